This design comes from an exercise in tuning for small area and a short achievable clock period on the open sky130 flow, not from production work.
At most, simulation tests tie the RTL to the original design; equivalence was not proved.
Order is by start time. A run may have started before the one above it ended, and the first run may already hold edits.
The series may have gaps, and a smaller design here may also do less where the tests do not look.
Function not checked in runs 9 to 13, 15, 17, 20, 22, 23, 26, 32 and 33: the RTL went through the layout flow alone.
Power is estimated from default activity; no workload was simulated.

### flow/run.sh
#!/bin/bash
# synth_recipe.tcl (not shown) runs the flow's synth.tcl, then flattens the netlist and writes it again
# the make line also repeats each setting of config.mk as NAME=value (left out here)
make -C /OpenROAD-flow-scripts/flow DESIGN_CONFIG=/design/flow/config.mk WORK_HOME=/design/flow/orfs CLKGATE_MAP_FILE= SYNTH_SCRIPT=/design/flow/synth_recipe.tcl finish
### flow/config.mk
export PLATFORM = sky130hd
export DESIGN_NAME = e203_exu_alu_dpath
export DESIGN_NICKNAME = e203_exu_alu_dpath
export VERILOG_FILES = /design/flow/design.v
export SDC_FILE = /design/flow/constraint.sdc
export NUM_CORES = 4
export LEC_CHECK = 0
export CAP_MARGIN = 20
export CORE_MARGIN = 2
export CORE_UTILIZATION = 40
export SETUP_SLACK_MARGIN = 0.3
export SLEW_MARGIN = 20
### flow/constraint.sdc
create_clock -name core_clock -period 8.5 [get_ports {clk}]
set_input_delay 1.7000 -clock core_clock [delete_from_list [all_inputs] [get_ports {clk}]]
set_output_delay 1.7000 -clock core_clock [all_outputs]
set_load 0.01 [all_outputs]
### flow/design.v
module sirv_gnrl_dffl # (
  parameter DW = 32
)(
  input lden,
  input [DW-1:0] dnxt,
  output [DW-1:0] qout,
  input clk
);
reg [DW-1:0] qout_r;
always @(posedge clk) begin: DFFL_PROC
  if (lden == 1'b1)
    qout_r <= dnxt;
end
assign qout = qout_r;
endmodule
module e203_exu_alu_dpath(
  input alu_req_alu,
  input alu_req_alu_add,
  input alu_req_alu_sub,
  input alu_req_alu_xor,
  input alu_req_alu_sll,
  input alu_req_alu_srl,
  input alu_req_alu_sra,
  input alu_req_alu_or,
  input alu_req_alu_and,
  input alu_req_alu_slt,
  input alu_req_alu_sltu,
  input alu_req_alu_lui,
  input [32-1:0] alu_req_alu_op1,
  input [32-1:0] alu_req_alu_op2,
  output [32-1:0] alu_req_alu_res,
  input bjp_req_alu,
  input [32-1:0] bjp_req_alu_op1,
  input [32-1:0] bjp_req_alu_op2,
  input bjp_req_alu_cmp_eq,
  input bjp_req_alu_cmp_ne,
  input bjp_req_alu_cmp_lt,
  input bjp_req_alu_cmp_gt,
  input bjp_req_alu_cmp_ltu,
  input bjp_req_alu_cmp_gtu,
  input bjp_req_alu_add,
  output bjp_req_alu_cmp_res,
  output [32-1:0] bjp_req_alu_add_res,
  input agu_req_alu,
  input [32-1:0] agu_req_alu_op1,
  input [32-1:0] agu_req_alu_op2,
  input agu_req_alu_swap,
  input agu_req_alu_add,
  input agu_req_alu_and,
  input agu_req_alu_or,
  input agu_req_alu_xor,
  input agu_req_alu_max,
  input agu_req_alu_min,
  input agu_req_alu_maxu,
  input agu_req_alu_minu,
  output [32-1:0] agu_req_alu_res,
  input agu_sbf_0_ena,
  input [32-1:0] agu_sbf_0_nxt,
  output [32-1:0] agu_sbf_0_r,
  input agu_sbf_1_ena,
  input [32-1:0] agu_sbf_1_nxt,
  output [32-1:0] agu_sbf_1_r,
  input clk,
  input rst_n
);
wire [32-1:0] mux_op1;
wire [32-1:0] mux_op2;
wire [32-1:0] misc_op1 = mux_op1[32-1:0];
wire [32-1:0] misc_op2 = mux_op2[32-1:0];
wire [32-1:0] shifter_op1 = alu_req_alu_op1[32-1:0];
wire [32-1:0] shifter_op2 = alu_req_alu_op2[32-1:0];
wire op_max;
wire op_min;
wire op_maxu;
wire op_minu;
wire op_add;
wire op_sub;
wire op_addsub = op_add | op_sub;
wire op_or;
wire op_xor;
wire op_and;
wire op_sll;
wire op_srl;
wire op_sra;
wire op_slt;
wire op_sltu;
wire op_mvop2;
wire op_cmp_eq;
wire op_cmp_ne;
wire op_cmp_lt;
wire op_cmp_gt;
wire op_cmp_ltu;
wire op_cmp_gtu;
wire cmp_res;
wire sbf_0_ena;
wire [32:0] sbf_0_nxt;
wire [32:0] sbf_0_r;
wire sbf_1_ena;
wire [32:0] sbf_1_nxt;
wire [32:0] sbf_1_r;
wire [32-1:0] shifter_in1;
wire [4:0] shifter_in2;
wire [32-1:0] shifter_res;
wire op_shift = op_sra | op_sll | op_srl;
wire [32-1:0] shifter_op1_reverse = {shifter_op1[00], shifter_op1[01], shifter_op1[02], shifter_op1[03],
                            shifter_op1[04], shifter_op1[05], shifter_op1[06], shifter_op1[07],
                            shifter_op1[08], shifter_op1[09], shifter_op1[10], shifter_op1[11],
                            shifter_op1[12], shifter_op1[13], shifter_op1[14], shifter_op1[15],
                            shifter_op1[16], shifter_op1[17], shifter_op1[18], shifter_op1[19],
                            shifter_op1[20], shifter_op1[21], shifter_op1[22], shifter_op1[23],
                            shifter_op1[24], shifter_op1[25], shifter_op1[26], shifter_op1[27],
                            shifter_op1[28], shifter_op1[29], shifter_op1[30], shifter_op1[31]};
assign shifter_in1 = {32{op_shift}} & ((op_sra | op_srl) ? shifter_op1_reverse : shifter_op1);
assign shifter_in2 = {5{op_shift}} & shifter_op2[4:0];
assign shifter_res = (shifter_in1 << shifter_in2);
wire [32-1:0] sll_res = shifter_res;
wire [32-1:0] srl_res = {shifter_res[00], shifter_res[01], shifter_res[02], shifter_res[03],
                                 shifter_res[04], shifter_res[05], shifter_res[06], shifter_res[07],
                                 shifter_res[08], shifter_res[09], shifter_res[10], shifter_res[11],
                                 shifter_res[12], shifter_res[13], shifter_res[14], shifter_res[15],
                                 shifter_res[16], shifter_res[17], shifter_res[18], shifter_res[19],
                                 shifter_res[20], shifter_res[21], shifter_res[22], shifter_res[23],
                                 shifter_res[24], shifter_res[25], shifter_res[26], shifter_res[27],
                                 shifter_res[28], shifter_res[29], shifter_res[30], shifter_res[31]};
wire [32-1:0] eff_mask = (~(32'b0)) >> shifter_in2;
wire [32-1:0] sra_res = (srl_res & eff_mask) | ({32{shifter_op1[31]}} & (~eff_mask));
wire op_unsigned = op_sltu | op_cmp_ltu | op_cmp_gtu | op_maxu | op_minu;
wire [(32+1)-1:0] misc_adder_op1 =
  {{(32+1) - 32{(~op_unsigned) & misc_op1[32-1]}}, misc_op1};
wire [(32+1)-1:0] misc_adder_op2 =
  {{(32+1) - 32{(~op_unsigned) & misc_op2[32-1]}}, misc_op2};
wire [(32+1)-1:0] adder_op1 =
  misc_adder_op1;
wire [(32+1)-1:0] adder_op2 =
  misc_adder_op2;
wire adder_cin;
wire [(32+1)-1:0] adder_in1;
wire [(32+1)-1:0] adder_in2;
wire [(32+1)-1:0] adder_res;
wire adder_add;
wire adder_sub;
assign adder_add =
  op_add;
assign adder_sub =
  (op_sub | (op_cmp_lt | op_cmp_gt |
             op_cmp_ltu | op_cmp_gtu |
             op_max | op_maxu |
             op_min | op_minu |
             op_slt | op_sltu));
wire adder_addsub = adder_add | adder_sub;
assign adder_in1 = {(32+1){adder_addsub}} & adder_op1;
assign adder_in2 = {(32+1){adder_addsub}} & (adder_sub ? (~adder_op2) : adder_op2);
assign adder_cin = adder_addsub & adder_sub;
assign adder_res = adder_in1 + adder_in2 + adder_cin;
wire [32-1:0] xorer_in1;
wire [32-1:0] xorer_in2;
wire xorer_op = op_xor | (op_cmp_eq | op_cmp_ne);
assign xorer_in1 = {32{xorer_op}} & misc_op1;
assign xorer_in2 = {32{xorer_op}} & misc_op2;
wire [32-1:0] xorer_res = xorer_in1 ^ xorer_in2;
wire [32-1:0] orer_res = misc_op1 | misc_op2;
wire [32-1:0] ander_res = misc_op1 & misc_op2;
wire neq = (|xorer_res);
wire cmp_res_ne = (op_cmp_ne & neq);
wire cmp_res_eq = op_cmp_eq & (~neq);
wire cmp_res_lt = op_cmp_lt & adder_res[32];
wire cmp_res_ltu = op_cmp_ltu & adder_res[32];
wire op1_gt_op2 = (~adder_res[32]);
wire cmp_res_gt = op_cmp_gt & op1_gt_op2;
wire cmp_res_gtu = op_cmp_gtu & op1_gt_op2;
assign cmp_res = cmp_res_eq | cmp_res_ne | cmp_res_lt |
                 cmp_res_gt | cmp_res_ltu | cmp_res_gtu;
wire [32-1:0] mvop2_res = misc_op2;
wire op_slttu = (op_slt | op_sltu);
wire slttu_cmp_lt = op_slttu & adder_res[32];
wire [32-1:0] slttu_res = slttu_cmp_lt ? 32'b1 : 32'b0;
wire maxmin_sel_op1 = ((op_max | op_maxu) & op1_gt_op2) |
                      ((op_min | op_minu) & (~op1_gt_op2));
wire [32-1:0] maxmin_res = maxmin_sel_op1 ? misc_op1 : misc_op2;
wire [32-1:0] alu_dpath_res = ({32{op_or}} & orer_res) |
                                      ({32{op_and}} & ander_res) |
                                      ({32{op_xor}} & xorer_res) |
                                      ({32{op_addsub}} & adder_res[32-1:0]) |
                                      ({32{op_srl}} & srl_res) |
                                      ({32{op_sll}} & sll_res) |
                                      ({32{op_sra}} & sra_res) |
                                      ({32{op_mvop2}} & mvop2_res) |
                                      ({32{op_slttu}} & slttu_res) |
                                      ({32{op_max | op_maxu | op_min | op_minu}} & maxmin_res);
sirv_gnrl_dffl #(33) sbf_0_dffl(sbf_0_ena, sbf_0_nxt, sbf_0_r, clk);
sirv_gnrl_dffl #(33) sbf_1_dffl(sbf_1_ena, sbf_1_nxt, sbf_1_r, clk);
localparam DPATH_MIX_WIDTH = ((32 * 2) + 21);
assign {
  mux_op1,
  mux_op2,
  op_max,
  op_min,
  op_maxu,
  op_minu,
  op_add,
  op_sub,
  op_or,
  op_xor,
  op_and,
  op_sll,
  op_srl,
  op_sra,
  op_slt,
  op_sltu,
  op_mvop2,
  op_cmp_eq,
  op_cmp_ne,
  op_cmp_lt,
  op_cmp_gt,
  op_cmp_ltu,
  op_cmp_gtu
} = ({DPATH_MIX_WIDTH{alu_req_alu}} & {
  alu_req_alu_op1,
  alu_req_alu_op2,
  1'b0,
  1'b0,
  1'b0,
  1'b0,
  alu_req_alu_add,
  alu_req_alu_sub,
  alu_req_alu_or,
  alu_req_alu_xor,
  alu_req_alu_and,
  alu_req_alu_sll,
  alu_req_alu_srl,
  alu_req_alu_sra,
  alu_req_alu_slt,
  alu_req_alu_sltu,
  alu_req_alu_lui,
  1'b0,
  1'b0,
  1'b0,
  1'b0,
  1'b0,
  1'b0
}) | ({DPATH_MIX_WIDTH{bjp_req_alu}} & {
  bjp_req_alu_op1,
  bjp_req_alu_op2,
  1'b0,
  1'b0,
  1'b0,
  1'b0,
  bjp_req_alu_add,
  1'b0,
  1'b0,
  1'b0,
  1'b0,
  1'b0,
  1'b0,
  1'b0,
  1'b0,
  1'b0,
  1'b0,
  bjp_req_alu_cmp_eq,
  bjp_req_alu_cmp_ne,
  bjp_req_alu_cmp_lt,
  bjp_req_alu_cmp_gt,
  bjp_req_alu_cmp_ltu,
  bjp_req_alu_cmp_gtu
}) | ({DPATH_MIX_WIDTH{agu_req_alu}} & {
  agu_req_alu_op1,
  agu_req_alu_op2,
  agu_req_alu_max,
  agu_req_alu_min,
  agu_req_alu_maxu,
  agu_req_alu_minu,
  agu_req_alu_add,
  1'b0,
  agu_req_alu_or,
  agu_req_alu_xor,
  agu_req_alu_and,
  1'b0,
  1'b0,
  1'b0,
  1'b0,
  1'b0,
  agu_req_alu_swap,
  1'b0,
  1'b0,
  1'b0,
  1'b0,
  1'b0,
  1'b0
});
assign alu_req_alu_res = alu_dpath_res[32-1:0];
assign agu_req_alu_res = alu_dpath_res[32-1:0];
assign bjp_req_alu_add_res = alu_dpath_res[32-1:0];
assign bjp_req_alu_cmp_res = cmp_res;
assign sbf_0_ena =
  agu_sbf_0_ena;
assign sbf_1_ena =
  agu_sbf_1_ena;
assign sbf_0_nxt =
  {1'b0, agu_sbf_0_nxt};
assign sbf_1_nxt =
  {1'b0, agu_sbf_1_nxt};
assign agu_sbf_0_r = sbf_0_r[32-1:0];
assign agu_sbf_1_r = sbf_1_r[32-1:0];
endmodule
==> notes.md, run 1 <==
maximum number of buffers from clock root to sink - 2
total via count after detailed routing - 15570
Clock Root Buffer - clkbuf_16
run status - finished clean
number of CTS-inserted buffers - 9
placer's final routability congestion estimate - 1.112
wire length of the first global-routing pass - 91870 um
Post-synth EDFFs - 64
post-route minimum period - 8.163 ns
Post-Place Cell Area - 16320 um^2
data arrival time of the critical path - 6.46 ns
antenna diode count - 0
path class of the lowest-slack min-delay path - input pin to flop
Area contributors post-synth - edfxtp_1, o21ai_0, nand2_1, a21oi_1, nor2_1
dominant cell type by area after synthesis - edfxtp_1
First-pass DRT Iterations - 8
synth unique cells - 74
antenna violations before repair - 1
cell with the most instances after synthesis - nand2_1
vias in the first global route - 14480
total number of nets in the final design - 2324
core area - 26060 um^2
number of filler cells placed in the layout - 2272
detailed-route DRC error count - 0
number of synthesized register bits - 64
Post-synth top flop - edfxtp_1
Port Buffers - 449
all-layer global routing usage - 43.28%
endpoint class of the critical path - output port
number of buffers inserted for hold repair after clock tree synthesis - 0
antenna-violating nets left - 0
final period utilization - 96.03%
Critical Path Source Type - input pin
type of the setup path with the least slack - input pin to output port
CP max FO - 8
die span in x - 166.9 um
total wirelength of the detailed-routed design - 64490 um
clock sink total - 64
CTS H-Tree Depth - 3
TNS Setup - 0 ns
maximum clock frequency - 122.5 MHz
DIE HEIGHT - 166.9 um
share of cells above drive strength 1 - 16.70%
worst slew pin tran - 0.8887 ns
LEAKAGE - 6.712 nW
Post-synth ARST share - 0%
number of placement rows - 59
area of the mapped netlist - 10610 um^2
floorplan die area - 27850 um^2
number of design-rule violations left by the first detailed-router iteration - 2468
half-perimeter wire length of the detailed placement result - 51560 um
number of warning messages in the yosys log - 1
pin count of the biggest net entering global routing - 79
max-cap violation count - 0
Slew headroom - 40.76%
IR Drop Worst-Case VDD - 0.1782 mV
Post-Layout Inst Area - 16860 um^2
initial cell density of the core - 40.73%
setup repair after global routing missed its margin - false
vias per cell - 6.650
total grt overflow - 0
Max Transition Viols Final - 0
top cell types by occurrence after synthesis - nand2_1, nor2_1, o21ai_0
area growth from synthesis to layout - 58.87%
power per standard cell area - 144.2 nW/um^2
count of endpoints failing setup in the final report - 0
total count of hold-check failures in the final report - 0
portion of synthesized cell area occupied by the leading cell type - 18.11%
required time of the worst setup path - 6.80 ns
I/O Pins - 451
Post-Syn Area per Cell - 7.191 um^2
sequential element share of the synthesized area - 18.11%
clock tree from TritonCTS - yes
worst hold margin - 1.924 ns
post-CTS clock slew at the launch and capture registers of the worst setup and hold paths - 0.06 ns
routed length per instance - 27.55 um
net count after synthesis - 1799
post-synthesis cell count - 1476
[registers in the layout (all words and copies together), names as in the netlist]
name and count:
sbf_0_dffl.qout_r 32, sbf_1_dffl.qout_r 32
[kinds of logic (layout without fill, tap and decap cells)]
kind of cell / count (synthesis) / in the layout / share of synthesized area (%)
compound gates: 595 / 595 / 37.95
simple gates: 464 / 464 / 19.77
buf+inv: 204 / 734 / 9.655
flops: 64 / 64 / 18.11
mux: 59 / 59 / 5.717
xor+xnor: 57 / 57 / 4.774
fa+ha+maj: 33 / 33 / 4.032
[worst max-delay path, stage by stage]
cell            delay [ns]
dlymetal6s2s_1        0.14
o41ai_2               0.32
buf_4                 0.16
and3_4                0.23
inv_2                 0.06
buf_4                 0.14
fa_2                  0.48
fa_2                  0.42
a21o_1                0.18
a221o_1               0.39
a31oi_4               0.26
o21ai_4               0.12
a31oi_4               0.23
xor2_2                0.19
mux2_4                0.39
buf_12                0.17
buf_4                 0.18
nand3_1               0.12
o211ai_1              0.11
buf_4                 0.17
dlygate4sd2_1         0.28
[where the power goes]
| part | switching (mW) | total (mW) | leakage (nW) | internal [mW] |
|---|---|---|---|---|
| clock network | 0.146 | 0.406 | 0.161 | 0.260 |
| logic | 0.902 | 1.64 | 5.93 | 0.740 |
| registers | 0.00863 | 0.384 | 0.626 | 0.375 |
[stage by stage]
step	utilization (%)	setup slack [ns]	total power, mW	cells
floorplan	-	0.3219	1.203	1476
global placement	62.64	-0.5879	1.949	2301
detailed placement	62.64	-0.6368	1.966	2301
CTS	64.00	0.2016	2.342	2325
global route	64.71	0.2709	2.513	2341
finish	64.71	0.3374	2.432	2341
[path summary, 6_finish.rpt]
check,cells past startpoint,startpoint,slack [ns],end
min,1,agu_sbf_1_nxt[12],1.92,sbf_1_dffl.qout_r[12]
max,21,bjp_req_alu_cmp_gtu,0.34,alu_req_alu_res[20]
[placed cells by master (no fill, tap or decap), drive strengths merged, types with 22 or more instances in the layout]
cell and count:
nor3 29, dlygate4sd2 65, mux2i 49, xnor2 34, nand4 22, o22ai 56, o21ai 116, o21a 33
xor2 23, clkdlybuf4s50 335, inv 28, a22oi 40, edfxtp 64, buf 261, a21oi 112, a222oi 38
o211ai 22, nand2 152, nand3 66, ha 31, nor2 132, a31oi 39
[timing repair]
item	4_1_cts	5_1_grt
cloned	0	1
gates resized for setup	181	54
endpoints found under the setup margin	97	97
pin swaps	27	22
buffers inserted	8	15
[layer usage]
metal / share of wire (%) / track usage, %
met5: 0.017 / 0
met4: 7.3 / 26.65
met3: 13 / 9.720
met2: 44 / 68.40
met1: 36 / 53.55
[final cells by class]
| cell class | count | area (um^2) | share of cell area [%] |
|---|---|---|---|
| Multi-Input combinational cell | 1208 | 7841 | 46.50 |
| Clock inverter | 7 | 100.1 | 0.5936 |
| Tap cell | 335 | 419.2 | 2.486 |
| Clock buffer | 9 | 225.2 | 1.336 |
| Sequential cell | 64 | 1922 | 11.40 |
| Inverter | 25 | 93.84 | 0.5565 |
| Timing Repair Buffer | 693 | 6261 | 37.13 |
==> inputs of run 2 (changes only) <==
==> flow/design.v (replaced) <==
module sirv_gnrl_dffl # (
  parameter DW = 32
)(
  input lden,
  input [DW-1:0] dnxt,
  output [DW-1:0] qout,
  input clk
);
reg [DW-1:0] qout_r;
always @(posedge clk) begin: DFFL_PROC
  if (lden == 1'b1)
    qout_r <= dnxt;
end
assign qout = qout_r;
endmodule
module e203_exu_alu_dpath(
  input alu_req_alu,
  input alu_req_alu_add,
  input alu_req_alu_sub,
  input alu_req_alu_xor,
  input alu_req_alu_sll,
  input alu_req_alu_srl,
  input alu_req_alu_sra,
  input alu_req_alu_or,
  input alu_req_alu_and,
  input alu_req_alu_slt,
  input alu_req_alu_sltu,
  input alu_req_alu_lui,
  input [32-1:0] alu_req_alu_op1,
  input [32-1:0] alu_req_alu_op2,
  output [32-1:0] alu_req_alu_res,
  input bjp_req_alu,
  input [32-1:0] bjp_req_alu_op1,
  input [32-1:0] bjp_req_alu_op2,
  input bjp_req_alu_cmp_eq,
  input bjp_req_alu_cmp_ne,
  input bjp_req_alu_cmp_lt,
  input bjp_req_alu_cmp_gt,
  input bjp_req_alu_cmp_ltu,
  input bjp_req_alu_cmp_gtu,
  input bjp_req_alu_add,
  output bjp_req_alu_cmp_res,
  output [32-1:0] bjp_req_alu_add_res,
  input agu_req_alu,
  input [32-1:0] agu_req_alu_op1,
  input [32-1:0] agu_req_alu_op2,
  input agu_req_alu_swap,
  input agu_req_alu_add,
  input agu_req_alu_and,
  input agu_req_alu_or,
  input agu_req_alu_xor,
  input agu_req_alu_max,
  input agu_req_alu_min,
  input agu_req_alu_maxu,
  input agu_req_alu_minu,
  output [32-1:0] agu_req_alu_res,
  input agu_sbf_0_ena,
  input [32-1:0] agu_sbf_0_nxt,
  output [32-1:0] agu_sbf_0_r,
  input agu_sbf_1_ena,
  input [32-1:0] agu_sbf_1_nxt,
  output [32-1:0] agu_sbf_1_r,
  input clk,
  input rst_n
);
localparam W = 32;
wire alu = alu_req_alu;
wire bjp = bjp_req_alu;
wire agu = agu_req_alu;
wire op_sub = (alu & (alu_req_alu_sub | alu_req_alu_slt | alu_req_alu_sltu))
            | (bjp & ~bjp_req_alu_add)
            | (agu & (agu_req_alu_max | agu_req_alu_min | agu_req_alu_maxu | agu_req_alu_minu));
wire e_c = (alu & (alu_req_alu_add | alu_req_alu_sub | alu_req_alu_lui))
         | (bjp & bjp_req_alu_add)
         | (agu & (agu_req_alu_add | agu_req_alu_swap));
wire op_or  = (alu & alu_req_alu_or)  | (agu & agu_req_alu_or);
wire op_and = (alu & alu_req_alu_and) | (agu & agu_req_alu_and);
wire op_xor = (alu & alu_req_alu_xor) | (agu & agu_req_alu_xor);
wire e_g = op_or | op_and;
wire e_p = ~(e_c | op_or | op_xor);
wire op_unsigned = (alu & alu_req_alu_sltu)
                 | (bjp & (bjp_req_alu_cmp_ltu | bjp_req_alu_cmp_gtu))
                 | (agu & (agu_req_alu_maxu | agu_req_alu_minu));
wire op_slt  = alu & (alu_req_alu_slt | alu_req_alu_sltu);
wire op_maxs = agu & (agu_req_alu_max | agu_req_alu_maxu);
wire op_mins = agu & (agu_req_alu_min | agu_req_alu_minu);
wire a_alu = alu & ~alu_req_alu_lui;
wire a_agu = agu & ~agu_req_alu_swap;
wire [W-1:0] a = ({W{a_alu}} & alu_req_alu_op1) | ({W{bjp}} & bjp_req_alu_op1) | ({W{a_agu}} & agu_req_alu_op1);
wire [W-1:0] b = ({W{alu}} & alu_req_alu_op2) | ({W{bjp}} & bjp_req_alu_op2) | ({W{agu}} & agu_req_alu_op2);
wire [W-1:0] bx = b ^ {W{op_sub}};
wire [W-1:0] p  = a ^ bx;
wire [W-1:0] g  = a & bx;
wire [W-1:0] G0 = {g[W-1:1], g[0] | (p[0] & op_sub)};
wire [W-1:0] P0 = p;
wire [W-1:0] Gl [0:5];
wire [W-1:0] Pl [0:5];
assign Gl[0] = G0;
assign Pl[0] = P0;
genvar lv, i;
generate
  for (lv = 0; lv < 5; lv = lv + 1) begin : g_lv
    for (i = 0; i < W; i = i + 1) begin : g_bit
      if ((i >> lv) & 1) begin : g_comb
        localparam integer J = ((i >> lv) << lv) - 1;
        assign Gl[lv+1][i] = Gl[lv][i] | (Pl[lv][i] & Gl[lv][J]);
        assign Pl[lv+1][i] = Pl[lv][i] & Pl[lv][J];
      end else begin : g_pass
        assign Gl[lv+1][i] = Gl[lv][i];
        assign Pl[lv+1][i] = Pl[lv][i];
      end
    end
  end
endgenerate
wire [W:0] c = {Gl[5], op_sub};
wire [W-1:0] x = (c[W-1:0] & {W{e_c}}) | (g & {W{e_g}}) | (p & {W{e_p}});
wire [W-1:0] sum_res = p ^ x;
wire ult = ~c[W];
wire lt  = ult ^ (~op_unsigned & (a[W-1] ^ b[W-1]));
wire eq  = &p;
assign bjp_req_alu_cmp_res = (bjp_req_alu_cmp_eq & eq)
                           | (bjp_req_alu_cmp_ne & ~eq)
                           | ((bjp_req_alu_cmp_lt | bjp_req_alu_cmp_ltu) & lt)
                           | ((bjp_req_alu_cmp_gt | bjp_req_alu_cmp_gtu) & ~lt);
wire sel_a = (op_maxs & ~lt) | (op_mins & lt);
wire sel_b = (op_maxs & lt) | (op_mins & ~lt);
wire [W-1:0] mm_res = (a & {W{sel_a}}) | (b & {W{sel_b}});
wire [4:0] sh = alu_req_alu_op2[4:0];
wire op_sll = alu & alu_req_alu_sll;
wire op_shift = alu & (alu_req_alu_sll | alu_req_alu_srl | alu_req_alu_sra);
wire [4:0] rot = op_sll ? (5'd0 - sh) : sh;   
wire [W-1:0] rl [0:5];
assign rl[0] = alu_req_alu_op1;
generate
  for (lv = 0; lv < 5; lv = lv + 1) begin : g_rot
    assign rl[lv+1] = rot[lv] ? {rl[lv][(1<<lv)-1:0], rl[lv][W-1:(1<<lv)]} : rl[lv];
  end
endgenerate
wire [W-1:0] shmask;
generate
  for (i = 0; i < W; i = i + 1) begin : g_mask
    assign shmask[i] = op_shift & (op_sll ? (sh <= i) : ((W - 1 - i) >= sh));
  end
endgenerate
wire fill = alu & alu_req_alu_sra & alu_req_alu_op1[W-1];
wire [W-1:0] sh_res = (rl[5] & shmask) | ({W{fill}} & ~shmask);
assign alu_req_alu_res     = sum_res | sh_res | {{W-1{1'b0}}, op_slt & lt};
assign agu_req_alu_res     = sum_res | mm_res;
assign bjp_req_alu_add_res = sum_res;
sirv_gnrl_dffl #(W) sbf_0_dffl(agu_sbf_0_ena, agu_sbf_0_nxt, agu_sbf_0_r, clk);
sirv_gnrl_dffl #(W) sbf_1_dffl(agu_sbf_1_ena, agu_sbf_1_nxt, agu_sbf_1_r, clk);
endmodule
==> notes.md, run 2 <==
wire length of the first global-routing pass - 66850 um (-27%)
Max Transition Viols Final - 0 (unchanged)
count of endpoints failing setup in the final report - 0 (unchanged)
maximum clock frequency - 122.2 MHz (-0.26%)
total count of hold-check failures in the final report - 0 (unchanged)
delay of the slowest critical-path stage - 0.73 ns (+0.25 ns)
max-cap violation count - 0 (unchanged)
total number of nets in the final design - 1860 (-20%)
power per standard cell area - 170.2 nW/um^2 (+18%)
number of design-rule violations left by the first detailed-router iteration - 1239 (-50%)
Reg area - 1922 um^2 (unchanged)
total wirelength of the detailed-routed design - 45720 um (-29%)
DIE HEIGHT - 152.2 um (-8.8%)
antenna-violating nets left - 0 (unchanged)
vias per cell - 6.081 (-8.6%)
Multi-input gate area - 6590 um^2 (-16%)
I/O Pins - 451 (unchanged)
antenna violations before repair - 1 (unchanged)
setup repair after global routing missed its margin - true
post-route minimum period - 8.184 ns (+0.02153 ns)
initial cell density of the core - 40.49% (-0.24 points)
startpoint of the lowest-slack hold path - agu_sbf_1_nxt[7]
type of the setup path with the least slack - input pin to output port
Slew headroom - 26.50% (-14 points)
Area contributors post-synth - edfxtp_1, mux2i_1, nand2_1, ha_1, a21oi_1
run status - finished clean
largest registers - sbf_0_dffl.qout_r: 32 flops, sbf_1_dffl.qout_r: 32 flops
Clock Root Buffer - clkbuf_16
Post-synth ARST share - 0% (unchanged)
total grt overflow - 0 (unchanged)
die span in x - 152.2 um (-8.8%)
placer's final routability congestion estimate - 1.013 (-8.9%)
CP max FO - 32 (+24)
clock sink total - 64 (unchanged)
number of filler cells placed in the layout - 1859 (-18%)
area of the mapped netlist - 8782 um^2 (-17%)
Worst Setup SP - alu_req_alu_lui
commonest cells after routing, fill and taps aside - clkdlybuf4s50_1, mux2i_1, nand2_1
Post-Layout Inst Area - 14590 um^2 (-13%)
sequential element share of the synthesized area - 21.88% (+3.8 points)
net count after synthesis - 1385 (-23%)
half-perimeter wire length of the detailed placement result - 36730 um (-29%)
number of placement rows - 54 (-8.5%)
required time of the worst setup path - 6.80 ns (about the same)
number of CTS-inserted buffers - 9 (unchanged)
detailed-route DRC error count - 0 (unchanged)
cell with the most instances after synthesis - mux2i_1
routed length per instance - 25.14 um (-8.8%)
Port Buffers - 449 (unchanged)
Post-Place Cell Area - 13980 um^2 (-14%)
IR Drop Worst-Case VDD - 0.1296 mV (-27%)
floorplan die area - 23160 um^2 (-17%)
number of synthesized register bits - 64 (unchanged)
final period utilization - 96.28% (+0.25 points)
all-layer global routing usage - 37.27% (-6.0 points)
First-pass DRT Iterations - 7 (-1)
number of buffers inserted for hold repair after clock tree synthesis - 0 (unchanged)
portion of synthesized cell area occupied by the leading cell type - 21.88% (+3.8 points)
total chip power - 2.484 mW (+2.1%)
worst slew pin tran - 1.103 ns (+0.2139 ns)
top cell types by occurrence after synthesis - mux2i_1, nand2_1, a21oi_1
synth unique cells - 70 (-5.4%)
CTS H-Tree Depth - 3 (unchanged)
commonest non-fill, non-tap cell in the layout - clkdlybuf4s50_1
vias in the first global route - 10880 (-25%)
dominant cell type by area after synthesis - edfxtp_1
post-CTS clock slew at the launch and capture registers of the worst setup and hold paths - 0.06 ns (about the same)
data arrival time of the critical path - 6.48 ns (+0.02 ns)
share of cells above drive strength 1 - 11.12% (-5.6 points)
endpoint class of the critical path - output port
post-synthesis cell count - 1058 (-28%)
Critical Path Source Type - input pin
number of warning messages in the yosys log - 2 (+1)
pin count of the biggest net entering global routing - 39 (-51%)
Post-synth EDFFs - 64 (unchanged)
total via count after detailed routing - 11060 (-29%)
Slowest-stage cell, CP - o21ai_0
area growth from synthesis to layout - 66.16%
Post-Syn Area per Cell - 8.301 um^2 (+15%)
Most Frequent Cell on Critical Path - clkdlybuf4s50_1
core area - 21690 um^2 (-17%)
Post-synth top flop - edfxtp_1
clock tree from TritonCTS - yes
path class of the lowest-slack min-delay path - input pin to flop
crit path cell chain - clkdlybuf4s50_1 -> nor2b_2 -> buf_12 -> a222oi_1 -> buf_4 -> inv_1 -> ha_1 -> nand4_1 -> or3_1 -> o22a_2 -> a31oi_1 -> a21boi_0 -> o21ai_0 -> a221o_1 -> clkdlybuf4s50_1
TNS Setup - 0 ns (unchanged)
maximum number of buffers from clock root to sink - 2 (unchanged)
LEAKAGE - 6.234 nW (-7.1%)
## run 2: routing by layer
| layer | vias to the layer above | GRT usage [%] | routed length, um |
|---|---|---|---|
| met1 | 5222 | 47.62 | 17950 |
| met4 | 0 | 8.812 | 1528 |
| li1 | 5072 | - | - |
| met3 | 88 | 8.959 | 4354 |
| met5 | - | 0 | 0 |
| met2 | 679 | 63.73 | 21880 |
## run 2: kinds of logic (layout without fill, tap and decap cells)
logic type | count (synthesis) | count (layout) | synth area share [%]
xor+xnor | 35 | 35 | 3.576
fa+ha+maj | 37 | 37 | 5.271
mux | 189 | 189 | 21.87
compound gates | 340 | 340 | 28.34
flops | 64 | 64 | 21.88
simple gates | 278 | 278 | 13.93
other cells | 0 | 1 | 0
buf+inv | 115 | 595 | 5.129
## run 2: worst paths after layout
| check | to | slack [ns] | depth (start not counted) |
|---|---|---|---|
| max | agu_req_alu_res[16] | 0.32 | 15 |
| min | sbf_1_dffl.qout_r[7] | 1.92 | 1 |
## run 2: stage by stage
stage,instances,worst slack (ns),util (%),hold slack [ns]
2_1_floorplan,1058,0.8626,-,1.799
3_3_place_gp,1783,0.1249,64.44,2.256
3_5_place_dp,1783,0.06126,64.44,2.258
4_1_cts,1804,0.2964,65.97,1.914
5_1_grt,1818,0.2227,67.27,1.915
6_report,1819,0.3159,67.28,1.923
## run 2: worst max-delay path, delay by kind of cell
family / cells / cell delay [ns]
adder cells (fa/ha/maj): 1 / 0.33
buffers and inverters: 5 / 1.49
AND/OR/NAND/NOR: 3 / 0.57
AO/OA/AOI/OAI: 6 / 2.38
## run 2: timing repair
| item | CTS | global route |
|---|---|---|
| setup endpoints to repair | 50 | 57 |
| resized for setup | 18 | 34 |
| setup buffers | 5 | 11 |
| cloned | 0 | 3 |
| pin swaps | 6 | 11 |
## run 2: area by class of cell
type,count,area share [%]
flip-flops and latches,64,13.17
inverters,40,1.029
clock inverters,7,0.3258
clock buffers,9,1.543
well taps,280,2.401
multi-input cells,879,45.16
diodes,1,0.01715
repair buffers,539,36.35
## run 2: power by group
group / switching, mW / internal, mW / total [mW]
sequential: 0.00703 / 0.375 / 0.382
combinational: 0.901 / 0.871 / 1.77
clock: 0.133 / 0.197 / 0.330
total: 1.04 / 1.44 / 2.48
==> inputs of run 3 (changes only) <==
==> flow/flow/run.sh (new file) <==
#!/bin/bash
set -euo pipefail
export BUFFER_PORTS_ARGS="-buffer_cell sky130_fd_sc_hd__buf_1"
bash standard.sh > standard_flow.log 2>&1
==> flow/standard.sh (new file) <==
#!/bin/bash
# synth_recipe.tcl (not shown) runs the flow's synth.tcl, then flattens the netlist and writes it again
# the make line also repeats each setting of config.mk as NAME=value (left out here)
make -C /OpenROAD-flow-scripts/flow DESIGN_CONFIG=/design/flow/config.mk WORK_HOME=/design/flow/orfs CLKGATE_MAP_FILE= SYNTH_SCRIPT=/design/flow/synth_recipe.tcl "${@:-finish}"
removed: flow/run.sh
==> notes.md, run 3 <==
run status - finished clean
post-CTS clock slew at the launch and capture registers of the worst setup and hold paths - 0.05 ns (about the same)
type of the setup path with the least slack - input pin to output port
fin cells - 1775 (-2.4%)
worst setup slack after placement - 0.4484 ns (+0.3871 ns)
Post-synth top flop - edfxtp_1
area growth from synthesis to layout - 28.91%
core area - 21690 um^2 (unchanged)
Switching Share - 46.11% (+4.2 points)
combinational share of power - 62.5% (-8.8 points)
total number of nets in the final design - 1817 (-2.3%)
placer's final routability congestion estimate - 1.068 (+5.4%)
total wirelength of the detailed-routed design - 41540 um (-9.2%)
First-pass DRT Iterations - 7 (unchanged)
crit path cell chain - clkbuf_2 -> buf_12 -> a222oi_1 -> xnor2_1 -> ha_1 -> and3_1 -> and2_1 -> a2111oi_0 -> a31o_2 -> o31ai_4 -> a31o_2 -> a31oi_1 -> a2bb2oi_1 -> o211ai_1 -> buf_1
buffers inserted by post-CTS timing repair - 0 (-5)
commonest cells after routing, fill and taps aside - buf_1, mux2i_1, nand2_1
total chip power - 2.135 mW (-14%)
final period utilization - 94.75% (-1.5 points)
maximum number of buffers from clock root to sink - 2 (unchanged)
sequential element share of the synthesized area - 21.88% (unchanged)
Port Buffers - 449 (unchanged)
TNS Setup - 0 ns (unchanged)
IR Drop Worst-Case VDD - 0.1817 mV (+40%)
Post-synth ARST share - 0% (unchanged)
area of the mapped netlist - 8782 um^2 (unchanged)
wire length of the first global-routing pass - 60860 um (-9.0%)
Post-Place Cells - 1759 (-1.3%)
data arrival time of the critical path - 6.35 ns (-0.13 ns)
path class of the lowest-slack min-delay path - input pin to flop
maximum clock frequency - 124.2 MHz (+1.6%)
CP delay by family, top - compound AO/OA/AOI/OAI gates
Max Transition Viols Final - 0 (unchanged)
count of endpoints failing setup in the final report - 0 (unchanged)
Critical Path Source Type - input pin
half-perimeter wire length of the detailed placement result - 33590 um (-8.5%)
synth unique cells - 70 (unchanged)
all-layer global routing usage - 33.96% (-3.3 points)
number of design-rule violations left by the first detailed-router iteration - 1297 (+4.7%)
worst slew pin tran - 1.103 ns (+0.0001678 ns)
cell with the most instances after synthesis - mux2i_1
Post-Layout Inst Area - 11320 um^2 (-22%)
Multi-input gate area - 6475 um^2 (-1.7%)
post-route minimum period - 8.053 ns (-0.1307 ns)
die span in x - 152.2 um (unchanged)
I/O Pins - 451 (unchanged)
antenna violations before repair - 2 (+1)
post-synthesis cell count - 1058 (unchanged)
largest registers - sbf_0_dffl.qout_r: 32 flops, sbf_1_dffl.qout_r: 32 flops
commonest non-fill, non-tap cell in the layout - buf_1
number of CTS-inserted buffers - 9 (unchanged)
number of warning messages in the yosys log - 2 (unchanged)
initial cell density of the core - 40.49% (unchanged)
delay of the slowest critical-path stage - 0.76 ns (+0.03 ns)
antenna-violating nets left - 0 (unchanged)
portion of total power attributed to sequential cells - 17.9% (+2.5 points)
DIE HEIGHT - 152.2 um (unchanged)
total via count after detailed routing - 10780 (-2.6%)
worst hold margin - 1.536 ns (-0.3876 ns)
floorplan die area - 23160 um^2 (unchanged)
CTS H-Tree Depth - 3 (unchanged)
routed length per instance - 23.40 um (-6.9%)
clock sink total - 64 (unchanged)
top cell types by occurrence after synthesis - mux2i_1, nand2_1, a21oi_1
Slowest-stage cell, CP - a222oi_1
portion of synthesized cell area occupied by the leading cell type - 21.88% (unchanged)
Reg area - 1922 um^2 (unchanged)
CP max FO - 41 (+28%)
Post-synth EDFFs - 64 (unchanged)
Clock Root Buffer - clkbuf_16
required time of the worst setup path - 6.80 ns (about the same)
vias in the first global route - 10140 (-6.8%)
endpoint class of the critical path - output port
setup repair after global routing missed its margin - false
number of placement rows - 54 (unchanged)
final core utilization - 52.20% (-15 points)
LEAKAGE - 4.688 nW (-25%)
number of buffers inserted for hold repair after clock tree synthesis - 0 (unchanged)
Post-Syn Area per Cell - 8.301 um^2 (unchanged)
internal power of the cells - 1.150 mW (-20%)
final setup slack of the worst path - 0.4466 ns (+0.1307 ns)
dominant cell type by area after synthesis - edfxtp_1
detailed-route DRC error count - 0 (unchanged)
total grt overflow - 0 (unchanged)
total count of hold-check failures in the final report - 0 (unchanged)
number of filler cells placed in the layout - 2221 (+19%)
Post-Place Cell Area - 10970 um^2 (-22%)
max-cap violation count - 0 (unchanged)
Slew headroom - 26.13% (-0.37 points)
power per standard cell area - 188.6 nW/um^2 (+11%)
net count after synthesis - 1385 (unchanged)
part of the total power dissipated in the clock network - 19.6% (+6.3 points)
vias per cell - 6.071 (-0.16%)
number of synthesized register bits - 64 (unchanged)
antenna diode count - 0 (-1)
clock tree from TritonCTS - yes
share of cells above drive strength 1 - 7.692% (-3.4 points)
Area contributors post-synth - edfxtp_1, mux2i_1, nand2_1, ha_1, a21oi_1
Most Frequent Cell on Critical Path - a31o_2
pin count of the biggest net entering global routing - 42 (+7.7%)
net switching component of the power - 984.2 uW (-5.4%)
Buf/Inv on CP - 3 (-2)
==> run 3: cell types whose count changed in the layout (fill, tap and decap cells not counted), moves of 3 or more <==
cell,previous run,this run
buf_6,3,0
buf_4,78,44
dlygate4sd2_1,7,0
bufinv_16,0,3
buf_1,0,446
buf_12,7,3
dlymetal6s2s_1,12,0
clkdlybuf4s50_1,426,0
buf_2,3,0
==> run 3: cells by family (layout without fill, tap and decap cells) <==
logic type | count (synthesis) | count (layout) | share of synthesized area, %
XOR/XNOR | 35 | 35 | 3.576
AO/OA/AOI/OAI | 340 | 340 | 28.34
multiplexers | 189 | 189 | 21.87
flip-flops | 64 | 64 | 21.88
buffers and inverters | 115 | 552 | 5.129
adder cells (fa/ha/maj) | 37 | 37 | 5.271
AND/OR/NAND/NOR | 278 | 278 | 13.93
==> run 3: repair_timing <==
action | in CTS | in global routing
endpoints found under the setup margin | 0 | 40
gates resized for setup | 0 | 4
endpoints found under the hold margin | 0 | 0
==> run 3: final cells by class <==
cell class                      instances  area share [%]
Inverter                               40           1.326
Tap cell                              280           3.095
Clock inverter                          7           1.050
Timing Repair Buffer                  496           18.37
Sequential cell                        64           16.98
Clock buffer                            9           1.989
Multi-Input combinational cell        879           57.19
==> run 3: layer usage <==
| layer | global-route usage [%] | vias to the layer above | share of wire (%) |
|---|---|---|---|
| li1 | - | 4971 | - |
| met1 | 44.58 | 5150 | 40 |
| met2 | 57.31 | 597 | 48 |
| met3 | 7.651 | 58 | 10 |
| met4 | 7.432 | 0 | 2.1 |
| met5 | 0 | - | 0 |
==> run 3: worst paths after layout <==
kind / depth (start not counted) / startpoint / end
worst min-delay path: 1 / agu_sbf_1_nxt[24] / sbf_1_dffl.qout_r[24]
worst max-delay path: 15 / bjp_req_alu / alu_req_alu_res[29]
==> run 3: power groups by stage <==
| stage | registers, mW | clock network, mW | logic, mW |
|---|---|---|---|
| after CTS | 0.382 | 0.424 | 1.31 |
| after floorplan | 0.402 | 0 | 0.778 |
| final | 0.382 | 0.418 | 1.34 |
| after global routing | 0.384 | 0.439 | 1.43 |
| after detailed placement | 0.388 | 0 | 1.30 |
| after global placement | 0.387 | 0 | 1.29 |
==> inputs of run 4 (changes only) <==
--- a/flow/config.mk
+++ b/flow/config.mk
@@ -5,8 +5,9 @@
 export SDC_FILE = /design/flow/constraint.sdc
 export NUM_CORES = 4
 export LEC_CHECK = 0
+export ABC_CLOCK_PERIOD_IN_PS = 3000
 export CAP_MARGIN = 20
 export CORE_MARGIN = 2
 export CORE_UTILIZATION = 40
-export SETUP_SLACK_MARGIN = 0.3
+export SETUP_SLACK_MARGIN = 2.0
 export SLEW_MARGIN = 20
==> notes.md, run 4 <==
power per standard cell area - 194.2 nW/um^2 (+3.0%)
share of cells above drive strength 1 - 28.06% (+20 points)
number of synthesized register bits - 64 (unchanged)
number of CTS-inserted buffers - 9 (unchanged)
I/O Pins - 451 (unchanged)
Port Buffers - 449 (unchanged)
worst slew pin tran - 0.9191 ns (-0.1836 ns)
net count after synthesis - 1385 (unchanged)
TNS Setup - 0 ns (unchanged)
required time of the worst setup path - 6.80 ns (about the same)
number of filler cells placed in the layout - 1834 (-17%)
Critical Path Source Type - input pin
Post-Syn Area per Cell - 8.301 um^2 (unchanged)
total number of nets in the final design - 1954 (+7.5%)
portion of synthesized cell area occupied by the leading cell type - 21.88% (unchanged)
run status - finished clean
endpoint class of the critical path - output port
Post-Place Cells - 1756 (-0.17%)
IR Drop Worst-Case VDD - 0.1711 mV (-5.9%)
maximum number of buffers from clock root to sink - 2 (unchanged)
wire length of the first global-routing pass - 66250 um (+8.9%)
post-synthesis cell count - 1058 (unchanged)
count of endpoints failing setup in the final report - 0 (unchanged)
type of the setup path with the least slack - input pin to output port
Clock Root Buffer - clkbuf_16
area of the mapped netlist - 8782 um^2 (unchanged)
data arrival time of the critical path - 5.78 ns (-0.57 ns)
number of warning messages in the yosys log - 2 (unchanged)
LEAKAGE - 5.859 nW (+25%)
vias per cell - 6.146 (+1.2%)
First-pass DRT Iterations - 7 (unchanged)
fin cells - 1912 (+7.7%)
clock sink total - 64 (unchanged)
number of buffers inserted for hold repair after clock tree synthesis - 0 (unchanged)
vias in the first global route - 10870 (+7.2%)
commonest non-fill, non-tap cell in the layout - buf_1
total via count after detailed routing - 11750 (+9.0%)
pin count of the biggest net entering global routing - 36 (-14%)
detailed-route DRC error count - 0 (unchanged)
placer's final routability congestion estimate - 0.9943 (-6.9%)
antenna violations before repair - 3 (+1)
number of design-rule violations left by the first detailed-router iteration - 1383 (+6.6%)
clock tree from TritonCTS - yes
final period utilization - 88.04% (-6.7 points)
post-CTS clock slew at the launch and capture registers of the worst setup and hold paths - 0.06 ns (about the same)
die span in x - 152.2 um (unchanged)
total grt overflow - 0 (unchanged)
top cell types by occurrence after synthesis - mux2i_1, nand2_1, a21oi_1
all-layer global routing usage - 36.85% (+2.9 points)
area growth from synthesis to layout - 61.58%
routed length per instance - 24.33 um (+4.0%)
Post-synth EDFFs - 64 (unchanged)
commonest cells after routing, fill and taps aside - buf_1, nand2_1, mux2i_1
maximum clock frequency - 133.6 MHz (+7.6%)
total wirelength of the detailed-routed design - 46530 um (+12%)
path class of the lowest-slack min-delay path - input pin to flop
worst hold margin - 1.535 ns (-0.0009300 ns)
floorplan die area - 23160 um^2 (unchanged)
dominant cell type by area after synthesis - edfxtp_1
Max Transition Viols Final - 0 (unchanged)
number of placement rows - 54 (unchanged)
Slew headroom - 38.08% (+12 points)
DIE HEIGHT - 152.2 um (unchanged)
total count of hold-check failures in the final report - 0 (unchanged)
half-perimeter wire length of the detailed placement result - 34110 um (+1.5%)
synth unique cells - 70 (unchanged)
core area - 21690 um^2 (unchanged)
total chip power - 2.756 mW (+29%)
antenna diode count - 0 (unchanged)
CTS H-Tree Depth - 3 (unchanged)
Area contributors post-synth - edfxtp_1, mux2i_1, nand2_1, ha_1, a21oi_1
initial cell density of the core - 40.49% (unchanged)
post-route minimum period - 7.484 ns (-0.5697 ns)
antenna-violating nets left - 0 (unchanged)
Post-synth top flop - edfxtp_1
setup repair after global routing missed its margin - true
largest registers - sbf_0_dffl.qout_r: 32 flops, sbf_1_dffl.qout_r: 32 flops
cell with the most instances after synthesis - mux2i_1
sequential element share of the synthesized area - 21.88% (unchanged)
Post-synth ARST share - 0% (unchanged)
max-cap violation count - 0 (unchanged)
CP max FO - 7 (-83%)
## run 4: cell type report
class / instances / area, um^2 / share of cell area [%]
multi-input combinational: 879 / 7535 / 53.10
sequential: 64 / 1922 / 13.54
timing repair buffer: 633 / 3889 / 27.40
tap: 280 / 350.3 / 2.469
clock inverter: 7 / 118.9 / 0.8377
inverter: 40 / 150.1 / 1.058
clock buffer: 9 / 225.2 / 1.587
## run 4: power breakdown
group	switching [mW]	internal, mW
clock	0.132	0.286
sequential	0.00643	0.375
combinational	1.05	0.905
## run 4: timing repair
action,in CTS,in global routing
gates resized for setup,205,153
gates cloned,6,1
setup endpoints to repair,91,92
pin swaps,59,44
buffers inserted,82,51
## run 4: final timing paths
path | from | end | slack [ns] | depth (start not counted)
max | agu_req_alu | alu_req_alu_res[25] | 1.02 | 18
min | agu_sbf_1_nxt[28] | sbf_1_dffl.qout_r[28] | 1.53 | 1
## run 4: critical path: stages
cell and delay (ns):
buf_8 0.10, nor2b_4 0.14, buf_12 0.14, a222oi_1 0.62, inv_1 0.21, ha_4 0.33, nand4_1 0.11, or3_1 0.33
o22a_2 0.23, a31o_4 0.26, o31ai_4 0.38, a21o_1 0.20, buf_4 0.11, buf_4 0.09, a21boi_2 0.06, o22ai_4 0.28
a311o_1 0.29, buf_2 0.18
## run 4: cell families (layout without fill, tap and decap cells)
family / count (synthesis) / count (layout) / share of synthesized area [%]
compound gates: 340 / 340 / 28.34
simple gates: 278 / 278 / 13.93
buf+inv: 115 / 689 / 5.129
xor+xnor: 35 / 35 / 3.576
mux: 189 / 189 / 21.87
fa+ha+maj: 37 / 37 / 5.271
flops: 64 / 64 / 21.88
## run 4: stage by stage
stage,area (um^2),setup slack (ns),util (%)
6_report,14190,1.016,65.43
5_1_grt,14190,1.024,65.43
3_3_place_gp,11130,0.7098,51.30
3_5_place_dp,11130,0.6840,51.30
2_1_floorplan,9020,1.489,-
4_1_cts,13150,1.186,60.64
## run 4: metal layers
| metal | vias up | track usage, % | wire (um) |
|---|---|---|---|
| met5 | - | 0 | 25 |
| met4 | 4 | 12.68 | 2231 |
| met3 | 140 | 8.333 | 4943 |
| met2 | 806 | 61.82 | 21740 |
| met1 | 5545 | 46.84 | 17590 |
| li1 | 5256 | - | - |
==> inputs of run 5 (changes only) <==
--- a/flow/config.mk
+++ b/flow/config.mk
@@ -5,7 +5,6 @@
 export SDC_FILE = /design/flow/constraint.sdc
 export NUM_CORES = 4
 export LEC_CHECK = 0
-export ABC_CLOCK_PERIOD_IN_PS = 3000
 export CAP_MARGIN = 20
 export CORE_MARGIN = 2
 export CORE_UTILIZATION = 40
==> notes.md, run 5 <==
total grt overflow - 0 (unchanged)
fin cells - 1912 (unchanged)
Post-Layout Inst Area - 14190 um^2 (unchanged)
Post-Place Cells - 1756 (unchanged)
CP max FO - 7 (unchanged)
endpoint class of the critical path - output port
vias in the first global route - 10870 (unchanged)
core area - 21690 um^2 (unchanged)
part of the total power dissipated in the clock network - 15.2% (about the same)
pin count of the biggest net entering global routing - 36 (unchanged)
worst slew pin tran - 0.9191 ns (unchanged)
synth unique cells - 70 (unchanged)
area growth from synthesis to layout - 61.58% (unchanged)
cell with the most instances after synthesis - mux2i_1
run status - finished clean
DIE HEIGHT - 152.2 um (unchanged)
First-pass DRT Iterations - 7 (unchanged)
setup repair after global routing missed its margin - true
total via count after detailed routing - 11750 (unchanged)
number of buffers inserted for hold repair after clock tree synthesis - 0 (unchanged)
Switching Share - 43.15% (unchanged)
portion of total power attributed to sequential cells - 13.9% (about the same)
all-layer global routing usage - 36.85% (unchanged)
vias per cell - 6.146 (unchanged)
combinational share of power - 70.9% (about the same)
maximum number of buffers from clock root to sink - 2 (unchanged)
net count after synthesis - 1385 (unchanged)
maximum clock frequency - 133.6 MHz (unchanged)
power per standard cell area - 194.2 nW/um^2 (unchanged)
Port Buffers - 449 (unchanged)
area of the mapped netlist - 8782 um^2 (unchanged)
antenna violations before repair - 3 (unchanged)
wire length of the first global-routing pass - 66250 um (unchanged)
crit path cell chain - buf_8 -> nor2b_4 -> buf_12 -> a222oi_1 -> inv_1 -> ha_4 -> nand4_1 -> or3_1 -> o22a_2 -> a31o_4 -> o31ai_4 -> a21o_1 -> buf_4 -> buf_4 -> a21boi_2 -> o22ai_4 -> a311o_1 -> buf_2
number of design-rule violations left by the first detailed-router iteration - 1383 (unchanged)
count of endpoints failing setup in the final report - 0 (unchanged)
Post-synth top flop - edfxtp_1
antenna diode count - 0 (unchanged)
number of placement rows - 54 (unchanged)
type of the setup path with the least slack - input pin to output port
number of CTS-inserted buffers - 9 (unchanged)
internal power of the cells - 1.567 mW (unchanged)
delay of the slowest critical-path stage - 0.62 ns (about the same)
Most Frequent Cell on Critical Path - buf_4
post-synthesis cell count - 1058 (unchanged)
share of cells above drive strength 1 - 28.06% (unchanged)
Area contributors post-synth - edfxtp_1, mux2i_1, nand2_1, ha_1, a21oi_1
final period utilization - 88.04% (unchanged)
Slew headroom - 38.08% (unchanged)
Post-synth ARST share - 0% (unchanged)
Max Transition Viols Final - 0 (unchanged)
Post-Syn Area per Cell - 8.301 um^2 (unchanged)
top cell types by occurrence after synthesis - mux2i_1, nand2_1, a21oi_1
placer's final routability congestion estimate - 0.9943 (unchanged)
total count of hold-check failures in the final report - 0 (unchanged)
half-perimeter wire length of the detailed placement result - 34110 um (unchanged)
Post-synth EDFFs - 64 (unchanged)
dominant cell type by area after synthesis - edfxtp_1
net switching component of the power - 1.189 mW (unchanged)
initial cell density of the core - 40.49% (unchanged)
post-CTS clock slew at the launch and capture registers of the worst setup and hold paths - 0.06 ns (about the same)
max-cap violation count - 0 (unchanged)
worst setup slack after placement - 0.6840 ns (unchanged)
total wirelength of the detailed-routed design - 46530 um (unchanged)
Clock Root Buffer - clkbuf_16
clock tree from TritonCTS - yes
floorplan die area - 23160 um^2 (unchanged)
IR Drop Worst-Case VDD - 0.1711 mV (unchanged)
die span in x - 152.2 um (unchanged)
final setup slack of the worst path - 1.016 ns (unchanged)
LEAKAGE - 5.859 nW (unchanged)
commonest cells after routing, fill and taps aside - buf_1, nand2_1, mux2i_1
path class of the lowest-slack min-delay path - input pin to flop
antenna-violating nets left - 0 (unchanged)
final core utilization - 65.43% (unchanged)
TNS Setup - 0 ns (unchanged)
Slowest-stage cell, CP - a222oi_1
Critical Path Source Type - input pin
clock sink total - 64 (unchanged)
routed length per instance - 24.33 um (unchanged)
commonest non-fill, non-tap cell in the layout - buf_1
Post-Place Cell Area - 11130 um^2 (unchanged)
largest registers - sbf_0_dffl.qout_r: 32 flops, sbf_1_dffl.qout_r: 32 flops
required time of the worst setup path - 6.80 ns (about the same)
post-route minimum period - 7.484 ns (unchanged)
I/O Pins - 451 (unchanged)
detailed-route DRC error count - 0 (unchanged)
number of synthesized register bits - 64 (unchanged)
data arrival time of the critical path - 5.78 ns (about the same)
total number of nets in the final design - 1954 (unchanged)
CTS H-Tree Depth - 3 (unchanged)
number of warning messages in the yosys log - 2 (unchanged)
portion of synthesized cell area occupied by the leading cell type - 21.88% (unchanged)
sequential element share of the synthesized area - 21.88% (unchanged)
run 5: cell counts after synthesis:
Identical to the previous run, type by type.
run 5: area by class of cell:
| class | count | area (um^2) |
|---|---|---|
| multi-input combinational | 879 | 7535 |
| clock buffer | 9 | 225.2 |
| fill | 1834 | 7498 |
| sequential | 64 | 1922 |
| inverter | 40 | 150.1 |
| timing repair buffer | 633 | 3889 |
| clock inverter | 7 | 118.9 |
| tap | 280 | 350.3 |
run 5: kinds of logic after synthesis:
group,after synthesis,synth area share (%)
simple gates,278,13.93
xor+xnor,35,3.576
fa+ha+maj,37,5.271
mux,189,21.87
buf+inv,115,5.129
compound gates,340,28.34
flops,64,21.88
run 5: power by group through the flow:
stage / logic [mW] / registers [mW] / clock network, mW
floorplan: 0.825 / 0.402 / 0
global placement: 1.34 / 0.387 / 0
detailed placement: 1.34 / 0.388 / 0
CTS: 1.70 / 0.382 / 0.426
global route: 2.04 / 0.385 / 0.436
finish: 1.96 / 0.382 / 0.419
run 5: per-stage QoR:
step / total power, mW / hold slack, ns
2_1_floorplan: 1.227 / 1.799
3_3_place_gp: 1.723 / 1.868
3_5_place_dp: 1.733 / 1.871
4_1_cts: 2.506 / 1.523
5_1_grt: 2.862 / 1.522
6_report: 2.756 / 1.535
run 5: what timing repair did:
item,4_1_cts,5_1_grt
endpoints found under the hold margin,0,0
pin swaps,59,44
resized for setup,205,153
endpoints found under the setup margin,91,92
setup buffers,82,51
gates cloned,6,1
run 5: layer usage:
| layer | global-route usage [%] | vias to the layer above | wire [um] |
|---|---|---|---|
| met3 | 8.333 | 140 | 4943 |
| met5 | 0 | - | 25 |
| met1 | 46.84 | 5545 | 17590 |
| met4 | 12.68 | 4 | 2231 |
| li1 | - | 5256 | - |
| met2 | 61.82 | 806 | 21740 |
run 5: worst paths after layout:
kind	slack (ns)	endpoint	start	depth (start not counted)
setup / recovery	1.02	alu_req_alu_res[25]	agu_req_alu	18
hold / removal	1.53	sbf_1_dffl.qout_r[28]	agu_sbf_1_nxt[28]	1
run 5: worst max-delay path: cells and delay by family:
family                   cells  cell delay (ns)
AO/OA/AOI/OAI                8             2.32
buffers and inverters        6             0.83
AND/OR/NAND/NOR              3             0.58
adder cells (fa/ha/maj)      1             0.33
==> inputs of run 6 (changes only) <==
--- a/flow/config.mk
+++ b/flow/config.mk
@@ -8,5 +8,5 @@
 export CAP_MARGIN = 20
 export CORE_MARGIN = 2
 export CORE_UTILIZATION = 40
-export SETUP_SLACK_MARGIN = 2.0
+export SETUP_SLACK_MARGIN = 1.3
 export SLEW_MARGIN = 20
==> notes.md, run 6 <==
number of filler cells placed in the layout - 2003 (+9.2%)
largest registers - sbf_0_dffl.qout_r: 32 flops, sbf_1_dffl.qout_r: 32 flops
CP max FO - 7 (unchanged)
GRT busiest layer - met2
post-CTS clock slew at the launch and capture registers of the worst setup and hold paths - 0.06 ns (about the same)
half-perimeter wire length of the detailed placement result - 34590 um (+1.4%)
commonest cells after routing, fill and taps aside - buf_1, mux2i_1, nand2_1
worst setup slack after placement - 0.5911 ns (-0.09293 ns)
Area contributors post-synth - edfxtp_1, mux2i_1, nand2_1, ha_1, a21oi_1
Slowest-stage cell, CP - a222oi_1
power per standard cell area - 187.9 nW/um^2 (-3.2%)
Port Buffers - 449 (unchanged)
top cell types by occurrence after synthesis - mux2i_1, nand2_1, a21oi_1
final setup slack of the worst path - 1.228 ns (+0.2118 ns)
data arrival time of the critical path - 5.57 ns (-0.21 ns)
total via count after detailed routing - 11490 (-2.2%)
number of design-rule violations left by the first detailed-router iteration - 1360 (-1.7%)
total number of nets in the final design - 1923 (-1.6%)
area growth from synthesis to layout - 51.02%
number of synthesized register bits - 64 (unchanged)
CTS H-Tree Depth - 3 (unchanged)
met1 capacity usage during global routing - 46.42% (-0.42 points)
TNS Setup - 0 ns (unchanged)
number of warning messages in the yosys log - 2 (unchanged)
First-pass DRT Iterations - 6 (-1)
cell with the most instances after synthesis - mux2i_1
Slew headroom - 32.13% (-6.0 points)
synth unique cells - 70 (unchanged)
Post-synth EDFFs - 64 (unchanged)
placer's final routability congestion estimate - 1.075 (+8.1%)
endpoint class of the critical path - output port
clock sink total - 64 (unchanged)
net count after synthesis - 1385 (unchanged)
setup repair after global routing missed its margin - true
initial cell density of the core - 40.49% (unchanged)
vias per cell - 6.105 (-0.66%)
core area - 21690 um^2 (unchanged)
all-layer global routing usage - 36.03% (-0.82 points)
crit path cell chain - clkbuf_16 -> nor2b_4 -> buf_12 -> a222oi_1 -> inv_1 -> ha_4 -> nand3_4 -> or3_1 -> o22a_2 -> a31o_4 -> o31ai_4 -> buf_6 -> a21o_1 -> a2111oi_2 -> or4_4 -> a211o_1 -> buf_6
Max Transition Viols Final - 0 (unchanged)
die span in x - 152.2 um (unchanged)
sequential element share of the synthesized area - 21.88% (unchanged)
number of CTS-inserted buffers - 9 (unchanged)
total chip power - 2.493 mW (-9.5%)
total wirelength of the detailed-routed design - 45990 um (-1.2%)
detailed-route DRC error count - 0 (unchanged)
Most Frequent Cell on Critical Path - buf_6
Post-Syn Area per Cell - 8.301 um^2 (unchanged)
path class of the lowest-slack min-delay path - input pin to flop
I/O Pins - 451 (unchanged)
delay of the slowest critical-path stage - 0.49 ns (-0.13 ns)
GR Util met2 - 61.80% (about the same)
portion of synthesized cell area occupied by the leading cell type - 21.88% (unchanged)
Critical Path Source Type - input pin
area of the mapped netlist - 8782 um^2 (unchanged)
wire length of the first global-routing pass - 64690 um (-2.4%)
commonest non-fill, non-tap cell in the layout - buf_1
maximum number of buffers from clock root to sink - 2 (unchanged)
antenna-violating nets left - 0 (unchanged)
required time of the worst setup path - 6.80 ns (about the same)
GRT met3 Usage - 6.826% (-1.5 points)
antenna violations before repair - 1 (-2)
post-synthesis cell count - 1058 (unchanged)
total count of hold-check failures in the final report - 0 (unchanged)
number of placement rows - 54 (unchanged)
dominant cell type by area after synthesis - edfxtp_1
routed length per instance - 24.44 um (+0.41%)
run status - finished clean
IR Drop Worst-Case VDD - 0.1621 mV (-5.3%)
total grt overflow - 0 (unchanged)
DIE HEIGHT - 152.2 um (unchanged)
Post-synth ARST share - 0% (unchanged)
worst slew pin tran - 1.007 ns (+0.08834 ns)
max-cap violation count - 0 (unchanged)
clock tree from TritonCTS - yes
floorplan die area - 23160 um^2 (unchanged)
share of cells above drive strength 1 - 20.80% (-7.3 points)
final period utilization - 85.55% (-2.5 points)
Clock Root Buffer - clkbuf_16
Post-synth top flop - edfxtp_1
LEAKAGE - 5.572 nW (-4.9%)
pin count of the biggest net entering global routing - 36 (unchanged)
post-route minimum period - 7.272 ns (-0.2118 ns)
count of endpoints failing setup in the final report - 0 (unchanged)
type of the setup path with the least slack - input pin to output port
vias in the first global route - 10710 (-1.5%)
maximum clock frequency - 137.5 MHz (+2.9%)
==> run 6: worst max-delay path: cells and delay by family <==
family | cells | cell delay [ns]
fa+ha+maj | 1 | 0.34
compound gates | 7 | 1.70
buf+inv | 5 | 0.81
simple gates | 4 | 1.01
==> run 6: report_power, final <==
group | switching [mW] | internal (mW) | leakage (nW)
clock network | 0.142 | 0.260 | 0.157
logic | 0.979 | 0.729 | 4.79
registers | 0.00697 | 0.375 | 0.626
total | 1.13 | 1.36 | 5.57
==> run 6: kinds of logic (layout without fill, tap and decap cells) <==
group,Yosys count,after routing,synth area share [%]
DFF,64,64,21.88
and+or+nand+nor,278,278,13.93
other,0,1,0
AOI/OAI and AO/OA,340,340,28.34
adders and majority gates,37,37,5.271
buffers and inverters,115,658,5.129
xor gates and xnor gates,35,35,3.576
muxes,189,189,21.87
==> run 6: stage by stage <==
stage          util (%)  std cells  hold slack [ns]  instance area, um^2
3_5_place_dp      50.75       1760            1.871                11010
6_report          61.15       1882            1.538                13260
3_3_place_gp      50.75       1760            1.869                11010
2_1_floorplan         -       1058            1.799                 8826
4_1_cts           56.37       1835            1.532                12230
5_1_grt           61.14       1881            1.530                13260
==> run 6: worst paths after layout <==
check / endpoint / cells past startpoint / start
max: alu_req_alu_res[26] / 17 / alu_req_alu
min: sbf_1_dffl.qout_r[26] / 1 / agu_sbf_1_nxt[26]
==> run 6: layout make-up <==
class / count / area, um^2 / share of cell area [%]
clock inverter: 7 / 102.6 / 0.7736
antenna: 1 / 2.502 / 0.01887
clock buffer: 9 / 225.2 / 1.698
tap: 280 / 350.3 / 2.642
multi-input combinational: 879 / 7208 / 54.35
sequential: 64 / 1922 / 14.49
timing repair buffer: 602 / 3299 / 24.88
inverter: 40 / 152.6 / 1.151
==> run 6: repair_timing <==
item | CTS | global route
endpoints found under the setup margin | 71 | 64
gates resized for setup | 66 | 167
buffers inserted | 54 | 42
hold buffers | 0 | 0
gates cloned | 5 | 3
pin swaps | 42 | 63
==> run 6: routing by layer <==
layer	up-vias	wire (um)
met5	-	0
met4	0	1640
met3	103	4324
met2	706	21930
met1	5484	18100
li1	5197	-
==> inputs of run 7 (changes only) <==
--- a/flow/config.mk
+++ b/flow/config.mk
@@ -8,5 +8,5 @@
 export CAP_MARGIN = 20
 export CORE_MARGIN = 2
 export CORE_UTILIZATION = 40
-export SETUP_SLACK_MARGIN = 1.3
+export SETUP_SLACK_MARGIN = 0.8
 export SLEW_MARGIN = 20
==> notes.md, run 7 <==
Switching Share - 45.94% (+0.66 points)
antenna diode count - 0 (-1)
Max Transition Viols Final - 0 (unchanged)
Port Buffers - 449 (unchanged)
TNS Setup - 0 ns (unchanged)
final period utilization - 89.71% (+4.2 points)
half-perimeter wire length of the detailed placement result - 33590 um (-2.9%)
path class of the lowest-slack min-delay path - input pin to flop
worst slew pin tran - 1.103 ns (+0.09510 ns)
largest registers - sbf_0_dffl.qout_r: 32 flops, sbf_1_dffl.qout_r: 32 flops
required time of the worst setup path - 6.80 ns (about the same)
Worst Setup SP - bjp_req_alu
vias in the first global route - 10190 (-4.9%)
internal power of the cells - 1.177 mW (-14%)
all-layer global routing usage - 34.01% (-2.0 points)
Post-synth ARST share - 0% (unchanged)
total routed wire length on the met1 layer - 16810 um (-7.1%)
total number of nets in the final design - 1837 (-4.5%)
share of cells above drive strength 1 - 9.835% (-11 points)
number of warning messages in the yosys log - 2 (unchanged)
clock tree from TritonCTS - yes
Slew headroom - 26.14% (-6.0 points)
commonest cells after routing, fill and taps aside - buf_1, mux2i_1, nand2_1
First-pass DRT Iterations - 6 (unchanged)
Worst Setup EP - alu_req_alu_res[26]
IR Drop Worst-Case VDD - 0.1824 mV (+13%)
number of buffers inserted for hold repair after clock tree synthesis - 0 (unchanged)
total via count after detailed routing - 10860 (-5.5%)
sequential element share of the synthesized area - 21.88% (unchanged)
post-synthesis cell count - 1058 (unchanged)
net switching component of the power - 1.000 mW (-11%)
post-CTS clock slew at the launch and capture registers of the worst setup and hold paths - 0.05 ns (about the same)
worst hold margin - 1.536 ns (-0.002000 ns)
Area contributors post-synth - edfxtp_1, mux2i_1, nand2_1, ha_1, a21oi_1
net count after synthesis - 1385 (unchanged)
antenna violations before repair - 2 (+1)
pin count of the biggest net entering global routing - 42 (+17%)
wire length of the first global-routing pass - 60940 um (-5.8%)
max-cap violation count - 0 (unchanged)
final core utilization - 53.54% (-7.6 points)
CTS H-Tree Depth - 3 (unchanged)
Clock Root Buffer - clkbuf_16
number of design-rule violations left by the first detailed-router iteration - 1392 (+2.4%)
Post-synth top flop - edfxtp_1
run status - finished clean
initial cell density of the core - 40.49% (unchanged)
commonest non-fill, non-tap cell in the layout - buf_1
placer's final routability congestion estimate - 1.068 (-0.62%)
Critical Path Source Type - input pin
portion of synthesized cell area occupied by the leading cell type - 21.88% (unchanged)
DIE HEIGHT - 152.2 um (unchanged)
part of the total power dissipated in the clock network - 19.2% (+3.1 points)
Post-Syn Area per Cell - 8.301 um^2 (unchanged)
number of placement rows - 54 (unchanged)
endpoint class of the critical path - output port
antenna-violating nets left - 0 (unchanged)
total grt overflow - 0 (unchanged)
wire length on met2 - 20210 um (-7.8%)
Slowest-stage cell, CP - a222oi_1
count of endpoints failing setup in the final report - 0 (unchanged)
combinational share of power - 63.2% (-5.3 points)
area growth from synthesis to layout - 32.21%
area of the mapped netlist - 8782 um^2 (unchanged)
cell with the most instances after synthesis - mux2i_1
vias per cell - 6.048 (-0.93%)
total wirelength of the detailed-routed design - 42530 um (-7.5%)
maximum clock frequency - 131.1 MHz (-4.6%)
portion of total power attributed to sequential cells - 17.5% (+2.2 points)
delay of the slowest critical-path stage - 0.61 ns (+0.12 ns)
synth unique cells - 70 (unchanged)
number of CTS-inserted buffers - 9 (unchanged)
wire length on met3 - 4476 um (+3.5%)
crit path cell chain - clkbuf_4 -> buf_12 -> a222oi_1 -> inv_1 -> ha_4 -> nand4_1 -> or3_1 -> o22a_2 -> a31o_2 -> o31ai_4 -> a21o_1 -> a2111oi_1 -> or4_4 -> a211o_1 -> clkbuf_2
post-route minimum period - 7.625 ns (+0.3532 ns)
number of synthesized register bits - 64 (unchanged)
type of the setup path with the least slack - input pin to output port
detailed-route DRC error count - 0 (unchanged)
die span in x - 152.2 um (unchanged)
setup repair after global routing missed its margin - false
Post-synth EDFFs - 64 (unchanged)
I/O Pins - 451 (unchanged)
total count of hold-check failures in the final report - 0 (unchanged)
core area - 21690 um^2 (unchanged)
CP max FO - 11 (+4)
top cell types by occurrence after synthesis - mux2i_1, nand2_1, a21oi_1
power per standard cell area - 187.5 nW/um^2 (-0.25%)
routed length per instance - 23.69 um (-3.0%)
clock sink total - 64 (unchanged)
data arrival time of the critical path - 5.93 ns (+0.36 ns)
top sig layer - met4
dominant cell type by area after synthesis - edfxtp_1
floorplan die area - 23160 um^2 (unchanged)
maximum number of buffers from clock root to sink - 2 (unchanged)
startpoint of the lowest-slack hold path - agu_sbf_1_nxt[15]
LEAKAGE - 4.824 nW (-13%)
run 7: cell counts after synthesis:
No cell type changed its count.
run 7: metal layers:
metal | global-route usage (%) | vias up
met2 | 57.76 | 658
met4 | 7.165 | 0
li1 | - | 5015
met3 | 7.679 | 64
met5 | 0 | -
met1 | 44.43 | 5120
run 7: final cells by class:
cell class / instances / area [um^2]
inverters: 40 / 150.1
multi-input cells: 880 / 6574
clock inverters: 7 / 118.9
well taps: 280 / 350.3
flip-flops and latches: 64 / 1922
repair buffers: 515 / 2271
clock buffers: 9 / 225.2
fillers: 2195 / 10080
run 7: worst min-delay path by stage:
| stage | endpoint | depth (start not counted) |
|---|---|---|
| floorplan | sbf_0_dffl.qout_r[0] | 0 |
| global placement | sbf_1_dffl.qout_r[14] | 1 |
| detailed placement | sbf_0_dffl.qout_r[3] | 1 |
| finish | sbf_1_dffl.qout_r[15] | 1 |
| CTS | sbf_1_dffl.qout_r[24] | 1 |
| global route | sbf_1_dffl.qout_r[26] | 1 |
run 7: cells by family after synthesis:
kind of cell	after synthesis	synth area share, %
flops	64	21.88
fa+ha+maj	37	5.271
mux	189	21.87
buf+inv	115	5.129
xor+xnor	35	3.576
compound gates	340	28.34
simple gates	278	13.93
run 7: what timing repair did:
action,CTS,global route
resized for setup,10,17
setup buffers,6,11
pin swaps,7,11
cloned,0,3
setup endpoints to repair,51,58
run 7: worst max-delay path: cells and delay by family:
kind / cells / cell delay, ns
AO/OA/AOI/OAI: 7 / 2.00
adder cells (fa/ha/maj): 1 / 0.34
buffers and inverters: 4 / 0.76
AND/OR/NAND/NOR: 3 / 1.11
run 7: metrics by stage:
stage | std cells | instance area [um^2] | setup WS (ns) | power [mW]
after CTS | 1781 | 11410 | 0.8025 | 2.128
final | 1795 | 11610 | 0.8749 | 2.177
after global routing | 1795 | 11610 | 0.8027 | 2.291
after detailed placement | 1759 | 10970 | 0.4484 | 1.691
after global placement | 1759 | 10970 | 0.5439 | 1.681
after floorplan | 1058 | 8782 | 0.8626 | 1.181
run 7: power groups by stage:
stage | clock network [mW] | logic, mW | registers (mW)
6_report | 0.418 | 1.38 | 0.382
5_1_grt | 0.439 | 1.47 | 0.384
4_1_cts | 0.424 | 1.32 | 0.382
3_5_place_dp | 0 | 1.30 | 0.388
3_3_place_gp | 0 | 1.29 | 0.387
2_1_floorplan | 0 | 0.778 | 0.402
==> inputs of run 8 (changes only) <==
==> flow/flow/run.sh (replaced) <==
#!/bin/bash
# Layout flow: the standard flow (standard.sh) with two changes:
#  - synthesis is the standard script (synth_recipe.tcl: same passes, flatten,
#    renames) except that ABC maps the logic with flow/abc.script;
#  - every port gets a buffer (as standard), but the plain buf_1 rather than
#    the delay cell buffer_ports picks by default.
set -euo pipefail
HERE=$(pwd)
export BUFFER_PORTS_ARGS="-buffer_cell sky130_fd_sc_hd__buf_1"
export MY_ABC_SCRIPT="$HERE/flow/abc.script"
make -C "$FLOW_HOME" DESIGN_CONFIG="$HERE/config.mk" WORK_HOME="$HERE/orfs" CLKGATE_MAP_FILE= \
  SYNTH_SCRIPT="$HERE/flow/synth.tcl" synth > "$HERE/synth_make.log" 2>&1
bash standard.sh > "$HERE/standard_flow.log" 2>&1
==> flow/flow/abc.script (new file) <==
strash
dch
map
buffer
upsize
dnsize
==> flow/flow/synth.tcl (new file) <==
# synth_recipe.tcl, with ABC's mapping script replaced by MY_ABC_SCRIPT.
proc synth {args} { yosys synth -nofsm -noshare {*}$args }
proc abc {args} {
  set i [lsearch -exact $args -script]
  if {$i >= 0 && [info exists ::env(MY_ABC_SCRIPT)]} { lset args [expr {$i + 1}] $::env(MY_ABC_SCRIPT) }
  puts "abc (own script): $args"
  yosys abc {*}$args
}
source $::env(SCRIPTS_DIR)/synth.tcl
# left out here: clear keep_hierarchy, flatten, clean up, hide names made inside functions, write 1_2_yosys.v
==> notes.md, run 8 <==
Post-synth ARST share - 0% (unchanged)
Area contributors post-synth - edfxtp_1, nand2_1, o21ai_0, nand3_1, a22oi_1
share of cells above drive strength 1 - 6.670% (-3.2 points)
detailed-route DRC error count - 0 (unchanged)
simple-gate portion of the synthesized area - 28.52% (+15 points)
worst setup slack after placement - 0.7601 ns (+0.3118 ns)
number of placement rows - 55 (+1.9%)
CTS H-Tree Depth - 3 (unchanged)
delay of the slowest critical-path stage - 0.40 ns (-0.21 ns)
wire length of the first global-routing pass - 66420 um (+9.0%)
core area - 22500 um^2 (+3.8%)
Post-synth top flop - edfxtp_1
Post-Layout Inst Area - 11430 um^2 (-1.6%)
Post-Place Cells - 2084 (+18%)
pin count of the biggest net entering global routing - 67 (+60%)
antenna violations before repair - 0 (-2)
half-perimeter wire length of the detailed placement result - 37610 um (+12%)
compound-gate portion of the synthesized area - 29.40% (+1.1 points)
Slew headroom - 42.43% (+16 points)
total wirelength of the detailed-routed design - 46030 um (+8.2%)
number of CTS-inserted buffers - 9 (unchanged)
fraction of the mapped netlist area in adder cells - 5.087% (-0.18 points)
total chip power - 2.081 mW (-4.4%)
Post-synth EDFFs - 64 (unchanged)
IR Drop Worst-Case VDD - 0.1312 mV (-28%)
worst slew pin tran - 0.8626 ns (-0.2399 ns)
sequential element share of the synthesized area - 21.12% (-0.76 points)
clock sink total - 64 (unchanged)
run status - finished clean
Most Frequent Cell on Critical Path - nand3_1
total via count after detailed routing - 12160 (+12%)
CP delay by family, top - compound AO/OA/AOI/OAI gates
initial cell density of the core - 40.44% (-0.053 points)
Port Buffers - 449 (unchanged)
mux contribution to synthesized area - 2.434% (-19 points)
number of warning messages in the yosys log - 2 (unchanged)
vias in the first global route - 11150 (+9.4%)
power per standard cell area - 182.1 nW/um^2 (-2.9%)
count of endpoints failing setup in the final report - 0 (unchanged)
portion of synthesized cell area occupied by the leading cell type - 21.12% (-0.76 points)
Slowest-stage cell, CP - o21bai_1
area of the mapped netlist - 9100 um^2 (+3.6%)
maximum number of buffers from clock root to sink - 2 (unchanged)
type of the setup path with the least slack - input pin to output port
top cell types by occurrence after synthesis - nand2_1, o21ai_0, nand3_1
commonest cells after routing, fill and taps aside - buf_1, nand2_1, o21ai_0
TNS Setup - 0 ns (unchanged)
number of synthesized register bits - 64 (unchanged)
I/O Pins - 451 (unchanged)
Critical Path Source Type - input pin
synth unique cells - 53 (-24%)
path class of the lowest-slack min-delay path - input pin to flop
die span in x - 154.8 um (+1.7%)
max-cap violation count - 0 (unchanged)
number of buffers inserted for hold repair after clock tree synthesis - 0 (unchanged)
First-pass DRT Iterations - 6 (unchanged)
data arrival time of the critical path - 5.75 ns (-0.18 ns)
final period utilization - 87.62% (-2.1 points)
total count of hold-check failures in the final report - 0 (unchanged)
crit path cell chain - buf_1 -> o21ai_2 -> o211a_1 -> nand2_4 -> buf_4 -> xor2_1 -> ha_1 -> a21oi_1 -> nor2_1 -> nor2_1 -> o21ai_0 -> nand3_1 -> nand3_1 -> o21bai_1 -> o211ai_1 -> nand3_1 -> buf_8 -> nand3_1 -> nand4_1 -> buf_1
largest registers - sbf_0_dffl.qout_r: 32 flops, sbf_1_dffl.qout_r: 32 flops
number of design-rule violations left by the first detailed-router iteration - 1247 (-10%)
Buf/Inv on CP - 4 (unchanged)
total number of nets in the final design - 2139 (+16%)
Max Transition Viols Final - 0 (unchanged)
LEAKAGE - 4.723 nW (-2.1%)
commonest non-fill, non-tap cell in the layout - buf_1
fin cells - 2099 (+17%)
xor/xnor share of the synthesized area - 4.042% (+0.47 points)
Post-Place Cell Area - 11130 um^2 (+1.5%)
vias per cell - 5.794 (-4.2%)
maximum clock frequency - 134.3 MHz (+2.4%)
routed length per instance - 21.93 um (-7.4%)
required time of the worst setup path - 6.80 ns (about the same)
post-CTS clock slew at the launch and capture registers of the worst setup and hold paths - 0.05 ns (about the same)
CP max FO - 32 (+21)
antenna-violating nets left - 0 (unchanged)
cell with the most instances after synthesis - nand2_1
net count after synthesis - 1725 (+25%)
endpoint class of the critical path - output port
Post-Syn Area per Cell - 6.509 um^2 (-22%)
placer's final routability congestion estimate - 1.030 (-3.5%)
worst hold margin - 1.541 ns (+0.004860 ns)
DIE HEIGHT - 154.8 um (+1.7%)
antenna diode count - 0 (unchanged)
all-layer global routing usage - 36.64% (+2.6 points)
post-synthesis cell count - 1398 (+32%)
post-route minimum period - 7.448 ns (-0.1774 ns)
total grt overflow - 0 (unchanged)
dominant cell type by area after synthesis - edfxtp_1
setup repair after global routing missed its margin - false
clock tree from TritonCTS - yes
area growth from synthesis to layout - 25.57%
floorplan die area - 23970 um^2 (+3.5%)
final setup slack of the worst path - 1.052 ns (+0.1774 ns)
Clock Root Buffer - clkbuf_16
final core utilization - 50.78% (-2.8 points)
main combinational cell family by area after synthesis - compound AO/OA/AOI/OAI gates
-- run 8: layout make-up --
| type | count | area [um^2] |
|---|---|---|
| clock buffer | 10 | 229.0 |
| clock inverter | 3 | 12.51 |
| fill | 2437 | 11080 |
| inverter | 132 | 495.5 |
| multi-input combinational | 1115 | 6390 |
| sequential | 64 | 1922 |
| tap | 285 | 356.6 |
| timing repair buffer | 490 | 2022 |
-- run 8: timing repair --
action / in CTS / in global routing
gates resized for setup: 1 / 9
pin swaps: 0 / 1
endpoints found under the setup margin: 6 / 35
buffers inserted: 0 / 2
-- run 8: path summary, 6_finish.rpt --
check	end	slack, ns	depth (start not counted)	from
worst max-delay path	agu_req_alu_res[20]	1.05	20	agu_req_alu_min
worst min-delay path	sbf_1_dffl.qout_r[3]	1.54	1	agu_sbf_1_nxt[3]
-- run 8: power by group --
group          internal [mW]  switching (mW)  leakage (nW)
registers              0.376         0.00719         0.626
clock network          0.189           0.122         0.119
logic                  0.424           0.962          3.98
-- run 8: metal layers --
layer,global-route usage (%),part of all wire [%]
met1,50.49,42
met2,56.57,43
met3,9.611,11
met4,10.54,3.2
met5,0,0
-- run 8: logic make-up (layout without fill, tap and decap cells) --
logic type,after synthesis,in the layout
xor+xnor,42,42
mux,22,22
buf+inv,219,635
simple gates,600,600
compound gates,414,414
flops,64,64
fa+ha+maj,37,37
==> inputs of run 9 (changes only) <==
--- a/flow/design.v
+++ b/flow/design.v
@@ -93,26 +93,124 @@
 wire [W-1:0] g  = a & bx;
 wire [W-1:0] G0 = {g[W-1:1], g[0] | (p[0] & op_sub)};
 wire [W-1:0] P0 = p;
-wire [W-1:0] Gl [0:5];
-wire [W-1:0] Pl [0:5];
-assign Gl[0] = G0;
-assign Pl[0] = P0;
+wire [W-1:0] Gout;
 genvar lv, i;
-generate
-  for (lv = 0; lv < 5; lv = lv + 1) begin : g_lv
-    for (i = 0; i < W; i = i + 1) begin : g_bit
-      if ((i >> lv) & 1) begin : g_comb
-        localparam integer J = ((i >> lv) << lv) - 1;
-        assign Gl[lv+1][i] = Gl[lv][i] | (Pl[lv][i] & Gl[lv][J]);
-        assign Pl[lv+1][i] = Pl[lv][i] & Pl[lv][J];
-      end else begin : g_pass
-        assign Gl[lv+1][i] = Gl[lv][i];
-        assign Pl[lv+1][i] = Pl[lv][i];
-      end
-    end
-  end
-endgenerate
-wire [W:0] c = {Gl[5], op_sub};
+wire pg_g0_1 = G0[1] | (P0[1] & G0[0]);
+wire pg_g0_3 = G0[3] | (P0[3] & G0[2]);
+wire pg_p0_3 = P0[3] & P0[2];
+wire pg_g0_5 = G0[5] | (P0[5] & G0[4]);
+wire pg_p0_5 = P0[5] & P0[4];
+wire pg_g0_7 = G0[7] | (P0[7] & G0[6]);
+wire pg_p0_7 = P0[7] & P0[6];
+wire pg_g0_9 = G0[9] | (P0[9] & G0[8]);
+wire pg_p0_9 = P0[9] & P0[8];
+wire pg_g0_11 = G0[11] | (P0[11] & G0[10]);
+wire pg_p0_11 = P0[11] & P0[10];
+wire pg_g0_13 = G0[13] | (P0[13] & G0[12]);
+wire pg_p0_13 = P0[13] & P0[12];
+wire pg_g0_15 = G0[15] | (P0[15] & G0[14]);
+wire pg_p0_15 = P0[15] & P0[14];
+wire pg_g0_17 = G0[17] | (P0[17] & G0[16]);
+wire pg_p0_17 = P0[17] & P0[16];
+wire pg_g0_19 = G0[19] | (P0[19] & G0[18]);
+wire pg_p0_19 = P0[19] & P0[18];
+wire pg_g0_21 = G0[21] | (P0[21] & G0[20]);
+wire pg_p0_21 = P0[21] & P0[20];
+wire pg_g0_23 = G0[23] | (P0[23] & G0[22]);
+wire pg_p0_23 = P0[23] & P0[22];
+wire pg_g0_25 = G0[25] | (P0[25] & G0[24]);
+wire pg_p0_25 = P0[25] & P0[24];
+wire pg_g0_27 = G0[27] | (P0[27] & G0[26]);
+wire pg_p0_27 = P0[27] & P0[26];
+wire pg_g0_29 = G0[29] | (P0[29] & G0[28]);
+wire pg_p0_29 = P0[29] & P0[28];
+wire pg_g0_31 = G0[31] | (P0[31] & G0[30]);
+wire pg_p0_31 = P0[31] & P0[30];
+wire pg_g1_3 = pg_g0_3 | (pg_p0_3 & pg_g0_1);
+wire pg_g1_7 = pg_g0_7 | (pg_p0_7 & pg_g0_5);
+wire pg_p1_7 = pg_p0_7 & pg_p0_5;
+wire pg_g1_11 = pg_g0_11 | (pg_p0_11 & pg_g0_9);
+wire pg_p1_11 = pg_p0_11 & pg_p0_9;
+wire pg_g1_15 = pg_g0_15 | (pg_p0_15 & pg_g0_13);
+wire pg_p1_15 = pg_p0_15 & pg_p0_13;
+wire pg_g1_19 = pg_g0_19 | (pg_p0_19 & pg_g0_17);
+wire pg_p1_19 = pg_p0_19 & pg_p0_17;
+wire pg_g1_23 = pg_g0_23 | (pg_p0_23 & pg_g0_21);
+wire pg_p1_23 = pg_p0_23 & pg_p0_21;
+wire pg_g1_27 = pg_g0_27 | (pg_p0_27 & pg_g0_25);
+wire pg_p1_27 = pg_p0_27 & pg_p0_25;
+wire pg_g1_31 = pg_g0_31 | (pg_p0_31 & pg_g0_29);
+wire pg_p1_31 = pg_p0_31 & pg_p0_29;
+wire pg_g2_7 = pg_g1_7 | (pg_p1_7 & pg_g1_3);
+wire pg_g2_15 = pg_g1_15 | (pg_p1_15 & pg_g1_11);
+wire pg_p2_15 = pg_p1_15 & pg_p1_11;
+wire pg_g2_23 = pg_g1_23 | (pg_p1_23 & pg_g1_19);
+wire pg_p2_23 = pg_p1_23 & pg_p1_19;
+wire pg_g2_31 = pg_g1_31 | (pg_p1_31 & pg_g1_27);
+wire pg_p2_31 = pg_p1_31 & pg_p1_27;
+wire pg_g3_15 = pg_g2_15 | (pg_p2_15 & pg_g2_7);
+wire pg_g3_31 = pg_g2_31 | (pg_p2_31 & pg_g2_23);
+wire pg_p3_31 = pg_p2_31 & pg_p2_23;
+wire pg_g4_31 = pg_g3_31 | (pg_p3_31 & pg_g3_15);
+wire pg_g5_23 = pg_g2_23 | (pg_p2_23 & pg_g3_15);
+wire pg_g6_11 = pg_g1_11 | (pg_p1_11 & pg_g2_7);
+wire pg_g6_19 = pg_g1_19 | (pg_p1_19 & pg_g3_15);
+wire pg_g6_27 = pg_g1_27 | (pg_p1_27 & pg_g5_23);
+wire pg_g7_5 = pg_g0_5 | (pg_p0_5 & pg_g1_3);
+wire pg_g7_9 = pg_g0_9 | (pg_p0_9 & pg_g2_7);
+wire pg_g7_13 = pg_g0_13 | (pg_p0_13 & pg_g6_11);
+wire pg_g7_17 = pg_g0_17 | (pg_p0_17 & pg_g3_15);
+wire pg_g7_21 = pg_g0_21 | (pg_p0_21 & pg_g6_19);
+wire pg_g7_25 = pg_g0_25 | (pg_p0_25 & pg_g5_23);
+wire pg_g7_29 = pg_g0_29 | (pg_p0_29 & pg_g6_27);
+wire pg_g8_2 = G0[2] | (P0[2] & pg_g0_1);
+wire pg_g8_4 = G0[4] | (P0[4] & pg_g1_3);
+wire pg_g8_6 = G0[6] | (P0[6] & pg_g7_5);
+wire pg_g8_8 = G0[8] | (P0[8] & pg_g2_7);
+wire pg_g8_10 = G0[10] | (P0[10] & pg_g7_9);
+wire pg_g8_12 = G0[12] | (P0[12] & pg_g6_11);
+wire pg_g8_14 = G0[14] | (P0[14] & pg_g7_13);
+wire pg_g8_16 = G0[16] | (P0[16] & pg_g3_15);
+wire pg_g8_18 = G0[18] | (P0[18] & pg_g7_17);
+wire pg_g8_20 = G0[20] | (P0[20] & pg_g6_19);
+wire pg_g8_22 = G0[22] | (P0[22] & pg_g7_21);
+wire pg_g8_24 = G0[24] | (P0[24] & pg_g5_23);
+wire pg_g8_26 = G0[26] | (P0[26] & pg_g7_25);
+wire pg_g8_28 = G0[28] | (P0[28] & pg_g6_27);
+wire pg_g8_30 = G0[30] | (P0[30] & pg_g7_29);
+assign Gout[0] = G0[0];
+assign Gout[1] = pg_g0_1;
+assign Gout[2] = pg_g8_2;
+assign Gout[3] = pg_g1_3;
+assign Gout[4] = pg_g8_4;
+assign Gout[5] = pg_g7_5;
+assign Gout[6] = pg_g8_6;
+assign Gout[7] = pg_g2_7;
+assign Gout[8] = pg_g8_8;
+assign Gout[9] = pg_g7_9;
+assign Gout[10] = pg_g8_10;
+assign Gout[11] = pg_g6_11;
+assign Gout[12] = pg_g8_12;
+assign Gout[13] = pg_g7_13;
+assign Gout[14] = pg_g8_14;
+assign Gout[15] = pg_g3_15;
+assign Gout[16] = pg_g8_16;
+assign Gout[17] = pg_g7_17;
+assign Gout[18] = pg_g8_18;
+assign Gout[19] = pg_g6_19;
+assign Gout[20] = pg_g8_20;
+assign Gout[21] = pg_g7_21;
+assign Gout[22] = pg_g8_22;
+assign Gout[23] = pg_g5_23;
+assign Gout[24] = pg_g8_24;
+assign Gout[25] = pg_g7_25;
+assign Gout[26] = pg_g8_26;
+assign Gout[27] = pg_g6_27;
+assign Gout[28] = pg_g8_28;
+assign Gout[29] = pg_g7_29;
+assign Gout[30] = pg_g8_30;
+assign Gout[31] = pg_g4_31;
+wire [W:0] c = {Gout, op_sub};
 wire [W-1:0] x = (c[W-1:0] & {W{e_c}}) | (g & {W{e_g}}) | (p & {W{e_p}});
 wire [W-1:0] sum_res = p ^ x;
 wire ult = ~c[W];
==> notes.md, run 9 <==
CTS H-Tree Depth - 3 (unchanged)
number of filler cells placed in the layout - 2355 (-3.4%)
data arrival time of the critical path - 5.81 ns (+0.06 ns)
number of CTS-inserted buffers - 9 (unchanged)
number of placement rows - 54 (-1.8%)
commonest non-fill, non-tap cell in the layout - buf_1
total number of nets in the final design - 2053 (-4.0%)
TNS Setup - 0 ns (unchanged)
maximum number of buffers from clock root to sink - 2 (unchanged)
post-synthesis cell count - 1310 (-6.3%)
compound-gate portion of the synthesized area - 30.42% (+1.0 points)
count of instances resized after the clock tree is built - 0 (-1)
endpoint class of the critical path - output port
share of cells above drive strength 1 - 5.604% (-1.1 points)
delay of the slowest critical-path stage - 0.41 ns (about the same)
final period utilization - 88.32% (+0.70 points)
count of endpoints failing setup in the final report - 0 (unchanged)
total via count after detailed routing - 11720 (-3.6%)
fin cells - 2011 (-4.2%)
crit path cell chain - clkbuf_2 -> buf_4 -> inv_1 -> nor2_2 -> buf_4 -> a22oi_1 -> o21ai_0 -> ha_1 -> a21oi_1 -> o21ai_0 -> a21oi_1 -> o21ai_0 -> a21oi_1 -> nand2_1 -> nand2_1 -> nand2_1 -> o21ai_2 -> buf_4 -> a221o_1 -> buf_1
area of the mapped netlist - 8773 um^2 (-3.6%)
I/O Pins - 451 (unchanged)
worst-case hold path end point - sbf_1_dffl.qout_r[14]
number of buffers inserted for hold repair after clock tree synthesis - 0 (unchanged)
half-perimeter wire length of the detailed placement result - 36330 um (-3.4%)
clock tree from TritonCTS - yes
Post-synth EDFFs - 64 (unchanged)
top cell types by occurrence after synthesis - nand2_1, o21ai_0, inv_1
pin count of the biggest net entering global routing - 40 (-40%)
CP delay by family, top - compound AO/OA/AOI/OAI gates
required time of the worst setup path - 6.80 ns (about the same)
Area contributors post-synth - edfxtp_1, nand2_1, a22oi_1, o21ai_0, ha_1
synth unique cells - 45 (-15%)
commonest cells after routing, fill and taps aside - buf_1, nand2_1, o21ai_0
largest registers - sbf_0_dffl.qout_r: 32 flops, sbf_1_dffl.qout_r: 32 flops
Post-Place Cell Area - 10780 um^2 (-3.1%)
number of synthesized register bits - 64 (unchanged)
die span in x - 152.1 um (-1.8%)
setup repair after global routing missed its margin - false
IR Drop Worst-Case VDD - 0.08660 mV (-34%)
total wirelength of the detailed-routed design - 43970 um (-4.5%)
number of warning messages in the yosys log - 2 (unchanged)
Port Buffers - 449 (unchanged)
Slew headroom - 42.29% (-0.14 points)
total chip power - 2.063 mW (-0.83%)
Post-synth top flop - edfxtp_1
core area - 21690 um^2 (-3.6%)
placer's final routability congestion estimate - 1.059 (+2.8%)
DIE HEIGHT - 152.1 um (-1.8%)
post-CTS clock slew at the launch and capture registers of the worst setup and hold paths - 0.06 ns (about the same)
Buf/Inv on CP - 6 (+2)
antenna diode count - 0 (unchanged)
path class of the lowest-slack min-delay path - input pin to flop
Post-Place Cells - 1995 (-4.3%)
Critical Path Source Type - input pin
all-layer global routing usage - 36.19% (-0.46 points)
LEAKAGE - 4.646 nW (-1.6%)
worst slew pin tran - 0.8648 ns (+0.002127 ns)
buffers inserted by post-CTS timing repair - 0 (unchanged)
initial cell density of the core - 40.45% (about the same)
post-route minimum period - 7.507 ns (+0.05975 ns)
detailed-route DRC error count - 0 (unchanged)
antenna violations before repair - 1 (+1)
area growth from synthesis to layout - 26.61%
fraction of the mapped netlist area in adder cells - 5.277% (+0.19 points)
maximum clock frequency - 133.2 MHz (-0.80%)
number of design-rule violations left by the first detailed-router iteration - 1410 (+13%)
CP max FO - 31 (-3.1%)
Slowest-stage cell, CP - ha_1
simple-gate portion of the synthesized area - 24.20% (-4.3 points)
net count after synthesis - 1637 (-5.1%)
sequential element share of the synthesized area - 21.91% (+0.79 points)
worst hold stages - 1 (unchanged)
clock sink total - 64 (unchanged)
cell with the most instances after synthesis - nand2_1
main combinational cell family by area after synthesis - compound AO/OA/AOI/OAI gates
Post-Syn Area per Cell - 6.697 um^2 (+2.9%)
Post-Layout Inst Area - 11110 um^2 (-2.8%)
run status - finished clean
vias in the first global route - 10510 (-5.7%)
Max Transition Viols Final - 0 (unchanged)
startpoint of the lowest-slack hold path - agu_sbf_1_nxt[14]
total grt overflow - 0 (unchanged)
floorplan die area - 23130 um^2 (-3.5%)
portion of synthesized cell area occupied by the leading cell type - 21.91% (+0.79 points)
power per standard cell area - 185.8 nW/um^2 (+2.0%)
vias per cell - 5.827 (+0.58%)
type of the setup path with the least slack - input pin to output port
mux contribution to synthesized area - 5.020% (+2.6 points)
Post-synth ARST share - 0% (unchanged)
antenna-violating nets left - 0 (unchanged)
First-pass DRT Iterations - 8 (+2)
wire length of the first global-routing pass - 64490 um (-2.9%)
xor/xnor share of the synthesized area - 4.492% (+0.45 points)
routed length per instance - 21.87 um (-0.29%)
total count of hold-check failures in the final report - 0 (unchanged)
Clock Root Buffer - clkbuf_16
max-cap violation count - 0 (unchanged)
dominant cell type by area after synthesis - edfxtp_1
==> run 9: cell count changes after synthesis, moves of 8 or more <==
cell,previous run,this run
nand3_1,144,59
o21ai_0,145,133
a22oi_1,73,104
nor2_1,82,74
mux2i_1,21,44
a21oi_1,61,71
inv_1,127,118
o21ai_1,15,1
==> run 9: worst max-delay path by stage <==
stage                startpoint             endpoint  slack [ns]  cells after the start
floorplan           alu_req_alu  agu_req_alu_res[24]        2.13                     18
global placement    bjp_req_alu  alu_req_alu_res[10]        1.10                     18
detailed placement  bjp_req_alu  alu_req_alu_res[10]        1.05                     18
CTS                 bjp_req_alu  alu_req_alu_res[10]        1.02                     18
global route        agu_req_alu   agu_req_alu_res[3]        0.79                     20
finish              agu_req_alu   agu_req_alu_res[3]        0.99                     20
==> run 9: power by group <==
part	internal [mW]	total, mW	switching, mW
clock	0.226	0.361	0.135
sequential	0.375	0.382	0.00660
combinational	0.410	1.32	0.911
total	1.01	2.06	1.05
==> run 9: cell type report <==
| type | count | area (um^2) | share of cell area [%] |
|---|---|---|---|
| Sequential cell | 64 | 1922 | 17.30 |
| Tap cell | 280 | 350.3 | 3.154 |
| Inverter | 120 | 450.4 | 4.055 |
| Clock inverter | 7 | 71.32 | 0.6420 |
| Clock buffer | 9 | 225.2 | 2.027 |
| Multi-Input combinational cell | 1049 | 6145 | 55.32 |
| Timing Repair Buffer | 482 | 1944 | 17.50 |
==> run 9: cell families (layout without fill, tap and decap cells) <==
group                      Yosys count  after routing
muxes                               44             44
adders and majority gates           37             37
and+or+nand+nor                    505            505
buffers and inverters              197            618
xor gates and xnor gates            45             45
AOI/OAI and AO/OA                  418            418
DFF                                 64             64
==> run 9: per-stage QoR <==
step                      util, %  worst slack (ns)  hold WS [ns]
after floorplan                 -             2.133         1.799
after global placement      49.71             1.097         1.869
after detailed placement    49.71             1.049         1.871
after CTS                   51.07             1.024         1.523
after global routing        51.22            0.7936         1.521
final                       51.22            0.9926         1.532
==> run 9: metal layers <==
metal / vias to the layer above / track usage (%) / part of all wire [%] / wire (um)
met5: - / 0 / 0.043 / 19
met4: 2 / 10.19 / 3.4 / 1506
met3: 102 / 7.844 / 11 / 4873
met2: 726 / 57.87 / 45 / 19760
met1: 5410 / 49.39 / 41 / 17810
li1: 5479 / - / - / -
==> inputs of run 10 (changes only) <==
--- a/flow/config.mk
+++ b/flow/config.mk
@@ -8,5 +8,5 @@
 export CAP_MARGIN = 20
 export CORE_MARGIN = 2
 export CORE_UTILIZATION = 40
-export SETUP_SLACK_MARGIN = 0.8
+export SETUP_SLACK_MARGIN = 1.2
 export SLEW_MARGIN = 20
==> notes.md, run 10 <==
run status - finished clean
vias in the first global route - 10520 (+0.10%)
portion of synthesized cell area occupied by the leading cell type - 21.91% (unchanged)
Area contributors post-synth - edfxtp_1, nand2_1, a22oi_1, o21ai_0, ha_1
wire length of the first global-routing pass - 64490 um (unchanged)
half-perimeter wire length of the detailed placement result - 36330 um (unchanged)
Post-synth ARST share - 0% (unchanged)
setup repair after global routing missed its margin - false
worst hold margin - 1.534 ns (+0.001480 ns)
total chip power - 2.082 mW (+0.90%)
number of design-rule violations left by the first detailed-router iteration - 1433 (+1.6%)
path class of the lowest-slack min-delay path - input pin to flop
Post-Layout Inst Area - 11210 um^2 (+0.89%)
die span in x - 152.1 um (unchanged)
TNS Setup - 0 ns (unchanged)
LEAKAGE - 4.686 nW (+0.86%)
number of warning messages in the yosys log - 2 (unchanged)
pin count of the biggest net entering global routing - 40 (unchanged)
Max Transition Viols Final - 0 (unchanged)
worst slew pin tran - 0.8670 ns (+0.002206 ns)
power per standard cell area - 185.8 nW/um^2 (about the same)
total number of nets in the final design - 2055 (+0.097%)
placer's final routability congestion estimate - 1.059 (unchanged)
detailed-route DRC error count - 0 (unchanged)
antenna-violating nets left - 0 (unchanged)
post-CTS clock slew at the launch and capture registers of the worst setup and hold paths - 0.06 ns (about the same)
commonest non-fill, non-tap cell in the layout - buf_1
cell with the most instances after synthesis - nand2_1
share of cells above drive strength 1 - 6.347% (+0.74 points)
net count after synthesis - 1637 (unchanged)
Post-synth EDFFs - 64 (unchanged)
Post-synth top flop - edfxtp_1
clock sink total - 64 (unchanged)
total count of hold-check failures in the final report - 0 (unchanged)
Post-Place Cells - 1995 (unchanged)
Critical Path Source Type - input pin
DIE HEIGHT - 152.1 um (unchanged)
endpoint class of the critical path - output port
post-synthesis cell count - 1310 (unchanged)
final core utilization - 51.67% (+0.46 points)
Worst Setup SP - alu_req_alu_op2[3]
Port Buffers - 449 (unchanged)
number of placement rows - 54 (unchanged)
post-route minimum period - 7.104 ns (-0.4037 ns)
maximum clock frequency - 140.8 MHz (+5.7%)
clock tree from TritonCTS - yes
dominant cell type by area after synthesis - edfxtp_1
all-layer global routing usage - 36.19% (about the same)
IR Drop Worst-Case VDD - 0.08678 mV (+0.21%)
Post-Place Cell Area - 10780 um^2 (unchanged)
total grt overflow - 0 (unchanged)
I/O Pins - 451 (unchanged)
Slew headroom - 42.14% (-0.15 points)
final setup slack of the worst path - 1.396 ns (+0.4037 ns)
Clock Root Buffer - clkbuf_16
synth unique cells - 45 (unchanged)
worst setup slack after placement - 1.049 ns (unchanged)
vias per cell - 5.834 (+0.11%)
count of endpoints failing setup in the final report - 0 (unchanged)
floorplan die area - 23130 um^2 (unchanged)
antenna diode count - 0 (unchanged)
antenna violations before repair - 1 (unchanged)
max-cap violation count - 0 (unchanged)
number of synthesized register bits - 64 (unchanged)
number of CTS-inserted buffers - 9 (unchanged)
required time of the worst setup path - 6.80 ns (about the same)
area growth from synthesis to layout - 27.74%
CTS H-Tree Depth - 3 (unchanged)
sequential element share of the synthesized area - 21.91% (unchanged)
routed length per instance - 21.80 um (-0.31%)
First-pass DRT Iterations - 7 (-1)
area of the mapped netlist - 8773 um^2 (unchanged)
total via count after detailed routing - 11740 (+0.20%)
commonest cells after routing, fill and taps aside - buf_1, nand2_1, o21ai_0
CP max FO - 21 (-32%)
top cell types by occurrence after synthesis - nand2_1, o21ai_0, inv_1
fin cells - 2013 (+0.099%)
initial cell density of the core - 40.45% (unchanged)
maximum number of buffers from clock root to sink - 2 (unchanged)
type of the setup path with the least slack - input pin to output port
total wirelength of the detailed-routed design - 43880 um (-0.21%)
Post-Syn Area per Cell - 6.697 um^2 (unchanged)
Worst Setup EP - agu_req_alu_res[3]
data arrival time of the critical path - 5.40 ns (-0.41 ns)
final period utilization - 83.57% (-4.7 points)
largest registers - sbf_0_dffl.qout_r: 32 flops, sbf_1_dffl.qout_r: 32 flops
core area - 21690 um^2 (unchanged)
==> run 10: cell counts after synthesis <==
Identical to the previous run, type by type.
==> run 10: critical path, cell delays in order <==
cell	delay, ns
buf_1	0.35
clkinvlp_4	0.36
o21ai_1	0.39
xor2_1	0.13
ha_1	0.35
inv_1	0.06
o21ai_0	0.26
o21bai_2	0.21
a21boi_4	0.10
o21bai_4	0.19
nand3_2	0.12
nand2_1	0.11
nand2_1	0.07
nand2_1	0.13
o21ai_2	0.08
buf_6	0.18
a221o_1	0.42
buf_1	0.17
==> run 10: worst min path at each step <==
stage	startpoint	endpoint	slack, ns	depth (start not counted)
5_1_grt	agu_sbf_1_nxt[14]	sbf_1_dffl.qout_r[14]	1.52	1
3_5_place_dp	agu_sbf_0_nxt[15]	sbf_0_dffl.qout_r[15]	1.87	1
4_1_cts	agu_sbf_1_nxt[12]	sbf_1_dffl.qout_r[12]	1.52	1
3_3_place_gp	agu_sbf_0_nxt[5]	sbf_0_dffl.qout_r[5]	1.87	1
6_report	agu_sbf_1_nxt[12]	sbf_1_dffl.qout_r[12]	1.53	1
2_1_floorplan	agu_sbf_0_nxt[0]	sbf_0_dffl.qout_r[0]	1.80	0
==> run 10: report_power, final <==
group          switching (mW)  internal (mW)  total [mW]
logic                   0.917          0.422        1.34
registers             0.00667          0.375       0.382
clock network           0.135          0.226       0.361
total                    1.06           1.02        2.08
==> run 10: area by class of cell <==
cell class / instances / area (um^2)
Fill cell: 2340 / 10480
Tap cell: 280 / 350.3
Clock buffer: 9 / 225.2
Timing Repair Buffer: 484 / 1987
Multi-Input combinational cell: 1049 / 6197
Clock inverter: 7 / 71.32
Inverter: 120 / 454.2
Sequential cell: 64 / 1922
==> run 10: logic make-up (layout without fill, tap and decap cells) <==
kind of cell | after synthesis | after routing | synth area share [%]
AOI/OAI and AO/OA | 418 | 418 | 30.42
xor gates and xnor gates | 45 | 45 | 4.492
adders and majority gates | 37 | 37 | 5.277
buffers and inverters | 197 | 620 | 8.685
DFF | 64 | 64 | 21.91
muxes | 44 | 44 | 5.020
and+or+nand+nor | 505 | 505 | 24.20
==> run 10: timing repair <==
item	4_1_cts	5_1_grt
buffers inserted	0	2
pin swaps	0	3
resized for setup	6	29
hold buffers	0	0
endpoints found under the setup margin	45	64
==> run 10: layer usage <==
layer	track usage, %	wire, um	vias up
met1	49.49	17910	5436
met4	10.01	1448	2
met2	58.00	19710	724
li1	-	-	5483
met3	7.644	4796	98
met5	0	19	-
==> inputs of run 11 (changes only) <==
--- a/flow/config.mk
+++ b/flow/config.mk
@@ -7,6 +7,6 @@
 export LEC_CHECK = 0
 export CAP_MARGIN = 20
 export CORE_MARGIN = 2
-export CORE_UTILIZATION = 40
-export SETUP_SLACK_MARGIN = 1.2
+export CORE_UTILIZATION = 60
+export SETUP_SLACK_MARGIN = 0.8
 export SLEW_MARGIN = 20
==> notes.md, run 11 <==
sequential element share of the synthesized area - 21.91% (unchanged)
Post-synth top flop - edfxtp_1
DIE HEIGHT - 124.9 um (-18%)
Post-synth ARST share - 0% (unchanged)
Post-synth EDFFs - 64 (unchanged)
run status - aborted with a tool error
Error Message - [ERROR PPL-0024] Number of IO pins (451) exceeds maximum number of available positions (444). Increase the die perimeter from 499.68um to 613.36um.
Area contributors post-synth - edfxtp_1, nand2_1, a22oi_1, o21ai_0, ha_1
top cell types by occurrence after synthesis - nand2_1, o21ai_0, inv_1
initial cell density of the core - 60.83% (+20 points)
portion of synthesized cell area occupied by the leading cell type - 21.91% (unchanged)
post-synthesis cell count - 1310 (unchanged)
number of warning messages in the yosys log - 2 (unchanged)
die span in x - 124.9 um (-18%)
last stage the flow got to - I/O pin placement
number of placement rows - 44 (-19%)
area of the mapped netlist - 8773 um^2 (unchanged)
dominant cell type by area after synthesis - edfxtp_1
cell with the most instances after synthesis - nand2_1
number of synthesized register bits - 64 (unchanged)
net count after synthesis - 1637 (unchanged)
synth unique cells - 45 (unchanged)
Post-Syn Area per Cell - 6.697 um^2 (unchanged)
-- run 11: cell counts after synthesis --
Identical to the previous run, type by type.
-- run 11: kinds of logic after synthesis --
logic type / after synthesis / share of synthesized area, %
muxes: 44 / 5.020
and+or+nand+nor: 505 / 24.20
adders and majority gates: 37 / 5.277
DFF: 64 / 21.91
buffers and inverters: 197 / 8.685
xor gates and xnor gates: 45 / 4.492
AOI/OAI and AO/OA: 418 / 30.42
==> inputs of run 12 (changes only) <==
--- a/flow/config.mk
+++ b/flow/config.mk
@@ -7,6 +7,6 @@
 export LEC_CHECK = 0
 export CAP_MARGIN = 20
 export CORE_MARGIN = 2
-export CORE_UTILIZATION = 60
-export SETUP_SLACK_MARGIN = 0.8
+export CORE_UTILIZATION = 40
+export SETUP_SLACK_MARGIN = 1.6
 export SLEW_MARGIN = 20
==> notes.md, run 12 <==
run status - finished clean
placer's final routability congestion estimate - 1.059
count of endpoints failing setup in the final report - 0
post-synthesis cell count - 1310 (unchanged)
synth unique cells - 45 (unchanged)
pin count of the biggest net entering global routing - 40
data arrival time of the critical path - 5.15 ns
commonest cells after routing, fill and taps aside - buf_1, nand2_1, inv_1, o21ai_0, a22oi_1
die span in x - 152.1 um (+22%)
Switching Share - 50.32%
commonest non-fill, non-tap cell in the layout - buf_1
power per standard cell area - 186.0 nW/um^2
number of placement rows - 54 (+23%)
total via count after detailed routing - 11970
portion of synthesized cell area occupied by the leading cell type - 21.91% (unchanged)
antenna diode count - 0
number of buffers inserted for hold repair after clock tree synthesis - 0
part of the total power dissipated in the clock network - 16.4%
total chip power - 2.211 mW
wire length of the first global-routing pass - 65160 um
Post-Layout Inst Area - 11890 um^2
type of the setup path with the least slack - input pin to output port
clock tree from TritonCTS - yes
number of CTS-inserted buffers - 9
Post-synth EDFFs - 64 (unchanged)
floorplan die area - 23130 um^2
Area contributors post-synth - edfxtp_1, nand2_1, a22oi_1, o21ai_0, ha_1
Post-Place Cells - 1995
total grt overflow - 0
endpoint class of the critical path - output port
net switching component of the power - 1.112 mW
CTS H-Tree Depth - 3
half-perimeter wire length of the detailed placement result - 36330 um
initial cell density of the core - 40.45% (-20 points)
Clock Root Buffer - clkbuf_16
IR Drop Worst-Case VDD - 0.08588 mV
clock sink total - 64
share of cells above drive strength 1 - 12.05%
DIE HEIGHT - 152.1 um (+22%)
top cell types by occurrence after synthesis - nand2_1, o21ai_0, inv_1
largest registers - sbf_0_dffl.qout_r: 32 flops, sbf_1_dffl.qout_r: 32 flops
Post-synth top flop - edfxtp_1
Critical Path Source Type - input pin
I/O Pins - 451
maximum clock frequency - 145.9 MHz
CP max FO - 29
post-CTS clock slew at the launch and capture registers of the worst setup and hold paths - 0.06 ns
dominant cell type by area after synthesis - edfxtp_1
maximum number of buffers from clock root to sink - 2
final period utilization - 80.64%
Post-Place Cell Area - 10780 um^2
Max Transition Viols Final - 0
Post-Syn Area per Cell - 6.697 um^2 (unchanged)
area growth from synthesis to layout - 35.47%
vias in the first global route - 10610
worst slew pin tran - 0.8118 ns
post-route minimum period - 6.855 ns
internal power of the cells - 1.098 mW
total wirelength of the detailed-routed design - 45310 um
core area - 21690 um^2
First-pass DRT Iterations - 6
detailed-route DRC error count - 0
Slowest-stage cell, CP - a221o_1
Port Buffers - 449
number of synthesized register bits - 64 (unchanged)
net count after synthesis - 1637 (unchanged)
TNS Setup - 0 ns
path class of the lowest-slack min-delay path - input pin to flop
delay of the slowest critical-path stage - 0.38 ns
required time of the worst setup path - 6.80 ns
antenna violations before repair - 0
routed length per instance - 22.31 um
portion of total power attributed to sequential cells - 17.3%
combinational share of power - 66.4%
area of the mapped netlist - 8773 um^2 (unchanged)
sequential element share of the synthesized area - 21.91% (unchanged)
number of warning messages in the yosys log - 2 (unchanged)
Slew headroom - 45.70%
max-cap violation count - 0
Most Frequent Cell on Critical Path - buf_12
fin cells - 2031
Post-synth ARST share - 0% (unchanged)
number of design-rule violations left by the first detailed-router iteration - 1497
antenna-violating nets left - 0
setup repair after global routing missed its margin - false
vias per cell - 5.895
total count of hold-check failures in the final report - 0
LEAKAGE - 4.867 nW
final core utilization - 54.80%
cell with the most instances after synthesis - nand2_1
total number of nets in the final design - 2073
crit path cell chain - clkbuf_4 -> inv_1 -> buf_6 -> nor2_4 -> buf_12 -> a22oi_2 -> nand2_2 -> ha_4 -> inv_1 -> nor3_4 -> nand4_1 -> o21bai_4 -> nand3_2 -> nand2_1 -> nand2_1 -> nand2_2 -> o21ai_4 -> buf_12 -> buf_12 -> a221o_1 -> clkbuf_2
all-layer global routing usage - 36.51%
==> run 12: worst max-delay path, delay by kind of cell <==
| family | cells | cell delay, ns |
|---|---|---|
| AND/OR/NAND/NOR | 8 | 1.05 |
| adder cells (fa/ha/maj) | 1 | 0.31 |
| AO/OA/AOI/OAI | 4 | 0.91 |
| buffers and inverters | 8 | 1.17 |
==> run 12: what timing repair did <==
item	in CTS	in global routing
cloned	1	3
endpoints found under the setup margin	80	80
setup buffers	3	13
gates resized for setup	48	117
pin swaps	3	26
==> run 12: final timing paths <==
check / to / cells past startpoint / startpoint
setup / recovery: agu_req_alu_res[3] / 21 / alu_req_alu
hold / removal: sbf_1_dffl.qout_r[12] / 1 / agu_sbf_1_nxt[12]
==> run 12: cell type report <==
cell class,instances,area [um^2]
clock buffer,9,225.2
clock inverter,7,71.32
fill,2278,9803
inverter,120,470.5
multi-input combinational,1050,6586
sequential,64,1922
tap,280,350.3
timing repair buffer,500,2255
timing repair inverter,1,5.005
==> run 12: metrics by stage <==
stage | worst slack (ns) | hold WS [ns]
floorplan | 2.133 | 1.799
global placement | 1.097 | 1.869
detailed placement | 1.049 | 1.871
CTS | 1.581 | 1.523
global route | 1.553 | 1.521
finish | 1.645 | 1.534
==> run 12: kinds of logic after synthesis <==
kind of cell	after synthesis	synth area share (%)
AO/OA/AOI/OAI	418	30.42
XOR/XNOR	45	4.492
adder cells (fa/ha/maj)	37	5.277
buffers and inverters	197	8.685
flip-flops	64	21.91
multiplexers	44	5.020
AND/OR/NAND/NOR	505	24.20
==> run 12: power by group through the flow <==
stage          clock network, mW  logic (mW)  registers, mW
2_1_floorplan                  0       0.730          0.402
3_3_place_gp                   0        1.27          0.387
3_5_place_dp                   0        1.27          0.389
4_1_cts                    0.368        1.31          0.382
5_1_grt                    0.382        1.55          0.384
6_report                   0.362        1.47          0.382
==> run 12: layer usage <==
layer  track usage, %  wire, um  vias up
met3            8.585      4960       68
li1                 -         -     5526
met5                0         0        -
met2            58.79     20930      728
met1            49.22     18320     5651
met4            9.924      1107        0
==> inputs of run 13 (changes only) <==
--- a/flow/config.mk
+++ b/flow/config.mk
@@ -8,5 +8,6 @@
 export CAP_MARGIN = 20
 export CORE_MARGIN = 2
 export CORE_UTILIZATION = 40
-export SETUP_SLACK_MARGIN = 1.6
+export CTS_BUF_LIST = sky130_fd_sc_hd__clkbuf_8
+export SETUP_SLACK_MARGIN = 1.2
 export SLEW_MARGIN = 20
==> notes.md, run 13 <==
type of the setup path with the least slack - input pin to output port
Post-synth top flop - edfxtp_1
number of buffers inserted for hold repair after clock tree synthesis - 0 (unchanged)
sequential element share of the synthesized area - 21.91% (unchanged)
clock sink total - 64 (unchanged)
net count after synthesis - 1637 (unchanged)
commonest cells after routing, fill and taps aside - buf_1, nand2_1, o21ai_0
Slowest-stage cell, CP - a221o_1
worst hold margin - 1.514 ns (-0.02071 ns)
required time of the worst setup path - 6.80 ns (about the same)
routed length per instance - 21.94 um (-1.7%)
Clock Root Buffer - clkbuf_8
number of synthesized register bits - 64 (unchanged)
data arrival time of the critical path - 5.41 ns (+0.26 ns)
Slew headroom - 40.63% (-5.1 points)
pin count of the biggest net entering global routing - 40 (unchanged)
run status - finished clean
Max Transition Viols Final - 0 (unchanged)
worst slew pin tran - 0.8896 ns (+0.07785 ns)
share of cells above drive strength 1 - 6.347% (-5.7 points)
all-layer global routing usage - 36.24% (-0.27 points)
maximum number of buffers from clock root to sink - 2 (unchanged)
wire length of the first global-routing pass - 64560 um (-0.92%)
maximum clock frequency - 140.6 MHz (-3.6%)
number of placement rows - 54 (unchanged)
CP max FO - 21 (-28%)
area growth from synthesis to layout - 26.58%
endpoint class of the critical path - output port
I/O Pins - 451 (unchanged)
delay of the slowest critical-path stage - 0.43 ns (+0.05 ns)
die span in x - 152.1 um (unchanged)
total grt overflow - 0 (unchanged)
antenna violations before repair - 1 (+1)
final setup slack of the worst path - 1.389 ns (-0.2564 ns)
placer's final routability congestion estimate - 1.059 (unchanged)
Post-Syn Area per Cell - 6.697 um^2 (unchanged)
largest registers - sbf_0_dffl.qout_r: 32 flops, sbf_1_dffl.qout_r: 32 flops
Most Frequent Cell on Critical Path - nand2_1
count of endpoints failing setup in the final report - 0 (unchanged)
number of CTS-inserted buffers - 9 (unchanged)
DIE HEIGHT - 152.1 um (unchanged)
total number of nets in the final design - 2055 (-0.87%)
Post-Place Cells - 1995 (unchanged)
Area contributors post-synth - edfxtp_1, nand2_1, a22oi_1, o21ai_0, ha_1
final core utilization - 51.21% (-3.6 points)
LEAKAGE - 4.640 nW (-4.7%)
Post-Place Cell Area - 10780 um^2 (unchanged)
number of warning messages in the yosys log - 2 (unchanged)
floorplan die area - 23130 um^2 (unchanged)
half-perimeter wire length of the detailed placement result - 36330 um (unchanged)
Post-synth EDFFs - 64 (unchanged)
core area - 21690 um^2 (unchanged)
post-synthesis cell count - 1310 (unchanged)
Critical Path Source Type - input pin
power per standard cell area - 178.5 nW/um^2 (-4.0%)
vias in the first global route - 10530 (-0.79%)
top cell types by occurrence after synthesis - nand2_1, o21ai_0, inv_1
TNS Setup - 0 ns (unchanged)
First-pass DRT Iterations - 6 (unchanged)
IR Drop Worst-Case VDD - 0.08690 mV (+1.2%)
dominant cell type by area after synthesis - edfxtp_1
crit path cell chain - buf_1 -> clkinvlp_4 -> o21ai_1 -> xor2_1 -> ha_1 -> inv_1 -> o21ai_0 -> o21bai_2 -> a21boi_4 -> o21bai_4 -> nand3_2 -> nand2_1 -> nand2_1 -> nand2_1 -> o21ai_2 -> buf_6 -> a221o_1 -> buf_1
total count of hold-check failures in the final report - 0 (unchanged)
total wirelength of the detailed-routed design - 44160 um (-2.5%)
commonest non-fill, non-tap cell in the layout - buf_1
synth unique cells - 45 (unchanged)
cell with the most instances after synthesis - nand2_1
CTS H-Tree Depth - 3 (unchanged)
clock tree from TritonCTS - yes
fin cells - 2013 (-0.89%)
detailed-route DRC error count - 0 (unchanged)
Post-synth ARST share - 0% (unchanged)
portion of synthesized cell area occupied by the leading cell type - 21.91% (unchanged)
worst setup slack after placement - 1.049 ns (unchanged)
Post-Layout Inst Area - 11110 um^2 (-6.6%)
setup repair after global routing missed its margin - false
post-route minimum period - 7.111 ns (+0.2564 ns)
number of design-rule violations left by the first detailed-router iteration - 1566 (+4.6%)
CP delay by family, top - compound AO/OA/AOI/OAI gates
area of the mapped netlist - 8773 um^2 (unchanged)
final period utilization - 83.66% (+3.0 points)
initial cell density of the core - 40.45% (unchanged)
antenna diode count - 0 (unchanged)
antenna-violating nets left - 0 (unchanged)
total chip power - 1.982 mW (-10%)
total via count after detailed routing - 11820 (-1.3%)
Buf/Inv on CP - 5 (-3)
post-CTS clock slew at the launch and capture registers of the worst setup and hold paths - 0.08 ns (+0.02 ns)
Port Buffers - 449 (unchanged)
vias per cell - 5.873 (-0.38%)
max-cap violation count - 0 (unchanged)
path class of the lowest-slack min-delay path - input pin to flop
-- run 13: logic make-up after synthesis --
logic type,count (synthesis),synth area share (%)
AOI/OAI and AO/OA,418,30.42
xor gates and xnor gates,45,4.492
muxes,44,5.020
adders and majority gates,37,5.277
buffers and inverters,197,8.685
DFF,64,21.91
and+or+nand+nor,505,24.20
-- run 13: layout make-up --
cell class                 count  area [um^2]
timing repair buffer         484         1987
tap                          280        350.3
sequential                    64         1922
clock inverter                 7        71.32
clock buffer                   9        123.9
multi-input combinational   1049         6197
fill                        2355        10580
inverter                     120        454.2
-- run 13: power breakdown --
| group | switching (mW) | internal, mW | total (mW) |
|---|---|---|---|
| sequential | 0.00684 | 0.375 | 0.382 |
| combinational | 0.921 | 0.422 | 1.34 |
| clock | 0.123 | 0.135 | 0.258 |
| total | 1.05 | 0.932 | 1.98 |
-- run 13: what timing repair did --
action,CTS,global route
setup endpoints to repair,45,64
endpoints found under the hold margin,0,0
pin swaps,0,3
gates resized for setup,6,29
buffers inserted,0,2
-- run 13: metal layers --
layer / part of all wire, % / up-vias / global-route usage, % / wire, um
li1: - / 5480 / - / -
met1: 40 / 5492 / 49.57 / 17760
met2: 45 / 762 / 58.17 / 20060
met3: 11 / 86 / 7.330 / 4960
met4: 3.1 / 2 / 10.32 / 1362
met5: 0.027 / - / 0 / 12
-- run 13: final timing paths --
path,from,to,slack (ns),depth (start not counted)
max,alu_req_alu_op2[3],agu_req_alu_res[3],1.39,18
min,agu_sbf_1_nxt[12],sbf_1_dffl.qout_r[12],1.51,1
==> inputs of run 14 (changes only) <==
--- a/flow/design.v
+++ b/flow/design.v
@@ -224,27 +224,38 @@
 wire sel_b = (op_maxs & lt) | (op_mins & ~lt);
 wire [W-1:0] mm_res = (a & {W{sel_a}}) | (b & {W{sel_b}});
 wire [4:0] sh = alu_req_alu_op2[4:0];
-wire op_sll = alu & alu_req_alu_sll;
-wire op_shift = alu & (alu_req_alu_sll | alu_req_alu_srl | alu_req_alu_sra);
-wire [4:0] rot = op_sll ? (5'd0 - sh) : sh;   
-wire [W-1:0] rl [0:5];
-assign rl[0] = alu_req_alu_op1;
-generate
-  for (lv = 0; lv < 5; lv = lv + 1) begin : g_rot
-    assign rl[lv+1] = rot[lv] ? {rl[lv][(1<<lv)-1:0], rl[lv][W-1:(1<<lv)]} : rl[lv];
-  end
-endgenerate
-wire [W-1:0] shmask;
-generate
-  for (i = 0; i < W; i = i + 1) begin : g_mask
-    assign shmask[i] = op_shift & (op_sll ? (sh <= i) : ((W - 1 - i) >= sh));
-  end
-endgenerate
-wire fill = alu & alu_req_alu_sra & alu_req_alu_op1[W-1];
-wire [W-1:0] sh_res = (rl[5] & shmask) | ({W{fill}} & ~shmask);
+wire [W-1:0] sh_res;
+e203_alu_shifter u_sh(.alu(alu), .sll(alu_req_alu_sll), .srl(alu_req_alu_srl), .sra(alu_req_alu_sra),
+                      .a(alu_req_alu_op1), .sh(sh), .sh_res(sh_res));
 assign alu_req_alu_res     = sum_res | sh_res | {{W-1{1'b0}}, op_slt & lt};
 assign agu_req_alu_res     = sum_res | mm_res;
 assign bjp_req_alu_add_res = sum_res;
 sirv_gnrl_dffl #(W) sbf_0_dffl(agu_sbf_0_ena, agu_sbf_0_nxt, agu_sbf_0_r, clk);
 sirv_gnrl_dffl #(W) sbf_1_dffl(agu_sbf_1_ena, agu_sbf_1_nxt, agu_sbf_1_r, clk);
 endmodule
+module e203_alu_shifter(
+  input alu, input sll, input srl, input sra,
+  input [31:0] a, input [4:0] sh,
+  output [31:0] sh_res
+);
+localparam W = 32;
+genvar lv, i;
+wire op_sll = alu & sll;
+wire op_shift = alu & (sll | srl | sra);
+wire op_right = alu & (srl | sra);
+wire fill = alu & sra & a[W-1];
+wire [W-1:0] shin;
+generate for (i = 0; i < W; i = i + 1) begin : g_rin
+  assign shin[i] = op_right ? a[W-1-i] : a[i];
+end endgenerate
+wire [W-1:0] sl [0:5];
+assign sl[0] = shin;
+generate
+  for (lv = 0; lv < 5; lv = lv + 1) begin : g_sl
+    assign sl[lv+1] = sh[lv] ? {sl[lv][W-1-(1<<lv):0], {(1<<lv){fill}}} : sl[lv];
+  end
+endgenerate
+generate for (i = 0; i < W; i = i + 1) begin : g_rout
+  assign sh_res[i] = op_shift & (op_right ? sl[5][W-1-i] : sl[5][i]);
+end endgenerate
+endmodule
==> flow/flow/run.sh (replaced) <==
#!/bin/bash
# Layout flow: the standard flow (standard.sh) with two changes:
#  - synthesis is the standard script (synth_recipe.tcl: same passes, then
#    flatten and renames) except for the ABC mapping scripts (see synth.tcl);
#  - every port gets a buffer, as standard, but the plain buf_1 rather than
#    the delay cell buffer_ports picks by default.
set -euo pipefail
HERE=$(pwd)
export BUFFER_PORTS_ARGS="-buffer_cell sky130_fd_sc_hd__buf_1"
export MY_ABC_SCRIPT="$HERE/flow/abc.script"
if [[ -f "$HERE/flow/abc_sh.script" ]]; then
  export MY_ABC_SCRIPT_SH="$HERE/flow/abc_sh.script"
  export SYNTH_KEEP_MODULES="e203_alu_shifter"
fi
make -C "$FLOW_HOME" DESIGN_CONFIG="$HERE/config.mk" WORK_HOME="$HERE/orfs" CLKGATE_MAP_FILE= \
  SYNTH_SCRIPT="$HERE/flow/synth.tcl" synth > "$HERE/synth_make.log" 2>&1
unset SYNTH_KEEP_MODULES MY_ABC_SCRIPT MY_ABC_SCRIPT_SH
bash standard.sh > "$HERE/standard_flow.log" 2>&1
==> flow/flow/abc_sh.script (new file) <==
strash
&get -n
&fraig -x
&put
scorr
dc2
strash
&get -n
&dch -f
&nf -R 1000
&put
buffer
upsize
dnsize
==> flow/flow/synth.tcl (replaced) <==
# synth_recipe.tcl, with ABC's mapping script replaced: flow/abc.script for the
# top module and, when the design keeps a shifter module apart
# (SYNTH_KEEP_MODULES), flow/abc_sh.script for that module. Everything is
# flattened at the end exactly as synth_recipe.tcl does.
proc synth {args} { yosys synth -nofsm -noshare {*}$args }
proc abc {args} {
  set i [lsearch -exact $args -script]
  set top $args
  lset top [expr {$i + 1}] $::env(MY_ABC_SCRIPT)
  if {[info exists ::env(MY_ABC_SCRIPT_SH)] && [info exists ::env(SYNTH_KEEP_MODULES)]} {
    set sh $args
    lset sh [expr {$i + 1}] $::env(MY_ABC_SCRIPT_SH)
    foreach m $::env(SYNTH_KEEP_MODULES) { yosys abc {*}$sh $m }
    yosys abc {*}$top $::env(DESIGN_NAME)
  } else {
    yosys abc {*}$top
  }
}
source $::env(SCRIPTS_DIR)/synth.tcl
# left out here: clear keep_hierarchy, flatten, clean up, hide names made inside functions, write 1_2_yosys.v
--- a/flow/config.mk
+++ b/flow/config.mk
@@ -8,6 +8,5 @@
 export CAP_MARGIN = 20
 export CORE_MARGIN = 2
 export CORE_UTILIZATION = 40
-export CTS_BUF_LIST = sky130_fd_sc_hd__clkbuf_8
 export SETUP_SLACK_MARGIN = 1.2
 export SLEW_MARGIN = 20
==> notes.md, run 14 <==
net switching component of the power - 970.7 uW (-7.6%)
commonest cells after routing, fill and taps aside - buf_1, nand2_1, nor2_1
placer's final routability congestion estimate - 0.9892 (-6.6%)
wire length of the first global-routing pass - 59050 um (-8.5%)
largest registers - sbf_0_dffl.qout_r: 32 flops, sbf_1_dffl.qout_r: 32 flops
total number of nets in the final design - 1970 (-4.1%)
number of filler cells placed in the layout - 2215 (-5.9%)
power per standard cell area - 182.9 nW/um^2 (+2.5%)
max-cap violation count - 0 (unchanged)
worst hold stages - 1 (unchanged)
post-synthesis cell count - 1237 (-5.6%)
I/O Pins - 451 (unchanged)
number of buffers inserted for hold repair after clock tree synthesis - 0 (unchanged)
worst slew pin tran - 0.9871 ns (+0.09751 ns)
cell with the most instances after synthesis - nand2_1
LEAKAGE - 4.366 nW (-5.9%)
combinational share of power - 62.6% (-5.1 points)
CTS H-Tree Depth - 3 (unchanged)
number of placement rows - 53 (-1.9%)
delay of the slowest critical-path stage - 0.46 ns (+0.03 ns)
detailed-route DRC error count - 0 (unchanged)
number of warning messages in the yosys log - 2 (unchanged)
Post-synth EDFFs - 64 (unchanged)
post-CTS clock slew at the launch and capture registers of the worst setup and hold paths - 0.05 ns (-0.03 ns)
fin cells - 1927 (-4.3%)
part of the total power dissipated in the clock network - 17.9% (+4.9 points)
sequential element share of the synthesized area - 22.74% (+0.83 points)
Switching Share - 49.31% (-3.7 points)
worst setup slack after placement - 0.6953 ns (-0.3541 ns)
half-perimeter wire length of the detailed placement result - 33650 um (-7.4%)
CP delay by family, top - simple AND/OR/NAND/NOR gates
maximum clock frequency - 140.6 MHz (about the same)
total via count after detailed routing - 10970 (-7.2%)
antenna violations before repair - 0 (-1)
area of the mapped netlist - 8452 um^2 (-3.7%)
pin count of the biggest net entering global routing - 54 (+35%)
core area - 20890 um^2 (-3.7%)
all-layer global routing usage - 35.13% (-1.1 points)
total wirelength of the detailed-routed design - 41330 um (-6.4%)
endpoint class of the critical path - output port
final setup slack of the worst path - 1.389 ns (+0.0005200 ns)
Max Transition Viols Final - 0 (unchanged)
internal power of the cells - 997.9 uW (+7.1%)
clock sink total - 64 (unchanged)
IR Drop Worst-Case VDD - 0.1135 mV (+31%)
setup repair after global routing missed its margin - false
number of synthesized register bits - 64 (unchanged)
commonest non-fill, non-tap cell in the layout - buf_1
dominant cell type by area after synthesis - edfxtp_1
path class of the lowest-slack min-delay path - input pin to flop
floorplan die area - 22310 um^2 (-3.6%)
number of CTS-inserted buffers - 9 (unchanged)
vias in the first global route - 9877 (-6.2%)
Post-Place Cell Area - 10350 um^2 (-4.0%)
First-pass DRT Iterations - 5 (-1)
Post-Layout Inst Area - 10760 um^2 (-3.1%)
number of design-rule violations left by the first detailed-router iteration - 1121 (-28%)
type of the setup path with the least slack - input pin to output port
clock tree from TritonCTS - yes
Critical Path Source Type - input pin
crit path cell chain - clkbuf_2 -> inv_1 -> nor2_2 -> buf_4 -> buf_6 -> a22oi_1 -> nand2_1 -> ha_1 -> inv_1 -> nor2_1 -> nand3_1 -> nor2_1 -> nand3_2 -> nand3_1 -> nand2_2 -> o21ai_4 -> buf_12 -> nand2_1 -> o2111ai_1 -> buf_1
Slowest-stage cell, CP - ha_1
run status - finished clean
total count of hold-check failures in the final report - 0 (unchanged)
antenna diode count - 0 (unchanged)
net count after synthesis - 1559 (-4.8%)
routed length per instance - 21.45 um (-2.2%)
share of cells above drive strength 1 - 6.719% (+0.37 points)
top cell types by occurrence after synthesis - nand2_1, nor2_1, o21ai_0
data arrival time of the critical path - 5.41 ns (about the same)
antenna-violating nets left - 0 (unchanged)
CP max FO - 32 (+52%)
Slew headroom - 34.19% (-6.4 points)
initial cell density of the core - 40.46% (about the same)
portion of synthesized cell area occupied by the leading cell type - 22.74% (+0.83 points)
portion of total power attributed to sequential cells - 19.4% (about the same)
maximum number of buffers from clock root to sink - 2 (unchanged)
Post-synth top flop - edfxtp_1
Port Buffers - 449 (unchanged)
Post-Place Cells - 1909 (-4.3%)
total grt overflow - 0 (unchanged)
post-route minimum period - 7.111 ns (-0.0005200 ns)
TNS Setup - 0 ns (unchanged)
count of endpoints failing setup in the final report - 0 (unchanged)
DIE HEIGHT - 149.4 um (-1.8%)
die span in x - 149.4 um (-1.8%)
required time of the worst setup path - 6.80 ns (about the same)
Post-synth ARST share - 0% (unchanged)
synth unique cells - 62 (+38%)
vias per cell - 5.691 (-3.1%)
area growth from synthesis to layout - 27.34%
Buf/Inv on CP - 7 (+2)
final period utilization - 83.66% (about the same)
Area contributors post-synth - edfxtp_1, nand2_1, o21ai_0, a22oi_1, nor2_1
Post-Syn Area per Cell - 6.833 um^2 (+2.0%)
WP depth - 20 (+2)
Clock Root Buffer - clkbuf_16
==> run 14: changes by cell type after synthesis, moves of 6 or more <==
cell / change
xor2_1: -6
nand2_1: -19
a21oi_1: +15
a31oi_1: -9
clkbuf_1: -7
or2_2: -13
nand3_1: -19
a22oi_2: +10
nor2_1: +58
o211ai_1: -14
inv_1: -45
o21ai_0: -16
a22oi_1: -34
==> run 14: Yosys stat by module (local to each module, per instance) <==
module	cell area (um^2)	copies in the design	flip-flops and latches	cells
e203_exu_alu_dpath	6166	1	64	803
e203_alu_shifter	2286	1	0	434
==> run 14: path summary, 6_finish.rpt <==
kind / start / slack (ns) / endpoint
worst max-delay path: alu_req_alu / 1.39 / agu_req_alu_res[23]
worst min-delay path: agu_sbf_0_nxt[19] / 1.54 / sbf_0_dffl.qout_r[19]
==> run 14: kinds of logic after synthesis <==
family	count (synthesis)	share of synthesized area, %
AOI/OAI and AO/OA	374	28.82
xor gates and xnor gates	39	4.041
muxes	48	5.773
DFF	64	22.74
buffers and inverters	151	7.491
and+or+nand+nor	529	26.40
adders and majority gates	32	4.737
==> run 14: power by group through the flow <==
stage / registers [mW] / clock network, mW / logic, mW
4_1_cts: 0.383 / 0.361 / 1.21
2_1_floorplan: 0.402 / 0 / 0.705
3_5_place_dp: 0.389 / 0 / 1.18
3_3_place_gp: 0.388 / 0 / 1.18
6_report: 0.383 / 0.353 / 1.23
5_1_grt: 0.385 / 0.376 / 1.33
==> run 14: layer usage <==
layer / part of all wire, % / GRT usage (%) / vias up / wire (um)
met5: 0 / 0 / - / 0
met4: 2.1 / 7.286 / 0 / 855
met3: 8.6 / 6.636 / 55 / 3555
met2: 48 / 59.70 / 599 / 19910
met1: 41 / 46.44 / 5138 / 17010
li1: - / - / 5174 / -
==> run 14: metrics by stage <==
stage | hold WS (ns) | power (mW) | util, %
floorplan | 1.799 | 1.108 | -
detailed placement | 1.871 | 1.572 | 49.54
global placement | 1.868 | 1.563 | 49.51
global route | 1.523 | 2.087 | 51.52
CTS | 1.527 | 1.950 | 51.13
finish | 1.541 | 1.969 | 51.52
==> run 14: repair_timing <==
| item | in CTS | in global routing |
|---|---|---|
| buffers inserted | 0 | 1 |
| pin swaps | 1 | 1 |
| endpoints found under the hold margin | 0 | 0 |
| setup endpoints to repair | 46 | 69 |
| cloned | 2 | 0 |
| gates resized for setup | 6 | 18 |
==> run 14: layout make-up <==
class,instances,area (um^2),share of cell area (%)
inverter,75,281.5,2.616
clock buffer,10,229.0,2.127
sequential,64,1922,17.86
timing repair buffer,474,1924,17.88
multi-input combinational,1024,6003,55.78
clock inverter,5,58.81,0.5464
tap,275,344.1,3.197
==> inputs of run 15 (changes only) <==
--- a/flow/design.v
+++ b/flow/design.v
@@ -224,38 +224,27 @@
 wire sel_b = (op_maxs & lt) | (op_mins & ~lt);
 wire [W-1:0] mm_res = (a & {W{sel_a}}) | (b & {W{sel_b}});
 wire [4:0] sh = alu_req_alu_op2[4:0];
-wire [W-1:0] sh_res;
-e203_alu_shifter u_sh(.alu(alu), .sll(alu_req_alu_sll), .srl(alu_req_alu_srl), .sra(alu_req_alu_sra),
-                      .a(alu_req_alu_op1), .sh(sh), .sh_res(sh_res));
+wire op_sll = alu & alu_req_alu_sll;
+wire op_shift = alu & (alu_req_alu_sll | alu_req_alu_srl | alu_req_alu_sra);
+wire [4:0] rot = op_sll ? (5'd0 - sh) : sh;   
+wire [W-1:0] rl [0:5];
+assign rl[0] = alu_req_alu_op1;
+generate
+  for (lv = 0; lv < 5; lv = lv + 1) begin : g_rot
+    assign rl[lv+1] = rot[lv] ? {rl[lv][(1<<lv)-1:0], rl[lv][W-1:(1<<lv)]} : rl[lv];
+  end
+endgenerate
+wire [W-1:0] shmask;
+generate
+  for (i = 0; i < W; i = i + 1) begin : g_mask
+    assign shmask[i] = op_shift & (op_sll ? (sh <= i) : ((W - 1 - i) >= sh));
+  end
+endgenerate
+wire fill = alu & alu_req_alu_sra & alu_req_alu_op1[W-1];
+wire [W-1:0] sh_res = (rl[5] & shmask) | ({W{fill}} & ~shmask);
 assign alu_req_alu_res     = sum_res | sh_res | {{W-1{1'b0}}, op_slt & lt};
 assign agu_req_alu_res     = sum_res | mm_res;
 assign bjp_req_alu_add_res = sum_res;
 sirv_gnrl_dffl #(W) sbf_0_dffl(agu_sbf_0_ena, agu_sbf_0_nxt, agu_sbf_0_r, clk);
 sirv_gnrl_dffl #(W) sbf_1_dffl(agu_sbf_1_ena, agu_sbf_1_nxt, agu_sbf_1_r, clk);
 endmodule
-module e203_alu_shifter(
-  input alu, input sll, input srl, input sra,
-  input [31:0] a, input [4:0] sh,
-  output [31:0] sh_res
-);
-localparam W = 32;
-genvar lv, i;
-wire op_sll = alu & sll;
-wire op_shift = alu & (sll | srl | sra);
-wire op_right = alu & (srl | sra);
-wire fill = alu & sra & a[W-1];
-wire [W-1:0] shin;
-generate for (i = 0; i < W; i = i + 1) begin : g_rin
-  assign shin[i] = op_right ? a[W-1-i] : a[i];
-end endgenerate
-wire [W-1:0] sl [0:5];
-assign sl[0] = shin;
-generate
-  for (lv = 0; lv < 5; lv = lv + 1) begin : g_sl
-    assign sl[lv+1] = sh[lv] ? {sl[lv][W-1-(1<<lv):0], {(1<<lv){fill}}} : sl[lv];
-  end
-endgenerate
-generate for (i = 0; i < W; i = i + 1) begin : g_rout
-  assign sh_res[i] = op_shift & (op_right ? sl[5][W-1-i] : sl[5][i]);
-end endgenerate
-endmodule
==> flow/flow/abc.script (replaced) <==
strash
&get -n
&fraig -x
&put
scorr
dc2
strash
&get -n
&dch -f
&nf -R 1000
&put
buffer
upsize
dnsize
removed: flow/flow/abc_sh.script
==> notes.md, run 15 <==
run status - finished clean
xor/xnor share of the synthesized area - 3.950% (-0.092 points)
setup repair after global routing missed its margin - true
post-route minimum period - 7.985 ns (+0.8742 ns)
half-perimeter wire length of the detailed placement result - 34450 um (+2.4%)
max-cap violation count - 0 (unchanged)
Post-synth EDFFs - 64 (unchanged)
number of design-rule violations left by the first detailed-router iteration - 1849 (+65%)
vias in the first global route - 10510 (+6.4%)
Switching Share - 48.29% (-1.0 points)
part of the total power dissipated in the clock network - 13.8% (-4.1 points)
cell with the most instances after synthesis - o21ai_0
post-CTS clock slew at the launch and capture registers of the worst setup and hold paths - 0.06 ns (about the same)
placer's final routability congestion estimate - 1.027 (+3.8%)
total wirelength of the detailed-routed design - 46740 um (+13%)
Post-Place Cells - 1730 (-9.4%)
commonest cells after routing, fill and taps aside - buf_1, nor2_1, buf_4
area of the mapped netlist - 7983 um^2 (-5.6%)
initial cell density of the core - 40.88% (+0.42 points)
compound-gate portion of the synthesized area - 34.00% (+5.2 points)
main combinational cell family by area after synthesis - compound AO/OA/AOI/OAI gates
Post-synth ARST share - 0% (unchanged)
total grt overflow - 0 (unchanged)
worst hold stages - 1 (unchanged)
final period utilization - 93.94% (+10 points)
core area - 19530 um^2 (-6.5%)
antenna-violating nets left - 0 (unchanged)
Post-synth top flop - edfxtp_1
number of placement rows - 51 (-3.8%)
TNS Setup - 0 ns (unchanged)
fin cells - 1834 (-4.8%)
vias per cell - 6.334 (+11%)
net switching component of the power - 1.187 mW (+22%)
First-pass DRT Iterations - 13 (+8)
delay of the slowest critical-path stage - 0.41 ns (-0.05 ns)
commonest non-fill, non-tap cell in the layout - buf_1
path class of the lowest-slack min-delay path - input pin to flop
count of endpoints failing setup in the final report - 0 (unchanged)
CP max FO - 19 (-41%)
antenna violations before repair - 5 (+5)
simple-gate portion of the synthesized area - 16.44% (-10 points)
Port Buffers - 449 (unchanged)
data arrival time of the critical path - 6.28 ns (+0.87 ns)
Area contributors post-synth - edfxtp_1, a222oi_1, o21ai_0, a21oi_1, mux2i_1
sequential element share of the synthesized area - 24.08% (+1.3 points)
portion of total power attributed to sequential cells - 15.5% (-3.9 points)
fraction of the mapped netlist area in adder cells - 5.799% (+1.1 points)
Slowest-stage cell, CP - a222oi_1
clock sink total - 64 (unchanged)
share of cells above drive strength 1 - 23.93% (+17 points)
worst slew pin tran - 1.266 ns (+0.2793 ns)
clock tree from TritonCTS - yes
post-synthesis cell count - 1051 (-15%)
number of synthesized register bits - 64 (unchanged)
required time of the worst setup path - 6.80 ns (about the same)
all-layer global routing usage - 40.21% (+5.1 points)
total count of hold-check failures in the final report - 0 (unchanged)
number of warning messages in the yosys log - 2 (unchanged)
mux contribution to synthesized area - 9.922% (+4.1 points)
internal power of the cells - 1.271 mW (+27%)
worst hold margin - 1.527 ns (-0.01393 ns)
floorplan die area - 21100 um^2 (-5.4%)
Critical Path Source Type - input pin
routed length per instance - 25.48 um (+19%)
power per standard cell area - 198.2 nW/um^2 (+8.4%)
Slew headroom - 14.68% (-20 points)
total number of nets in the final design - 1889 (-4.1%)
synth unique cells - 58 (-6.5%)
detailed-route DRC error count - 0 (unchanged)
maximum clock frequency - 125.2 MHz (-11%)
net count after synthesis - 1378 (-12%)
Post-Syn Area per Cell - 7.595 um^2 (+11%)
wire length of the first global-routing pass - 65070 um (+10%)
number of filler cells placed in the layout - 1765 (-20%)
Max Transition Viols Final - 0 (unchanged)
total via count after detailed routing - 11620 (+5.9%)
top cell types by occurrence after synthesis - o21ai_0, a21oi_1, nor2_1
die span in x - 145.3 um (-2.7%)
portion of synthesized cell area occupied by the leading cell type - 24.08% (+1.3 points)
area growth from synthesis to layout - 55.33%
maximum number of buffers from clock root to sink - 2 (unchanged)
Most Frequent Cell on Critical Path - buf_4
I/O Pins - 451 (unchanged)
dominant cell type by area after synthesis - edfxtp_1
IR Drop Worst-Case VDD - 0.1267 mV (+12%)
type of the setup path with the least slack - input pin to output port
DIE HEIGHT - 145.3 um (-2.7%)
endpoint class of the critical path - output port
LEAKAGE - 4.945 nW (+13%)
CTS H-Tree Depth - 3 (unchanged)
crit path cell chain - clkbuf_16 -> nor2b_4 -> buf_4 -> buf_4 -> nand2_1 -> nand2_1 -> ha_1 -> nand4_1 -> nor2_2 -> a2111oi_4 -> nor2_2 -> a2111oi_4 -> o21ai_2 -> a21oi_2 -> o21ai_2 -> and2_4 -> inv_4 -> o22ai_4 -> buf_4 -> a222oi_1 -> nand3_1 -> o21ai_4 -> a211o_1 -> clkbuf_2
combinational share of power - 70.6% (+8.0 points)
Clock Root Buffer - clkbuf_16
pin count of the biggest net entering global routing - 47 (-13%)
number of CTS-inserted buffers - 9 (unchanged)
largest registers - sbf_0_dffl.qout_r: 32 flops, sbf_1_dffl.qout_r: 32 flops
[run 15: logic make-up after synthesis]
logic type | count (synthesis)
muxes | 76
AOI/OAI and AO/OA | 419
buffers and inverters | 120
and+or+nand+nor | 299
xor gates and xnor gates | 36
adders and majority gates | 37
DFF | 64
[run 15: worst max-delay path: cells and delay by family]
family | cells | cell delay, ns
and+or+nand+nor | 8 | 1.48
adders and majority gates | 1 | 0.36
buffers and inverters | 6 | 0.96
AOI/OAI and AO/OA | 9 | 1.74
[run 15: layout make-up]
| type | count | area [um^2] | share of cell area (%) |
|---|---|---|---|
| flip-flops and latches | 64 | 1922 | 15.50 |
| multi-input cells | 870 | 6511 | 52.51 |
| repair buffers | 579 | 3201 | 25.81 |
| diodes | 2 | 5.005 | 0.04036 |
| clock buffers | 9 | 225.2 | 1.816 |
| clock inverters | 7 | 46.29 | 0.3734 |
| inverters | 38 | 157.7 | 1.271 |
| well taps | 265 | 331.6 | 2.674 |
[run 15: per-layer routing]
layer / vias to the layer above / GRT usage (%) / routed length (um)
met5: - / 0 / 23
met4: 4 / 11.32 / 1982
met3: 152 / 10.28 / 5797
met2: 947 / 65.40 / 20910
met1: 5419 / 52.89 / 18020
li1: 5094 / - / -
[run 15: through the flow]
stage	power, mW	area (um^2)	setup slack, ns	util (%)
finish	2.457	12400	0.5152	63.50
global route	2.550	12390	0.3956	63.48
CTS	2.239	11690	0.7492	59.88
detailed placement	1.638	10310	0.2025	52.79
global placement	1.633	10310	0.2737	52.79
floorplan	1.146	8258	1.141	-
[run 15: worst paths after layout]
kind | startpoint | end | slack (ns)
setup / recovery | agu_req_alu | alu_req_alu_res[29] | 0.52
hold / removal | agu_sbf_1_nxt[28] | sbf_1_dffl.qout_r[28] | 1.53
[run 15: timing repair]
item / CTS / global route
buffers inserted: 40 / 38
pin swaps: 42 / 21
cloned: 6 / 2
hold endpoints to repair: 0 / 0
resized for setup: 173 / 101
endpoints found under the setup margin: 70 / 75
hold buffers: 0 / 0
[run 15: power groups by stage]
stage / combinational [mW] / sequential, mW / clock, mW
final: 1.74 / 0.382 / 0.340
after global placement: 1.25 / 0.387 / 0
after global routing: 1.81 / 0.384 / 0.357
after floorplan: 0.744 / 0.402 / 0
after CTS: 1.52 / 0.382 / 0.340
after detailed placement: 1.25 / 0.388 / 0
==> inputs of run 16 (changes only) <==
--- a/flow/design.v
+++ b/flow/design.v
@@ -224,27 +224,38 @@
 wire sel_b = (op_maxs & lt) | (op_mins & ~lt);
 wire [W-1:0] mm_res = (a & {W{sel_a}}) | (b & {W{sel_b}});
 wire [4:0] sh = alu_req_alu_op2[4:0];
-wire op_sll = alu & alu_req_alu_sll;
-wire op_shift = alu & (alu_req_alu_sll | alu_req_alu_srl | alu_req_alu_sra);
-wire [4:0] rot = op_sll ? (5'd0 - sh) : sh;   
-wire [W-1:0] rl [0:5];
-assign rl[0] = alu_req_alu_op1;
-generate
-  for (lv = 0; lv < 5; lv = lv + 1) begin : g_rot
-    assign rl[lv+1] = rot[lv] ? {rl[lv][(1<<lv)-1:0], rl[lv][W-1:(1<<lv)]} : rl[lv];
-  end
-endgenerate
-wire [W-1:0] shmask;
-generate
-  for (i = 0; i < W; i = i + 1) begin : g_mask
-    assign shmask[i] = op_shift & (op_sll ? (sh <= i) : ((W - 1 - i) >= sh));
-  end
-endgenerate
-wire fill = alu & alu_req_alu_sra & alu_req_alu_op1[W-1];
-wire [W-1:0] sh_res = (rl[5] & shmask) | ({W{fill}} & ~shmask);
+wire [W-1:0] sh_res;
+e203_alu_shifter u_sh(.alu(alu), .sll(alu_req_alu_sll), .srl(alu_req_alu_srl), .sra(alu_req_alu_sra),
+                      .a(alu_req_alu_op1), .sh(sh), .sh_res(sh_res));
 assign alu_req_alu_res     = sum_res | sh_res | {{W-1{1'b0}}, op_slt & lt};
 assign agu_req_alu_res     = sum_res | mm_res;
 assign bjp_req_alu_add_res = sum_res;
 sirv_gnrl_dffl #(W) sbf_0_dffl(agu_sbf_0_ena, agu_sbf_0_nxt, agu_sbf_0_r, clk);
 sirv_gnrl_dffl #(W) sbf_1_dffl(agu_sbf_1_ena, agu_sbf_1_nxt, agu_sbf_1_r, clk);
 endmodule
+module e203_alu_shifter(
+  input alu, input sll, input srl, input sra,
+  input [31:0] a, input [4:0] sh,
+  output [31:0] sh_res
+);
+localparam W = 32;
+genvar lv, i;
+wire op_sll = alu & sll;
+wire op_shift = alu & (sll | srl | sra);
+wire op_right = alu & (srl | sra);
+wire fill = alu & sra & a[W-1];
+wire [W-1:0] shin;
+generate for (i = 0; i < W; i = i + 1) begin : g_rin
+  assign shin[i] = op_right ? a[W-1-i] : a[i];
+end endgenerate
+wire [W-1:0] sl [0:5];
+assign sl[0] = shin;
+generate
+  for (lv = 0; lv < 5; lv = lv + 1) begin : g_sl
+    assign sl[lv+1] = sh[lv] ? {sl[lv][W-1-(1<<lv):0], {(1<<lv){fill}}} : sl[lv];
+  end
+endgenerate
+generate for (i = 0; i < W; i = i + 1) begin : g_rout
+  assign sh_res[i] = op_shift & (op_right ? sl[5][W-1-i] : sl[5][i]);
+end endgenerate
+endmodule
==> flow/flow/abc.script (replaced) <==
strash
dch
map
buffer
upsize
dnsize
==> flow/flow/abc_sh.script (new file) <==
strash
&get -n
&fraig -x
&put
scorr
dc2
strash
&get -n
&dch -f
&nf -R 1000
&put
buffer
upsize
dnsize
--- a/flow/config.mk
+++ b/flow/config.mk
@@ -8,5 +8,6 @@
 export CAP_MARGIN = 20
 export CORE_MARGIN = 2
 export CORE_UTILIZATION = 40
+export CTS_BUF_LIST = sky130_fd_sc_hd__clkbuf_8
 export SETUP_SLACK_MARGIN = 1.2
 export SLEW_MARGIN = 20
==> notes.md, run 16 <==
routed length per instance - 21.32 um (-16%)
vias per cell - 5.632 (-11%)
post-CTS clock slew at the launch and capture registers of the worst setup and hold paths - 0.08 ns (+0.02 ns)
placer's final routability congestion estimate - 0.9892 (-3.7%)
met1 capacity usage during global routing - 46.27% (-6.6 points)
Multi-input gate area - 5998 um^2 (-7.9%)
TNS Setup - 0 ns (unchanged)
GRT busiest layer - met2
crit path cell chain - buf_1 -> o21ai_2 -> o211a_4 -> nand2_4 -> buf_4 -> xor2_1 -> ha_1 -> nand2_1 -> nor3_1 -> nand4_1 -> o21bai_4 -> nand3_2 -> nand2_2 -> nand2_1 -> nand3_1 -> o21a_2 -> a21oi_1 -> nand2_1 -> buf_1
CTS H-Tree Depth - 3 (unchanged)
worst slew pin tran - 0.9704 ns (-0.2961 ns)
max-cap violation count - 0 (unchanged)
GRT met3 Usage - 6.850% (-3.4 points)
number of CTS-inserted buffers - 9 (unchanged)
all-layer global routing usage - 34.83% (-5.4 points)
GR Util met2 - 58.49% (-6.9 points)
setup repair after global routing missed its margin - true
area of the mapped netlist - 8452 um^2 (+5.9%)
clock tree from TritonCTS - yes
number of warning messages in the yosys log - 2 (unchanged)
area growth from synthesis to layout - 26.04%
Max Transition Viols Final - 0 (unchanged)
total wirelength of the detailed-routed design - 41080 um (-12%)
Post-synth top flop - edfxtp_1
total via count after detailed routing - 10850 (-6.6%)
largest registers - sbf_0_dffl.qout_r: 32 flops, sbf_1_dffl.qout_r: 32 flops
cell with the most instances after synthesis - nand2_1
top cell types by occurrence after synthesis - nand2_1, nor2_1, o21ai_0
antenna diode count - 0 (-2)
synth unique cells - 62 (+6.9%)
half-perimeter wire length of the detailed placement result - 33650 um (-2.3%)
share of cells above drive strength 1 - 6.598% (-17 points)
total count of hold-check failures in the final report - 0 (unchanged)
sequential element share of the synthesized area - 22.74% (-1.3 points)
floorplan die area - 22310 um^2 (+5.7%)
DIE HEIGHT - 149.4 um (+2.8%)
Post-synth ARST share - 0% (unchanged)
type of the setup path with the least slack - input pin to output port
wire length of the first global-routing pass - 58640 um (-9.9%)
antenna-violating nets left - 0 (unchanged)
power per standard cell area - 174.6 nW/um^2 (-12%)
path class of the lowest-slack min-delay path - input pin to flop
CP max FO - 13 (-6)
core area - 20890 um^2 (+7.0%)
final setup slack of the worst path - 1.382 ns (+0.8668 ns)
clock sink total - 64 (unchanged)
number of placement rows - 53 (+3.9%)
post-synthesis cell count - 1237 (+18%)
count of endpoints failing setup in the final report - 0 (unchanged)
startpoint of the lowest-slack hold path - agu_sbf_0_nxt[8]
number of design-rule violations left by the first detailed-router iteration - 947 (-49%)
maximum number of buffers from clock root to sink - 2 (unchanged)
Slew headroom - 35.31% (+21 points)
final period utilization - 83.74% (-10 points)
Most Frequent Cell on Critical Path - nand2_1
detailed-route DRC error count - 0 (unchanged)
IR Drop Worst-Case VDD - 0.1085 mV (-14%)
Post-synth EDFFs - 64 (unchanged)
post-route minimum period - 7.118 ns (-0.8668 ns)
die span in x - 149.4 um (+2.8%)
commonest non-fill, non-tap cell in the layout - buf_1
initial cell density of the core - 40.46% (-0.42 points)
Slowest-stage cell, CP - o21a_2
vias in the first global route - 9778 (-7.0%)
Port Buffers - 449 (unchanged)
number of filler cells placed in the layout - 2238 (+27%)
Reg area - 1922 um^2 (unchanged)
number of synthesized register bits - 64 (unchanged)
number of buffers inserted for hold repair after clock tree synthesis - 0 (unchanged)
Area contributors post-synth - edfxtp_1, nand2_1, o21ai_0, a22oi_1, nor2_1
maximum clock frequency - 140.5 MHz (+12%)
delay of the slowest critical-path stage - 0.41 ns (about the same)
worst hold stages - 1 (unchanged)
worst-case hold path end point - sbf_0_dffl.qout_r[8]
Post-Syn Area per Cell - 6.833 um^2 (-10%)
required time of the worst setup path - 6.80 ns (about the same)
run status - finished clean
antenna violations before repair - 0 (-5)
data arrival time of the critical path - 5.42 ns (-0.86 ns)
endpoint class of the critical path - output port
pin count of the biggest net entering global routing - 54 (+15%)
I/O Pins - 451 (unchanged)
net count after synthesis - 1559 (+13%)
Clock Root Buffer - clkbuf_8
Critical Path Source Type - input pin
dominant cell type by area after synthesis - edfxtp_1
total number of nets in the final design - 1970 (+4.3%)
portion of synthesized cell area occupied by the leading cell type - 22.74% (-1.3 points)
total grt overflow - 0 (unchanged)
LEAKAGE - 4.323 nW (-13%)
worst setup slack after placement - 0.6953 ns (+0.4928 ns)
commonest cells after routing, fill and taps aside - buf_1, nand2_1, nor2_1
First-pass DRT Iterations - 6 (-7)
run 16: cell type report:
| class | instances | area share (%) |
|---|---|---|
| clock buffers | 9 | 1.163 |
| repair buffers | 474 | 18.03 |
| inverters | 75 | 2.643 |
| well taps | 275 | 3.230 |
| clock inverters | 6 | 0.5873 |
| multi-input cells | 1024 | 56.31 |
| flip-flops and latches | 64 | 18.04 |
run 16: logic make-up (layout without fill, tap and decap cells):
group	Yosys count	in the layout	share of synthesized area (%)
AND/OR/NAND/NOR	529	529	26.40
AO/OA/AOI/OAI	374	376	28.82
buffers and inverters	151	564	7.491
flip-flops	64	64	22.74
multiplexers	48	48	5.773
XOR/XNOR	39	39	4.041
adder cells (fa/ha/maj)	32	32	4.737
run 16: metal layers:
metal  vias up  wire (um)
met4         0       1004
met5         -          0
met1      5079      16970
li1       5174          -
met2       537      19510
met3        63       3598
run 16: per-module statistics from Yosys, one instance, submodules excluded:
| module | area [um^2] | flip-flops and latches | cells inside |
|---|---|---|---|
| e203_alu_shifter | 2286 | 0 | 434 |
| e203_exu_alu_dpath | 6166 | 64 | 803 |
run 16: critical path: cells and delay by family:
kind            cells  cell delay [ns]
simple gates        9             1.34
compound gates      5             1.30
buf+inv             3             0.54
fa+ha+maj           1             0.35
xor+xnor            1             0.17
run 16: how the worst max path moves through the flow:
stage | from | to | slack [ns] | depth (start not counted)
after floorplan | agu_req_alu_min | agu_req_alu_res[19] | 1.92 | 20
after global placement | agu_req_alu | agu_req_alu_res[23] | 0.80 | 18
after detailed placement | agu_req_alu | agu_req_alu_res[23] | 0.70 | 18
after CTS | agu_req_alu | agu_req_alu_res[21] | 1.18 | 19
after global routing | alu_req_alu | agu_req_alu_res[23] | 1.18 | 22
final | agu_req_alu_minu | agu_req_alu_res[6] | 1.38 | 19
run 16: where the power goes:
part           internal, mW  switching [mW]
logic                 0.397           0.833
clock network         0.133           0.115
registers             0.375         0.00696
run 16: through the flow:
| step | utilization [%] | total power, mW | area, um^2 | instances | hold slack [ns] |
|---|---|---|---|---|---|
| after floorplan | - | 1.108 | 8452 | 1237 | 1.799 |
| after global placement | 49.51 | 1.563 | 10340 | 1909 | 1.868 |
| after detailed placement | 49.54 | 1.572 | 10350 | 1909 | 1.871 |
| after CTS | 50.68 | 1.841 | 10590 | 1926 | 1.509 |
| after global routing | 51.00 | 1.977 | 10650 | 1927 | 1.499 |
| final | 51.00 | 1.860 | 10650 | 1927 | 1.525 |
run 16: repair_timing:
action,4_1_cts,5_1_grt
pin swaps,1,1
setup endpoints to repair,46,67
setup buffers,0,1
gates cloned,2,0
resized for setup,6,15
==> inputs of run 17 (changes only) <==
--- a/flow/design.v
+++ b/flow/design.v
@@ -224,10 +224,9 @@
 wire sel_b = (op_maxs & lt) | (op_mins & ~lt);
 wire [W-1:0] mm_res = (a & {W{sel_a}}) | (b & {W{sel_b}});
 wire [4:0] sh = alu_req_alu_op2[4:0];
-wire [W-1:0] sh_res;
 e203_alu_shifter u_sh(.alu(alu), .sll(alu_req_alu_sll), .srl(alu_req_alu_srl), .sra(alu_req_alu_sra),
-                      .a(alu_req_alu_op1), .sh(sh), .sh_res(sh_res));
-assign alu_req_alu_res     = sum_res | sh_res | {{W-1{1'b0}}, op_slt & lt};
+                      .a(alu_req_alu_op1), .sh(sh), .base(sum_res | {{W-1{1'b0}}, op_slt & lt}),
+                      .res(alu_req_alu_res));
 assign agu_req_alu_res     = sum_res | mm_res;
 assign bjp_req_alu_add_res = sum_res;
 sirv_gnrl_dffl #(W) sbf_0_dffl(agu_sbf_0_ena, agu_sbf_0_nxt, agu_sbf_0_r, clk);
@@ -236,7 +235,8 @@
 module e203_alu_shifter(
   input alu, input sll, input srl, input sra,
   input [31:0] a, input [4:0] sh,
-  output [31:0] sh_res
+  input [31:0] base,
+  output [31:0] res
 );
 localparam W = 32;
 genvar lv, i;
@@ -256,6 +256,6 @@
   end
 endgenerate
 generate for (i = 0; i < W; i = i + 1) begin : g_rout
-  assign sh_res[i] = op_shift & (op_right ? sl[5][W-1-i] : sl[5][i]);
+  assign res[i] = base[i] | (op_shift & (op_right ? sl[5][W-1-i] : sl[5][i]));
 end endgenerate
 endmodule
==> notes.md, run 17 <==
run status - finished clean
number of synthesized register bits - 64 (unchanged)
all-layer global routing usage - 35.50% (+0.67 points)
number of warning messages in the yosys log - 2 (unchanged)
GRT busiest layer - met2
clock sink total - 64 (unchanged)
post-synthesis cell count - 1185 (-4.2%)
sequential element share of the synthesized area - 23.26% (+0.52 points)
fin cells - 1884 (-2.2%)
post-route minimum period - 7.156 ns (+0.03807 ns)
type of the setup path with the least slack - input pin to output port
detailed-route DRC error count - 0 (unchanged)
die span in x - 147.7 um (-1.1%)
half-perimeter wire length of the detailed placement result - 32610 um (-3.1%)
number of CTS-inserted buffers - 9 (unchanged)
area of the mapped netlist - 8262 um^2 (-2.3%)
antenna-violating nets left - 0 (unchanged)
power per standard cell area - 182.8 nW/um^2 (+4.7%)
Clock Root Buffer - clkbuf_8
net count after synthesis - 1507 (-3.3%)
required time of the worst setup path - 6.80 ns (about the same)
TNS Setup - 0 ns (unchanged)
dominant cell type by area after synthesis - edfxtp_1
cell with the most instances after synthesis - nand2_1
total count of hold-check failures in the final report - 0 (unchanged)
I/O Pins - 451 (unchanged)
count of endpoints failing setup in the final report - 0 (unchanged)
placer's final routability congestion estimate - 1.009 (+2.0%)
LEAKAGE - 4.386 nW (+1.5%)
worst hold stages - 1 (unchanged)
synth unique cells - 64 (+3.2%)
total via count after detailed routing - 10640 (-1.9%)
core area - 20230 um^2 (-3.1%)
top cell types by occurrence after synthesis - nand2_1, nor2_1, a21oi_1
clock tree from TritonCTS - yes
vias in the first global route - 9758 (-0.20%)
commonest cells after routing, fill and taps aside - buf_1, nand2_1, nor2_1
number of buffers inserted for hold repair after clock tree synthesis - 0 (unchanged)
antenna diode count - 0 (unchanged)
path class of the lowest-slack min-delay path - input pin to flop
CP max FO - 18 (+5)
total grt overflow - 0 (unchanged)
vias per cell - 5.650 (+0.31%)
total number of nets in the final design - 1931 (-2.0%)
area growth from synthesis to layout - 29.86%
routed length per instance - 21.69 um (+1.7%)
GR Util met2 - 55.77% (-2.7 points)
maximum number of buffers from clock root to sink - 2 (unchanged)
Post-synth EDFFs - 64 (unchanged)
DIE HEIGHT - 147.7 um (-1.1%)
portion of synthesized cell area occupied by the leading cell type - 23.26% (+0.52 points)
First-pass DRT Iterations - 5 (-1)
worst-case hold path end point - sbf_0_dffl.qout_r[10]
Area contributors post-synth - edfxtp_1, nand2_1, a21oi_1, a22oi_1, o21ai_0
largest registers - sbf_0_dffl.qout_r: 32 flops, sbf_1_dffl.qout_r: 32 flops
number of design-rule violations left by the first detailed-router iteration - 1077 (+14%)
total wirelength of the detailed-routed design - 40860 um (-0.54%)
wire length of the first global-routing pass - 58330 um (-0.52%)
maximum clock frequency - 139.7 MHz (-0.53%)
commonest non-fill, non-tap cell in the layout - buf_1
antenna violations before repair - 0 (unchanged)
GRT met3 Usage - 5.525% (-1.3 points)
pin count of the biggest net entering global routing - 67 (+24%)
max-cap violation count - 0 (unchanged)
Post-Place Cells - 1853 (-2.9%)
setup repair after global routing missed its margin - false
initial cell density of the core - 40.83% (+0.37 points)
data arrival time of the critical path - 5.46 ns (+0.04 ns)
Critical Path Source Type - input pin
final core utilization - 53.02% (+2.0 points)
total chip power - 1.961 mW (+5.4%)
endpoint class of the critical path - output port
floorplan die area - 21820 um^2 (-2.2%)
CTS H-Tree Depth - 3 (unchanged)
number of filler cells placed in the layout - 2170 (-3.0%)
number of placement rows - 52 (-1.9%)
startpoint of the lowest-slack hold path - agu_sbf_0_nxt[10]
Post-synth top flop - edfxtp_1
Post-synth ARST share - 0% (unchanged)
Port Buffers - 449 (unchanged)
Post-Syn Area per Cell - 6.972 um^2 (+2.0%)
IR Drop Worst-Case VDD - 0.1304 mV (+20%)
post-CTS clock slew at the launch and capture registers of the worst setup and hold paths - 0.08 ns (about the same)
met1 capacity usage during global routing - 49.62% (+3.4 points)
share of cells above drive strength 1 - 9.356% (+2.8 points)
Max Transition Viols Final - 0 (unchanged)
Slew headroom - 40.59% (+5.3 points)
final period utilization - 84.19% (+0.45 points)
worst slew pin tran - 0.8818 ns (-0.08863 ns)
[run 17: cell types whose count changed in the layout (fill, tap and decap cells not counted), sizes merged, moves of 12 or more]
cell,change
nand2,-17
a21oi,+29
inv,-12
clkbuf,+14
o21a,-14
or2,-16
[run 17: power breakdown]
part | total [mW] | internal [mW] | switching, mW
Sequential | 0.382 | 0.375 | 0.00706
Clock | 0.260 | 0.135 | 0.125
Combinational | 1.32 | 0.443 | 0.875
Total | 1.96 | 0.953 | 1.01
[run 17: cell type report]
class,instances,area (um^2),area share (%)
multi-input combinational,982,5871,54.72
timing repair buffer,489,2167,20.20
sequential,64,1922,17.91
tap,270,337.8,3.149
inverter,63,236.5,2.204
clock buffer,9,123.9,1.155
clock inverter,7,71.32,0.6647
[run 17: logic make-up (layout without fill, tap and decap cells)]
| logic type | after synthesis | after routing | synth area share [%] |
|---|---|---|---|
| AOI/OAI and AO/OA | 383 | 384 | 29.70 |
| xor gates and xnor gates | 39 | 39 | 4.135 |
| adders and majority gates | 32 | 32 | 4.846 |
| buffers and inverters | 140 | 568 | 7.345 |
| DFF | 64 | 64 | 23.26 |
| muxes | 56 | 56 | 7.466 |
| and+or+nand+nor | 471 | 471 | 23.25 |
[run 17: worst max-delay path, cell delays in order]
cell	delay, ns
buf_1	0.09
o21ai_2	0.25
o211a_4	0.24
nand2_4	0.07
buf_12	0.17
buf_6	0.15
xor2_1	0.14
ha_1	0.33
a21oi_2	0.16
o21ai_0	0.10
a21oi_1	0.20
nor2_1	0.07
nor2_1	0.14
inv_2	0.08
a221oi_4	0.36
nand2_2	0.11
nand2_2	0.10
nand2_4	0.08
o21ai_4	0.24
buf_6	0.14
buf_12	0.12
a21oi_1	0.06
nand2_1	0.19
buf_2	0.17
[run 17: worst max path at each step]
| stage | from | end | slack, ns | cells past startpoint |
|---|---|---|---|---|
| floorplan | agu_req_alu_min | alu_req_alu_res[31] | 1.96 | 18 |
| global placement | alu_req_alu | agu_req_alu_res[21] | 0.82 | 23 |
| finish | agu_req_alu_max | agu_req_alu_res[7] | 1.34 | 24 |
| CTS | agu_req_alu | agu_req_alu_res[3] | 1.21 | 24 |
| detailed placement | alu_req_alu | agu_req_alu_res[21] | 0.75 | 23 |
| global route | alu_req_alu | agu_req_alu_res[9] | 1.14 | 24 |
[run 17: routing by layer]
layer,up-vias,share of wire [%]
met1,4931,43
li1,5065,-
met2,573,45
met3,75,8.7
met5,-,0
met4,0,3.7
[run 17: metrics by stage]
| stage | cell area (um^2) | setup slack, ns | hold slack (ns) |
|---|---|---|---|
| 6_report | 10730 | 1.344 | 1.515 |
| 3_5_place_dp | 10160 | 0.7490 | 1.870 |
| 3_3_place_gp | 10160 | 0.8176 | 1.868 |
| 2_1_floorplan | 8262 | 1.958 | 1.799 |
| 5_1_grt | 10730 | 1.140 | 1.497 |
| 4_1_cts | 10520 | 1.205 | 1.503 |
[run 17: repair_timing]
item	CTS	global route
hold endpoints to repair	0	0
pin swaps	4	13
endpoints found under the setup margin	46	51
resized for setup	18	53
setup buffers	3	8
cloned	3	1
[run 17: modules after synthesis (local to each module, per instance)]
module,cells,flip-flops and latches,times used
e203_exu_alu_dpath,766,64,1
e203_alu_shifter,419,0,1
==> inputs of run 18 (changes only) <==
--- a/flow/design.v
+++ b/flow/design.v
@@ -224,9 +224,10 @@
 wire sel_b = (op_maxs & lt) | (op_mins & ~lt);
 wire [W-1:0] mm_res = (a & {W{sel_a}}) | (b & {W{sel_b}});
 wire [4:0] sh = alu_req_alu_op2[4:0];
+wire [W-1:0] sh_res;
 e203_alu_shifter u_sh(.alu(alu), .sll(alu_req_alu_sll), .srl(alu_req_alu_srl), .sra(alu_req_alu_sra),
-                      .a(alu_req_alu_op1), .sh(sh), .base(sum_res | {{W-1{1'b0}}, op_slt & lt}),
-                      .res(alu_req_alu_res));
+                      .a(alu_req_alu_op1), .sh(sh), .sh_res(sh_res));
+assign alu_req_alu_res     = sum_res | sh_res | {{W-1{1'b0}}, op_slt & lt};
 assign agu_req_alu_res     = sum_res | mm_res;
 assign bjp_req_alu_add_res = sum_res;
 sirv_gnrl_dffl #(W) sbf_0_dffl(agu_sbf_0_ena, agu_sbf_0_nxt, agu_sbf_0_r, clk);
@@ -235,8 +236,7 @@
 module e203_alu_shifter(
   input alu, input sll, input srl, input sra,
   input [31:0] a, input [4:0] sh,
-  input [31:0] base,
-  output [31:0] res
+  output [31:0] sh_res
 );
 localparam W = 32;
 genvar lv, i;
@@ -256,6 +256,6 @@
   end
 endgenerate
 generate for (i = 0; i < W; i = i + 1) begin : g_rout
-  assign res[i] = base[i] | (op_shift & (op_right ? sl[5][W-1-i] : sl[5][i]));
+  assign sh_res[i] = op_shift & (op_right ? sl[5][W-1-i] : sl[5][i]);
 end endgenerate
 endmodule
--- a/flow/config.mk
+++ b/flow/config.mk
@@ -9,5 +9,5 @@
 export CORE_MARGIN = 2
 export CORE_UTILIZATION = 40
 export CTS_BUF_LIST = sky130_fd_sc_hd__clkbuf_8
-export SETUP_SLACK_MARGIN = 1.2
+export SETUP_SLACK_MARGIN = 1.0
 export SLEW_MARGIN = 20
==> notes.md, run 18 <==
Switching Share - 51.41% (about the same)
final period utilization - 85.87% (+1.7 points)
post-route minimum period - 7.299 ns (+0.1431 ns)
Reg area - 1922 um^2 (unchanged)
antenna violations before repair - 1 (+1)
number of buffers inserted for hold repair after clock tree synthesis - 0 (unchanged)
top cell types by occurrence after synthesis - nand2_1, nor2_1, o21ai_0
endpoint class of the critical path - output port
Most Frequent Cell on Critical Path - nand2_2
Post-synth EDFFs - 64 (unchanged)
LEAKAGE - 4.305 nW (-1.8%)
Post-synth top flop - edfxtp_1
internal power of the cells - 901.8 uW (-5.4%)
total number of nets in the final design - 1968 (+1.9%)
power per standard cell area - 175.1 nW/um^2 (-4.2%)
CTS H-Tree Depth - 3 (unchanged)
post-CTS clock slew at the launch and capture registers of the worst setup and hold paths - 0.07 ns (about the same)
commonest non-fill, non-tap cell in the layout - buf_1
Post-Layout Inst Area - 10600 um^2 (-1.2%)
startpoint of the lowest-slack hold path - agu_sbf_0_nxt[26]
Area contributors post-synth - edfxtp_1, nand2_1, o21ai_0, a22oi_1, nor2_1
net switching component of the power - 954.3 uW (-5.3%)
portion of synthesized cell area occupied by the leading cell type - 22.74% (-0.52 points)
all-layer global routing usage - 34.61% (-0.89 points)
number of CTS-inserted buffers - 9 (unchanged)
placer's final routability congestion estimate - 0.9892 (-2.0%)
half-perimeter wire length of the detailed placement result - 33650 um (+3.2%)
worst hold stages - 1 (unchanged)
clock sink total - 64 (unchanged)
CP delay by family, top - compound AO/OA/AOI/OAI gates
data arrival time of the critical path - 5.60 ns (+0.14 ns)
wire length of the first global-routing pass - 57940 um (-0.67%)
area growth from synthesis to layout - 25.43%
die span in x - 149.4 um (+1.1%)
largest registers - sbf_0_dffl.qout_r: 32 flops, sbf_1_dffl.qout_r: 32 flops
Slowest-stage cell, CP - a22oi_1
maximum number of buffers from clock root to sink - 2 (unchanged)
routed length per instance - 21.24 um (-2.1%)
max-cap violation count - 0 (unchanged)
synth unique cells - 62 (-3.1%)
total chip power - 1.856 mW (-5.3%)
WP depth - 20 (-17%)
buffers inserted by post-CTS timing repair - 0 (-3)
CP max FO - 53 (+35)
floorplan die area - 22310 um^2 (+2.2%)
IR Drop Worst-Case VDD - 0.1071 mV (-18%)
net count after synthesis - 1559 (+3.5%)
vias per cell - 5.597 (-0.94%)
post-synthesis cell count - 1237 (+4.4%)
Post-synth ARST share - 0% (unchanged)
Multi-input gate area - 5971 um^2 (+1.7%)
share of cells above drive strength 1 - 6.303% (-3.1 points)
commonest cells after routing, fill and taps aside - buf_1, nand2_1, nor2_1
number of warning messages in the yosys log - 2 (unchanged)
part of the total power dissipated in the clock network - 13.4% (about the same)
fin cells - 1926 (+2.2%)
worst-case hold path end point - sbf_0_dffl.qout_r[26]
antenna-violating nets left - 0 (unchanged)
I/O Pins - 451 (unchanged)
worst hold margin - 1.524 ns (+0.009520 ns)
dominant cell type by area after synthesis - edfxtp_1
First-pass DRT Iterations - 5 (unchanged)
total via count after detailed routing - 10780 (+1.3%)
cell with the most instances after synthesis - nand2_1
total wirelength of the detailed-routed design - 40900 um (+0.10%)
count of endpoints failing setup in the final report - 0 (unchanged)
Clock Root Buffer - clkbuf_8
setup repair after global routing missed its margin - true
TNS Setup - 0 ns (unchanged)
Post-Place Cell Area - 10350 um^2 (+1.9%)
Slew headroom - 26.15% (-14 points)
core area - 20890 um^2 (+3.2%)
clock tree from TritonCTS - yes
final core utilization - 50.75% (-2.3 points)
combinational share of power - 66.1% (-1.1 points)
area of the mapped netlist - 8452 um^2 (+2.3%)
delay of the slowest critical-path stage - 0.54 ns (+0.18 ns)
Post-Place Cells - 1909 (+3.0%)
sequential element share of the synthesized area - 22.74% (-0.52 points)
number of design-rule violations left by the first detailed-router iteration - 994 (-7.7%)
number of synthesized register bits - 64 (unchanged)
initial cell density of the core - 40.46% (-0.37 points)
maximum clock frequency - 137.0 MHz (-2.0%)
number of placement rows - 53 (+1.9%)
Max Transition Viols Final - 0 (unchanged)
run status - finished clean
crit path cell chain - clkbuf_2 -> buf_4 -> a22oi_1 -> nand2_1 -> ha_1 -> a21oi_1 -> o21ai_0 -> a21oi_1 -> nor2_1 -> nor2_1 -> inv_1 -> a221oi_4 -> nand2_2 -> nand2_2 -> nand2_2 -> o21ai_4 -> buf_12 -> nand2_1 -> o2111ai_1 -> buf_1
final setup slack of the worst path - 1.201 ns (-0.1431 ns)
Port Buffers - 449 (unchanged)
worst setup slack after placement - 0.6953 ns (-0.05364 ns)
total count of hold-check failures in the final report - 0 (unchanged)
number of filler cells placed in the layout - 2234 (+2.9%)
vias in the first global route - 9768 (+0.10%)
DIE HEIGHT - 149.4 um (+1.1%)
total grt overflow - 0 (unchanged)
pin count of the biggest net entering global routing - 54 (-19%)
path class of the lowest-slack min-delay path - input pin to flop
Post-Syn Area per Cell - 6.833 um^2 (-2.0%)
detailed-route DRC error count - 0 (unchanged)
portion of total power attributed to sequential cells - 20.6% (+1.1 points)
worst slew pin tran - 1.108 ns (+0.2258 ns)
Buf/Inv on CP - 5 (-2)
type of the setup path with the least slack - input pin to output port
required time of the worst setup path - 6.80 ns (about the same)
Critical Path Source Type - input pin
[run 18: cell types whose count changed after synthesis, moves of 12 or more]
| cell | before | now |
|---|---|---|
| a21oi_1 | 113 | 86 |
| inv_1 | 61 | 73 |
| nand2_1 | 276 | 293 |
| o21a_1 | 5 | 18 |
| o21ai_0 | 102 | 117 |
| or2_2 | 1 | 17 |
[run 18: power groups by stage]
stage	Clock, mW	Combinational (mW)	Sequential (mW)
2_1_floorplan	0	0.705	0.402
3_3_place_gp	0	1.18	0.388
3_5_place_dp	0	1.18	0.389
4_1_cts	0.253	1.20	0.382
5_1_grt	0.269	1.32	0.384
6_report	0.248	1.23	0.382
[run 18: what timing repair did]
action                     CTS  global route
setup endpoints to repair   32            47
gates cloned                 1             0
resized for setup            3             9
pin swaps                    1             1
[run 18: cell families (layout without fill, tap and decap cells)]
family	Yosys count	in the layout	synth area share (%)
AND/OR/NAND/NOR	529	529	26.40
AO/OA/AOI/OAI	374	375	28.82
buffers and inverters	151	563	7.491
flip-flops	64	64	22.74
multiplexers	48	48	5.773
XOR/XNOR	39	39	4.041
adder cells (fa/ha/maj)	32	32	4.737
other	0	1	0
[run 18: worst max-delay path by stage]
stage          slack [ns]                   to             from
2_1_floorplan        1.92  agu_req_alu_res[19]  agu_req_alu_min
3_3_place_gp         0.80  agu_req_alu_res[23]      agu_req_alu
3_5_place_dp         0.70  agu_req_alu_res[23]      agu_req_alu
4_1_cts              1.13  agu_req_alu_res[23]      agu_req_alu
5_1_grt              0.98  agu_req_alu_res[23]      agu_req_alu
6_report             1.20  agu_req_alu_res[23]      bjp_req_alu
[run 18: modules after synthesis, one instance, submodules excluded]
module,area (um^2),times used
e203_alu_shifter,2286,1
e203_exu_alu_dpath,6166,1
[run 18: area by class of cell]
class / count / share of cell area, %
flip-flops and latches: 64 / 18.13
clock buffers: 9 / 1.168
multi-input cells: 1023 / 56.32
clock inverters: 6 / 0.5901
inverters: 75 / 2.655
repair buffers: 473 / 17.87
diodes: 1 / 0.02360
well taps: 275 / 3.246
[run 18: metal layers]
metal  up-vias  GRT usage (%)  part of all wire [%]
li1       5164              -                     -
met1      4970          45.25                    41
met2       562          55.57                    46
met3        83          8.196                   8.7
met4         0          12.62                   3.7
met5         -              0                     0
==> inputs of run 19 (changes only) <==
--- a/flow/config.mk
+++ b/flow/config.mk
@@ -9,5 +9,5 @@
 export CORE_MARGIN = 2
 export CORE_UTILIZATION = 40
 export CTS_BUF_LIST = sky130_fd_sc_hd__clkbuf_8
-export SETUP_SLACK_MARGIN = 1.0
+export SETUP_SLACK_MARGIN = 1.5
 export SLEW_MARGIN = 20
==> notes.md, run 19 <==
Critical Path Source Type - input pin
clock tree from TritonCTS - yes
maximum number of buffers from clock root to sink - 2 (unchanged)
Post-Syn Area per Cell - 6.833 um^2 (unchanged)
Buf/Inv on CP - 6 (+1)
Clock Root Buffer - clkbuf_8
sequential element share of the synthesized area - 22.74% (unchanged)
antenna violations before repair - 0 (-1)
wire length of the first global-routing pass - 58510 um (+0.99%)
WP depth - 22 (+10%)
area growth from synthesis to layout - 32.41%
count of endpoints failing setup in the final report - 0 (unchanged)
area of the mapped netlist - 8452 um^2 (unchanged)
TNS Setup - 0 ns (unchanged)
dominant cell type by area after synthesis - edfxtp_1
type of the setup path with the least slack - input pin to output port
path class of the lowest-slack min-delay path - input pin to flop
final period utilization - 81.88% (-4.0 points)
Worst Setup SP - agu_req_alu_maxu
core area - 20890 um^2 (unchanged)
post-synthesis cell count - 1237 (unchanged)
CP delay by family, top - compound AO/OA/AOI/OAI gates
vias in the first global route - 9848 (+0.82%)
endpoint class of the critical path - output port
CP max FO - 8 (-85%)
vias per cell - 5.665 (+1.2%)
Port Buffers - 449 (unchanged)
First-pass DRT Iterations - 6 (+1)
Post-Place Cell Area - 10350 um^2 (unchanged)
Post-Place Cells - 1909 (unchanged)
run status - finished clean
Most Frequent Cell on Critical Path - nand2_4
number of CTS-inserted buffers - 9 (unchanged)
power per standard cell area - 173.5 nW/um^2 (-0.88%)
post-CTS clock slew at the launch and capture registers of the worst setup and hold paths - 0.07 ns (about the same)
data arrival time of the critical path - 5.26 ns (-0.34 ns)
die span in x - 149.4 um (unchanged)
DIE HEIGHT - 149.4 um (unchanged)
net count after synthesis - 1559 (unchanged)
final setup slack of the worst path - 1.540 ns (+0.3391 ns)
I/O Pins - 451 (unchanged)
detailed-route DRC error count - 0 (unchanged)
cell with the most instances after synthesis - nand2_1
portion of synthesized cell area occupied by the leading cell type - 22.74% (unchanged)
top cell types by occurrence after synthesis - nand2_1, nor2_1, o21ai_0
CTS H-Tree Depth - 3 (unchanged)
clock sink total - 64 (unchanged)
pin count of the biggest net entering global routing - 54 (unchanged)
Post-synth ARST share - 0% (unchanged)
maximum clock frequency - 143.7 MHz (+4.9%)
antenna diode count - 0 (-1)
Max Transition Viols Final - 0 (unchanged)
final core utilization - 53.57% (+2.8 points)
post-route minimum period - 6.960 ns (-0.3391 ns)
commonest non-fill, non-tap cell in the layout - buf_1
commonest cells after routing, fill and taps aside - buf_1, nand2_1, nor2_1
max-cap violation count - 0 (unchanged)
required time of the worst setup path - 6.80 ns (about the same)
half-perimeter wire length of the detailed placement result - 33650 um (unchanged)
synth unique cells - 62 (unchanged)
total wirelength of the detailed-routed design - 42260 um (+3.3%)
fin cells - 1951 (+1.3%)
antenna-violating nets left - 0 (unchanged)
largest registers - sbf_0_dffl.qout_r: 32 flops, sbf_1_dffl.qout_r: 32 flops
number of warning messages in the yosys log - 2 (unchanged)
Slowest-stage cell, CP - o21ai_4
total via count after detailed routing - 11050 (+2.5%)
placer's final routability congestion estimate - 0.9892 (unchanged)
worst slew pin tran - 0.8862 ns (-0.2214 ns)
number of synthesized register bits - 64 (unchanged)
Post-Layout Inst Area - 11190 um^2 (+5.6%)
setup repair after global routing missed its margin - false
Worst Setup EP - agu_req_alu_res[23]
initial cell density of the core - 40.46% (unchanged)
Area contributors post-synth - edfxtp_1, nand2_1, o21ai_0, a22oi_1, nor2_1
total grt overflow - 0 (unchanged)
total count of hold-check failures in the final report - 0 (unchanged)
routed length per instance - 21.66 um (+2.0%)
all-layer global routing usage - 34.87% (+0.26 points)
Slew headroom - 40.92% (+15 points)
share of cells above drive strength 1 - 10.98% (+4.7 points)
floorplan die area - 22310 um^2 (unchanged)
IR Drop Worst-Case VDD - 0.1073 mV (+0.14%)
number of design-rule violations left by the first detailed-router iteration - 1000 (+0.60%)
number of placement rows - 53 (unchanged)
number of buffers inserted for hold repair after clock tree synthesis - 0 (unchanged)
Post-synth EDFFs - 64 (unchanged)
crit path cell chain - buf_1 -> o21ai_4 -> o21a_1 -> nand2_4 -> buf_12 -> buf_6 -> xor2_1 -> ha_1 -> inv_1 -> o21ai_0 -> a21oi_1 -> a21boi_4 -> o21bai_4 -> nand3_4 -> nand2_2 -> nand2_4 -> nand2_4 -> o21ai_4 -> buf_12 -> nand2_1 -> o2111ai_1 -> buf_2
worst setup slack after placement - 0.6953 ns (unchanged)
delay of the slowest critical-path stage - 0.34 ns (-0.20 ns)
LEAKAGE - 4.510 nW (+4.8%)
Post-synth top flop - edfxtp_1
total number of nets in the final design - 1994 (+1.3%)
run 19: layout make-up:
| cell class | count | area, um^2 |
|---|---|---|
| Clock inverter | 6 | 62.56 |
| Sequential cell | 64 | 1922 |
| Inverter | 75 | 281.5 |
| Timing Repair Buffer | 498 | 2208 |
| Clock buffer | 9 | 123.9 |
| Tap cell | 275 | 344.1 |
| Fill cell | 2170 | 9698 |
| Multi-Input combinational cell | 1024 | 6248 |
run 19: how the worst min path moves through the flow:
stage                            startpoint                    end  slack (ns)  cells after the start
after floorplan            agu_sbf_0_nxt[0]   sbf_0_dffl.qout_r[0]        1.80                      0
after global placement    agu_sbf_0_nxt[19]  sbf_0_dffl.qout_r[19]        1.87                      1
after detailed placement  agu_sbf_0_nxt[12]  sbf_0_dffl.qout_r[12]        1.87                      1
after CTS                 agu_sbf_0_nxt[26]  sbf_0_dffl.qout_r[26]        1.51                      1
after global routing      agu_sbf_0_nxt[21]  sbf_0_dffl.qout_r[21]        1.50                      1
final                     agu_sbf_0_nxt[26]  sbf_0_dffl.qout_r[26]        1.52                      1
run 19: repair_timing:
action | CTS | global route
cloned | 2 | 3
resized for setup | 18 | 87
endpoints found under the setup margin | 78 | 79
pin swaps | 2 | 22
buffers inserted | 2 | 20
run 19: cell families (layout without fill, tap and decap cells):
group                    after synthesis  count (layout)  synth area share (%)
adder cells (fa/ha/maj)               32              32                 4.737
AND/OR/NAND/NOR                      529             529                 26.40
multiplexers                          48              48                 5.773
XOR/XNOR                              39              39                 4.041
flip-flops                            64              64                 22.74
buffers and inverters                151             588                 7.491
AO/OA/AOI/OAI                        374             376                 28.82
run 19: per-module statistics from Yosys, one instance, submodules excluded:
module | cells inside | copies in the design | cell area [um^2] | flops+latches
e203_exu_alu_dpath | 803 | 1 | 6166 | 64
e203_alu_shifter | 434 | 1 | 2286 | 0
run 19: report_power, final:
| part | internal [mW] | total (mW) | switching (mW) | leakage (nW) |
|---|---|---|---|---|
| registers | 0.375 | 0.382 | 0.00696 | 0.626 |
| clock network | 0.133 | 0.249 | 0.116 | 0.0925 |
| logic | 0.442 | 1.31 | 0.869 | 3.79 |
run 19: stage by stage:
step	hold slack, ns	power (mW)
6_report	1.524	1.942
5_1_grt	1.499	2.051
4_1_cts	1.509	1.847
3_5_place_dp	1.871	1.572
3_3_place_gp	1.868	1.563
2_1_floorplan	1.799	1.108
run 19: per-layer routing:
| metal | share of wire, % | GRT usage, % | up-vias |
|---|---|---|---|
| li1 | - | - | 5224 |
| met1 | 40 | 45.14 | 5137 |
| met2 | 47 | 57.34 | 606 |
| met3 | 9.0 | 8.379 | 86 |
| met4 | 3.3 | 10.86 | 0 |
| met5 | 0 | 0 | - |
==> inputs of run 20 (changes only) <==
--- a/flow/design.v
+++ b/flow/design.v
@@ -64,6 +64,7 @@
   input rst_n
 );
 localparam W = 32;
+genvar lv, i;
 wire alu = alu_req_alu;
 wire bjp = bjp_req_alu;
 wire agu = agu_req_alu;
@@ -84,9 +85,15 @@
 wire op_slt  = alu & (alu_req_alu_slt | alu_req_alu_sltu);
 wire op_maxs = agu & (agu_req_alu_max | agu_req_alu_maxu);
 wire op_mins = agu & (agu_req_alu_min | agu_req_alu_minu);
-wire a_alu = alu & ~alu_req_alu_lui;
+wire a_alu_r = alu & (alu_req_alu_srl | alu_req_alu_sra);
+wire a_alu = alu & ~alu_req_alu_lui & ~(alu_req_alu_srl | alu_req_alu_sra);
 wire a_agu = agu & ~agu_req_alu_swap;
-wire [W-1:0] a = ({W{a_alu}} & alu_req_alu_op1) | ({W{bjp}} & bjp_req_alu_op1) | ({W{a_agu}} & agu_req_alu_op1);
+wire [W-1:0] alu_op1_rev;
+generate for (i = 0; i < W; i = i + 1) begin : g_op1rev
+  assign alu_op1_rev[i] = alu_req_alu_op1[W-1-i];
+end endgenerate
+wire [W-1:0] a = ({W{a_alu}} & alu_req_alu_op1) | ({W{a_alu_r}} & alu_op1_rev)
+               | ({W{bjp}} & bjp_req_alu_op1) | ({W{a_agu}} & agu_req_alu_op1);
 wire [W-1:0] b = ({W{alu}} & alu_req_alu_op2) | ({W{bjp}} & bjp_req_alu_op2) | ({W{agu}} & agu_req_alu_op2);
 wire [W-1:0] bx = b ^ {W{op_sub}};
 wire [W-1:0] p  = a ^ bx;
@@ -94,7 +101,6 @@
 wire [W-1:0] G0 = {g[W-1:1], g[0] | (p[0] & op_sub)};
 wire [W-1:0] P0 = p;
 wire [W-1:0] Gout;
-genvar lv, i;
 wire pg_g0_1 = G0[1] | (P0[1] & G0[0]);
 wire pg_g0_3 = G0[3] | (P0[3] & G0[2]);
 wire pg_p0_3 = P0[3] & P0[2];
@@ -224,10 +230,9 @@
 wire sel_b = (op_maxs & lt) | (op_mins & ~lt);
 wire [W-1:0] mm_res = (a & {W{sel_a}}) | (b & {W{sel_b}});
 wire [4:0] sh = alu_req_alu_op2[4:0];
-wire [W-1:0] sh_res;
 e203_alu_shifter u_sh(.alu(alu), .sll(alu_req_alu_sll), .srl(alu_req_alu_srl), .sra(alu_req_alu_sra),
-                      .a(alu_req_alu_op1), .sh(sh), .sh_res(sh_res));
-assign alu_req_alu_res     = sum_res | sh_res | {{W-1{1'b0}}, op_slt & lt};
+                      .a(a), .a31(alu_req_alu_op1[W-1]), .sh(sh), .base(sum_res | {{W-1{1'b0}}, op_slt & lt}),
+                      .res(alu_req_alu_res));
 assign agu_req_alu_res     = sum_res | mm_res;
 assign bjp_req_alu_add_res = sum_res;
 sirv_gnrl_dffl #(W) sbf_0_dffl(agu_sbf_0_ena, agu_sbf_0_nxt, agu_sbf_0_r, clk);
@@ -235,27 +240,26 @@
 endmodule
 module e203_alu_shifter(
   input alu, input sll, input srl, input sra,
-  input [31:0] a, input [4:0] sh,
-  output [31:0] sh_res
+  input [31:0] a,    
+  input a31,         
+  input [4:0] sh,
+  input [31:0] base,
+  output [31:0] res
 );
 localparam W = 32;
 genvar lv, i;
 wire op_sll = alu & sll;
 wire op_shift = alu & (sll | srl | sra);
 wire op_right = alu & (srl | sra);
-wire fill = alu & sra & a[W-1];
-wire [W-1:0] shin;
-generate for (i = 0; i < W; i = i + 1) begin : g_rin
-  assign shin[i] = op_right ? a[W-1-i] : a[i];
-end endgenerate
+wire fill = alu & sra & a31;
 wire [W-1:0] sl [0:5];
-assign sl[0] = shin;
+assign sl[0] = a;
 generate
   for (lv = 0; lv < 5; lv = lv + 1) begin : g_sl
     assign sl[lv+1] = sh[lv] ? {sl[lv][W-1-(1<<lv):0], {(1<<lv){fill}}} : sl[lv];
   end
 endgenerate
 generate for (i = 0; i < W; i = i + 1) begin : g_rout
-  assign sh_res[i] = op_shift & (op_right ? sl[5][W-1-i] : sl[5][i]);
+  assign res[i] = base[i] | (op_shift & (op_right ? sl[5][W-1-i] : sl[5][i]));
 end endgenerate
 endmodule
--- a/flow/config.mk
+++ b/flow/config.mk
@@ -9,5 +9,5 @@
 export CORE_MARGIN = 2
 export CORE_UTILIZATION = 40
 export CTS_BUF_LIST = sky130_fd_sc_hd__clkbuf_8
-export SETUP_SLACK_MARGIN = 1.5
+export SETUP_SLACK_MARGIN = 1.2
 export SLEW_MARGIN = 20
==> notes.md, run 20 <==
worst slew pin tran - 1.048 ns (+0.1616 ns)
placer's final routability congestion estimate - 1.056 (+6.7%)
post-route minimum period - 7.189 ns (+0.2288 ns)
Slew headroom - 29.41% (-12 points)
share of cells above drive strength 1 - 10.75% (-0.23 points)
number of buffers inserted for hold repair after clock tree synthesis - 0 (unchanged)
Buf/Inv on CP - 6 (unchanged)
CP max FO - 14 (+6)
First-pass DRT Iterations - 8 (+2)
core area - 19650 um^2 (-5.9%)
DIE HEIGHT - 146.1 um (-2.2%)
cell with the most instances after synthesis - nand2_1
vias in the first global route - 10090 (+2.4%)
die span in x - 146.1 um (-2.2%)
max-cap violation count - 0 (unchanged)
vias per cell - 5.737 (+1.3%)
initial cell density of the core - 41.09% (+0.63 points)
LEAKAGE - 4.472 nW (-0.85%)
dominant cell type by area after synthesis - edfxtp_1
Worst Setup EP - alu_req_alu_res[0]
number of CTS-inserted buffers - 9 (unchanged)
maximum number of buffers from clock root to sink - 2 (unchanged)
CP delay by family, top - compound AO/OA/AOI/OAI gates
path class of the lowest-slack min-delay path - input pin to flop
commonest non-fill, non-tap cell in the layout - buf_1
I/O Pins - 451 (unchanged)
all-layer global routing usage - 38.27% (+3.4 points)
post-synthesis cell count - 1174 (-5.1%)
IR Drop Worst-Case VDD - 0.1204 mV (+12%)
clock sink total - 64 (unchanged)
antenna-violating nets left - 0 (unchanged)
maximum clock frequency - 139.1 MHz (-3.2%)
CTS H-Tree Depth - 3 (unchanged)
area of the mapped netlist - 8075 um^2 (-4.5%)
power per standard cell area - 186.7 nW/um^2 (+7.6%)
pin count of the biggest net entering global routing - 54 (unchanged)
antenna violations before repair - 1 (+1)
Post-synth ARST share - 0% (unchanged)
net count after synthesis - 1496 (-4.0%)
Post-synth top flop - edfxtp_1
commonest cells after routing, fill and taps aside - buf_1, nand2_1, a21oi_1, o21ai_0, inv_1
Critical Path Source Type - input pin
sequential element share of the synthesized area - 23.80% (+1.1 points)
top cell types by occurrence after synthesis - nand2_1, o21ai_0, a21oi_1
worst hold margin - 1.489 ns (-0.03511 ns)
count of endpoints failing setup in the final report - 0 (unchanged)
area growth from synthesis to layout - 35.92%
Max Transition Viols Final - 0 (unchanged)
clock tree from TritonCTS - yes
total via count after detailed routing - 10970 (-0.76%)
number of placement rows - 51 (-3.8%)
number of design-rule violations left by the first detailed-router iteration - 1153 (+15%)
synth unique cells - 50 (-19%)
Post-Syn Area per Cell - 6.878 um^2 (+0.67%)
wire length of the first global-routing pass - 61790 um (+5.6%)
floorplan die area - 21340 um^2 (-4.3%)
Port Buffers - 449 (unchanged)
run status - finished clean
routed length per instance - 22.74 um (+5.0%)
delay of the slowest critical-path stage - 0.46 ns (+0.12 ns)
total grt overflow - 0 (unchanged)
number of synthesized register bits - 64 (unchanged)
endpoint class of the critical path - output port
post-CTS clock slew at the launch and capture registers of the worst setup and hold paths - 0.09 ns (+0.02 ns)
Post-synth EDFFs - 64 (unchanged)
total wirelength of the detailed-routed design - 43490 um (+2.9%)
type of the setup path with the least slack - input pin to output port
setup repair after global routing missed its margin - false
number of warning messages in the yosys log - 2 (unchanged)
required time of the worst setup path - 6.80 ns (about the same)
data arrival time of the critical path - 5.49 ns (+0.23 ns)
portion of synthesized cell area occupied by the leading cell type - 23.80% (+1.1 points)
final period utilization - 84.58% (+2.7 points)
TNS Setup - 0 ns (unchanged)
half-perimeter wire length of the detailed placement result - 35240 um (+4.7%)
crit path cell chain - clkbuf_2 -> buf_8 -> o21ai_4 -> o211a_1 -> nand2_2 -> buf_12 -> xor2_1 -> ha_1 -> a21oi_2 -> o21ai_1 -> a21oi_2 -> nor2_1 -> nor2_1 -> nand2_1 -> a221oi_2 -> o211ai_1 -> nand2_2 -> buf_4 -> inv_1 -> o31ai_1 -> a221o_1 -> buf_1
Clock Root Buffer - clkbuf_8
total count of hold-check failures in the final report - 0 (unchanged)
WP depth - 22 (unchanged)
detailed-route DRC error count - 0 (unchanged)
Worst Setup SP - agu_req_alu
worst hold stages - 1 (unchanged)
Slowest-stage cell, CP - o31ai_1
Area contributors post-synth - edfxtp_1, nand2_1, o21ai_0, a21oi_1, ha_1
total number of nets in the final design - 1963 (-1.6%)
largest registers - sbf_0_dffl.qout_r: 32 flops, sbf_1_dffl.qout_r: 32 flops
==> run 20: changes by cell type in the layout (fill, tap and decap cells not counted), moves of 10 or more <==
cell and delta:
a221o_1 +19, a22oi_1 -26, a22oi_2 -17, buf_4 +40, mux2i_1 -11, nand2_1 +18, nand3_1 +26, nand3b_1 -10
nand4_1 +37, nor2_1 -60, o21ai_0 -37, o21ai_1 +12, or2_2 -17
==> run 20: cell families after synthesis <==
| family | Yosys count | share of synthesized area [%] |
|---|---|---|
| simple gates | 502 | 26.17 |
| compound gates | 334 | 26.50 |
| buf+inv | 155 | 7.871 |
| flops | 64 | 23.80 |
| mux | 49 | 6.585 |
| xor+xnor | 38 | 4.121 |
| fa+ha+maj | 32 | 4.958 |
==> run 20: metal layers <==
| layer | vias to the layer above | track usage (%) | share of wire (%) |
|---|---|---|---|
| li1 | 5131 | - | - |
| met4 | 0 | 13.54 | 3.7 |
| met3 | 85 | 6.656 | 9.7 |
| met5 | - | 0 | 0 |
| met2 | 677 | 65.42 | 48 |
| met1 | 5076 | 48.72 | 39 |
==> run 20: worst min-delay path by stage <==
stage	from	endpoint	slack, ns
after floorplan	agu_sbf_0_nxt[0]	sbf_0_dffl.qout_r[0]	1.80
after global placement	agu_sbf_1_nxt[5]	sbf_1_dffl.qout_r[5]	1.87
after detailed placement	agu_sbf_1_nxt[16]	sbf_1_dffl.qout_r[16]	1.87
after CTS	agu_sbf_1_nxt[16]	sbf_1_dffl.qout_r[16]	1.48
after global routing	agu_sbf_1_nxt[16]	sbf_1_dffl.qout_r[16]	1.47
final	agu_sbf_1_nxt[21]	sbf_1_dffl.qout_r[21]	1.49
==> run 20: per-module statistics from Yosys (local to each module, per instance) <==
module / cell area, um^2 / cells inside / flops+latches
e203_alu_shifter: 2021 / 324 / 0
e203_exu_alu_dpath: 6055 / 850 / 64
==> run 20: through the flow <==
step | instances | power (mW) | utilization, % | instance area [um^2] | setup WS [ns]
after global routing | 1912 | 2.155 | 55.84 | 10980 | 1.210
after detailed placement | 1867 | 1.627 | 51.84 | 10190 | 0.5156
final | 1912 | 2.049 | 55.84 | 10980 | 1.311
after CTS | 1895 | 1.964 | 54.00 | 10610 | 1.200
after global placement | 1867 | 1.618 | 51.84 | 10190 | 0.6564
after floorplan | 1174 | 1.117 | - | 8075 | 1.786
==> run 20: what timing repair did <==
action | in CTS | in global routing
setup buffers | 10 | 14
pin swaps | 2 | 16
gates cloned | 2 | 2
gates resized for setup | 17 | 56
setup endpoints to repair | 55 | 63
==> run 20: final cells by class <==
class | instances | area, um^2
clock inverters | 7 | 102.6
diodes | 1 | 2.502
fillers | 2093 | 8678
multi-input cells | 955 | 5756
well taps | 265 | 331.6
flip-flops and latches | 64 | 1922
inverters | 79 | 300.3
repair buffers | 531 | 2430
repair inverters | 1 | 7.507
clock buffers | 9 | 123.9
==> run 20: report_power, final <==
part / switching (mW) / internal (mW) / total [mW]
Clock: 0.143 / 0.168 / 0.311
Sequential: 0.00898 / 0.375 / 0.384
Combinational: 0.889 / 0.466 / 1.35
Total: 1.04 / 1.01 / 2.05
==> inputs of run 21 (changes only) <==
==> flow/design.v: back to that of run 14 <==
--- a/flow/config.mk
+++ b/flow/config.mk
@@ -9,5 +9,7 @@
 export CORE_MARGIN = 2
 export CORE_UTILIZATION = 40
 export CTS_BUF_LIST = sky130_fd_sc_hd__clkbuf_8
+export CTS_CLUSTER_DIAMETER = 200
+export CTS_CLUSTER_SIZE = 32
 export SETUP_SLACK_MARGIN = 1.2
 export SLEW_MARGIN = 20
==> notes.md, run 21 <==
Port Buffers - 449 (unchanged)
post-route minimum period - 7.118 ns (-0.07086 ns)
Slowest-stage cell, CP - o21a_2
portion of synthesized cell area occupied by the leading cell type - 22.74% (-1.1 points)
maximum number of buffers from clock root to sink - 2 (unchanged)
DIE HEIGHT - 149.4 um (+2.2%)
post-CTS clock slew at the launch and capture registers of the worst setup and hold paths - 0.08 ns (about the same)
wire length of the first global-routing pass - 58640 um (-5.1%)
antenna-violating nets left - 0 (unchanged)
top cell types by occurrence after synthesis - nand2_1, nor2_1, o21ai_0
cell with the most instances after synthesis - nand2_1
I/O Pins - 451 (unchanged)
number of CTS-inserted buffers - 9 (unchanged)
setup repair after global routing missed its margin - true
core area - 20890 um^2 (+6.3%)
antenna violations before repair - 0 (-1)
Clock Root Buffer - clkbuf_8
Most Frequent Cell on Critical Path - nand2_1
share of cells above drive strength 1 - 6.598% (-4.2 points)
Slew headroom - 35.31% (+5.9 points)
total wirelength of the detailed-routed design - 41080 um (-5.5%)
First-pass DRT Iterations - 6 (-2)
largest registers - sbf_0_dffl.qout_r: 32 flops, sbf_1_dffl.qout_r: 32 flops
path class of the lowest-slack min-delay path - input pin to flop
number of design-rule violations left by the first detailed-router iteration - 947 (-18%)
worst hold stages - 1 (unchanged)
Buf/Inv on CP - 3 (-3)
power per standard cell area - 174.6 nW/um^2 (-6.5%)
IR Drop Worst-Case VDD - 0.1085 mV (-9.9%)
Area contributors post-synth - edfxtp_1, nand2_1, o21ai_0, a22oi_1, nor2_1
CTS H-Tree Depth - 3 (unchanged)
area growth from synthesis to layout - 26.04%
commonest cells after routing, fill and taps aside - buf_1, nand2_1, nor2_1
Critical Path Source Type - input pin
endpoint class of the critical path - output port
placer's final routability congestion estimate - 0.9892 (-6.3%)
WP depth - 19 (-14%)
CP delay by family, top - simple AND/OR/NAND/NOR gates
maximum clock frequency - 140.5 MHz (+0.99%)
vias per cell - 5.632 (-1.8%)
post-synthesis cell count - 1237 (+5.4%)
delay of the slowest critical-path stage - 0.41 ns (-0.05 ns)
Max Transition Viols Final - 0 (unchanged)
required time of the worst setup path - 6.80 ns (about the same)
Post-synth EDFFs - 64 (unchanged)
data arrival time of the critical path - 5.42 ns (-0.07 ns)
Post-Syn Area per Cell - 6.833 um^2 (-0.67%)
sequential element share of the synthesized area - 22.74% (-1.1 points)
dominant cell type by area after synthesis - edfxtp_1
CP max FO - 13 (-1)
run status - finished clean
number of warning messages in the yosys log - 2 (unchanged)
Post-Layout Inst Area - 10650 um^2 (-2.9%)
Post-synth top flop - edfxtp_1
pin count of the biggest net entering global routing - 54 (unchanged)
worst slew pin tran - 0.9704 ns (-0.07738 ns)
Post-Place Cell Area - 10350 um^2 (+1.6%)
total grt overflow - 0 (unchanged)
commonest non-fill, non-tap cell in the layout - buf_1
floorplan die area - 22310 um^2 (+4.5%)
count of endpoints failing setup in the final report - 0 (unchanged)
synth unique cells - 62 (+24%)
all-layer global routing usage - 34.83% (-3.4 points)
total via count after detailed routing - 10850 (-1.1%)
vias in the first global route - 9778 (-3.1%)
half-perimeter wire length of the detailed placement result - 33650 um (-4.5%)
net count after synthesis - 1559 (+4.2%)
die span in x - 149.4 um (+2.2%)
clock sink total - 64 (unchanged)
max-cap violation count - 0 (unchanged)
total number of nets in the final design - 1970 (+0.36%)
initial cell density of the core - 40.46% (-0.63 points)
crit path cell chain - buf_1 -> o21ai_2 -> o211a_4 -> nand2_4 -> buf_4 -> xor2_1 -> ha_1 -> nand2_1 -> nor3_1 -> nand4_1 -> o21bai_4 -> nand3_2 -> nand2_2 -> nand2_1 -> nand3_1 -> o21a_2 -> a21oi_1 -> nand2_1 -> buf_1
clock tree from TritonCTS - yes
total count of hold-check failures in the final report - 0 (unchanged)
number of placement rows - 53 (+3.9%)
TNS Setup - 0 ns (unchanged)
Post-synth ARST share - 0% (unchanged)
LEAKAGE - 4.323 nW (-3.3%)
area of the mapped netlist - 8452 um^2 (+4.7%)
routed length per instance - 21.32 um (-6.3%)
antenna diode count - 0 (-1)
final period utilization - 83.74% (-0.83 points)
detailed-route DRC error count - 0 (unchanged)
type of the setup path with the least slack - input pin to output port
number of synthesized register bits - 64 (unchanged)
## run 21: kinds of logic (layout without fill, tap and decap cells)
kind of cell / Yosys count / in the layout / synth area share, %
xor+xnor: 39 / 39 / 4.041
fa+ha+maj: 32 / 32 / 4.737
buf+inv: 151 / 564 / 7.491
mux: 48 / 48 / 5.773
flops: 64 / 64 / 22.74
compound gates: 374 / 376 / 28.82
simple gates: 529 / 529 / 26.40
## run 21: Yosys stat by module, one instance, submodules excluded
module	cell area (um^2)	cells	flops+latches	copies in the design
e203_exu_alu_dpath	6166	803	64	1
e203_alu_shifter	2286	434	0	1
## run 21: path summary, 6_finish.rpt
path	to	slack (ns)	start
worst max-delay path	agu_req_alu_res[6]	1.38	agu_req_alu_minu
worst min-delay path	sbf_0_dffl.qout_r[8]	1.52	agu_sbf_0_nxt[8]
## run 21: final cells by class
cell class | count | area (um^2)
multi-input combinational | 1024 | 5998
clock buffer | 9 | 123.9
inverter | 75 | 281.5
sequential | 64 | 1922
timing repair buffer | 474 | 1921
clock inverter | 6 | 62.56
tap | 275 | 344.1
fill | 2238 | 10240
## run 21: timing repair
| item | 4_1_cts | 5_1_grt |
|---|---|---|
| setup endpoints to repair | 46 | 67 |
| gates resized for setup | 6 | 15 |
| hold buffers | 0 | 0 |
| setup buffers | 0 | 1 |
| pin swaps | 1 | 1 |
| cloned | 2 | 0 |
## run 21: report_power, final
part           total (mW)  internal (mW)  leakage, nW  switching, mW
Combinational        1.23          0.397         3.60          0.833
Sequential          0.382          0.375        0.626        0.00696
Clock               0.248          0.133       0.0925          0.115
## run 21: metal layers
metal	up-vias	GRT usage (%)	routed length (um)
met5	-	0	0
met4	0	7.714	1004
met3	63	6.850	3598
met2	537	58.49	19510
met1	5079	46.27	16970
li1	5174	-	-
## run 21: metrics by stage
step	worst slack, ns	power, mW	util, %	cells	hold WS (ns)
finish	1.382	1.860	51.00	1927	1.525
global route	1.181	1.977	51.00	1927	1.499
CTS	1.185	1.841	50.68	1926	1.509
detailed placement	0.6953	1.572	49.54	1909	1.871
global placement	0.8000	1.563	49.51	1909	1.868
floorplan	1.918	1.108	-	1237	1.799
==> inputs of run 22 (changes only) <==
--- a/flow/design.v
+++ b/flow/design.v
@@ -127,88 +127,134 @@
 wire pg_g0_31 = G0[31] | (P0[31] & G0[30]);
 wire pg_p0_31 = P0[31] & P0[30];
 wire pg_g1_3 = pg_g0_3 | (pg_p0_3 & pg_g0_1);
+wire pg_g1_5 = pg_g0_5 | (pg_p0_5 & pg_g0_3);
+wire pg_p1_5 = pg_p0_5 & pg_p0_3;
 wire pg_g1_7 = pg_g0_7 | (pg_p0_7 & pg_g0_5);
 wire pg_p1_7 = pg_p0_7 & pg_p0_5;
+wire pg_g1_9 = pg_g0_9 | (pg_p0_9 & pg_g0_7);
+wire pg_p1_9 = pg_p0_9 & pg_p0_7;
 wire pg_g1_11 = pg_g0_11 | (pg_p0_11 & pg_g0_9);
 wire pg_p1_11 = pg_p0_11 & pg_p0_9;
+wire pg_g1_13 = pg_g0_13 | (pg_p0_13 & pg_g0_11);
+wire pg_p1_13 = pg_p0_13 & pg_p0_11;
 wire pg_g1_15 = pg_g0_15 | (pg_p0_15 & pg_g0_13);
 wire pg_p1_15 = pg_p0_15 & pg_p0_13;
+wire pg_g1_17 = pg_g0_17 | (pg_p0_17 & pg_g0_15);
+wire pg_p1_17 = pg_p0_17 & pg_p0_15;
 wire pg_g1_19 = pg_g0_19 | (pg_p0_19 & pg_g0_17);
 wire pg_p1_19 = pg_p0_19 & pg_p0_17;
+wire pg_g1_21 = pg_g0_21 | (pg_p0_21 & pg_g0_19);
+wire pg_p1_21 = pg_p0_21 & pg_p0_19;
 wire pg_g1_23 = pg_g0_23 | (pg_p0_23 & pg_g0_21);
 wire pg_p1_23 = pg_p0_23 & pg_p0_21;
+wire pg_g1_25 = pg_g0_25 | (pg_p0_25 & pg_g0_23);
+wire pg_p1_25 = pg_p0_25 & pg_p0_23;
 wire pg_g1_27 = pg_g0_27 | (pg_p0_27 & pg_g0_25);
 wire pg_p1_27 = pg_p0_27 & pg_p0_25;
+wire pg_g1_29 = pg_g0_29 | (pg_p0_29 & pg_g0_27);
+wire pg_p1_29 = pg_p0_29 & pg_p0_27;
 wire pg_g1_31 = pg_g0_31 | (pg_p0_31 & pg_g0_29);
 wire pg_p1_31 = pg_p0_31 & pg_p0_29;
+wire pg_g2_5 = pg_g1_5 | (pg_p1_5 & pg_g0_1);
 wire pg_g2_7 = pg_g1_7 | (pg_p1_7 & pg_g1_3);
+wire pg_g2_9 = pg_g1_9 | (pg_p1_9 & pg_g1_5);
+wire pg_p2_9 = pg_p1_9 & pg_p1_5;
+wire pg_g2_11 = pg_g1_11 | (pg_p1_11 & pg_g1_7);
+wire pg_p2_11 = pg_p1_11 & pg_p1_7;
+wire pg_g2_13 = pg_g1_13 | (pg_p1_13 & pg_g1_9);
+wire pg_p2_13 = pg_p1_13 & pg_p1_9;
 wire pg_g2_15 = pg_g1_15 | (pg_p1_15 & pg_g1_11);
 wire pg_p2_15 = pg_p1_15 & pg_p1_11;
+wire pg_g2_17 = pg_g1_17 | (pg_p1_17 & pg_g1_13);
+wire pg_p2_17 = pg_p1_17 & pg_p1_13;
+wire pg_g2_19 = pg_g1_19 | (pg_p1_19 & pg_g1_15);
+wire pg_p2_19 = pg_p1_19 & pg_p1_15;
+wire pg_g2_21 = pg_g1_21 | (pg_p1_21 & pg_g1_17);
+wire pg_p2_21 = pg_p1_21 & pg_p1_17;
 wire pg_g2_23 = pg_g1_23 | (pg_p1_23 & pg_g1_19);
 wire pg_p2_23 = pg_p1_23 & pg_p1_19;
+wire pg_g2_25 = pg_g1_25 | (pg_p1_25 & pg_g1_21);
+wire pg_p2_25 = pg_p1_25 & pg_p1_21;
+wire pg_g2_27 = pg_g1_27 | (pg_p1_27 & pg_g1_23);
+wire pg_p2_27 = pg_p1_27 & pg_p1_23;
+wire pg_g2_29 = pg_g1_29 | (pg_p1_29 & pg_g1_25);
+wire pg_p2_29 = pg_p1_29 & pg_p1_25;
 wire pg_g2_31 = pg_g1_31 | (pg_p1_31 & pg_g1_27);
 wire pg_p2_31 = pg_p1_31 & pg_p1_27;
+wire pg_g3_9 = pg_g2_9 | (pg_p2_9 & pg_g0_1);
+wire pg_g3_11 = pg_g2_11 | (pg_p2_11 & pg_g1_3);
+wire pg_g3_13 = pg_g2_13 | (pg_p2_13 & pg_g2_5);
 wire pg_g3_15 = pg_g2_15 | (pg_p2_15 & pg_g2_7);
+wire pg_g3_17 = pg_g2_17 | (pg_p2_17 & pg_g2_9);
+wire pg_p3_17 = pg_p2_17 & pg_p2_9;
+wire pg_g3_19 = pg_g2_19 | (pg_p2_19 & pg_g2_11);
+wire pg_p3_19 = pg_p2_19 & pg_p2_11;
+wire pg_g3_21 = pg_g2_21 | (pg_p2_21 & pg_g2_13);
+wire pg_p3_21 = pg_p2_21 & pg_p2_13;
+wire pg_g3_23 = pg_g2_23 | (pg_p2_23 & pg_g2_15);
+wire pg_p3_23 = pg_p2_23 & pg_p2_15;
+wire pg_g3_25 = pg_g2_25 | (pg_p2_25 & pg_g2_17);
+wire pg_p3_25 = pg_p2_25 & pg_p2_17;
+wire pg_g3_27 = pg_g2_27 | (pg_p2_27 & pg_g2_19);
+wire pg_p3_27 = pg_p2_27 & pg_p2_19;
+wire pg_g3_29 = pg_g2_29 | (pg_p2_29 & pg_g2_21);
+wire pg_p3_29 = pg_p2_29 & pg_p2_21;
 wire pg_g3_31 = pg_g2_31 | (pg_p2_31 & pg_g2_23);
 wire pg_p3_31 = pg_p2_31 & pg_p2_23;
+wire pg_g4_17 = pg_g3_17 | (pg_p3_17 & pg_g0_1);
+wire pg_g4_19 = pg_g3_19 | (pg_p3_19 & pg_g1_3);
+wire pg_g4_21 = pg_g3_21 | (pg_p3_21 & pg_g2_5);
+wire pg_g4_23 = pg_g3_23 | (pg_p3_23 & pg_g2_7);
+wire pg_g4_25 = pg_g3_25 | (pg_p3_25 & pg_g3_9);
+wire pg_g4_27 = pg_g3_27 | (pg_p3_27 & pg_g3_11);
+wire pg_g4_29 = pg_g3_29 | (pg_p3_29 & pg_g3_13);
 wire pg_g4_31 = pg_g3_31 | (pg_p3_31 & pg_g3_15);
-wire pg_g5_23 = pg_g2_23 | (pg_p2_23 & pg_g3_15);
-wire pg_g6_11 = pg_g1_11 | (pg_p1_11 & pg_g2_7);
-wire pg_g6_19 = pg_g1_19 | (pg_p1_19 & pg_g3_15);
-wire pg_g6_27 = pg_g1_27 | (pg_p1_27 & pg_g5_23);
-wire pg_g7_5 = pg_g0_5 | (pg_p0_5 & pg_g1_3);
-wire pg_g7_9 = pg_g0_9 | (pg_p0_9 & pg_g2_7);
-wire pg_g7_13 = pg_g0_13 | (pg_p0_13 & pg_g6_11);
-wire pg_g7_17 = pg_g0_17 | (pg_p0_17 & pg_g3_15);
-wire pg_g7_21 = pg_g0_21 | (pg_p0_21 & pg_g6_19);
-wire pg_g7_25 = pg_g0_25 | (pg_p0_25 & pg_g5_23);
-wire pg_g7_29 = pg_g0_29 | (pg_p0_29 & pg_g6_27);
-wire pg_g8_2 = G0[2] | (P0[2] & pg_g0_1);
-wire pg_g8_4 = G0[4] | (P0[4] & pg_g1_3);
-wire pg_g8_6 = G0[6] | (P0[6] & pg_g7_5);
-wire pg_g8_8 = G0[8] | (P0[8] & pg_g2_7);
-wire pg_g8_10 = G0[10] | (P0[10] & pg_g7_9);
-wire pg_g8_12 = G0[12] | (P0[12] & pg_g6_11);
-wire pg_g8_14 = G0[14] | (P0[14] & pg_g7_13);
-wire pg_g8_16 = G0[16] | (P0[16] & pg_g3_15);
-wire pg_g8_18 = G0[18] | (P0[18] & pg_g7_17);
-wire pg_g8_20 = G0[20] | (P0[20] & pg_g6_19);
-wire pg_g8_22 = G0[22] | (P0[22] & pg_g7_21);
-wire pg_g8_24 = G0[24] | (P0[24] & pg_g5_23);
-wire pg_g8_26 = G0[26] | (P0[26] & pg_g7_25);
-wire pg_g8_28 = G0[28] | (P0[28] & pg_g6_27);
-wire pg_g8_30 = G0[30] | (P0[30] & pg_g7_29);
+wire pg_g5_2 = G0[2] | (P0[2] & pg_g0_1);
+wire pg_g5_4 = G0[4] | (P0[4] & pg_g1_3);
+wire pg_g5_6 = G0[6] | (P0[6] & pg_g2_5);
+wire pg_g5_8 = G0[8] | (P0[8] & pg_g2_7);
+wire pg_g5_10 = G0[10] | (P0[10] & pg_g3_9);
+wire pg_g5_12 = G0[12] | (P0[12] & pg_g3_11);
+wire pg_g5_14 = G0[14] | (P0[14] & pg_g3_13);
+wire pg_g5_16 = G0[16] | (P0[16] & pg_g3_15);
+wire pg_g5_18 = G0[18] | (P0[18] & pg_g4_17);
+wire pg_g5_20 = G0[20] | (P0[20] & pg_g4_19);
+wire pg_g5_22 = G0[22] | (P0[22] & pg_g4_21);
+wire pg_g5_24 = G0[24] | (P0[24] & pg_g4_23);
+wire pg_g5_26 = G0[26] | (P0[26] & pg_g4_25);
+wire pg_g5_28 = G0[28] | (P0[28] & pg_g4_27);
+wire pg_g5_30 = G0[30] | (P0[30] & pg_g4_29);
 assign Gout[0] = G0[0];
 assign Gout[1] = pg_g0_1;
-assign Gout[2] = pg_g8_2;
+assign Gout[2] = pg_g5_2;
 assign Gout[3] = pg_g1_3;
-assign Gout[4] = pg_g8_4;
-assign Gout[5] = pg_g7_5;
-assign Gout[6] = pg_g8_6;
+assign Gout[4] = pg_g5_4;
+assign Gout[5] = pg_g2_5;
+assign Gout[6] = pg_g5_6;
 assign Gout[7] = pg_g2_7;
-assign Gout[8] = pg_g8_8;
-assign Gout[9] = pg_g7_9;
-assign Gout[10] = pg_g8_10;
-assign Gout[11] = pg_g6_11;
-assign Gout[12] = pg_g8_12;
-assign Gout[13] = pg_g7_13;
-assign Gout[14] = pg_g8_14;
+assign Gout[8] = pg_g5_8;
+assign Gout[9] = pg_g3_9;
+assign Gout[10] = pg_g5_10;
+assign Gout[11] = pg_g3_11;
+assign Gout[12] = pg_g5_12;
+assign Gout[13] = pg_g3_13;
+assign Gout[14] = pg_g5_14;
 assign Gout[15] = pg_g3_15;
-assign Gout[16] = pg_g8_16;
-assign Gout[17] = pg_g7_17;
-assign Gout[18] = pg_g8_18;
-assign Gout[19] = pg_g6_19;
-assign Gout[20] = pg_g8_20;
-assign Gout[21] = pg_g7_21;
-assign Gout[22] = pg_g8_22;
-assign Gout[23] = pg_g5_23;
-assign Gout[24] = pg_g8_24;
-assign Gout[25] = pg_g7_25;
-assign Gout[26] = pg_g8_26;
-assign Gout[27] = pg_g6_27;
-assign Gout[28] = pg_g8_28;
-assign Gout[29] = pg_g7_29;
-assign Gout[30] = pg_g8_30;
+assign Gout[16] = pg_g5_16;
+assign Gout[17] = pg_g4_17;
+assign Gout[18] = pg_g5_18;
+assign Gout[19] = pg_g4_19;
+assign Gout[20] = pg_g5_20;
+assign Gout[21] = pg_g4_21;
+assign Gout[22] = pg_g5_22;
+assign Gout[23] = pg_g4_23;
+assign Gout[24] = pg_g5_24;
+assign Gout[25] = pg_g4_25;
+assign Gout[26] = pg_g5_26;
+assign Gout[27] = pg_g4_27;
+assign Gout[28] = pg_g5_28;
+assign Gout[29] = pg_g4_29;
+assign Gout[30] = pg_g5_30;
 assign Gout[31] = pg_g4_31;
 wire [W:0] c = {Gout, op_sub};
 wire [W-1:0] x = (c[W-1:0] & {W{e_c}}) | (g & {W{e_g}}) | (p & {W{e_p}});
--- a/flow/config.mk
+++ b/flow/config.mk
@@ -9,7 +9,5 @@
 export CORE_MARGIN = 2
 export CORE_UTILIZATION = 40
 export CTS_BUF_LIST = sky130_fd_sc_hd__clkbuf_8
-export CTS_CLUSTER_DIAMETER = 200
-export CTS_CLUSTER_SIZE = 32
 export SETUP_SLACK_MARGIN = 1.2
 export SLEW_MARGIN = 20
==> notes.md, run 22 <==
CTS H-Tree Depth - 3 (unchanged)
First-pass DRT Iterations - 6 (unchanged)
Area contributors post-synth - edfxtp_1, nand2_1, nand3_1, nor2_1, a22oi_1
type of the setup path with the least slack - input pin to output port
run status - finished clean
number of CTS-inserted buffers - 9 (unchanged)
Post-Syn Area per Cell - 6.654 um^2 (-2.6%)
synth unique cells - 60 (-3.2%)
IR Drop Worst-Case VDD - 0.06790 mV (-37%)
commonest cells after routing, fill and taps aside - buf_1, nand2_1, nor2_1
area growth from synthesis to layout - 25.92% (about the same)
count of endpoints failing setup in the final report - 0 (unchanged)
final period utilization - 84.61% (+0.87 points)
die span in x - 151.5 um (+1.4%)
Post-Layout Inst Area - 10960 um^2 (+2.9%)
CP delay by family, top - buffers and inverters
Clock Root Buffer - clkbuf_8
clock tree from TritonCTS - yes
path class of the lowest-slack min-delay path - input pin to flop
number of buffers inserted for hold repair after clock tree synthesis - 0 (unchanged)
portion of total power attributed to sequential cells - 19.7% (-0.8 points)
total number of nets in the final design - 2042 (+3.7%)
TNS Setup - 0 ns (unchanged)
CP max FO - 32 (+19)
all-layer global routing usage - 37.59% (+2.8 points)
number of placement rows - 53 (unchanged)
endpoint class of the critical path - output port
LEAKAGE - 4.500 nW (+4.1%)
antenna violations before repair - 0 (unchanged)
detailed-route DRC error count - 0 (unchanged)
share of cells above drive strength 1 - 5.568% (-1.0 points)
net count after synthesis - 1630 (+4.6%)
clock sink total - 64 (unchanged)
Max Transition Viols Final - 0 (unchanged)
post-route minimum period - 7.192 ns (+0.07362 ns)
worst slew pin tran - 0.9055 ns (-0.06489 ns)
number of design-rule violations left by the first detailed-router iteration - 996 (+5.2%)
Post-synth EDFFs - 64 (unchanged)
total chip power - 1.943 mW (+4.5%)
initial cell density of the core - 41.01% (+0.55 points)
WP depth - 19 (unchanged)
total wirelength of the detailed-routed design - 45470 um (+11%)
maximum clock frequency - 139.0 MHz (-1.0%)
largest registers - sbf_0_dffl.qout_r: 32 flops, sbf_1_dffl.qout_r: 32 flops
part of the total power dissipated in the clock network - 11.4% (-1.9 points)
Post-Place Cell Area - 10590 um^2 (+2.4%)
sequential element share of the synthesized area - 22.08% (-0.66 points)
routed length per instance - 22.74 um (+6.6%)
placer's final routability congestion estimate - 1.004 (+1.5%)
number of filler cells placed in the layout - 2259 (+0.94%)
combinational share of power - 68.8% (+2.7 points)
maximum number of buffers from clock root to sink - 2 (unchanged)
Slew headroom - 39.62% (+4.3 points)
vias per cell - 5.797 (+2.9%)
Post-synth ARST share - 0% (unchanged)
top cell types by occurrence after synthesis - nand2_1, nor2_1, nand3_1
Slowest-stage cell, CP - ha_1
Port Buffers - 449 (unchanged)
total count of hold-check failures in the final report - 0 (unchanged)
power per standard cell area - 177.3 nW/um^2 (+1.6%)
setup repair after global routing missed its margin - true
area of the mapped netlist - 8703 um^2 (+3.0%)
pin count of the biggest net entering global routing - 50 (-7.4%)
dominant cell type by area after synthesis - edfxtp_1
portion of synthesized cell area occupied by the leading cell type - 22.08% (-0.66 points)
max-cap violation count - 0 (unchanged)
number of synthesized register bits - 64 (unchanged)
worst hold stages - 1 (unchanged)
wire length of the first global-routing pass - 63840 um (+8.9%)
net switching component of the power - 1.034 mW (+8.3%)
half-perimeter wire length of the detailed placement result - 37030 um (+10%)
core area - 21220 um^2 (+1.6%)
commonest non-fill, non-tap cell in the layout - buf_1
internal power of the cells - 908.9 uW (+0.48%)
required time of the worst setup path - 6.80 ns (about the same)
floorplan die area - 22950 um^2 (+2.9%)
cell with the most instances after synthesis - nand2_1
number of warning messages in the yosys log - 2 (unchanged)
delay of the slowest critical-path stage - 0.38 ns (-0.03 ns)
crit path cell chain - clkbuf_2 -> buf_4 -> a22oi_1 -> nand2_1 -> xor2_1 -> ha_1 -> a21oi_1 -> o21ai_0 -> a21oi_1 -> nor2_1 -> nor3_1 -> buf_4 -> nand2_1 -> nand2_1 -> nand3_1 -> buf_12 -> nand3_1 -> nand3_1 -> buf_1
Buf/Inv on CP - 5 (+2)
total via count after detailed routing - 11590 (+6.8%)
total grt overflow - 0 (unchanged)
Post-synth top flop - edfxtp_1
Critical Path Source Type - input pin
I/O Pins - 451 (unchanged)
post-CTS clock slew at the launch and capture registers of the worst setup and hold paths - 0.08 ns (about the same)
DIE HEIGHT - 151.5 um (+1.4%)
post-synthesis cell count - 1308 (+5.7%)
vias in the first global route - 10580 (+8.2%)
Switching Share - 53.23% (+1.9 points)
antenna-violating nets left - 0 (unchanged)
data arrival time of the critical path - 5.49 ns (+0.07 ns)
==> run 22: changes by cell type in the layout (fill, tap and decap cells not counted), moves of 7 or more <==
| cell | change |
|---|---|
| nand3_1 | +95 |
| nand2_1 | -38 |
| o21a_1 | +15 |
| o21ai_0 | -14 |
| nand3b_1 | -12 |
| nor2_1 | +12 |
| or2_1 | +11 |
| a22oi_2 | -10 |
| inv_1 | +10 |
| o21ai_1 | +9 |
| a21oi_1 | -8 |
| a31oi_1 | +7 |
==> run 22: what timing repair did <==
item / in CTS / in global routing
gates resized for setup: 7 / 14
setup buffers: 0 / 5
setup endpoints to repair: 32 / 36
gates cloned: 2 / 0
pin swaps: 2 / 4
==> run 22: final cells by class <==
cell class | instances | area (um^2) | share of cell area [%]
Antenna cell | 1 | 2.502 | 0.02283
Clock buffer | 9 | 123.9 | 1.130
Clock inverter | 6 | 37.54 | 0.3425
Inverter | 86 | 322.8 | 2.946
Multi-Input combinational cell | 1078 | 6191 | 56.49
Sequential cell | 64 | 1922 | 17.54
Tap cell | 275 | 344.1 | 3.140
Timing Repair Buffer | 481 | 2016 | 18.39
==> run 22: cells by family after synthesis <==
family	Yosys count	synth area share, %
simple gates	587	28.90
compound gates	373	27.31
buf+inv	168	7.907
flops	64	22.08
mux	46	5.377
xor+xnor	38	3.824
fa+ha+maj	32	4.600
==> run 22: worst paths after layout <==
check,from,to
max,bjp_req_alu,agu_req_alu_res[2]
min,agu_sbf_1_nxt[7],sbf_1_dffl.qout_r[7]
==> run 22: power by group through the flow <==
stage	clock network, mW	registers (mW)	logic [mW]
2_1_floorplan	0	0.402	0.744
3_3_place_gp	0	0.389	1.26
3_5_place_dp	0	0.390	1.26
4_1_cts	0.227	0.383	1.28
5_1_grt	0.239	0.386	1.43
6_report	0.222	0.383	1.34
==> run 22: metrics by stage <==
step / hold slack [ns] / util (%) / setup WS (ns) / std cells
floorplan: 1.799 / - / 2.037 / 1308
global placement: 1.868 / 49.92 / 0.7776 / 1977
detailed placement: 1.871 / 49.92 / 0.7813 / 1977
CTS: 1.489 / 50.97 / 1.233 / 1994
global route: 1.501 / 51.63 / 1.158 / 1999
finish: 1.513 / 51.64 / 1.308 / 2000
==> run 22: metal layers <==
metal | part of all wire, % | global-route usage, % | wire (um) | up-vias
met1 | 38 | 46.17 | 17370 | 5308
met2 | 46 | 62.47 | 20990 | 711
met3 | 9.3 | 5.719 | 4220 | 116
met5 | 0 | 0 | 0 | -
li1 | - | - | - | 5459
met4 | 6.4 | 22.08 | 2891 | 0
==> run 22: modules after synthesis (local to each module, per instance) <==
module,copies in the design,cell area (um^2),cells inside,flip-flops and latches
e203_alu_shifter,1,2286,434,0
e203_exu_alu_dpath,1,6417,874,64
==> inputs of run 23 (changes only) <==
--- a/flow/config.mk
+++ b/flow/config.mk
@@ -9,5 +9,5 @@
 export CORE_MARGIN = 2
 export CORE_UTILIZATION = 40
 export CTS_BUF_LIST = sky130_fd_sc_hd__clkbuf_8
-export SETUP_SLACK_MARGIN = 1.2
+export SETUP_SLACK_MARGIN = 1.5
 export SLEW_MARGIN = 20
==> notes.md, run 23 <==
CP delay by family, top - compound AO/OA/AOI/OAI gates
maximum clock frequency - 143.7 MHz (+3.4%)
I/O Pins - 451 (unchanged)
Critical Path Source Type - input pin
vias per cell - 5.885 (+1.5%)
TNS Setup - 0 ns (unchanged)
number of synthesized register bits - 64 (unchanged)
endpoint class of the critical path - output port
pin count of the biggest net entering global routing - 50 (unchanged)
clock sink total - 64 (unchanged)
worst slew pin tran - 0.8846 ns (-0.02091 ns)
all-layer global routing usage - 37.72% (+0.13 points)
sequential element share of the synthesized area - 22.08% (unchanged)
initial cell density of the core - 41.01% (unchanged)
total number of nets in the final design - 2051 (+0.44%)
LEAKAGE - 4.613 nW (+2.5%)
Port Buffers - 449 (unchanged)
post-CTS clock slew at the launch and capture registers of the worst setup and hold paths - 0.08 ns (about the same)
setup repair after global routing missed its margin - true
max-cap violation count - 0 (unchanged)
Post-synth top flop - edfxtp_1
largest registers - sbf_0_dffl.qout_r: 32 flops, sbf_1_dffl.qout_r: 32 flops
count of endpoints failing setup in the final report - 0 (unchanged)
final setup slack of the worst path - 1.542 ns (+0.2335 ns)
detailed-route DRC error count - 0 (unchanged)
number of filler cells placed in the layout - 2248 (-0.49%)
core area - 21220 um^2 (unchanged)
share of cells above drive strength 1 - 7.559% (+2.0 points)
total via count after detailed routing - 11820 (+1.9%)
post-synthesis cell count - 1308 (unchanged)
Post-synth EDFFs - 64 (unchanged)
Slowest-stage cell, CP - ha_1
antenna-violating nets left - 0 (unchanged)
number of placement rows - 53 (unchanged)
DIE HEIGHT - 151.5 um (unchanged)
vias in the first global route - 10590 (+0.095%)
number of warning messages in the yosys log - 2 (unchanged)
commonest non-fill, non-tap cell in the layout - buf_1
CP max FO - 17 (-47%)
Slew headroom - 41.03% (+1.4 points)
part of the total power dissipated in the clock network - 11.1% (-0.3 points)
dominant cell type by area after synthesis - edfxtp_1
area of the mapped netlist - 8703 um^2 (unchanged)
run status - finished clean
Area contributors post-synth - edfxtp_1, nand2_1, nand3_1, nor2_1, a22oi_1
delay of the slowest critical-path stage - 0.40 ns (+0.02 ns)
antenna diode count - 0 (-1)
maximum number of buffers from clock root to sink - 2 (unchanged)
data arrival time of the critical path - 5.26 ns (-0.23 ns)
power per standard cell area - 177.9 nW/um^2 (+0.31%)
First-pass DRT Iterations - 7 (+1)
die span in x - 151.5 um (unchanged)
wire length of the first global-routing pass - 64030 um (+0.30%)
area growth from synthesis to layout - 29.41%
total wirelength of the detailed-routed design - 47070 um (+3.5%)
IR Drop Worst-Case VDD - 0.06813 mV (+0.35%)
crit path cell chain - buf_1 -> o21ai_4 -> o21a_1 -> nand2_2 -> buf_12 -> xor2_1 -> ha_1 -> a21oi_2 -> inv_1 -> o21bai_1 -> a21oi_2 -> o21bai_4 -> nand2_1 -> nand2_1 -> nand3_2 -> buf_12 -> nand3_1 -> nand3_1 -> buf_1
net count after synthesis - 1630 (unchanged)
synth unique cells - 60 (unchanged)
CTS H-Tree Depth - 3 (unchanged)
Max Transition Viols Final - 0 (unchanged)
final period utilization - 81.86% (-2.7 points)
antenna violations before repair - 0 (unchanged)
commonest cells after routing, fill and taps aside - buf_1, nand2_1, nor2_1
half-perimeter wire length of the detailed placement result - 37030 um (unchanged)
number of buffers inserted for hold repair after clock tree synthesis - 0 (unchanged)
Buf/Inv on CP - 5 (unchanged)
total chip power - 2.003 mW (+3.1%)
required time of the worst setup path - 6.80 ns (about the same)
Post-Syn Area per Cell - 6.654 um^2 (unchanged)
Post-synth ARST share - 0% (unchanged)
worst hold margin - 1.511 ns (-0.001980 ns)
post-route minimum period - 6.958 ns (-0.2335 ns)
placer's final routability congestion estimate - 1.004 (unchanged)
cell with the most instances after synthesis - nand2_1
path class of the lowest-slack min-delay path - input pin to flop
clock tree from TritonCTS - yes
number of CTS-inserted buffers - 9 (unchanged)
top cell types by occurrence after synthesis - nand2_1, nor2_1, nand3_1
number of design-rule violations left by the first detailed-router iteration - 1155 (+16%)
portion of total power attributed to sequential cells - 19.1% (-0.6 points)
total count of hold-check failures in the final report - 0 (unchanged)
floorplan die area - 22950 um^2 (unchanged)
routed length per instance - 23.44 um (+3.1%)
portion of synthesized cell area occupied by the leading cell type - 22.08% (unchanged)
internal power of the cells - 935.8 uW (+3.0%)
combinational share of power - 69.8% (+1.0 points)
type of the setup path with the least slack - input pin to output port
worst setup slack after placement - 0.7813 ns (unchanged)
total grt overflow - 0 (unchanged)
Switching Share - 53.29% (+0.060 points)
net switching component of the power - 1.068 mW (+3.2%)
Clock Root Buffer - clkbuf_8
## run 23: cell types whose count changed in the layout (fill, tap and decap cells not counted), sizes merged
cell    previous run  this run
clkbuf            15        22
buf              475       477
diode              1         0
## run 23: final timing paths
kind,from,endpoint,cells after the start
max,agu_req_alu_max,agu_req_alu_res[5],19
min,agu_sbf_1_nxt[19],sbf_1_dffl.qout_r[19],1
## run 23: cells by family (layout without fill, tap and decap cells)
logic type / count (synthesis) / count (layout) / synth area share (%)
xor gates and xnor gates: 38 / 38 / 3.824
DFF: 64 / 64 / 22.08
AOI/OAI and AO/OA: 373 / 373 / 27.31
and+or+nand+nor: 587 / 589 / 28.90
buffers and inverters: 168 / 591 / 7.907
adders and majority gates: 32 / 32 / 4.600
muxes: 46 / 46 / 5.377
## run 23: power by group through the flow
stage	clock network [mW]	registers [mW]	logic, mW
finish	0.222	0.384	1.40
global route	0.239	0.386	1.49
CTS	0.227	0.383	1.31
detailed placement	0	0.390	1.26
global placement	0	0.389	1.26
floorplan	0	0.402	0.744
## run 23: metal layers
layer	wire length, um	track usage, %
met1	17510	46.30
met2	21580	62.96
met3	4763	5.629
met4	3215	21.81
met5	0	0
## run 23: modules after synthesis (local to each module, per instance)
module,cell area (um^2),times used,flops+latches
e203_alu_shifter,2286,1,0
e203_exu_alu_dpath,6417,1,64
## run 23: metrics by stage
stage,util (%),cells,cell area [um^2]
2_1_floorplan,-,1308,8703
3_3_place_gp,49.92,1977,10590
3_5_place_dp,49.92,1977,10590
4_1_cts,51.53,1996,10940
5_1_grt,53.08,2008,11260
6_report,53.08,2008,11260
## run 23: what timing repair did
| action | CTS | global route |
|---|---|---|
| resized for setup | 26 | 45 |
| pin swaps | 2 | 9 |
| gates cloned | 2 | 5 |
| setup buffers | 2 | 7 |
| setup endpoints to repair | 49 | 59 |
## run 23: area by class of cell
type / instances / area, um^2 / share of cell area [%]
Sequential cell: 64 / 1922 / 17.06
Tap cell: 275 / 344.1 / 3.055
Inverter: 86 / 327.8 / 2.910
Timing Repair Buffer: 490 / 2195 / 19.48
Multi-Input combinational cell: 1078 / 6314 / 56.05
Clock buffer: 9 / 123.9 / 1.100
Clock inverter: 6 / 37.54 / 0.3333
==> inputs of run 24 (changes only) <==
==> flow/design.v: back to that of run 14 <==
==> flow/flow/abc.script (replaced) <==
strash
dch -f
map
topo
buffer
upsize
dnsize
--- a/flow/config.mk
+++ b/flow/config.mk
@@ -9,5 +9,5 @@
 export CORE_MARGIN = 2
 export CORE_UTILIZATION = 40
 export CTS_BUF_LIST = sky130_fd_sc_hd__clkbuf_8
-export SETUP_SLACK_MARGIN = 1.5
+export SETUP_SLACK_MARGIN = 1.2
 export SLEW_MARGIN = 20
==> notes.md, run 24 <==
Most Frequent Cell on Critical Path - nand3_1
share of cells above drive strength 1 - 5.443% (-2.1 points)
Worst Setup SP - alu_req_alu
Post-Place Cell Area - 10350 um^2 (-2.3%)
delay of the slowest critical-path stage - 0.46 ns (+0.06 ns)
synth unique cells - 59 (-1.7%)
final setup slack of the worst path - 1.378 ns (-0.1638 ns)
worst setup slack after placement - 0.9104 ns (+0.1291 ns)
core area - 20820 um^2 (-1.9%)
path class of the lowest-slack min-delay path - input pin to flop
wire length of the first global-routing pass - 57710 um (-9.9%)
floorplan die area - 22220 um^2 (-3.2%)
post-CTS clock slew at the launch and capture registers of the worst setup and hold paths - 0.07 ns (about the same)
dominant cell type by area after synthesis - edfxtp_1
data arrival time of the critical path - 5.42 ns (+0.16 ns)
number of CTS-inserted buffers - 9 (unchanged)
total wirelength of the detailed-routed design - 40450 um (-14%)
total via count after detailed routing - 10780 (-8.8%)
Post-Syn Area per Cell - 6.701 um^2 (+0.71%)
die span in x - 149.1 um (-1.6%)
commonest non-fill, non-tap cell in the layout - buf_1
total chip power - 1.798 mW (-10%)
routed length per instance - 20.76 um (-11%)
WP depth - 19 (unchanged)
Clock Root Buffer - clkbuf_8
endpoint class of the critical path - output port
total number of nets in the final design - 1990 (-3.0%)
area growth from synthesis to layout - 26.15%
crit path cell chain - clkbuf_2 -> inv_1 -> nor2_4 -> buf_4 -> a22oi_1 -> nand2_1 -> ha_1 -> inv_1 -> nor2_1 -> nand3_1 -> nor2_1 -> nand3_1 -> nand3_1 -> nand3b_1 -> nand2_4 -> buf_8 -> nand2_1 -> nand3_1 -> buf_1
vias per cell - 5.532 (-6.0%)
Critical Path Source Type - input pin
buffers inserted by post-CTS timing repair - 0 (-2)
Post-synth EDFFs - 64 (unchanged)
CTS H-Tree Depth - 3 (unchanged)
largest registers - sbf_0_dffl.qout_r: 32 flops, sbf_1_dffl.qout_r: 32 flops
worst slew pin tran - 1.082 ns (+0.1976 ns)
startpoint of the lowest-slack hold path - agu_sbf_0_nxt[4]
total count of hold-check failures in the final report - 0 (unchanged)
antenna-violating nets left - 0 (unchanged)
IR Drop Worst-Case VDD - 0.1061 mV (+56%)
Port Buffers - 449 (unchanged)
CP delay by family, top - simple AND/OR/NAND/NOR gates
maximum clock frequency - 140.4 MHz (-2.3%)
power per standard cell area - 169.3 nW/um^2 (-4.8%)
half-perimeter wire length of the detailed placement result - 33640 um (-9.2%)
portion of synthesized cell area occupied by the leading cell type - 22.83% (+0.75 points)
Buf/Inv on CP - 6 (+1)
post-route minimum period - 7.122 ns (+0.1638 ns)
maximum number of buffers from clock root to sink - 2 (unchanged)
antenna violations before repair - 1 (+1)
Slew headroom - 27.85% (-13 points)
total grt overflow - 0 (unchanged)
number of design-rule violations left by the first detailed-router iteration - 861 (-25%)
area of the mapped netlist - 8417 um^2 (-3.3%)
required time of the worst setup path - 6.80 ns (about the same)
final period utilization - 83.79% (+1.9 points)
Max Transition Viols Final - 0 (unchanged)
run status - finished clean
top cell types by occurrence after synthesis - nand2_1, nor2_1, o21ai_0
Area contributors post-synth - edfxtp_1, nand2_1, a22oi_1, o21ai_0, nor2_1
clock tree from TritonCTS - yes
commonest cells after routing, fill and taps aside - buf_1, nand2_1, nor2_1
clock sink total - 64 (unchanged)
worst-case hold path end point - sbf_0_dffl.qout_r[4]
sequential element share of the synthesized area - 22.83% (+0.75 points)
post-synthesis cell count - 1256 (-4.0%)
Slowest-stage cell, CP - a22oi_1
Post-synth ARST share - 0% (unchanged)
First-pass DRT Iterations - 7 (unchanged)
TNS Setup - 0 ns (unchanged)
initial cell density of the core - 40.42% (-0.59 points)
DIE HEIGHT - 149.1 um (-1.6%)
Post-synth top flop - edfxtp_1
type of the setup path with the least slack - input pin to output port
Post-Layout Inst Area - 10620 um^2 (-5.7%)
CP max FO - 23 (+6)
count of endpoints failing setup in the final report - 0 (unchanged)
placer's final routability congestion estimate - 0.9864 (-1.7%)
number of warning messages in the yosys log - 2 (unchanged)
net count after synthesis - 1578 (-3.2%)
LEAKAGE - 4.384 nW (-5.0%)
worst hold stages - 1 (unchanged)
vias in the first global route - 9799 (-7.4%)
worst hold margin - 1.537 ns (+0.02610 ns)
cell with the most instances after synthesis - nand2_1
I/O Pins - 451 (unchanged)
number of placement rows - 53 (unchanged)
number of buffers inserted for hold repair after clock tree synthesis - 0 (unchanged)
all-layer global routing usage - 34.31% (-3.4 points)
setup repair after global routing missed its margin - false
detailed-route DRC error count - 0 (unchanged)
max-cap violation count - 0 (unchanged)
pin count of the biggest net entering global routing - 50 (unchanged)
number of synthesized register bits - 64 (unchanged)
-- run 24: timing repair --
item / CTS / global route
gates resized for setup: 6 / 16
endpoints found under the setup margin: 26 / 29
pin swaps: 0 / 2
-- run 24: power breakdown --
part	internal, mW	switching (mW)
clock	0.100	0.107
combinational	0.390	0.819
sequential	0.375	0.00612
-- run 24: cell type report --
| class | count | area, um^2 |
|---|---|---|
| Fill cell | 2224 | 10200 |
| Multi-Input combinational cell | 1032 | 5931 |
| Timing Repair Buffer | 480 | 1961 |
| Sequential cell | 64 | 1922 |
| Tap cell | 275 | 344.1 |
| Inverter | 81 | 304.0 |
| Clock buffer | 9 | 123.9 |
| Clock inverter | 6 | 30.03 |
| Antenna cell | 1 | 2.502 |
-- run 24: cell families after synthesis --
group / count (synthesis) / share of synthesized area (%)
AOI/OAI and AO/OA: 345 / 25.93
xor gates and xnor gates: 42 / 4.370
adders and majority gates: 32 / 4.757
buffers and inverters: 160 / 7.804
DFF: 64 / 22.83
muxes: 48 / 5.797
and+or+nand+nor: 565 / 28.51
-- run 24: stage by stage --
stage | std cells | util, %
2_1_floorplan | 1256 | -
3_3_place_gp | 1932 | 49.72
3_5_place_dp | 1932 | 49.72
4_1_cts | 1947 | 50.59
5_1_grt | 1948 | 50.99
6_report | 1948 | 50.99
-- run 24: how the worst max path moves through the flow --
stage	endpoint	slack, ns
after floorplan	agu_req_alu_res[19]	2.05
after global placement	agu_req_alu_res[31]	0.93
after detailed placement	agu_req_alu_res[31]	0.91
after CTS	agu_req_alu_res[27]	1.21
after global routing	agu_req_alu_res[17]	1.17
final	agu_req_alu_res[17]	1.38
-- run 24: modules after synthesis (local to each module, per instance) --
module,cell area [um^2],flip-flops and latches
e203_alu_shifter,2286,0
e203_exu_alu_dpath,6131,64
-- run 24: metal layers --
metal  global-route usage (%)  vias up  routed length, um
met4                    11.90        0               1399
met1                    43.93     4920              16170
met5                        0        -                  0
li1                         -     5235                  -
met2                    55.85      557              18860
met3                    9.205       64               4014
==> inputs of run 25 (changes only) <==
==> flow/flow/abc.script (replaced) <==
strash
dch
amap
buffer
upsize
dnsize
--- a/flow/config.mk
+++ b/flow/config.mk
@@ -9,5 +9,5 @@
 export CORE_MARGIN = 2
 export CORE_UTILIZATION = 40
 export CTS_BUF_LIST = sky130_fd_sc_hd__clkbuf_8
-export SETUP_SLACK_MARGIN = 1.2
+export SETUP_SLACK_MARGIN = 1.0
 export SLEW_MARGIN = 20
==> notes.md, run 25 <==
Post-synth top flop - edfxtp_1
Slew headroom - 20.05% (-7.8 points)
pin count of the biggest net entering global routing - 50 (unchanged)
number of synthesized register bits - 64 (unchanged)
number of CTS-inserted buffers - 9 (unchanged)
combinational share of power - 65.3% (-2.0 points)
routed length per instance - 23.92 um (+15%)
top cell types by occurrence after synthesis - nor2_1, o21ai_0, a21oi_1
Post-Syn Area per Cell - 7.140 um^2 (+6.5%)
floorplan die area - 20530 um^2 (-7.6%)
delay of the slowest critical-path stage - 0.33 ns (-0.13 ns)
Worst Setup EP - agu_req_alu_res[2]
total count of hold-check failures in the final report - 0 (unchanged)
commonest cells after routing, fill and taps aside - buf_1, nor2_1, o21ai_0
core area - 18890 um^2 (-9.3%)
largest registers - sbf_0_dffl.qout_r: 32 flops, sbf_1_dffl.qout_r: 32 flops
Critical Path Source Type - input pin
total via count after detailed routing - 11000 (+2.1%)
initial cell density of the core - 41.08% (+0.66 points)
internal power of the cells - 1.071 mW (+24%)
portion of synthesized cell area occupied by the leading cell type - 24.76% (+1.9 points)
TNS Setup - 0 ns (unchanged)
maximum number of buffers from clock root to sink - 2 (unchanged)
power per standard cell area - 185.3 nW/um^2 (+9.5%)
max-cap violation count - 0 (unchanged)
Post-synth ARST share - 0% (unchanged)
Worst Setup SP - agu_req_alu_minu
I/O Pins - 451 (unchanged)
vias per cell - 5.958 (+7.7%)
all-layer global routing usage - 40.30% (+6.0 points)
final core utilization - 58.12% (+7.1 points)
LEAKAGE - 4.409 nW (+0.57%)
placer's final routability congestion estimate - 1.029 (+4.3%)
CTS H-Tree Depth - 3 (unchanged)
run status - finished clean
Post-Place Cells - 1759 (-9.0%)
clock sink total - 64 (unchanged)
net count after synthesis - 1409 (-11%)
post-CTS clock slew at the launch and capture registers of the worst setup and hold paths - 0.08 ns (about the same)
IR Drop Worst-Case VDD - 0.1342 mV (+27%)
setup repair after global routing missed its margin - true
worst hold stages - 1 (unchanged)
required time of the worst setup path - 6.80 ns (about the same)
wire length of the first global-routing pass - 61020 um (+5.7%)
Switching Share - 47.38% (-4.5 points)
share of cells above drive strength 1 - 16.73% (+11 points)
synth unique cells - 53 (-10%)
data arrival time of the critical path - 6.15 ns (+0.73 ns)
commonest non-fill, non-tap cell in the layout - buf_1
path class of the lowest-slack min-delay path - input pin to flop
antenna violations before repair - 2 (+1)
endpoint class of the critical path - output port
area of the mapped netlist - 7761 um^2 (-7.8%)
total wirelength of the detailed-routed design - 44160 um (+9.2%)
area growth from synthesis to layout - 41.48%
sequential element share of the synthesized area - 24.76% (+1.9 points)
part of the total power dissipated in the clock network - 15.9% (+4.4 points)
number of buffers inserted for hold repair after clock tree synthesis - 0 (unchanged)
First-pass DRT Iterations - 14 (+7)
Clock Root Buffer - clkbuf_8
Most Frequent Cell on Critical Path - nor2_1
Post-synth EDFFs - 64 (unchanged)
clock tree from TritonCTS - yes
number of design-rule violations left by the first detailed-router iteration - 1932 (+120%)
CP max FO - 8 (-65%)
antenna-violating nets left - 0 (unchanged)
die span in x - 143.3 um (-3.9%)
Max Transition Viols Final - 0 (unchanged)
type of the setup path with the least slack - input pin to output port
count of endpoints failing setup in the final report - 0 (unchanged)
portion of total power attributed to sequential cells - 18.8% (-2.4 points)
Slowest-stage cell, CP - a2111oi_4
half-perimeter wire length of the detailed placement result - 35390 um (+5.2%)
Port Buffers - 449 (unchanged)
detailed-route DRC error count - 0 (unchanged)
worst slew pin tran - 1.199 ns (+0.1171 ns)
net switching component of the power - 964.2 uW (+3.4%)
vias in the first global route - 9832 (+0.34%)
Area contributors post-synth - edfxtp_1, nor2_1, a222oi_1, o21ai_0, a21oi_1
final period utilization - 92.30% (+8.5 points)
post-synthesis cell count - 1087 (-13%)
number of placement rows - 50 (-5.7%)
maximum clock frequency - 127.5 MHz (-9.2%)
fin cells - 1846 (-5.2%)
DIE HEIGHT - 143.3 um (-3.9%)
cell with the most instances after synthesis - nor2_1
dominant cell type by area after synthesis - edfxtp_1
post-route minimum period - 7.845 ns (+0.7231 ns)
total number of nets in the final design - 1901 (-4.5%)
number of warning messages in the yosys log - 2 (unchanged)
total grt overflow - 0 (unchanged)
==> run 25: modules after synthesis (local to each module, per instance) <==
| module | copies in the design | flops+latches |
|---|---|---|
| e203_alu_shifter | 1 | 0 |
| e203_exu_alu_dpath | 1 | 64 |
==> run 25: logic make-up after synthesis <==
family	synth area share (%)
multiplexers	5.900
AND/OR/NAND/NOR	19.30
buffers and inverters	8.238
AO/OA/AOI/OAI	36.64
adder cells (fa/ha/maj)	5.159
flip-flops	24.76
==> run 25: stage by stage <==
stage | area [um^2] | hold slack, ns | power, mW | setup slack, ns
2_1_floorplan | 7761 | 1.799 | 1.027 | 1.079
3_3_place_gp | 9793 | 1.868 | 1.490 | 0.5013
3_5_place_dp | 9793 | 1.871 | 1.494 | 0.4076
4_1_cts | 10630 | 1.507 | 1.916 | 0.8369
5_1_grt | 10980 | 1.495 | 2.126 | 0.4557
6_report | 10980 | 1.515 | 2.035 | 0.6549
==> run 25: worst max-delay path, delay by kind of cell <==
family | cells | cell delay (ns)
compound gates | 11 | 2.17
buf+inv | 7 | 1.01
simple gates | 12 | 1.03
fa+ha+maj | 1 | 0.23
==> run 25: layer usage <==
layer	global-route usage, %	vias up	share of wire [%]
li1	-	5044	-
met1	54.66	5147	39
met2	63.13	735	46
met3	12.00	73	13
met4	9.804	0	2.6
met5	0	-	0
==> run 25: worst min-delay path by stage <==
stage / start / to / slack, ns
final: agu_sbf_1_nxt[31] / sbf_1_dffl.qout_r[31] / 1.51
after global routing: agu_sbf_0_nxt[16] / sbf_0_dffl.qout_r[16] / 1.49
after CTS: agu_sbf_0_nxt[31] / sbf_0_dffl.qout_r[31] / 1.51
after detailed placement: agu_sbf_1_nxt[31] / sbf_1_dffl.qout_r[31] / 1.87
after global placement: agu_sbf_0_nxt[15] / sbf_0_dffl.qout_r[15] / 1.87
after floorplan: agu_sbf_0_nxt[0] / sbf_0_dffl.qout_r[0] / 1.80
==> run 25: cell type report <==
type | instances | area (um^2)
fillers | 1972 | 7913
multi-input cells | 865 | 5455
repair buffers | 560 | 2729
flip-flops and latches | 64 | 1922
well taps | 260 | 325.3
inverters | 79 | 301.5
clock buffers | 9 | 123.9
clock inverters | 7 | 118.9
diodes | 2 | 5.005
==> run 25: power groups by stage <==
| stage | sequential [mW] | combinational [mW] | clock (mW) |
|---|---|---|---|
| after global routing | 0.384 | 1.40 | 0.338 |
| after floorplan | 0.402 | 0.625 | 0 |
| after global placement | 0.388 | 1.10 | 0 |
| final | 0.382 | 1.33 | 0.323 |
| after CTS | 0.382 | 1.21 | 0.322 |
| after detailed placement | 0.389 | 1.11 | 0 |
==> run 25: what timing repair did <==
| action | 4_1_cts | 5_1_grt |
|---|---|---|
| buffers inserted | 38 | 26 |
| gates cloned | 4 | 1 |
| pin swaps | 27 | 18 |
| endpoints found under the setup margin | 59 | 68 |
| resized for setup | 73 | 54 |
==> inputs of run 26 (changes only) <==
--- a/flow/design.v
+++ b/flow/design.v
@@ -70,9 +70,9 @@
 wire op_sub = (alu & (alu_req_alu_sub | alu_req_alu_slt | alu_req_alu_sltu))
             | (bjp & ~bjp_req_alu_add)
             | (agu & (agu_req_alu_max | agu_req_alu_min | agu_req_alu_maxu | agu_req_alu_minu));
-wire e_c = (alu & (alu_req_alu_add | alu_req_alu_sub | alu_req_alu_lui))
+wire e_c = (alu & (alu_req_alu_add | alu_req_alu_sub))
          | (bjp & bjp_req_alu_add)
-         | (agu & (agu_req_alu_add | agu_req_alu_swap));
+         | (agu & agu_req_alu_add);
 wire op_or  = (alu & alu_req_alu_or)  | (agu & agu_req_alu_or);
 wire op_and = (alu & alu_req_alu_and) | (agu & agu_req_alu_and);
 wire op_xor = (alu & alu_req_alu_xor) | (agu & agu_req_alu_xor);
@@ -82,11 +82,10 @@
                  | (bjp & (bjp_req_alu_cmp_ltu | bjp_req_alu_cmp_gtu))
                  | (agu & (agu_req_alu_maxu | agu_req_alu_minu));
 wire op_slt  = alu & (alu_req_alu_slt | alu_req_alu_sltu);
+wire op_mvb  = (alu & alu_req_alu_lui) | (agu & agu_req_alu_swap);
 wire op_maxs = agu & (agu_req_alu_max | agu_req_alu_maxu);
 wire op_mins = agu & (agu_req_alu_min | agu_req_alu_minu);
-wire a_alu = alu & ~alu_req_alu_lui;
-wire a_agu = agu & ~agu_req_alu_swap;
-wire [W-1:0] a = ({W{a_alu}} & alu_req_alu_op1) | ({W{bjp}} & bjp_req_alu_op1) | ({W{a_agu}} & agu_req_alu_op1);
+wire [W-1:0] a = ({W{alu}} & alu_req_alu_op1) | ({W{bjp}} & bjp_req_alu_op1) | ({W{agu}} & agu_req_alu_op1);
 wire [W-1:0] b = ({W{alu}} & alu_req_alu_op2) | ({W{bjp}} & bjp_req_alu_op2) | ({W{agu}} & agu_req_alu_op2);
 wire [W-1:0] bx = b ^ {W{op_sub}};
 wire [W-1:0] p  = a ^ bx;
@@ -221,13 +220,12 @@
                            | ((bjp_req_alu_cmp_lt | bjp_req_alu_cmp_ltu) & lt)
                            | ((bjp_req_alu_cmp_gt | bjp_req_alu_cmp_gtu) & ~lt);
 wire sel_a = (op_maxs & ~lt) | (op_mins & lt);
-wire sel_b = (op_maxs & lt) | (op_mins & ~lt);
+wire sel_b = (op_maxs & lt) | (op_mins & ~lt) | op_mvb;
 wire [W-1:0] mm_res = (a & {W{sel_a}}) | (b & {W{sel_b}});
 wire [4:0] sh = alu_req_alu_op2[4:0];
-wire [W-1:0] sh_res;
 e203_alu_shifter u_sh(.alu(alu), .sll(alu_req_alu_sll), .srl(alu_req_alu_srl), .sra(alu_req_alu_sra),
-                      .a(alu_req_alu_op1), .sh(sh), .sh_res(sh_res));
-assign alu_req_alu_res     = sum_res | sh_res | {{W-1{1'b0}}, op_slt & lt};
+                      .a(alu_req_alu_op1), .sh(sh), .base(sum_res | mm_res | {{W-1{1'b0}}, op_slt & lt}),
+                      .res(alu_req_alu_res));
 assign agu_req_alu_res     = sum_res | mm_res;
 assign bjp_req_alu_add_res = sum_res;
 sirv_gnrl_dffl #(W) sbf_0_dffl(agu_sbf_0_ena, agu_sbf_0_nxt, agu_sbf_0_r, clk);
@@ -236,7 +234,8 @@
 module e203_alu_shifter(
   input alu, input sll, input srl, input sra,
   input [31:0] a, input [4:0] sh,
-  output [31:0] sh_res
+  input [31:0] base,
+  output [31:0] res
 );
 localparam W = 32;
 genvar lv, i;
@@ -256,6 +255,6 @@
   end
 endgenerate
 generate for (i = 0; i < W; i = i + 1) begin : g_rout
-  assign sh_res[i] = op_shift & (op_right ? sl[5][W-1-i] : sl[5][i]);
+  assign res[i] = base[i] | (op_shift & (op_right ? sl[5][W-1-i] : sl[5][i]));
 end endgenerate
 endmodule
==> flow/flow/abc.script (replaced) <==
strash
dch -f
map
topo
buffer
upsize
dnsize
--- a/flow/config.mk
+++ b/flow/config.mk
@@ -9,5 +9,5 @@
 export CORE_MARGIN = 2
 export CORE_UTILIZATION = 40
 export CTS_BUF_LIST = sky130_fd_sc_hd__clkbuf_8
-export SETUP_SLACK_MARGIN = 1.0
+export SETUP_SLACK_MARGIN = 1.2
 export SLEW_MARGIN = 20
==> notes.md, run 26 <==
die span in x - 146.4 um (+2.2%)
portion of total power attributed to sequential cells - 19.9% (+1.1 points)
Port Buffers - 449 (unchanged)
cell with the most instances after synthesis - nand2_1
total wirelength of the detailed-routed design - 40740 um (-7.7%)
Post-synth EDFFs - 64 (unchanged)
synth unique cells - 62 (+17%)
setup repair after global routing missed its margin - true
area growth from synthesis to layout - 31.48%
LEAKAGE - 4.247 nW (-3.7%)
IR Drop Worst-Case VDD - 0.06881 mV (-49%)
number of synthesized register bits - 64 (unchanged)
maximum number of buffers from clock root to sink - 2 (unchanged)
sequential element share of the synthesized area - 23.70% (-1.1 points)
vias in the first global route - 9610 (-2.3%)
count of endpoints failing setup in the final report - 0 (unchanged)
initial cell density of the core - 40.47% (-0.61 points)
detailed-route DRC error count - 0 (unchanged)
First-pass DRT Iterations - 6 (-8)
half-perimeter wire length of the detailed placement result - 32770 um (-7.4%)
data arrival time of the critical path - 5.59 ns (-0.56 ns)
Max Transition Viols Final - 0 (unchanged)
vias per cell - 5.778 (-3.0%)
required time of the worst setup path - 6.80 ns (about the same)
dominant cell type by area after synthesis - edfxtp_1
final setup slack of the worst path - 1.214 ns (+0.5596 ns)
internal power of the cells - 951.0 uW (-11%)
antenna-violating nets left - 0 (unchanged)
CP max FO - 55 (+47)
worst setup slack after placement - 0.6934 ns (+0.2858 ns)
type of the setup path with the least slack - input pin to output port
Post-synth top flop - edfxtp_1
CTS H-Tree Depth - 3 (unchanged)
maximum clock frequency - 137.3 MHz (+7.7%)
antenna violations before repair - 0 (-2)
DIE HEIGHT - 146.4 um (+2.2%)
clock sink total - 64 (unchanged)
clock tree from TritonCTS - yes
largest registers - sbf_0_dffl.qout_r: 32 flops, sbf_1_dffl.qout_r: 32 flops
net switching component of the power - 969.2 uW (+0.51%)
number of CTS-inserted buffers - 9 (unchanged)
post-synthesis cell count - 1166 (+7.3%)
combinational share of power - 65.3% (about the same)
total grt overflow - 0 (unchanged)
Multi-input gate area - 5954 um^2 (+9.2%)
post-route minimum period - 7.286 ns (-0.5596 ns)
net count after synthesis - 1488 (+5.6%)
path class of the lowest-slack min-delay path - input pin to flop
placer's final routability congestion estimate - 0.9860 (-4.2%)
top cell types by occurrence after synthesis - nand2_1, nor2_1, a21oi_1
number of placement rows - 52 (+4.0%)
Post-Syn Area per Cell - 6.955 um^2 (-2.6%)
commonest cells after routing, fill and taps aside - buf_1, nand2_1, nor2_1
Post-synth ARST share - 0% (unchanged)
area of the mapped netlist - 8109 um^2 (+4.5%)
max-cap violation count - 0 (unchanged)
floorplan die area - 21430 um^2 (+4.4%)
commonest non-fill, non-tap cell in the layout - buf_1
Post-Place Cell Area - 9975 um^2 (+1.9%)
run status - finished clean
Critical Path Source Type - input pin
Worst Setup SP - agu_req_alu
all-layer global routing usage - 35.67% (-4.6 points)
Clock Root Buffer - clkbuf_8
number of warning messages in the yosys log - 2 (unchanged)
I/O Pins - 451 (unchanged)
Post-Layout Inst Area - 10660 um^2 (-2.9%)
Area contributors post-synth - edfxtp_1, nand2_1, a22oi_1, a21oi_1, o21ai_0
total via count after detailed routing - 10730 (-2.5%)
post-CTS clock slew at the launch and capture registers of the worst setup and hold paths - 0.08 ns (about the same)
startpoint of the lowest-slack hold path - agu_sbf_0_nxt[23]
routed length per instance - 21.94 um (-8.3%)
endpoint class of the critical path - output port
antenna diode count - 0 (-2)
Slew headroom - 40.56% (+21 points)
total count of hold-check failures in the final report - 0 (unchanged)
portion of synthesized cell area occupied by the leading cell type - 23.70% (-1.1 points)
number of filler cells placed in the layout - 2115 (+7.3%)
total number of nets in the final design - 1904 (+0.16%)
wire length of the first global-routing pass - 58350 um (-4.4%)
Reg area - 1922 um^2 (unchanged)
core area - 20040 um^2 (+6.1%)
Switching Share - 50.47% (+3.1 points)
power per standard cell area - 180.1 nW/um^2 (-2.8%)
final period utilization - 85.71% (-6.6 points)
number of design-rule violations left by the first detailed-router iteration - 1103 (-43%)
worst slew pin tran - 0.8916 ns (-0.3077 ns)
share of cells above drive strength 1 - 8.696% (-8.0 points)
pin count of the biggest net entering global routing - 74 (+48%)
TNS Setup - 0 ns (unchanged)
part of the total power dissipated in the clock network - 14.9% (-1.0 points)
run 26: cell count changes after synthesis, sizes merged, moves of 40 or more:
| cell | delta |
|---|---|
| a22oi | +72 |
| nor2 | -116 |
| a222oi | -78 |
| inv | -40 |
| nand3 | +56 |
| nand2 | +207 |
run 26: through the flow:
stage          utilization [%]  total power, mW  instances  hold slack [ns]
4_1_cts                  51.49            1.833       1842            1.502
3_5_place_dp             49.78            1.521       1824            1.871
6_report                 53.20            1.920       1857            1.518
2_1_floorplan                -            1.070       1166            1.799
3_3_place_gp             49.78            1.514       1824            1.867
5_1_grt                  53.20            2.015       1857            1.503
run 26: final timing paths:
check,endpoint,slack (ns),cells after the start
setup / recovery,alu_req_alu_res[22],1.21,21
hold / removal,sbf_0_dffl.qout_r[23],1.52,1
run 26: what timing repair did:
| item | CTS | global route |
|---|---|---|
| gates cloned | 0 | 1 |
| pin swaps | 2 | 15 |
| gates resized for setup | 19 | 41 |
| hold buffers | 0 | 0 |
| hold endpoints to repair | 0 | 0 |
| setup endpoints to repair | 62 | 50 |
| setup buffers | 2 | 14 |
run 26: Yosys stat by module (local to each module, per instance):
module              cells inside  flip-flops and latches  times used
e203_alu_shifter             419                       0           1
e203_exu_alu_dpath           747                      64           1
run 26: layout make-up:
class	count	share of cell area [%]
inverters	38	1.338
multi-input cells	982	55.85
clock buffers	9	1.162
repair buffers	487	19.58
well taps	270	3.169
clock inverters	7	0.8802
flip-flops and latches	64	18.03
run 26: logic make-up (layout without fill, tap and decap cells):
logic type	after synthesis	after routing	synth area share, %
AO/OA/AOI/OAI	374	374	28.84
XOR/XNOR	35	35	3.780
adder cells (fa/ha/maj)	32	32	4.937
buffers and inverters	120	541	6.388
flip-flops	64	64	23.70
multiplexers	57	57	7.730
AND/OR/NAND/NOR	484	484	24.63
run 26: power groups by stage:
stage / logic, mW / clock network, mW / registers, mW
2_1_floorplan: 0.668 / 0 / 0.402
3_3_place_gp: 1.13 / 0 / 0.388
3_5_place_dp: 1.13 / 0 / 0.389
4_1_cts: 1.16 / 0.290 / 0.382
5_1_grt: 1.33 / 0.301 / 0.384
6_report: 1.25 / 0.286 / 0.382
run 26: routing by layer:
metal  GRT usage, %  part of all wire [%]  vias to the layer above
li1               -                     -                     5029
met2          61.91                    49                      578
met5              0                     0                        -
met3          4.000                   7.3                       77
met1          45.65                    40                     5045
met4          13.64                   3.9                        0
run 26: worst max-delay path: stages:
cell      delay (ns)
clkbuf_2        0.16
buf_12          0.21
a22oi_2         0.21
nand2_2         0.13
xor2_1          0.19
ha_1            0.35
a21oi_2         0.19
nor3_1          0.06
nor3_1          0.20
nor4_1          0.08
a2111o_1        0.37
a21oi_2         0.22
nand3_2         0.15
nand3_2         0.14
nand3_4         0.13
buf_12          0.19
nand2_1         0.06
nand4_1         0.32
a21oi_1         0.23
o21ai_0         0.11
buf_1           0.15
==> inputs of run 27 (changes only) <==
==> flow/design.v: back to that of run 14 <==
--- a/flow/config.mk
+++ b/flow/config.mk
@@ -9,5 +9,5 @@
 export CORE_MARGIN = 2
 export CORE_UTILIZATION = 40
 export CTS_BUF_LIST = sky130_fd_sc_hd__clkbuf_8
-export SETUP_SLACK_MARGIN = 1.2
+export SETUP_SLACK_MARGIN = 1.3
 export SLEW_MARGIN = 20
==> notes.md, run 27 <==
run status - finished clean
Post-Place Cell Area - 10350 um^2 (+3.8%)
largest registers - sbf_0_dffl.qout_r: 32 flops, sbf_1_dffl.qout_r: 32 flops
Switching Share - 51.81% (+1.3 points)
net switching component of the power - 934.1 uW (-3.6%)
Slew headroom - 26.86% (-14 points)
maximum clock frequency - 140.7 MHz (+2.5%)
number of placement rows - 53 (+1.9%)
top cell types by occurrence after synthesis - nand2_1, nor2_1, o21ai_0
Post-Layout Inst Area - 10650 um^2 (-0.15%)
antenna-violating nets left - 0 (unchanged)
required time of the worst setup path - 6.80 ns (about the same)
total wirelength of the detailed-routed design - 40520 um (-0.54%)
setup repair after global routing missed its margin - true
total chip power - 1.803 mW (-6.1%)
IR Drop Worst-Case VDD - 0.1061 mV (+54%)
initial cell density of the core - 40.42% (-0.044 points)
CP max FO - 23 (-58%)
TNS Setup - 0 ns (unchanged)
net count after synthesis - 1578 (+6.0%)
total grt overflow - 0 (unchanged)
CTS H-Tree Depth - 3 (unchanged)
routed length per instance - 20.78 um (-5.3%)
pin count of the biggest net entering global routing - 50 (-32%)
startpoint of the lowest-slack hold path - agu_sbf_0_nxt[4]
max-cap violation count - 0 (unchanged)
area growth from synthesis to layout - 26.48%
cell with the most instances after synthesis - nand2_1
delay of the slowest critical-path stage - 0.40 ns (+0.03 ns)
number of buffers inserted for hold repair after clock tree synthesis - 0 (unchanged)
number of design-rule violations left by the first detailed-router iteration - 802 (-27%)
placer's final routability congestion estimate - 0.9864 (about the same)
floorplan die area - 22220 um^2 (+3.7%)
First-pass DRT Iterations - 6 (unchanged)
count of endpoints failing setup in the final report - 0 (unchanged)
final setup slack of the worst path - 1.394 ns (+0.1797 ns)
Area contributors post-synth - edfxtp_1, nand2_1, a22oi_1, o21ai_0, nor2_1
maximum number of buffers from clock root to sink - 2 (unchanged)
Post-synth top flop - edfxtp_1
vias per cell - 5.544 (-4.1%)
endpoint class of the critical path - output port
combinational share of power - 67.4% (+2.1 points)
number of CTS-inserted buffers - 9 (unchanged)
final period utilization - 83.60% (-2.1 points)
Post-synth EDFFs - 64 (unchanged)
DIE HEIGHT - 149.1 um (+1.8%)
all-layer global routing usage - 34.31% (-1.4 points)
wire length of the first global-routing pass - 57710 um (-1.1%)
post-route minimum period - 7.106 ns (-0.1797 ns)
crit path cell chain - clkbuf_2 -> inv_1 -> nor2_4 -> buf_4 -> a22oi_1 -> nand2_1 -> ha_1 -> a21oi_1 -> o21ai_0 -> nand4_1 -> o311ai_0 -> a21oi_4 -> nand2_1 -> nand2_1 -> nand3b_1 -> nand2_4 -> buf_8 -> nand2_1 -> o2111ai_1 -> buf_1
Most Frequent Cell on Critical Path - nand2_1
worst slew pin tran - 1.097 ns (+0.2056 ns)
vias in the first global route - 9799 (+2.0%)
share of cells above drive strength 1 - 5.675% (-3.0 points)
Post-Syn Area per Cell - 6.701 um^2 (-3.6%)
area of the mapped netlist - 8417 um^2 (+3.8%)
Worst Setup SP - alu_req_alu
portion of total power attributed to sequential cells - 21.1% (+1.2 points)
Max Transition Viols Final - 0 (unchanged)
number of synthesized register bits - 64 (unchanged)
part of the total power dissipated in the clock network - 11.5% (-3.4 points)
total number of nets in the final design - 1992 (+4.6%)
Critical Path Source Type - input pin
clock tree from TritonCTS - yes
sequential element share of the synthesized area - 22.83% (-0.87 points)
total via count after detailed routing - 10810 (+0.75%)
antenna violations before repair - 1 (+1)
path class of the lowest-slack min-delay path - input pin to flop
detailed-route DRC error count - 0 (unchanged)
total count of hold-check failures in the final report - 0 (unchanged)
number of warning messages in the yosys log - 2 (unchanged)
LEAKAGE - 4.401 nW (+3.6%)
post-CTS clock slew at the launch and capture registers of the worst setup and hold paths - 0.07 ns (about the same)
Post-synth ARST share - 0% (unchanged)
internal power of the cells - 868.8 uW (-8.6%)
dominant cell type by area after synthesis - edfxtp_1
I/O Pins - 451 (unchanged)
commonest cells after routing, fill and taps aside - buf_1, nand2_1, nor2_1
synth unique cells - 59 (-4.8%)
Clock Root Buffer - clkbuf_8
data arrival time of the critical path - 5.41 ns (-0.18 ns)
half-perimeter wire length of the detailed placement result - 33640 um (+2.7%)
Port Buffers - 449 (unchanged)
die span in x - 149.1 um (+1.8%)
type of the setup path with the least slack - input pin to output port
power per standard cell area - 169.4 nW/um^2 (-6.0%)
Slowest-stage cell, CP - ha_1
commonest non-fill, non-tap cell in the layout - buf_1
portion of synthesized cell area occupied by the leading cell type - 22.83% (-0.87 points)
core area - 20820 um^2 (+3.9%)
post-synthesis cell count - 1256 (+7.7%)
worst setup slack after placement - 0.9104 ns (+0.2170 ns)
clock sink total - 64 (unchanged)
run 27: cell count changes in the layout (fill, tap and decap cells not counted), sizes merged, moves of 10 or more:
| cell | before | now |
|---|---|---|
| a21oi | 112 | 78 |
| inv | 39 | 82 |
| nand2 | 270 | 294 |
| nand3b | 5 | 15 |
| nand4 | 5 | 16 |
| o21a | 6 | 18 |
| or2 | 2 | 17 |
run 27: kinds of logic after synthesis:
logic type | share of synthesized area, %
flip-flops | 22.83
adder cells (fa/ha/maj) | 4.757
XOR/XNOR | 4.370
AND/OR/NAND/NOR | 28.51
AO/OA/AOI/OAI | 25.93
multiplexers | 5.797
buffers and inverters | 7.804
run 27: per-module statistics from Yosys, one instance, submodules excluded:
module | cells | area (um^2) | flops+latches | times used
e203_alu_shifter | 434 | 2286 | 0 | 1
e203_exu_alu_dpath | 822 | 6131 | 64 | 1
run 27: final timing paths:
check | to | slack [ns] | cells past startpoint
hold / removal | sbf_0_dffl.qout_r[4] | 1.54 | 1
setup / recovery | agu_req_alu_res[27] | 1.39 | 20
run 27: cell type report:
| type | count | area (um^2) |
|---|---|---|
| antenna | 1 | 2.502 |
| clock buffer | 9 | 123.9 |
| clock inverter | 6 | 30.03 |
| fill | 2221 | 10180 |
| inverter | 81 | 304.0 |
| multi-input combinational | 1032 | 5943 |
| sequential | 64 | 1922 |
| tap | 275 | 344.1 |
| timing repair buffer | 482 | 1976 |
run 27: timing repair:
item | in CTS | in global routing
setup endpoints to repair | 28 | 34
setup buffers | 0 | 2
gates resized for setup | 8 | 17
pin swaps | 0 | 2
run 27: metrics by stage:
step / hold WS [ns] / util, % / cells
global placement: 1.867 / 49.72 / 1932
global route: 1.511 / 51.12 / 1950
CTS: 1.519 / 50.62 / 1947
detailed placement: 1.871 / 49.72 / 1932
floorplan: 1.799 / - / 1256
finish: 1.536 / 51.12 / 1950
run 27: metal layers:
layer	share of wire (%)	GRT usage [%]	wire, um
met4	3.5	11.90	1405
met2	47	55.85	18870
met3	9.4	9.205	3793
met5	0	0	0
met1	41	43.93	16450
run 27: worst max-delay path: cells and delay by family:
kind            cells  cell delay [ns]
compound gates      6             1.29
fa+ha+maj           1             0.40
buf+inv             5             0.85
simple gates        8             1.14
run 27: power by group through the flow:
stage               clock network, mW  logic [mW]  registers, mW
floorplan                           0       0.700          0.402
global placement                    0        1.17          0.387
detailed placement                  0        1.17          0.388
CTS                             0.212        1.18          0.381
global route                    0.226        1.31          0.384
finish                          0.207        1.21          0.381
==> inputs of run 28 (changes only) <==
==> flow/flow/run.sh (replaced) <==
#!/bin/bash
# Layout flow: the standard flow (standard.sh) with these changes:
#  - synthesis is the standard script (synth_recipe.tcl: same passes, then
#    flatten and renames) except for the ABC mapping scripts (see synth.tcl);
#  - every port gets a buffer, as standard, but the plain buf_1 rather than
#    the delay cell buffer_ports picks by default;
#  - extra make variables for the layout steps, if flow/make_args.txt exists
#    (e.g. letting timing repair resize cells across footprints).
set -euo pipefail
HERE=$(pwd)
export BUFFER_PORTS_ARGS="-buffer_cell sky130_fd_sc_hd__buf_1"
export MY_ABC_SCRIPT="$HERE/flow/abc.script"
if [[ -f "$HERE/flow/abc_sh.script" ]]; then
  export MY_ABC_SCRIPT_SH="$HERE/flow/abc_sh.script"
  export SYNTH_KEEP_MODULES="e203_alu_shifter"
fi
make -C "$FLOW_HOME" DESIGN_CONFIG="$HERE/config.mk" WORK_HOME="$HERE/orfs" CLKGATE_MAP_FILE= \
  SYNTH_SCRIPT="$HERE/flow/synth.tcl" synth > "$HERE/synth_make.log" 2>&1
unset SYNTH_KEEP_MODULES MY_ABC_SCRIPT MY_ABC_SCRIPT_SH
EXTRA=()
if [[ -f "$HERE/flow/make_args.txt" ]]; then
  read -r -a EXTRA < "$HERE/flow/make_args.txt"
fi
bash standard.sh "${EXTRA[@]}" finish > "$HERE/standard_flow.log" 2>&1
==> flow/flow/make_args.txt (new file) <==
MATCH_CELL_FOOTPRINT=0
--- a/flow/config.mk
+++ b/flow/config.mk
@@ -9,5 +9,5 @@
 export CORE_MARGIN = 2
 export CORE_UTILIZATION = 40
 export CTS_BUF_LIST = sky130_fd_sc_hd__clkbuf_8
-export SETUP_SLACK_MARGIN = 1.3
+export SETUP_SLACK_MARGIN = 1.2
 export SLEW_MARGIN = 20
==> notes.md, run 28 <==
run status - finished clean
I/O Pins - 451 (unchanged)
synth unique cells - 59 (unchanged)
floorplan die area - 22220 um^2 (unchanged)
max-cap violation count - 0 (unchanged)
worst hold stages - 1 (unchanged)
portion of synthesized cell area occupied by the leading cell type - 22.83% (unchanged)
portion of total power attributed to sequential cells - 21.2% (about the same)
all-layer global routing usage - 34.31% (unchanged)
number of CTS-inserted buffers - 9 (unchanged)
number of design-rule violations left by the first detailed-router iteration - 861 (+7.4%)
commonest non-fill, non-tap cell in the layout - buf_1
Max Transition Viols Final - 0 (unchanged)
total count of hold-check failures in the final report - 0 (unchanged)
core area - 20820 um^2 (unchanged)
Switching Share - 51.85% (about the same)
half-perimeter wire length of the detailed placement result - 33640 um (unchanged)
DIE HEIGHT - 149.1 um (unchanged)
TNS Setup - 0 ns (unchanged)
number of warning messages in the yosys log - 2 (unchanged)
Critical Path Source Type - input pin
commonest cells after routing, fill and taps aside - buf_1, nand2_1, nor2_1
sequential element share of the synthesized area - 22.83% (unchanged)
post-synthesis cell count - 1256 (unchanged)
total number of nets in the final design - 1990 (-0.10%)
Post-synth top flop - edfxtp_1
cell with the most instances after synthesis - nand2_1
worst slew pin tran - 1.082 ns (-0.01498 ns)
maximum number of buffers from clock root to sink - 2 (unchanged)
required time of the worst setup path - 6.80 ns (about the same)
worst hold margin - 1.537 ns (+0.0007400 ns)
clock tree from TritonCTS - yes
antenna violations before repair - 1 (unchanged)
IR Drop Worst-Case VDD - 0.1061 mV (about the same)
wire length of the first global-routing pass - 57710 um (unchanged)
routed length per instance - 20.76 um (about the same)
internal power of the cells - 865.5 uW (-0.39%)
area of the mapped netlist - 8417 um^2 (unchanged)
total via count after detailed routing - 10780 (-0.31%)
part of the total power dissipated in the clock network - 11.5% (about the same)
dominant cell type by area after synthesis - edfxtp_1
maximum clock frequency - 140.4 MHz (-0.23%)
detailed-route DRC error count - 0 (unchanged)
post-route minimum period - 7.122 ns (+0.01614 ns)
combinational share of power - 67.3% (about the same)
type of the setup path with the least slack - input pin to output port
number of placement rows - 53 (unchanged)
Area contributors post-synth - edfxtp_1, nand2_1, a22oi_1, o21ai_0, nor2_1
Post-Syn Area per Cell - 6.701 um^2 (unchanged)
top cell types by occurrence after synthesis - nand2_1, nor2_1, o21ai_0
Post-synth EDFFs - 64 (unchanged)
largest registers - sbf_0_dffl.qout_r: 32 flops, sbf_1_dffl.qout_r: 32 flops
LEAKAGE - 4.384 nW (-0.39%)
post-CTS clock slew at the launch and capture registers of the worst setup and hold paths - 0.07 ns (about the same)
antenna-violating nets left - 0 (unchanged)
CTS H-Tree Depth - 3 (unchanged)
vias in the first global route - 9799 (unchanged)
power per standard cell area - 169.3 nW/um^2 (about the same)
Clock Root Buffer - clkbuf_8
initial cell density of the core - 40.42% (unchanged)
setup repair after global routing missed its margin - false
final period utilization - 83.79% (+0.19 points)
area growth from synthesis to layout - 26.15%
Post-synth ARST share - 0% (unchanged)
total grt overflow - 0 (unchanged)
number of filler cells placed in the layout - 2224 (+0.14%)
vias per cell - 5.532 (-0.21%)
path class of the lowest-slack min-delay path - input pin to flop
count of endpoints failing setup in the final report - 0 (unchanged)
CP max FO - 23 (unchanged)
Slew headroom - 27.85% (+1.0 points)
die span in x - 149.1 um (unchanged)
Port Buffers - 449 (unchanged)
number of synthesized register bits - 64 (unchanged)
share of cells above drive strength 1 - 5.443% (-0.23 points)
First-pass DRT Iterations - 7 (+1)
endpoint class of the critical path - output port
total wirelength of the detailed-routed design - 40450 um (-0.18%)
pin count of the biggest net entering global routing - 50 (unchanged)
net count after synthesis - 1578 (unchanged)
net switching component of the power - 932.1 uW (-0.22%)
placer's final routability congestion estimate - 0.9864 (unchanged)
total chip power - 1.798 mW (-0.30%)
clock sink total - 64 (unchanged)
data arrival time of the critical path - 5.42 ns (about the same)
[run 28: cell counts after synthesis]
No cell type changed its count.
[run 28: per-module statistics from Yosys, one instance, submodules excluded]
module | area [um^2] | copies in the design | flops+latches | cells inside
e203_exu_alu_dpath | 6131 | 1 | 64 | 822
e203_alu_shifter | 2286 | 1 | 0 | 434
[run 28: worst max-delay path: stages]
cell      delay (ns)
clkbuf_2        0.10
inv_1           0.14
nor2_4          0.11
buf_4           0.20
a22oi_1         0.46
nand2_1         0.21
ha_1            0.37
inv_1           0.06
nor2_1          0.23
nand3_1         0.11
nor2_1          0.33
nand3_1         0.21
nand3_1         0.23
nand3b_1        0.17
nand2_4         0.19
buf_8           0.22
nand2_1         0.07
nand3_1         0.12
buf_1           0.18
[run 28: layout make-up]
type	count	area, um^2	share of cell area, %
repair buffers	480	1961	18.47
inverters	81	304.0	2.864
clock inverters	6	30.03	0.2828
clock buffers	9	123.9	1.167
well taps	275	344.1	3.241
multi-input cells	1032	5931	55.86
flip-flops and latches	64	1922	18.10
diodes	1	2.502	0.02357
[run 28: cells by family (layout without fill, tap and decap cells)]
| family | count (synthesis) | in the layout | share of synthesized area (%) |
|---|---|---|---|
| muxes | 48 | 48 | 5.797 |
| and+or+nand+nor | 565 | 565 | 28.51 |
| xor gates and xnor gates | 42 | 42 | 4.370 |
| DFF | 64 | 64 | 22.83 |
| buffers and inverters | 160 | 576 | 7.804 |
| other | 0 | 1 | 0 |
| adders and majority gates | 32 | 32 | 4.757 |
| AOI/OAI and AO/OA | 345 | 345 | 25.93 |
[run 28: what timing repair did]
item,4_1_cts,5_1_grt
gates resized for setup,6,16
setup buffers,0,0
hold buffers,0,0
cloned,0,0
hold endpoints to repair,0,0
pin swaps,0,2
setup endpoints to repair,26,29
[run 28: path summary, 6_finish.rpt]
path	startpoint	end	slack, ns
worst min-delay path	agu_sbf_0_nxt[4]	sbf_0_dffl.qout_r[4]	1.54
worst max-delay path	alu_req_alu	agu_req_alu_res[17]	1.38
[run 28: layer usage]
metal | vias to the layer above | wire, um | GRT usage (%)
met2 | 557 | 18860 | 55.85
met3 | 64 | 4014 | 9.205
li1 | 5235 | - | -
met1 | 4920 | 16170 | 43.93
met5 | - | 0 | 0
met4 | 0 | 1399 | 11.90
[run 28: through the flow]
step                instances  area, um^2  worst slack [ns]  utilization [%]
global placement         1932       10350            0.9281            49.72
global route             1948       10620             1.172            50.99
floorplan                1256        8417             2.054                -
detailed placement       1932       10350            0.9104            49.72
finish                   1948       10620             1.378            50.99
CTS                      1947       10530             1.206            50.59
[run 28: power groups by stage]
stage	logic (mW)	clock network [mW]	registers, mW
after detailed placement	1.17	0	0.388
after floorplan	0.700	0	0.402
after global routing	1.31	0.226	0.384
final	1.21	0.207	0.381
after CTS	1.18	0.212	0.381
after global placement	1.17	0	0.387
==> inputs of run 29 (changes only) <==
--- a/flow/config.mk
+++ b/flow/config.mk
@@ -9,5 +9,5 @@
 export CORE_MARGIN = 2
 export CORE_UTILIZATION = 40
 export CTS_BUF_LIST = sky130_fd_sc_hd__clkbuf_8
-export SETUP_SLACK_MARGIN = 1.2
+export SETUP_SLACK_MARGIN = 1.6
 export SLEW_MARGIN = 20
==> notes.md, run 29 <==
Worst Setup SP - agu_req_alu
Post-synth top flop - edfxtp_1
antenna-violating nets left - 0 (unchanged)
area of the mapped netlist - 8417 um^2 (unchanged)
share of cells above drive strength 1 - 9.263% (+3.8 points)
setup repair after global routing missed its margin - true
combinational share of power - 68.4% (+1.1 points)
DIE HEIGHT - 149.1 um (unchanged)
Post-Place Cell Area - 10350 um^2 (unchanged)
fin cells - 1971 (+1.2%)
dominant cell type by area after synthesis - edfxtp_1
cell with the most instances after synthesis - nand2_1
detailed-route DRC error count - 0 (unchanged)
number of placement rows - 53 (unchanged)
maximum number of buffers from clock root to sink - 2 (unchanged)
top cell types by occurrence after synthesis - nand2_1, nor2_1, o21ai_0
CP max FO - 28 (+22%)
count of endpoints failing setup in the final report - 0 (unchanged)
die span in x - 149.1 um (unchanged)
vias per cell - 5.532 (about the same)
synth unique cells - 59 (unchanged)
data arrival time of the critical path - 5.09 ns (-0.33 ns)
placer's final routability congestion estimate - 0.9864 (unchanged)
Max Transition Viols Final - 0 (unchanged)
portion of total power attributed to sequential cells - 20.5% (-0.7 points)
IR Drop Worst-Case VDD - 0.1061 mV (about the same)
total number of nets in the final design - 2013 (+1.2%)
Switching Share - 51.35% (-0.51 points)
TNS Setup - 0 ns (unchanged)
total via count after detailed routing - 10900 (+1.2%)
clock sink total - 64 (unchanged)
post-synthesis cell count - 1256 (unchanged)
maximum clock frequency - 147.2 MHz (+4.9%)
Port Buffers - 449 (unchanged)
power per standard cell area - 168.8 nW/um^2 (-0.27%)
commonest cells after routing, fill and taps aside - buf_1, nand2_1, nor2_1
number of warning messages in the yosys log - 2 (unchanged)
sequential element share of the synthesized area - 22.83% (unchanged)
Critical Path Source Type - input pin
half-perimeter wire length of the detailed placement result - 33640 um (unchanged)
Post-Syn Area per Cell - 6.701 um^2 (unchanged)
total wirelength of the detailed-routed design - 40840 um (+0.96%)
Slew headroom - 49.75% (+22 points)
run status - finished clean
wire length of the first global-routing pass - 57730 um (about the same)
clock tree from TritonCTS - yes
number of design-rule violations left by the first detailed-router iteration - 788 (-8.5%)
final core utilization - 52.96% (+2.0 points)
initial cell density of the core - 40.42% (unchanged)
portion of synthesized cell area occupied by the leading cell type - 22.83% (unchanged)
net count after synthesis - 1578 (unchanged)
core area - 20820 um^2 (unchanged)
total grt overflow - 0 (unchanged)
CTS H-Tree Depth - 3 (unchanged)
First-pass DRT Iterations - 5 (-2)
number of CTS-inserted buffers - 9 (unchanged)
path class of the lowest-slack min-delay path - input pin to flop
floorplan die area - 22220 um^2 (unchanged)
Post-Place Cells - 1932 (unchanged)
antenna violations before repair - 1 (unchanged)
max-cap violation count - 0 (unchanged)
largest registers - sbf_0_dffl.qout_r: 32 flops, sbf_1_dffl.qout_r: 32 flops
final period utilization - 79.91% (-3.9 points)
type of the setup path with the least slack - input pin to output port
internal power of the cells - 905.9 uW (+4.7%)
Clock Root Buffer - clkbuf_8
Post-synth EDFFs - 64 (unchanged)
post-CTS clock slew at the launch and capture registers of the worst setup and hold paths - 0.07 ns (about the same)
commonest non-fill, non-tap cell in the layout - buf_1
part of the total power dissipated in the clock network - 11.1% (-0.4 points)
endpoint class of the critical path - output port
net switching component of the power - 956.0 uW (+2.6%)
I/O Pins - 451 (unchanged)
area growth from synthesis to layout - 31.02%
total chip power - 1.862 mW (+3.6%)
total count of hold-check failures in the final report - 0 (unchanged)
post-route minimum period - 6.792 ns (-0.3299 ns)
all-layer global routing usage - 34.34% (about the same)
worst slew pin tran - 0.7514 ns (-0.3308 ns)
startpoint of the lowest-slack hold path - agu_sbf_0_nxt[4]
number of filler cells placed in the layout - 2208 (-0.72%)
vias in the first global route - 9865 (+0.67%)
LEAKAGE - 4.560 nW (+4.0%)
Post-Layout Inst Area - 11030 um^2 (+3.9%)
number of synthesized register bits - 64 (unchanged)
required time of the worst setup path - 6.80 ns (about the same)
Area contributors post-synth - edfxtp_1, nand2_1, a22oi_1, o21ai_0, nor2_1
routed length per instance - 20.72 um (-0.21%)
Post-synth ARST share - 0% (unchanged)
pin count of the biggest net entering global routing - 50 (unchanged)
[run 29: cell counts after synthesis]
Identical to the previous run, type by type.
[run 29: cell type report]
class / count / area, um^2 / share of cell area [%]
timing repair buffer: 503 / 2208 / 20.02
inverter: 81 / 304.0 / 2.757
clock inverter: 6 / 30.03 / 0.2723
tap: 275 / 344.1 / 3.120
clock buffer: 9 / 123.9 / 1.123
antenna: 1 / 2.502 / 0.02269
sequential: 64 / 1922 / 17.43
multi-input combinational: 1032 / 6093 / 55.25
[run 29: kinds of logic after synthesis]
group           synth area share, %
simple gates                  28.51
fa+ha+maj                     4.757
xor+xnor                      4.370
flops                         22.83
compound gates                25.93
buf+inv                       7.804
mux                           5.797
[run 29: stage by stage]
| stage | hold WS [ns] | setup WS [ns] |
|---|---|---|
| floorplan | 1.799 | 2.054 |
| global placement | 1.867 | 0.9281 |
| detailed placement | 1.871 | 0.9104 |
| CTS | 1.519 | 1.606 |
| global route | 1.511 | 1.559 |
| finish | 1.537 | 1.708 |
[run 29: worst paths after layout]
check / to / slack, ns / depth (start not counted)
setup / recovery: agu_req_alu_res[31] / 1.71 / 21
hold / removal: sbf_0_dffl.qout_r[4] / 1.54 / 1
[run 29: critical path, stage by stage]
cell and delay, ns:
clkbuf_2 0.17, buf_6 0.20, nand2_1 0.08, inv_2 0.12, buf_12 0.21, nand2_1 0.11, nand2_2 0.20, ha_1 0.28
nand2_1 0.09, nor3_1 0.06, inv_1 0.12, nor2_1 0.06, a2111o_1 0.37, a21oi_4 0.21, nand2_1 0.11, nand2_1 0.11
nand3_1 0.12, buf_6 0.19, a32oi_4 0.28, nand3_1 0.12, buf_1 0.16
[run 29: power by group through the flow]
stage | sequential [mW] | clock [mW] | combinational (mW)
finish | 0.381 | 0.208 | 1.27
global route | 0.384 | 0.226 | 1.37
CTS | 0.381 | 0.212 | 1.20
detailed placement | 0.388 | 0 | 1.17
global placement | 0.387 | 0 | 1.17
floorplan | 0.402 | 0 | 0.700
[run 29: timing repair]
action,4_1_cts,5_1_grt
setup endpoints to repair,52,72
gates resized for setup,28,56
pin swaps,3,8
setup buffers,3,20
hold buffers,0,0
[run 29: modules after synthesis (local to each module, per instance)]
module	copies in the design	flip-flops and latches	cells
e203_alu_shifter	1	0	434
e203_exu_alu_dpath	1	64	822
[run 29: per-layer routing]
| metal | routed length (um) | vias up | GRT usage (%) |
|---|---|---|---|
| met5 | 0 | - | 0 |
| met4 | 1556 | 0 | 12.29 |
| met3 | 3727 | 75 | 9.358 |
| met2 | 19140 | 505 | 55.92 |
| met1 | 16420 | 5031 | 43.70 |
| li1 | - | 5293 | - |
==> inputs of run 30 (changes only) <==
--- a/flow/config.mk
+++ b/flow/config.mk
@@ -9,5 +9,5 @@
 export CORE_MARGIN = 2
 export CORE_UTILIZATION = 40
 export CTS_BUF_LIST = sky130_fd_sc_hd__clkbuf_8
-export SETUP_SLACK_MARGIN = 1.6
+export SETUP_SLACK_MARGIN = 2.3
 export SLEW_MARGIN = 20
==> notes.md, run 30 <==
floorplan die area - 22220 um^2 (unchanged)
max-cap violation count - 0 (unchanged)
routed length per instance - 23.12 um (+12%)
Area contributors post-synth - edfxtp_1, nand2_1, a22oi_1, o21ai_0, nor2_1
number of filler cells placed in the layout - 1855 (-16%)
maximum number of buffers from clock root to sink - 2 (unchanged)
number of CTS-inserted buffers - 9 (unchanged)
Critical Path Source Type - input pin
Post-synth top flop - edfxtp_1
type of the setup path with the least slack - input pin to output port
vias per cell - 5.894 (+6.5%)
First-pass DRT Iterations - 8 (+3)
number of design-rule violations left by the first detailed-router iteration - 1455 (+85%)
endpoint class of the critical path - output port
synth unique cells - 59 (unchanged)
I/O Pins - 451 (unchanged)
number of placement rows - 53 (unchanged)
maximum clock frequency - 145.4 MHz (-1.3%)
DIE HEIGHT - 149.1 um (unchanged)
IR Drop Worst-Case VDD - 0.1247 mV (+18%)
total wirelength of the detailed-routed design - 48420 um (+19%)
Post-Layout Inst Area - 13640 um^2 (+24%)
total number of nets in the final design - 2137 (+6.2%)
required time of the worst setup path - 6.80 ns (about the same)
wire length of the first global-routing pass - 64390 um (+12%)
worst hold stages - 1 (unchanged)
CP max FO - 6 (-79%)
post-synthesis cell count - 1256 (unchanged)
all-layer global routing usage - 38.56% (+4.2 points)
worst slew pin tran - 0.8101 ns (+0.05874 ns)
path class of the lowest-slack min-delay path - input pin to flop
post-CTS clock slew at the launch and capture registers of the worst setup and hold paths - 0.08 ns (about the same)
detailed-route DRC error count - 0 (unchanged)
setup repair after global routing missed its margin - true
number of synthesized register bits - 64 (unchanged)
total via count after detailed routing - 12340 (+13%)
worst-case hold path end point - sbf_0_dffl.qout_r[23]
power per standard cell area - 185.7 nW/um^2 (+10%)
vias in the first global route - 10870 (+10%)
core area - 20820 um^2 (unchanged)
die span in x - 149.1 um (unchanged)
Multi-input gate area - 7052 um^2 (+16%)
Post-Place Cell Area - 10370 um^2 (+0.13%)
count of endpoints failing setup in the final report - 0 (unchanged)
share of cells above drive strength 1 - 28.81% (+20 points)
Post-synth EDFFs - 64 (unchanged)
top cell types by occurrence after synthesis - nand2_1, nor2_1, o21ai_0
Post-synth ARST share - 0% (unchanged)
total grt overflow - 0 (unchanged)
number of warning messages in the yosys log - 2 (unchanged)
antenna-violating nets left - 0 (unchanged)
Reg area - 1922 um^2 (unchanged)
LEAKAGE - 5.781 nW (+27%)
area growth from synthesis to layout - 62.08%
antenna diode count - 0 (-1)
commonest non-fill, non-tap cell in the layout - buf_1
antenna violations before repair - 1 (unchanged)
largest registers - sbf_0_dffl.qout_r: 32 flops, sbf_1_dffl.qout_r: 32 flops
run status - finished clean
portion of synthesized cell area occupied by the leading cell type - 22.83% (unchanged)
commonest cells after routing, fill and taps aside - buf_1, nand2_1, buf_4
half-perimeter wire length of the detailed placement result - 34290 um (+2.0%)
initial cell density of the core - 40.42% (unchanged)
cell with the most instances after synthesis - nand2_1
post-route minimum period - 6.879 ns (+0.08688 ns)
data arrival time of the critical path - 5.18 ns (+0.09 ns)
final period utilization - 80.93% (+1.0 points)
number of buffers inserted for hold repair after clock tree synthesis - 0 (unchanged)
dominant cell type by area after synthesis - edfxtp_1
Max Transition Viols Final - 0 (unchanged)
pin count of the biggest net entering global routing - 50 (unchanged)
CTS H-Tree Depth - 3 (unchanged)
area of the mapped netlist - 8417 um^2 (unchanged)
Post-Syn Area per Cell - 6.701 um^2 (unchanged)
startpoint of the lowest-slack hold path - agu_sbf_0_nxt[23]
total count of hold-check failures in the final report - 0 (unchanged)
TNS Setup - 0 ns (unchanged)
net count after synthesis - 1578 (unchanged)
Slew headroom - 45.93% (-3.8 points)
Port Buffers - 449 (unchanged)
placer's final routability congestion estimate - 0.9990 (+1.3%)
clock sink total - 64 (unchanged)
Clock Root Buffer - clkbuf_8
sequential element share of the synthesized area - 22.83% (unchanged)
clock tree from TritonCTS - yes
run 30: cell counts after synthesis:
Identical to the previous run, type by type.
run 30: worst max-delay path, cell delays in order:
cell and delay [ns]:
buf_6 0.10, o21ai_4 0.15, o211a_1 0.22, nand2_4 0.11, buf_4 0.16, xor2_1 0.23
ha_1 0.31, inv_2 0.10, nor3_4 0.05, a211oi_2 0.20, nor2_1 0.07, a2111o_1 0.40
a21oi_4 0.27, nand2_4 0.10, nand2_4 0.08, nand3b_1 0.22, nand2_8 0.20, buf_12 0.14
nand2_2 0.04, nand4_1 0.14, buf_2 0.16
run 30: report_power, final:
group	total, mW	switching, mW	internal, mW
combinational	1.89	1.09	0.803
sequential	0.381	0.00588	0.375
clock	0.259	0.124	0.135
total	2.53	1.22	1.31
run 30: how the worst max path moves through the flow:
stage                     startpoint             endpoint  depth (start not counted)  slack (ns)
finish               agu_req_alu_max  agu_req_alu_res[15]                         21        1.62
global route         agu_req_alu_min  bjp_req_alu_cmp_res                         18        1.46
CTS                 agu_req_alu_maxu  agu_req_alu_res[15]                         21        1.68
detailed placement       agu_req_alu  agu_req_alu_res[31]                         18         1.0
global placement         alu_req_alu  agu_req_alu_res[31]                         20        1.00
floorplan                agu_req_alu   agu_req_alu_res[7]                         19        2.32
run 30: cells by family after synthesis:
family	share of synthesized area, %
AND/OR/NAND/NOR	28.51
AO/OA/AOI/OAI	25.93
buffers and inverters	7.804
flip-flops	22.83
multiplexers	5.797
XOR/XNOR	4.370
adder cells (fa/ha/maj)	4.757
run 30: layout make-up:
type / count / area share (%)
clock inverter: 6 / 0.5136
timing repair buffer: 624 / 27.88
inverter: 81 / 2.339
sequential: 64 / 14.09
clock buffer: 9 / 0.9080
multi-input combinational: 1034 / 51.69
tap: 275 / 2.522
timing repair inverter: 1 / 0.05503
run 30: per-module statistics from Yosys (local to each module, per instance):
| module | copies in the design | flip-flops and latches | cell area, um^2 | cells inside |
|---|---|---|---|---|
| e203_exu_alu_dpath | 1 | 64 | 6131 | 822 |
| e203_alu_shifter | 1 | 0 | 2286 | 434 |
run 30: timing repair:
action                                  4_1_cts  5_1_grt
endpoints found under the setup margin       93       94
pin swaps                                    71      100
setup buffers                                94       43
gates resized for setup                     354      212
gates cloned                                  9        4
endpoints found under the hold margin         0        0
run 30: stage by stage:
step	hold slack (ns)	total power, mW	worst slack [ns]	instances	utilization, %
finish	1.511	2.534	1.621	2094	65.52
detailed placement	1.870	1.578	0.9988	1929	49.78
CTS	1.496	2.203	1.677	2047	59.64
floorplan	1.799	1.105	2.316	1256	-
global placement	1.867	1.575	1.004	1929	49.78
global route	1.496	2.623	1.456	2094	65.52
run 30: routing by layer:
layer	vias up	wire length, um	track usage [%]
met5	-	13	0
met3	214	5696	10.28
met4	2	3571	21.95
li1	5523	-	-
met2	902	21890	62.12
met1	5700	17250	46.53
==> inputs of run 31 (changes only) <==
--- a/flow/config.mk
+++ b/flow/config.mk
@@ -9,5 +9,5 @@
 export CORE_MARGIN = 2
 export CORE_UTILIZATION = 40
 export CTS_BUF_LIST = sky130_fd_sc_hd__clkbuf_8
-export SETUP_SLACK_MARGIN = 2.3
+export SETUP_SLACK_MARGIN = 1.9
 export SLEW_MARGIN = 20
==> notes.md, run 31 <==
run status - finished clean
Critical Path Source Type - input pin
maximum number of buffers from clock root to sink - 2 (unchanged)
data arrival time of the critical path - 5.12 ns (-0.06 ns)
placer's final routability congestion estimate - 0.9864 (-1.3%)
pin count of the biggest net entering global routing - 50 (unchanged)
post-route minimum period - 6.819 ns (-0.06000 ns)
total wirelength of the detailed-routed design - 44240 um (-8.6%)
mux contribution to synthesized area - 5.798% (unchanged)
main combinational cell family by area after synthesis - simple AND/OR/NAND/NOR gates
type of the setup path with the least slack - input pin to output port
commonest cells after routing, fill and taps aside - buf_1, nand2_1, nor2_1
number of placement rows - 53 (unchanged)
final core utilization - 59.01% (-6.5 points)
endpoint class of the critical path - output port
Clock Root Buffer - clkbuf_8
CP max FO - 10 (+4)
core area - 20820 um^2 (unchanged)
TNS Setup - 0 ns (unchanged)
setup repair after global routing missed its margin - true
CTS H-Tree Depth - 3 (unchanged)
number of CTS-inserted buffers - 9 (unchanged)
clock tree from TritonCTS - yes
total count of hold-check failures in the final report - 0 (unchanged)
antenna violations before repair - 2 (+1)
Post-Syn Area per Cell - 6.701 um^2 (unchanged)
number of warning messages in the yosys log - 2 (unchanged)
all-layer global routing usage - 37.02% (-1.5 points)
Port Buffers - 449 (unchanged)
vias per cell - 5.724 (-2.9%)
Post-synth top flop - edfxtp_1
fraction of the mapped netlist area in adder cells - 4.757% (unchanged)
net count after synthesis - 1578 (unchanged)
die span in x - 149.1 um (unchanged)
maximum clock frequency - 146.6 MHz (+0.88%)
half-perimeter wire length of the detailed placement result - 33640 um (-1.9%)
cell with the most instances after synthesis - nand2_1
post-CTS clock slew at the launch and capture registers of the worst setup and hold paths - 0.07 ns (about the same)
Worst Setup SP - bjp_req_alu
power per standard cell area - 172.8 nW/um^2 (-7.0%)
count of endpoints failing setup in the final report - 0 (unchanged)
commonest non-fill, non-tap cell in the layout - buf_1
synth unique cells - 59 (unchanged)
Post-synth EDFFs - 64 (unchanged)
I/O Pins - 451 (unchanged)
routed length per instance - 21.81 um (-5.7%)
startpoint of the lowest-slack hold path - agu_sbf_0_nxt[4]
xor/xnor share of the synthesized area - 4.370% (unchanged)
Post-synth ARST share - 0% (unchanged)
simple-gate portion of the synthesized area - 28.51% (unchanged)
required time of the worst setup path - 6.80 ns (about the same)
path class of the lowest-slack min-delay path - input pin to flop
detailed-route DRC error count - 0 (unchanged)
share of cells above drive strength 1 - 21.00% (-7.8 points)
antenna-violating nets left - 0 (unchanged)
area of the mapped netlist - 8417 um^2 (unchanged)
number of design-rule violations left by the first detailed-router iteration - 984 (-32%)
First-pass DRT Iterations - 6 (-2)
number of filler cells placed in the layout - 2040 (+10%)
wire length of the first global-routing pass - 62450 um (-3.0%)
vias in the first global route - 10490 (-3.5%)
Max Transition Viols Final - 0 (unchanged)
clock sink total - 64 (unchanged)
largest registers - sbf_0_dffl.qout_r: 32 flops, sbf_1_dffl.qout_r: 32 flops
initial cell density of the core - 40.42% (unchanged)
portion of synthesized cell area occupied by the leading cell type - 22.83% (unchanged)
number of synthesized register bits - 64 (unchanged)
number of buffers inserted for hold repair after clock tree synthesis - 0 (unchanged)
IR Drop Worst-Case VDD - 0.1062 mV (-15%)
Area contributors post-synth - edfxtp_1, nand2_1, a22oi_1, o21ai_0, nor2_1
sequential element share of the synthesized area - 22.83% (unchanged)
top cell types by occurrence after synthesis - nand2_1, nor2_1, o21ai_0
dominant cell type by area after synthesis - edfxtp_1
total via count after detailed routing - 11610 (-5.9%)
Slew headroom - 49.68% (+3.7 points)
DIE HEIGHT - 149.1 um (unchanged)
LEAKAGE - 5.203 nW (-10%)
total grt overflow - 0 (unchanged)
post-synthesis cell count - 1256 (unchanged)
floorplan die area - 22220 um^2 (unchanged)
area growth from synthesis to layout - 45.99%
worst slew pin tran - 0.7524 ns (-0.05774 ns)
compound-gate portion of the synthesized area - 25.93% (unchanged)
max-cap violation count - 0 (unchanged)
final period utilization - 80.22% (-0.71 points)
total number of nets in the final design - 2070 (-3.1%)
-- run 31: routing by layer --
layer	track usage, %	part of all wire (%)
met1	47.07	39
met2	60.30	47
met3	8.807	9.2
met4	15.38	4.9
met5	0	0.029
-- run 31: path summary, 6_finish.rpt --
kind / depth (start not counted) / slack (ns) / to
setup / recovery: 25 / 1.68 / agu_req_alu_res[19]
hold / removal: 1 / 1.54 / sbf_0_dffl.qout_r[4]
-- run 31: worst max-delay path, stage by stage --
cell,delay (ns)
buf_6,0.13
buf_12,0.15
a22oi_2,0.39
nand2_2,0.12
buf_4,0.15
buf_4,0.12
buf_4,0.12
buf_4,0.12
buf_4,0.12
buf_4,0.12
buf_4,0.13
buf_4,0.13
buf_4,0.12
buf_4,0.12
buf_4,0.13
buf_4,0.12
buf_4,0.12
buf_4,0.12
buf_4,0.13
buf_4,0.12
buf_4,0.12
buf_4,0.12
nand3_1,0.09
nand4_1,0.12
buf_2,0.16
-- run 31: cell type report --
cell class                 instances  area, um^2  share of cell area [%]
inverter                          81       314.1                   2.556
clock buffer                       9       123.9                   1.008
multi-input combinational       1033        6569                   53.46
sequential                        64        1922                   15.64
antenna                            1       2.502                 0.02036
timing repair inverter             1       5.005                 0.04073
tap                              275       344.1                   2.800
clock inverter                     6       30.03                  0.2444
timing repair buffer             558        2978                   24.23
-- run 31: modules after synthesis, one instance, submodules excluded --
module | times used | area, um^2 | flip-flops and latches | cells inside
e203_alu_shifter | 1 | 2286 | 0 | 434
e203_exu_alu_dpath | 1 | 6131 | 64 | 822
-- run 31: cells by family (layout without fill, tap and decap cells) --
| family | after synthesis | in the layout |
|---|---|---|
| buffers and inverters | 160 | 655 |
| adders and majority gates | 32 | 32 |
| and+or+nand+nor | 565 | 565 |
| xor gates and xnor gates | 42 | 42 |
| muxes | 48 | 48 |
| DFF | 64 | 64 |
| AOI/OAI and AO/OA | 345 | 346 |
| other | 0 | 1 |
-- run 31: timing repair --
action	4_1_cts	5_1_grt
pin swaps	41	47
cloned	7	3
gates resized for setup	205	145
endpoints found under the setup margin	88	86
endpoints found under the hold margin	0	0
setup buffers	53	17
-- run 31: through the flow --
| stage | setup WS, ns | hold slack (ns) | area [um^2] | instances | total power [mW] |
|---|---|---|---|---|---|
| 2_1_floorplan | 2.054 | 1.799 | 8417 | 1256 | 1.102 |
| 3_3_place_gp | 0.9281 | 1.867 | 10350 | 1932 | 1.554 |
| 3_5_place_dp | 0.9104 | 1.871 | 10350 | 1932 | 1.561 |
| 4_1_cts | 1.778 | 1.519 | 11700 | 2007 | 1.967 |
| 5_1_grt | 1.607 | 1.511 | 12290 | 2028 | 2.237 |
| 6_report | 1.681 | 1.536 | 12290 | 2028 | 2.123 |
-- run 31: where the power goes --
group	leakage [nW]	internal (mW)	switching, mW
clock	0.0889	0.100	0.107
combinational	4.49	0.593	0.941
sequential	0.626	0.375	0.00616
total	5.20	1.07	1.05
==> inputs of run 32 (changes only) <==
==> flow/design.v: back to that of run 22 <==
--- a/flow/config.mk
+++ b/flow/config.mk
@@ -9,5 +9,5 @@
 export CORE_MARGIN = 2
 export CORE_UTILIZATION = 40
 export CTS_BUF_LIST = sky130_fd_sc_hd__clkbuf_8
-export SETUP_SLACK_MARGIN = 1.9
+export SETUP_SLACK_MARGIN = 1.6
 export SLEW_MARGIN = 20
==> notes.md, run 32 <==
share of cells above drive strength 1 - 10.84% (-10 points)
cell with the most instances after synthesis - nand2_1
run status - finished clean
TNS Setup - 0 ns (unchanged)
First-pass DRT Iterations - 6 (unchanged)
worst setup slack after placement - 0.5058 ns (-0.4046 ns)
floorplan die area - 22960 um^2 (+3.3%)
type of the setup path with the least slack - input pin to output port
Worst Setup EP - alu_req_alu_res[14]
data arrival time of the critical path - 5.14 ns (+0.02 ns)
internal power of the cells - 1.021 mW (-4.4%)
commonest cells after routing, fill and taps aside - buf_1, nand2_1, nor2_1
vias per cell - 5.863 (+2.4%)
antenna-violating nets left - 0 (unchanged)
mux contribution to synthesized area - 5.376% (-0.42 points)
sequential element share of the synthesized area - 22.08% (-0.75 points)
worst slew pin tran - 0.8913 ns (+0.1389 ns)
I/O Pins - 451 (unchanged)
Critical Path Source Type - input pin
LEAKAGE - 4.744 nW (-8.8%)
synth unique cells - 62 (+5.1%)
number of design-rule violations left by the first detailed-router iteration - 1080 (+9.8%)
pin count of the biggest net entering global routing - 67 (+34%)
number of filler cells placed in the layout - 2244 (+10%)
number of placement rows - 53 (unchanged)
CP max FO - 15 (+5)
net count after synthesis - 1633 (+3.5%)
clock tree from TritonCTS - yes
post-synthesis cell count - 1311 (+4.4%)
portion of synthesized cell area occupied by the leading cell type - 22.08% (-0.75 points)
setup repair after global routing missed its margin - false
wire length of the first global-routing pass - 64760 um (+3.7%)
total via count after detailed routing - 11840 (+2.0%)
number of synthesized register bits - 64 (unchanged)
endpoint class of the critical path - output port
placer's final routability congestion estimate - 1.031 (+4.5%)
IR Drop Worst-Case VDD - 0.08388 mV (-21%)
Post-Syn Area per Cell - 6.640 um^2 (-0.92%)
total grt overflow - 0 (unchanged)
largest registers - sbf_0_dffl.qout_r: 32 flops, sbf_1_dffl.qout_r: 32 flops
net switching component of the power - 1.097 mW (+4.0%)
simple-gate portion of the synthesized area - 28.49% (about the same)
maximum number of buffers from clock root to sink - 2 (unchanged)
area growth from synthesis to layout - 33.76%
main combinational cell family by area after synthesis - simple AND/OR/NAND/NOR gates
total number of nets in the final design - 2060 (-0.48%)
Post-synth top flop - edfxtp_1
count of endpoints failing setup in the final report - 0 (unchanged)
post-route minimum period - 6.838 ns (+0.01900 ns)
dominant cell type by area after synthesis - edfxtp_1
Worst Setup SP - agu_req_alu
detailed-route DRC error count - 0 (unchanged)
worst hold margin - 1.507 ns (-0.02941 ns)
Port Buffers - 449 (unchanged)
Max Transition Viols Final - 0 (unchanged)
fraction of the mapped netlist area in adder cells - 4.600% (-0.16 points)
CTS H-Tree Depth - 3 (unchanged)
Switching Share - 51.79% (+2.1 points)
clock sink total - 64 (unchanged)
Area contributors post-synth - edfxtp_1, nand2_1, nand3_1, o21ai_0, a22oi_1
combinational share of power - 67.7% (-4.6 points)
number of warning messages in the yosys log - 2 (unchanged)
required time of the worst setup path - 6.80 ns (about the same)
die span in x - 151.5 um (+1.6%)
antenna violations before repair - 1 (-1)
number of CTS-inserted buffers - 9 (unchanged)
half-perimeter wire length of the detailed placement result - 37140 um (+10%)
power per standard cell area - 181.9 nW/um^2 (+5.3%)
Slew headroom - 40.58% (-9.1 points)
post-CTS clock slew at the launch and capture registers of the worst setup and hold paths - 0.08 ns (about the same)
part of the total power dissipated in the clock network - 14.3% (+4.5 points)
max-cap violation count - 0 (unchanged)
portion of total power attributed to sequential cells - 18.0% (about the same)
final period utilization - 80.45% (+0.22 points)
final setup slack of the worst path - 1.662 ns (-0.01900 ns)
xor/xnor share of the synthesized area - 3.823% (-0.55 points)
top cell types by occurrence after synthesis - nand2_1, nor2_1, nand3_1
DIE HEIGHT - 151.5 um (+1.6%)
initial cell density of the core - 41.02% (+0.60 points)
compound-gate portion of the synthesized area - 27.38% (+1.5 points)
area of the mapped netlist - 8705 um^2 (+3.4%)
Post-synth ARST share - 0% (unchanged)
routed length per instance - 23.06 um (+5.7%)
all-layer global routing usage - 38.18% (+1.2 points)
path class of the lowest-slack min-delay path - input pin to flop
total wirelength of the detailed-routed design - 46560 um (+5.2%)
core area - 21220 um^2 (+1.9%)
Post-synth EDFFs - 64 (unchanged)
vias in the first global route - 10750 (+2.5%)
total count of hold-check failures in the final report - 0 (unchanged)
commonest non-fill, non-tap cell in the layout - buf_1
maximum clock frequency - 146.2 MHz (-0.28%)
Clock Root Buffer - clkbuf_8
-- run 32: changes by cell type in the layout (fill, tap and decap cells not counted), sizes merged, moves of 16 or more --
cell / previous run / this run
buf: 521 / 481
clkbuf: 46 / 24
o21ai: 117 / 133
inv: 80 / 97
nand3: 75 / 133
nand2: 294 / 257
-- run 32: cells by family (layout without fill, tap and decap cells) --
family          count (synthesis)  count (layout)
mux                            46              46
compound gates                373             373
buf+inv                       178             609
xor+xnor                       38              38
simple gates                  580             581
fa+ha+maj                      32              32
flops                          64              64
other cells                     0               1
-- run 32: modules after synthesis, one instance, submodules excluded --
module | flops+latches | copies in the design
e203_alu_shifter | 0 | 1
e203_exu_alu_dpath | 64 | 1
-- run 32: cell type report --
type                            count  area, um^2  share of cell area (%)
Multi-Input combinational cell   1070        6549                   56.24
Clock inverter                      7       102.6                  0.8811
Sequential cell                    64        1922                   16.51
Clock buffer                        9       123.9                   1.064
Timing Repair Buffer              496        2232                   19.17
Inverter                           97       367.9                   3.159
Antenna cell                        1       2.502                 0.02149
Tap cell                          275       344.1                   2.955
-- run 32: how the worst min path moves through the flow --
stage                 startpoint                    end  slack, ns  cells past startpoint
6_report        agu_sbf_0_nxt[5]   sbf_0_dffl.qout_r[5]       1.51                      1
5_1_grt         agu_sbf_0_nxt[5]   sbf_0_dffl.qout_r[5]       1.49                      1
4_1_cts        agu_sbf_1_nxt[24]  sbf_1_dffl.qout_r[24]       1.49                      1
3_5_place_dp    agu_sbf_0_nxt[1]   sbf_0_dffl.qout_r[1]       1.87                      1
3_3_place_gp   agu_sbf_0_nxt[22]  sbf_0_dffl.qout_r[22]       1.87                      1
2_1_floorplan   agu_sbf_0_nxt[0]   sbf_0_dffl.qout_r[0]       1.80                      0
-- run 32: what timing repair did --
item / 4_1_cts / 5_1_grt
gates resized for setup: 57 / 78
setup endpoints to repair: 81 / 68
gates cloned: 2 / 3
hold buffers: 0 / 0
pin swaps: 7 / 9
buffers inserted: 16 / 2
-- run 32: through the flow --
step	cells	cell area [um^2]	power, mW	utilization (%)
floorplan	1311	8705	1.135	-
global placement	1979	10610	1.639	50.01
detailed placement	1979	10610	1.645	50.01
CTS	2013	11250	2.023	53.01
global route	2019	11640	2.233	54.87
finish	2019	11640	2.118	54.87
-- run 32: worst max-delay path, cell delays in order --
cell	delay (ns)
buf_6	0.15
buf_12	0.18
nand2_2	0.09
clkinvlp_4	0.21
buf_4	0.24
nand2_1	0.06
nand2_1	0.11
ha_2	0.43
a21o_1	0.22
a21boi_2	0.08
o21ai_1	0.30
o21a_1	0.25
a31oi_4	0.07
nand2_1	0.15
nor3_1	0.07
a21oi_2	0.20
inv_1	0.15
or2_2	0.30
buf_1	0.14
-- run 32: power by group through the flow --
| stage | combinational (mW) | clock (mW) | sequential, mW |
|---|---|---|---|
| final | 1.43 | 0.303 | 0.382 |
| after floorplan | 0.732 | 0 | 0.402 |
| after global placement | 1.25 | 0 | 0.388 |
| after CTS | 1.33 | 0.310 | 0.382 |
| after global routing | 1.53 | 0.322 | 0.385 |
| after detailed placement | 1.26 | 0 | 0.389 |
-- run 32: routing by layer --
layer	global-route usage, %	wire length [um]
met1	47.69	18030
met5	0	0
met2	63.55	21650
met3	6.018	4253
met4	19.91	2625
==> inputs of run 33 (changes only) <==
--- a/flow/config.mk
+++ b/flow/config.mk
@@ -9,5 +9,5 @@
 export CORE_MARGIN = 2
 export CORE_UTILIZATION = 40
 export CTS_BUF_LIST = sky130_fd_sc_hd__clkbuf_8
-export SETUP_SLACK_MARGIN = 1.6
+export SETUP_SLACK_MARGIN = 2.0
 export SLEW_MARGIN = 20
==> notes.md, run 33 <==
run status - finished clean
fraction of the mapped netlist area in adder cells - 4.600% (unchanged)
post-route minimum period - 6.640 ns (-0.1977 ns)
Slowest-stage cell, CP - ha_1
main combinational cell family by area after synthesis - simple AND/OR/NAND/NOR gates
total chip power - 2.434 mW (+15%)
Post-Place Cell Area - 10610 um^2 (unchanged)
power per standard cell area - 184.4 nW/um^2 (+1.4%)
net count after synthesis - 1633 (unchanged)
Multi-input gate area - 7356 um^2 (+12%)
placer's final routability congestion estimate - 1.031 (unchanged)
routed length per instance - 23.72 um (+2.8%)
Post-Layout Inst Area - 13200 um^2 (+13%)
Max Transition Viols Final - 0 (unchanged)
path class of the lowest-slack min-delay path - input pin to flop
Slew headroom - 39.84% (-0.75 points)
number of design-rule violations left by the first detailed-router iteration - 1297 (+20%)
setup repair after global routing missed its margin - true
delay of the slowest critical-path stage - 0.35 ns (-0.08 ns)
commonest cells after routing, fill and taps aside - buf_1, nand2_1, nor2_1
compound-gate portion of the synthesized area - 27.38% (unchanged)
antenna-violating nets left - 0 (unchanged)
number of warning messages in the yosys log - 2 (unchanged)
worst hold stages - 1 (unchanged)
Post-synth EDFFs - 64 (unchanged)
area of the mapped netlist - 8705 um^2 (unchanged)
Post-Place Cells - 1979 (unchanged)
vias in the first global route - 11100 (+3.3%)
combinational share of power - 71.8% (+4.1 points)
post-CTS clock slew at the launch and capture registers of the worst setup and hold paths - 0.08 ns (about the same)
commonest non-fill, non-tap cell in the layout - buf_1
clock sink total - 64 (unchanged)
Post-synth ARST share - 0% (unchanged)
sequential element share of the synthesized area - 22.08% (unchanged)
post-synthesis cell count - 1311 (unchanged)
Post-synth top flop - edfxtp_1
all-layer global routing usage - 39.29% (+1.1 points)
floorplan die area - 22960 um^2 (unchanged)
Clock Root Buffer - clkbuf_8
LEAKAGE - 5.383 nW (+13%)
total number of nets in the final design - 2116 (+2.7%)
cell with the most instances after synthesis - nand2_1
Critical Path Source Type - input pin
portion of synthesized cell area occupied by the leading cell type - 22.08% (unchanged)
total wirelength of the detailed-routed design - 49210 um (+5.7%)
top cell types by occurrence after synthesis - nand2_1, nor2_1, nand3_1
total count of hold-check failures in the final report - 0 (unchanged)
IR Drop Worst-Case VDD - 0.09333 mV (+11%)
synth unique cells - 62 (unchanged)
required time of the worst setup path - 6.80 ns (about the same)
net switching component of the power - 1.228 mW (+12%)
CP max FO - 8 (-7)
number of synthesized register bits - 64 (unchanged)
max-cap violation count - 0 (unchanged)
share of cells above drive strength 1 - 22.90% (+12 points)
number of filler cells placed in the layout - 2041 (-9.0%)
First-pass DRT Iterations - 6 (unchanged)
wire length of the first global-routing pass - 66560 um (+2.8%)
portion of total power attributed to sequential cells - 15.7% (-2.3 points)
final period utilization - 78.12% (-2.3 points)
simple-gate portion of the synthesized area - 28.49% (unchanged)
Switching Share - 50.43% (-1.4 points)
vias per cell - 5.950 (+1.5%)
pin count of the biggest net entering global routing - 67 (unchanged)
count of endpoints failing setup in the final report - 0 (unchanged)
number of buffers inserted for hold repair after clock tree synthesis - 0 (unchanged)
area growth from synthesis to layout - 51.60%
CTS H-Tree Depth - 3 (unchanged)
detailed-route DRC error count - 0 (unchanged)
Area contributors post-synth - edfxtp_1, nand2_1, nand3_1, o21ai_0, a22oi_1
type of the setup path with the least slack - input pin to output port
fin cells - 2075 (+2.8%)
maximum clock frequency - 150.6 MHz (+3.0%)
initial cell density of the core - 41.02% (unchanged)
xor/xnor share of the synthesized area - 3.823% (unchanged)
total via count after detailed routing - 12350 (+4.3%)
Port Buffers - 449 (unchanged)
mux contribution to synthesized area - 5.376% (unchanged)
worst slew pin tran - 0.9025 ns (+0.01120 ns)
half-perimeter wire length of the detailed placement result - 37140 um (unchanged)
number of CTS-inserted buffers - 9 (unchanged)
maximum number of buffers from clock root to sink - 2 (unchanged)
crit path cell chain - buf_1 -> o21ai_4 -> o21a_1 -> nand2_4 -> buf_12 -> buf_12 -> xor2_1 -> ha_1 -> a21oi_2 -> o21ai_2 -> a2111oi_4 -> buf_4 -> o2bb2ai_4 -> buf_6 -> nand3_4 -> clkbuf_16 -> nand3_1 -> nand3_1 -> clkbuf_2
endpoint class of the critical path - output port
number of placement rows - 53 (unchanged)
die span in x - 151.5 um (unchanged)
Post-Syn Area per Cell - 6.640 um^2 (unchanged)
TNS Setup - 0 ns (unchanged)
I/O Pins - 451 (unchanged)
DIE HEIGHT - 151.5 um (unchanged)
part of the total power dissipated in the clock network - 12.5% (-1.8 points)
core area - 21220 um^2 (unchanged)
worst hold margin - 1.506 ns (-0.0003800 ns)
data arrival time of the critical path - 4.94 ns (-0.20 ns)
Reg area - 1922 um^2 (unchanged)
largest registers - sbf_0_dffl.qout_r: 32 flops, sbf_1_dffl.qout_r: 32 flops
antenna violations before repair - 2 (+1)
total grt overflow - 0 (unchanged)
clock tree from TritonCTS - yes
internal power of the cells - 1.206 mW (+18%)
dominant cell type by area after synthesis - edfxtp_1
run 33: stage by stage:
| step | util (%) | setup slack (ns) |
|---|---|---|
| 2_1_floorplan | - | 2.035 |
| 3_3_place_gp | 50.01 | 0.5785 |
| 3_5_place_dp | 50.01 | 0.5058 |
| 4_1_cts | 57.15 | 1.912 |
| 5_1_grt | 62.19 | 1.778 |
| 6_report | 62.19 | 1.860 |
run 33: worst max-delay path, delay by kind of cell:
kind	cells	cell delay, ns
buf+inv	7	1.13
xor+xnor	1	0.14
simple gates	4	0.36
compound gates	6	1.25
fa+ha+maj	1	0.35
run 33: final timing paths:
check / slack [ns] / start / to
setup / recovery: 1.86 / agu_req_alu_maxu / agu_req_alu_res[10]
hold / removal: 1.51 / agu_sbf_1_nxt[17] / sbf_1_dffl.qout_r[17]
run 33: cell type report:
cell class	count	area share, %
Timing Repair Buffer	549	22.45
Timing Repair inverter	1	0.05689
Tap cell	275	2.607
Clock buffer	9	0.9387
Clock inverter	7	0.7775
Antenna cell	1	0.01896
Inverter	97	2.844
Sequential cell	64	14.56
Multi-Input combinational cell	1072	55.74
run 33: logic make-up after synthesis:
family | Yosys count
XOR/XNOR | 38
AND/OR/NAND/NOR | 580
multiplexers | 46
flip-flops | 64
AO/OA/AOI/OAI | 373
buffers and inverters | 178
adder cells (fa/ha/maj) | 32
run 33: what timing repair did:
item,in CTS,in global routing
pin swaps,31,66
setup buffers,41,29
gates resized for setup,198,216
gates cloned,5,4
setup endpoints to repair,94,81
run 33: Yosys stat by module (local to each module, per instance):
| module | cells inside | area (um^2) | flops+latches | times used |
|---|---|---|---|---|
| e203_alu_shifter | 434 | 2286 | 0 | 1 |
| e203_exu_alu_dpath | 877 | 6419 | 64 | 1 |
run 33: power groups by stage:
stage | Combinational (mW) | Sequential, mW | Clock [mW]
after floorplan | 0.732 | 0.402 | 0
after global placement | 1.25 | 0.388 | 0
after detailed placement | 1.26 | 0.389 | 0
after CTS | 1.48 | 0.382 | 0.310
after global routing | 1.84 | 0.385 | 0.322
final | 1.75 | 0.382 | 0.305
run 33: routing by layer:
layer	up-vias	GRT usage (%)	wire length (um)
met5	-	0	17
met4	2	22.82	3286
met3	159	7.695	5347
li1	5593	-	-
met1	5741	47.82	17910
met2	852	64.68	22650
==> inputs of run 34 (changes only) <==
--- a/flow/design.v
+++ b/flow/design.v
@@ -94,7 +94,6 @@
 wire [W-1:0] G0 = {g[W-1:1], g[0] | (p[0] & op_sub)};
 wire [W-1:0] P0 = p;
 wire [W-1:0] Gout;
-genvar lv, i;
 wire pg_g0_1 = G0[1] | (P0[1] & G0[0]);
 wire pg_g0_3 = G0[3] | (P0[3] & G0[2]);
 wire pg_p0_3 = P0[3] & P0[2];
@@ -127,134 +126,88 @@
 wire pg_g0_31 = G0[31] | (P0[31] & G0[30]);
 wire pg_p0_31 = P0[31] & P0[30];
 wire pg_g1_3 = pg_g0_3 | (pg_p0_3 & pg_g0_1);
-wire pg_g1_5 = pg_g0_5 | (pg_p0_5 & pg_g0_3);
-wire pg_p1_5 = pg_p0_5 & pg_p0_3;
 wire pg_g1_7 = pg_g0_7 | (pg_p0_7 & pg_g0_5);
 wire pg_p1_7 = pg_p0_7 & pg_p0_5;
-wire pg_g1_9 = pg_g0_9 | (pg_p0_9 & pg_g0_7);
-wire pg_p1_9 = pg_p0_9 & pg_p0_7;
 wire pg_g1_11 = pg_g0_11 | (pg_p0_11 & pg_g0_9);
 wire pg_p1_11 = pg_p0_11 & pg_p0_9;
-wire pg_g1_13 = pg_g0_13 | (pg_p0_13 & pg_g0_11);
-wire pg_p1_13 = pg_p0_13 & pg_p0_11;
 wire pg_g1_15 = pg_g0_15 | (pg_p0_15 & pg_g0_13);
 wire pg_p1_15 = pg_p0_15 & pg_p0_13;
-wire pg_g1_17 = pg_g0_17 | (pg_p0_17 & pg_g0_15);
-wire pg_p1_17 = pg_p0_17 & pg_p0_15;
 wire pg_g1_19 = pg_g0_19 | (pg_p0_19 & pg_g0_17);
 wire pg_p1_19 = pg_p0_19 & pg_p0_17;
-wire pg_g1_21 = pg_g0_21 | (pg_p0_21 & pg_g0_19);
-wire pg_p1_21 = pg_p0_21 & pg_p0_19;
 wire pg_g1_23 = pg_g0_23 | (pg_p0_23 & pg_g0_21);
 wire pg_p1_23 = pg_p0_23 & pg_p0_21;
-wire pg_g1_25 = pg_g0_25 | (pg_p0_25 & pg_g0_23);
-wire pg_p1_25 = pg_p0_25 & pg_p0_23;
 wire pg_g1_27 = pg_g0_27 | (pg_p0_27 & pg_g0_25);
 wire pg_p1_27 = pg_p0_27 & pg_p0_25;
-wire pg_g1_29 = pg_g0_29 | (pg_p0_29 & pg_g0_27);
-wire pg_p1_29 = pg_p0_29 & pg_p0_27;
 wire pg_g1_31 = pg_g0_31 | (pg_p0_31 & pg_g0_29);
 wire pg_p1_31 = pg_p0_31 & pg_p0_29;
-wire pg_g2_5 = pg_g1_5 | (pg_p1_5 & pg_g0_1);
 wire pg_g2_7 = pg_g1_7 | (pg_p1_7 & pg_g1_3);
-wire pg_g2_9 = pg_g1_9 | (pg_p1_9 & pg_g1_5);
-wire pg_p2_9 = pg_p1_9 & pg_p1_5;
-wire pg_g2_11 = pg_g1_11 | (pg_p1_11 & pg_g1_7);
-wire pg_p2_11 = pg_p1_11 & pg_p1_7;
-wire pg_g2_13 = pg_g1_13 | (pg_p1_13 & pg_g1_9);
-wire pg_p2_13 = pg_p1_13 & pg_p1_9;
 wire pg_g2_15 = pg_g1_15 | (pg_p1_15 & pg_g1_11);
 wire pg_p2_15 = pg_p1_15 & pg_p1_11;
-wire pg_g2_17 = pg_g1_17 | (pg_p1_17 & pg_g1_13);
-wire pg_p2_17 = pg_p1_17 & pg_p1_13;
-wire pg_g2_19 = pg_g1_19 | (pg_p1_19 & pg_g1_15);
-wire pg_p2_19 = pg_p1_19 & pg_p1_15;
-wire pg_g2_21 = pg_g1_21 | (pg_p1_21 & pg_g1_17);
-wire pg_p2_21 = pg_p1_21 & pg_p1_17;
 wire pg_g2_23 = pg_g1_23 | (pg_p1_23 & pg_g1_19);
 wire pg_p2_23 = pg_p1_23 & pg_p1_19;
-wire pg_g2_25 = pg_g1_25 | (pg_p1_25 & pg_g1_21);
-wire pg_p2_25 = pg_p1_25 & pg_p1_21;
-wire pg_g2_27 = pg_g1_27 | (pg_p1_27 & pg_g1_23);
-wire pg_p2_27 = pg_p1_27 & pg_p1_23;
-wire pg_g2_29 = pg_g1_29 | (pg_p1_29 & pg_g1_25);
-wire pg_p2_29 = pg_p1_29 & pg_p1_25;
 wire pg_g2_31 = pg_g1_31 | (pg_p1_31 & pg_g1_27);
 wire pg_p2_31 = pg_p1_31 & pg_p1_27;
-wire pg_g3_9 = pg_g2_9 | (pg_p2_9 & pg_g0_1);
-wire pg_g3_11 = pg_g2_11 | (pg_p2_11 & pg_g1_3);
-wire pg_g3_13 = pg_g2_13 | (pg_p2_13 & pg_g2_5);
 wire pg_g3_15 = pg_g2_15 | (pg_p2_15 & pg_g2_7);
-wire pg_g3_17 = pg_g2_17 | (pg_p2_17 & pg_g2_9);
-wire pg_p3_17 = pg_p2_17 & pg_p2_9;
-wire pg_g3_19 = pg_g2_19 | (pg_p2_19 & pg_g2_11);
-wire pg_p3_19 = pg_p2_19 & pg_p2_11;
-wire pg_g3_21 = pg_g2_21 | (pg_p2_21 & pg_g2_13);
-wire pg_p3_21 = pg_p2_21 & pg_p2_13;
-wire pg_g3_23 = pg_g2_23 | (pg_p2_23 & pg_g2_15);
-wire pg_p3_23 = pg_p2_23 & pg_p2_15;
-wire pg_g3_25 = pg_g2_25 | (pg_p2_25 & pg_g2_17);
-wire pg_p3_25 = pg_p2_25 & pg_p2_17;
-wire pg_g3_27 = pg_g2_27 | (pg_p2_27 & pg_g2_19);
-wire pg_p3_27 = pg_p2_27 & pg_p2_19;
-wire pg_g3_29 = pg_g2_29 | (pg_p2_29 & pg_g2_21);
-wire pg_p3_29 = pg_p2_29 & pg_p2_21;
 wire pg_g3_31 = pg_g2_31 | (pg_p2_31 & pg_g2_23);
 wire pg_p3_31 = pg_p2_31 & pg_p2_23;
-wire pg_g4_17 = pg_g3_17 | (pg_p3_17 & pg_g0_1);
-wire pg_g4_19 = pg_g3_19 | (pg_p3_19 & pg_g1_3);
-wire pg_g4_21 = pg_g3_21 | (pg_p3_21 & pg_g2_5);
-wire pg_g4_23 = pg_g3_23 | (pg_p3_23 & pg_g2_7);
-wire pg_g4_25 = pg_g3_25 | (pg_p3_25 & pg_g3_9);
-wire pg_g4_27 = pg_g3_27 | (pg_p3_27 & pg_g3_11);
-wire pg_g4_29 = pg_g3_29 | (pg_p3_29 & pg_g3_13);
 wire pg_g4_31 = pg_g3_31 | (pg_p3_31 & pg_g3_15);
-wire pg_g5_2 = G0[2] | (P0[2] & pg_g0_1);
-wire pg_g5_4 = G0[4] | (P0[4] & pg_g1_3);
-wire pg_g5_6 = G0[6] | (P0[6] & pg_g2_5);
-wire pg_g5_8 = G0[8] | (P0[8] & pg_g2_7);
-wire pg_g5_10 = G0[10] | (P0[10] & pg_g3_9);
-wire pg_g5_12 = G0[12] | (P0[12] & pg_g3_11);
-wire pg_g5_14 = G0[14] | (P0[14] & pg_g3_13);
-wire pg_g5_16 = G0[16] | (P0[16] & pg_g3_15);
-wire pg_g5_18 = G0[18] | (P0[18] & pg_g4_17);
-wire pg_g5_20 = G0[20] | (P0[20] & pg_g4_19);
-wire pg_g5_22 = G0[22] | (P0[22] & pg_g4_21);
-wire pg_g5_24 = G0[24] | (P0[24] & pg_g4_23);
-wire pg_g5_26 = G0[26] | (P0[26] & pg_g4_25);
-wire pg_g5_28 = G0[28] | (P0[28] & pg_g4_27);
-wire pg_g5_30 = G0[30] | (P0[30] & pg_g4_29);
+wire pg_g5_23 = pg_g2_23 | (pg_p2_23 & pg_g3_15);
+wire pg_g6_11 = pg_g1_11 | (pg_p1_11 & pg_g2_7);
+wire pg_g6_19 = pg_g1_19 | (pg_p1_19 & pg_g3_15);
+wire pg_g6_27 = pg_g1_27 | (pg_p1_27 & pg_g5_23);
+wire pg_g7_5 = pg_g0_5 | (pg_p0_5 & pg_g1_3);
+wire pg_g7_9 = pg_g0_9 | (pg_p0_9 & pg_g2_7);
+wire pg_g7_13 = pg_g0_13 | (pg_p0_13 & pg_g6_11);
+wire pg_g7_17 = pg_g0_17 | (pg_p0_17 & pg_g3_15);
+wire pg_g7_21 = pg_g0_21 | (pg_p0_21 & pg_g6_19);
+wire pg_g7_25 = pg_g0_25 | (pg_p0_25 & pg_g5_23);
+wire pg_g7_29 = pg_g0_29 | (pg_p0_29 & pg_g6_27);
+wire pg_g8_2 = G0[2] | (P0[2] & pg_g0_1);
+wire pg_g8_4 = G0[4] | (P0[4] & pg_g1_3);
+wire pg_g8_6 = G0[6] | (P0[6] & pg_g7_5);
+wire pg_g8_8 = G0[8] | (P0[8] & pg_g2_7);
+wire pg_g8_10 = G0[10] | (P0[10] & pg_g7_9);
+wire pg_g8_12 = G0[12] | (P0[12] & pg_g6_11);
+wire pg_g8_14 = G0[14] | (P0[14] & pg_g7_13);
+wire pg_g8_16 = G0[16] | (P0[16] & pg_g3_15);
+wire pg_g8_18 = G0[18] | (P0[18] & pg_g7_17);
+wire pg_g8_20 = G0[20] | (P0[20] & pg_g6_19);
+wire pg_g8_22 = G0[22] | (P0[22] & pg_g7_21);
+wire pg_g8_24 = G0[24] | (P0[24] & pg_g5_23);
+wire pg_g8_26 = G0[26] | (P0[26] & pg_g7_25);
+wire pg_g8_28 = G0[28] | (P0[28] & pg_g6_27);
+wire pg_g8_30 = G0[30] | (P0[30] & pg_g7_29);
 assign Gout[0] = G0[0];
 assign Gout[1] = pg_g0_1;
-assign Gout[2] = pg_g5_2;
+assign Gout[2] = pg_g8_2;
 assign Gout[3] = pg_g1_3;
-assign Gout[4] = pg_g5_4;
-assign Gout[5] = pg_g2_5;
-assign Gout[6] = pg_g5_6;
+assign Gout[4] = pg_g8_4;
+assign Gout[5] = pg_g7_5;
+assign Gout[6] = pg_g8_6;
 assign Gout[7] = pg_g2_7;
-assign Gout[8] = pg_g5_8;
-assign Gout[9] = pg_g3_9;
-assign Gout[10] = pg_g5_10;
-assign Gout[11] = pg_g3_11;
-assign Gout[12] = pg_g5_12;
-assign Gout[13] = pg_g3_13;
-assign Gout[14] = pg_g5_14;
+assign Gout[8] = pg_g8_8;
+assign Gout[9] = pg_g7_9;
+assign Gout[10] = pg_g8_10;
+assign Gout[11] = pg_g6_11;
+assign Gout[12] = pg_g8_12;
+assign Gout[13] = pg_g7_13;
+assign Gout[14] = pg_g8_14;
 assign Gout[15] = pg_g3_15;
-assign Gout[16] = pg_g5_16;
-assign Gout[17] = pg_g4_17;
-assign Gout[18] = pg_g5_18;
-assign Gout[19] = pg_g4_19;
-assign Gout[20] = pg_g5_20;
-assign Gout[21] = pg_g4_21;
-assign Gout[22] = pg_g5_22;
-assign Gout[23] = pg_g4_23;
-assign Gout[24] = pg_g5_24;
-assign Gout[25] = pg_g4_25;
-assign Gout[26] = pg_g5_26;
-assign Gout[27] = pg_g4_27;
-assign Gout[28] = pg_g5_28;
-assign Gout[29] = pg_g4_29;
-assign Gout[30] = pg_g5_30;
+assign Gout[16] = pg_g8_16;
+assign Gout[17] = pg_g7_17;
+assign Gout[18] = pg_g8_18;
+assign Gout[19] = pg_g6_19;
+assign Gout[20] = pg_g8_20;
+assign Gout[21] = pg_g7_21;
+assign Gout[22] = pg_g8_22;
+assign Gout[23] = pg_g5_23;
+assign Gout[24] = pg_g8_24;
+assign Gout[25] = pg_g7_25;
+assign Gout[26] = pg_g8_26;
+assign Gout[27] = pg_g6_27;
+assign Gout[28] = pg_g8_28;
+assign Gout[29] = pg_g7_29;
+assign Gout[30] = pg_g8_30;
 assign Gout[31] = pg_g4_31;
 wire [W:0] c = {Gout, op_sub};
 wire [W-1:0] x = (c[W-1:0] & {W{e_c}}) | (g & {W{e_g}}) | (p & {W{e_p}});
@@ -286,7 +239,6 @@
 );
 localparam W = 32;
 genvar lv, i;
-wire op_sll = alu & sll;
 wire op_shift = alu & (sll | srl | sra);
 wire op_right = alu & (srl | sra);
 wire fill = alu & sra & a[W-1];
--- a/flow/config.mk
+++ b/flow/config.mk
@@ -9,5 +9,5 @@
 export CORE_MARGIN = 2
 export CORE_UTILIZATION = 40
 export CTS_BUF_LIST = sky130_fd_sc_hd__clkbuf_8
-export SETUP_SLACK_MARGIN = 2.0
+export SETUP_SLACK_MARGIN = 1.6
 export SLEW_MARGIN = 20
==> notes.md, run 34 <==
run status - finished clean
total grt overflow - 0 (unchanged)
sequential element share of the synthesized area - 22.83% (+0.75 points)
Slew headroom - 50.48% (+11 points)
final setup slack of the worst path - 1.690 ns (-0.1702 ns)
Post-synth EDFFs - 64 (unchanged)
synth unique cells - 59 (-4.8%)
CP max FO - 66 (+58)
Post-Syn Area per Cell - 6.701 um^2 (+0.93%)
clock sink total - 64 (unchanged)
post-route minimum period - 6.810 ns (+0.1702 ns)
number of filler cells placed in the layout - 2210 (+8.3%)
dominant cell type by area after synthesis - edfxtp_1
CTS H-Tree Depth - 3 (unchanged)
final core utilization - 54.57% (-7.6 points)
maximum number of buffers from clock root to sink - 2 (unchanged)
Critical Path Source Type - input pin
Area contributors post-synth - edfxtp_1, nand2_1, a22oi_1, o21ai_0, nor2_1
DIE HEIGHT - 149.1 um (-1.6%)
vias in the first global route - 10000 (-9.9%)
number of buffers inserted for hold repair after clock tree synthesis - 0 (unchanged)
Max Transition Viols Final - 0 (unchanged)
routed length per instance - 21.53 um (-9.2%)
First-pass DRT Iterations - 6 (unchanged)
power per standard cell area - 171.8 nW/um^2 (-6.9%)
fin cells - 1975 (-4.8%)
path class of the lowest-slack min-delay path - input pin to flop
all-layer global routing usage - 35.36% (-3.9 points)
share of cells above drive strength 1 - 10.06% (-13 points)
Port Buffers - 449 (unchanged)
total count of hold-check failures in the final report - 0 (unchanged)
floorplan die area - 22220 um^2 (-3.2%)
pin count of the biggest net entering global routing - 67 (unchanged)
commonest non-fill, non-tap cell in the layout - buf_1
required time of the worst setup path - 6.80 ns (about the same)
detailed-route DRC error count - 0 (unchanged)
number of warning messages in the yosys log - 2 (unchanged)
Clock Root Buffer - clkbuf_8
wire length of the first global-routing pass - 59170 um (-11%)
IR Drop Worst-Case VDD - 0.1028 mV (+10%)
commonest cells after routing, fill and taps aside - buf_1, nand2_1, nor2_1
core area - 20820 um^2 (-1.9%)
worst setup slack after placement - 0.9065 ns (+0.4007 ns)
number of CTS-inserted buffers - 9 (unchanged)
number of design-rule violations left by the first detailed-router iteration - 1110 (-14%)
worst slew pin tran - 0.7405 ns (-0.1620 ns)
area growth from synthesis to layout - 35.01%
total wirelength of the detailed-routed design - 42530 um (-14%)
type of the setup path with the least slack - input pin to output port
total via count after detailed routing - 11160 (-9.6%)
count of endpoints failing setup in the final report - 0 (unchanged)
vias per cell - 5.652 (-5.0%)
area of the mapped netlist - 8417 um^2 (-3.3%)
post-CTS clock slew at the launch and capture registers of the worst setup and hold paths - 0.08 ns (about the same)
Post-synth ARST share - 0% (unchanged)
worst hold margin - 1.520 ns (+0.01340 ns)
final period utilization - 80.12% (+2.0 points)
number of synthesized register bits - 64 (unchanged)
cell with the most instances after synthesis - nand2_1
LEAKAGE - 4.649 nW (-14%)
placer's final routability congestion estimate - 0.9519 (-7.6%)
Worst Setup SP - bjp_req_alu
number of placement rows - 53 (unchanged)
top cell types by occurrence after synthesis - nand2_1, nor2_1, o21ai_0
startpoint of the lowest-slack hold path - agu_sbf_1_nxt[0]
net count after synthesis - 1578 (-3.4%)
antenna-violating nets left - 0 (unchanged)
largest registers - sbf_0_dffl.qout_r: 32 flops, sbf_1_dffl.qout_r: 32 flops
data arrival time of the critical path - 5.11 ns (+0.17 ns)
total number of nets in the final design - 2016 (-4.7%)
max-cap violation count - 0 (unchanged)
Post-synth top flop - edfxtp_1
die span in x - 149.1 um (-1.6%)
setup repair after global routing missed its margin - false
initial cell density of the core - 40.42% (-0.60 points)
antenna violations before repair - 3 (+1)
Post-Place Cells - 1927 (-2.6%)
I/O Pins - 451 (unchanged)
TNS Setup - 0 ns (unchanged)
portion of synthesized cell area occupied by the leading cell type - 22.83% (+0.75 points)
half-perimeter wire length of the detailed placement result - 33780 um (-9.1%)
post-synthesis cell count - 1256 (-4.2%)
clock tree from TritonCTS - yes
maximum clock frequency - 146.8 MHz (-2.5%)
endpoint class of the critical path - output port
[run 34: changes by cell type after synthesis, moves of 6 or more]
cell	delta
nand3_1	-55
nand2_1	+37
inv_1	-15
nand3b_1	+15
nor2_1	-14
o21ai_1	-11
o21a_1	-10
nand4_1	+8
or2_1	-7
a31oi_1	-6
[run 34: per-module statistics from Yosys (local to each module, per instance)]
module	cells	flip-flops and latches	cell area, um^2
e203_exu_alu_dpath	822	64	6131
e203_alu_shifter	434	0	2286
[run 34: stage by stage]
step                      power, mW  area [um^2]
after floorplan               1.101         8417
after global placement        1.562        10350
after detailed placement      1.569        10350
after CTS                     1.852        10740
after global routing          2.065        11360
final                         1.952        11360
[run 34: per-layer routing]
metal / track usage [%] / vias up / routed length [um]
met4: 14.24 / 4 / 1725
met2: 56.27 / 646 / 19690
met1: 46.69 / 5126 / 16780
met3: 7.645 / 103 / 4304
met5: 0 / - / 21
li1: - / 5284 / -
[run 34: cell type report]
class / instances / area, um^2 / share of cell area [%]
Antenna cell: 1 / 2.502 / 0.02202
Clock buffer: 9 / 123.9 / 1.090
Clock inverter: 7 / 72.57 / 0.6386
Sequential cell: 64 / 1922 / 16.91
Timing Repair Buffer: 506 / 2376 / 20.91
Tap cell: 275 / 344.1 / 3.028
Multi-Input combinational cell: 1032 / 6215 / 54.69
Inverter: 81 / 307.8 / 2.709
[run 34: kinds of logic (layout without fill, tap and decap cells)]
kind of cell               Yosys count  after routing  synth area share, %
and+or+nand+nor                    565            565                28.54
AOI/OAI and AO/OA                  345            345                26.00
buffers and inverters              160            603                7.700
DFF                                 64             64                22.83
muxes                               48             48                5.797
xor gates and xnor gates            42             42                4.370
adders and majority gates           32             32                4.757
other                                0              1                    0
[run 34: worst max-delay path, cell delays in order]
cell	delay [ns]
clkbuf_2	0.14
buf_12	0.32
a22oi_1	0.11
nand2_1	0.18
xor2_2	0.24
ha_4	0.25
inv_1	0.07
nor3_1	0.05
a211oi_2	0.20
nor2_1	0.08
a2111o_1	0.46
a21oi_4	0.24
nand3_2	0.13
nand3b_1	0.17
nand2_4	0.13
buf_12	0.17
nand2_1	0.05
nand4_1	0.20
buf_2	0.20
[run 34: repair_timing]
action | in CTS | in global routing
pin swaps | 6 | 36
endpoints found under the setup margin | 58 | 64
gates resized for setup | 24 | 80
setup buffers | 7 | 17
gates cloned | 1 | 6
endpoints found under the hold margin | 0 | 0
[run 34: power breakdown]
part | switching [mW] | internal (mW)
clock network | 0.122 | 0.136
logic | 0.862 | 0.449
registers | 0.00756 | 0.375
[run 34: final timing paths]
kind	to	slack [ns]	cells past startpoint
worst min-delay path	sbf_1_dffl.qout_r[0]	1.52	1
worst max-delay path	agu_req_alu_res[19]	1.69	19
==> inputs of run 35 (changes only) <==
--- a/flow/design.v
+++ b/flow/design.v
@@ -223,10 +223,9 @@
 wire sel_b = (op_maxs & lt) | (op_mins & ~lt);
 wire [W-1:0] mm_res = (a & {W{sel_a}}) | (b & {W{sel_b}});
 wire [4:0] sh = alu_req_alu_op2[4:0];
-wire [W-1:0] sh_res;
 e203_alu_shifter u_sh(.alu(alu), .sll(alu_req_alu_sll), .srl(alu_req_alu_srl), .sra(alu_req_alu_sra),
-                      .a(alu_req_alu_op1), .sh(sh), .sh_res(sh_res));
-assign alu_req_alu_res     = sum_res | sh_res | {{W-1{1'b0}}, op_slt & lt};
+                      .a(alu_req_alu_op1), .sh(sh), .base(sum_res | {{W-1{1'b0}}, op_slt & lt}),
+                      .res(alu_req_alu_res));
 assign agu_req_alu_res     = sum_res | mm_res;
 assign bjp_req_alu_add_res = sum_res;
 sirv_gnrl_dffl #(W) sbf_0_dffl(agu_sbf_0_ena, agu_sbf_0_nxt, agu_sbf_0_r, clk);
@@ -235,25 +234,45 @@
 module e203_alu_shifter(
   input alu, input sll, input srl, input sra,
   input [31:0] a, input [4:0] sh,
-  output [31:0] sh_res
+  input [31:0] base,
+  output [31:0] res
 );
 localparam W = 32;
 genvar lv, i;
-wire op_shift = alu & (sll | srl | sra);
+wire op_left  = alu & sll;
 wire op_right = alu & (srl | sra);
+wire op_shift = op_left | op_right;
 wire fill = alu & sra & a[W-1];
-wire [W-1:0] shin;
-generate for (i = 0; i < W; i = i + 1) begin : g_rin
-  assign shin[i] = op_right ? a[W-1-i] : a[i];
-end endgenerate
-wire [W-1:0] sl [0:5];
-assign sl[0] = shin;
+wire [W-1:0] st [0:5];
+assign st[0] = a;
 generate
-  for (lv = 0; lv < 5; lv = lv + 1) begin : g_sl
-    assign sl[lv+1] = sh[lv] ? {sl[lv][W-1-(1<<lv):0], {(1<<lv){fill}}} : sl[lv];
+  for (lv = 0; lv < 5; lv = lv + 1) begin : g_st
+    localparam integer K = 1 << lv;
+    localparam INV = lv & 1;             
+    wire l = op_left & sh[lv];
+    wire r = op_right & sh[lv];
+    wire n = ~sh[lv];
+    wire f = INV ? ~fill : fill;         
+    for (i = 0; i < W; i = i + 1) begin : g_b
+      wire from_r = (i + K < W) ? st[lv][i+K] : f;
+      if (i >= K) begin : g_mid
+        e203_aoi222 u(.a0(l), .b0(st[lv][i-K]), .a1(r), .b1(from_r), .a2(n), .b2(st[lv][i]), .y(st[lv+1][i]));
+      end else if (INV) begin : g_lo_inv
+        e203_aoi221 u(.a0(r), .b0(from_r), .a1(n), .b1(st[lv][i]), .c(l), .y(st[lv+1][i]));
+      end else begin : g_lo
+        e203_aoi22 u(.a0(r), .b0(from_r), .a1(n), .b1(st[lv][i]), .y(st[lv+1][i]));
+      end
+    end
   end
 endgenerate
-generate for (i = 0; i < W; i = i + 1) begin : g_rout
-  assign sh_res[i] = op_shift & (op_right ? sl[5][W-1-i] : sl[5][i]);
-end endgenerate
-endmodule
+assign res = base | ({W{op_shift}} & ~st[5]);
+endmodule
+module e203_aoi222(input a0, input b0, input a1, input b1, input a2, input b2, output y);
+assign y = ~((a0 & b0) | (a1 & b1) | (a2 & b2));
+endmodule
+module e203_aoi221(input a0, input b0, input a1, input b1, input c, output y);
+assign y = ~((a0 & b0) | (a1 & b1) | c);
+endmodule
+module e203_aoi22(input a0, input b0, input a1, input b1, output y);
+assign y = ~((a0 & b0) | (a1 & b1));
+endmodule
--- a/flow/flow/run.sh
+++ b/flow/flow/run.sh
@@ -11,8 +11,9 @@
 export BUFFER_PORTS_ARGS="-buffer_cell sky130_fd_sc_hd__buf_1"
 export MY_ABC_SCRIPT="$HERE/flow/abc.script"
 if [[ -f "$HERE/flow/abc_sh.script" ]]; then
+  # modules kept apart until the end of synthesis and mapped with abc_sh.script
   export MY_ABC_SCRIPT_SH="$HERE/flow/abc_sh.script"
-  export SYNTH_KEEP_MODULES="e203_alu_shifter"
+  export SYNTH_KEEP_MODULES="$(cat "$HERE/flow/keep_modules.txt")"
 fi
 make -C "$FLOW_HOME" DESIGN_CONFIG="$HERE/config.mk" WORK_HOME="$HERE/orfs" CLKGATE_MAP_FILE= \
   SYNTH_SCRIPT="$HERE/flow/synth.tcl" synth > "$HERE/synth_make.log" 2>&1
==> flow/flow/abc_sh.script (replaced) <==
strash
&get -n
&fraig -x
&put
scorr
dc2
strash
&get -n
&dch -f
&nf -R 1000
&put
==> flow/flow/keep_modules.txt (new file) <==
e203_alu_shifter e203_aoi222 e203_aoi221 e203_aoi22
==> notes.md, run 35 <==
run status - finished clean
CP max FO - 22 (-67%)
commonest non-fill, non-tap cell in the layout - buf_1
clock sink total - 64 (unchanged)
floorplan die area - 20590 um^2 (-7.3%)
I/O Pins - 451 (unchanged)
portion of synthesized cell area occupied by the leading cell type - 24.69% (+1.9 points)
Post-Syn Area per Cell - 7.822 um^2 (+17%)
top cell types by occurrence after synthesis - nand2_1, a222oi_1, a22oi_1
initial cell density of the core - 40.38% (about the same)
setup repair after global routing missed its margin - true
vias per cell - 6.311 (+12%)
LEAKAGE - 4.179 nW (-10%)
number of filler cells placed in the layout - 1931 (-13%)
IR Drop Worst-Case VDD - 0.1591 mV (+55%)
number of CTS-inserted buffers - 9 (unchanged)
Area contributors post-synth - edfxtp_1, a222oi_1, nand2_1, a22oi_1, ha_1
combinational share of power - 65.4% (-1.8 points)
net count after synthesis - 1317 (-17%)
routed length per instance - 23.62 um (+9.7%)
wire length of the first global-routing pass - 55920 um (-5.5%)
die span in x - 143.5 um (-3.7%)
core area - 19270 um^2 (-7.5%)
power per standard cell area - 185.2 nW/um^2 (+7.8%)
total count of hold-check failures in the final report - 0 (unchanged)
post-CTS clock slew at the launch and capture registers of the worst setup and hold paths - 0.08 ns (about the same)
synth unique cells - 50 (-15%)
maximum number of buffers from clock root to sink - 2 (unchanged)
area growth from synthesis to layout - 41.45%
maximum clock frequency - 144.6 MHz (-1.5%)
pin count of the biggest net entering global routing - 67 (unchanged)
post-synthesis cell count - 995 (-21%)
required time of the worst setup path - 6.80 ns (about the same)
CTS H-Tree Depth - 3 (unchanged)
Post-synth ARST share - 0% (unchanged)
half-perimeter wire length of the detailed placement result - 31350 um (-7.2%)
part of the total power dissipated in the clock network - 15.9% (+2.7 points)
number of placement rows - 51 (-3.8%)
internal power of the cells - 1.044 mW (+8.8%)
clock tree from TritonCTS - yes
largest registers - sbf_0_dffl.qout_r: 32 flops, sbf_1_dffl.qout_r: 32 flops
Port Buffers - 449 (unchanged)
number of design-rule violations left by the first detailed-router iteration - 1895 (+71%)
total chip power - 2.038 mW (+4.4%)
max-cap violation count - 0 (unchanged)
number of synthesized register bits - 64 (unchanged)
Post-synth top flop - edfxtp_1
total wirelength of the detailed-routed design - 41470 um (-2.5%)
TNS Setup - 0 ns (unchanged)
antenna violations before repair - 0 (-3)
total number of nets in the final design - 1808 (-10%)
type of the setup path with the least slack - input pin to output port
share of cells above drive strength 1 - 11.40% (+1.3 points)
Max Transition Viols Final - 0 (unchanged)
final period utilization - 81.34% (+1.2 points)
total grt overflow - 0 (unchanged)
placer's final routability congestion estimate - 1.021 (+7.3%)
count of endpoints failing setup in the final report - 0 (unchanged)
Slew headroom - 23.92% (-27 points)
all-layer global routing usage - 36.12% (+0.76 points)
path class of the lowest-slack min-delay path - input pin to flop
sequential element share of the synthesized area - 24.69% (+1.9 points)
worst slew pin tran - 1.141 ns (+0.4008 ns)
area of the mapped netlist - 7782 um^2 (-7.5%)
data arrival time of the critical path - 5.21 ns (+0.10 ns)
commonest cells after routing, fill and taps aside - buf_1, nand2_1, a222oi_1
Critical Path Source Type - input pin
endpoint class of the critical path - output port
antenna diode count - 0 (-1)
Switching Share - 48.76% (-2.0 points)
post-route minimum period - 6.914 ns (+0.1038 ns)
DIE HEIGHT - 143.5 um (-3.7%)
cell with the most instances after synthesis - nand2_1
Post-synth EDFFs - 64 (unchanged)
dominant cell type by area after synthesis - edfxtp_1
detailed-route DRC error count - 0 (unchanged)
number of buffers inserted for hold repair after clock tree synthesis - 0 (unchanged)
portion of total power attributed to sequential cells - 18.7% (-0.9 points)
First-pass DRT Iterations - 17 (+11)
total via count after detailed routing - 11080 (-0.73%)
antenna-violating nets left - 0 (unchanged)
net switching component of the power - 993.9 uW (+0.24%)
Clock Root Buffer - clkbuf_8
number of warning messages in the yosys log - 2 (unchanged)
vias in the first global route - 9501 (-5.0%)
==> run 35: cell count changes after synthesis, sizes merged, moves of 21 or more <==
cell / delta
clkbuf: -21
inv: -21
o21ai: -79
o21bai: +32
a21oi: -39
a222oi: +129
mux2i: -43
nor2: -102
nand2: -62
a22oi: +23
==> run 35: stage by stage <==
step           util, %  hold WS [ns]  instance area [um^2]  setup slack [ns]  std cells
2_1_floorplan        -         1.799                  7782             1.951        995
3_3_place_gp     51.18         1.867                  9863            0.7854       1696
3_5_place_dp     51.18         1.871                  9863            0.7511       1696
4_1_cts          54.17         1.503                 10440             1.585       1731
5_1_grt          57.12         1.501                 11010             1.493       1756
6_report         57.12         1.523                 11010             1.586       1756
==> run 35: per-module statistics from Yosys (local to each module, per instance) <==
module	times used	area (um^2)	flip-flops and latches
e203_aoi221	10	8.758	0
e203_exu_alu_dpath	1	5903	64
e203_alu_shifter	1	342.8	0
e203_aoi22	21	7.507	0
e203_aoi222	129	10.01	0
==> run 35: logic make-up (layout without fill, tap and decap cells) <==
kind of cell / count (synthesis) / in the layout / synth area share, %
flops: 64 / 64 / 24.69
buf+inv: 106 / 600 / 5.450
simple gates: 367 / 369 / 20.32
xor+xnor: 40 / 40 / 4.502
compound gates: 384 / 384 / 39.63
fa+ha+maj: 32 / 32 / 5.145
mux: 2 / 2 / 0.2572
==> run 35: final timing paths <==
path / startpoint / to / depth (start not counted)
worst max-delay path: alu_req_alu / alu_req_alu_res[25] / 11
worst min-delay path: agu_sbf_0_nxt[12] / sbf_0_dffl.qout_r[12] / 1
==> run 35: layer usage <==
layer  track usage (%)  wire length [um]  vias up
met3             7.564              4609      123
li1                  -                 -     5037
met2             59.27             19300      849
met1             44.03             15130     5073
met5                 0                 0        -
met4             20.38              2436        0
==> run 35: layout make-up <==
cell class,instances,area (um^2),share of cell area [%]
repair buffers,518,2461,22.36
clock inverters,7,125.1,1.137
multi-input cells,827,5787,52.57
well taps,265,331.6,3.012
clock buffers,9,123.9,1.125
flip-flops and latches,64,1922,17.46
inverters,66,257.7,2.341
==> run 35: worst max-delay path, cell delays in order <==
cell and delay [ns]:
buf_6 0.12, buf_12 0.14, and3_1 0.43, buf_4 0.31, a222oi_1 0.60, a222oi_1 0.25, a222oi_1 0.50, a222oi_1 0.20
a222oi_1 0.65, o21bai_1 0.16, buf_1 0.15
==> run 35: power by group through the flow <==
stage                     sequential [mW]  combinational, mW  clock, mW
after floorplan                     0.402              0.690          0
after global placement              0.387               1.16          0
after detailed placement            0.389               1.16          0
after CTS                           0.382               1.22      0.331
after global routing                0.384               1.42      0.343
final                               0.381               1.33      0.324
==> run 35: repair_timing <==
action | in CTS | in global routing
endpoints found under the setup margin | 79 | 77
cloned | 2 | 5
buffers inserted | 17 | 20
pin swaps | 10 | 24
gates resized for setup | 36 | 94
==> inputs of run 36 (changes only) <==
--- a/flow/config.mk
+++ b/flow/config.mk
@@ -9,5 +9,5 @@
 export CORE_MARGIN = 2
 export CORE_UTILIZATION = 40
 export CTS_BUF_LIST = sky130_fd_sc_hd__clkbuf_8
-export SETUP_SLACK_MARGIN = 1.6
+export SETUP_SLACK_MARGIN = 1.2
 export SLEW_MARGIN = 20
==> notes.md, run 36 <==
max-cap violation count - 0 (unchanged)
post-route minimum period - 7.140 ns (+0.2252 ns)
routed length per instance - 22.85 um (-3.3%)
core area - 19270 um^2 (unchanged)
commonest cells after routing, fill and taps aside - buf_1, nand2_1, a222oi_1
number of design-rule violations left by the first detailed-router iteration - 1638 (-14%)
clock sink total - 64 (unchanged)
antenna-violating nets left - 0 (unchanged)
number of synthesized register bits - 64 (unchanged)
die span in x - 143.5 um (unchanged)
number of buffers inserted for hold repair after clock tree synthesis - 0 (unchanged)
synth unique cells - 50 (unchanged)
CP max FO - 17 (-23%)
total number of nets in the final design - 1774 (-1.9%)
LEAKAGE - 3.883 nW (-7.1%)
required time of the worst setup path - 6.80 ns (about the same)
dominant cell type by area after synthesis - edfxtp_1
number of warning messages in the yosys log - 2 (unchanged)
number of placement rows - 51 (unchanged)
Post-synth top flop - edfxtp_1
wire length of the first global-routing pass - 54930 um (-1.8%)
initial cell density of the core - 40.38% (unchanged)
largest registers - sbf_0_dffl.qout_r: 32 flops, sbf_1_dffl.qout_r: 32 flops
total grt overflow - 0 (unchanged)
count of endpoints failing setup in the final report - 0 (unchanged)
antenna diode count - 0 (unchanged)
antenna violations before repair - 0 (unchanged)
maximum number of buffers from clock root to sink - 2 (unchanged)
Port Buffers - 449 (unchanged)
placer's final routability congestion estimate - 1.021 (unchanged)
net count after synthesis - 1317 (unchanged)
Slew headroom - 22.90% (-1.0 points)
sequential element share of the synthesized area - 24.69% (unchanged)
Post-synth ARST share - 0% (unchanged)
type of the setup path with the least slack - input pin to output port
final period utilization - 83.99% (+2.6 points)
Max Transition Viols Final - 0 (unchanged)
area of the mapped netlist - 7782 um^2 (unchanged)
total count of hold-check failures in the final report - 0 (unchanged)
post-CTS clock slew at the launch and capture registers of the worst setup and hold paths - 0.08 ns (about the same)
TNS Setup - 0 ns (unchanged)
portion of synthesized cell area occupied by the leading cell type - 24.69% (unchanged)
Critical Path Source Type - input pin
detailed-route DRC error count - 0 (unchanged)
Reg area - 1922 um^2 (unchanged)
number of filler cells placed in the layout - 1992 (+3.2%)
Clock Root Buffer - clkbuf_8
total via count after detailed routing - 10710 (-3.3%)
area growth from synthesis to layout - 33.42%
half-perimeter wire length of the detailed placement result - 31350 um (unchanged)
run status - finished clean
top cell types by occurrence after synthesis - nand2_1, a222oi_1, a22oi_1
I/O Pins - 451 (unchanged)
IR Drop Worst-Case VDD - 0.1586 mV (-0.33%)
vias in the first global route - 9378 (-1.3%)
clock tree from TritonCTS - yes
share of cells above drive strength 1 - 6.040% (-5.4 points)
number of CTS-inserted buffers - 9 (unchanged)
Area contributors post-synth - edfxtp_1, a222oi_1, nand2_1, a22oi_1, ha_1
floorplan die area - 20590 um^2 (unchanged)
DIE HEIGHT - 143.5 um (unchanged)
maximum clock frequency - 140.1 MHz (-3.2%)
vias per cell - 6.220 (-1.4%)
Post-Syn Area per Cell - 7.822 um^2 (unchanged)
CTS H-Tree Depth - 3 (unchanged)
post-synthesis cell count - 995 (unchanged)
setup repair after global routing missed its margin - true
Post-synth EDFFs - 64 (unchanged)
all-layer global routing usage - 35.40% (-0.72 points)
cell with the most instances after synthesis - nand2_1
power per standard cell area - 186.2 nW/um^2 (+0.57%)
total chip power - 1.934 mW (-5.1%)
data arrival time of the critical path - 5.44 ns (+0.23 ns)
worst slew pin tran - 1.156 ns (+0.01527 ns)
commonest non-fill, non-tap cell in the layout - buf_1
path class of the lowest-slack min-delay path - input pin to flop
First-pass DRT Iterations - 22 (+5)
pin count of the biggest net entering global routing - 67 (unchanged)
total wirelength of the detailed-routed design - 39350 um (-5.1%)
endpoint class of the critical path - output port
Multi-input gate area - 5605 um^2 (-3.1%)
run 36: per-layer routing:
layer	part of all wire, %	global-route usage, %	up-vias
li1	-	-	4970
met1	37	42.79	4933
met2	47	58.10	690
met3	10	7.697	118
met4	6.0	20.43	0
met5	0	0	-
run 36: critical path, cell delays in order:
cell,delay [ns]
buf_1,0.14
o21ai_4,0.28
o21a_1,0.24
nand2_4,0.15
buf_12,0.20
xor2_1,0.15
ha_1,0.33
nand2_1,0.10
nor3_2,0.25
nand4_1,0.26
o21bai_4,0.28
a21boi_1,0.13
o21ai_0,0.18
a22oi_1,0.10
or2_2,0.30
nand2_1,0.19
o21bai_2,0.23
buf_1,0.19
run 36: final timing paths:
kind               from               endpoint  slack (ns)  cells past startpoint
max    agu_req_alu_minu    alu_req_alu_res[21]        1.36                     18
min   agu_sbf_0_nxt[11]  sbf_0_dffl.qout_r[11]        1.52                      1
run 36: where the power goes:
part | internal [mW] | leakage [nW] | total (mW) | switching, mW
Combinational | 0.410 | 3.13 | 1.23 | 0.818
Clock | 0.198 | 0.125 | 0.324 | 0.126
Sequential | 0.375 | 0.626 | 0.381 | 0.00668
Total | 0.983 | 3.88 | 1.93 | 0.951
run 36: kinds of logic (layout without fill, tap and decap cells):
group | count (synthesis) | in the layout | share of synthesized area [%]
fa+ha+maj | 32 | 32 | 5.145
flops | 64 | 64 | 24.69
xor+xnor | 40 | 40 | 4.502
mux | 2 | 2 | 0.2572
compound gates | 384 | 384 | 39.63
simple gates | 367 | 368 | 20.32
buf+inv | 106 | 567 | 5.450
run 36: what timing repair did:
action | 4_1_cts | 5_1_grt
cloned | 0 | 1
endpoints found under the hold margin | 0 | 0
pin swaps | 0 | 5
buffers inserted | 0 | 9
gates resized for setup | 12 | 29
setup endpoints to repair | 47 | 58
run 36: per-stage QoR:
stage | hold WS, ns | util, % | std cells | cell area (um^2) | setup slack (ns)
after floorplan | 1.799 | - | 995 | 7782 | 1.951
after global placement | 1.867 | 51.18 | 1696 | 9863 | 0.7854
after detailed placement | 1.871 | 51.18 | 1696 | 9863 | 0.7511
after CTS | 1.503 | 52.78 | 1712 | 10170 | 1.223
after global routing | 1.501 | 53.88 | 1722 | 10380 | 1.172
final | 1.522 | 53.88 | 1722 | 10380 | 1.360
run 36: per-module statistics from Yosys, one instance, submodules excluded:
| module | cells | times used | area, um^2 |
|---|---|---|---|
| e203_exu_alu_dpath | 784 | 1 | 5903 |
| e203_alu_shifter | 51 | 1 | 342.8 |
| e203_aoi222 | 1 | 129 | 10.01 |
| e203_aoi221 | 1 | 10 | 8.758 |
| e203_aoi22 | 1 | 21 | 7.507 |
run 36: layout make-up:
class                      count  share of cell area (%)
multi-input combinational    826                   53.98
timing repair buffer         485                   19.50
sequential                    64                   18.51
tap                          265                   3.193
inverter                      66                   2.422
clock inverter                 7                   1.205
clock buffer                   9                   1.193
==> inputs of run 37 (changes only) <==
--- a/flow/config.mk
+++ b/flow/config.mk
@@ -9,5 +9,5 @@
 export CORE_MARGIN = 2
 export CORE_UTILIZATION = 40
 export CTS_BUF_LIST = sky130_fd_sc_hd__clkbuf_8
-export SETUP_SLACK_MARGIN = 1.2
+export SETUP_SLACK_MARGIN = 1.4
 export SLEW_MARGIN = 20
==> notes.md, run 37 <==
antenna-violating nets left - 0 (unchanged)
number of filler cells placed in the layout - 1991 (-0.050%)
endpoint class of the critical path - output port
type of the setup path with the least slack - input pin to output port
count of endpoints failing setup in the final report - 0 (unchanged)
antenna violations before repair - 0 (unchanged)
Area contributors post-synth - edfxtp_1, a222oi_1, nand2_1, a22oi_1, ha_1
data arrival time of the critical path - 5.31 ns (-0.13 ns)
total via count after detailed routing - 10950 (+2.2%)
area growth from synthesis to layout - 35.92%
Post-Place Cell Area - 9863 um^2 (unchanged)
number of CTS-inserted buffers - 9 (unchanged)
Post-Syn Area per Cell - 7.822 um^2 (unchanged)
synth unique cells - 50 (unchanged)
placer's final routability congestion estimate - 1.021 (unchanged)
routed length per instance - 23.11 um (+1.1%)
IR Drop Worst-Case VDD - 0.1591 mV (+0.32%)
First-pass DRT Iterations - 20 (-9.1%)
Post-synth EDFFs - 64 (unchanged)
post-CTS clock slew at the launch and capture registers of the worst setup and hold paths - 0.08 ns (about the same)
commonest non-fill, non-tap cell in the layout - buf_1
Most Frequent Cell on Critical Path - a222oi_1
TNS Setup - 0 ns (unchanged)
Buf/Inv on CP - 4 (+1)
all-layer global routing usage - 36.06% (+0.66 points)
CTS H-Tree Depth - 3 (unchanged)
commonest cells after routing, fill and taps aside - buf_1, nand2_1, a222oi_1
share of cells above drive strength 1 - 7.807% (+1.8 points)
net count after synthesis - 1317 (unchanged)
maximum clock frequency - 142.6 MHz (+1.8%)
post-route minimum period - 7.011 ns (-0.1289 ns)
number of synthesized register bits - 64 (unchanged)
wire length of the first global-routing pass - 55790 um (+1.6%)
maximum number of buffers from clock root to sink - 2 (unchanged)
portion of synthesized cell area occupied by the leading cell type - 24.69% (unchanged)
CP max FO - 22 (+5)
final period utilization - 82.48% (-1.5 points)
required time of the worst setup path - 6.80 ns (about the same)
number of buffers inserted for hold repair after clock tree synthesis - 0 (unchanged)
Clock Root Buffer - clkbuf_8
total wirelength of the detailed-routed design - 40170 um (+2.1%)
Port Buffers - 449 (unchanged)
Critical Path Source Type - input pin
worst-case hold path end point - sbf_0_dffl.qout_r[12]
total grt overflow - 0 (unchanged)
Slew headroom - 22.53% (-0.37 points)
antenna diode count - 0 (unchanged)
Post-Layout Inst Area - 10580 um^2 (+1.9%)
clock sink total - 64 (unchanged)
total count of hold-check failures in the final report - 0 (unchanged)
setup repair after global routing missed its margin - true
I/O Pins - 451 (unchanged)
initial cell density of the core - 40.38% (unchanged)
vias per cell - 6.297 (+1.2%)
floorplan die area - 20590 um^2 (unchanged)
clock tree from TritonCTS - yes
Max Transition Viols Final - 0 (unchanged)
DIE HEIGHT - 143.5 um (unchanged)
CP delay by family, top - compound AO/OA/AOI/OAI gates
run status - finished clean
core area - 19270 um^2 (unchanged)
power per standard cell area - 185.4 nW/um^2 (-0.43%)
pin count of the biggest net entering global routing - 67 (unchanged)
LEAKAGE - 3.986 nW (+2.7%)
Post-synth top flop - edfxtp_1
crit path cell chain - clkbuf_4 -> buf_12 -> and3_1 -> buf_4 -> a222oi_1 -> a222oi_1 -> a222oi_1 -> a222oi_1 -> a222oi_1 -> o21bai_1 -> buf_1
max-cap violation count - 0 (unchanged)
top cell types by occurrence after synthesis - nand2_1, a222oi_1, a22oi_1
die span in x - 143.5 um (unchanged)
total number of nets in the final design - 1790 (+0.90%)
delay of the slowest critical-path stage - 0.62 ns (+0.29 ns)
area of the mapped netlist - 7782 um^2 (unchanged)
worst hold stages - 1 (unchanged)
number of placement rows - 51 (unchanged)
worst slew pin tran - 1.162 ns (+0.005549 ns)
sequential element share of the synthesized area - 24.69% (unchanged)
cell with the most instances after synthesis - nand2_1
largest registers - sbf_0_dffl.qout_r: 32 flops, sbf_1_dffl.qout_r: 32 flops
Slowest-stage cell, CP - a222oi_1
path class of the lowest-slack min-delay path - input pin to flop
vias in the first global route - 9461 (+0.89%)
startpoint of the lowest-slack hold path - agu_sbf_0_nxt[12]
number of warning messages in the yosys log - 2 (unchanged)
Post-synth ARST share - 0% (unchanged)
detailed-route DRC error count - 0 (unchanged)
dominant cell type by area after synthesis - edfxtp_1
number of design-rule violations left by the first detailed-router iteration - 1844 (+13%)
post-synthesis cell count - 995 (unchanged)
half-perimeter wire length of the detailed placement result - 31350 um (unchanged)
[run 37: cell counts after synthesis]
No cell type changed its count.
[run 37: Yosys stat by module (local to each module, per instance)]
module              cells  copies in the design
e203_aoi22              1                    21
e203_aoi221             1                    10
e203_alu_shifter       51                     1
e203_exu_alu_dpath    784                     1
e203_aoi222             1                   129
[run 37: power by group]
group | switching [mW] | total [mW] | leakage (nW) | internal [mW]
clock network | 0.126 | 0.324 | 0.125 | 0.198
registers | 0.00662 | 0.381 | 0.626 | 0.375
logic | 0.831 | 1.26 | 3.23 | 0.425
[run 37: routing by layer]
layer  GRT usage [%]  up-vias  share of wire (%)
met5               0        -                  0
met4           19.92        0                6.1
met3           7.298      117                 11
met2           59.47      757                 47
met1           44.05     5074                 36
li1                -     4997                  -
[run 37: worst max-delay path by stage]
stage,from,to,slack [ns],cells past startpoint
final,alu_req_alu,alu_req_alu_res[25],1.49,11
after global routing,alu_req_alu,agu_req_alu_res[1],1.31,24
after CTS,agu_req_alu,alu_req_alu_res[0],1.41,20
after detailed placement,agu_req_alu,agu_req_alu_res[31],0.75,19
after global placement,agu_req_alu,agu_req_alu_res[31],0.79,19
after floorplan,agu_req_alu_max,alu_req_alu_res[23],1.95,16
[run 37: per-stage QoR]
stage / instances / setup WS, ns / util (%) / hold WS, ns / total power, mW
final: 1738 / 1.489 / 54.89 / 1.523 / 1.961
after global routing: 1738 / 1.309 / 54.89 / 1.501 / 2.071
after CTS: 1726 / 1.406 / 53.80 / 1.503 / 1.918
after detailed placement: 1696 / 0.7511 / 51.18 / 1.871 / 1.550
after global placement: 1696 / 0.7854 / 51.18 / 1.867 / 1.542
after floorplan: 995 / 1.951 / - / 1.799 / 1.093
[run 37: area by class of cell]
cell class              count  area [um^2]  area share (%)
well taps                 265        331.6           3.135
clock buffers               9        123.9           1.171
repair buffers            500         2180           20.61
flip-flops and latches     64         1922           18.17
clock inverters             7        125.1           1.183
inverters                  66        255.2           2.413
multi-input cells         827         5640           53.32
[run 37: timing repair]
| action | 4_1_cts | 5_1_grt |
|---|---|---|
| cloned | 2 | 1 |
| gates resized for setup | 26 | 33 |
| setup endpoints to repair | 69 | 64 |
| buffers inserted | 12 | 11 |
| pin swaps | 6 | 13 |
| endpoints found under the hold margin | 0 | 0 |
[run 37: cells by family (layout without fill, tap and decap cells)]
logic type / count (synthesis) / in the layout / share of synthesized area, %
AO/OA/AOI/OAI: 384 / 384 / 39.63
AND/OR/NAND/NOR: 367 / 369 / 20.32
buffers and inverters: 106 / 582 / 5.450
flip-flops: 64 / 64 / 24.69
XOR/XNOR: 40 / 40 / 4.502
adder cells (fa/ha/maj): 32 / 32 / 5.145
multiplexers: 2 / 2 / 0.2572
==> inputs of run 38 (changes only) <==
--- a/flow/config.mk
+++ b/flow/config.mk
@@ -9,5 +9,6 @@
 export CORE_MARGIN = 2
 export CORE_UTILIZATION = 40
 export CTS_BUF_LIST = sky130_fd_sc_hd__clkbuf_8
-export SETUP_SLACK_MARGIN = 1.4
+export PLACE_DENSITY = 0.45
+export SETUP_SLACK_MARGIN = 1.2
 export SLEW_MARGIN = 20
==> notes.md, run 38 <==
Post-Layout Inst Area - 10400 um^2 (-1.7%)
placer's final routability congestion estimate - 0.9911 (-2.9%)
Port Buffers - 449 (unchanged)
Post-synth top flop - edfxtp_1
all-layer global routing usage - 34.03% (-2.0 points)
number of CTS-inserted buffers - 9 (unchanged)
number of placement rows - 51 (unchanged)
combinational share of power - 64.0% (about the same)
Worst Setup EP - agu_req_alu_res[21]
initial cell density of the core - 40.38% (unchanged)
commonest cells after routing, fill and taps aside - buf_1, nand2_1, a222oi_1
total via count after detailed routing - 10730 (-2.0%)
power per standard cell area - 184.8 nW/um^2 (-0.34%)
synth unique cells - 50 (unchanged)
detailed-route DRC error count - 0 (unchanged)
Post-synth ARST share - 0% (unchanged)
clock sink total - 64 (unchanged)
area of the mapped netlist - 7782 um^2 (unchanged)
clock tree from TritonCTS - yes
Post-Place Cell Area - 9861 um^2 (about the same)
Critical Path Source Type - input pin
number of design-rule violations left by the first detailed-router iteration - 1658 (-10%)
Max Transition Viols Final - 0 (unchanged)
part of the total power dissipated in the clock network - 16.2% (-0.3 points)
endpoint class of the critical path - output port
Clock Root Buffer - clkbuf_8
data arrival time of the critical path - 5.47 ns (+0.16 ns)
CTS H-Tree Depth - 3 (unchanged)
Post-synth EDFFs - 64 (unchanged)
net count after synthesis - 1317 (unchanged)
maximum clock frequency - 139.5 MHz (-2.2%)
Worst Setup SP - agu_req_alu_max
IR Drop Worst-Case VDD - 0.1189 mV (-25%)
portion of synthesized cell area occupied by the leading cell type - 24.69% (unchanged)
number of warning messages in the yosys log - 2 (unchanged)
half-perimeter wire length of the detailed placement result - 30450 um (-2.9%)
Switching Share - 49.07% (about the same)
count of endpoints failing setup in the final report - 0 (unchanged)
floorplan die area - 20590 um^2 (unchanged)
First-pass DRT Iterations - 10 (-50%)
vias in the first global route - 9279 (-1.9%)
total wirelength of the detailed-routed design - 38370 um (-4.5%)
commonest non-fill, non-tap cell in the layout - buf_1
LEAKAGE - 3.904 nW (-2.1%)
share of cells above drive strength 1 - 6.366% (-1.4 points)
antenna violations before repair - 0 (unchanged)
Post-Syn Area per Cell - 7.822 um^2 (unchanged)
routed length per instance - 22.22 um (-3.9%)
core area - 19270 um^2 (unchanged)
net switching component of the power - 943.2 uW (-2.1%)
largest registers - sbf_0_dffl.qout_r: 32 flops, sbf_1_dffl.qout_r: 32 flops
worst slew pin tran - 1.079 ns (-0.08336 ns)
CP max FO - 13 (-41%)
internal power of the cells - 978.9 uW (-1.9%)
die span in x - 143.5 um (unchanged)
I/O Pins - 451 (unchanged)
required time of the worst setup path - 6.80 ns (about the same)
area growth from synthesis to layout - 33.67%
DIE HEIGHT - 143.5 um (unchanged)
post-synthesis cell count - 995 (unchanged)
post-CTS clock slew at the launch and capture registers of the worst setup and hold paths - 0.07 ns (about the same)
total number of nets in the final design - 1778 (-0.67%)
maximum number of buffers from clock root to sink - 2 (unchanged)
pin count of the biggest net entering global routing - 67 (unchanged)
total grt overflow - 0 (unchanged)
final period utilization - 84.31% (+1.8 points)
final core utilization - 53.98% (-0.91 points)
cell with the most instances after synthesis - nand2_1
run status - finished clean
type of the setup path with the least slack - input pin to output port
post-route minimum period - 7.167 ns (+0.1559 ns)
path class of the lowest-slack min-delay path - input pin to flop
setup repair after global routing missed its margin - false
wire length of the first global-routing pass - 53320 um (-4.4%)
antenna-violating nets left - 0 (unchanged)
dominant cell type by area after synthesis - edfxtp_1
max-cap violation count - 0 (unchanged)
total count of hold-check failures in the final report - 0 (unchanged)
worst hold margin - 1.514 ns (-0.008400 ns)
number of buffers inserted for hold repair after clock tree synthesis - 0 (unchanged)
vias per cell - 6.211 (-1.4%)
portion of total power attributed to sequential cells - 19.8% (+0.4 points)
TNS Setup - 0 ns (unchanged)
Slew headroom - 28.09% (+5.6 points)
number of synthesized register bits - 64 (unchanged)
sequential element share of the synthesized area - 24.69% (unchanged)
Area contributors post-synth - edfxtp_1, a222oi_1, nand2_1, a22oi_1, ha_1
top cell types by occurrence after synthesis - nand2_1, a222oi_1, a22oi_1
## run 38: through the flow
| stage | setup slack [ns] | power [mW] | instances |
|---|---|---|---|
| 2_1_floorplan | 1.951 | 1.093 | 995 |
| 5_1_grt | 1.173 | 2.029 | 1726 |
| 6_report | 1.333 | 1.922 | 1727 |
| 3_5_place_dp | 0.6585 | 1.554 | 1694 |
| 3_3_place_gp | 0.7021 | 1.550 | 1694 |
| 4_1_cts | 1.171 | 1.875 | 1714 |
## run 38: metal layers
metal / up-vias / track usage, % / part of all wire, %
li1: 4978 / - / -
met1: 5023 / 46.39 / 41
met2: 655 / 56.24 / 47
met3: 71 / 4.898 / 8.8
met4: 0 / 9.391 / 3.1
met5: - / 0 / 0
## run 38: logic make-up after synthesis
| logic type | after synthesis | share of synthesized area, % |
|---|---|---|
| multiplexers | 2 | 0.2572 |
| adder cells (fa/ha/maj) | 32 | 5.145 |
| AND/OR/NAND/NOR | 367 | 20.32 |
| XOR/XNOR | 40 | 4.502 |
| buffers and inverters | 106 | 5.450 |
| flip-flops | 64 | 24.69 |
| AO/OA/AOI/OAI | 384 | 39.63 |
## run 38: per-module statistics from Yosys, one instance, submodules excluded
module / area [um^2] / copies in the design / flip-flops and latches
e203_aoi22: 7.507 / 21 / 0
e203_alu_shifter: 342.8 / 1 / 0
e203_aoi222: 10.01 / 129 / 0
e203_exu_alu_dpath: 5903 / 1 / 64
e203_aoi221: 8.758 / 10 / 0
## run 38: critical path, stage by stage
cell      delay, ns
buf_1          0.08
o21ai_2        0.23
o211a_1        0.25
nand2_4        0.11
buf_8          0.18
xor2_1         0.15
ha_1           0.34
inv_1          0.11
nor3_1         0.06
a211oi_2       0.18
nor2_1         0.07
nor4_2         0.35
inv_1          0.15
a21oi_2        0.25
nand2_1        0.10
nand2_1        0.15
nand3b_1       0.24
buf_6          0.22
nand2_4        0.15
nand2_1        0.07
nand4_1        0.14
buf_1          0.17
## run 38: area by class of cell
type / count / area [um^2]
Antenna cell: 1 / 2.502
Clock buffer: 9 / 123.9
Clock inverter: 7 / 111.4
Fill cell: 2039 / 8869
Inverter: 66 / 255.2
Multi-Input combinational cell: 828 / 5585
Sequential cell: 64 / 1922
Tap cell: 265 / 331.6
Timing Repair Buffer: 487 / 2071
## run 38: repair_timing
| action | 4_1_cts | 5_1_grt |
|---|---|---|
| pin swaps | 2 | 8 |
| setup buffers | 4 | 9 |
| endpoints found under the setup margin | 67 | 67 |
| gates cloned | 0 | 3 |
| gates resized for setup | 15 | 31 |
## run 38: power by group through the flow
stage	combinational, mW	clock (mW)	sequential, mW
2_1_floorplan	0.690	0	0.402
3_3_place_gp	1.16	0	0.387
3_5_place_dp	1.17	0	0.387
4_1_cts	1.18	0.315	0.381
5_1_grt	1.32	0.326	0.383
6_report	1.23	0.311	0.381
## run 38: worst min-delay path by stage
| stage | startpoint | end | slack, ns | cells past startpoint |
|---|---|---|---|---|
| 2_1_floorplan | agu_sbf_0_nxt[0] | sbf_0_dffl.qout_r[0] | 1.80 | 0 |
| 3_3_place_gp | agu_sbf_0_nxt[8] | sbf_0_dffl.qout_r[8] | 1.87 | 1 |
| 3_5_place_dp | agu_sbf_1_nxt[27] | sbf_1_dffl.qout_r[27] | 1.87 | 1 |
| 4_1_cts | agu_sbf_1_nxt[23] | sbf_1_dffl.qout_r[23] | 1.50 | 1 |
| 5_1_grt | agu_sbf_0_nxt[31] | sbf_0_dffl.qout_r[31] | 1.49 | 1 |
| 6_report | agu_sbf_1_nxt[9] | sbf_1_dffl.qout_r[9] | 1.51 | 1 |
==> inputs of run 39 (changes only) <==
--- a/flow/flow/run.sh
+++ b/flow/flow/run.sh
@@ -5,7 +5,8 @@
 #  - every port gets a buffer, as standard, but the plain buf_1 rather than
 #    the delay cell buffer_ports picks by default;
 #  - extra make variables for the layout steps, if flow/make_args.txt exists
-#    (e.g. letting timing repair resize cells across footprints).
+#    (e.g. letting timing repair resize cells across footprints);
+#  - clock tree options from flow/cts_args.txt, if it exists.
 set -euo pipefail
 HERE=$(pwd)
 export BUFFER_PORTS_ARGS="-buffer_cell sky130_fd_sc_hd__buf_1"
@@ -18,6 +19,10 @@
 make -C "$FLOW_HOME" DESIGN_CONFIG="$HERE/config.mk" WORK_HOME="$HERE/orfs" CLKGATE_MAP_FILE= \
   SYNTH_SCRIPT="$HERE/flow/synth.tcl" synth > "$HERE/synth_make.log" 2>&1
 unset SYNTH_KEEP_MODULES MY_ABC_SCRIPT MY_ABC_SCRIPT_SH
+# clock tree options, if flow/cts_args.txt exists (replaces ORFS's defaults)
+if [[ -f "$HERE/flow/cts_args.txt" ]]; then
+  export CTS_ARGS="$(cat "$HERE/flow/cts_args.txt")"
+fi
 EXTRA=()
 if [[ -f "$HERE/flow/make_args.txt" ]]; then
   read -r -a EXTRA < "$HERE/flow/make_args.txt"
==> flow/flow/cts_args.txt (new file) <==
-sink_clustering_enable -repair_clock_nets -buf_list sky130_fd_sc_hd__clkbuf_8 -dont_use_dummy_load
--- a/flow/config.mk
+++ b/flow/config.mk
@@ -9,6 +9,5 @@
 export CORE_MARGIN = 2
 export CORE_UTILIZATION = 40
 export CTS_BUF_LIST = sky130_fd_sc_hd__clkbuf_8
-export PLACE_DENSITY = 0.45
 export SETUP_SLACK_MARGIN = 1.2
 export SLEW_MARGIN = 20
==> notes.md, run 39 <==
max-cap violation count - 0 (unchanged)
commonest non-fill, non-tap cell in the layout - buf_1
number of design-rule violations left by the first detailed-router iteration - 1672 (+0.84%)
floorplan die area - 20590 um^2 (unchanged)
setup repair after global routing missed its margin - true
cell with the most instances after synthesis - nand2_1
Post-synth top flop - edfxtp_1
number of synthesized register bits - 64 (unchanged)
area growth from synthesis to layout - 31.82%
pin count of the biggest net entering global routing - 67 (unchanged)
type of the setup path with the least slack - input pin to output port
die span in x - 143.5 um (unchanged)
portion of synthesized cell area occupied by the leading cell type - 24.69% (unchanged)
synth unique cells - 50 (unchanged)
IR Drop Worst-Case VDD - 0.1303 mV (+9.6%)
final period utilization - 84.03% (-0.28 points)
vias in the first global route - 9366 (+0.94%)
worst setup slack after placement - 0.7511 ns (+0.09260 ns)
I/O Pins - 451 (unchanged)
commonest cells after routing, fill and taps aside - buf_1, nand2_1, a222oi_1
maximum clock frequency - 140.0 MHz (+0.34%)
post-route minimum period - 7.143 ns (-0.02395 ns)
antenna-violating nets left - 0 (unchanged)
worst slew pin tran - 1.153 ns (+0.07389 ns)
Slew headroom - 23.16% (-4.9 points)
all-layer global routing usage - 35.43% (+1.4 points)
area of the mapped netlist - 7782 um^2 (unchanged)
core area - 19270 um^2 (unchanged)
number of placement rows - 51 (unchanged)
required time of the worst setup path - 6.80 ns (about the same)
post-CTS clock slew at the launch and capture registers of the worst setup and hold paths - 0.08 ns (about the same)
top cell types by occurrence after synthesis - nand2_1, a222oi_1, a22oi_1
clock sink total - 64 (unchanged)
placer's final routability congestion estimate - 1.021 (+3.0%)
Post-Syn Area per Cell - 7.822 um^2 (unchanged)
total count of hold-check failures in the final report - 0 (unchanged)
total chip power - 1.802 mW (-6.2%)
post-synthesis cell count - 995 (unchanged)
number of CTS-inserted buffers - 9 (unchanged)
antenna diode count - 0 (-1)
total wirelength of the detailed-routed design - 39410 um (+2.7%)
routed length per instance - 22.98 um (+3.4%)
CP max FO - 32 (+19)
path class of the lowest-slack min-delay path - input pin to flop
DIE HEIGHT - 143.5 um (unchanged)
dominant cell type by area after synthesis - edfxtp_1
Post-synth EDFFs - 64 (unchanged)
Multi-input gate area - 5605 um^2 (+0.36%)
sequential element share of the synthesized area - 24.69% (unchanged)
total grt overflow - 0 (unchanged)
half-perimeter wire length of the detailed placement result - 31350 um (+3.0%)
total via count after detailed routing - 10700 (-0.23%)
detailed-route DRC error count - 0 (unchanged)
TNS Setup - 0 ns (unchanged)
First-pass DRT Iterations - 14 (+4)
final setup slack of the worst path - 1.357 ns (+0.02395 ns)
CTS H-Tree Depth - 3 (unchanged)
antenna violations before repair - 0 (unchanged)
total number of nets in the final design - 1774 (-0.22%)
maximum number of buffers from clock root to sink - 2 (unchanged)
Post-synth ARST share - 0% (unchanged)
net count after synthesis - 1317 (unchanged)
largest registers - sbf_0_dffl.qout_r: 32 flops, sbf_1_dffl.qout_r: 32 flops
LEAKAGE - 3.823 nW (-2.1%)
Port Buffers - 449 (unchanged)
Critical Path Source Type - input pin
clock tree from TritonCTS - yes
number of warning messages in the yosys log - 2 (unchanged)
Max Transition Viols Final - 0 (unchanged)
Reg area - 1922 um^2 (unchanged)
initial cell density of the core - 40.38% (unchanged)
Clock Root Buffer - clkbuf_8
count of endpoints failing setup in the final report - 0 (unchanged)
data arrival time of the critical path - 5.44 ns (-0.03 ns)
run status - finished clean
endpoint class of the critical path - output port
share of cells above drive strength 1 - 5.586% (-0.78 points)
power per standard cell area - 175.7 nW/um^2 (-4.9%)
Area contributors post-synth - edfxtp_1, a222oi_1, nand2_1, a22oi_1, ha_1
vias per cell - 6.240 (+0.47%)
wire length of the first global-routing pass - 54940 um (+3.0%)
number of filler cells placed in the layout - 2009 (-1.5%)
==> run 39: worst max-delay path, cell delays in order <==
cell and delay, ns:
buf_1 0.13, clkinv_1 0.67, a222oi_1 0.92, a222oi_1 0.31, a222oi_1 0.54, a222oi_1 0.20, a222oi_1 0.64, o21bai_1 0.16
buf_1 0.15
==> run 39: per-module statistics from Yosys, one instance, submodules excluded <==
module	cell area, um^2	cells inside
e203_exu_alu_dpath	5903	784
e203_aoi22	7.507	1
e203_aoi222	10.01	1
e203_aoi221	8.758	1
e203_alu_shifter	342.8	51
==> run 39: metal layers <==
layer,GRT usage (%),vias up,part of all wire [%]
li1,-,4960,-
met1,42.74,4956,38
met2,58.17,686,47
met3,7.831,100,9.8
met4,20.43,0,5.5
met5,0,-,0
==> run 39: cell families (layout without fill, tap and decap cells) <==
group                    after synthesis  count (layout)  share of synthesized area (%)
multiplexers                           2               2                         0.2572
flip-flops                            64              64                          24.69
adder cells (fa/ha/maj)               32              32                          5.145
XOR/XNOR                              40              40                          4.502
AO/OA/AOI/OAI                        384             384                          39.63
AND/OR/NAND/NOR                      367             368                          20.32
buffers and inverters                106             560                          5.450
==> run 39: final cells by class <==
cell class,count,share of cell area [%]
Clock buffer,9,1.207
Inverter,66,2.452
Multi-Input combinational cell,826,54.64
Sequential cell,64,18.73
Tap cell,265,3.232
Timing Repair Buffer,485,19.73
==> run 39: final timing paths <==
check / from / to / slack [ns] / cells past startpoint
hold / removal: agu_sbf_0_nxt[12] / sbf_0_dffl.qout_r[12] / 1.52 / 1
setup / recovery: alu_req_alu_op2[0] / alu_req_alu_res[25] / 1.36 / 9
==> run 39: report_power, final <==
| group | internal [mW] | total [mW] | leakage, nW | switching (mW) |
|---|---|---|---|---|
| clock network | 0.0940 | 0.194 | 0.0647 | 0.100 |
| registers | 0.375 | 0.382 | 0.626 | 0.00669 |
| logic | 0.410 | 1.23 | 3.13 | 0.816 |
| total | 0.879 | 1.80 | 3.82 | 0.923 |
==> run 39: stage by stage <==
step                      hold WS [ns]  util, %  area, um^2  instances
after floorplan                  1.799        -        7782        995
after global placement           1.867    51.18        9863       1696
after detailed placement         1.871    51.18        9863       1696
after CTS                        1.498    52.13       10050       1705
after global routing             1.498    53.23       10260       1715
final                            1.519    53.23       10260       1715
==> run 39: what timing repair did <==
action,in CTS,in global routing
endpoints found under the setup margin,47,58
hold buffers,0,0
setup buffers,0,9
gates cloned,0,1
resized for setup,12,29
pin swaps,0,5
==> inputs of run 40 (changes only) <==
==> flow/design.v: back to that of run 34 <==
==> flow/flow/abc_sh.script (replaced) <==
strash
&get -n
&fraig -x
&put
scorr
dc2
strash
&get -n
&dch -f
&nf -R 1000
&put
buffer
upsize
dnsize
==> flow/flow/keep_modules.txt (replaced) <==
e203_alu_shifter
==> notes.md, run 40 <==
run status - finished clean
Post-Place Cells - 1927 (+14%)
Port Buffers - 449 (unchanged)
total chip power - 1.797 mW (-0.32%)
vias in the first global route - 9867 (+5.3%)
Clock Root Buffer - clkbuf_8
worst hold margin - 1.514 ns (-0.004250 ns)
setup repair after global routing missed its margin - false
Area contributors post-synth - edfxtp_1, nand2_1, a22oi_1, o21ai_0, nor2_1
First-pass DRT Iterations - 6 (-8)
dominant cell type by area after synthesis - edfxtp_1
floorplan die area - 22220 um^2 (+7.9%)
LEAKAGE - 4.370 nW (+14%)
pin count of the biggest net entering global routing - 67 (unchanged)
vias per cell - 5.623 (-9.9%)
number of placement rows - 53 (+3.9%)
total via count after detailed routing - 10910 (+1.9%)
count of endpoints failing setup in the final report - 0 (unchanged)
fin cells - 1940 (+13%)
cell with the most instances after synthesis - nand2_1
power per standard cell area - 169.4 nW/um^2 (-3.6%)
path class of the lowest-slack min-delay path - input pin to flop
number of filler cells placed in the layout - 2295 (+14%)
sequential element share of the synthesized area - 22.83% (-1.9 points)
internal power of the cells - 865.9 uW (-1.5%)
CP max FO - 24 (-25%)
number of synthesized register bits - 64 (unchanged)
net count after synthesis - 1578 (+20%)
portion of total power attributed to sequential cells - 21.3% (about the same)
Post-synth EDFFs - 64 (unchanged)
antenna violations before repair - 3 (+3)
Max Transition Viols Final - 0 (unchanged)
combinational share of power - 68.0% (about the same)
net switching component of the power - 930.7 uW (+0.83%)
type of the setup path with the least slack - input pin to output port
total number of nets in the final design - 1988 (+12%)
Post-synth ARST share - 0% (unchanged)
TNS Setup - 0 ns (unchanged)
Post-Layout Inst Area - 10600 um^2 (+3.4%)
part of the total power dissipated in the clock network - 10.7% (about the same)
wire length of the first global-routing pass - 58330 um (+6.2%)
post-CTS clock slew at the launch and capture registers of the worst setup and hold paths - 0.07 ns (about the same)
all-layer global routing usage - 34.96% (-0.48 points)
number of CTS-inserted buffers - 9 (unchanged)
worst setup slack after placement - 0.9065 ns (+0.1554 ns)
final core utilization - 50.92% (-2.3 points)
maximum number of buffers from clock root to sink - 2 (unchanged)
placer's final routability congestion estimate - 0.9519 (-6.8%)
die span in x - 149.1 um (+3.9%)
total count of hold-check failures in the final report - 0 (unchanged)
clock tree from TritonCTS - yes
commonest non-fill, non-tap cell in the layout - buf_1
required time of the worst setup path - 6.80 ns (about the same)
endpoint class of the critical path - output port
data arrival time of the critical path - 5.40 ns (-0.04 ns)
area of the mapped netlist - 8417 um^2 (+8.2%)
detailed-route DRC error count - 0 (unchanged)
CTS H-Tree Depth - 3 (unchanged)
synth unique cells - 59 (+18%)
total wirelength of the detailed-routed design - 41030 um (+4.1%)
DIE HEIGHT - 149.1 um (+3.9%)
total grt overflow - 0 (unchanged)
final setup slack of the worst path - 1.401 ns (+0.04336 ns)
worst slew pin tran - 0.7643 ns (-0.3883 ns)
Critical Path Source Type - input pin
maximum clock frequency - 140.9 MHz (+0.61%)
clock sink total - 64 (unchanged)
largest registers - sbf_0_dffl.qout_r: 32 flops, sbf_1_dffl.qout_r: 32 flops
Slew headroom - 48.88% (+26 points)
number of design-rule violations left by the first detailed-router iteration - 1060 (-37%)
number of buffers inserted for hold repair after clock tree synthesis - 0 (unchanged)
top cell types by occurrence after synthesis - nand2_1, nor2_1, o21ai_0
I/O Pins - 451 (unchanged)
antenna-violating nets left - 0 (unchanged)
post-synthesis cell count - 1256 (+26%)
Post-Syn Area per Cell - 6.701 um^2 (-14%)
area growth from synthesis to layout - 25.97%
Switching Share - 51.80% (+0.59 points)
number of warning messages in the yosys log - 2 (unchanged)
share of cells above drive strength 1 - 5.108% (-0.48 points)
portion of synthesized cell area occupied by the leading cell type - 22.83% (-1.9 points)
max-cap violation count - 0 (unchanged)
initial cell density of the core - 40.42% (about the same)
half-perimeter wire length of the detailed placement result - 33780 um (+7.7%)
IR Drop Worst-Case VDD - 0.1035 mV (-21%)
routed length per instance - 21.15 um (-8.0%)
final period utilization - 83.52% (-0.51 points)
core area - 20820 um^2 (+8.1%)
commonest cells after routing, fill and taps aside - buf_1, nand2_1, nor2_1
Post-Place Cell Area - 10350 um^2 (+5.0%)
post-route minimum period - 7.099 ns (-0.04336 ns)
Post-synth top flop - edfxtp_1
==> run 40: path summary, 6_finish.rpt <==
check | from | endpoint | slack [ns] | cells after the start
worst min-delay path | agu_sbf_1_nxt[0] | sbf_1_dffl.qout_r[0] | 1.51 | 1
worst max-delay path | alu_req_alu | agu_req_alu_res[28] | 1.40 | 19
==> run 40: layout make-up <==
| cell class | count | area [um^2] | share of cell area, % |
|---|---|---|---|
| diodes | 1 | 2.502 | 0.02360 |
| clock buffers | 9 | 123.9 | 1.168 |
| inverters | 81 | 304.0 | 2.868 |
| multi-input cells | 1032 | 5918 | 55.82 |
| flip-flops and latches | 64 | 1922 | 18.13 |
| well taps | 275 | 344.1 | 3.245 |
| repair buffers | 478 | 1988 | 18.75 |
==> run 40: Yosys stat by module (local to each module, per instance) <==
module / area, um^2 / cells / flip-flops and latches
e203_exu_alu_dpath: 6131 / 822 / 64
e203_alu_shifter: 2286 / 434 / 0
==> run 40: per-layer routing <==
layer,wire length [um],global-route usage [%],share of wire (%)
met2,18870,55.55,46
met5,16,0,0.039
met1,16370,45.81,40
met4,1707,13.57,4.2
met3,4068,8.532,9.9
==> run 40: repair_timing <==
item                       CTS  global route
pin swaps                    0             1
gates resized for setup      6            11
setup endpoints to repair   26            42
setup buffers                0             2
cloned                       0             1
==> run 40: worst max-delay path: stages <==
cell      delay, ns
clkbuf_2       0.15
inv_1          0.16
nor2_4         0.09
buf_4          0.24
a22oi_1        0.55
nand2_1        0.16
ha_1           0.34
a21oi_1        0.23
nor3_1         0.07
a2111o_1       0.40
a21oi_2        0.19
nand2_1        0.10
nand2_1        0.13
nand3b_1       0.15
nand2_4        0.14
buf_8          0.19
nand2_1        0.06
nand4_1        0.13
buf_1          0.20
==> run 40: power by group through the flow <==
stage / clock [mW] / combinational, mW / sequential [mW]
after CTS: 0.198 / 1.19 / 0.383
after global routing: 0.207 / 1.32 / 0.385
after global placement: 0 / 1.17 / 0.388
after floorplan: 0 / 0.699 / 0.402
after detailed placement: 0 / 1.18 / 0.389
final: 0.192 / 1.22 / 0.383
==> run 40: cell families (layout without fill, tap and decap cells) <==
| logic type | after synthesis | count (layout) | share of synthesized area [%] |
|---|---|---|---|
| mux | 48 | 48 | 5.797 |
| other cells | 0 | 1 | 0 |
| fa+ha+maj | 32 | 32 | 4.757 |
| compound gates | 345 | 345 | 26.00 |
| simple gates | 565 | 565 | 28.54 |
| xor+xnor | 42 | 42 | 4.370 |
| flops | 64 | 64 | 22.83 |
| buf+inv | 160 | 568 | 7.700 |
==> inputs of run 41 (changes only) <==
--- a/flow/config.mk
+++ b/flow/config.mk
@@ -9,5 +9,6 @@
 export CORE_MARGIN = 2
 export CORE_UTILIZATION = 40
 export CTS_BUF_LIST = sky130_fd_sc_hd__clkbuf_8
+export PLACE_DENSITY = 0.75
 export SETUP_SLACK_MARGIN = 1.2
 export SLEW_MARGIN = 20
==> notes.md, run 41 <==
number of warning messages in the yosys log - 2 (unchanged)
maximum number of buffers from clock root to sink - 2 (unchanged)
I/O Pins - 451 (unchanged)
number of synthesized register bits - 64 (unchanged)
area of the mapped netlist - 8417 um^2 (unchanged)
number of CTS-inserted buffers - 9 (unchanged)
post-synthesis cell count - 1256 (unchanged)
mux contribution to synthesized area - 5.798% (unchanged)
fraction of the mapped netlist area in adder cells - 4.757% (unchanged)
placer's final routability congestion estimate - 0.9858 (+3.6%)
simple-gate portion of the synthesized area - 28.54% (unchanged)
all-layer global routing usage - 34.52% (-0.43 points)
Post-Layout Inst Area - 10590 um^2 (-0.14%)
top cell types by occurrence after synthesis - nand2_1, nor2_1, o21ai_0
largest registers - sbf_0_dffl.qout_r: 32 flops, sbf_1_dffl.qout_r: 32 flops
endpoint class of the critical path - output port
commonest non-fill, non-tap cell in the layout - buf_1
clock sink total - 64 (unchanged)
share of cells above drive strength 1 - 5.232% (+0.12 points)
post-CTS clock slew at the launch and capture registers of the worst setup and hold paths - 0.08 ns (about the same)
total count of hold-check failures in the final report - 0 (unchanged)
IR Drop Worst-Case VDD - 0.1513 mV (+46%)
detailed-route DRC error count - 0 (unchanged)
LEAKAGE - 4.353 nW (-0.38%)
number of filler cells placed in the layout - 2186 (-4.7%)
delay of the slowest critical-path stage - 0.74 ns (+0.19 ns)
max-cap violation count - 0 (unchanged)
routed length per instance - 20.63 um (-2.5%)
DIE HEIGHT - 149.1 um (unchanged)
Post-synth ARST share - 0% (unchanged)
final setup slack of the worst path - 1.405 ns (+0.004370 ns)
Critical Path Source Type - input pin
Clock Root Buffer - clkbuf_8
final core utilization - 50.85% (-0.072 points)
die span in x - 149.1 um (unchanged)
Max Transition Viols Final - 0 (unchanged)
worst slew pin tran - 0.9269 ns (+0.1627 ns)
Slowest-stage cell, CP - o21ai_0
clock tree from TritonCTS - yes
CP max FO - 12 (-50%)
final period utilization - 83.47% (about the same)
number of design-rule violations left by the first detailed-router iteration - 1054 (-0.57%)
initial cell density of the core - 40.42% (unchanged)
synth unique cells - 59 (unchanged)
number of buffers inserted for hold repair after clock tree synthesis - 0 (unchanged)
portion of synthesized cell area occupied by the leading cell type - 22.83% (unchanged)
Post-Syn Area per Cell - 6.701 um^2 (unchanged)
floorplan die area - 22220 um^2 (unchanged)
total grt overflow - 0 (unchanged)
setup repair after global routing missed its margin - false
total via count after detailed routing - 10920 (+0.15%)
post-route minimum period - 7.095 ns (-0.004370 ns)
commonest cells after routing, fill and taps aside - buf_1, nand2_1, nor2_1
Slew headroom - 37.55% (-11 points)
data arrival time of the critical path - 5.39 ns (about the same)
fin cells - 1940 (unchanged)
path class of the lowest-slack min-delay path - input pin to flop
TNS Setup - 0 ns (unchanged)
maximum clock frequency - 140.9 MHz (about the same)
half-perimeter wire length of the detailed placement result - 33090 um (-2.0%)
required time of the worst setup path - 6.80 ns (about the same)
type of the setup path with the least slack - input pin to output port
area growth from synthesis to layout - 25.79%
number of placement rows - 53 (unchanged)
power per standard cell area - 168.2 nW/um^2 (-0.76%)
Post-synth top flop - edfxtp_1
vias in the first global route - 10150 (+2.8%)
vias per cell - 5.631 (+0.15%)
count of endpoints failing setup in the final report - 0 (unchanged)
total wirelength of the detailed-routed design - 40020 um (-2.5%)
pin count of the biggest net entering global routing - 67 (unchanged)
worst setup slack after placement - 0.8112 ns (-0.09532 ns)
main combinational cell family by area after synthesis - simple AND/OR/NAND/NOR gates
xor/xnor share of the synthesized area - 4.370% (unchanged)
Post-synth EDFFs - 64 (unchanged)
CTS H-Tree Depth - 3 (unchanged)
antenna violations before repair - 2 (-1)
dominant cell type by area after synthesis - edfxtp_1
core area - 20820 um^2 (unchanged)
Port Buffers - 449 (unchanged)
cell with the most instances after synthesis - nand2_1
wire length of the first global-routing pass - 58280 um (about the same)
antenna-violating nets left - 0 (unchanged)
compound-gate portion of the synthesized area - 26.00% (unchanged)
crit path cell chain - clkbuf_2 -> o21ai_2 -> o21a_1 -> nand2_4 -> buf_4 -> xor2_1 -> ha_1 -> nand2_1 -> nor3_2 -> nand4_1 -> o21bai_4 -> a22oi_1 -> o21ai_0 -> or2_2 -> buf_1
Area contributors post-synth - edfxtp_1, nand2_1, a22oi_1, o21ai_0, nor2_1
sequential element share of the synthesized area - 22.83% (unchanged)
run status - finished clean
Post-Place Cell Area - 10310 um^2 (-0.40%)
total number of nets in the final design - 1987 (-0.050%)
First-pass DRT Iterations - 8 (+2)
Post-Place Cells - 1924 (-0.16%)
net count after synthesis - 1578 (unchanged)
run 41: cell counts after synthesis:
No cell type changed its count.
run 41: per-module statistics from Yosys (local to each module, per instance):
module              flops+latches  area, um^2  copies in the design  cells
e203_exu_alu_dpath             64        6131                     1    822
e203_alu_shifter                0        2286                     1    434
run 41: metrics by stage:
| step | total power, mW | hold WS [ns] |
|---|---|---|
| after global routing | 1.898 | 1.496 |
| after CTS | 1.754 | 1.501 |
| after floorplan | 1.101 | 1.799 |
| final | 1.780 | 1.521 |
| after global placement | 1.543 | 1.867 |
| after detailed placement | 1.556 | 1.871 |
run 41: report_power, final:
| group | total [mW] | internal (mW) | switching, mW |
|---|---|---|---|
| combinational | 1.21 | 0.391 | 0.819 |
| clock | 0.189 | 0.0940 | 0.0948 |
| sequential | 0.382 | 0.375 | 0.00676 |
| total | 1.78 | 0.860 | 0.920 |
run 41: cells by family after synthesis:
kind of cell | Yosys count
buffers and inverters | 160
muxes | 48
adders and majority gates | 32
DFF | 64
xor gates and xnor gates | 42
and+or+nand+nor | 565
AOI/OAI and AO/OA | 345
run 41: worst paths after layout:
| path | cells after the start | startpoint | endpoint |
|---|---|---|---|
| worst max-delay path | 15 | agu_req_alu | alu_req_alu_res[16] |
| worst min-delay path | 1 | agu_sbf_0_nxt[30] | sbf_0_dffl.qout_r[30] |
run 41: layer usage:
| layer | up-vias | share of wire (%) | wire length, um | global-route usage (%) |
|---|---|---|---|---|
| met5 | - | 0 | 0 | 0 |
| met1 | 5012 | 40 | 16100 | 45.16 |
| met4 | 0 | 4.0 | 1587 | 13.62 |
| li1 | 5220 | - | - | - |
| met3 | 82 | 9.6 | 3847 | 6.544 |
| met2 | 610 | 46 | 18480 | 56.29 |
run 41: area by class of cell:
type                            instances  area (um^2)  share of cell area [%]
Antenna cell                            2        5.005                 0.04727
Timing Repair Buffer                  477         1958                   18.49
Sequential cell                        64         1922                   18.15
Tap cell                              275        344.1                   3.250
Multi-Input combinational cell       1032         5927                   55.98
Inverter                               81        307.8                   2.907
Clock buffer                            9        123.9                   1.170
run 41: timing repair:
item | CTS | global route
endpoints found under the hold margin | 0 | 0
setup buffers | 2 | 3
resized for setup | 9 | 15
endpoints found under the setup margin | 36 | 36
pin swaps | 0 | 2
run 41: worst max-delay path, delay by kind of cell:
family,cells,cell delay (ns)
AO/OA/AOI/OAI,5,1.58
adder cells (fa/ha/maj),1,0.35
XOR/XNOR,1,0.16
AND/OR/NAND/NOR,5,0.89
buffers and inverters,3,0.68
==> inputs of run 42 (changes only) <==
==> flow/flow/cts_args.txt (replaced) <==
-sink_clustering_enable -repair_clock_nets -buf_list sky130_fd_sc_hd__clkbuf_8 -dont_use_dummy_load -sink_clustering_size 32 -sink_clustering_max_diameter 150
--- a/flow/config.mk
+++ b/flow/config.mk
@@ -9,6 +9,5 @@
 export CORE_MARGIN = 2
 export CORE_UTILIZATION = 40
 export CTS_BUF_LIST = sky130_fd_sc_hd__clkbuf_8
-export PLACE_DENSITY = 0.75
 export SETUP_SLACK_MARGIN = 1.2
 export SLEW_MARGIN = 20
==> notes.md, run 42 <==
max-cap violation count - 0 (unchanged)
total grt overflow - 0 (unchanged)
TNS Setup - 0 ns (unchanged)
CP max FO - 24 (+12)
worst-case hold path end point - sbf_1_dffl.qout_r[0]
net switching component of the power - 930.7 uW (+1.1%)
total via count after detailed routing - 10910 (-0.15%)
synth unique cells - 59 (unchanged)
post-CTS clock slew at the launch and capture registers of the worst setup and hold paths - 0.07 ns (about the same)
sequential element share of the synthesized area - 22.83% (unchanged)
mux contribution to synthesized area - 5.798% (unchanged)
share of cells above drive strength 1 - 5.108% (-0.12 points)
final setup slack of the worst path - 1.401 ns (-0.004370 ns)
total chip power - 1.797 mW (+0.91%)
setup repair after global routing missed its margin - false
simple-gate portion of the synthesized area - 28.54% (unchanged)
commonest non-fill, non-tap cell in the layout - buf_1
cell with the most instances after synthesis - nand2_1
I/O Pins - 451 (unchanged)
number of synthesized register bits - 64 (unchanged)
dominant cell type by area after synthesis - edfxtp_1
startpoint of the lowest-slack hold path - agu_sbf_1_nxt[0]
number of buffers inserted for hold repair after clock tree synthesis - 0 (unchanged)
IR Drop Worst-Case VDD - 0.1035 mV (-32%)
combinational share of power - 68.0% (about the same)
Post-Syn Area per Cell - 6.701 um^2 (unchanged)
area growth from synthesis to layout - 25.97%
First-pass DRT Iterations - 6 (-2)
post-synthesis cell count - 1256 (unchanged)
half-perimeter wire length of the detailed placement result - 33780 um (+2.1%)
path class of the lowest-slack min-delay path - input pin to flop
Switching Share - 51.80% (+0.11 points)
placer's final routability congestion estimate - 0.9519 (-3.4%)
total count of hold-check failures in the final report - 0 (unchanged)
Post-synth ARST share - 0% (unchanged)
clock tree from TritonCTS - yes
data arrival time of the critical path - 5.40 ns (about the same)
initial cell density of the core - 40.42% (unchanged)
LEAKAGE - 4.370 nW (+0.38%)
worst hold stages - 1 (unchanged)
Max Transition Viols Final - 0 (unchanged)
portion of synthesized cell area occupied by the leading cell type - 22.83% (unchanged)
Critical Path Source Type - input pin
die span in x - 149.1 um (unchanged)
number of warning messages in the yosys log - 2 (unchanged)
all-layer global routing usage - 34.96% (+0.43 points)
antenna-violating nets left - 0 (unchanged)
maximum number of buffers from clock root to sink - 2 (unchanged)
vias per cell - 5.623 (-0.15%)
detailed-route DRC error count - 0 (unchanged)
part of the total power dissipated in the clock network - 10.7% (about the same)
Port Buffers - 449 (unchanged)
Post-Place Cells - 1927 (+0.16%)
xor/xnor share of the synthesized area - 4.370% (unchanged)
floorplan die area - 22220 um^2 (unchanged)
Post-synth EDFFs - 64 (unchanged)
CTS H-Tree Depth - 3 (unchanged)
fraction of the mapped netlist area in adder cells - 4.757% (unchanged)
wire length of the first global-routing pass - 58330 um (about the same)
top cell types by occurrence after synthesis - nand2_1, nor2_1, o21ai_0
endpoint class of the critical path - output port
run status - finished clean
final period utilization - 83.52% (about the same)
total wirelength of the detailed-routed design - 41030 um (+2.5%)
number of CTS-inserted buffers - 9 (unchanged)
clock sink total - 64 (unchanged)
worst setup slack after placement - 0.9065 ns (+0.09532 ns)
number of design-rule violations left by the first detailed-router iteration - 1060 (+0.57%)
internal power of the cells - 865.9 uW (+0.67%)
Clock Root Buffer - clkbuf_8
main combinational cell family by area after synthesis - simple AND/OR/NAND/NOR gates
fin cells - 1940 (unchanged)
commonest cells after routing, fill and taps aside - buf_1, nand2_1, nor2_1
Area contributors post-synth - edfxtp_1, nand2_1, a22oi_1, o21ai_0, nor2_1
total number of nets in the final design - 1988 (+0.050%)
power per standard cell area - 169.4 nW/um^2 (+0.76%)
maximum clock frequency - 140.9 MHz (about the same)
Slew headroom - 48.88% (+11 points)
post-route minimum period - 7.099 ns (+0.004370 ns)
type of the setup path with the least slack - input pin to output port
count of endpoints failing setup in the final report - 0 (unchanged)
antenna violations before repair - 3 (+1)
pin count of the biggest net entering global routing - 67 (unchanged)
DIE HEIGHT - 149.1 um (unchanged)
Post-Layout Inst Area - 10600 um^2 (+0.14%)
largest registers - sbf_0_dffl.qout_r: 32 flops, sbf_1_dffl.qout_r: 32 flops
compound-gate portion of the synthesized area - 26.00% (unchanged)
area of the mapped netlist - 8417 um^2 (unchanged)
vias in the first global route - 9867 (-2.7%)
worst slew pin tran - 0.7643 ns (-0.1627 ns)
required time of the worst setup path - 6.80 ns (about the same)
net count after synthesis - 1578 (unchanged)
Post-synth top flop - edfxtp_1
number of placement rows - 53 (unchanged)
routed length per instance - 21.15 um (+2.5%)
core area - 20820 um^2 (unchanged)
Post-Place Cell Area - 10350 um^2 (+0.40%)
portion of total power attributed to sequential cells - 21.3% (-0.2 points)
run 42: cell counts after synthesis:
Identical to the previous run, type by type.
run 42: area by class of cell:
| cell class | count | area [um^2] |
|---|---|---|
| Fill cell | 2295 | 10220 |
| Multi-Input combinational cell | 1032 | 5918 |
| Timing Repair Buffer | 478 | 1988 |
| Sequential cell | 64 | 1922 |
| Tap cell | 275 | 344.1 |
| Inverter | 81 | 304.0 |
| Clock buffer | 9 | 123.9 |
| Antenna cell | 1 | 2.502 |
run 42: per-stage QoR:
step                      hold slack [ns]  utilization (%)
after floorplan                     1.799                -
after global placement              1.869            49.70
after detailed placement            1.870            49.73
after CTS                           1.494            50.46
after global routing                1.496            50.92
final                               1.514            50.92
run 42: layer usage:
| metal | track usage, % | vias up | wire length (um) |
|---|---|---|---|
| met5 | 0 | - | 16 |
| met4 | 13.57 | 4 | 1707 |
| met3 | 8.532 | 92 | 4068 |
| met2 | 55.55 | 575 | 18870 |
| met1 | 45.81 | 5024 | 16370 |
| li1 | - | 5213 | - |
run 42: critical path, cell delays in order:
cell	delay [ns]
clkbuf_2	0.15
inv_1	0.16
nor2_4	0.09
buf_4	0.24
a22oi_1	0.55
nand2_1	0.16
ha_1	0.34
a21oi_1	0.23
nor3_1	0.07
a2111o_1	0.40
a21oi_2	0.19
nand2_1	0.10
nand2_1	0.13
nand3b_1	0.15
nand2_4	0.14
buf_8	0.19
nand2_1	0.06
nand4_1	0.13
buf_1	0.20
run 42: how the worst max path moves through the flow:
stage / startpoint / endpoint / slack (ns)
2_1_floorplan: agu_req_alu_max / agu_req_alu_res[16] / 2.04
3_3_place_gp: agu_req_alu / agu_req_alu_res[19] / 0.99
3_5_place_dp: agu_req_alu / agu_req_alu_res[19] / 0.91
4_1_cts: agu_req_alu / agu_req_alu_res[28] / 1.26
5_1_grt: agu_req_alu_max / agu_req_alu_res[31] / 1.23
6_report: alu_req_alu / agu_req_alu_res[28] / 1.40
run 42: logic make-up after synthesis:
group	count (synthesis)
AO/OA/AOI/OAI	345
XOR/XNOR	42
adder cells (fa/ha/maj)	32
buffers and inverters	160
flip-flops	64
multiplexers	48
AND/OR/NAND/NOR	565
run 42: modules after synthesis, one instance, submodules excluded:
module	flip-flops and latches	cells
e203_exu_alu_dpath	64	822
e203_alu_shifter	0	434
run 42: power by group through the flow:
| stage | sequential (mW) | combinational, mW | clock (mW) |
|---|---|---|---|
| after global routing | 0.385 | 1.32 | 0.207 |
| final | 0.383 | 1.22 | 0.192 |
| after detailed placement | 0.389 | 1.18 | 0 |
| after floorplan | 0.402 | 0.699 | 0 |
| after CTS | 0.383 | 1.19 | 0.198 |
| after global placement | 0.388 | 1.17 | 0 |
run 42: repair_timing:
item,CTS,global route
gates cloned,0,1
setup buffers,0,2
gates resized for setup,6,11
pin swaps,0,1
endpoints found under the setup margin,26,42
hold endpoints to repair,0,0
==> inputs of run 43 (changes only) <==
==> flow/flow/cts_args.txt (replaced) <==
-sink_clustering_enable -repair_clock_nets -buf_list sky130_fd_sc_hd__clkbuf_4 -dont_use_dummy_load -sink_clustering_size 16 -sink_clustering_max_diameter 100
==> notes.md, run 43 <==
core area - 20820 um^2 (unchanged)
run status - finished clean
fin cells - 1940 (unchanged)
LEAKAGE - 4.346 nW (-0.53%)
Multi-input gate area - 5918 um^2 (unchanged)
top cell types by occurrence after synthesis - nand2_1, nor2_1, o21ai_0
endpoint class of the critical path - output port
vias per cell - 5.616 (-0.12%)
I/O Pins - 451 (unchanged)
DIE HEIGHT - 149.1 um (unchanged)
net switching component of the power - 922.1 uW (-0.92%)
commonest non-fill, non-tap cell in the layout - buf_1
post-synthesis cell count - 1256 (unchanged)
Post-synth top flop - edfxtp_1
wire length of the first global-routing pass - 58300 um (about the same)
Port Buffers - 449 (unchanged)
setup repair after global routing missed its margin - false
number of design-rule violations left by the first detailed-router iteration - 1030 (-2.8%)
worst slew pin tran - 0.7555 ns (-0.008769 ns)
largest registers - sbf_0_dffl.qout_r: 32 flops, sbf_1_dffl.qout_r: 32 flops
required time of the worst setup path - 6.80 ns (about the same)
initial cell density of the core - 40.42% (unchanged)
maximum clock frequency - 140.4 MHz (-0.32%)
total wirelength of the detailed-routed design - 40940 um (-0.22%)
final period utilization - 83.79% (+0.27 points)
portion of total power attributed to sequential cells - 21.9% (+0.6 points)
combinational share of power - 70.1% (+2.1 points)
detailed-route DRC error count - 0 (unchanged)
type of the setup path with the least slack - input pin to output port
post-route minimum period - 7.122 ns (+0.02267 ns)
placer's final routability congestion estimate - 0.9519 (unchanged)
Worst Setup SP - alu_req_alu
startpoint of the lowest-slack hold path - agu_sbf_1_nxt[0]
Area contributors post-synth - edfxtp_1, nand2_1, a22oi_1, o21ai_0, nor2_1
portion of synthesized cell area occupied by the leading cell type - 22.83% (unchanged)
max-cap violation count - 0 (unchanged)
die span in x - 149.1 um (unchanged)
clock sink total - 64 (unchanged)
all-layer global routing usage - 34.87% (-0.084 points)
pin count of the biggest net entering global routing - 67 (unchanged)
Post-synth ARST share - 0% (unchanged)
TNS Setup - 0 ns (unchanged)
total via count after detailed routing - 10900 (-0.12%)
Worst Setup EP - agu_req_alu_res[28]
commonest cells after routing, fill and taps aside - buf_1, nand2_1, nor2_1
power per standard cell area - 165.2 nW/um^2 (-2.5%)
share of cells above drive strength 1 - 5.108% (unchanged)
number of CTS-inserted buffers - 9 (unchanged)
internal power of the cells - 820.5 uW (-5.2%)
routed length per instance - 21.11 um (-0.22%)
number of synthesized register bits - 64 (unchanged)
total number of nets in the final design - 1988 (unchanged)
number of filler cells placed in the layout - 2301 (+0.26%)
sequential element share of the synthesized area - 22.83% (unchanged)
vias in the first global route - 9882 (+0.15%)
Post-synth EDFFs - 64 (unchanged)
synth unique cells - 59 (unchanged)
cell with the most instances after synthesis - nand2_1
count of endpoints failing setup in the final report - 0 (unchanged)
net count after synthesis - 1578 (unchanged)
clock tree from TritonCTS - yes
total count of hold-check failures in the final report - 0 (unchanged)
Critical Path Source Type - input pin
post-CTS clock slew at the launch and capture registers of the worst setup and hold paths - 0.11 ns (+0.04 ns)
antenna violations before repair - 3 (unchanged)
Reg area - 1922 um^2 (unchanged)
Clock Root Buffer - clkbuf_4
half-perimeter wire length of the detailed placement result - 33780 um (unchanged)
Slew headroom - 49.47% (+0.59 points)
part of the total power dissipated in the clock network - 8.0% (-2.7 points)
Post-Syn Area per Cell - 6.701 um^2 (unchanged)
data arrival time of the critical path - 5.42 ns (+0.02 ns)
Post-Place Cells - 1927 (unchanged)
area of the mapped netlist - 8417 um^2 (unchanged)
dominant cell type by area after synthesis - edfxtp_1
area growth from synthesis to layout - 25.30%
worst hold margin - 1.450 ns (-0.06454 ns)
Max Transition Viols Final - 0 (unchanged)
antenna-violating nets left - 0 (unchanged)
floorplan die area - 22220 um^2 (unchanged)
path class of the lowest-slack min-delay path - input pin to flop
Post-Place Cell Area - 10350 um^2 (unchanged)
number of warning messages in the yosys log - 2 (unchanged)
Post-Layout Inst Area - 10550 um^2 (-0.53%)
maximum number of buffers from clock root to sink - 2 (unchanged)
total grt overflow - 0 (unchanged)
CP max FO - 24 (unchanged)
number of placement rows - 53 (unchanged)
Switching Share - 52.91% (+1.1 points)
total chip power - 1.743 mW (-3.0%)
IR Drop Worst-Case VDD - 0.1154 mV (+12%)
First-pass DRT Iterations - 5 (-1)
CTS H-Tree Depth - 3 (unchanged)
## run 43: cell counts after synthesis
Identical to the previous run, type by type.
## run 43: worst min-delay path by stage
stage                            endpoint  slack, ns  cells past startpoint
floorplan            sbf_0_dffl.qout_r[0]       1.80                      0
global placement    sbf_1_dffl.qout_r[28]       1.87                      1
detailed placement  sbf_1_dffl.qout_r[23]       1.87                      1
CTS                 sbf_1_dffl.qout_r[20]       1.43                      1
global route         sbf_1_dffl.qout_r[8]       1.42                      1
finish               sbf_1_dffl.qout_r[0]       1.45                      1
## run 43: stage by stage
| stage | setup slack [ns] | utilization [%] |
|---|---|---|
| after floorplan | 2.036 | - |
| after global placement | 0.9868 | 49.70 |
| after detailed placement | 0.9065 | 49.73 |
| after CTS | 1.265 | 50.19 |
| after global routing | 1.227 | 50.65 |
| final | 1.378 | 50.65 |
## run 43: cell families after synthesis
| kind of cell | after synthesis | synth area share, % |
|---|---|---|
| buffers and inverters | 160 | 7.700 |
| AO/OA/AOI/OAI | 345 | 26.00 |
| flip-flops | 64 | 22.83 |
| AND/OR/NAND/NOR | 565 | 28.54 |
| XOR/XNOR | 42 | 4.370 |
| adder cells (fa/ha/maj) | 32 | 4.757 |
| multiplexers | 48 | 5.797 |
## run 43: power groups by stage
stage	logic, mW	clock network (mW)	registers (mW)
4_1_cts	1.19	0.144	0.382
3_5_place_dp	1.18	0	0.389
6_report	1.22	0.139	0.382
5_1_grt	1.32	0.154	0.385
2_1_floorplan	0.699	0	0.402
3_3_place_gp	1.17	0	0.388
## run 43: what timing repair did
item	CTS	global route
pin swaps	0	1
resized for setup	6	11
hold buffers	0	0
buffers inserted	0	2
setup endpoints to repair	26	42
cloned	0	1
## run 43: layer usage
metal	up-vias	global-route usage, %	wire (um)
met5	-	0	16
met4	4	13.33	1632
met3	90	8.532	4340
met2	609	55.55	18910
met1	4975	45.65	16040
li1	5217	-	-
## run 43: Yosys stat by module (local to each module, per instance)
module              copies in the design  cells inside
e203_alu_shifter                       1           434
e203_exu_alu_dpath                     1           822
## run 43: layout make-up
| class | instances | share of cell area [%] |
|---|---|---|
| multi-input cells | 1032 | 56.12 |
| repair buffers | 478 | 18.85 |
| flip-flops and latches | 64 | 18.22 |
| well taps | 275 | 3.263 |
| inverters | 81 | 2.883 |
| clock buffers | 9 | 0.6406 |
| diodes | 1 | 0.02373 |
## run 43: worst max-delay path, cell delays in order
cell and delay [ns]:
clkbuf_2 0.16, inv_1 0.16, nor2_4 0.09, buf_4 0.25, a22oi_1 0.56, nand2_1 0.16, ha_1 0.34, a21oi_1 0.23
nor3_1 0.07, a2111o_1 0.40, a21oi_2 0.19, nand2_1 0.10, nand2_1 0.13, nand3b_1 0.15, nand2_4 0.14, buf_8 0.18
nand2_1 0.06, nand4_1 0.13, buf_1 0.20
==> inputs of run 44 (changes only) <==
==> flow/design.v: back to that of run 35 <==
==> flow/flow/abc_sh.script (replaced) <==
strash
&get -n
&fraig -x
&put
scorr
dc2
strash
&get -n
&dch -f
&nf -R 1000
&put
==> flow/flow/cts_args.txt (replaced) <==
-sink_clustering_enable -repair_clock_nets -buf_list sky130_fd_sc_hd__clkbuf_4 -dont_use_dummy_load
==> flow/flow/keep_modules.txt (replaced) <==
e203_alu_shifter e203_aoi222 e203_aoi221 e203_aoi22
--- a/flow/config.mk
+++ b/flow/config.mk
@@ -8,6 +8,6 @@
 export CAP_MARGIN = 20
 export CORE_MARGIN = 2
 export CORE_UTILIZATION = 40
-export CTS_BUF_LIST = sky130_fd_sc_hd__clkbuf_8
-export SETUP_SLACK_MARGIN = 1.2
+export CTS_BUF_LIST = sky130_fd_sc_hd__clkbuf_4
+export SETUP_SLACK_MARGIN = 1.3
 export SLEW_MARGIN = 20
==> notes.md, run 44 <==
top cell types by occurrence after synthesis - nand2_1, a222oi_1, a22oi_1
delay of the slowest critical-path stage - 0.84 ns (+0.28 ns)
mux contribution to synthesized area - 0.2572% (-5.5 points)
xor/xnor share of the synthesized area - 4.502% (+0.13 points)
antenna violations before repair - 1 (-2)
final setup slack of the worst path - 1.469 ns (+0.09089 ns)
antenna-violating nets left - 0 (unchanged)
number of buffers inserted for hold repair after clock tree synthesis - 0 (unchanged)
Critical Path Source Type - input pin
endpoint class of the critical path - output port
worst slew pin tran - 1.134 ns (+0.3790 ns)
detailed-route DRC error count - 0 (unchanged)
half-perimeter wire length of the detailed placement result - 31350 um (-7.2%)
number of synthesized register bits - 64 (unchanged)
number of design-rule violations left by the first detailed-router iteration - 1789 (+74%)
crit path cell chain - buf_1 -> clkinv_1 -> a222oi_1 -> a222oi_1 -> a222oi_1 -> a222oi_1 -> a222oi_1 -> o21bai_1 -> buf_1
worst setup slack after placement - 0.7511 ns (-0.1554 ns)
I/O Pins - 451 (unchanged)
initial cell density of the core - 40.38% (about the same)
total count of hold-check failures in the final report - 0 (unchanged)
Slowest-stage cell, CP - a222oi_1
clock tree from TritonCTS - yes
pin count of the biggest net entering global routing - 67 (unchanged)
largest registers - sbf_0_dffl.qout_r: 32 flops, sbf_1_dffl.qout_r: 32 flops
post-CTS clock slew at the launch and capture registers of the worst setup and hold paths - 0.12 ns (about the same)
max-cap violation count - 0 (unchanged)
floorplan die area - 20590 um^2 (-7.3%)
total grt overflow - 0 (unchanged)
die span in x - 143.5 um (-3.7%)
post-synthesis cell count - 995 (-21%)
data arrival time of the critical path - 5.33 ns (-0.09 ns)
CP max FO - 32 (+33%)
power per standard cell area - 171.0 nW/um^2 (+3.5%)
portion of synthesized cell area occupied by the leading cell type - 24.69% (+1.9 points)
total chip power - 1.749 mW (+0.35%)
total number of nets in the final design - 1778 (-11%)
DIE HEIGHT - 143.5 um (-3.7%)
Slew headroom - 24.37% (-25 points)
worst hold margin - 1.455 ns (+0.004730 ns)
worst-case hold path end point - sbf_0_dffl.qout_r[12]
IR Drop Worst-Case VDD - 0.1349 mV (+17%)
path class of the lowest-slack min-delay path - input pin to flop
share of cells above drive strength 1 - 5.983% (+0.88 points)
simple-gate portion of the synthesized area - 20.32% (-8.2 points)
routed length per instance - 23.09 um (+9.4%)
Post-synth top flop - edfxtp_1
all-layer global routing usage - 35.81% (+0.94 points)
Clock Root Buffer - clkbuf_4
maximum number of buffers from clock root to sink - 2 (unchanged)
number of warning messages in the yosys log - 2 (unchanged)
setup repair after global routing missed its margin - false
commonest non-fill, non-tap cell in the layout - buf_1
total wirelength of the detailed-routed design - 39710 um (-3.0%)
vias in the first global route - 9427 (-4.6%)
core area - 19270 um^2 (-7.5%)
Post-synth EDFFs - 64 (unchanged)
placer's final routability congestion estimate - 1.021 (+7.3%)
required time of the worst setup path - 6.80 ns (about the same)
First-pass DRT Iterations - 17 (+12)
number of CTS-inserted buffers - 9 (unchanged)
final period utilization - 82.72% (-1.1 points)
type of the setup path with the least slack - input pin to output port
main combinational cell family by area after synthesis - compound AO/OA/AOI/OAI gates
Post-Syn Area per Cell - 7.822 um^2 (+17%)
sequential element share of the synthesized area - 24.69% (+1.9 points)
post-route minimum period - 7.031 ns (-0.09089 ns)
Most Frequent Cell on Critical Path - a222oi_1
run status - finished clean
worst hold stages - 1 (unchanged)
number of filler cells placed in the layout - 2006 (-13%)
TNS Setup - 0 ns (unchanged)
clock sink total - 64 (unchanged)
LEAKAGE - 3.818 nW (-12%)
wire length of the first global-routing pass - 55430 um (-4.9%)
synth unique cells - 50 (-15%)
Post-synth ARST share - 0% (unchanged)
CTS H-Tree Depth - 3 (unchanged)
total via count after detailed routing - 10760 (-1.2%)
compound-gate portion of the synthesized area - 39.63% (+14 points)
Area contributors post-synth - edfxtp_1, a222oi_1, nand2_1, a22oi_1, ha_1
count of endpoints failing setup in the final report - 0 (unchanged)
area growth from synthesis to layout - 31.40%
Port Buffers - 449 (unchanged)
maximum clock frequency - 142.2 MHz (+1.3%)
number of placement rows - 51 (-3.8%)
vias per cell - 6.258 (+11%)
area of the mapped netlist - 7782 um^2 (-7.5%)
cell with the most instances after synthesis - nand2_1
fraction of the mapped netlist area in adder cells - 5.145% (+0.39 points)
Max Transition Viols Final - 0 (unchanged)
net count after synthesis - 1317 (-17%)
Worst Setup SP - alu_req_alu_op2[0]
startpoint of the lowest-slack hold path - agu_sbf_0_nxt[12]
dominant cell type by area after synthesis - edfxtp_1
commonest cells after routing, fill and taps aside - buf_1, nand2_1, a222oi_1
run 44: cell count changes after synthesis, sizes merged, moves of 14 or more:
cell | previous run | this run
a222oi | 0 | 129
a22oi | 73 | 96
nor2 | 123 | 21
o21ai | 116 | 37
o21a | 18 | 3
or2 | 17 | 3
mux2i | 45 | 2
inv | 80 | 59
a21oi | 78 | 39
nand2 | 294 | 232
o21bai | 6 | 38
buf | 31 | 13
clkbuf | 48 | 27
run 44: area by class of cell:
cell class | count | area, um^2 | share of cell area [%]
diodes | 1 | 2.502 | 0.02447
clock buffers | 9 | 67.56 | 0.6607
flip-flops and latches | 64 | 1922 | 18.79
well taps | 265 | 331.6 | 3.242
inverters | 66 | 251.5 | 2.459
repair buffers | 489 | 2049 | 20.04
multi-input cells | 826 | 5602 | 54.78
run 44: how the worst max path moves through the flow:
stage	end	slack (ns)	cells past startpoint
finish	alu_req_alu_res[25]	1.47	9
detailed placement	agu_req_alu_res[31]	0.75	19
global route	agu_req_alu_res[23]	1.29	19
global placement	agu_req_alu_res[31]	0.79	19
floorplan	alu_req_alu_res[23]	1.95	16
CTS	agu_req_alu_res[0]	1.29	21
run 44: cell families after synthesis:
| kind of cell | after synthesis |
|---|---|
| mux | 2 |
| xor+xnor | 40 |
| buf+inv | 106 |
| simple gates | 367 |
| flops | 64 |
| compound gates | 384 |
| fa+ha+maj | 32 |
run 44: layer usage:
layer / track usage [%] / wire length [um] / up-vias
li1: - / - / 4972
met1: 43.13 / 14470 / 4933
met2: 59.35 / 18470 / 743
met3: 8.097 / 4459 / 116
met4: 19.40 / 2309 / 0
met5: 0 / 0 / -
run 44: report_power, final:
group / leakage [nW] / switching (mW) / total (mW) / internal (mW)
sequential: 0.626 / 0.00663 / 0.381 / 0.375
combinational: 3.15 / 0.818 / 1.23 / 0.409
clock: 0.0414 / 0.0909 / 0.140 / 0.0492
run 44: timing repair:
| item | CTS | global route |
|---|---|---|
| resized for setup | 15 | 25 |
| endpoints found under the setup margin | 62 | 62 |
| endpoints found under the hold margin | 0 | 0 |
| pin swaps | 5 | 2 |
| buffers inserted | 9 | 4 |
| gates cloned | 1 | 0 |
run 44: modules after synthesis (local to each module, per instance):
module	cell area (um^2)	flip-flops and latches
e203_exu_alu_dpath	5903	64
e203_alu_shifter	342.8	0
e203_aoi222	10.01	0
e203_aoi22	7.507	0
e203_aoi221	8.758	0
run 44: per-stage QoR:
| step | cell area (um^2) | util [%] | cells |
|---|---|---|---|
| after floorplan | 7782 | - | 995 |
| after global placement | 9863 | 51.18 | 1696 |
| after detailed placement | 9863 | 51.18 | 1696 |
| after CTS | 10090 | 52.38 | 1715 |
| after global routing | 10230 | 53.06 | 1720 |
| final | 10230 | 53.06 | 1720 |
run 44: worst max-delay path, delay by kind of cell:
family          cells  cell delay, ns
buf+inv             3            0.95
compound gates      6            2.66

afterwards: timing with drivers on the ports:
The results above use ideal ports. As a check the final layouts listed here were re-extracted and re-timed, cells and wires unchanged. Step 1 assumes that a clkbuf_16 drives the clock port and a buf_2 every other input. Step 2 moves the port delays by t, midway between the first and last clock arrival at a register: inputs arrive t later, outputs are due t later. That takes back most of the time a late clock gives input paths. a / b / c = ideal ports / drivers / drivers and shift; a / b = the first two.
run	t, ns	setup slack, ns	latest minus earliest clock arrival (ns)	worst data-port slew with drivers (ns)	cell pins on the clock port's net
run 1	0.363	0.337 / 0.308 / 0.308	0.009 / 0.009	0.09	1
run 2	0.358	0.316 / 0.282 / 0.282	0.009 / 0.010	0.07	1
run 3	0.363	0.447 / 0.389 / 0.389	0.005 / 0.004	0.08	1
run 4	0.364	1.016 / 0.970 / 0.970	0.007 / 0.008	0.08	1
run 5	0.364	1.016 / 0.970 / 0.970	0.007 / 0.008	0.08	1
run 6	0.361	1.228 / 1.159 / 1.159	0.007 / 0.007	0.11	1
run 7	0.361	0.875 / 0.848 / 0.848	0.007 / 0.007	0.08	1
run 8	0.357	1.052 / 1.009 / 1.009	0.004 / 0.004	0.06	1
run 9	0.364	0.993 / 0.968 / 0.968	0.007 / 0.007	0.07	1
run 10	0.363	1.396 / 1.372 / 1.372	0.007 / 0.007	0.07	1
run 12	0.362	1.645 / 1.621 / 1.621	0.006 / 0.005	0.07	1
run 13	0.373	1.389 / 1.365 / 1.365	0.014 / 0.014	0.07	1
run 14	0.357	1.389 / 1.369 / 1.369	0.006 / 0.005	0.07	1
run 15	0.370	0.515 / 0.443 / 0.443	0.007 / 0.008	0.14	1
run 16	0.363	1.382 / 1.361 / 1.361	0.010 / 0.011	0.08	1
run 17	0.373	1.344 / 1.320 / 1.320	0.010 / 0.011	0.13	1
run 18	0.365	1.201 / 1.176 / 1.176	0.009 / 0.009	0.07	1
run 19	0.365	1.540 / 1.517 / 1.517	0.009 / 0.009	0.08	1
run 20	0.402	1.311 / 1.279 / 1.279	0.021 / 0.021	0.11	1
run 21	0.363	1.382 / 1.361 / 1.361	0.010 / 0.011	0.08	1
run 22	0.378	1.308 / 1.259 / 1.259	0.016 / 0.017	0.08	1
run 23	0.379	1.542 / 1.489 / 1.489	0.016 / 0.016	0.08	1
run 24	0.354	1.378 / 1.352 / 1.352	0.009 / 0.009	0.07	1
run 25	0.377	0.655 / 0.621 / 0.621	0.011 / 0.011	0.09	1
run 26	0.367	1.214 / 1.193 / 1.193	0.017 / 0.016	0.09	1
run 27	0.354	1.394 / 1.369 / 1.369	0.008 / 0.007	0.08	1
run 28	0.354	1.378 / 1.352 / 1.352	0.009 / 0.009	0.07	1
run 29	0.354	1.708 / 1.676 / 1.676	0.009 / 0.010	0.08	1
run 30	0.373	1.621 / 1.575 / 1.575	0.013 / 0.013	0.09	1
run 31	0.355	1.681 / 1.645 / 1.645	0.008 / 0.008	0.08	1
run 32	0.392	1.662 / 1.630 / 1.630	0.013 / 0.012	0.12	1
run 33	0.393	1.860 / 1.829 / 1.829	0.012 / 0.012	0.12	1
run 34	0.367	1.690 / 1.655 / 1.655	0.011 / 0.010	0.07	1
run 35	0.368	1.586 / 1.553 / 1.553	0.012 / 0.013	0.09	1
run 36	0.369	1.360 / 1.330 / 1.330	0.013 / 0.013	0.08	1
run 37	0.369	1.489 / 1.466 / 1.466	0.012 / 0.012	0.10	1
run 38	0.374	1.333 / 1.311 / 1.311	0.010 / 0.011	0.08	1
run 39	0.363	1.357 / 1.334 / 1.334	0.032 / 0.033	0.09	1
run 40	0.365	1.401 / 1.375 / 1.375	0.027 / 0.027	0.07	1
run 41	0.358	1.405 / 1.385 / 1.385	0.028 / 0.028	0.10	1
run 42	0.365	1.401 / 1.375 / 1.375	0.027 / 0.027	0.07	1
run 43	0.416	1.378 / 1.353 / 1.353	0.040 / 0.040	0.06	1
run 44	0.413	1.469 / 1.446 / 1.446	0.050 / 0.050	0.10	1
After both steps every run listed still meets setup and hold. For run 15, which loses most, drivers alone change the setup slack by -0.072 ns; drivers and shift together by -0.072 ns.
